Source: an optimization exercise on an open RTL-to-GDS flow (aim: small area, a short achievable clock period and few clock cycles per item). Production flows keep margins and buffers that such runs may drop. At most, simulation tests tie the RTL to the original design; equivalence was not proved. Runs are listed by start time; runs that overlapped did not see each other's results, and the first one shown may already differ from the original design. The series may have gaps, and a smaller design here may also do less where the tests do not look. No functional check of the RTL was part of runs 12 to 18, 22, 25, 29, 30, 32, 34, 37 and 43.

[design/flow/config.mk]
export PLATFORM = sky130hd
export DESIGN_NAME = HitTest
export DESIGN_NICKNAME = HitTest
export VERILOG_FILES = /design/flow/design.v
export SDC_FILE = /design/flow/constraint.sdc
export NUM_CORES = 4
export LEC_CHECK = 0
export CAP_MARGIN = 20
export CORE_MARGIN = 2
export CORE_UTILIZATION = 40
export SLEW_MARGIN = 20
[design/flow/constraint.sdc]
create_clock -name core_clock -period 10.0 [get_ports {clk}]
set_input_delay 2.0000 -clock core_clock [delete_from_list [all_inputs] [get_ports {clk}]]
set_output_delay 2.0000 -clock core_clock [all_outputs]
set_load 0.01 [all_outputs]
[design/flow/design.v]
module Calvalid(
    input clk,
    input rst,
    input start,
    input [15:0] r2,
    input signed [15:0] x,dx,
    input signed [15:0] y,dy,
    output valid,
    output ready
);
reg [1:0] state;
reg res;
reg val;
reg signed [31:0] xx;
reg signed [31:0] yy;
assign ready=res;
assign valid=val;
always @(posedge clk)begin
    if(rst)begin
        state<=2'd0;
        res<=0;
    end else
    case(state)
        2'd1:begin
            xx<=xx*xx;
            yy<=yy*yy;
            state<=2'd2;
        end 
        2'd2:begin
            val<=(r2>=(xx+yy));
            res<=1;
            state<=2'd0;
        end
        2'd0:begin
            res<=0;
            if(start)begin
                xx<=x-dx;
                yy<=y-dy;
                state<=2'd1;
            end
        end
    endcase
end
endmodule
module HitTest(
    input clk,
    input rst,
    input start,
    input rsel,             
    input [15:0] x,
    input [15:0] y,
    input [15:0] notex,
    input [15:0] notey,
    input signed [15:0] indx,
    input signed [15:0] indy,
    output valJR,
    output valE,
    output valr,
    output valR,
    output ready
);
wire [15:0] r2 =( rsel)?8'd26:8'd37;
localparam [15:0] E = 16'd32;
localparam [15:0] JR = 16'd75;
wire valErd,valrrd,valRrd,valJRrd;
assign ready=valJRrd&valErd&valrrd&valRrd;
Calvalid calvJR(
    .start(start),
    .clk(clk),
    .rst(rst),
    .x(x),
    .dx(notex),
    .y(y),
    .dy(notey),
    .r2(JR*JR),
    .valid(valJR),
    .ready(valJRrd)
);
Calvalid calvE(
    .start(start),
    .clk(clk),
    .rst(rst),
    .x(x),
    .dx(notex),
    .y(y),
    .dy(notey),
    .r2(E*E),
    .valid(valE),
    .ready(valErd)
);
Calvalid calvr(
    .start(start),
    .clk(clk),
    .rst(rst),
    .x(x),
    .dx(notex),
    .y(y),
    .dy(notey),
    .r2(r2),
    .valid(valr),
    .ready(valrrd)
);
Calvalid calvR(
    .start(start),
    .clk(clk),
    .rst(rst),
    .x(x),
    .dx(indx),
    .y(y),
    .dy(indy),
    .r2(r2),
    .valid(valR),
    .ready(valRrd)
);
endmodule
[design/flow/run.sh]
#!/bin/bash
# synth_recipe.tcl (not shown) runs the flow's synth.tcl, then flattens the netlist and writes it again
# the make line also repeats each setting of config.mk as NAME=value (left out here)
make -C /OpenROAD-flow-scripts/flow DESIGN_CONFIG=/design/flow/config.mk WORK_HOME=/design/flow/orfs CLKGATE_MAP_FILE= SYNTH_SCRIPT=/design/flow/synth_recipe.tcl finish
==> metrics.md, run 1 <==
| Metric | Value |
|---|---|
| Critical path capture point type | `flip-flop` |
| Clock Sinks | `272` |
| Post-CTS Setup Inserts | `0` |
| Setup TNS | `0 ns` |
| Worst path buffer plus inverter count | `6` |
| Critical Path End | `calvr.yy[30]` |
| Clock latency (worst-skew pair) | `0.69 ns` |
| Initial antenna violation count | `18` |
| Largest family of logic cells by synthesized area | `adder cells` |
| Slowest stage delay, CP | `around 1.1 ns` |
| Die area | `between 300,000 and 400,000 sq um` |
| Commonest cells after routing, fill and taps aside | `inv_1, fa_1, ha_1` |
| Maxcap violations | `0` |
| Detailed Routing Iterations Pass 1 | `5` |
| CP Launch Type | `flip-flop` |
| Synth area leaders | `fa_1, ha_1, inv_1` |
| Routability cong. | `approximately 0.9` |
| Root Driver | `clkbuf_16` |
| Post-synth EDFFs | `260` |
| Initial DRC Count | `about 5,000` |
| Slew Limit Fails | `0` |
| Placed Instance Area | `~130,000 sq um` |
| Hold_buf cts | `0` |
| RSZ-0062 raised after global routing | `false` |
| Worst Path Required | `slightly above 10 ns` |
| Crit path max-delay family | `adder cells` |
| Area growth syn-to-layout | `5.912%` |
| Fraction of layout cells with a size suffix above 1 | `0.02534` |
| WP data arrival | `approximately 9.4 ns` |
| Dpl hpwl | `around 280,000 microns` |
| Slew at the pin with the worst max-slew slack | `1.127 ns` |
| Io pins | `roughly 110` |
| Critical R2R Launch | `calvr.yy[7]` |
| Top cell type by total area after synthesis | `fa_1` |
| Most common flop cell mapped by yosys | `edfxtp_1` |
| Synthesized cell area | `~130,000 sq um` |
| Fmax | `approximately 110 MHz` |
| Post-synth ARST share | `0` |
| Initial core utilization | `0.4022` |
| H-tree levels | `2` |
| Commonest non-fill, non-tap cell in the layout | `inv_1` |
| Die extent in x | `~570 microns` |
| Reg2Reg Capture Point | `calvr.yy[30]` |
| Post-layout nets | `about 18,000` |
| Compound-Gate Fraction of Synth Area | `0.06075` |
| Outcome | `complete, no violations` |
| Total grt overflow | `0` |
| TritonCTS clock tree | `built` |
| Mux contribution to synthesized area | `0.004363` |
| Top cell type's share of synthesized area | `0.4624` |
| Core footprint | `roughly 320,000 sq um` |
| Crit path depth | `27` |
| Port bufs | `around 100` |
| Drt via density | `~5.0` |
| Distinct cells, synth | `94` |
| Simple-gate portion of the synthesized area | `0.1198` |
| Synth Area in Adders | `0.5994` |
| Crit path kind | `reg2reg` |
| Setup WS post-layout | `approximately 1 ns` |
| Crit. Startpoint | `calvr.yy[7]` |
| Routed len/inst | `19.44 microns` |
| Synth Area in XOR/XNOR | `0.03634` |
| Synthesized area per cell | `around 9.6 sq um` |
| CTS clk-pin slew, worst paths | `0.06 ns` |
| Worst Hold Class | `reg2reg` |
| Clock Skew | `a little under 0.05 ns` |
| R2r setup slk | `~0.99 ns` |
| Vias in the first global route | `around 94,000` |
| HP Start | `calvR.state[0]` |
| Max-slew headroom | `0.2490` |
| DRC Markers | `0` |
| Post-route cell area | `134,300 sq um` |
| CTS max path bufs | `3` |
| Global-route usage over all layers | `0.2175` |
| Die H | `567.0 microns` |
| Period utilisation layout | `0.9010` |
| Fin util | `0.4259` |
| Final ANT Viol Nets | `0` |
| Final setup fails | `0` |
| Slowest cell on the critical path | `edfxtp_1` |
| Most frequent cell on the critical path | `fa_1` |
| Hold Vio Cnt, Final | `0` |
| Placement row count | `206` |
| Largest net degree at the start of global routing | `63` |
| Filler cell count | `30,910` |
| Min cycle time layout | `approximately 9 ns` |
| DRT Wirelength | `approximately 340,000 microns` |
| Warnings, synthesis | `1` |
| Total number of vias | `between 80,000 and 90,000` |
| Resized Gates After CTS | `0` |
| Sequential-to-total area share from yosys stat | `0.06348` |
| Synthesis-stage register bit count | `roughly 270` |
| Synth Instances | `13,220` |
| First-pass GRT wire length | `approximately 550,000 microns` |
| Crit path max fanout | `23` |
| TritonCTS Buffers | `between 40 and 50` |
| Reg2Reg Depth | `27` |
| Pre-CTS setup slack | `about 1.1 ns` |
final cells by class:
cell class / count / area, sq um / share of cell area
multi-input combinational: 9038 / 104100 / 0.7756
clock buffer: 51 / 1115 / 0.008303
clock inverter: 26 / 232.7 / 0.001733
timing repair buffer: 267 / 2292 / 0.01707
sequential: 272 / 8048 / 0.05994
tap: 4160 / 5205 / 0.03877
inverter: 3525 / 13230 / 0.09855
antenna: 3 / 7.507 / 0.00005591
layer usage:
layer,vias to the layer above,share of wire,track usage
met5,-,0.000039,0
met4,2,0.028,0.05249
met3,317,0.054,0.02503
met2,1984,0.47,0.3566
met1,44300,0.45,0.3073
li1,39600,-,-
worst min path at each step:
stage	slack, ns	endpoint	cells after the start
final	0.48	calvR.state[0]	2
after global routing	0.50	calvR.state[0]	2
after CTS	0.48	calvR.state[0]	2
after detailed placement	0.47	calvR.state[0]	2
after global placement	0.47	calvr.state[0]	2
after floorplan	0.42	calvJR.res	1
metrics by stage:
step,hold slack [ns],std cells
floorplan,0.4193,13220
global placement,0.4688,17260
detailed placement,0.4733,17260
CTS,0.4818,17340
global route,0.4961,17340
finish,0.4785,17340
synthesized netlist by cell type (all sizes together) (27+ instances only):
library cell / number
inv: 3525
fa: 2928
ha: 1388
and2: 1261
nand2: 894
clkbuf: 373
xnor2: 353
nor2: 342
o21ai: 319
a21oi: 307
edfxtp: 260
xor2: 173
a21o: 132
nor3: 90
nor2b: 66
nand3: 60
a31oi: 56
nand2b: 56
o21bai: 47
o21a: 44
a211oi: 33
o31ai: 33
and3: 32
a21boi: 27
cell families (layout without fill, tap and decap cells):
| family | Yosys count | count (layout) |
|---|---|---|
| multiplexers | 52 | 52 |
| adder cells (fa/ha/maj) | 4316 | 4316 |
| XOR/XNOR | 526 | 526 |
| other | 1 | 6 |
| AND/OR/NAND/NOR | 2933 | 2933 |
| flip-flops | 272 | 272 |
| buffers and inverters | 3911 | 3869 |
| AO/OA/AOI/OAI | 1208 | 1208 |
sequential cells by signal (all words and copies together), names as in the netlist, 2 cells and up:
signal,cells
calvE.yy,32
calvR.state,2
calvr.yy,32
calvR.yy,32
calvE.state,2
calvJR.state,2
calvJR.xx,32
calvE.xx,32
calvr.xx,32
calvr.state,2
calvR.xx,32
calvJR.yy,32
worst min-delay path, cell delays in order (launching register included):
cell and delay [ns]:
dfxtp_1 0.32, nand2_1 0.06, a21oi_1 0.05
Testbench counts, summed over its fixed seeds: cycles 48,000, items 16,000.
Power of run 1 is left out: the tool's default activity adds up to more than one toggle a clock period on the data nets, which glitch-free logic cannot reach.
==> run 2: too many edits to list; what changed since run 1 <==
design/flow/design.v: 115 -> 1723 lines; modules unchanged: 0
  Calvalid: edited, 44 -> 842 lines, not shown
  CalvalidR: new, 847 lines, shown in part
  FullAdd: new, 4 lines
  HitTest: edited, 71 -> 30 lines
==> module CalvalidR as of run 2, first 73 of 847 lines <==
module CalvalidR(
    input [15:0] x, dx,
    input [15:0] y, dy,
    input rsel,
    output inR
);
wire [16:0] a = {x[15], x} - {dx[15], dx};
wire [16:0] b = {y[15], y} - {dy[15], dy};
wire t1 = a[1] & ~a[0];
wire t2 = a[2] & ~a[1];
wire t3 = a[3] & ~a[2];
wire t4 = a[4] & ~a[3];
wire t5 = a[5] & ~a[4];
wire t6 = a[6] & ~a[5];
wire t7 = a[7] & ~a[6];
wire t8 = a[8] & ~a[7];
wire t9 = a[9] & ~a[8];
wire t10 = a[10] & ~a[9];
wire t11 = a[11] & ~a[10];
wire t12 = a[12] & ~a[11];
wire t13 = a[13] & ~a[12];
wire t14 = a[14] & ~a[13];
wire t15 = a[15] & ~a[14];
wire t16 = a[0] & a[1];
wire t17 = a[0] & a[2];
wire t18 = a[0] & a[3];
wire t19 = a[0] & a[4];
wire t20 = a[0] & a[5];
wire t21 = a[0] & a[6];
wire t22 = a[0] & a[7];
wire t23 = a[0] & a[8];
wire t24 = a[0] & a[9];
wire t25 = a[0] & a[10];
wire t26 = a[0] & a[11];
wire t27 = a[0] & a[12];
wire t28 = a[0] & a[13];
wire t29 = a[0] & a[14];
wire t30 = a[0] & a[15];
wire t31 = a[1] & a[2];
wire t32 = a[1] & a[3];
wire t33 = a[1] & a[4];
wire t34 = a[1] & a[5];
wire t35 = a[1] & a[6];
wire t36 = a[1] & a[7];
wire t37 = a[1] & a[8];
wire t38 = a[1] & a[9];
wire t39 = a[1] & a[10];
wire t40 = a[1] & a[11];
wire t41 = a[1] & a[12];
wire t42 = a[1] & a[13];
wire t43 = a[1] & a[14];
wire t44 = a[1] & a[15];
wire t45 = a[2] & a[3];
wire t46 = a[2] & a[4];
wire t47 = a[2] & a[5];
wire t48 = a[2] & a[6];
wire t49 = a[2] & a[7];
wire t50 = a[2] & a[8];
wire t51 = a[2] & a[9];
wire t52 = a[2] & a[10];
wire t53 = a[2] & a[11];
wire t54 = a[2] & a[12];
wire t55 = a[2] & a[13];
wire t56 = a[2] & a[14];
wire t57 = a[2] & a[15];
wire t58 = a[3] & a[4];
wire t59 = a[3] & a[5];
wire t60 = a[3] & a[6];
wire t61 = a[3] & a[7];
wire t62 = a[3] & a[8];
wire t63 = a[3] & a[9];
wire t64 = a[3] & a[10];
wire t65 = a[3] & a[11];
==> module FullAdd as of run 2 <==
module FullAdd(input a, b, c, output s, co);
assign s = a ^ b ^ c;
assign co = (a & b) | (c & (a ^ b));
endmodule
==> module HitTest as of run 2 <==
module HitTest(
    input clk,
    input rst,
    input start,
    input rsel,
    input [15:0] x,
    input [15:0] y,
    input [15:0] notex,
    input [15:0] notey,
    input signed [15:0] indx,
    input signed [15:0] indy,
    output reg valJR,
    output reg valE,
    output reg valr,
    output reg valR,
    output reg ready
);
wire nJR, nE, nR, iJR, iE, iR;
Calvalid calvN(.x(x), .dx(notex), .y(y), .dy(notey), .rsel(rsel),
               .inJR(nJR), .inE(nE), .inR(nR));
CalvalidR calvI(.x(x), .dx(indx), .y(y), .dy(indy), .rsel(rsel),
               .inR(iR));
always @(posedge clk) begin
    ready <= start & ~rst;
    valJR <= nJR;
    valE  <= nE;
    valr  <= nR;
    valR  <= iR;
end
endmodule
--- a/design/flow/config.mk
+++ b/design/flow/config.mk
@@ -10,2 +10,4 @@
 export CORE_UTILIZATION = 40
 export SLEW_MARGIN = 20
+export SYNTH_HIERARCHICAL = 1
+export SYNTH_MINIMUM_KEEP_SIZE = 0
==> run 2 against run 1 <==
Against the previous run:
- still clean
- count of clock-buffer cells in the layout decreased by 47
- synthesized area decreased by 86%
- first-iteration DRC count decreased by 78%
- worst setup slack got worse by 0.45 ns
- sequential share of layout area decreased by 5.5 points
- cell count decreased by 85%
==> metrics.md, run 2 <==
| Metric | Value |
|---|---|
| Setup WS post-layout | `approximately 0.54 ns` |
| Dpl hpwl | `~45,000 microns` |
| Distinct cells, synth | `between 70 and 80` |
| Placement row count | `slightly below 80` |
| DRC Markers | `0` |
| Hold_buf cts | `0` |
| Pre-CTS setup slack | `about 0.36 ns` |
| Initial core utilization | `0.4045` |
| Maxcap violations | `0` |
| Total grt overflow | `0` |
| Root Driver | `clkbuf_16` |
| Synthesized area per cell | `between 9 and 10 sq um` |
| Total number of vias | `about 15,000` |
| Clock Sinks | `5` |
| Resized Gates After CTS | `0` |
| CP Launch Type | `input port` |
| Synth area leaders | `fa_1, ha_1, nor2_1` |
| Crit path kind | `in2reg` |
| Worst Path Required | `just over 10 ns` |
| Die area | `~48,000 sq um` |
| Hold slack | `2.314 ns` |
| Crit path max fanout | `18` |
| Placed Instance Area | `just over 20,000 sq um` |
| Top cell type's share of synthesized area | `0.5180` |
| TritonCTS Buffers | `3` |
| Synth Instances | `just under 2,000` |
| DRT Wirelength | `~56,000 microns` |
| N_diodes | `0` |
| Commonest non-fill, non-tap cell in the layout | `nor2_1` |
| Count leader, synth | `nor2_1` |
| Core footprint | `45,380 sq um` |
| Global-route usage over all layers | `0.2425` |
| Warnings, synthesis | `7` |
| CTS clk-pin slew, worst paths | `0.05 ns` |
| Slew at the pin with the worst max-slew slack | `around 1.0 ns` |
| Routability cong. | `between 0.8 and 0.9` |
| Post-synth EDFFs | `0` |
| Synthesis-stage register bit count | `5` |
| RSZ-0062 raised after global routing | `false` |
| Top cell type by total area after synthesis | `fa_1` |
| Detailed Routing Iterations Pass 1 | `5` |
| Slew Limit Fails | `0` |
| Seq. cell area | `about 100 sq um` |
| Hold Vio Cnt, Final | `0` |
| Max-slew headroom | `0.3083` |
| Drt via density | `between 5 and 6` |
| Most frequent cells after synthesis | `nor2_1, fa_1, ha_1` |
| Final ANT Viol Nets | `0` |
| Post-synth ARST share | `0` |
| Sequential-to-total area share from yosys stat | `0.005453` |
| Post-CTS Setup Inserts | `0` |
| Routed len/inst | `about 21 microns` |
| Synthesized cell area | `between 15,000 and 20,000 sq um` |
| Port bufs | `104` |
| WP data arrival | `around 9.6 ns` |
| Filler cell count | `4,340` |
| Die H | `~220 microns` |
| Critical path capture point type | `flip-flop` |
| Most common flop cell mapped by yosys | `dfxtp_1` |
| Initial antenna violation count | `1` |
| Fmax | `between 100 and 150 MHz` |
| Commonest cells after routing, fill and taps aside | `nor2_1, fa_1, ha_1` |
| Post-route cell area | `approximately 21,000 sq um` |
| Critical Path End | `valJR` |
| Setup TNS | `0 ns` |
| CTS max path bufs | `2` |
| Crit. Startpoint | `y[0]` |
| Fraction of layout cells with a size suffix above 1 | `0.05528` |
| Die extent in x | `around 220 microns` |
| Period utilisation layout | `0.9465` |
| Area of the multi-input gates | `approximately 17,000 sq um` |
| Post-layout nets | `about 2,800` |
| TritonCTS clock tree | `built` |
| Initial DRC Count | `1,107` |
| H-tree levels | `1` |
| Min cycle time layout | `approximately 9.5 ns` |
| Worst Hold Class | `in2reg` |
| First-pass GRT wire length | `between 80,000 and 90,000 microns` |
| Io pins | `~110` |
| Area growth syn-to-layout | `11.97%` |
| Final setup fails | `0` |
| Vias in the first global route | `16,000` |
| Largest net degree at the start of global routing | `19` |
| Outcome | `complete, no violations` |
==> run 2: cell types whose count changed in the layout (fill, tap and decap cells not counted), moves of 103 or more <==
cell,previous run,this run
nand2_1,894,42
xor2_1,172,54
xnor2_1,350,64
nor2_1,339,527
and2_1,1261,7
a21o_1,132,29
ha_1,1385,172
fa_1,2928,475
o21ai_0,303,31
edfxtp_1,260,0
a21oi_1,303,57
inv_1,3524,149
==> run 2: worst min path at each step <==
| stage | endpoint | cells past startpoint | startpoint |
|---|---|---|---|
| after global routing | ready | 2 | start |
| after detailed placement | ready | 2 | start |
| final | ready | 2 | start |
| after CTS | ready | 2 | start |
| after global placement | ready | 2 | start |
| after floorplan | ready | 1 | rst |
==> run 2: per-module statistics from Yosys, one instance, submodules excluded <==
module     flip-flops and latches  cells  times used
FullAdd                         0      1         468
HitTest                         5      6           1
Calvalid                        0    747           1
CalvalidR                       0    714           1
==> run 2: area by class of cell <==
class / count / share of cell area
clock buffers: 4 / 0.003835
repair buffers: 180 / 0.07962
flip-flops and latches: 5 / 0.004870
inverters: 149 / 0.02721
multi-input cells: 1706 / 0.8479
well taps: 600 / 0.03653
==> run 2: through the flow <==
stage,utilization,instances
3_5_place_dp,0.4510,2640
2_1_floorplan,-,1935
6_report,0.4529,2644
3_3_place_gp,0.4508,2640
4_1_cts,0.4527,2644
5_1_grt,0.4529,2644
==> run 2: worst max-delay path: stages <==
cell and delay [ns]:
clkdlybuf4s50_1 0.44, inv_1 0.07, ha_1 0.21, inv_1 0.07, fa_1 0.47, a211oi_2 0.29
o21ai_1 0.16, a31oi_2 0.41, o21bai_1 0.10, a21oi_1 0.18, xor2_1 0.16, buf_4 0.31
nor2_1 0.11, fa_1 0.44, fa_1 0.58, fa_1 0.45, fa_1 0.54, fa_1 0.43
fa_1 0.48, ha_1 0.32, xnor2_1 0.13, nor4_1 0.28, nand3_1 0.16, nor4_1 0.23
buf_4 0.19, inv_1 0.06, a2111oi_2 0.32
==> run 2: kinds of logic after synthesis <==
logic type | Yosys count | synth area share
and+or+nand+nor | 741 | 0.1752
muxes | 3 | 0.001908
xor gates and xnor gates | 125 | 0.06244
buffers and inverters | 224 | 0.04621
adders and majority gates | 647 | 0.6353
AOI/OAI and AO/OA | 190 | 0.07355
DFF | 5 | 0.005453
==> run 2: per-layer routing <==
metal,GRT usage,vias up,part of all wire
met5,0,-,0.00023
met4,0.04014,2,0.014
met3,0.04078,63,0.085
met2,0.3908,614,0.46
met1,0.3487,7499,0.44
li1,-,6351,-
Testbench counts for the RTL of run 2, summed over its fixed seeds: cycles 16,000, items 16,000.
Power of run 2 is left out for the same reason.
==> run 3, diff against run 2 <==
--- a/design/flow/config.mk
+++ b/design/flow/config.mk
@@ -9,4 +9,5 @@
 export CORE_MARGIN = 2
 export CORE_UTILIZATION = 40
+export SETUP_SLACK_MARGIN = 2
 export SLEW_MARGIN = 20
 export SYNTH_HIERARCHICAL = 1
==> run 3 against run 2 <==
Against the previous run:
- die area is the same
- synthesized area stayed put
- final area rose by 13%
- utilization increased by 5.8 points
- flip-flop and latch count unchanged
- routed wire length is 8.7% higher
- global-route usage rose by 2.1 points
- critical endpoint is now valE
- worst setup slack improved by 0.94 ns
- first-iteration DRC count grew 12%
==> metrics.md, run 3 <==
| Metric | Value |
|---|---|
| Top cell type by total area after synthesis | `fa_1` |
| Commonest non-fill, non-tap cell in the layout | `nor2_1` |
| Io pins | `roughly 110` |
| Min cycle time layout | `8.527 ns` |
| DRC Markers | `0` |
| Maxcap violations | `0` |
| Fmax | `between 100 and 150 MHz` |
| DRT Wirelength | `60,400 microns` |
| Most frequent cells after synthesis | `nor2_1, fa_1, ha_1` |
| Final ANT Viol Nets | `0` |
| Dpl hpwl | `46,860 microns` |
| Crit. Startpoint | `x[0]` |
| Synth area leaders | `fa_1, ha_1, nor2_1` |
| Initial DRC Count | `approximately 1,200` |
| Hold Vio Cnt, Final | `0` |
| RSZ-0062 raised after global routing | `true` |
| Synthesized area per cell | `approximately 9.5 sq um` |
| Drt via density | `5.444` |
| Setup WS post-layout | `around 1.5 ns` |
| CP Launch Type | `input port` |
| Slew at the pin with the worst max-slew slack | `between 1 and 1.5 ns` |
| Synthesized cell area | `18,360 sq um` |
| Pre-CTS setup slack | `between 0.2 and 0.25 ns` |
| Post-route cell area | `around 23,000 sq um` |
| Global-route usage over all layers | `0.2636` |
| Synth Instances | `approximately 1,900` |
| Die area | `47,620 sq um` |
| Crit path kind | `in2reg` |
| TritonCTS clock tree | `built` |
| Clock Sinks | `5` |
| Critical path capture point type | `flip-flop` |
| Top cell type's share of synthesized area | `0.5180` |
| Period utilisation layout | `0.8527` |
| Die extent in x | `218.2 microns` |
| Die H | `approximately 220 microns` |
| Worst hold stages | `2` |
| Distinct cells, synth | `just under 80` |
| Most common flop cell mapped by yosys | `dfxtp_1` |
| Worst Hold Class | `in2reg` |
| Initial antenna violation count | `1` |
| Post-synth ARST share | `0` |
| Placed Instance Area | `20,670 sq um` |
| Setup TNS | `0 ns` |
| Core footprint | `between 40,000 and 50,000 sq um` |
| Crit path max fanout | `4` |
| Routed len/inst | `21.61 microns` |
| Outcome | `complete, no violations` |
| Seq. cell area | `100.1 sq um` |
| Max-slew headroom | `0.2892` |
| Placement row count | `78` |
| TritonCTS Buffers | `3` |
| Area of the multi-input gates | `between 15,000 and 20,000 sq um` |
| HP Start | `start` |
| Initial core utilization | `0.4045` |
| Fraction of layout cells with a size suffix above 1 | `0.2251` |
| Slew Limit Fails | `0` |
| Detailed Routing Iterations Pass 1 | `6` |
| Commonest cells after routing, fill and taps aside | `nor2_1, fa_1, buf_4` |
| Total grt overflow | `0` |
| Filler cell count | `about 4,100` |
| First-pass GRT wire length | `between 90,000 and 100,000 microns` |
| Count leader, synth | `nor2_1` |
| WP data arrival | `slightly below 9 ns` |
| Post-synth EDFFs | `0` |
| Vias in the first global route | `around 17,000` |
| Port bufs | `104` |
| Total number of vias | `15,220` |
| Critical Path End | `valE` |
| H-tree levels | `1` |
| Synthesis-stage register bit count | `5` |
| Root Driver | `clkbuf_16` |
| CTS clk-pin slew, worst paths | `~0.04 ns` |
| Worst Path Required | `slightly above 10 ns` |
| Area growth syn-to-layout | `26.38%` |
| N_diodes | `0` |
| Largest net degree at the start of global routing | `19` |
| CTS max path bufs | `2` |
| Sequential-to-total area share from yosys stat | `0.005453` |
| Final setup fails | `0` |
| Post-layout nets | `about 3,000` |
| Routability cong. | `roughly 0.9` |
| Warnings, synthesis | `7` |
==> run 3: per-layer routing <==
layer  global-route usage  part of all wire
met2               0.4309              0.47
met3              0.05303             0.083
met1               0.3476              0.41
met4              0.09456             0.039
met5                    0                 0
==> run 3: layout make-up <==
class                           count  area share
Inverter                          149     0.02508
Timing Repair Buffer              331      0.1271
Sequential cell                     5    0.004315
Multi-Input combinational cell   1706      0.8077
Tap cell                          600     0.03236
Clock buffer                        4    0.003398
==> run 3: logic make-up after synthesis <==
| group | synth area share |
|---|---|
| simple gates | 0.1752 |
| buf+inv | 0.04621 |
| fa+ha+maj | 0.6353 |
| compound gates | 0.07355 |
| flops | 0.005453 |
| mux | 0.001908 |
| xor+xnor | 0.06244 |
==> run 3: through the flow <==
step | std cells | utilization | hold slack (ns)
final | 2795 | 0.5112 | 2.338
after global routing | 2795 | 0.5112 | 2.357
after CTS | 2770 | 0.5016 | 2.340
after detailed placement | 2646 | 0.4555 | 2.584
after global placement | 2646 | 0.4552 | 2.569
after floorplan | 1935 | - | 2.064
==> run 3: worst min-delay path by stage <==
stage,endpoint
floorplan,ready
CTS,ready
global route,ready
finish,ready
detailed placement,ready
global placement,ready
==> run 3: timing repair <==
item | CTS | global route
cloned | 3 | 0
pin swaps | 123 | 62
resized for setup | 318 | 63
hold buffers | 0 | 0
endpoints found under the setup margin | 4 | 4
buffers inserted | 117 | 25
==> run 3: worst max-delay path: stages <==
cell      delay, ns
buf_8          0.11
inv_4          0.05
ha_4           0.13
inv_2          0.04
fa_2           0.38
nand3_4        0.11
a21oi_4        0.07
o31ai_2        0.22
nand2b_1       0.13
a21o_1         0.19
a21o_1         0.22
xnor2_4        0.25
buf_4          0.17
nor2_2         0.04
fa_2           0.52
fa_2           0.44
fa_1           0.51
fa_1           0.44
fa_2           0.57
fa_2           0.46
ha_4           0.26
xnor2_2        0.12
nor4_1         0.20
nand3_1        0.18
nor4_4         0.46
inv_2          0.11
nor4_2         0.29
==> run 3: per-module statistics from Yosys, one instance, submodules excluded <==
module     area [sq um]  copies in the design
HitTest           113.9                     1
Calvalid           4497                     1
FullAdd           20.02                   468
CalvalidR          4377                     1
Power of run 3 is left out for the same reason.
==> run 4, diff against run 3 <==
--- a/design/flow/config.mk
+++ b/design/flow/config.mk
@@ -9,5 +9,5 @@
 export CORE_MARGIN = 2
 export CORE_UTILIZATION = 40
-export SETUP_SLACK_MARGIN = 2
+export SETUP_SLACK_MARGIN = 1
 export SLEW_MARGIN = 20
 export SYNTH_HIERARCHICAL = 1
==> run 4 against run 3 <==
Against the previous run:
- worst hold slack got worse by 0.025 ns
- fmax down 2.3%
- die area did not move
- flip-flop and latch count is the same
==> metrics.md, run 4 <==
| Metric | Value |
|---|---|
| DRT Wirelength | `~57,000 microns` |
| Placement row count | `78` |
| Port bufs | `~100` |
| Critical path capture point type | `flip-flop` |
| Dpl hpwl | `approximately 45,000 microns` |
| Count leader, synth | `nor2_1` |
| Filler cell count | `~4,300` |
| Period utilisation layout | `0.8730` |
| Crit path kind | `in2reg` |
| Most frequent cells after synthesis | `nor2_1, fa_1, ha_1` |
| Min cycle time layout | `between 8 and 9 ns` |
| Routability cong. | `between 0.8 and 0.9` |
| Commonest cells after routing, fill and taps aside | `nor2_1, fa_1, ha_1` |
| DRC Markers | `0` |
| Sequential-to-total area share from yosys stat | `0.005453` |
| Top cell type by total area after synthesis | `fa_1` |
| Slowest cell on the critical path | `fa_1` |
| Worst Hold Class | `in2reg` |
| WP data arrival | `8.89 ns` |
| First-pass GRT wire length | `a little under 90,000 microns` |
| Initial DRC Count | `1,119` |
| Post-synth EDFFs | `0` |
| Detailed Routing Iterations Pass 1 | `5` |
| Hold Vio Cnt, Final | `0` |
| TritonCTS clock tree | `built` |
| Top cell type's share of synthesized area | `0.5180` |
| Final setup fails | `0` |
| Global-route usage over all layers | `0.2433` |
| Core footprint | `approximately 45,000 sq um` |
| Clock Sinks | `5` |
| Post-layout nets | `2,843` |
| Synthesized cell area | `about 18,000 sq um` |
| Worst Path Required | `10.15 ns` |
| Slew Limit Fails | `0` |
| Die H | `218.2 microns` |
| N_diodes | `0` |
| Synth area leaders | `fa_1, ha_1, nor2_1` |
| Commonest non-fill, non-tap cell in the layout | `nor2_1` |
| Most common flop cell mapped by yosys | `dfxtp_1` |
| Hold_buf cts | `0` |
| CP Launch Type | `input port` |
| Warnings, synthesis | `7` |
| Post-synth ARST share | `0` |
| Maxcap violations | `0` |
| Die area | `roughly 48,000 sq um` |
| Max-slew headroom | `0.3463` |
| TritonCTS Buffers | `3` |
| Vias in the first global route | `16,080` |
| CTS max path bufs | `2` |
| Synthesized area per cell | `9.486 sq um` |
| Fmax | `114.5 MHz` |
| Setup TNS | `0 ns` |
| Area growth syn-to-layout | `17.35%` |
| Drt via density | `5.480` |
| Slowest stage delay, CP | `between 0.5 and 0.6 ns` |
| Slew at the pin with the worst max-slew slack | `0.9773 ns` |
| Initial antenna violation count | `1` |
| Synth Instances | `a little under 2,000` |
| Crit path max fanout | `7` |
| Fraction of layout cells with a size suffix above 1 | `0.1169` |
| Io pins | `around 110` |
| Root Driver | `clkbuf_16` |
| Total grt overflow | `0` |
| Total number of vias | `14,770` |
| Most frequent cell on the critical path | `fa_1` |
| H-tree levels | `1` |
| Distinct cells, synth | `just under 80` |
| Initial core utilization | `0.4045` |
| CTS clk-pin slew, worst paths | `around 0.050 ns` |
| Final ANT Viol Nets | `0` |
| Routed len/inst | `about 21 microns` |
| Largest net degree at the start of global routing | `19` |
| Synthesis-stage register bit count | `5` |
| Die extent in x | `around 220 microns` |
| Outcome | `complete, no violations` |
| RSZ-0062 raised after global routing | `false` |
-- run 4: through the flow --
| stage | hold WS, ns | worst slack, ns | cells | util | instance area, sq um |
|---|---|---|---|---|---|
| 2_1_floorplan | 2.064 | 1.341 | 1935 | - | 18360 |
| 3_3_place_gp | 2.571 | 0.4146 | 2640 | 0.4508 | 20460 |
| 3_5_place_dp | 2.581 | 0.3571 | 2640 | 0.4510 | 20470 |
| 4_1_cts | 2.313 | 1.006 | 2659 | 0.4575 | 20760 |
| 5_1_grt | 2.338 | 0.9623 | 2695 | 0.4747 | 21540 |
| 6_report | 2.314 | 1.270 | 2695 | 0.4747 | 21540 |
-- run 4: per-module statistics from Yosys (local to each module, per instance) --
module	times used	cells	flip-flops and latches	area (sq um)
Calvalid	1	747	0	4497
CalvalidR	1	714	0	4377
FullAdd	468	1	0	20.02
HitTest	1	6	5	113.9
-- run 4: routing by layer --
metal  GRT usage  part of all wire
met1      0.3481              0.44
met2      0.3925              0.46
met3     0.04245             0.081
met4     0.04104             0.015
met5           0           0.00023
-- run 4: worst paths after layout --
| check | startpoint | end | cells past startpoint |
|---|---|---|---|
| max | notex[5] | valr | 26 |
| min | start | ready | 2 |
-- run 4: critical path, delay by kind of cell --
| family | cells | cell delay (ns) |
|---|---|---|
| compound gates | 2 | 0.32 |
| xor+xnor | 2 | 0.28 |
| fa+ha+maj | 8 | 3.37 |
| buf+inv | 6 | 1.17 |
| simple gates | 8 | 1.73 |
-- run 4: logic make-up after synthesis --
group | after synthesis | share of synthesized area
AND/OR/NAND/NOR | 741 | 0.1752
adder cells (fa/ha/maj) | 647 | 0.6353
buffers and inverters | 224 | 0.04621
AO/OA/AOI/OAI | 190 | 0.07355
XOR/XNOR | 125 | 0.06244
flip-flops | 5 | 0.005453
multiplexers | 3 | 0.001908
-- run 4: final cells by class --
cell class              count  area [sq um]  share of cell area
multi-input cells        1706         17890              0.8304
repair buffers            231          2165              0.1005
well taps                 600         750.7             0.03485
inverters                 149         559.3             0.02596
flip-flops and latches      5         100.1            0.004647
clock buffers               4         78.83            0.003659
-- run 4: timing repair --
action / in CTS / in global routing
setup buffers: 15 / 36
cloned: 0 / 0
hold endpoints to repair: 0 / 0
pin swaps: 3 / 56
gates resized for setup: 20 / 120
endpoints found under the setup margin: 3 / 4
Power of run 4 is left out for the same reason.
--- run 5: outline of the changes from run 4 ---
design/flow/design.v: 1723 -> 1760 lines; modules unchanged: 1
  Calvalid: edited, 842 -> 841 lines, not shown
  CalvalidR: edited, 847 -> 846 lines, shown in part
  HitTest: edited, 30 -> 35 lines
  RippleSub: new, 34 lines
==> module CalvalidR, changes in run 5, first 49 of 685 lines <==
@@ -1,10 +1,9 @@
 module CalvalidR(
-    input [15:0] x, dx,
-    input [15:0] y, dy,
+    input [16:0] na, nb,
     input rsel,
     output inR
 );
-wire [16:0] a = {x[15], x} - {dx[15], dx};
-wire [16:0] b = {y[15], y} - {dy[15], dy};
+wire [16:0] a = ~na;
+wire [16:0] b = ~nb;
 wire t1 = a[1] & ~a[0];
 wire t2 = a[2] & ~a[1];
@@ -307,236 +306,236 @@
 wire t299 = ~(b[16] & b[13]);
 wire t300 = ~(b[16] & b[14]);
-wire s301 = t81 ^ t231;
-wire c301 = t81 & t231;
+wire s301 = t27 ^ t40;
+wire c301 = t27 & t40;
 wire s302, c302;
-FullAdd fa302(.a(t7), .b(t157), .c(t83), .s(s302), .co(c302));
+FullAdd fa302(.a(t7), .b(t28), .c(t41), .s(s302), .co(c302));
 wire s303, c303;
-FullAdd fa303(.a(t91), .b(t241), .c(t92), .s(s303), .co(c303));
+FullAdd fa303(.a(t29), .b(t42), .c(t54), .s(s303), .co(c303));
 wire s304, c304;
-FullAdd fa304(.a(t242), .b(t84), .c(t234), .s(s304), .co(c304));
+FullAdd fa304(.a(t65), .b(t75), .c(t84), .s(s304), .co(c304));
 wire s305, c305;
-FullAdd fa305(.a(t8), .b(t158), .c(t93), .s(s305), .co(c305));
+FullAdd fa305(.a(t8), .b(t30), .c(t43), .s(s305), .co(c305));
 wire s306, c306;
-FullAdd fa306(.a(t243), .b(t85), .c(t235), .s(s306), .co(c306));
-wire s307 = t76 ^ t226;
-wire c307 = t76 & t226;
+FullAdd fa306(.a(t55), .b(t66), .c(t76), .s(s306), .co(c306));
+wire s307 = t85 ^ t93;
+wire c307 = t85 & t93;
 wire s308, c308;
-FullAdd fa308(.a(t100), .b(t250), .c(t101), .s(s308), .co(c308));
+FullAdd fa308(.a(t44), .b(t56), .c(t67), .s(s308), .co(c308));
 wire s309, c309;
-FullAdd fa309(.a(t251), .b(t94), .c(t244), .s(s309), .co(c309));
+FullAdd fa309(.a(t77), .b(t86), .c(t94), .s(s309), .co(c309));
 wire s310, c310;
-FullAdd fa310(.a(t86), .b(t236), .c(t77), .s(s310), .co(c310));
+FullAdd fa310(.a(t100), .b(t101), .c(t136), .s(s310), .co(c310));
==> module HitTest as of run 5 <==
module HitTest(
    input clk,
    input rst,
    input start,
    input rsel,
    input [15:0] x,
    input [15:0] y,
    input [15:0] notex,
    input [15:0] notey,
    input signed [15:0] indx,
    input signed [15:0] indy,
    output valJR,
    output valE,
    output valr,
    output valR,
    output reg ready
);
reg [16:0] nax, nay, nbx, nby;
reg rs;
wire [16:0] dax, day, dbx, dby;
RippleSub subax(.p(x), .c(notex), .nd(dax));
RippleSub subay(.p(y), .c(notey), .nd(day));
RippleSub subbx(.p(x), .c(indx), .nd(dbx));
RippleSub subby(.p(y), .c(indy), .nd(dby));
always @(posedge clk) begin
    ready <= start & ~rst;
    nax <= dax;
    nay <= day;
    nbx <= dbx;
    nby <= dby;
    rs <= rsel;
end
Calvalid calvN(.na(nax), .nb(nay), .rsel(rs), .inJR(valJR), .inE(valE), .inR(valr));
CalvalidR calvI(.na(nbx), .nb(nby), .rsel(rs), .inR(valR));
endmodule
==> module RippleSub as of run 5 <==
module RippleSub(
    input [15:0] p,
    input [15:0] c,
    output [16:0] nd
);
wire [16:0] u = ~{p[15], p};
wire [16:0] v = {c[15], c};
wire [17:0] k;
wire [7:0] g = u[7:0] & v[7:0];
wire [7:0] t = u[7:0] | v[7:0];
wire G1 = g[1] | (t[1] & g[0]);
wire G2 = g[3] | (t[3] & g[2]);
wire T2 = t[3] & t[2];
wire G3 = G2 | (T2 & G1);
wire G4 = g[5] | (t[5] & g[4]);
wire T4 = t[5] & t[4];
wire G5 = g[7] | (t[7] & g[6]);
wire T5 = t[7] & t[6];
wire G6 = G5 | (T5 & G4);
wire T6 = T5 & T4;
wire G7 = G6 | (T6 & G3);
assign k[0] = 1'b0;
assign k[8] = G7;
assign nd[0] = u[0] ^ v[0];
assign k[1] = g[0];
genvar i;
generate for (i = 1; i < 17; i = i + 1) begin : r
    if (i != 7) begin : f
        FullAdd fa(.a(u[i]), .b(v[i]), .c(k[i]), .s(nd[i]), .co(k[i + 1]));
    end else begin : e
        assign nd[i] = u[i] ^ v[i] ^ k[i];
    end
end endgenerate
endmodule
==> run 5 against run 4 <==
Against the previous run:
- global-route usage shrank 2.2 points
- via count shrank 14%
- worst hold slack lost 0.22 ns
- flip-flop and latch count grew 65
- routed wire length shrank 10%
- cell count shrank 10%
- synthesized area grew 2.4%
- die area grew 2.3%
- sequential share of layout area grew 6.4 points
- synthesized cell count shrank 6.4%
- worst setup slack gained 0.062 ns
- critical path type is now reg2out
- critical endpoint is now valr
==> metrics.md, run 5 <==
| Metric | Value |
|---|---|
| Routability cong. | `between 0.9 and 1` |
| Post-layout nets | `approximately 2,600` |
| Synthesized area per cell | `between 10 and 15 sq um` |
| Setup TNS | `0 ns` |
| Top cell type's share of synthesized area | `0.5658` |
| Commonest non-fill, non-tap cell in the layout | `fa_1` |
| Slew Limit Fails | `0` |
| Vias in the first global route | `around 14,000` |
| DRC Markers | `0` |
| Crit path kind | `reg2out` |
| Hold_buf cts | `0` |
| Synthesis-stage register bit count | `70` |
| Crit path max fanout | `18` |
| Initial antenna violation count | `2` |
| H-tree levels | `3` |
| Io pins | `105` |
| Maxcap violations | `0` |
| Total grt overflow | `0` |
| Area growth syn-to-layout | `8.544%` |
| Post-synth EDFFs | `0` |
| Outcome | `complete, no violations` |
| Post-CTS Setup Inserts | `0` |
| Port bufs | `~100` |
| Detailed Routing Iterations Pass 1 | `5` |
| Count leader, synth | `fa_1` |
| Fmax | `115.4 MHz` |
| RSZ-0062 raised after global routing | `false` |
| Final setup fails | `0` |
| Die H | `220.7 microns` |
| Synth area leaders | `fa_1, nor2_1, ha_1` |
| CTS max path bufs | `2` |
| TritonCTS clock tree | `built` |
| Post-synth ARST share | `0` |
| CTS clk-pin slew, worst paths | `~0.05 ns` |
| Top cell type by total area after synthesis | `fa_1` |
| TritonCTS Buffers | `9` |
| DRT Wirelength | `~50,000 microns` |
| WP data arrival | `6.67 ns` |
| Most common flop cell mapped by yosys | `dfxtp_1` |
| Global-route usage over all layers | `0.2211` |
| Die area | `roughly 49,000 sq um` |
| Initial core utilization | `0.4044` |
| Filler cell count | `about 4,400` |
| Worst Hold Class | `in2reg` |
| Placement row count | `a little under 80` |
| Worst Path Required | `about 8.0 ns` |
| Routed len/inst | `between 20 and 25 microns` |
| Core footprint | `about 46,000 sq um` |
| Total number of vias | `12,770` |
| First-pass GRT wire length | `about 81,000 microns` |
| Critical path capture point type | `primary output` |
| Final ANT Viol Nets | `0` |
| Hold Vio Cnt, Final | `0` |
| Distinct cells, synth | `50` |
| Synth Instances | `~1,800` |
| Initial DRC Count | `approximately 750` |
| Root Driver | `clkbuf_16` |
| Synthesized cell area | `18,790 sq um` |
| Most frequent cells after synthesis | `fa_1, nor2_1, inv_1` |
| Max-slew headroom | `0.2954` |
| Fraction of layout cells with a size suffix above 1 | `0.05429` |
| Min cycle time layout | `around 8.7 ns` |
| Commonest cells after routing, fill and taps aside | `fa_1, nor2_1, inv_1` |
| Drt via density | `between 5 and 6` |
| Slew at the pin with the worst max-slew slack | `approximately 1.1 ns` |
| Die extent in x | `around 220 microns` |
| Sequential-to-total area share from yosys stat | `0.07459` |
| Period utilisation layout | `0.8669` |
| Largest net degree at the start of global routing | `19` |
| Clock Sinks | `70` |
| Dpl hpwl | `40,620 microns` |
| Fin util | `0.4390` |
| Warnings, synthesis | `7` |
| Resized Gates After CTS | `0` |
| CP Launch Type | `flip-flop` |
[run 5: changes by cell type after synthesis, moves of 44 or more]
cell	before	now
dfxtp_1	5	70
clkbuf_1	69	131
fa_1	475	531
or2_2	1	56
ha_1	172	120
a21oi_1	57	13
[run 5: final timing paths]
| check | from | end | slack, ns | depth (start not counted) |
|---|---|---|---|---|
| hold / removal | rsel | rs | 2.10 | 1 |
| setup / recovery | nax[0] | valr | 1.33 | 16 |
[run 5: modules after synthesis, one instance, submodules excluded]
module,cells inside,times used,flops+latches
CalvalidR,509,1,0
FullAdd,1,528,0
Calvalid,556,1,0
HitTest,71,1,70
RippleSub,37,4,0
[run 5: metrics by stage]
stage / hold WS, ns / cell area [sq um] / setup slack [ns] / cells
2_1_floorplan: 2.028 / 18790 / 2.874 / 1812
3_3_place_gp: 2.460 / 20120 / 1.741 / 2397
3_5_place_dp: 2.460 / 20120 / 1.677 / 2397
4_1_cts: 2.088 / 20390 / 1.290 / 2412
5_1_grt: 2.108 / 20390 / 1.074 / 2414
6_report: 2.098 / 20390 / 1.331 / 2414
[run 5: per-layer routing]
metal	part of all wire	track usage	routed length, microns
met2	0.50	0.3677	25160
met5	0	0	0
met1	0.40	0.2890	20380
met4	0.027	0.06822	1391
met3	0.076	0.04921	3878
[run 5: logic make-up (layout without fill, tap and decap cells)]
group	count (synthesis)	after routing	share of synthesized area
XOR/XNOR	71	71	0.03390
adder cells (fa/ha/maj)	659	659	0.6502
AO/OA/AOI/OAI	64	64	0.02644
AND/OR/NAND/NOR	675	675	0.1591
buffers and inverters	273	266	0.05574
flip-flops	70	70	0.07459
other	0	2	0
[run 5: final cells by class]
cell class / instances / area, sq um / area share
diodes: 2 / 5.005 / 0.0002454
clock buffers: 9 / 225.2 / 0.01104
clock inverters: 6 / 40.04 / 0.001963
inverters: 139 / 521.8 / 0.02558
multi-input cells: 1469 / 16340 / 0.8012
flip-flops and latches: 70 / 1401 / 0.06872
well taps: 607 / 759.5 / 0.03724
repair buffers: 112 / 1101 / 0.05399
[run 5: critical path, cell delays in order, from the launching register on]
cell	delay (ns)
dfxtp_1	0.84
nor2_1	0.14
fa_1	0.59
fa_1	0.44
fa_1	0.50
fa_1	0.41
fa_1	0.45
fa_1	0.49
inv_1	0.04
ha_1	0.27
xnor2_1	0.17
nor4_1	0.30
nand3_1	0.17
nor3_4	0.34
o211ai_1	0.19
nor4b_2	0.36
clkdlybuf4s50_1	0.60
Testbench counts for the RTL of run 5, summed over its fixed seeds: cycles 16,000, items 16,000.
Power of run 5 is left out for the same reason.
==> run 6, diff against run 5 <==
--- a/design/flow/config.mk
+++ b/design/flow/config.mk
@@ -9,5 +9,5 @@
 export CORE_MARGIN = 2
 export CORE_UTILIZATION = 40
-export SETUP_SLACK_MARGIN = 1
+export SETUP_SLACK_MARGIN = 3
 export SLEW_MARGIN = 20
 export SYNTH_HIERARCHICAL = 1
==> run 6 against run 5 <==
Against the previous run:
- largest cell class unchanged
- routed wire length increased by 2.1%
- via count up 1.1%
- utilization up 1.8 points
- still clean on timing, DRC and antenna
- highest routed layer unchanged
- critical path type unchanged
- die area is the same
- critical path depth increased by 3
==> metrics.md, run 6 <==
| Metric | Value |
|---|---|
| Outcome | `complete, no violations` |
| Min cycle time layout | `roughly 7.7 ns` |
| Max-slew headroom | `0.4930` |
| Dpl hpwl | `approximately 41,000 microns` |
| Warnings, synthesis | `7` |
| Fin util | `0.4573` |
| CP Launch Type | `flip-flop` |
| Most frequent cells after synthesis | `fa_1, nor2_1, inv_1` |
| Seq. cell area | `between 1500 and 2000 sq um` |
| Post-synth EDFFs | `0` |
| Maxcap violations | `0` |
| Synth Instances | `about 1,800` |
| Detailed Routing Iterations Pass 1 | `6` |
| Slew Limit Fails | `0` |
| H-tree levels | `3` |
| TritonCTS Buffers | `9` |
| Die H | `between 200 and 250 microns` |
| Placement row count | `79` |
| CTS clk-pin slew, worst paths | `roughly 0.07 ns` |
| Worst hold stages | `3` |
| WP data arrival | `around 5.7 ns` |
| Hold Vio Cnt, Final | `0` |
| TritonCTS clock tree | `built` |
| Routability cong. | `around 0.9` |
| Initial DRC Count | `799` |
| Sequential-to-total area share from yosys stat | `0.07459` |
| Die extent in x | `between 200 and 250 microns` |
| Synthesized cell area | `18,790 sq um` |
| Critical path capture point type | `primary output` |
| Final ANT Viol Nets | `0` |
| Total number of vias | `between 10,000 and 15,000` |
| Fmax | `130.2 MHz` |
| Placed cell count | `between 2,000 and 2,500` |
| Period utilisation layout | `0.7683` |
| Core footprint | `46,460 sq um` |
| Area of the multi-input gates | `16,560 sq um` |
| Setup TNS | `0 ns` |
| Crit path kind | `reg2out` |
| Largest net degree at the start of global routing | `19` |
| Final non-filler cell total | `between 2,000 and 2,500` |
| Count leader, synth | `fa_1` |
| Final setup fails | `0` |
| Initial antenna violation count | `2` |
| HP Start | `y[0]` |
| CTS max path bufs | `2` |
| Distinct cells, synth | `50` |
| Initial core utilization | `0.4044` |
| Slew at the pin with the worst max-slew slack | `0.7594 ns` |
| Die area | `approximately 49,000 sq um` |
| First-pass GRT wire length | `roughly 80,000 microns` |
| Top cell type's share of synthesized area | `0.5658` |
| Worst Path Required | `roughly 8 ns` |
| Routed len/inst | `~21 microns` |
| Area growth syn-to-layout | `13.08%` |
| Commonest non-fill, non-tap cell in the layout | `fa_1` |
| DRT Wirelength | `a little over 50,000 microns` |
| Vias in the first global route | `~15,000` |
| Synth area leaders | `fa_1, nor2_1, ha_1` |
| Total grt overflow | `0` |
| Synthesis-stage register bit count | `70` |
| Post-synth ARST share | `0` |
| Io pins | `105` |
| Crit path max fanout | `6` |
| Commonest cells after routing, fill and taps aside | `fa_1, nor2_1, inv_1` |
| Hold path endpoint | `nby[0]` |
| Fraction of layout cells with a size suffix above 1 | `0.1470` |
| Top cell type by total area after synthesis | `fa_1` |
| Clock Sinks | `70` |
| Port bufs | `between 100 and 150` |
| Worst Hold Class | `in2reg` |
| Global-route usage over all layers | `0.2257` |
| RSZ-0062 raised after global routing | `true` |
| Hold slack | `roughly 2.0 ns` |
| Drt via density | `5.236` |
| Root Driver | `clkbuf_16` |
| Most common flop cell mapped by yosys | `dfxtp_1` |
| DRC Markers | `0` |
| Filler cell count | `roughly 4,300` |
| Post-layout nets | `around 2,600` |
| Synthesized area per cell | `roughly 10 sq um` |
-- run 6: cell count changes in the layout (fill, tap and decap cells not counted), sizes merged --
cell,delta
diode,-1
dlymetal6s2s,+5
clkinv,-2
inv,+1
clkbuf,+3
bufinv,+2
clkdlybuf4s15,+1
clkdlybuf4s50,-21
clkinvlp,-1
dlygate4sd2,+9
buf,+55
-- run 6: logic make-up after synthesis --
| logic type | after synthesis | synth area share |
|---|---|---|
| AO/OA/AOI/OAI | 64 | 0.02644 |
| XOR/XNOR | 71 | 0.03390 |
| adder cells (fa/ha/maj) | 659 | 0.6502 |
| buffers and inverters | 273 | 0.05574 |
| flip-flops | 70 | 0.07459 |
| AND/OR/NAND/NOR | 675 | 0.1591 |
-- run 6: worst max-delay path by stage --
stage	cells after the start	from	slack, ns	to
detailed placement	16	nax[1]	1.90	valr
floorplan	17	nax[12]	3.00	valr
CTS	17	nax[0]	2.33	valr
global placement	16	nax[0]	1.97	valr
global route	17	nax[6]	2.13	valr
finish	19	nax[13]	2.32	valr
-- run 6: timing repair --
action,in CTS,in global routing
cloned,0,0
buffers inserted,39,10
setup endpoints to repair,9,8
pin swaps,30,31
hold buffers,0,0
gates resized for setup,157,58
-- run 6: stage by stage --
step | setup WS [ns] | instance area [sq um]
global placement | 1.973 | 20140
floorplan | 3.001 | 18810
CTS | 2.332 | 21000
global route | 2.128 | 21250
detailed placement | 1.903 | 20140
finish | 2.317 | 21250
-- run 6: modules after synthesis (local to each module, per instance) --
module	flops+latches	times used	cells inside	area, sq um
Calvalid	0	1	556	3107
CalvalidR	0	1	509	2795
FullAdd	0	528	1	20.02
HitTest	70	1	71	1415
RippleSub	0	4	37	225.2
-- run 6: final cells by class --
class                      instances  share of cell area
antenna                            1           0.0001178
clock inverter                     6            0.004476
clock buffer                      10             0.01078
timing repair buffer             163             0.07126
inverter                         139             0.02456
tap                              607             0.03575
sequential                        70             0.07367
multi-input combinational       1469              0.7794
-- run 6: worst max-delay path: stages (launching register included) --
cell and delay, ns:
dfxtp_4 0.42, buf_6 0.15, buf_4 0.11, nor2_1 0.05, fa_2 0.38, fa_1 0.47, fa_1 0.55, fa_2 0.36
fa_1 0.51, fa_1 0.41, ha_1 0.29, xnor2_1 0.15, nand4_1 0.11, nor3_2 0.18, nand3_2 0.11, nor3_4 0.28
o211ai_1 0.22, buf_4 0.19, nor4b_2 0.18, buf_2 0.18
-- run 6: routing by layer --
metal / track usage / wire length (microns) / vias up
li1: - / - / 5565
met1: 0.2977 / 21240 / 6804
met2: 0.3732 / 25470 / 463
met3: 0.05113 / 3939 / 74
met4: 0.06600 / 1250 / 0
met5: 0 / 0 / -
Power of run 6 is left out for the same reason.
==> run 7, diff against run 6 <==
--- a/design/flow/config.mk
+++ b/design/flow/config.mk
@@ -9,5 +9,5 @@
 export CORE_MARGIN = 2
 export CORE_UTILIZATION = 40
-export SETUP_SLACK_MARGIN = 3
+export SETUP_SLACK_MARGIN = 2.5
 export SLEW_MARGIN = 20
 export SYNTH_HIERARCHICAL = 1
==> run 7 against run 6 <==
Against the previous run:
- still clean on timing, DRC and antenna
- utilization fell by 0.30 points
- die area did not move
- fmax fell by 0.59%
- worst setup slack got worse by 0.045 ns
- via count rose by 0.73%
- critical endpoint unchanged
- largest cell class unchanged
==> metrics.md, run 7 <==
| Metric | Value |
|---|---|
| Initial DRC Count | `just under 800` |
| Die H | `~220 microns` |
| Worst Path Required | `approximately 8 ns` |
| Clock Sinks | `70` |
| Synthesized cell area | `between 15,000 and 20,000 sq um` |
| CP Launch Type | `flip-flop` |
| Fraction of layout cells with a size suffix above 1 | `0.1316` |
| Die extent in x | `around 220 microns` |
| Final ANT Viol Nets | `0` |
| Final setup fails | `0` |
| Hold_buf cts | `0` |
| Max-slew headroom | `0.3740` |
| CTS max path bufs | `2` |
| TritonCTS Buffers | `9` |
| Routed len/inst | `21.09 microns` |
| DRC Markers | `0` |
| Area of the multi-input gates | `~17,000 sq um` |
| Filler cell count | `between 4,000 and 5,000` |
| Slew at the pin with the worst max-slew slack | `around 0.94 ns` |
| Detailed Routing Iterations Pass 1 | `5` |
| Distinct cells, synth | `50` |
| Min cycle time layout | `7.728 ns` |
| Crit path kind | `reg2out` |
| Synth Instances | `1,812` |
| Worst Hold Class | `in2reg` |
| Top cell type's share of synthesized area | `0.5658` |
| Setup WS post-layout | `2.272 ns` |
| Initial antenna violation count | `2` |
| Io pins | `105` |
| First-pass GRT wire length | `around 80,000 microns` |
| Core footprint | `between 40,000 and 50,000 sq um` |
| Fmax | `approximately 130 MHz` |
| Most common flop cell mapped by yosys | `dfxtp_1` |
| Most frequent cells after synthesis | `fa_1, nor2_1, inv_1` |
| Die area | `a little under 50,000 sq um` |
| Critical path capture point type | `primary output` |
| Commonest cells after routing, fill and taps aside | `fa_1, nor2_1, inv_1` |
| Dpl hpwl | `~41,000 microns` |
| Placement row count | `79` |
| Count leader, synth | `fa_1` |
| Setup TNS | `0 ns` |
| Global-route usage over all layers | `0.2236` |
| Routed wl met3 | `between 4000 and 5000 microns` |
| Crit path max fanout | `6` |
| M1 wire length | `just over 20,000 microns` |
| Port bufs | `104` |
| CTS clk-pin slew, worst paths | `~0.060 ns` |
| H-tree levels | `3` |
| Synthesized area per cell | `between 10 and 15 sq um` |
| Outcome | `complete, no violations` |
| Top cell type by total area after synthesis | `fa_1` |
| DRT Wirelength | `between 50,000 and 60,000 microns` |
| Post-synth ARST share | `0` |
| Synth area leaders | `fa_1, nor2_1, ha_1` |
| RSZ-0062 raised after global routing | `true` |
| Slew Limit Fails | `0` |
| Vias in the first global route | `about 14,000` |
| Area growth syn-to-layout | `12.35%` |
| Pre-CTS setup slack | `1.677 ns` |
| WP data arrival | `5.73 ns` |
| Maxcap violations | `0` |
| Seq. cell area | `1565 sq um` |
| Synthesis-stage register bit count | `70` |
| Routability cong. | `0.9270` |
| Post-layout nets | `2,601` |
| Post-synth EDFFs | `0` |
| Drt via density | `around 5.3` |
| Total number of vias | `~13,000` |
| TritonCTS clock tree | `built` |
| Initial core utilization | `0.4044` |
| Sequential-to-total area share from yosys stat | `0.07459` |
| Highest Signal Layer | `met4` |
| Largest net degree at the start of global routing | `19` |
| Warnings, synthesis | `7` |
| Commonest non-fill, non-tap cell in the layout | `fa_1` |
| Root Driver | `clkbuf_16` |
| Period utilisation layout | `0.7728` |
| Met2 routed WL | `roughly 26,000 microns` |
| Hold Vio Cnt, Final | `0` |
| Total grt overflow | `0` |
==> run 7: area by class of cell <==
type                    count  area share
clock buffers               9     0.01067
flip-flops and latches     70     0.07416
diodes                      2   0.0002371
multi-input cells        1469      0.7829
clock inverters             6    0.001897
well taps                 607     0.03598
inverters                 139     0.02472
repair buffers            161     0.06947
==> run 7: path summary, 6_finish.rpt <==
kind	cells after the start	startpoint	slack [ns]	end
hold / removal	1	rsel	2.10	rs
setup / recovery	16	nax[16]	2.27	valr
==> run 7: per-layer routing <==
layer,vias up,global-route usage
met1,6863,0.2916
li1,5552,-
met4,0,0.06578
met3,76,0.05086
met5,-,0
met2,509,0.3734
==> run 7: critical path, cell delays in order, from the launching register on <==
cell	delay [ns]
dfxtp_4	0.37
buf_4	0.16
or2_2	0.28
fa_1	0.57
fa_1	0.47
fa_1	0.58
fa_1	0.45
fa_1	0.52
ha_4	0.30
xor2_2	0.16
nand4_1	0.14
nor3_2	0.18
nand3_2	0.12
nor3_4	0.33
o211ai_1	0.19
nor4b_2	0.35
buf_2	0.19
==> run 7: modules after synthesis (local to each module, per instance) <==
module	cell area, sq um	flops+latches
FullAdd	20.02	0
Calvalid	3107	0
RippleSub	225.2	0
HitTest	1415	70
CalvalidR	2795	0
==> run 7: logic make-up (layout without fill, tap and decap cells) <==
group | count (synthesis) | count (layout) | share of synthesized area
simple gates | 675 | 675 | 0.1591
fa+ha+maj | 659 | 659 | 0.6502
compound gates | 64 | 64 | 0.02644
other cells | 0 | 2 | 0
xor+xnor | 71 | 71 | 0.03390
buf+inv | 273 | 315 | 0.05574
flops | 70 | 70 | 0.07459
==> run 7: metrics by stage <==
step / hold WS (ns) / area, sq um / instances / util
floorplan: 2.028 / 18790 / 1812 / -
global placement: 2.460 / 20120 / 2397 / 0.4332
detailed placement: 2.460 / 20120 / 2397 / 0.4332
CTS: 2.088 / 20630 / 2424 / 0.4441
global route: 2.108 / 21110 / 2463 / 0.4544
finish: 2.099 / 21110 / 2463 / 0.4544
==> run 7: what timing repair did <==
| item | 4_1_cts | 5_1_grt |
|---|---|---|
| gates resized for setup | 103 | 51 |
| endpoints found under the setup margin | 4 | 4 |
| pin swaps | 7 | 27 |
| setup buffers | 12 | 37 |
Power of run 7 is left out for the same reason.
==> run 8, diff against run 7 <==
--- a/design/flow/config.mk
+++ b/design/flow/config.mk
@@ -9,4 +9,6 @@
 export CORE_MARGIN = 2
 export CORE_UTILIZATION = 40
+export CTS_CLUSTER_DIAMETER = 500
+export CTS_CLUSTER_SIZE = 100
 export SETUP_SLACK_MARGIN = 2.5
 export SLEW_MARGIN = 20
==> run 8 against run 7 <==
Against the previous run:
- via count did not move
- utilization stayed put
- first-iteration DRC count unchanged
- worst hold slack did not move
- final area is the same
- fmax unchanged
- sequential share of layout area unchanged
- worst setup slack unchanged
- critical endpoint unchanged
==> metrics.md, run 8 <==
| Metric | Value |
|---|---|
| RSZ-0062 raised after global routing | `true` |
| Min cycle time layout | `7.728 ns` |
| Synthesized cell area | `~19,000 sq um` |
| Total number of vias | `around 13,000` |
| Filler cell count | `around 4,300` |
| Clock Sinks | `70` |
| DRC Markers | `0` |
| Final ANT Viol Nets | `0` |
| Most frequent cells after synthesis | `fa_1, nor2_1, inv_1` |
| Largest net degree at the start of global routing | `19` |
| Commonest cells after routing, fill and taps aside | `fa_1, nor2_1, inv_1` |
| Initial antenna violation count | `2` |
| Global-route usage over all layers | `0.2236` |
| Io pins | `between 100 and 150` |
| Fraction of layout cells with a size suffix above 1 | `0.1316` |
| Initial DRC Count | `between 700 and 800` |
| Placement row count | `79` |
| Initial core utilization | `0.4044` |
| TritonCTS clock tree | `built` |
| Hold Vio Cnt, Final | `0` |
| Synth area leaders | `fa_1, nor2_1, ha_1` |
| WP data arrival | `~5.7 ns` |
| Core footprint | `roughly 46,000 sq um` |
| Area growth syn-to-layout | `12.35%` |
| Critical path capture point type | `primary output` |
| Hold path endpoint | `rs` |
| Setup TNS | `0 ns` |
| Total grt overflow | `0` |
| CTS clk-pin slew, worst paths | `0.06 ns` |
| Worst Path Required | `8.00 ns` |
| Outcome | `complete, no violations` |
| Distinct cells, synth | `50` |
| Dpl hpwl | `40,620 microns` |
| Post-synth ARST share | `0` |
| Seq. cell area | `around 1600 sq um` |
| HP Start | `rsel` |
| Synthesized area per cell | `around 10 sq um` |
| Drt via density | `between 5 and 6` |
| Die extent in x | `approximately 220 microns` |
| Top cell type's share of synthesized area | `0.5658` |
| Crit path max fanout | `6` |
| Period utilisation layout | `0.7728` |
| First-pass GRT wire length | `slightly above 80,000 microns` |
| CTS max path bufs | `2` |
| Sequential-to-total area share from yosys stat | `0.07459` |
| Detailed Routing Iterations Pass 1 | `5` |
| Die H | `around 220 microns` |
| Vias in the first global route | `14,480` |
| Area of the multi-input gates | `16,520 sq um` |
| DRT Wirelength | `about 52,000 microns` |
| Worst hold stages | `1` |
| Post-layout nets | `2,601` |
| Die area | `approximately 50,000 sq um` |
| Port bufs | `between 100 and 150` |
| Max-slew headroom | `0.3740` |
| Post-synth EDFFs | `0` |
| Most common flop cell mapped by yosys | `dfxtp_1` |
| Hold_buf cts | `0` |
| Slew Limit Fails | `0` |
| CP Launch Type | `flip-flop` |
| Warnings, synthesis | `7` |
| Synth Instances | `roughly 1,800` |
| Worst Hold Class | `in2reg` |
| Commonest non-fill, non-tap cell in the layout | `fa_1` |
| TritonCTS Buffers | `9` |
| Slew at the pin with the worst max-slew slack | `around 0.94 ns` |
| Final setup fails | `0` |
| Fmax | `approximately 130 MHz` |
| H-tree levels | `3` |
| Crit path kind | `reg2out` |
| Routed len/inst | `21.09 microns` |
| Synthesis-stage register bit count | `70` |
| Routability cong. | `0.9270` |
| Count leader, synth | `fa_1` |
| Root Driver | `clkbuf_16` |
| Top cell type by total area after synthesis | `fa_1` |
| Maxcap violations | `0` |
-- run 8: Yosys stat by module, one instance, submodules excluded --
| module | cells inside | times used | cell area, sq um |
|---|---|---|---|
| Calvalid | 556 | 1 | 3107 |
| CalvalidR | 509 | 1 | 2795 |
| HitTest | 71 | 1 | 1415 |
| RippleSub | 37 | 4 | 225.2 |
| FullAdd | 1 | 528 | 20.02 |
-- run 8: through the flow --
step / setup WS (ns) / util / area [sq um] / std cells / hold WS [ns]
final: 2.272 / 0.4544 / 21110 / 2463 / 2.099
after global routing: 2.166 / 0.4544 / 21110 / 2463 / 2.108
after CTS: 2.316 / 0.4441 / 20630 / 2424 / 2.088
after detailed placement: 1.677 / 0.4332 / 20120 / 2397 / 2.460
after global placement: 1.741 / 0.4332 / 20120 / 2397 / 2.460
after floorplan: 2.874 / - / 18790 / 1812 / 2.028
-- run 8: final cells by class --
| type | instances | share of cell area |
|---|---|---|
| clock inverters | 6 | 0.001897 |
| repair buffers | 161 | 0.06947 |
| well taps | 607 | 0.03598 |
| flip-flops and latches | 70 | 0.07416 |
| clock buffers | 9 | 0.01067 |
| diodes | 2 | 0.0002371 |
| inverters | 139 | 0.02472 |
| multi-input cells | 1469 | 0.7829 |
-- run 8: logic make-up (layout without fill, tap and decap cells) --
group | after synthesis | count (layout) | synth area share
compound gates | 64 | 64 | 0.02644
simple gates | 675 | 675 | 0.1591
buf+inv | 273 | 315 | 0.05574
other cells | 0 | 2 | 0
flops | 70 | 70 | 0.07459
fa+ha+maj | 659 | 659 | 0.6502
xor+xnor | 71 | 71 | 0.03390
-- run 8: worst max-delay path, stage by stage, from the launching register on --
cell	delay, ns
dfxtp_4	0.37
buf_4	0.16
or2_2	0.28
fa_1	0.57
fa_1	0.47
fa_1	0.58
fa_1	0.45
fa_1	0.52
ha_4	0.30
xor2_2	0.16
nand4_1	0.14
nor3_2	0.18
nand3_2	0.12
nor3_4	0.33
o211ai_1	0.19
nor4b_2	0.35
buf_2	0.19
-- run 8: metal layers --
layer  vias up  GRT usage  part of all wire
met4         0    0.06578             0.028
met2       509     0.3734              0.50
met1      6863     0.2916              0.40
met3        76    0.05086             0.081
met5         -          0                 0
li1       5552          -                 -
-- run 8: worst max-delay path by stage --
stage / from / endpoint / slack (ns) / cells after the start
6_report: nax[16] / valr / 2.27 / 16
3_3_place_gp: nax[0] / valr / 1.74 / 16
5_1_grt: nax[7] / valr / 2.17 / 17
4_1_cts: nax[1] / valr / 2.32 / 16
2_1_floorplan: nax[12] / valr / 2.87 / 17
3_5_place_dp: nax[0] / valr / 1.68 / 16
-- run 8: repair_timing --
| action | in CTS | in global routing |
|---|---|---|
| gates cloned | 0 | 0 |
| setup buffers | 12 | 37 |
| pin swaps | 7 | 27 |
| endpoints found under the setup margin | 4 | 4 |
| gates resized for setup | 103 | 51 |
Power of run 8 is left out for the same reason.
==> run 9, diff against run 8 <==
--- a/design/flow/config.mk
+++ b/design/flow/config.mk
@@ -8,7 +8,5 @@
 export CAP_MARGIN = 20
 export CORE_MARGIN = 2
-export CORE_UTILIZATION = 40
-export CTS_CLUSTER_DIAMETER = 500
-export CTS_CLUSTER_SIZE = 100
+export CORE_UTILIZATION = 60
 export SETUP_SLACK_MARGIN = 2.5
 export SLEW_MARGIN = 20
==> run 9 against run 8 <==
Against the previous run:
- fmax up 1.6%
- flip-flop and latch count did not move
- synthesized cell count did not move
- synthesized area unchanged
- global-route usage rose by 10 points
- critical endpoint unchanged
- count of clock-buffer cells in the layout rose by 1
- highest routed layer unchanged
- final area decreased by 0.91%
- cell count down 8.6%
- worst hold slack better by 0.0072 ns
==> metrics.md, run 9 <==
| Metric | Value |
|---|---|
| Outcome | `complete, no violations` |
| CP Launch Type | `flip-flop` |
| Worst path buffer plus inverter count | `2` |
| First-pass GRT wire length | `80,760 microns` |
| TritonCTS clock tree | `built` |
| Io pins | `105` |
| Setup TNS | `0 ns` |
| Slowest cell on the critical path | `fa_1` |
| Maxcap violations | `0` |
| WP data arrival | `approximately 5.6 ns` |
| Cell Chain, Critical Path | `nor2_1 > fa_1 > fa_1 > fa_1 > fa_2 > fa_1 > fa_1 > ha_4 > xnor2_4 > nand4_1 > nor3_1 > nand3_1 > nor3_4 > o211ai_1 > buf_4 > nor4b_2 > buf_2` |
| Commonest non-fill, non-tap cell in the layout | `fa_1` |
| Root Driver | `clkbuf_16` |
| Slew at the pin with the worst max-slew slack | `around 0.63 ns` |
| Area growth syn-to-layout | `11.32%` |
| Critical Path End | `valr` |
| Hold Vio Cnt, Final | `0` |
| Count leader, synth | `fa_1` |
| Synthesized area per cell | `slightly above 10 sq um` |
| Die extent in x | `~180 microns` |
| Routed len/inst | `21.85 microns` |
| Initial antenna violation count | `0` |
| DRC Markers | `0` |
| Vias in the first global route | `14,860` |
| Post-layout nets | `roughly 2,600` |
| Placed Instance Area | `between 15,000 and 20,000 sq um` |
| Clock Sinks | `70` |
| Min cycle time layout | `around 7.6 ns` |
| Routability cong. | `~0.91` |
| Distinct cells, synth | `50` |
| Total number of vias | `between 10,000 and 15,000` |
| Core footprint | `~30,000 sq um` |
| Port bufs | `~100` |
| Global-route usage over all layers | `0.3266` |
| Filler cell count | `around 2,400` |
| Crit path depth | `17` |
| Hold_buf cts | `0` |
| Detailed Routing Iterations Pass 1 | `5` |
| H-tree levels | `3` |
| Top cell type by total area after synthesis | `fa_1` |
| RSZ-0062 raised after global routing | `true` |
| Fraction of layout cells with a size suffix above 1 | `0.1348` |
| Fmax | `approximately 130 MHz` |
| Post-route cell area | `20,920 sq um` |
| Most common flop cell mapped by yosys | `dfxtp_1` |
| Post-synth EDFFs | `0` |
| Critical path capture point type | `primary output` |
| Final setup fails | `0` |
| Placement row count | `64` |
| Most frequent cell on the critical path | `fa_1` |
| Commonest cells after routing, fill and taps aside | `fa_1, nor2_1, inv_1` |
| Synth area leaders | `fa_1, nor2_1, ha_1` |
| Largest net degree at the start of global routing | `19` |
| Post-synth ARST share | `0` |
| Crit path max-delay family | `adder cells` |
| Slew Limit Fails | `0` |
| Most frequent cells after synthesis | `fa_1, nor2_1, inv_1` |
| Top cell type's share of synthesized area | `0.5658` |
| Period utilisation layout | `0.7608` |
| Max-slew headroom | `0.5790` |
| Crit. Startpoint | `nax[4]` |
| DRT Wirelength | `49,180 microns` |
| CTS max path bufs | `2` |
| Initial core utilization | `0.6110` |
| Dpl hpwl | `approximately 38,000 microns` |
| TritonCTS Buffers | `9` |
| Crit path kind | `reg2out` |
| Slowest stage delay, CP | `0.54 ns` |
| Initial DRC Count | `between 700 and 800` |
| Warnings, synthesis | `7` |
| Die area | `32,740 sq um` |
| Worst Path Required | `roughly 8.0 ns` |
| Drt via density | `approximately 5.8` |
| Worst Hold Class | `in2reg` |
| Sequential-to-total area share from yosys stat | `0.07459` |
| Total grt overflow | `0` |
| Synthesized cell area | `about 19,000 sq um` |
| CTS clk-pin slew, worst paths | `0.06 ns` |
| Die H | `roughly 180 microns` |
| Crit path max fanout | `18` |
| Synth Instances | `between 1,500 and 2,000` |
| Synthesis-stage register bit count | `70` |
| Final ANT Viol Nets | `0` |
-- run 9: area by class of cell --
| class | count | area (sq um) | area share |
|---|---|---|---|
| antenna | 1 | 2.502 | 0.0001196 |
| clock buffer | 10 | 229.0 | 0.01095 |
| clock inverter | 6 | 86.33 | 0.004128 |
| inverter | 139 | 521.8 | 0.02495 |
| multi-input combinational | 1469 | 16490 | 0.7885 |
| sequential | 70 | 1604 | 0.07669 |
| tap | 396 | 495.5 | 0.02369 |
| timing repair buffer | 160 | 1485 | 0.07101 |
-- run 9: through the flow --
stage | instances | setup slack, ns | utilization | hold slack, ns
6_report | 2251 | 2.392 | 0.6802 | 2.106
5_1_grt | 2250 | 2.258 | 0.6801 | 2.101
4_1_cts | 2222 | 2.404 | 0.6684 | 2.098
3_5_place_dp | 2181 | 1.844 | 0.6446 | 2.463
3_3_place_gp | 2181 | 1.927 | 0.6446 | 2.456
2_1_floorplan | 1812 | 2.874 | - | 2.028
-- run 9: logic make-up (layout without fill, tap and decap cells) --
family                     Yosys count  count (layout)  synth area share
buffers and inverters              273             315           0.05574
and+or+nand+nor                    675             675            0.1591
adders and majority gates          659             659            0.6502
xor gates and xnor gates            71              71           0.03390
AOI/OAI and AO/OA                   64              64           0.02644
other                                0               1                 0
DFF                                 70              70           0.07459
-- run 9: worst min path at each step --
stage / start / to / depth (start not counted)
after floorplan: rsel / rs / 0
after global placement: rsel / rs / 1
after detailed placement: rsel / rs / 1
after CTS: rsel / rs / 1
after global routing: rsel / rs / 1
final: rsel / rs / 1
-- run 9: modules after synthesis (local to each module, per instance) --
module / flip-flops and latches / cells / cell area, sq um
FullAdd: 0 / 1 / 20.02
RippleSub: 0 / 37 / 225.2
HitTest: 70 / 71 / 1415
Calvalid: 0 / 556 / 3107
CalvalidR: 0 / 509 / 2795
-- run 9: routing by layer --
| metal | up-vias | wire length, microns | GRT usage |
|---|---|---|---|
| li1 | 5558 | - | - |
| met1 | 6782 | 18770 | 0.4183 |
| met2 | 512 | 25210 | 0.5634 |
| met3 | 124 | 3239 | 0.05059 |
| met4 | 0 | 1959 | 0.1291 |
| met5 | - | 0 | 0 |
-- run 9: repair_timing --
item / CTS / global route
buffers inserted: 25 / 28
pin swaps: 8 / 12
endpoints found under the setup margin: 4 / 4
gates resized for setup: 115 / 59
Power of run 9 is left out for the same reason.
==> run 10, diff against run 9 <==
--- a/design/flow/design.v
+++ b/design/flow/design.v
@@ -815,28 +815,71 @@
 wire [12:0] lx = {s536, s535, s534, s533, s532, s531, s530, s529, s528, s527, t1, 1'b0, a[0]};
 wire [12:0] ly = {c535, c534, c533, c532, c531, c530, c529, c528, c527, s498, t151, 1'b0, b[0]};
-wire [13:0] lsum = lx + ly;
-wire hi_ok = ((s537 ^ c536) == lsum[13]) &
-    ((s538 ^ c537) == (s537 | c536)) &
-    ((s539 ^ c538) == (s538 | c537)) &
-    ((s540 ^ c539) == (s539 | c538)) &
-    ((s541 ^ c540) == (s540 | c539)) &
-    ((s542 ^ c541 ^ 1'b1) == (s541 | c540)) &
-    ((s543 ^ c542 ^ 1'b1) == (s542 & c541)) &
-    ((s544 ^ c543 ^ 1'b1) == (s543 & c542)) &
-    ((s545 ^ c544 ^ 1'b1) == (s544 & c543)) &
-    ((s546 ^ c545 ^ 1'b1) == (s545 & c544)) &
-    ((s547 ^ c546 ^ 1'b1) == (s546 & c545)) &
-    ((s548 ^ c547 ^ 1'b1) == (s547 & c546)) &
-    ((s549 ^ c548 ^ 1'b1) == (s548 & c547)) &
-    ((s550 ^ c549 ^ 1'b1) == (s549 & c548)) &
-    ((s551 ^ c550 ^ 1'b1) == (s550 & c549)) &
-    ((s552 ^ c551 ^ 1'b1) == (s551 & c550)) &
-    ((s553 ^ c552 ^ 1'b1) == (s552 & c551)) &
-    ((s554 ^ c553 ^ 1'b1) == (s553 & c552)) &
-    ((s555 ^ c554 ^ 1'b1) == (s554 & c553));
-wire [12:0] l = lsum[12:0];
-assign inJR = hi_ok & (l <= 13'd5625);
-assign inE = hi_ok & (l <= 13'd1024);
-assign inR = hi_ok & (l <= (rsel ? 13'd26 : 13'd37));
+wire cl;
+wire h556;
+LowBit #(.ZI(0)) hb556(.x(s537), .y(c536), .c(cl), .ok(h556));
+wire h557;
+HiBit #(.ZI(0), .ZP(0)) hb557(.x(s538), .y(c537), .xp(s537), .yp(c536), .ok(h557));
+wire h558;
+HiBit #(.ZI(0), .ZP(0)) hb558(.x(s539), .y(c538), .xp(s538), .yp(c537), .ok(h558));
+wire h559;
+HiBit #(.ZI(0), .ZP(0)) hb559(.x(s540), .y(c539), .xp(s539), .yp(c538), .ok(h559));
+wire h560;
+HiBit #(.ZI(0), .ZP(0)) hb560(.x(s541), .y(c540), .xp(s540), .yp(c539), .ok(h560));
+wire h561;
+HiBit #(.ZI(1), .ZP(0)) hb561(.x(s542), .y(c541), .xp(s541), .yp(c540), .ok(h561));
+wire h562;
+HiBit #(.ZI(1), .ZP(1)) hb562(.x(s543), .y(c542), .xp(s542), .yp(c541), .ok(h562));
+wire h563;
+HiBit #(.ZI(1), .ZP(1)) hb563(.x(s544), .y(c543), .xp(s543), .yp(c542), .ok(h563));
+wire h564;
+HiBit #(.ZI(1), .ZP(1)) hb564(.x(s545), .y(c544), .xp(s544), .yp(c543), .ok(h564));
+wire h565;
+HiBit #(.ZI(1), .ZP(1)) hb565(.x(s546), .y(c545), .xp(s545), .yp(c544), .ok(h565));
+wire h566;
+HiBit #(.ZI(1), .ZP(1)) hb566(.x(s547), .y(c546), .xp(s546), .yp(c545), .ok(h566));
+wire h567;
+HiBit #(.ZI(1), .ZP(1)) hb567(.x(s548), .y(c547), .xp(s547), .yp(c546), .ok(h567));
+wire h568;
+HiBit #(.ZI(1), .ZP(1)) hb568(.x(s549), .y(c548), .xp(s548), .yp(c547), .ok(h568));
+wire h569;
+HiBit #(.ZI(1), .ZP(1)) hb569(.x(s550), .y(c549), .xp(s549), .yp(c548), .ok(h569));
+wire h570;
+HiBit #(.ZI(1), .ZP(1)) hb570(.x(s551), .y(c550), .xp(s550), .yp(c549), .ok(h570));
+wire h571;
+HiBit #(.ZI(1), .ZP(1)) hb571(.x(s552), .y(c551), .xp(s551), .yp(c550), .ok(h571));
+wire h572;
+HiBit #(.ZI(1), .ZP(1)) hb572(.x(s553), .y(c552), .xp(s552), .yp(c551), .ok(h572));
+wire h573;
+HiBit #(.ZI(1), .ZP(1)) hb573(.x(s554), .y(c553), .xp(s553), .yp(c552), .ok(h573));
+wire h574;
+HiBit #(.ZI(1), .ZP(1)) hb574(.x(s555), .y(c554), .xp(s554), .yp(c553), .ok(h574));
+wire q575;
+Nand3 g575(.a(h556), .b(h557), .c(h558), .y(q575));
+wire q576;
+Nand3 g576(.a(h559), .b(h560), .c(h561), .y(q576));
+wire q577;
+Nand3 g577(.a(h562), .b(h563), .c(h564), .y(q577));
+wire q578;
+Nand3 g578(.a(h565), .b(h566), .c(h567), .y(q578));
+wire q579;
+Nand3 g579(.a(h568), .b(h569), .c(h570), .y(q579));
+wire q580;
+Nand2 g580(.a(h571), .b(h572), .y(q580));
+wire q581;
+Nand2 g581(.a(h573), .b(h574), .y(q581));
+wire q582;
+Nor3 g582(.a(q575), .b(q576), .c(q577), .y(q582));
+wire q583;
+Nor2 g583(.a(q578), .b(q579), .y(q583));
+wire q584;
+Nor2 g584(.a(q580), .b(q581), .y(q584));
+wire q585;
+Nand3 g585(.a(q582), .b(q583), .c(q584), .y(q585));
+wire hi_ok = ~q585;
+wire lJR, lE, lR;
+LowN low(.lx(lx), .ly(ly), .rsel(rsel), .c(cl), .inJR(lJR), .inE(lE), .inR(lR));
+assign inJR = hi_ok & lJR;
+assign inE = hi_ok & lE;
+assign inR = hi_ok & lR;
 endmodule
 module CalvalidR(
@@ -1656,33 +1699,120 @@
 wire [5:0] lx = {s529, s528, s527, t1, 1'b0, a[0]};
 wire [5:0] ly = {c528, c527, s498, t151, 1'b0, b[0]};
-wire [6:0] lsum = lx + ly;
-wire hi_ok = ((s530 ^ c529) == lsum[6]) &
-    ((s531 ^ c530) == (s530 | c529)) &
-    ((s532 ^ c531) == (s531 | c530)) &
-    ((s533 ^ c532) == (s532 | c531)) &
-    ((s534 ^ c533) == (s533 | c532)) &
-    ((s535 ^ c534) == (s534 | c533)) &
-    ((s536 ^ c535) == (s535 | c534)) &
-    ((s537 ^ c536) == (s536 | c535)) &
-    ((s538 ^ c537) == (s537 | c536)) &
-    ((s539 ^ c538) == (s538 | c537)) &
-    ((s540 ^ c539) == (s539 | c538)) &
-    ((s541 ^ c540) == (s540 | c539)) &
-    ((s542 ^ c541 ^ 1'b1) == (s541 | c540)) &
-    ((s543 ^ c542 ^ 1'b1) == (s542 & c541)) &
-    ((s544 ^ c543 ^ 1'b1) == (s543 & c542)) &
-    ((s545 ^ c544 ^ 1'b1) == (s544 & c543)) &
-    ((s546 ^ c545 ^ 1'b1) == (s545 & c544)) &
-    ((s547 ^ c546 ^ 1'b1) == (s546 & c545)) &
-    ((s548 ^ c547 ^ 1'b1) == (s547 & c546)) &
-    ((s549 ^ c548 ^ 1'b1) == (s548 & c547)) &
-    ((s550 ^ c549 ^ 1'b1) == (s549 & c548)) &
-    ((s551 ^ c550 ^ 1'b1) == (s550 & c549)) &
-    ((s552 ^ c551 ^ 1'b1) == (s551 & c550)) &
-    ((s553 ^ c552 ^ 1'b1) == (s552 & c551)) &
-    ((s554 ^ c553 ^ 1'b1) == (s553 & c552)) &
-    ((s555 ^ c554 ^ 1'b1) == (s554 & c553));
-wire [5:0] l = lsum[5:0];
-assign inR = hi_ok & (l <= (rsel ? 6'd26 : 6'd37));
+wire cl;
+wire h556;
+LowBit #(.ZI(0)) hb556(.x(s530), .y(c529), .c(cl), .ok(h556));
+wire h557;
+HiBit #(.ZI(0), .ZP(0)) hb557(.x(s531), .y(c530), .xp(s530), .yp(c529), .ok(h557));
+wire h558;
+HiBit #(.ZI(0), .ZP(0)) hb558(.x(s532), .y(c531), .xp(s531), .yp(c530), .ok(h558));
+wire h559;
+HiBit #(.ZI(0), .ZP(0)) hb559(.x(s533), .y(c532), .xp(s532), .yp(c531), .ok(h559));
+wire h560;
+HiBit #(.ZI(0), .ZP(0)) hb560(.x(s534), .y(c533), .xp(s533), .yp(c532), .ok(h560));
+wire h561;
+HiBit #(.ZI(0), .ZP(0)) hb561(.x(s535), .y(c534), .xp(s534), .yp(c533), .ok(h561));
+wire h562;
+HiBit #(.ZI(0), .ZP(0)) hb562(.x(s536), .y(c535), .xp(s535), .yp(c534), .ok(h562));
+wire h563;
+HiBit #(.ZI(0), .ZP(0)) hb563(.x(s537), .y(c536), .xp(s536), .yp(c535), .ok(h563));
+wire h564;
+HiBit #(.ZI(0), .ZP(0)) hb564(.x(s538), .y(c537), .xp(s537), .yp(c536), .ok(h564));
+wire h565;
+HiBit #(.ZI(0), .ZP(0)) hb565(.x(s539), .y(c538), .xp(s538), .yp(c537), .ok(h565));
+wire h566;
+HiBit #(.ZI(0), .ZP(0)) hb566(.x(s540), .y(c539), .xp(s539), .yp(c538), .ok(h566));
+wire h567;
+HiBit #(.ZI(0), .ZP(0)) hb567(.x(s541), .y(c540), .xp(s540), .yp(c539), .ok(h567));
+wire h568;
+HiBit #(.ZI(1), .ZP(0)) hb568(.x(s542), .y(c541), .xp(s541), .yp(c540), .ok(h568));
+wire h569;
+HiBit #(.ZI(1), .ZP(1)) hb569(.x(s543), .y(c542), .xp(s542), .yp(c541), .ok(h569));
+wire h570;
+HiBit #(.ZI(1), .ZP(1)) hb570(.x(s544), .y(c543), .xp(s543), .yp(c542), .ok(h570));
+wire h571;
+HiBit #(.ZI(1), .ZP(1)) hb571(.x(s545), .y(c544), .xp(s544), .yp(c543), .ok(h571));
+wire h572;
+HiBit #(.ZI(1), .ZP(1)) hb572(.x(s546), .y(c545), .xp(s545), .yp(c544), .ok(h572));
+wire h573;
+HiBit #(.ZI(1), .ZP(1)) hb573(.x(s547), .y(c546), .xp(s546), .yp(c545), .ok(h573));
+wire h574;
+HiBit #(.ZI(1), .ZP(1)) hb574(.x(s548), .y(c547), .xp(s547), .yp(c546), .ok(h574));
+wire h575;
+HiBit #(.ZI(1), .ZP(1)) hb575(.x(s549), .y(c548), .xp(s548), .yp(c547), .ok(h575));
+wire h576;
+HiBit #(.ZI(1), .ZP(1)) hb576(.x(s550), .y(c549), .xp(s549), .yp(c548), .ok(h576));
+wire h577;
+HiBit #(.ZI(1), .ZP(1)) hb577(.x(s551), .y(c550), .xp(s550), .yp(c549), .ok(h577));
+wire h578;
+HiBit #(.ZI(1), .ZP(1)) hb578(.x(s552), .y(c551), .xp(s551), .yp(c550), .ok(h578));
+wire h579;
+HiBit #(.ZI(1), .ZP(1)) hb579(.x(s553), .y(c552), .xp(s552), .yp(c551), .ok(h579));
+wire h580;
+HiBit #(.ZI(1), .ZP(1)) hb580(.x(s554), .y(c553), .xp(s553), .yp(c552), .ok(h580));
+wire h581;
+HiBit #(.ZI(1), .ZP(1)) hb581(.x(s555), .y(c554), .xp(s554), .yp(c553), .ok(h581));
+wire q582;
+Nand3 g582(.a(h556), .b(h557), .c(h558), .y(q582));
+wire q583;
+Nand3 g583(.a(h559), .b(h560), .c(h561), .y(q583));
+wire q584;
+Nand3 g584(.a(h562), .b(h563), .c(h564), .y(q584));
+wire q585;
+Nand3 g585(.a(h565), .b(h566), .c(h567), .y(q585));
+wire q586;
+Nand3 g586(.a(h568), .b(h569), .c(h570), .y(q586));
+wire q587;
+Nand3 g587(.a(h571), .b(h572), .c(h573), .y(q587));
+wire q588;
+Nand3 g588(.a(h574), .b(h575), .c(h576), .y(q588));
+wire q589;
+Nand3 g589(.a(h577), .b(h578), .c(h579), .y(q589));
+wire q590;
+Nand2 g590(.a(h580), .b(h581), .y(q590));
+wire q591;
+Nor3 g591(.a(q582), .b(q583), .c(q584), .y(q591));
+wire q592;
+Nor3 g592(.a(q585), .b(q586), .c(q587), .y(q592));
+wire q593;
+Nor3 g593(.a(q588), .b(q589), .c(q590), .y(q593));
+wire q594;
+Nand3 g594(.a(q591), .b(q592), .c(q593), .y(q594));
+wire hi_ok = ~q594;
+wire lR;
+LowR low(.lx(lx), .ly(ly), .rsel(rsel), .c(cl), .inR(lR));
+assign inR = hi_ok & lR;
+endmodule
+module LowN(input [12:0] lx, ly, input rsel, output c, inJR, inE, inR);
+wire [12:0] l;
+assign {c, l} = lx + ly;
+assign inJR = l <= 13'd5625;
+assign inE = l <= 13'd1024;
+assign inR = l <= (rsel ? 13'd26 : 13'd37);
+endmodule
+module LowR(input [5:0] lx, ly, input rsel, output c, inR);
+wire [5:0] l;
+assign {c, l} = lx + ly;
+assign inR = l <= (rsel ? 6'd26 : 6'd37);
+endmodule
+module HiBit #(parameter ZI = 0, ZP = 0) (input x, y, xp, yp, output ok);
+wire p = ZI ? ~(x ^ y) : (x ^ y);
+wire g = ZP ? (xp & yp) : (xp | yp);
+assign ok = p == g;
+endmodule
+module LowBit #(parameter ZI = 0) (input x, y, c, output ok);
+wire p = ZI ? ~(x ^ y) : (x ^ y);
+assign ok = p == c;
+endmodule
+module Nand2(input a, b, output y);
+assign y = ~(a & b);
+endmodule
+module Nand3(input a, b, c, output y);
+assign y = ~(a & b & c);
+endmodule
+module Nor2(input a, b, output y);
+assign y = ~(a | b);
+endmodule
+module Nor3(input a, b, c, output y);
+assign y = ~(a | b | c);
 endmodule
 module FullAdd(input a, b, c, output s, co);
==> design/flow/flow/run.sh (new file) <==
#!/bin/bash
# The standard layout, with the ports buffered by the smallest buffer
# (sky130_fd_sc_hd__buf_1) rather than the cell buffer_ports picks by itself;
# timing repair still resizes any port buffer on a critical path.
set -euo pipefail
bash standard.sh BUFFER_PORTS_ARGS="-buffer_cell sky130_fd_sc_hd__buf_1" finish > standard.log 2>&1
==> design/flow/standard.sh (new file) <==
#!/bin/bash
# synth_recipe.tcl (not shown) runs the flow's synth.tcl, then flattens the netlist and writes it again
# the make line also repeats each setting of config.mk as NAME=value (left out here)
make -C /OpenROAD-flow-scripts/flow DESIGN_CONFIG=/design/flow/config.mk WORK_HOME=/design/flow/orfs CLKGATE_MAP_FILE= SYNTH_SCRIPT=/design/flow/synth_recipe.tcl "${@:-finish}"
removed: design/flow/run.sh
==> run 10 against run 9 <==
Against the previous run:
- fmax rose by 5.0%
- via count about the same
- die area increased by 0.54%
- flip-flop and latch count unchanged
- final area shrank 5.5%
- non-clock buffer count decreased by 39
- count of clock-buffer cells in the layout is 1 lower
- critical path type unchanged
- critical endpoint is now valJR
==> metrics.md, run 10 <==
| Metric | Value |
|---|---|
| TritonCTS clock tree | `built` |
| Slew Limit Fails | `0` |
| DRC Markers | `0` |
| First-pass GRT wire length | `76,300 microns` |
| Total grt overflow | `0` |
| Synth Instances | `~1,800` |
| Die extent in x | `181.4 microns` |
| TritonCTS Buffers | `9` |
| Die area | `~33,000 sq um` |
| Sequential-to-total area share from yosys stat | `0.07418` |
| Post-synth EDFFs | `0` |
| Drt via density | `approximately 5.8` |
| Mux contribution to synthesized area | `0` |
| Crit path max fanout | `18` |
| Largest family of logic cells by synthesized area | `adder cells` |
| DRT Wirelength | `between 40,000 and 50,000 microns` |
| Largest net degree at the start of global routing | `19` |
| Fmax | `~140 MHz` |
| Synthesis-stage register bit count | `70` |
| Min cycle time layout | `between 7 and 8 ns` |
| Dpl hpwl | `between 30,000 and 40,000 microns` |
| Worst hold stages | `1` |
| Outcome | `complete, no violations` |
| Vias in the first global route | `14,540` |
| Placement row count | `64` |
| Cell Chain, Critical Path | `buf_4 > nor2_1 > fa_1 > fa_1 > fa_1 > ha_1 > a21oi_4 > nand2_2 > a2111oi_4 > o31ai_1 > a21o_1 > a21o_1 > xnor3_1 > nand3_1 > nor3_2 > nand3_1 > nor2b_1 > buf_1` |
| Most frequent cell on the critical path | `fa_1` |
| Hold_buf cts | `0` |
| Final setup fails | `0` |
| Synth area leaders | `fa_1, nor2_1, dfxtp_1` |
| Core footprint | `about 31,000 sq um` |
| Post-layout nets | `about 2,600` |
| Global-route usage over all layers | `0.3026` |
| Post-synth ARST share | `0` |
| Synth Area in XOR/XNOR | `0.05570` |
| Area growth syn-to-layout | `4.597%` |
| Detailed Routing Iterations Pass 1 | `5` |
| Simple-gate portion of the synthesized area | `0.1715` |
| Hold slack | `1.764 ns` |
| Commonest cells after routing, fill and taps aside | `fa_1, nor2_1, buf_1` |
| Io pins | `between 100 and 150` |
| Period utilisation layout | `0.7245` |
| Die H | `181.4 microns` |
| M1 wire length | `~18,000 microns` |
| Synth Area in Adders | `0.6185` |
| Routed len/inst | `approximately 20 microns` |
| HP Start | `rsel` |
| Count leader, synth | `fa_1` |
| Warnings, synthesis | `7` |
| Final ANT Viol Nets | `0` |
| Initial antenna violation count | `3` |
| Hold Vio Cnt, Final | `0` |
| RSZ-0062 raised after global routing | `false` |
| Worst Path Required | `~8 ns` |
| CTS clk-pin slew, worst paths | `approximately 0.06 ns` |
| Routability cong. | `approximately 0.85` |
| CP Launch Type | `flip-flop` |
| Synthesized area per cell | `a little over 10 sq um` |
| H-tree levels | `3` |
| Most frequent cells after synthesis | `fa_1, nor2_1, clkbuf_1` |
| Maxcap violations | `0` |
| Routed wl met3 | `between 3000 and 4000 microns` |
| WP data arrival | `~5.3 ns` |
| Fraction of layout cells with a size suffix above 1 | `0.08616` |
| Slew at the pin with the worst max-slew slack | `0.8774 ns` |
| Top cell type's share of synthesized area | `0.5617` |
| Top cell type by total area after synthesis | `fa_1` |
| Most common flop cell mapped by yosys | `dfxtp_1` |
| Initial core utilization | `0.6127` |
| Critical path capture point type | `primary output` |
| Port bufs | `around 100` |
| Crit path kind | `reg2out` |
| Slowest cell on the critical path | `fa_1` |
| Slowest stage delay, CP | `about 0.50 ns` |
| Root Driver | `clkbuf_16` |
| Hold path endpoint | `rs` |
| Distinct cells, synth | `59` |
| Compound-Gate Fraction of Synth Area | `0.03173` |
| CTS max path bufs | `2` |
| Met2 routed WL | `approximately 23,000 microns` |
| Total number of vias | `between 10,000 and 15,000` |
| Commonest non-fill, non-tap cell in the layout | `fa_1` |
| Setup TNS | `0 ns` |
| Highest Signal Layer | `met5` |
| Synthesized cell area | `roughly 19,000 sq um` |
| Clock Sinks | `70` |
| Max-slew headroom | `0.4143` |
| Worst Hold Class | `in2reg` |
| Initial DRC Count | `roughly 730` |
[run 10: cell count changes in the layout (fill, tap and decap cells not counted), moves of 35 or more]
cell             delta
buf_1             +104
clkdlybuf4s50_1   -100
dfxtp_4            -40
inv_1              -38
ha_1               -36
buf_4              -35
[run 10: Yosys stat by module (local to each module, per instance), a selection]
| module | copies in the design | area, sq um | cells |
|---|---|---|---|
| Nand2 | 3 | 3.754 | 1 |
| FullAdd | 528 | 20.02 | 1 |
| Nor3 | 4 | 10.01 | 1 |
| LowR | 1 | 380.4 | 45 |
| RippleSub | 4 | 225.2 | 37 |
| Calvalid | 1 | 1837 | 393 |
| Nor2 | 2 | 3.754 | 1 |
| Nand3 | 15 | 5.005 | 1 |
[run 10: worst max-delay path by stage]
stage                 from    end  slack (ns)  cells after the start
floorplan           nax[4]   valE        3.32                     18
global placement    nax[4]   valr        2.74                     17
detailed placement  nax[2]  valJR        2.66                     17
CTS                 nax[8]  valJR        2.54                     14
global route        nby[7]   valR        2.51                     13
finish              nay[5]  valJR        2.75                     18
[run 10: critical path: cells and delay by family (launching register included)]
family | cells | cell delay (ns)
fa+ha+maj | 4 | 1.84
compound gates | 5 | 1.22
buf+inv | 2 | 0.46
simple gates | 6 | 0.88
xor+xnor | 1 | 0.19
flops | 1 | 0.30
[run 10: per-stage QoR]
step / worst slack [ns] / cell area [sq um] / instances / utilization
2_1_floorplan: 3.321 / 18910 / 1854 / -
3_3_place_gp: 2.743 / 19380 / 2235 / 0.6285
3_5_place_dp: 2.657 / 19380 / 2235 / 0.6285
4_1_cts: 2.539 / 19650 / 2250 / 0.6375
5_1_grt: 2.512 / 19760 / 2255 / 0.6409
6_report: 2.755 / 19760 / 2255 / 0.6409
[run 10: timing repair]
action / CTS / global route
buffers inserted: 0 / 3
gates resized for setup: 9 / 43
endpoints found under the hold margin: 0 / 0
setup endpoints to repair: 3 / 4
[run 10: cells by family (layout without fill, tap and decap cells)]
| family | after synthesis | count (layout) |
|---|---|---|
| DFF | 70 | 70 |
| buffers and inverters | 234 | 237 |
| xor gates and xnor gates | 113 | 113 |
| and+or+nand+nor | 738 | 738 |
| AOI/OAI and AO/OA | 74 | 74 |
| adders and majority gates | 617 | 617 |
| other | 2 | 10 |
[run 10: area by class of cell]
class	count	area, sq um
multi-input cells	1550	16620
fillers	2532	11070
flip-flops and latches	70	1475
repair buffers	121	521.8
well taps	396	495.5
inverters	101	379.1
clock buffers	9	225.2
clock inverters	6	40.04
diodes	2	5.005
[run 10: layer usage]
layer,GRT usage,vias up
li1,-,5599
met1,0.3974,6807
met2,0.5067,473
met3,0.06639,104
met4,0.09789,2
met5,0,-
Testbench counts for the RTL of run 10, summed over its fixed seeds: cycles 16,000, items 16,000.
Power of run 10 is left out for the same reason.
==> run 11, diff against run 10 <==
==> design/flow/run.sh (new file) <==
#!/bin/bash
# synth_recipe.tcl (not shown) runs the flow's synth.tcl, then flattens the netlist and writes it again
# the make line also repeats each setting of config.mk as NAME=value (left out here)
make -C /OpenROAD-flow-scripts/flow DESIGN_CONFIG=/design/flow/config.mk WORK_HOME=/design/flow/orfs CLKGATE_MAP_FILE= SYNTH_SCRIPT=/design/flow/synth_recipe.tcl finish
removed: design/flow/flow/run.sh
removed: design/flow/standard.sh
==> run 11 against run 10 <==
Against the previous run:
- global-route usage down 0.28 points
- synthesized area did not move
- flip-flop and latch count stayed put
- first-iteration DRC count up 5.4%
- synthesized cell count unchanged
- critical path depth is 4 lower
- worst hold slack improved by 0.35 ns
==> metrics.md, run 11 <==
| Metric | Value |
|---|---|
| Clock Sinks | `70` |
| Commonest non-fill, non-tap cell in the layout | `fa_1` |
| TritonCTS clock tree | `built` |
| Drt via density | `5.769` |
| Vias in the first global route | `approximately 15,000` |
| Port bufs | `104` |
| Fmax | `~130 MHz` |
| Highest Signal Layer | `met5` |
| Slew at the pin with the worst max-slew slack | `approximately 0.77 ns` |
| Initial core utilization | `0.6127` |
| Post-synth ARST share | `0` |
| Final setup fails | `0` |
| Most frequent cells after synthesis | `fa_1, nor2_1, clkbuf_1` |
| DRC Markers | `0` |
| Synth Instances | `1,848` |
| CTS clk-pin slew, worst paths | `roughly 0.060 ns` |
| Dpl hpwl | `36,180 microns` |
| Total grt overflow | `0` |
| M1 wire length | `approximately 17,000 microns` |
| Setup TNS | `0 ns` |
| Top cell type's share of synthesized area | `0.5617` |
| Routability cong. | `a little under 0.9` |
| Crit path kind | `reg2out` |
| CTS max path bufs | `2` |
| Synthesis-stage register bit count | `70` |
| CP Launch Type | `flip-flop` |
| Global-route usage over all layers | `0.2998` |
| Distinct cells, synth | `a little under 60` |
| Maxcap violations | `0` |
| Period utilisation layout | `0.7470` |
| Placement row count | `between 60 and 70` |
| Synthesized cell area | `roughly 19,000 sq um` |
| Final ANT Viol Nets | `0` |
| Crit path max fanout | `14` |
| HP Start | `rsel` |
| WP data arrival | `about 5.5 ns` |
| Warnings, synthesis | `7` |
| Total number of vias | `~13,000` |
| Synth area leaders | `fa_1, nor2_1, dfxtp_1` |
| Fraction of layout cells with a size suffix above 1 | `0.09547` |
| Commonest cells after routing, fill and taps aside | `fa_1, nor2_1, inv_1, clkdlybuf4s50_1, ha_1` |
| Filler cell count | `approximately 2,500` |
| Worst Hold Class | `in2reg` |
| Slowest cell on the critical path | `clkdlybuf4s50_1` |
| Slowest stage delay, CP | `0.55 ns` |
| Area growth syn-to-layout | `8.643%` |
| Most common flop cell mapped by yosys | `dfxtp_1` |
| Hold Vio Cnt, Final | `0` |
| Die area | `~33,000 sq um` |
| Die H | `around 180 microns` |
| Post-synth EDFFs | `0` |
| DRT Wirelength | `about 45,000 microns` |
| Sequential-to-total area share from yosys stat | `0.07418` |
| RSZ-0062 raised after global routing | `true` |
| Post-layout nets | `2,558` |
| Met2 routed WL | `between 20,000 and 25,000 microns` |
| Top cell type by total area after synthesis | `fa_1` |
| Outcome | `complete, no violations` |
| Core footprint | `around 30,000 sq um` |
| Die extent in x | `181.4 microns` |
| Worst hold stages | `1` |
| Initial antenna violation count | `10` |
| Detailed Routing Iterations Pass 1 | `5` |
| Hold path endpoint | `rs` |
| Io pins | `around 110` |
| Slew Limit Fails | `0` |
| Max-slew headroom | `0.4831` |
| Count leader, synth | `fa_1` |
| Worst Path Required | `~8 ns` |
| Initial DRC Count | `a little under 800` |
| Routed wl met3 | `~3900 microns` |
| Synthesized area per cell | `10.22 sq um` |
| Largest net degree at the start of global routing | `19` |
| H-tree levels | `3` |
| TritonCTS Buffers | `9` |
| Cell Chain, Critical Path | `or2_2 > fa_1 > fa_1 > fa_1 > fa_1 > fa_1 > fa_1 > xor2_1 > xnor2_1 > nand3_1 > nor3_2 > nand3_2 > nor2b_1 > clkdlybuf4s50_1` |
| Root Driver | `clkbuf_16` |
| First-pass GRT wire length | `roughly 76,000 microns` |
| Most frequent cell on the critical path | `fa_1` |
| Routed len/inst | `about 20 microns` |
| Critical path capture point type | `primary output` |
| Worst path buffer plus inverter count | `1` |
| Crit path max-delay family | `adder cells` |
| Min cycle time layout | `~7.5 ns` |
## run 11: cell count changes in the layout (fill, tap and decap cells not counted), sizes merged
cell           before  now
clkinvlp            1    2
clkinv              5    2
inv               101  102
clkdlybuf4s50       0  101
clkbuf              9   11
diode               2    5
dlymetal6s2s        0    3
buf               121   13
## run 11: logic make-up (layout without fill, tap and decap cells)
family / after synthesis / in the layout / share of synthesized area
compound gates: 74 / 74 / 0.03173
other cells: 2 / 13 / 0.0003976
xor+xnor: 113 / 113 / 0.05570
flops: 70 / 70 / 0.07418
buf+inv: 234 / 234 / 0.04802
simple gates: 738 / 738 / 0.1715
fa+ha+maj: 617 / 617 / 0.6185
## run 11: routing by layer
layer / GRT usage / vias to the layer above
met5: 0 / -
met1: 0.3870 / 6790
met2: 0.5016 / 518
li1: - / 5588
met4: 0.09268 / 10
met3: 0.07842 / 102
## run 11: what timing repair did
item,in CTS,in global routing
buffers inserted,1,3
setup endpoints to repair,4,4
hold buffers,0,0
resized for setup,72,34
pin swaps,1,4
## run 11: area by class of cell
cell class	instances	area, sq um	area share
multi-input cells	1550	16640	0.8108
flip-flops and latches	70	1562	0.07608
repair buffers	117	1157	0.05639
well taps	396	495.5	0.02414
inverters	101	379.1	0.01847
clock buffers	11	242.7	0.01183
clock inverters	5	33.78	0.001646
diodes	5	12.51	0.0006096
## run 11: through the flow
step | cell area [sq um] | cells | setup WS (ns) | hold slack, ns | utilization
after global routing | 20510 | 2251 | 2.296 | 2.109 | 0.6654
after floorplan | 18910 | 1854 | 3.321 | 2.028 | -
after global placement | 19990 | 2230 | 2.336 | 2.460 | 0.6484
after CTS | 20390 | 2247 | 2.506 | 2.110 | 0.6614
final | 20520 | 2255 | 2.530 | 2.114 | 0.6657
after detailed placement | 19990 | 2230 | 2.317 | 2.462 | 0.6484
## run 11: worst max path at each step
| stage | start | to | slack (ns) | cells past startpoint |
|---|---|---|---|---|
| 2_1_floorplan | nax[4] | valE | 3.32 | 18 |
| 3_3_place_gp | nax[3] | valr | 2.34 | 17 |
| 3_5_place_dp | nay[0] | valJR | 2.32 | 17 |
| 4_1_cts | nax[0] | valJR | 2.51 | 14 |
| 5_1_grt | nax[0] | valr | 2.30 | 14 |
| 6_report | nax[0] | valr | 2.53 | 14 |
## run 11: per-module statistics from Yosys (local to each module, per instance), a selection
module | cell area (sq um) | flip-flops and latches
Nor3 | 10.01 | 0
LowR | 380.4 | 0
FullAdd | 20.02 | 0
Nor2 | 3.754 | 0
HitTest | 1415 | 70
Calvalid | 1837 | 0
Nand2 | 3.754 | 0
LowN | 870.8 | 0
CalvalidR | 1823 | 0
Nand3 | 5.005 | 0
RippleSub | 225.2 | 0
Power of run 11 is left out for the same reason.
## Run 12: large edit since run 11, in outline
design/flow/design.v: 1890 -> 1908 lines; modules unchanged: 11
  Calvalid: edited, 884 -> 900 lines, not shown
  CalvalidR: edited, 900 -> 902 lines, shown in part
==> module CalvalidR, changes in run 12, first 44 of 875 lines <==
@@ -306,520 +306,520 @@
 wire t299 = ~(b[16] & b[13]);
 wire t300 = ~(b[16] & b[14]);
-wire s301 = t27 ^ t40;
-wire c301 = t27 & t40;
+wire s301, c301;
+FullAdd fa301(.a(t16), .b(t17), .c(t166), .s(s301), .co(c301));
 wire s302, c302;
-FullAdd fa302(.a(t7), .b(t28), .c(t41), .s(s302), .co(c302));
+FullAdd fa302(.a(t2), .b(t18), .c(t152), .s(s302), .co(c302));
 wire s303, c303;
-FullAdd fa303(.a(t29), .b(t42), .c(t54), .s(s303), .co(c303));
+FullAdd fa303(.a(t19), .b(t31), .c(t32), .s(s303), .co(c303));
 wire s304, c304;
-FullAdd fa304(.a(t65), .b(t75), .c(t84), .s(s304), .co(c304));
-wire s305, c305;
-FullAdd fa305(.a(t8), .b(t30), .c(t43), .s(s305), .co(c305));
+FullAdd fa304(.a(t169), .b(t181), .c(t182), .s(s304), .co(c304));
+wire s305 = t27 ^ t40;
+wire c305 = t27 & t40;
 wire s306, c306;
-FullAdd fa306(.a(t55), .b(t66), .c(t76), .s(s306), .co(c306));
-wire s307 = t85 ^ t93;
-wire c307 = t85 & t93;
+FullAdd fa306(.a(t7), .b(t28), .c(t41), .s(s306), .co(c306));
+wire s307, c307;
+FullAdd fa307(.a(t29), .b(t42), .c(t54), .s(s307), .co(c307));
 wire s308, c308;
-FullAdd fa308(.a(t44), .b(t56), .c(t67), .s(s308), .co(c308));
+FullAdd fa308(.a(t65), .b(t75), .c(t84), .s(s308), .co(c308));
 wire s309, c309;
-FullAdd fa309(.a(t77), .b(t86), .c(t94), .s(s309), .co(c309));
+FullAdd fa309(.a(t8), .b(t30), .c(t43), .s(s309), .co(c309));
 wire s310, c310;
-FullAdd fa310(.a(t100), .b(t101), .c(t136), .s(s310), .co(c310));
-wire s311, c311;
-FullAdd fa311(.a(t194), .b(t206), .c(t217), .s(s311), .co(c311));
+FullAdd fa310(.a(t55), .b(t66), .c(t76), .s(s310), .co(c310));
+wire s311 = t85 ^ t93;
+wire c311 = t85 & t93;
 wire s312, c312;
-FullAdd fa312(.a(t9), .b(t57), .c(t68), .s(s312), .co(c312));
+FullAdd fa312(.a(t44), .b(t56), .c(t67), .s(s312), .co(c312));
 wire s313, c313;
removed: design/flow/run.sh
==> design/flow/flow/run.sh (new file) <==
#!/bin/bash
# The standard layout, with the ports buffered by the smallest buffer
# (sky130_fd_sc_hd__buf_1) rather than the cell buffer_ports picks by itself;
# timing repair still resizes any port buffer on a critical path.
set -euo pipefail
bash standard.sh BUFFER_PORTS_ARGS="-buffer_cell sky130_fd_sc_hd__buf_1" finish > standard.log 2>&1
==> design/flow/standard.sh (new file) <==
#!/bin/bash
# synth_recipe.tcl (not shown) runs the flow's synth.tcl, then flattens the netlist and writes it again
# the make line also repeats each setting of config.mk as NAME=value (left out here)
make -C /OpenROAD-flow-scripts/flow DESIGN_CONFIG=/design/flow/config.mk WORK_HOME=/design/flow/orfs CLKGATE_MAP_FILE= SYNTH_SCRIPT=/design/flow/synth_recipe.tcl "${@:-finish}"
==> run 12 against run 11 <==
Against the previous run:
- global-route usage rose by 0.81 points
- synthesized area rose by 0.92%
- critical endpoint is now valR
- synthesized cell count rose by 1.2%
- worst setup slack improved by 0.26 ns
- utilization fell by 2.9 points
- routed wire length rose by 2.8%
- cell count rose by 1.3%
- via count rose by 1.0%
==> metrics.md, run 12 <==
| Metric | Value |
|---|---|
| Outcome | `complete, no violations` |
| Slew Limit Fails | `0` |
| First-pass GRT wire length | `around 79,000 microns` |
| Count leader, synth | `fa_1` |
| Final ANT Viol Nets | `0` |
| Clock Sinks | `70` |
| Max-slew headroom | `0.3131` |
| Area growth syn-to-layout | `4.811%` |
| Total number of vias | `roughly 13,000` |
| Commonest non-fill, non-tap cell in the layout | `fa_1` |
| Post-route cell area | `roughly 20,000 sq um` |
| Setup TNS | `0 ns` |
| Synthesized cell area | `~19,000 sq um` |
| Routed len/inst | `20.47 microns` |
| Commonest cells after routing, fill and taps aside | `fa_1, nor2_1, inv_1, buf_1, ha_1` |
| Placed Instance Area | `between 15,000 and 20,000 sq um` |
| Core footprint | `roughly 31,000 sq um` |
| Die H | `~180 microns` |
| Root Driver | `clkbuf_16` |
| Top cell type by total area after synthesis | `fa_1` |
| Synthesis-stage register bit count | `70` |
| DRT Wirelength | `between 40,000 and 50,000 microns` |
| TritonCTS clock tree | `built` |
| RSZ-0062 raised after global routing | `false` |
| Die extent in x | `~180 microns` |
| Worst Path Required | `around 8 ns` |
| Initial antenna violation count | `2` |
| TritonCTS Buffers | `9` |
| CTS max path bufs | `2` |
| Crit path max fanout | `18` |
| Post-synth EDFFs | `0` |
| CP Launch Type | `flip-flop` |
| Placement row count | `65` |
| Drt via density | `between 5 and 6` |
| WP data arrival | `between 5 and 6 ns` |
| Die area | `approximately 33,000 sq um` |
| Crit path kind | `reg2out` |
| DRC Markers | `0` |
| Area of the multi-input gates | `16,770 sq um` |
| Filler cell count | `~2,700` |
| Period utilisation layout | `0.7207` |
| Slew at the pin with the worst max-slew slack | `~1.0 ns` |
| Hold_buf cts | `0` |
| Fmax | `between 100 and 150 MHz` |
| Largest net degree at the start of global routing | `19` |
| Global-route usage over all layers | `0.3079` |
| Most frequent cells after synthesis | `fa_1, nor2_1, clkbuf_1` |
| CTS clk-pin slew, worst paths | `~0.060 ns` |
| Worst Hold Class | `in2reg` |
| Detailed Routing Iterations Pass 1 | `5` |
| Fraction of layout cells with a size suffix above 1 | `0.08302` |
| H-tree levels | `3` |
| Final setup fails | `0` |
| Maxcap violations | `0` |
| Distinct cells, synth | `64` |
| Port bufs | `between 100 and 150` |
| Min cycle time layout | `7.207 ns` |
| Critical path capture point type | `primary output` |
| Warnings, synthesis | `7` |
| Top cell type's share of synthesized area | `0.5565` |
| Seq. cell area | `1483 sq um` |
| Hold Vio Cnt, Final | `0` |
| Dpl hpwl | `about 37,000 microns` |
| Post-layout nets | `2,593` |
| Sequential-to-total area share from yosys stat | `0.07351` |
| Most common flop cell mapped by yosys | `dfxtp_1` |
| Post-synth ARST share | `0` |
| Initial core utilization | `0.6073` |
| Synthesized area per cell | `~10 sq um` |
| Routability cong. | `just under 0.9` |
| Vias in the first global route | `roughly 15,000` |
| Synth area leaders | `fa_1, nor2_1, dfxtp_1` |
| Total grt overflow | `0` |
| Synth Instances | `about 1,900` |
| Initial DRC Count | `659` |
| Io pins | `between 100 and 150` |
## run 12: cell types whose count changed after synthesis, moves of 3 or more
| cell | before | now |
|---|---|---|
| a211oi_1 | 1 | 4 |
| a21oi_1 | 13 | 16 |
| buf_2 | 11 | 8 |
| ha_1 | 79 | 88 |
| inv_1 | 101 | 104 |
| nand2_1 | 39 | 47 |
| nand2b_1 | 14 | 11 |
## run 12: path summary, 6_finish.rpt
| kind | from | slack (ns) | depth (start not counted) | to |
|---|---|---|---|---|
| setup / recovery | nby[7] | 2.79 | 13 | valR |
| hold / removal | rsel | 1.77 | 1 | rs |
## run 12: layout make-up
class | instances | share of cell area
Multi-Input combinational cell | 1570 | 0.8395
Sequential cell | 70 | 0.07420
Timing Repair Buffer | 120 | 0.02555
Tap cell | 402 | 0.02517
Inverter | 104 | 0.01954
Clock buffer | 10 | 0.01146
Clock inverter | 5 | 0.004195
Antenna cell | 3 | 0.0003757
## run 12: per-module statistics from Yosys, one instance, submodules excluded, a selection
module / cell area (sq um) / flip-flops and latches / cells inside
Calvalid: 1936 / 0 / 401
LowN: 935.9 / 0 / 130
LowR: 380.4 / 0 / 45
Nand3: 5.005 / 0 / 1
Nand2: 3.754 / 0 / 1
Nor3: 10.01 / 0 / 1
HitTest: 1415 / 70 / 71
## run 12: worst max-delay path, stage by stage, from the launching register on
cell and delay (ns):
dfxtp_1 0.97, nor2_1 0.17, fa_1 0.50, fa_1 0.47, fa_1 0.57, fa_1 0.43
fa_1 0.56, xor2_1 0.18, xnor2_1 0.13, nand3_1 0.10, nor3_2 0.29, nand3_1 0.18
nor2b_1 0.15, buf_1 0.16
## run 12: metal layers
metal	global-route usage	vias up	routed length, microns
li1	-	5685	-
met1	0.4137	6911	18720
met2	0.5235	466	23420
met3	0.05268	77	3286
met4	0.08452	0	1324
met5	0	-	0
## run 12: cell families (layout without fill, tap and decap cells)
group	count (synthesis)	count (layout)	synth area share
buffers and inverters	236	239	0.04778
other	2	11	0.0003939
adder cells (fa/ha/maj)	626	626	0.6188
AND/OR/NAND/NOR	743	743	0.1706
flip-flops	70	70	0.07351
AO/OA/AOI/OAI	84	84	0.03603
XOR/XNOR	109	109	0.05296
## run 12: metrics by stage
stage                     hold slack [ns]  worst slack, ns    util  cells
final                               1.771            2.793  0.6365   2284
after global routing                1.766            2.503  0.6363   2281
after CTS                           1.760            2.503  0.6341   2281
after detailed placement            2.105            2.808  0.6237   2266
after global placement              2.101            2.895  0.6237   2266
after floorplan                     2.028            3.359       -   1876
## run 12: what timing repair did
action                     in CTS  in global routing
setup endpoints to repair       3                  4
gates resized for setup        10                 44
cloned                          0                  0
setup buffers                   0                  0
Power of run 12 is left out for the same reason.
==> run 13, diff against run 12 <==
--- a/design/flow/design.v
+++ b/design/flow/design.v
@@ -1858,8 +1858,9 @@
 reg rs;
 wire [16:0] dax, day, dbx, dby;
-RippleSub subax(.p(x), .c(notex), .nd(dax));
-RippleSub subay(.p(y), .c(notey), .nd(day));
-RippleSub subbx(.p(x), .c(indx), .nd(dbx));
-RippleSub subby(.p(y), .c(indy), .nd(dby));
+wire [15:0] nx = ~x, ny = ~y;    
+RippleSub subax(.np(nx), .c(notex), .nd(dax));
+RippleSub subay(.np(ny), .c(notey), .nd(day));
+RippleSub subbx(.np(nx), .c(indx), .nd(dbx));
+RippleSub subby(.np(ny), .c(indy), .nd(dby));
 always @(posedge clk) begin
     ready <= start & ~rst;
@@ -1874,13 +1875,13 @@
 endmodule
 module RippleSub(
-    input [15:0] p,
+    input [15:0] np,
     input [15:0] c,
     output [16:0] nd
 );
-wire [16:0] u = ~{p[15], p};
+wire [16:0] u = {np[15], np};
 wire [16:0] v = {c[15], c};
 wire [17:0] k;
-wire [7:0] g = u[7:0] & v[7:0];
-wire [7:0] t = u[7:0] | v[7:0];
+wire [8:0] g = u[8:0] & v[8:0];
+wire [8:0] t = u[8:0] | v[8:0];
 wire G1 = g[1] | (t[1] & g[0]);
 wire G2 = g[3] | (t[3] & g[2]);
@@ -1894,11 +1895,12 @@
 wire T6 = T5 & T4;
 wire G7 = G6 | (T6 & G3);
+wire G8 = g[8] | (t[8] & G7);
 assign k[0] = 1'b0;
-assign k[8] = G7;
+assign k[9] = G8;
 assign nd[0] = u[0] ^ v[0];
 assign k[1] = g[0];
 genvar i;
 generate for (i = 1; i < 17; i = i + 1) begin : r
-    if (i != 7) begin : f
+    if (i != 8) begin : f
         FullAdd fa(.a(u[i]), .b(v[i]), .c(k[i]), .s(nd[i]), .co(k[i + 1]));
     end else begin : e
--- a/design/flow/config.mk
+++ b/design/flow/config.mk
@@ -9,5 +9,5 @@
 export CORE_MARGIN = 2
 export CORE_UTILIZATION = 60
-export SETUP_SLACK_MARGIN = 2.5
+export SETUP_SLACK_MARGIN = 3.5
 export SLEW_MARGIN = 20
 export SYNTH_HIERARCHICAL = 1
==> run 13 against run 12 <==
Against the previous run:
- critical path depth is 3 higher
- non-clock buffer count is 76 higher
- synthesized area is 0.89% lower
- global-route usage is 1.2 points higher
- highest routed layer unchanged
- routed wire length is 2.3% higher
- critical path type unchanged
- fmax is 3.6% higher
- die area is 0.87% lower
- utilization is 3.6 points higher
==> metrics.md, run 13 <==
| Metric | Value |
|---|---|
| Outcome | `complete, no violations` |
| Detailed Routing Iterations Pass 1 | `5` |
| Worst Path Required | `about 8.0 ns` |
| Dpl hpwl | `roughly 36,000 microns` |
| Vias in the first global route | `15,340` |
| DRT Wirelength | `~48,000 microns` |
| Worst path buffer plus inverter count | `3` |
| Initial antenna violation count | `1` |
| Setup TNS | `0 ns` |
| CTS max path bufs | `2` |
| Final setup fails | `0` |
| Drt via density | `between 5 and 6` |
| Crit path max-delay family | `adder cells` |
| H-tree levels | `3` |
| Critical path capture point type | `primary output` |
| Largest net degree at the start of global routing | `19` |
| Routed len/inst | `between 20 and 25 microns` |
| Count leader, synth | `fa_1` |
| TritonCTS Buffers | `9` |
| Slew Limit Fails | `0` |
| Total grt overflow | `0` |
| Synthesized cell area | `about 19,000 sq um` |
| Sequential-to-total area share from yosys stat | `0.07416` |
| DRC Markers | `0` |
| Total number of vias | `about 13,000` |
| Maxcap violations | `0` |
| Synthesis-stage register bit count | `70` |
| Worst Hold Class | `in2reg` |
| Io pins | `around 110` |
| TritonCTS clock tree | `built` |
| Crit path kind | `reg2out` |
| Final ANT Viol Nets | `0` |
| Initial DRC Count | `941` |
| Final non-filler cell total | `between 2,000 and 2,500` |
| Crit path max fanout | `4` |
| Filler cell count | `~2,500` |
| Top cell type by total area after synthesis | `fa_1` |
| Slowest cell on the critical path | `fa_2` |
| WP data arrival | `around 5.0 ns` |
| Warnings, synthesis | `7` |
| Max-slew headroom | `0.5860` |
| Fraction of layout cells with a size suffix above 1 | `0.1540` |
| Most frequent cells after synthesis | `fa_1, nor2_1, clkbuf_1` |
| CTS clk-pin slew, worst paths | `around 0.06 ns` |
| Clock Sinks | `70` |
| Port bufs | `roughly 100` |
| Root Driver | `clkbuf_16` |
| Commonest non-fill, non-tap cell in the layout | `fa_1` |
| Slew at the pin with the worst max-slew slack | `approximately 0.62 ns` |
| First-pass GRT wire length | `80,150 microns` |
| Post-synth ARST share | `0` |
| Slowest stage delay, CP | `around 0.60 ns` |
| Die area | `~33,000 sq um` |
| Synth Instances | `between 1,500 and 2,000` |
| Routability cong. | `0.8696` |
| Top cell type's share of synthesized area | `0.5615` |
| Global-route usage over all layers | `0.3197` |
| Post-synth EDFFs | `0` |
| Seq. cell area | `1605 sq um` |
| Min cycle time layout | `between 6 and 7 ns` |
| Post-layout nets | `about 2,600` |
| Die H | `181.5 microns` |
| Core footprint | `between 30,000 and 40,000 sq um` |
| Placement row count | `between 60 and 70` |
| Hold Vio Cnt, Final | `0` |
| Area of the multi-input gates | `16,930 sq um` |
| Period utilisation layout | `0.6955` |
| Die extent in x | `between 150 and 200 microns` |
| Commonest cells after routing, fill and taps aside | `fa_1, nor2_1, buf_1` |
| Initial core utilization | `0.6129` |
| Fmax | `~140 MHz` |
| Synthesized area per cell | `10.30 sq um` |
| Most frequent cell on the critical path | `fa_2` |
| Synth area leaders | `fa_1, nor2_1, dfxtp_1` |
| Area growth syn-to-layout | `9.714%` |
| Most common flop cell mapped by yosys | `dfxtp_1` |
| Placed cell count | `2,210` |
| RSZ-0062 raised after global routing | `true` |
| Hold slack | `about 1.8 ns` |
| Cell Chain, Critical Path | `buf_12 > buf_4 > nor2_2 > fa_1 > fa_2 > fa_2 > fa_2 > fa_2 > fa_1 > xor2_1 > xnor2_1 > nand3_1 > nor3_2 > nand3_4 > nor2b_2 > buf_2` |
| Distinct cells, synth | `between 50 and 60` |
| CP Launch Type | `flip-flop` |
[run 13: logic make-up (layout without fill, tap and decap cells)]
logic type                 Yosys count  after routing  synth area share
and+or+nand+nor                    734            734            0.1707
adders and majority gates          618            618            0.6198
buffers and inverters              192            267           0.04019
xor gates and xnor gates           114            114           0.05575
AOI/OAI and AO/OA                  103            103           0.03794
DFF                                 70             70           0.07416
other                                2              9         0.0003974
muxes                                2              2          0.001060
[run 13: worst paths after layout]
check	end	from	slack (ns)	cells after the start
worst max-delay path	valr	nax[1]	3.04	16
worst min-delay path	rs	rsel	1.77	1
[run 13: metrics by stage]
step                      cell area [sq um]  utilization  setup WS, ns
after floorplan                       18980            -         3.500
after global placement                19310       0.6263         2.764
after CTS                             20610       0.6687         3.025
final                                 20730       0.6724         3.045
after detailed placement              19310       0.6263         2.746
after global routing                  20730       0.6724         2.835
[run 13: per-module statistics from Yosys, one instance, submodules excluded, excerpt]
| module | cells | times used |
|---|---|---|
| Nor3 | 1 | 4 |
| CalvalidR | 392 | 1 |
| RippleSub | 22 | 4 |
| HitTest | 103 | 1 |
| LowN | 123 | 1 |
| Calvalid | 401 | 1 |
| Nand3 | 1 | 15 |
[run 13: area by class of cell]
cell class / count / share of cell area
multi-input cells: 1579 / 0.8166
repair buffers: 196 / 0.05806
clock inverters: 6 / 0.002414
diodes: 1 / 0.0001207
clock buffers: 10 / 0.01153
flip-flops and latches: 70 / 0.07743
inverters: 55 / 0.009958
well taps: 396 / 0.02390
[run 13: repair_timing]
item | CTS | global route
endpoints found under the setup margin | 4 | 4
pin swaps | 30 | 11
resized for setup | 161 | 25
buffers inserted | 83 | 3
hold buffers | 0 | 0
[run 13: routing by layer]
layer  vias to the layer above  GRT usage  wire, microns
li1                       5788          -              -
met1                      6878     0.4199          18390
met2                       566     0.5476          24050
met3                        95    0.05917           3814
met4                         0    0.09431           1566
met5                         -          0              0
Power of run 13 is left out for the same reason.
==> run 14, diff against run 13 <==
--- a/design/flow/config.mk
+++ b/design/flow/config.mk
@@ -9,5 +9,5 @@
 export CORE_MARGIN = 2
 export CORE_UTILIZATION = 60
-export SETUP_SLACK_MARGIN = 3.5
+export SETUP_SLACK_MARGIN = 3
 export SLEW_MARGIN = 20
 export SYNTH_HIERARCHICAL = 1
==> run 14 against run 13 <==
Against the previous run:
- count of clock-buffer cells in the layout unchanged
- cell count down 0.69%
- worst setup slack worse by 0.038 ns
- largest cell class unchanged
==> metrics.md, run 14 <==
| Metric | Value |
|---|---|
| Synthesized area per cell | `10.30 sq um` |
| TritonCTS Buffers | `9` |
| Initial antenna violation count | `1` |
| DRT Wirelength | `between 40,000 and 50,000 microns` |
| Placement row count | `64` |
| N_diodes | `0` |
| Routed len/inst | `roughly 21 microns` |
| Commonest cells after routing, fill and taps aside | `fa_1, nor2_1, buf_1` |
| Commonest non-fill, non-tap cell in the layout | `fa_1` |
| Post-synth ARST share | `0` |
| CP Launch Type | `flip-flop` |
| Warnings, synthesis | `7` |
| RSZ-0062 raised after global routing | `true` |
| Critical Path End | `valE` |
| Total number of vias | `between 10,000 and 15,000` |
| Max-slew headroom | `0.6486` |
| Hold Vio Cnt, Final | `0` |
| Top cell type by total area after synthesis | `fa_1` |
| Largest net degree at the start of global routing | `19` |
| Port bufs | `roughly 100` |
| Hold_buf cts | `0` |
| CTS max path bufs | `2` |
| Global-route usage over all layers | `0.3168` |
| DRC Markers | `0` |
| Initial DRC Count | `approximately 790` |
| Worst Path Required | `~8 ns` |
| H-tree levels | `3` |
| Clock Sinks | `70` |
| First-pass GRT wire length | `between 70,000 and 80,000 microns` |
| Root Driver | `clkbuf_16` |
| Detailed Routing Iterations Pass 1 | `5` |
| Drt via density | `roughly 5.9` |
| Critical path capture point type | `primary output` |
| Worst Hold Class | `in2reg` |
| CTS clk-pin slew, worst paths | `about 0.060 ns` |
| Io pins | `around 110` |
| Slew at the pin with the worst max-slew slack | `0.5271 ns` |
| Crit path kind | `reg2out` |
| Min cycle time layout | `approximately 7.0 ns` |
| Most common flop cell mapped by yosys | `dfxtp_1` |
| Crit. Startpoint | `nax[1]` |
| WP data arrival | `4.99 ns` |
| Core footprint | `around 30,000 sq um` |
| Synth Instances | `~1,800` |
| HP Start | `rsel` |
| Maxcap violations | `0` |
| Period utilisation layout | `0.6993` |
| Outcome | `complete, no violations` |
| Post-layout nets | `2,615` |
| Final ANT Viol Nets | `0` |
| Slew Limit Fails | `0` |
| Vias in the first global route | `~15,000` |
| Initial core utilization | `0.6129` |
| TritonCTS clock tree | `built` |
| Setup TNS | `0 ns` |
| Synthesis-stage register bit count | `70` |
| Post-synth EDFFs | `0` |
| Synth area leaders | `fa_1, nor2_1, dfxtp_1` |
| Total grt overflow | `0` |
| Sequential-to-total area share from yosys stat | `0.07416` |
| Area growth syn-to-layout | `9.753%` |
| Distinct cells, synth | `57` |
| Count leader, synth | `fa_1` |
| Final setup fails | `0` |
| Most frequent cells after synthesis | `fa_1, nor2_1, clkbuf_1` |
| Fmax | `143.0 MHz` |
| Die extent in x | `approximately 180 microns` |
| Die H | `around 180 microns` |
| Crit path max fanout | `13` |
| Synthesized cell area | `around 19,000 sq um` |
| Routability cong. | `just under 0.9` |
| Die area | `roughly 33,000 sq um` |
| Fraction of layout cells with a size suffix above 1 | `0.1420` |
| Dpl hpwl | `between 30,000 and 40,000 microns` |
| Top cell type's share of synthesized area | `0.5615` |
## run 14: cell counts after synthesis
Identical to the previous run, type by type.
## run 14: cell type report
cell class	count	area [sq um]
clock buffer	10	239.0
tap	396	495.5
inverter	55	206.4
multi-input combinational	1579	16920
fill	2488	10090
sequential	70	1607
clock inverter	5	106.4
timing repair buffer	182	1167
## run 14: Yosys stat by module (local to each module, per instance), a selection
module | copies in the design | cell area, sq um | flip-flops and latches | cells inside
FullAdd | 528 | 20.02 | 0 | 1
RippleSub | 4 | 147.6 | 0 | 22
Calvalid | 1 | 1936 | 0 | 401
Nand3 | 15 | 5.005 | 0 | 1
LowR | 1 | 380.4 | 0 | 45
CalvalidR | 1 | 1833 | 0 | 392
Nor2 | 2 | 3.754 | 0 | 1
HitTest | 1 | 1535 | 70 | 103
Nor3 | 4 | 10.01 | 0 | 1
Nand2 | 3 | 3.754 | 0 | 1
LowN | 1 | 957.2 | 0 | 123
## run 14: through the flow
stage,worst slack (ns),cells,util,hold slack (ns),cell area [sq um]
3_3_place_gp,2.813,2212,0.6264,2.110,19310
5_1_grt,2.797,2297,0.6727,1.760,20740
6_report,3.007,2297,0.6727,1.777,20740
3_5_place_dp,2.734,2212,0.6264,2.113,19310
4_1_cts,2.984,2247,0.6501,1.763,20040
2_1_floorplan,3.315,1841,-,2.028,18920
## run 14: routing by layer
| layer | up-vias | GRT usage | wire length (microns) |
|---|---|---|---|
| met5 | - | 0 | 14 |
| met4 | 2 | 0.1063 | 1820 |
| met3 | 117 | 0.05235 | 3064 |
| met2 | 562 | 0.5477 | 24780 |
| met1 | 7036 | 0.4102 | 18840 |
| li1 | 5762 | - | - |
## run 14: logic make-up after synthesis
group	Yosys count	share of synthesized area
flip-flops	70	0.07416
buffers and inverters	192	0.04019
multiplexers	2	0.001060
adder cells (fa/ha/maj)	618	0.6198
AND/OR/NAND/NOR	734	0.1707
AO/OA/AOI/OAI	103	0.03794
XOR/XNOR	114	0.05575
other	2	0.0003974
## run 14: worst min path at each step
stage,endpoint,slack (ns),depth (start not counted)
after floorplan,rs,2.03,0
after global placement,rs,2.11,1
after detailed placement,rs,2.11,1
after CTS,rs,1.76,1
after global routing,rs,1.76,1
final,rs,1.78,1
## run 14: repair_timing
action / 4_1_cts / 5_1_grt
pin swaps: 4 / 20
resized for setup: 112 / 65
endpoints found under the setup margin: 4 / 4
setup buffers: 20 / 49
gates cloned: 0 / 1
## run 14: critical path: stages (launching register included)
cell and delay [ns]:
dfxtp_4 0.40, or2_2 0.33, fa_1 0.42, fa_1 0.45, fa_1 0.49, fa_2 0.41, fa_1 0.48, fa_1 0.58
xor2_1 0.19, xnor2_1 0.14, nand3_1 0.13, nor3_2 0.20, nand3_4 0.15, nor2b_2 0.15, buf_2 0.14
Power of run 14 is left out for the same reason.
==> run 15, diff against run 14 <==
--- a/design/flow/config.mk
+++ b/design/flow/config.mk
@@ -9,5 +9,5 @@
 export CORE_MARGIN = 2
 export CORE_UTILIZATION = 60
-export SETUP_SLACK_MARGIN = 3
+export SETUP_SLACK_MARGIN = 2.5
 export SLEW_MARGIN = 20
 export SYNTH_HIERARCHICAL = 1
==> run 15 against run 14 <==
Against the previous run:
- still clean on timing, DRC and antenna
- synthesized cell count is the same
- sequential share of layout area shrank 0.16 points
- flip-flop and latch count is the same
- first-iteration DRC count down 12%
- die area stayed put
- worst hold slack lost 0.0062 ns
- routed wire length decreased by 3.4%
- utilization fell by 3.2 points
- final area down 4.7%
- fmax fell by 3.6%
- via count shrank 2.9%
- synthesized area unchanged
==> metrics.md, run 15 <==
| Metric | Value |
|---|---|
| Outcome | `complete, no violations` |
| Final non-filler cell total | `~2,200` |
| DRT Wirelength | `approximately 47,000 microns` |
| Synth Instances | `about 1,800` |
| Routability cong. | `about 0.88` |
| Detailed Routing Iterations Pass 1 | `5` |
| Final ANT Viol Nets | `0` |
| TritonCTS Buffers | `9` |
| Drt via density | `between 5 and 6` |
| Synth area leaders | `fa_1, nor2_1, dfxtp_1` |
| Die H | `around 180 microns` |
| Top cell type's share of synthesized area | `0.5615` |
| Crit path kind | `reg2out` |
| Final setup fails | `0` |
| Commonest cells after routing, fill and taps aside | `fa_1, nor2_1, buf_1` |
| Setup TNS | `0 ns` |
| Global-route usage over all layers | `0.3135` |
| Maxcap violations | `0` |
| Die area | `~33,000 sq um` |
| Warnings, synthesis | `7` |
| Fmax | `roughly 140 MHz` |
| Clock Sinks | `70` |
| Total grt overflow | `0` |
| Area growth syn-to-layout | `4.562%` |
| Largest net degree at the start of global routing | `19` |
| Crit path max fanout | `18` |
| Hold Vio Cnt, Final | `0` |
| Initial core utilization | `0.6129` |
| Worst Path Required | `8.00 ns` |
| Total number of vias | `around 13,000` |
| Slew Limit Fails | `0` |
| DRC Markers | `0` |
| Synthesized area per cell | `10.30 sq um` |
| Routed len/inst | `around 21 microns` |
| CTS clk-pin slew, worst paths | `approximately 0.06 ns` |
| Initial antenna violation count | `1` |
| Core footprint | `30,830 sq um` |
| CTS max path bufs | `2` |
| N_diodes | `0` |
| Top cell type by total area after synthesis | `fa_1` |
| Die extent in x | `roughly 180 microns` |
| Io pins | `roughly 110` |
| TritonCTS clock tree | `built` |
| Hold_buf cts | `0` |
| Placement row count | `64` |
| Min cycle time layout | `about 7.3 ns` |
| H-tree levels | `3` |
| Most frequent cells after synthesis | `fa_1, nor2_1, clkbuf_1` |
| Dpl hpwl | `37,050 microns` |
| Synthesized cell area | `about 19,000 sq um` |
| Mux contribution to synthesized area | `0.001059` |
| Post-layout nets | `2,545` |
| Critical path capture point type | `primary output` |
| Simple-gate portion of the synthesized area | `0.1707` |
| WP data arrival | `approximately 5.3 ns` |
| Compound-Gate Fraction of Synth Area | `0.03794` |
| Distinct cells, synth | `57` |
| Synth Area in Adders | `0.6198` |
| Period utilisation layout | `0.7256` |
| Placed cell count | `about 2,200` |
| Root Driver | `clkbuf_16` |
| Commonest non-fill, non-tap cell in the layout | `fa_1` |
| CP Launch Type | `flip-flop` |
| Most common flop cell mapped by yosys | `dfxtp_1` |
| Count leader, synth | `fa_1` |
| Port bufs | `about 100` |
| Vias in the first global route | `14,920` |
| Fraction of layout cells with a size suffix above 1 | `0.07974` |
| Sequential-to-total area share from yosys stat | `0.07416` |
| RSZ-0062 raised after global routing | `true` |
| Max-slew headroom | `0.3382` |
| Post-synth EDFFs | `0` |
| Post-synth ARST share | `0` |
| Synth Area in XOR/XNOR | `0.05575` |
| First-pass GRT wire length | `about 79,000 microns` |
| Worst Hold Class | `in2reg` |
| Largest family of logic cells by synthesized area | `adder cells` |
| Synthesis-stage register bit count | `70` |
| Initial DRC Count | `691` |
| Slew at the pin with the worst max-slew slack | `0.9913 ns` |
## run 15: through the flow
stage / hold WS (ns) / worst slack, ns / utilization / instance area (sq um)
3_5_place_dp: 2.113 / 2.734 / 0.6264 / 19310
4_1_cts: 1.763 / 2.508 / 0.6383 / 19680
2_1_floorplan: 2.028 / 3.315 / - / 18920
3_3_place_gp: 2.110 / 2.813 / 0.6264 / 19310
6_report: 1.771 / 2.744 / 0.6409 / 19760
5_1_grt: 1.758 / 2.490 / 0.6409 / 19760
## run 15: per-module statistics from Yosys (local to each module, per instance), a selection
module     copies in the design  cells inside  cell area, sq um  flip-flops and latches
LowN                          1           123             957.2                       0
HitTest                       1           103              1535                      70
Nor3                          4             1             10.01                       0
Nor2                          2             1             3.754                       0
CalvalidR                     1           392              1833                       0
FullAdd                     528             1             20.02                       0
Calvalid                      1           401              1936                       0
RippleSub                     4            22             147.6                       0
LowR                          1            45             380.4                       0
Nand3                        15             1             5.005                       0
Nand2                         3             1             3.754                       0
## run 15: worst max-delay path, cell delays in order, from the launching register on
cell and delay (ns):
dfxtp_1 0.97, nor2_1 0.12, ha_1 0.33, fa_1 0.53, fa_1 0.47, fa_1 0.42
fa_1 0.46, fa_1 0.55, xor2_1 0.18, xnor2_1 0.13, nand3_1 0.18, nor3_2 0.14
nand3_1 0.14, nor2b_1 0.13, buf_1 0.16
## run 15: cell type report
class	instances	area [sq um]
Inverter	55	206.4
Timing Repair Buffer	112	454.2
Sequential cell	70	1499
Multi-Input combinational cell	1579	16760
Tap cell	396	495.5
Fill cell	2559	11070
Clock inverter	5	106.4
Clock buffer	10	239.0
## run 15: cell families after synthesis
| family | count (synthesis) |
|---|---|
| adder cells (fa/ha/maj) | 618 |
| other | 2 |
| AND/OR/NAND/NOR | 734 |
| AO/OA/AOI/OAI | 103 |
| flip-flops | 70 |
| buffers and inverters | 192 |
| multiplexers | 2 |
| XOR/XNOR | 114 |
## run 15: worst paths after layout
check / start / end / slack (ns) / depth (start not counted)
hold / removal: rsel / rs / 1.77 / 1
setup / recovery: nby[5] / valR / 2.74 / 14
## run 15: timing repair
action / in CTS / in global routing
endpoints found under the setup margin: 3 / 4
resized for setup: 17 / 46
pin swaps: 0 / 0
buffers inserted: 0 / 0
## run 15: metal layers
layer  global-route usage  vias to the layer above  wire length (microns)
li1                     -                     5619                      -
met1               0.4070                     6852                  18240
met2               0.5418                      498                  23760
met3              0.04914                      114                   3039
met4               0.1076                        2                   1836
met5                    0                        -                      8
Power of run 15 is left out for the same reason.
==> run 16, diff against run 15 <==
--- a/design/flow/config.mk
+++ b/design/flow/config.mk
@@ -8,6 +8,6 @@
 export CAP_MARGIN = 20
 export CORE_MARGIN = 2
-export CORE_UTILIZATION = 60
-export SETUP_SLACK_MARGIN = 2.5
+export CORE_UTILIZATION = 75
+export SETUP_SLACK_MARGIN = 3.5
 export SLEW_MARGIN = 20
 export SYNTH_HIERARCHICAL = 1
==> run 16 against run 15 <==
Against the previous run:
- global-route usage grew 7.3 points
- via count grew 7.9%
- routed wire length grew 3.4%
- synthesized cell count is the same
- final area grew 4.9%
- cell count grew 0.90%
- sequential share of layout area grew 0.24 points
- worst hold slack lost 0.0080 ns
- worst setup slack gained 0.32 ns
==> metrics.md, run 16 <==
| Metric | Value |
|---|---|
| Outcome | `complete, no violations` |
| Synthesized cell area | `around 19,000 sq um` |
| WP data arrival | `between 4 and 5 ns` |
| Top cell type by total area after synthesis | `fa_1` |
| DRT Wirelength | `~48,000 microns` |
| Crit path kind | `reg2out` |
| Count leader, synth | `fa_1` |
| Commonest cells after routing, fill and taps aside | `fa_1, nor2_1, buf_1` |
| Layer with the highest usage | `met2` |
| Compound-Gate Fraction of Synth Area | `0.03794` |
| Die H | `approximately 160 microns` |
| Synthesis-stage register bit count | `70` |
| Synth Instances | `about 1,800` |
| TritonCTS Buffers | `9` |
| Mux contribution to synthesized area | `0.001059` |
| RSZ-0062 raised after global routing | `true` |
| Crit path max-delay family | `adder cells` |
| Synth Area in XOR/XNOR | `0.05575` |
| Distinct cells, synth | `57` |
| Hold Vio Cnt, Final | `0` |
| Slew Limit Fails | `0` |
| CP Launch Type | `flip-flop` |
| Setup TNS | `0 ns` |
| Detailed Routing Iterations Pass 1 | `7` |
| Synth Area in Adders | `0.6198` |
| Total number of vias | `14,120` |
| Die area | `around 26,000 sq um` |
| CTS clk-pin slew, worst paths | `0.06 ns` |
| Slowest stage delay, CP | `0.59 ns` |
| Routed len/inst | `approximately 22 microns` |
| Most frequent cells after synthesis | `fa_1, nor2_1, clkbuf_1` |
| Routability cong. | `0.9537` |
| Initial DRC Count | `1,271` |
| Post-synth EDFFs | `0` |
| Worst Path Required | `~8.0 ns` |
| Root Driver | `clkbuf_16` |
| Core footprint | `around 25,000 sq um` |
| Largest family of logic cells by synthesized area | `adder cells` |
| Worst Hold Class | `in2reg` |
| Die extent in x | `roughly 160 microns` |
| Largest net degree at the start of global routing | `19` |
| Io pins | `approximately 110` |
| Total grt overflow | `0` |
| Cell Chain, Critical Path | `buf_6 > buf_4 > nor2_4 > fa_2 > fa_1 > fa_2 > fa_2 > fa_1 > fa_1 > xnor2_2 > xnor2_1 > nand3_1 > nor3_2 > nand3_2 > nor2b_2 > buf_2` |
| Fmax | `~140 MHz` |
| Port bufs | `104` |
| GR Util met1 | `0.4857` |
| Top cell type's share of synthesized area | `0.5615` |
| Area growth syn-to-layout | `9.694%` |
| Slowest cell on the critical path | `fa_1` |
| Global-route usage over all layers | `0.3864` |
| Dpl hpwl | `35,260 microns` |
| Post-layout nets | `2,629` |
| Initial antenna violation count | `1` |
| Final ANT Viol Nets | `0` |
| M3 GR Usage | `0.07512` |
| Worst path buffer plus inverter count | `3` |
| Fraction of layout cells with a size suffix above 1 | `0.1566` |
| Min cycle time layout | `~7 ns` |
| Synth area leaders | `fa_1, nor2_1, dfxtp_1` |
| First-pass GRT wire length | `77,600 microns` |
| Drt via density | `6.284` |
| Slew at the pin with the worst max-slew slack | `0.6087 ns` |
| Clock Sinks | `70` |
| DRC Markers | `0` |
| TritonCTS clock tree | `built` |
| Max-slew headroom | `0.5937` |
| H-tree levels | `3` |
| Initial core utilization | `0.7569` |
| Crit path max fanout | `5` |
| Critical path capture point type | `primary output` |
| GRT met2 Usage | `0.6583` |
| Warnings, synthesis | `7` |
| Post-synth ARST share | `0` |
| Sequential-to-total area share from yosys stat | `0.07416` |
| Vias in the first global route | `approximately 15,000` |
| Most common flop cell mapped by yosys | `dfxtp_1` |
| Simple-gate portion of the synthesized area | `0.1707` |
| CTS max path bufs | `2` |
| Period utilisation layout | `0.6932` |
| Maxcap violations | `0` |
| Placement row count | `58` |
| Synthesized area per cell | `slightly above 10 sq um` |
| Commonest non-fill, non-tap cell in the layout | `fa_1` |
| Final setup fails | `0` |
run 16: timing repair:
item | 4_1_cts | 5_1_grt
pin swaps | 16 | 30
setup buffers | 43 | 46
cloned | 0 | 1
endpoints found under the setup margin | 4 | 4
gates resized for setup | 131 | 55
hold buffers | 0 | 0
run 16: final cells by class:
type	count	area (sq um)
multi-input cells	1579	16940
well taps	330	412.9
clock inverters	6	93.84
fillers	1480	4237
flip-flops and latches	70	1623
clock buffers	10	229.0
diodes	1	2.502
inverters	55	206.4
repair buffers	196	1219
run 16: path summary, 6_finish.rpt:
| kind | start | end | slack, ns | depth (start not counted) |
|---|---|---|---|---|
| setup / recovery | nax[0] | valJR | 3.07 | 16 |
| hold / removal | rsel | rs | 1.76 | 1 |
run 16: Yosys stat by module (local to each module, per instance), excerpt:
module     cell area, sq um  cells  flops+latches
Calvalid               1936    401              0
CalvalidR              1833    392              0
HitTest                1535    103             70
LowN                  957.2    123              0
LowR                  380.4     45              0
RippleSub             147.6     22              0
FullAdd               20.02      1              0
Nor3                  10.01      1              0
Nand3                 5.005      1              0
Nand2                 3.754      1              0
Nor2                  3.754      1              0
run 16: cell families after synthesis:
group,Yosys count
compound gates,103
xor+xnor,114
fa+ha+maj,618
buf+inv,192
flops,70
mux,2
other cells,2
simple gates,734
run 16: per-stage QoR:
step                worst slack, ns  utilization  hold slack, ns  cell area (sq um)  cells
detailed placement            2.874       0.7689           2.100              19190   2140
global route                  2.871       0.8303           1.774              20730   2247
global placement              2.937       0.7689           2.100              19190   2140
finish                        3.068       0.8303           1.763              20730   2247
CTS                           3.035       0.8074           1.765              20160   2199
floorplan                     3.500            -           2.028              18980   1841
run 16: metal layers:
| metal | part of all wire | vias to the layer above | wire [microns] |
|---|---|---|---|
| met5 | 0 | - | 0 |
| met4 | 0.055 | 0 | 2664 |
| met3 | 0.10 | 208 | 4833 |
| met2 | 0.51 | 939 | 24590 |
| met1 | 0.34 | 7179 | 16390 |
| li1 | - | 5794 | - |
Power of run 16 is left out for the same reason.
==> run 17, diff against run 16 <==
==> design/flow/flow/run.sh (replaced) <==
#!/bin/bash
set -euo pipefail
B="BUFFER_PORTS_ARGS=-buffer_cell sky130_fd_sc_hd__buf_1"
R=orfs/results/sky130hd/HitTest/base
bash standard.sh "$B" place > standard_place.log 2>&1
cat > upsize.tcl <<EOT
read_liberty $FLOW_HOME/platforms/sky130hd/lib/sky130_fd_sc_hd__tt_025C_1v80.lib
read_db $R/3_place.odb
set n 0
foreach inst [[ord::get_db_block] getInsts] {
  set name [\$inst getName]
  if {[[\$inst getMaster] getName] eq "sky130_fd_sc_hd__dfxtp_1" && [string match {n[ab][xy]*} \$name]} {
    replace_cell \$name sky130_fd_sc_hd__dfxtp_4
    incr n
  }
}
puts "upsized \$n registers"
detailed_placement
check_placement -verbose
write_db $R/3_place.odb
EOT
openroad -no_init -exit upsize.tcl > upsize.log 2>&1
bash standard.sh "$B" finish > standard_finish.log 2>&1
--- a/design/flow/config.mk
+++ b/design/flow/config.mk
@@ -8,6 +8,6 @@
 export CAP_MARGIN = 20
 export CORE_MARGIN = 2
-export CORE_UTILIZATION = 75
-export SETUP_SLACK_MARGIN = 3.5
+export CORE_UTILIZATION = 60
+export SETUP_SLACK_MARGIN = 2.5
 export SLEW_MARGIN = 20
 export SYNTH_HIERARCHICAL = 1
==> run 17 against run 16 <==
Against the previous run:
- still clean on timing, DRC and antenna
- critical path depth grew 2
- global-route usage shrank 7.3 points
- flip-flop and latch count is the same
- critical path type unchanged
==> metrics.md, run 17 <==
| Metric | Value |
|---|---|
| Routed len/inst | `~21 microns` |
| TritonCTS clock tree | `built` |
| Total number of vias | `between 10,000 and 15,000` |
| Routability cong. | `just under 0.9` |
| Post-synth EDFFs | `0` |
| Crit path max fanout | `18` |
| Slew Limit Fails | `0` |
| Largest net degree at the start of global routing | `19` |
| CTS max path bufs | `2` |
| Outcome | `complete, no violations` |
| RSZ-0062 raised after global routing | `false` |
| Synth Area in XOR/XNOR | `0.05575` |
| Largest family of logic cells by synthesized area | `adder cells` |
| Die area | `roughly 33,000 sq um` |
| Setup TNS | `0 ns` |
| Core footprint | `a little over 30,000 sq um` |
| Compound-Gate Fraction of Synth Area | `0.03794` |
| Vias in the first global route | `14,930` |
| Final setup fails | `0` |
| Cell Chain, Critical Path | `buf_4 > nor2_1 > fa_1 > fa_1 > ha_1 > fa_1 > ha_1 > ha_1 > a21oi_1 > o21ai_1 > a21o_1 > a21o_1 > xnor3_1 > nand3_1 > nor3_2 > nand3_2 > nor2b_1 > buf_1` |
| Drt via density | `slightly below 6` |
| CP Launch Type | `flip-flop` |
| Maxcap violations | `0` |
| Clock Sinks | `70` |
| Initial DRC Count | `roughly 740` |
| Worst hold stages | `1` |
| Port bufs | `approximately 100` |
| Die H | `about 180 microns` |
| H-tree levels | `3` |
| Filler cell count | `2,556` |
| Crit path kind | `reg2out` |
| Global-route usage over all layers | `0.3136` |
| Critical path capture point type | `primary output` |
| Fraction of layout cells with a size suffix above 1 | `0.09175` |
| N_diodes | `0` |
| Most frequent cells after synthesis | `fa_1, nor2_1, clkbuf_1` |
| Root Driver | `clkbuf_16` |
| Min cycle time layout | `roughly 7 ns` |
| Area growth syn-to-layout | `4.979%` |
| Detailed Routing Iterations Pass 1 | `5` |
| First-pass GRT wire length | `roughly 79,000 microns` |
| Most common flop cell mapped by yosys | `dfxtp_1` |
| Slowest stage delay, CP | `~0.48 ns` |
| Sequential-to-total area share from yosys stat | `0.07416` |
| Dpl hpwl | `about 37,000 microns` |
| Worst Path Required | `~8.0 ns` |
| Post-layout nets | `2,545` |
| Post-synth ARST share | `0` |
| Period utilisation layout | `0.7149` |
| Hold path endpoint | `rs` |
| Slowest cell on the critical path | `fa_1` |
| Hold Vio Cnt, Final | `0` |
| Mux contribution to synthesized area | `0.001059` |
| Synth Area in Adders | `0.6198` |
| Commonest non-fill, non-tap cell in the layout | `fa_1` |
| TritonCTS Buffers | `9` |
| Synthesized area per cell | `between 10 and 15 sq um` |
| Count leader, synth | `fa_1` |
| Worst Hold Class | `in2reg` |
| Hold_buf cts | `0` |
| DRT Wirelength | `approximately 47,000 microns` |
| Total grt overflow | `0` |
| Die extent in x | `around 180 microns` |
| Initial core utilization | `0.6129` |
| Warnings, synthesis | `7` |
| CTS clk-pin slew, worst paths | `~0.060 ns` |
| Simple-gate portion of the synthesized area | `0.1707` |
| Initial antenna violation count | `1` |
| Post-CTS Setup Inserts | `0` |
| Fmax | `between 100 and 150 MHz` |
| Distinct cells, synth | `57` |
| Top cell type by total area after synthesis | `fa_1` |
| Io pins | `between 100 and 150` |
| Placement row count | `64` |
| DRC Markers | `0` |
| Synth Instances | `~1,800` |
| Synthesis-stage register bit count | `70` |
| Commonest cells after routing, fill and taps aside | `fa_1, nor2_1, buf_1` |
| HP Start | `rsel` |
| Final ANT Viol Nets | `0` |
| Top cell type's share of synthesized area | `0.5615` |
| Synthesized cell area | `18,900 sq um` |
| Synth area leaders | `fa_1, nor2_1, dfxtp_1` |
| WP data arrival | `between 5 and 6 ns` |
| Resized Gates After CTS | `0` |
run 17: cell counts after synthesis:
Identical to the previous run, type by type.
run 17: worst max-delay path by stage:
| stage | start | to | slack [ns] |
|---|---|---|---|
| after floorplan | nax[2] | valE | 3.32 |
| after global placement | nay[3] | valE | 2.81 |
| after detailed placement | nay[1] | valE | 2.73 |
| after CTS | nay[7] | valE | 2.78 |
| after global routing | nay[7] | valE | 2.53 |
| final | nay[7] | valE | 2.85 |
run 17: worst max-delay path, delay by kind of cell (launching register included):
kind	cells	cell delay (ns)
AO/OA/AOI/OAI	4	0.73
adder cells (fa/ha/maj)	6	2.38
AND/OR/NAND/NOR	5	0.75
buffers and inverters	2	0.44
XOR/XNOR	1	0.19
flip-flops	1	0.33
run 17: modules after synthesis, one instance, submodules excluded, excerpt:
| module | flops+latches | copies in the design | cell area (sq um) | cells |
|---|---|---|---|---|
| Nor2 | 0 | 2 | 3.754 | 1 |
| Nand3 | 0 | 15 | 5.005 | 1 |
| FullAdd | 0 | 528 | 20.02 | 1 |
| RippleSub | 0 | 4 | 147.6 | 22 |
| Calvalid | 0 | 1 | 1936 | 401 |
| Nand2 | 0 | 3 | 3.754 | 1 |
| HitTest | 70 | 1 | 1535 | 103 |
| LowN | 0 | 1 | 957.2 | 123 |
| Nor3 | 0 | 4 | 10.01 | 1 |
| CalvalidR | 0 | 1 | 1833 | 392 |
run 17: metal layers:
layer,GRT usage,routed length (microns)
met5,0,8
met4,0.1037,1833
met3,0.04773,2870
met2,0.5445,23860
met1,0.4074,18380
run 17: cell families (layout without fill, tap and decap cells):
kind of cell             count (synthesis)  count (layout)
other                                    2               8
adder cells (fa/ha/maj)                618             618
XOR/XNOR                               114             114
multiplexers                             2               2
AND/OR/NAND/NOR                        734             734
AO/OA/AOI/OAI                          103             103
buffers and inverters                  192             182
flip-flops                              70              70
run 17: cell type report:
class | count | area (sq um) | area share
clock buffers | 9 | 225.2 | 0.01135
clock inverters | 6 | 40.04 | 0.002018
inverters | 55 | 206.4 | 0.01041
multi-input cells | 1579 | 16760 | 0.8450
flip-flops and latches | 70 | 1657 | 0.08351
well taps | 396 | 495.5 | 0.02498
repair buffers | 112 | 450.4 | 0.02271
run 17: stage by stage:
step | setup WS, ns | utilization | cell area (sq um) | instances | hold WS (ns)
finish | 2.851 | 0.6434 | 19840 | 2227 | 1.773
global route | 2.525 | 0.6434 | 19840 | 2227 | 1.764
CTS | 2.778 | 0.6433 | 19830 | 2227 | 1.766
detailed placement | 2.734 | 0.6264 | 19310 | 2212 | 2.113
global placement | 2.813 | 0.6264 | 19310 | 2212 | 2.110
floorplan | 3.315 | - | 18920 | 1841 | 2.028
Power of run 17 is left out for the same reason.
==> run 18, diff against run 17 <==
--- a/design/flow/flow/run.sh
+++ b/design/flow/flow/run.sh
@@ -3,8 +3,8 @@
 B="BUFFER_PORTS_ARGS=-buffer_cell sky130_fd_sc_hd__buf_1"
 R=orfs/results/sky130hd/HitTest/base
-bash standard.sh "$B" place > standard_place.log 2>&1
+bash standard.sh "$B" floorplan > standard_floorplan.log 2>&1
 cat > upsize.tcl <<EOT
 read_liberty $FLOW_HOME/platforms/sky130hd/lib/sky130_fd_sc_hd__tt_025C_1v80.lib
-read_db $R/3_place.odb
+read_db $R/2_floorplan.odb
 set n 0
 foreach inst [[ord::get_db_block] getInsts] {
@@ -16,7 +16,5 @@
 }
 puts "upsized \$n registers"
-detailed_placement
-check_placement -verbose
-write_db $R/3_place.odb
+write_db $R/2_floorplan.odb
 EOT
 openroad -no_init -exit upsize.tcl > upsize.log 2>&1
==> run 18 against run 17 <==
Against the previous run:
- still clean on timing, DRC and antenna
- first-iteration DRC count rose by 11%
- utilization is 0.073 points lower
- non-clock buffer count fell by 8
- routed wire length decreased by 3.0%
- worst setup slack improved by 0.037 ns
- final area down 0.11%
- fmax up 0.51%
- via count down 1.2%
- global-route usage decreased by 1.2 points
- count of clock-buffer cells in the layout increased by 1
- worst hold slack lost 0.015 ns
- flip-flop and latch count unchanged
- critical path type unchanged
==> metrics.md, run 18 <==
| Metric | Value |
|---|---|
| Outcome | `complete, no violations` |
| M3 GR Usage | `0.05415` |
| Worst Path Required | `roughly 8 ns` |
| Drt via density | `around 5.8` |
| Fraction of layout cells with a size suffix above 1 | `0.08827` |
| Initial DRC Count | `815` |
| Placement row count | `64` |
| Count leader, synth | `fa_1` |
| Top cell type by total area after synthesis | `fa_1` |
| TritonCTS clock tree | `built` |
| Synthesized area per cell | `~10 sq um` |
| DRC Markers | `0` |
| Root Driver | `clkbuf_16` |
| Final setup fails | `0` |
| Dpl hpwl | `between 30,000 and 40,000 microns` |
| Period utilisation layout | `0.7113` |
| Hold Vio Cnt, Final | `0` |
| Slew Limit Fails | `0` |
| Worst Hold Class | `in2reg` |
| Layer with the highest usage | `met2` |
| Total grt overflow | `0` |
| Largest net degree at the start of global routing | `19` |
| Routability cong. | `0.9110` |
| Synthesis-stage register bit count | `70` |
| GRT met2 Usage | `0.5001` |
| CTS clk-pin slew, worst paths | `~0.06 ns` |
| Crit path kind | `reg2out` |
| Setup TNS | `0 ns` |
| H-tree levels | `3` |
| Total number of vias | `12,980` |
| Post-synth EDFFs | `0` |
| Setup WS post-layout | `2.887 ns` |
| Resized Gates After CTS | `0` |
| Global-route usage over all layers | `0.3012` |
| Fmax | `between 100 and 150 MHz` |
| Synth Instances | `1,835` |
| Die area | `between 30,000 and 40,000 sq um` |
| Commonest non-fill, non-tap cell in the layout | `fa_1` |
| Min cycle time layout | `between 7 and 8 ns` |
| Maxcap violations | `0` |
| Vias in the first global route | `14,410` |
| Pre-CTS setup slack | `between 3 and 4 ns` |
| Die extent in x | `181.5 microns` |
| Die H | `181.5 microns` |
| Core footprint | `approximately 30,000 sq um` |
| Io pins | `roughly 110` |
| Synthesized cell area | `18,900 sq um` |
| Initial antenna violation count | `0` |
| Commonest cells after routing, fill and taps aside | `fa_1, nor2_1, buf_1` |
| Warnings, synthesis | `7` |
| Distinct cells, synth | `57` |
| Routed len/inst | `between 20 and 25 microns` |
| Most frequent cells after synthesis | `fa_1, nor2_1, clkbuf_1` |
| Post-CTS Setup Inserts | `0` |
| Crit path max fanout | `18` |
| Top cell type's share of synthesized area | `0.5615` |
| CP Launch Type | `flip-flop` |
| Initial core utilization | `0.6129` |
| Most common flop cell mapped by yosys | `dfxtp_1` |
| Post-synth ARST share | `0` |
| Clock Sinks | `70` |
| N_diodes | `0` |
| DRT Wirelength | `45,520 microns` |
| Post-layout nets | `about 2,500` |
| Sequential-to-total area share from yosys stat | `0.07416` |
| Fin util | `0.6427` |
| RSZ-0062 raised after global routing | `false` |
| WP data arrival | `5.11 ns` |
| CTS max path bufs | `2` |
| GR Util met1 | `0.4071` |
| TritonCTS Buffers | `9` |
| Synth area leaders | `fa_1, nor2_1, dfxtp_1` |
| Area growth syn-to-layout | `4.860%` |
| Critical path capture point type | `primary output` |
| Hold_buf cts | `0` |
| Port bufs | `104` |
| First-pass GRT wire length | `approximately 76,000 microns` |
| Final ANT Viol Nets | `0` |
| Detailed Routing Iterations Pass 1 | `5` |
[run 18: cell count changes in the layout (fill, tap and decap cells not counted)]
cell,change
buf_4,-8
nand3_2,-1
clkinvlp_4,-2
clkinv_1,-1
inv_6,+2
nand3_1,+1
clkbuf_8,+1
bufinv_16,+1
[run 18: modules after synthesis (local to each module, per instance), excerpt]
module,times used,cells
LowN,1,123
LowR,1,45
CalvalidR,1,392
HitTest,1,103
Nor3,4,1
FullAdd,528,1
Calvalid,1,401
[run 18: worst paths after layout]
check	start	endpoint	cells after the start	slack [ns]
hold / removal	rsel	rs	1	1.76
setup / recovery	nax[4]	valJR	17	2.89
[run 18: final cells by class]
cell class,count,area (sq um)
Tap cell,396,495.5
Timing Repair Buffer,104,390.4
Fill cell,2585,11020
Clock buffer,10,239.0
Sequential cell,70,1657
Clock inverter,6,68.82
Multi-Input combinational cell,1579,16760
Inverter,55,206.4
[run 18: per-layer routing]
layer | wire, microns | vias up
met5 | 0 | -
met4 | 1573 | 0
met3 | 3277 | 97
met2 | 22430 | 523
met1 | 18230 | 6746
li1 | - | 5610
[run 18: through the flow]
| step | cell area, sq um | std cells | hold WS (ns) |
|---|---|---|---|
| finish | 19810 | 2220 | 1.758 |
| detailed placement | 19510 | 2204 | 2.112 |
| floorplan | 18920 | 1841 | 2.028 |
| global route | 19810 | 2220 | 1.755 |
| global placement | 19510 | 2204 | 2.105 |
| CTS | 19810 | 2220 | 1.746 |
[run 18: cells by family after synthesis]
logic type / after synthesis / synth area share
muxes: 2 / 0.001060
buffers and inverters: 192 / 0.04019
adders and majority gates: 618 / 0.6198
other: 2 / 0.0003974
DFF: 70 / 0.07416
and+or+nand+nor: 734 / 0.1707
xor gates and xnor gates: 114 / 0.05575
AOI/OAI and AO/OA: 103 / 0.03794
[run 18: critical path, cell delays in order, from the launching register on]
cell and delay (ns):
dfxtp_4 0.49, nor2b_1 0.22, fa_1 0.44, fa_1 0.48, ha_1 0.30, fa_1 0.46
ha_1 0.29, ha_1 0.39, a21oi_1 0.28, o21ai_1 0.12, a21o_1 0.19, a21o_1 0.17
xnor3_1 0.19, nand3_1 0.09, nor3_2 0.16, nand3_1 0.20, nor2b_1 0.16, buf_1 0.16
Power of run 18 is left out for the same reason.
==> run 19, diff against run 18 <==
--- a/design/flow/design.v
+++ b/design/flow/design.v
@@ -834,4 +834,5 @@
 wire h564;
 LowBit #(.ZI(0)) hb564(.x(s545), .y(c525), .c(cl), .ok(h564));
+wire okl = h564;
 wire h565;
 HiBit #(.ZI(0), .ZP(0)) hb565(.x(s546), .y(c545), .xp(s545), .yp(c525), .ok(h565));
@@ -871,31 +872,27 @@
 HiBit #(.ZI(1), .ZP(1)) hb582(.x(s563), .y(c562), .xp(s562), .yp(c561), .ok(h582));
 wire q583;
-Nand3 g583(.a(h564), .b(h565), .c(h566), .y(q583));
+Nand3 g583(.a(h565), .b(h566), .c(h567), .y(q583));
 wire q584;
-Nand3 g584(.a(h567), .b(h568), .c(h569), .y(q584));
+Nand3 g584(.a(h568), .b(h569), .c(h570), .y(q584));
 wire q585;
-Nand3 g585(.a(h570), .b(h571), .c(h572), .y(q585));
+Nand3 g585(.a(h571), .b(h572), .c(h573), .y(q585));
 wire q586;
-Nand3 g586(.a(h573), .b(h574), .c(h575), .y(q586));
+Nand3 g586(.a(h574), .b(h575), .c(h576), .y(q586));
 wire q587;
-Nand3 g587(.a(h576), .b(h577), .c(h578), .y(q587));
+Nand3 g587(.a(h577), .b(h578), .c(h579), .y(q587));
 wire q588;
-Nand2 g588(.a(h579), .b(h580), .y(q588));
+Nand3 g588(.a(h580), .b(h581), .c(h582), .y(q588));
 wire q589;
-Nand2 g589(.a(h581), .b(h582), .y(q589));
+Nor3 g589(.a(q583), .b(q584), .c(q585), .y(q589));
 wire q590;
-Nor3 g590(.a(q583), .b(q584), .c(q585), .y(q590));
+Nor3 g590(.a(q586), .b(q587), .c(q588), .y(q590));
 wire q591;
-Nor2 g591(.a(q586), .b(q587), .y(q591));
-wire q592;
-Nor2 g592(.a(q588), .b(q589), .y(q592));
-wire q593;
-Nand3 g593(.a(q590), .b(q591), .c(q592), .y(q593));
-wire hi_ok = ~q593;
+Nand2 g591(.a(q589), .b(q590), .y(q591));
+wire hi_ok = ~q591;
 wire lJR, lE, lR;
 LowN low(.lx(lx), .ly(ly), .rsel(rsel), .c(cl), .inJR(lJR), .inE(lE), .inR(lR));
-assign inJR = hi_ok & lJR;
-assign inE = hi_ok & lE;
-assign inR = hi_ok & lR;
+assign inJR = hi_ok & okl & lJR;
+assign inE = hi_ok & okl & lE;
+assign inR = hi_ok & okl & lR;
 endmodule
 module CalvalidR(
@@ -1720,4 +1717,5 @@
 wire h557;
 LowBit #(.ZI(0)) hb557(.x(s531), .y(c331), .c(cl), .ok(h557));
+wire okl = h557;
 wire h558;
 HiBit #(.ZI(0), .ZP(0)) hb558(.x(s532), .y(c531), .xp(s531), .yp(c331), .ok(h558));
@@ -1771,19 +1769,19 @@
 HiBit #(.ZI(1), .ZP(1)) hb582(.x(s556), .y(c555), .xp(s555), .yp(c554), .ok(h582));
 wire q583;
-Nand3 g583(.a(h557), .b(h558), .c(h559), .y(q583));
+Nand3 g583(.a(h558), .b(h559), .c(h560), .y(q583));
 wire q584;
-Nand3 g584(.a(h560), .b(h561), .c(h562), .y(q584));
+Nand3 g584(.a(h561), .b(h562), .c(h563), .y(q584));
 wire q585;
-Nand3 g585(.a(h563), .b(h564), .c(h565), .y(q585));
+Nand3 g585(.a(h564), .b(h565), .c(h566), .y(q585));
 wire q586;
-Nand3 g586(.a(h566), .b(h567), .c(h568), .y(q586));
+Nand3 g586(.a(h567), .b(h568), .c(h569), .y(q586));
 wire q587;
-Nand3 g587(.a(h569), .b(h570), .c(h571), .y(q587));
+Nand3 g587(.a(h570), .b(h571), .c(h572), .y(q587));
 wire q588;
-Nand3 g588(.a(h572), .b(h573), .c(h574), .y(q588));
+Nand3 g588(.a(h573), .b(h574), .c(h575), .y(q588));
 wire q589;
-Nand3 g589(.a(h575), .b(h576), .c(h577), .y(q589));
+Nand3 g589(.a(h576), .b(h577), .c(h578), .y(q589));
 wire q590;
-Nand3 g590(.a(h578), .b(h579), .c(h580), .y(q590));
+Nand2 g590(.a(h579), .b(h580), .y(q590));
 wire q591;
 Nand2 g591(.a(h581), .b(h582), .y(q591));
@@ -1799,5 +1797,5 @@
 wire lR;
 LowR low(.lx(lx), .ly(ly), .rsel(rsel), .c(cl), .inR(lR));
-assign inR = hi_ok & lR;
+assign inR = hi_ok & okl & lR;
 endmodule
 module LowN(input [12:0] lx, ly, input rsel, output c, inJR, inE, inR);
==> run 19 against run 18 <==
Against the previous run:
- still clean on timing, DRC and antenna
- flip-flop and latch count unchanged
- fmax decreased by 0.15%
- first-iteration DRC count decreased by 23%
- routed wire length increased by 1.7%
- global-route usage increased by 0.70 points
==> metrics.md, run 19 <==
| Metric | Value |
|---|---|
| Most frequent cell on the critical path | `fa_1` |
| Core footprint | `approximately 31,000 sq um` |
| Maxcap violations | `0` |
| Die H | `roughly 180 microns` |
| Post-layout nets | `2,537` |
| Commonest non-fill, non-tap cell in the layout | `fa_1` |
| Crit path max fanout | `18` |
| Critical path capture point type | `primary output` |
| Fmax | `around 140 MHz` |
| Total grt overflow | `0` |
| Synthesis-stage register bit count | `70` |
| CTS clk-pin slew, worst paths | `0.06 ns` |
| Final ANT Viol Nets | `0` |
| Outcome | `complete, no violations` |
| Post-CTS Setup Inserts | `0` |
| Synth Instances | `1,835` |
| RSZ-0062 raised after global routing | `false` |
| Most common flop cell mapped by yosys | `dfxtp_1` |
| Placed Instance Area | `between 15,000 and 20,000 sq um` |
| H-tree levels | `3` |
| Die area | `around 33,000 sq um` |
| CP Launch Type | `flip-flop` |
| Drt via density | `~5.8` |
| Cell Chain, Critical Path | `nor2b_1 > fa_1 > fa_1 > fa_1 > fa_1 > fa_1 > fa_1 > xnor2_1 > xnor2_1 > nand3_1 > nor3_2 > nand2_1 > nor2b_1 > and2_1 > buf_1` |
| Slowest stage delay, CP | `between 0.5 and 0.6 ns` |
| Top cell type's share of synthesized area | `0.5612` |
| Post-route cell area | `~20,000 sq um` |
| Total number of vias | `12,900` |
| Clock Sinks | `70` |
| Initial DRC Count | `630` |
| Most frequent cells after synthesis | `fa_1, nor2_1, clkbuf_1` |
| Port bufs | `around 100` |
| Routed len/inst | `~21 microns` |
| Area growth syn-to-layout | `4.771%` |
| Largest net degree at the start of global routing | `19` |
| Vias in the first global route | `14,760` |
| Die extent in x | `roughly 180 microns` |
| Final setup fails | `0` |
| Commonest cells after routing, fill and taps aside | `fa_1, nor2_1, buf_1` |
| Period utilisation layout | `0.7123` |
| Hold Vio Cnt, Final | `0` |
| Crit path max-delay family | `adder cells` |
| Dpl hpwl | `36,190 microns` |
| Synthesized cell area | `approximately 19,000 sq um` |
| Post-synth EDFFs | `0` |
| Root Driver | `clkbuf_16` |
| Post-synth ARST share | `0` |
| Initial antenna violation count | `0` |
| N_diodes | `0` |
| DRC Markers | `0` |
| Min cycle time layout | `just over 7 ns` |
| TritonCTS Buffers | `9` |
| Worst path buffer plus inverter count | `1` |
| Io pins | `around 110` |
| Detailed Routing Iterations Pass 1 | `5` |
| Fraction of layout cells with a size suffix above 1 | `0.08832` |
| CTS max path bufs | `2` |
| Setup TNS | `0 ns` |
| WP data arrival | `approximately 5 ns` |
| Synth area leaders | `fa_1, nor2_1, dfxtp_1` |
| Worst Path Required | `about 8 ns` |
| Initial core utilization | `0.6132` |
| DRT Wirelength | `46,290 microns` |
| Worst Hold Class | `in2reg` |
| Placement row count | `64` |
| Sequential-to-total area share from yosys stat | `0.07412` |
| Routability cong. | `slightly below 0.9` |
| Resized Gates After CTS | `0` |
| Slowest cell on the critical path | `fa_1` |
| Hold_buf cts | `0` |
| First-pass GRT wire length | `approximately 78,000 microns` |
| TritonCTS clock tree | `built` |
| Crit path kind | `reg2out` |
| Synthesized area per cell | `~10 sq um` |
| Count leader, synth | `fa_1` |
| Distinct cells, synth | `between 50 and 60` |
| Warnings, synthesis | `7` |
| Slew Limit Fails | `0` |
| Global-route usage over all layers | `0.3081` |
| Top cell type by total area after synthesis | `fa_1` |
==> run 19: cell count changes after synthesis <==
cell	previous run	this run
nor3_2	5	6
and2_1	0	3
clkbuf_1	121	117
nand3_1	20	19
nand2_1	36	37
nor2b_1	65	62
nor2_1	514	513
buf_2	10	14
==> run 19: cell families after synthesis <==
group	synth area share
buf+inv	0.04044
compound gates	0.03792
flops	0.07412
simple gates	0.1709
mux	0.001059
other cells	0.0003972
xor+xnor	0.05573
fa+ha+maj	0.6195
==> run 19: per-module statistics from Yosys, one instance, submodules excluded, excerpt <==
module | cells | area, sq um
Calvalid | 402 | 1943
Nor3 | 1 | 10.01
RippleSub | 22 | 147.6
LowN | 123 | 957.2
HitTest | 103 | 1535
LowR | 45 | 380.4
Nand2 | 1 | 3.754
FullAdd | 1 | 20.02
CalvalidR | 393 | 1838
Nand3 | 1 | 5.005
==> run 19: through the flow <==
stage	cells	utilization	hold WS (ns)	setup WS, ns
floorplan	1841	-	2.028	3.415
global placement	2204	0.6329	2.097	3.322
detailed placement	2204	0.6329	2.093	3.205
CTS	2219	0.6425	1.753	2.840
global route	2219	0.6425	1.765	2.571
finish	2219	0.6425	1.762	2.877
==> run 19: cell type report <==
cell class	count	area, sq um
clock buffer	9	225.2
clock inverter	6	71.32
tap	396	495.5
inverter	55	206.4
timing repair buffer	104	390.4
multi-input combinational	1579	16760
sequential	70	1657
fill	2536	11020
==> run 19: per-layer routing <==
metal / GRT usage / part of all wire
met3: 0.04914 / 0.063
met1: 0.4175 / 0.41
met2: 0.5238 / 0.50
met5: 0 / 0
met4: 0.08163 / 0.028
==> run 19: worst paths after layout <==
kind,startpoint,end,depth (start not counted)
max,nax[7],valJR,15
min,rsel,rs,1
Testbench counts for the RTL of run 19, summed over its fixed seeds: cycles 16,000, items 16,000.
Power of run 19 is left out for the same reason.
==> run 20, diff against run 19 <==
--- a/design/flow/config.mk
+++ b/design/flow/config.mk
@@ -9,5 +9,5 @@
 export CORE_MARGIN = 2
 export CORE_UTILIZATION = 60
-export SETUP_SLACK_MARGIN = 2.5
+export SETUP_SLACK_MARGIN = 3
 export SLEW_MARGIN = 20
 export SYNTH_HIERARCHICAL = 1
==> run 20 against run 19 <==
Against the previous run:
- still clean
- critical endpoint unchanged
- fmax is 1.8% higher
- via count is 2.4% higher
- largest cell class unchanged
- cell count is 2.9% higher
- final area is 3.3% higher
- die area stayed put
==> metrics.md, run 20 <==
| Metric | Value |
|---|---|
| Global-route usage over all layers | `0.3103` |
| Synth Instances | `approximately 1,800` |
| Initial DRC Count | `between 700 and 800` |
| Synth Area in Adders | `0.6195` |
| Post-layout nets | `~2,600` |
| DRC Markers | `0` |
| Die H | `~180 microns` |
| Synth area leaders | `fa_1, nor2_1, dfxtp_1` |
| Commonest non-fill, non-tap cell in the layout | `fa_1` |
| Root Driver | `clkbuf_16` |
| Initial antenna violation count | `0` |
| Maxcap violations | `0` |
| Detailed Routing Iterations Pass 1 | `5` |
| Placement row count | `64` |
| Sequential-to-total area share from yosys stat | `0.07412` |
| Drt via density | `just under 6` |
| Core footprint | `between 30,000 and 40,000 sq um` |
| Routed len/inst | `between 20 and 25 microns` |
| Worst Hold Class | `in2reg` |
| Port bufs | `roughly 100` |
| Initial core utilization | `0.6132` |
| Area growth syn-to-layout | `8.253%` |
| Post-synth EDFFs | `0` |
| RSZ-0062 raised after global routing | `true` |
| Simple-gate portion of the synthesized area | `0.1709` |
| Vias in the first global route | `14,820` |
| First-pass GRT wire length | `between 70,000 and 80,000 microns` |
| Fin util | `0.6638` |
| WP data arrival | `around 5 ns` |
| CTS max path bufs | `2` |
| Most common flop cell mapped by yosys | `dfxtp_1` |
| Die area | `around 33,000 sq um` |
| Synthesized cell area | `18,910 sq um` |
| Crit path kind | `reg2out` |
| Critical path capture point type | `primary output` |
| Routability cong. | `between 0.8 and 0.9` |
| Warnings, synthesis | `7` |
| Synthesized area per cell | `between 10 and 15 sq um` |
| Most frequent cells after synthesis | `fa_1, nor2_1, clkbuf_1` |
| Dpl hpwl | `36,190 microns` |
| Total number of vias | `around 13,000` |
| Period utilisation layout | `0.6998` |
| Clock Sinks | `70` |
| Top cell type by total area after synthesis | `fa_1` |
| CP Launch Type | `flip-flop` |
| Outcome | `complete, no violations` |
| Compound-Gate Fraction of Synth Area | `0.03792` |
| Io pins | `roughly 110` |
| Final setup fails | `0` |
| Count leader, synth | `fa_1` |
| Fmax | `between 100 and 150 MHz` |
| Hold slack | `~1.8 ns` |
| N_diodes | `0` |
| Hold Vio Cnt, Final | `0` |
| Setup TNS | `0 ns` |
| TritonCTS clock tree | `built` |
| Largest family of logic cells by synthesized area | `adder cells` |
| Commonest cells after routing, fill and taps aside | `fa_1, nor2_1, buf_1` |
| Min cycle time layout | `6.998 ns` |
| DRT Wirelength | `47,420 microns` |
| Post-synth ARST share | `0` |
| Mux contribution to synthesized area | `0.001059` |
| CTS clk-pin slew, worst paths | `~0.060 ns` |
| Top cell type's share of synthesized area | `0.5612` |
| Synth Area in XOR/XNOR | `0.05572` |
| Crit path max fanout | `9` |
| Hold_buf cts | `0` |
| Slew Limit Fails | `0` |
| Synthesis-stage register bit count | `70` |
| Worst Path Required | `8.00 ns` |
| Die extent in x | `roughly 180 microns` |
| H-tree levels | `3` |
| Fraction of layout cells with a size suffix above 1 | `0.1394` |
| TritonCTS Buffers | `9` |
| Largest net degree at the start of global routing | `19` |
| Distinct cells, synth | `58` |
| Final ANT Viol Nets | `0` |
| Total grt overflow | `0` |
run 20: changes by cell type in the layout (fill, tap and decap cells not counted), moves of 3 or more:
| cell | before | now |
|---|---|---|
| buf_1 | 104 | 100 |
| buf_12 | 0 | 3 |
| buf_2 | 0 | 4 |
| buf_4 | 0 | 58 |
| fa_1 | 530 | 511 |
| fa_2 | 0 | 19 |
| nor2_1 | 513 | 510 |
| nor2_2 | 2 | 5 |
| nor2b_1 | 62 | 57 |
| nor2b_2 | 0 | 5 |
run 20: metrics by stage:
step | setup WS, ns | std cells | cell area (sq um)
floorplan | 3.415 | 1841 | 18930
global placement | 3.322 | 2204 | 19510
detailed placement | 3.205 | 2204 | 19510
CTS | 3.003 | 2232 | 19940
global route | 2.782 | 2283 | 20470
finish | 3.002 | 2283 | 20470
run 20: path summary, 6_finish.rpt:
| kind | from | end | slack, ns | cells past startpoint |
|---|---|---|---|---|
| min | rsel | rs | 1.76 | 1 |
| max | nax[3] | valJR | 3.00 | 16 |
run 20: critical path, stage by stage (launching register included):
cell,delay [ns]
dfxtp_4,0.38
buf_8,0.15
or2_4,0.26
ha_4,0.16
fa_2,0.54
fa_1,0.46
fa_2,0.60
fa_2,0.45
fa_1,0.58
xor2_1,0.18
xnor2_1,0.13
nand3_1,0.12
nor3_2,0.12
nand2_1,0.12
nor2b_2,0.17
and2_1,0.14
buf_2,0.12
run 20: timing repair:
item                       CTS  global route
setup endpoints to repair    3             4
gates resized for setup     12            34
buffers inserted            13            51
pin swaps                    6            25
run 20: layer usage:
metal | wire, microns | GRT usage | part of all wire | vias up
met1 | 19420 | 0.4216 | 0.41 | 6890
met3 | 3290 | 0.04914 | 0.069 | 75
li1 | - | - | - | 5738
met4 | 1259 | 0.08195 | 0.027 | 0
met5 | 0 | 0 | 0 | -
met2 | 23450 | 0.5264 | 0.49 | 503
run 20: Yosys stat by module, one instance, submodules excluded, a selection:
module     cells inside  flops+latches
Nor3                  1              0
HitTest             103             70
LowR                 45              0
Nand3                 1              0
CalvalidR           393              0
FullAdd               1              0
Calvalid            402              0
LowN                123              0
RippleSub            22              0
Nand2                 1              0
run 20: area by class of cell:
cell class	count	area (sq um)
sequential	70	1657
fill	2483	10360
clock buffer	9	225.2
multi-input combinational	1579	16880
timing repair buffer	168	925.9
inverter	55	206.4
clock inverter	6	71.32
tap	396	495.5
run 20: logic make-up (layout without fill, tap and decap cells):
logic type	count (synthesis)	after routing
adder cells (fa/ha/maj)	618	618
multiplexers	2	2
flip-flops	70	70
AND/OR/NAND/NOR	734	734
other	2	8
XOR/XNOR	114	114
AO/OA/AOI/OAI	103	103
buffers and inverters	192	238
Power of run 20 is left out for the same reason.
==> run 21, diff against run 20 <==
--- a/design/flow/config.mk
+++ b/design/flow/config.mk
@@ -9,5 +9,5 @@
 export CORE_MARGIN = 2
 export CORE_UTILIZATION = 60
-export SETUP_SLACK_MARGIN = 3
+export SETUP_SLACK_MARGIN = 2
 export SLEW_MARGIN = 20
 export SYNTH_HIERARCHICAL = 1
==> run 21 against run 20 <==
Against the previous run:
- non-clock buffer count down 64
- cell count down 2.8%
- die area unchanged
- synthesized area unchanged
- utilization down 2.1 points
==> metrics.md, run 21 <==
| Metric | Value |
|---|---|
| Min cycle time layout | `a little over 7 ns` |
| Total grt overflow | `0` |
| Die area | `~33,000 sq um` |
| Slowest cell on the critical path | `fa_1` |
| Vias in the first global route | `approximately 15,000` |
| Top cell type's share of synthesized area | `0.5612` |
| First-pass GRT wire length | `77,680 microns` |
| RSZ-0062 raised after global routing | `false` |
| Slowest stage delay, CP | `around 0.54 ns` |
| Setup TNS | `0 ns` |
| Die extent in x | `181.5 microns` |
| CP Launch Type | `flip-flop` |
| Warnings, synthesis | `7` |
| Post-synth EDFFs | `0` |
| Worst Hold Class | `in2reg` |
| TritonCTS Buffers | `9` |
| Worst path buffer plus inverter count | `1` |
| Hold Vio Cnt, Final | `0` |
| DRC Markers | `0` |
| Period utilisation layout | `0.7123` |
| Area of the multi-input gates | `between 15,000 and 20,000 sq um` |
| Synth area leaders | `fa_1, nor2_1, dfxtp_1` |
| CTS max path bufs | `2` |
| Placed Instance Area | `19,510 sq um` |
| Crit path max-delay family | `adder cells` |
| Sequential-to-total area share from yosys stat | `0.07412` |
| Root Driver | `clkbuf_16` |
| Initial core utilization | `0.6132` |
| Commonest cells after routing, fill and taps aside | `fa_1, nor2_1, buf_1` |
| Maxcap violations | `0` |
| Routability cong. | `approximately 0.87` |
| Post-route cell area | `a little under 20,000 sq um` |
| Post-synth ARST share | `0` |
| CTS clk-pin slew, worst paths | `about 0.060 ns` |
| Outcome | `complete, no violations` |
| Port bufs | `between 100 and 150` |
| H-tree levels | `3` |
| Placed cell count | `between 2,000 and 2,500` |
| Critical path capture point type | `primary output` |
| Commonest non-fill, non-tap cell in the layout | `fa_1` |
| Seq. cell area | `between 1500 and 2000 sq um` |
| Placement row count | `64` |
| Fmax | `about 140 MHz` |
| Initial DRC Count | `630` |
| Post-layout nets | `between 2,000 and 3,000` |
| Worst Path Required | `about 8.0 ns` |
| Distinct cells, synth | `58` |
| Crit path max fanout | `18` |
| Most frequent cells after synthesis | `fa_1, nor2_1, clkbuf_1` |
| Detailed Routing Iterations Pass 1 | `5` |
| N_diodes | `0` |
| Filler cell count | `between 2,000 and 3,000` |
| Area growth syn-to-layout | `4.771%` |
| Routed len/inst | `20.86 microns` |
| Global-route usage over all layers | `0.3081` |
| Synthesized cell area | `about 19,000 sq um` |
| Final ANT Viol Nets | `0` |
| Hold_buf cts | `0` |
| Fraction of layout cells with a size suffix above 1 | `0.08832` |
| Die H | `about 180 microns` |
| Core footprint | `between 30,000 and 40,000 sq um` |
| Count leader, synth | `fa_1` |
| Cell Chain, Critical Path | `nor2b_1 > fa_1 > fa_1 > fa_1 > fa_1 > fa_1 > fa_1 > xnor2_1 > xnor2_1 > nand3_1 > nor3_2 > nand2_1 > nor2b_1 > and2_1 > buf_1` |
| Dpl hpwl | `around 36,000 microns` |
| Synth Instances | `1,835` |
| Final setup fails | `0` |
| Hold slack | `roughly 1.8 ns` |
| Final non-filler cell total | `~2,200` |
| Resized Gates After CTS | `0` |
| Initial antenna violation count | `0` |
| Total number of vias | `approximately 13,000` |
| DRT Wirelength | `46,290 microns` |
| Largest net degree at the start of global routing | `19` |
| Post-CTS Setup Inserts | `0` |
| Most frequent cell on the critical path | `fa_1` |
| Crit path kind | `reg2out` |
| Synthesis-stage register bit count | `70` |
| Synthesized area per cell | `roughly 10 sq um` |
| TritonCTS clock tree | `built` |
| Top cell type by total area after synthesis | `fa_1` |
| Clock Sinks | `70` |
| Io pins | `105` |
| Most common flop cell mapped by yosys | `dfxtp_1` |
| WP data arrival | `just over 5 ns` |
| Slew Limit Fails | `0` |
| Drt via density | `a little under 6` |
==> run 21: cell counts after synthesis <==
No cell type changed its count.
==> run 21: per-stage QoR <==
step,util,setup slack (ns)
after global routing,0.6425,2.571
after CTS,0.6425,2.840
after detailed placement,0.6329,3.205
after global placement,0.6329,3.322
final,0.6425,2.877
after floorplan,-,3.415
==> run 21: path summary, 6_finish.rpt <==
check	from	to	slack (ns)	cells after the start
hold / removal	rsel	rs	1.76	1
setup / recovery	nax[7]	valJR	2.88	15
==> run 21: logic make-up (layout without fill, tap and decap cells) <==
logic type	after synthesis	count (layout)	share of synthesized area
muxes	2	2	0.001059
adders and majority gates	618	618	0.6195
buffers and inverters	192	174	0.04044
other	2	8	0.0003972
AOI/OAI and AO/OA	103	103	0.03792
DFF	70	70	0.07412
and+or+nand+nor	734	734	0.1709
xor gates and xnor gates	114	114	0.05573
==> run 21: metal layers <==
layer / GRT usage / share of wire / up-vias
met5: 0 / 0 / -
li1: - / - / 5609
met2: 0.5238 / 0.50 / 481
met1: 0.4175 / 0.41 / 6738
met4: 0.08163 / 0.028 / 0
met3: 0.04914 / 0.063 / 68
==> run 21: area by class of cell <==
type | instances | area share
Tap cell | 396 | 0.02501
Multi-Input combinational cell | 1579 | 0.8463
Timing Repair Buffer | 104 | 0.01971
Sequential cell | 70 | 0.08363
Clock buffer | 9 | 0.01137
Inverter | 55 | 0.01042
Clock inverter | 6 | 0.003601
==> run 21: Yosys stat by module (local to each module, per instance), a selection <==
module / cell area (sq um) / cells inside / copies in the design / flip-flops and latches
Calvalid: 1943 / 402 / 1 / 0
CalvalidR: 1838 / 393 / 1 / 0
FullAdd: 20.02 / 1 / 528 / 0
HitTest: 1535 / 103 / 1 / 70
LowN: 957.2 / 123 / 1 / 0
LowR: 380.4 / 45 / 1 / 0
Nand2: 3.754 / 1 / 3 / 0
Nand3: 5.005 / 1 / 14 / 0
Nor3: 10.01 / 1 / 5 / 0
RippleSub: 147.6 / 22 / 4 / 0
Power of run 21 is left out for the same reason.
==> run 22, diff against run 21 <==
--- a/design/flow/design.v
+++ b/design/flow/design.v
@@ -871,4 +871,6 @@
 wire h582;
 HiBit #(.ZI(1), .ZP(1)) hb582(.x(s563), .y(c562), .xp(s562), .yp(c561), .ok(h582));
+wire lJR, lE, lR;
+LowN low(.lx(lx), .ly(ly), .rsel(rsel), .c(cl), .inJR(lJR), .inE(lE), .inR(lR));
 wire q583;
 Nand3 g583(.a(h565), .b(h566), .c(h567), .y(q583));
@@ -887,12 +889,7 @@
 wire q590;
 Nor3 g590(.a(q586), .b(q587), .c(q588), .y(q590));
-wire q591;
-Nand2 g591(.a(q589), .b(q590), .y(q591));
-wire hi_ok = ~q591;
-wire lJR, lE, lR;
-LowN low(.lx(lx), .ly(ly), .rsel(rsel), .c(cl), .inJR(lJR), .inE(lE), .inR(lR));
-assign inJR = hi_ok & okl & lJR;
-assign inE = hi_ok & okl & lE;
-assign inR = hi_ok & okl & lR;
+And4 g591(.a(q589), .b(q590), .c(lJR), .d(okl), .y(inJR));
+And4 g592(.a(q589), .b(q590), .c(lE), .d(okl), .y(inE));
+And4 g593(.a(q589), .b(q590), .c(lR), .d(okl), .y(inR));
 endmodule
 module CalvalidR(
@@ -1768,4 +1765,6 @@
 wire h582;
 HiBit #(.ZI(1), .ZP(1)) hb582(.x(s556), .y(c555), .xp(s555), .yp(c554), .ok(h582));
+wire lR;
+LowR low(.lx(lx), .ly(ly), .rsel(rsel), .c(cl), .inR(lR));
 wire q583;
 Nand3 g583(.a(h558), .b(h559), .c(h560), .y(q583));
@@ -1792,10 +1791,7 @@
 wire q594;
 Nor3 g594(.a(q589), .b(q590), .c(q591), .y(q594));
-wire q595;
-Nand3 g595(.a(q592), .b(q593), .c(q594), .y(q595));
-wire hi_ok = ~q595;
-wire lR;
-LowR low(.lx(lx), .ly(ly), .rsel(rsel), .c(cl), .inR(lR));
-assign inR = hi_ok & okl & lR;
+wire ol595;
+And2 g596(.a(lR), .b(okl), .y(ol595));
+And4 g597(.a(q592), .b(q593), .c(q594), .d(ol595), .y(inR));
 endmodule
 module LowN(input [12:0] lx, ly, input rsel, output c, inJR, inE, inR);
@@ -1820,4 +1816,13 @@
 assign ok = p == c;
 endmodule
+module And2(input a, b, output y);
+assign y = a & b;
+endmodule
+module And3(input a, b, c, output y);
+assign y = a & b & c;
+endmodule
+module And4(input a, b, c, d, output y);
+assign y = a & b & c & d;
+endmodule
 module Nand2(input a, b, output y);
 assign y = ~(a & b);
--- a/design/flow/config.mk
+++ b/design/flow/config.mk
@@ -9,5 +9,5 @@
 export CORE_MARGIN = 2
 export CORE_UTILIZATION = 60
-export SETUP_SLACK_MARGIN = 2
+export SETUP_SLACK_MARGIN = 2.5
 export SLEW_MARGIN = 20
 export SYNTH_HIERARCHICAL = 1
==> run 22 against run 21 <==
Against the previous run:
- worst hold slack got worse by 0.016 ns
- synthesized cell count fell by 0.16%
- count of clock-buffer cells in the layout rose by 1
- cell count barely moved
- die area did not move
- highest routed layer is now met5
- routed wire length rose by 1.4%
- synthesized area did not move
==> metrics.md, run 22 <==
| Metric | Value |
|---|---|
| Outcome | `complete, no violations` |
| Total grt overflow | `0` |
| Worst Hold Class | `in2reg` |
| Crit path max fanout | `18` |
| Top cell type's share of synthesized area | `0.5612` |
| Hold Vio Cnt, Final | `0` |
| Total number of vias | `approximately 13,000` |
| Critical path capture point type | `primary output` |
| Sequential-to-total area share from yosys stat | `0.07412` |
| CTS max path bufs | `2` |
| Hold_buf cts | `0` |
| Warnings, synthesis | `7` |
| Core footprint | `a little over 30,000 sq um` |
| Filler cell count | `2,534` |
| Most frequent cells after synthesis | `fa_1, nor2_1, clkbuf_1` |
| Count leader, synth | `fa_1` |
| Post-synth EDFFs | `0` |
| Post-synth ARST share | `0` |
| TritonCTS Buffers | `9` |
| Initial core utilization | `0.6132` |
| Global-route usage over all layers | `0.3108` |
| CTS clk-pin slew, worst paths | `roughly 0.060 ns` |
| Synthesized cell area | `roughly 19,000 sq um` |
| Die extent in x | `around 180 microns` |
| Initial DRC Count | `646` |
| Crit path kind | `reg2out` |
| Fmax | `around 140 MHz` |
| Initial antenna violation count | `3` |
| Vias in the first global route | `around 15,000` |
| Final setup fails | `0` |
| Die H | `between 150 and 200 microns` |
| Min cycle time layout | `a little over 7 ns` |
| Period utilisation layout | `0.7193` |
| Root Driver | `clkbuf_16` |
| Slew Limit Fails | `0` |
| CP Launch Type | `flip-flop` |
| Die area | `about 33,000 sq um` |
| Port bufs | `about 100` |
| Setup TNS | `0 ns` |
| Fraction of layout cells with a size suffix above 1 | `0.09046` |
| Dpl hpwl | `between 30,000 and 40,000 microns` |
| Placement row count | `64` |
| Synthesized area per cell | `between 10 and 15 sq um` |
| Detailed Routing Iterations Pass 1 | `5` |
| Commonest non-fill, non-tap cell in the layout | `fa_1` |
| Synth area leaders | `fa_1, nor2_1, dfxtp_1` |
| Synthesis-stage register bit count | `70` |
| Maxcap violations | `0` |
| Most common flop cell mapped by yosys | `dfxtp_1` |
| Distinct cells, synth | `just under 60` |
| DRC Markers | `0` |
| Io pins | `105` |
| H-tree levels | `3` |
| Final ANT Viol Nets | `0` |
| Routed len/inst | `21.15 microns` |
| Top cell type by total area after synthesis | `fa_1` |
| First-pass GRT wire length | `around 78,000 microns` |
| DRT Wirelength | `46,960 microns` |
| WP data arrival | `around 5.2 ns` |
| Clock Sinks | `70` |
| Area growth syn-to-layout | `4.937%` |
| N_diodes | `0` |
| Post-layout nets | `approximately 2,500` |
| TritonCTS clock tree | `built` |
| Routability cong. | `0.8651` |
| Drt via density | `5.894` |
| Worst Path Required | `8.00 ns` |
| Commonest cells after routing, fill and taps aside | `fa_1, nor2_1, buf_1` |
| Worst hold stages | `1` |
| Largest net degree at the start of global routing | `19` |
| RSZ-0062 raised after global routing | `false` |
| Synth Instances | `between 1,500 and 2,000` |
-- run 22: cell count changes after synthesis, sizes merged --
| cell | delta |
|---|---|
| nand3 | -1 |
| and4 | +4 |
| and2 | -2 |
| nor2 | -1 |
| nand2 | -2 |
| nor2b | -1 |
-- run 22: final cells by class --
class                      instances  area, sq um  share of cell area
clock buffer                      10        229.0             0.01154
inverter                          55        206.4             0.01041
timing repair buffer             107        412.9             0.02081
clock inverter                     6        70.07            0.003532
multi-input combinational       1576        16770              0.8452
sequential                        70         1657             0.08350
tap                              396        495.5             0.02497
-- run 22: path summary, 6_finish.rpt --
| check | startpoint | slack (ns) | end |
|---|---|---|---|
| setup / recovery | nay[10] | 2.81 | valE |
| hold / removal | rsel | 1.75 | rs |
-- run 22: Yosys stat by module (local to each module, per instance), a selection --
| module | flops+latches | cell area (sq um) | cells inside |
|---|---|---|---|
| Nor3 | 0 | 10.01 | 1 |
| And2 | 0 | 6.256 | 1 |
| Nand3 | 0 | 5.005 | 1 |
| And4 | 0 | 8.758 | 1 |
| Calvalid | 0 | 1919 | 398 |
| FullAdd | 0 | 20.02 | 1 |
| RippleSub | 0 | 147.6 | 22 |
-- run 22: cell families after synthesis --
logic type      synth area share
mux                     0.001059
buf+inv                  0.04044
compound gates           0.03792
xor+xnor                 0.05573
other cells            0.0003972
flops                    0.07412
simple gates              0.1709
fa+ha+maj                 0.6195
-- run 22: through the flow --
| stage | cells | util | hold WS, ns | cell area, sq um | worst slack [ns] |
|---|---|---|---|---|---|
| after detailed placement | 2201 | 0.6329 | 2.099 | 19510 | 3.095 |
| after global routing | 2220 | 0.6435 | 1.744 | 19840 | 2.545 |
| after CTS | 2217 | 0.6426 | 1.730 | 19810 | 2.708 |
| after global placement | 2201 | 0.6329 | 2.096 | 19510 | 3.173 |
| after floorplan | 1838 | - | 2.028 | 18930 | 3.333 |
| final | 2220 | 0.6435 | 1.746 | 19840 | 2.807 |
-- run 22: metal layers --
layer | global-route usage | vias up | part of all wire
met4 | 0.1200 | 2 | 0.038
met1 | 0.3932 | 6840 | 0.38
met5 | 0 | - | 0.00023
met3 | 0.05195 | 128 | 0.066
met2 | 0.5393 | 502 | 0.52
li1 | - | 5612 | -
-- run 22: critical path, stage by stage, from the launching register on --
cell       delay (ns)
dfxtp_4          0.51
nor2_1           0.10
fa_1             0.59
fa_1             0.45
ha_1             0.33
fa_1             0.54
fa_1             0.41
ha_1             0.40
nor2b_1          0.18
a2bb2oi_1        0.18
nand3_1          0.09
mux2i_1          0.24
nand3b_1         0.14
nor4_2           0.20
o21a_1           0.15
and4_1           0.18
buf_1            0.15
-- run 22: what timing repair did --
item                                    4_1_cts  5_1_grt
gates resized for setup                       0        1
endpoints found under the setup margin        0        1
buffers inserted                              0        3
Power of run 22 is left out for the same reason.
==> run 23, diff against run 22 <==
--- a/design/flow/design.v
+++ b/design/flow/design.v
@@ -871,6 +871,4 @@
 wire h582;
 HiBit #(.ZI(1), .ZP(1)) hb582(.x(s563), .y(c562), .xp(s562), .yp(c561), .ok(h582));
-wire lJR, lE, lR;
-LowN low(.lx(lx), .ly(ly), .rsel(rsel), .c(cl), .inJR(lJR), .inE(lE), .inR(lR));
 wire q583;
 Nand3 g583(.a(h565), .b(h566), .c(h567), .y(q583));
@@ -889,7 +887,12 @@
 wire q590;
 Nor3 g590(.a(q586), .b(q587), .c(q588), .y(q590));
-And4 g591(.a(q589), .b(q590), .c(lJR), .d(okl), .y(inJR));
-And4 g592(.a(q589), .b(q590), .c(lE), .d(okl), .y(inE));
-And4 g593(.a(q589), .b(q590), .c(lR), .d(okl), .y(inR));
+wire q591;
+Nand2 g591(.a(q589), .b(q590), .y(q591));
+wire hi_ok = ~q591;
+wire lJR, lE, lR;
+LowN low(.lx(lx), .ly(ly), .rsel(rsel), .c(cl), .inJR(lJR), .inE(lE), .inR(lR));
+assign inJR = hi_ok & okl & lJR;
+assign inE = hi_ok & okl & lE;
+assign inR = hi_ok & okl & lR;
 endmodule
 module CalvalidR(
@@ -1765,6 +1768,4 @@
 wire h582;
 HiBit #(.ZI(1), .ZP(1)) hb582(.x(s556), .y(c555), .xp(s555), .yp(c554), .ok(h582));
-wire lR;
-LowR low(.lx(lx), .ly(ly), .rsel(rsel), .c(cl), .inR(lR));
 wire q583;
 Nand3 g583(.a(h558), .b(h559), .c(h560), .y(q583));
@@ -1791,7 +1792,10 @@
 wire q594;
 Nor3 g594(.a(q589), .b(q590), .c(q591), .y(q594));
-wire ol595;
-And2 g596(.a(lR), .b(okl), .y(ol595));
-And4 g597(.a(q592), .b(q593), .c(q594), .d(ol595), .y(inR));
+wire q595;
+Nand3 g595(.a(q592), .b(q593), .c(q594), .y(q595));
+wire hi_ok = ~q595;
+wire lR;
+LowR low(.lx(lx), .ly(ly), .rsel(rsel), .c(cl), .inR(lR));
+assign inR = hi_ok & okl & lR;
 endmodule
 module LowN(input [12:0] lx, ly, input rsel, output c, inJR, inE, inR);
@@ -1816,13 +1820,4 @@
 assign ok = p == c;
 endmodule
-module And2(input a, b, output y);
-assign y = a & b;
-endmodule
-module And3(input a, b, c, output y);
-assign y = a & b & c;
-endmodule
-module And4(input a, b, c, d, output y);
-assign y = a & b & c & d;
-endmodule
 module Nand2(input a, b, output y);
 assign y = ~(a & b);
--- a/design/flow/config.mk
+++ b/design/flow/config.mk
@@ -9,4 +9,5 @@
 export CORE_MARGIN = 2
 export CORE_UTILIZATION = 60
+export CTS_BUF_LIST = sky130_fd_sc_hd__clkbuf_8
 export SETUP_SLACK_MARGIN = 2.5
 export SLEW_MARGIN = 20
==> run 23 against run 22 <==
Against the previous run:
- still clean
- utilization fell by 0.43 points
- via count down 1.3%
- synthesized cell count up 0.16%
- worst setup slack improved by 0.043 ns
- cell count hardly changed
- count of clock-buffer cells in the layout shrank 1
- flip-flop and latch count unchanged
- critical endpoint is now valJR
==> metrics.md, run 23 <==
| Metric | Value |
|---|---|
| Synthesized cell area | `roughly 19,000 sq um` |
| Port bufs | `about 100` |
| Outcome | `complete, no violations` |
| Post-layout nets | `around 2,500` |
| Routed wl met3 | `roughly 3000 microns` |
| Initial core utilization | `0.6132` |
| Min cycle time layout | `a little over 7 ns` |
| Fin util | `0.6392` |
| Sequential-to-total area share from yosys stat | `0.07412` |
| Crit path max fanout | `18` |
| Count leader, synth | `fa_1` |
| Top cell type by total area after synthesis | `fa_1` |
| Most common flop cell mapped by yosys | `dfxtp_1` |
| Post-CTS Setup Inserts | `0` |
| Die extent in x | `181.5 microns` |
| Root Driver | `clkbuf_8` |
| Commonest non-fill, non-tap cell in the layout | `fa_1` |
| Initial antenna violation count | `0` |
| Vias in the first global route | `between 10,000 and 15,000` |
| Critical path capture point type | `primary output` |
| Slowest cell on the critical path | `fa_1` |
| Detailed Routing Iterations Pass 1 | `4` |
| Drt via density | `between 5 and 6` |
| Worst Path Required | `~8.0 ns` |
| RSZ-0062 raised after global routing | `false` |
| Worst Hold Class | `in2reg` |
| Fmax | `between 100 and 150 MHz` |
| Total grt overflow | `0` |
| Highest Signal Layer | `met4` |
| Die H | `181.5 microns` |
| Synthesized area per cell | `10.30 sq um` |
| Post-synth ARST share | `0` |
| DRC Markers | `0` |
| CTS clk-pin slew, worst paths | `~0.080 ns` |
| Met2 routed WL | `around 23,000 microns` |
| Io pins | `roughly 110` |
| Distinct cells, synth | `58` |
| N_diodes | `0` |
| Post-synth EDFFs | `0` |
| Largest net degree at the start of global routing | `19` |
| Total number of vias | `12,910` |
| Routability cong. | `0.8713` |
| Filler cell count | `2,552` |
| TritonCTS clock tree | `built` |
| Commonest cells after routing, fill and taps aside | `fa_1, nor2_1, buf_1` |
| CP Launch Type | `flip-flop` |
| Slew Limit Fails | `0` |
| Synth Instances | `1,835` |
| Final setup fails | `0` |
| WP data arrival | `between 5 and 6 ns` |
| Maxcap violations | `0` |
| Warnings, synthesis | `7` |
| Die area | `about 33,000 sq um` |
| Initial DRC Count | `672` |
| Critical Path End | `valJR` |
| H-tree levels | `3` |
| Hold slack | `1.734 ns` |
| Area growth syn-to-layout | `4.236%` |
| Synth area leaders | `fa_1, nor2_1, dfxtp_1` |
| Synthesis-stage register bit count | `70` |
| Slowest stage delay, CP | `~0.54 ns` |
| CTS max path bufs | `2` |
| Setup TNS | `0 ns` |
| Final ANT Viol Nets | `0` |
| M1 wire length | `approximately 19,000 microns` |
| Crit path kind | `reg2out` |
| Core footprint | `around 30,000 sq um` |
| Top cell type's share of synthesized area | `0.5612` |
| Placement row count | `64` |
| Resized Gates After CTS | `0` |
| Global-route usage over all layers | `0.3074` |
| Dpl hpwl | `36,190 microns` |
| Hold Vio Cnt, Final | `0` |
| Most frequent cells after synthesis | `fa_1, nor2_1, clkbuf_1` |
| Period utilisation layout | `0.7150` |
| First-pass GRT wire length | `about 77,000 microns` |
| DRT Wirelength | `around 46,000 microns` |
| TritonCTS Buffers | `9` |
| Crit. Startpoint | `nax[5]` |
| Hold_buf cts | `0` |
| Fraction of layout cells with a size suffix above 1 | `0.08832` |
| Routed len/inst | `just over 20 microns` |
| Clock Sinks | `70` |
| Cell Chain, Critical Path | `nor2_1 > fa_1 > fa_1 > fa_1 > fa_1 > fa_1 > fa_1 > xor2_1 > xnor2_1 > nand3_1 > nor3_2 > nand2_1 > nor2b_1 > and2_1 > buf_1` |
| Most frequent cell on the critical path | `fa_1` |
## run 23: final cells by class
type / instances / area (sq um) / share of cell area
clock buffers: 9 / 123.9 / 0.006286
clock inverters: 6 / 71.32 / 0.003619
inverters: 55 / 206.4 / 0.01048
multi-input cells: 1579 / 16760 / 0.8506
flip-flops and latches: 70 / 1657 / 0.08406
well taps: 396 / 495.5 / 0.02514
repair buffers: 104 / 390.4 / 0.01981
## run 23: modules after synthesis, one instance, submodules excluded, a selection
module | area (sq um) | times used | flops+latches | cells inside
FullAdd | 20.02 | 528 | 0 | 1
HitTest | 1535 | 1 | 70 | 103
LowN | 957.2 | 1 | 0 | 123
LowR | 380.4 | 1 | 0 | 45
Nand2 | 3.754 | 3 | 0 | 1
Nand3 | 5.005 | 14 | 0 | 1
Nor3 | 10.01 | 5 | 0 | 1
RippleSub | 147.6 | 4 | 0 | 22
## run 23: critical path, delay by kind of cell (launching register included)
kind,cells,cell delay [ns]
flip-flops,1,0.50
AND/OR/NAND/NOR,6,0.96
XOR/XNOR,2,0.32
adder cells (fa/ha/maj),6,2.88
buffers and inverters,1,0.15
## run 23: routing by layer
layer	GRT usage	vias up
met1	0.4172	6756
li1	-	5611
met5	0	-
met3	0.04914	78
met4	0.08163	0
met2	0.5218	469
## run 23: cells by family (layout without fill, tap and decap cells)
group | after synthesis | after routing | share of synthesized area
simple gates | 734 | 734 | 0.1709
fa+ha+maj | 618 | 618 | 0.6195
buf+inv | 192 | 174 | 0.04044
xor+xnor | 114 | 114 | 0.05573
compound gates | 103 | 103 | 0.03792
flops | 70 | 70 | 0.07412
other cells | 2 | 8 | 0.0003972
mux | 2 | 2 | 0.001059
## run 23: metrics by stage
| stage | setup WS [ns] | instances | cell area (sq um) |
|---|---|---|---|
| floorplan | 3.415 | 1841 | 18930 |
| global placement | 3.322 | 2204 | 19510 |
| detailed placement | 3.205 | 2204 | 19510 |
| CTS | 2.804 | 2219 | 19710 |
| global route | 2.533 | 2219 | 19710 |
| finish | 2.850 | 2219 | 19710 |
## run 23: worst min-delay path by stage
| stage | start | to | slack (ns) | cells past startpoint |
|---|---|---|---|---|
| global placement | rsel | rs | 2.10 | 1 |
| global route | rsel | rs | 1.73 | 1 |
| CTS | rsel | rs | 1.72 | 1 |
| floorplan | rsel | rs | 2.03 | 0 |
| finish | rsel | rs | 1.73 | 1 |
| detailed placement | rsel | rs | 2.09 | 1 |
Testbench counts for the RTL of run 23, summed over its fixed seeds: cycles 16,000, items 16,000.
Power of run 23 is left out for the same reason.
==> run 24, diff against run 23 <==
--- a/design/flow/design.v
+++ b/design/flow/design.v
@@ -829,70 +829,79 @@
 FullAdd fa562(.a(c519), .b(s543), .c(c542), .s(s562), .co(c562));
 wire s563 = c521 ^ s544 ^ c543;
-wire [12:0] lx = {c524, c523, c482, c481, s424, c422, s358, c356, s302, t167, t1, 1'b0, a[0]};
-wire [12:0] ly = {s525, s524, s523, s482, s481, s423, s422, s357, s356, s301, t151, 1'b0, b[0]};
+wire s564 = a[0] ^ b[0];
+wire c564 = a[0] & b[0];
+wire s565 = t1 ^ t151;
+wire c565 = t1 & t151;
+wire s566, c566;
+FullAdd fa566(.a(t167), .b(c565), .c(s301), .s(s566), .co(c566));
+wire s567, c567;
+FullAdd fa567(.a(s302), .b(s356), .c(c566), .s(s567), .co(c567));
+wire s568, c568;
+FullAdd fa568(.a(c356), .b(s357), .c(c567), .s(s568), .co(c568));
+wire [5:0] ll = {s568, s567, s566, s565, c564, s564};
+wire cr = c568;
+wire [6:0] lx = {c524, c523, c482, c481, s424, c422, s358};
+wire [6:0] ly = {s525, s524, s523, s482, s481, s423, s422};
 wire cl;
-wire h564;
-LowBit #(.ZI(0)) hb564(.x(s545), .y(c525), .c(cl), .ok(h564));
-wire okl = h564;
-wire h565;
-HiBit #(.ZI(0), .ZP(0)) hb565(.x(s546), .y(c545), .xp(s545), .yp(c525), .ok(h565));
-wire h566;
-HiBit #(.ZI(0), .ZP(0)) hb566(.x(s547), .y(c546), .xp(s546), .yp(c545), .ok(h566));
-wire h567;
-HiBit #(.ZI(0), .ZP(0)) hb567(.x(s548), .y(c547), .xp(s547), .yp(c546), .ok(h567));
-wire h568;
-HiBit #(.ZI(0), .ZP(0)) hb568(.x(s549), .y(c548), .xp(s548), .yp(c547), .ok(h568));
 wire h569;
-HiBit #(.ZI(1), .ZP(0)) hb569(.x(s550), .y(c549), .xp(s549), .yp(c548), .ok(h569));
+LowBit #(.ZI(0)) hb569(.x(s545), .y(c525), .c(cl), .ok(h569));
+wire okl = h569;
 wire h570;
-HiBit #(.ZI(1), .ZP(1)) hb570(.x(s551), .y(c550), .xp(s550), .yp(c549), .ok(h570));
+HiBit #(.ZI(0), .ZP(0)) hb570(.x(s546), .y(c545), .xp(s545), .yp(c525), .ok(h570));
 wire h571;
-HiBit #(.ZI(1), .ZP(1)) hb571(.x(s552), .y(c551), .xp(s551), .yp(c550), .ok(h571));
+HiBit #(.ZI(0), .ZP(0)) hb571(.x(s547), .y(c546), .xp(s546), .yp(c545), .ok(h571));
 wire h572;
-HiBit #(.ZI(1), .ZP(1)) hb572(.x(s553), .y(c552), .xp(s552), .yp(c551), .ok(h572));
+HiBit #(.ZI(0), .ZP(0)) hb572(.x(s548), .y(c547), .xp(s547), .yp(c546), .ok(h572));
 wire h573;
-HiBit #(.ZI(1), .ZP(1)) hb573(.x(s554), .y(c553), .xp(s553), .yp(c552), .ok(h573));
+HiBit #(.ZI(0), .ZP(0)) hb573(.x(s549), .y(c548), .xp(s548), .yp(c547), .ok(h573));
 wire h574;
-HiBit #(.ZI(1), .ZP(1)) hb574(.x(s555), .y(c554), .xp(s554), .yp(c553), .ok(h574));
+HiBit #(.ZI(1), .ZP(0)) hb574(.x(s550), .y(c549), .xp(s549), .yp(c548), .ok(h574));
 wire h575;
-HiBit #(.ZI(1), .ZP(1)) hb575(.x(s556), .y(c555), .xp(s555), .yp(c554), .ok(h575));
+HiBit #(.ZI(1), .ZP(1)) hb575(.x(s551), .y(c550), .xp(s550), .yp(c549), .ok(h575));
 wire h576;
-HiBit #(.ZI(1), .ZP(1)) hb576(.x(s557), .y(c556), .xp(s556), .yp(c555), .ok(h576));
+HiBit #(.ZI(1), .ZP(1)) hb576(.x(s552), .y(c551), .xp(s551), .yp(c550), .ok(h576));
 wire h577;
-HiBit #(.ZI(1), .ZP(1)) hb577(.x(s558), .y(c557), .xp(s557), .yp(c556), .ok(h577));
+HiBit #(.ZI(1), .ZP(1)) hb577(.x(s553), .y(c552), .xp(s552), .yp(c551), .ok(h577));
 wire h578;
-HiBit #(.ZI(1), .ZP(1)) hb578(.x(s559), .y(c558), .xp(s558), .yp(c557), .ok(h578));
+HiBit #(.ZI(1), .ZP(1)) hb578(.x(s554), .y(c553), .xp(s553), .yp(c552), .ok(h578));
 wire h579;
-HiBit #(.ZI(1), .ZP(1)) hb579(.x(s560), .y(c559), .xp(s559), .yp(c558), .ok(h579));
+HiBit #(.ZI(1), .ZP(1)) hb579(.x(s555), .y(c554), .xp(s554), .yp(c553), .ok(h579));
 wire h580;
-HiBit #(.ZI(1), .ZP(1)) hb580(.x(s561), .y(c560), .xp(s560), .yp(c559), .ok(h580));
+HiBit #(.ZI(1), .ZP(1)) hb580(.x(s556), .y(c555), .xp(s555), .yp(c554), .ok(h580));
 wire h581;
-HiBit #(.ZI(1), .ZP(1)) hb581(.x(s562), .y(c561), .xp(s561), .yp(c560), .ok(h581));
+HiBit #(.ZI(1), .ZP(1)) hb581(.x(s557), .y(c556), .xp(s556), .yp(c555), .ok(h581));
 wire h582;
-HiBit #(.ZI(1), .ZP(1)) hb582(.x(s563), .y(c562), .xp(s562), .yp(c561), .ok(h582));
-wire q583;
-Nand3 g583(.a(h565), .b(h566), .c(h567), .y(q583));
-wire q584;
-Nand3 g584(.a(h568), .b(h569), .c(h570), .y(q584));
-wire q585;
-Nand3 g585(.a(h571), .b(h572), .c(h573), .y(q585));
-wire q586;
-Nand3 g586(.a(h574), .b(h575), .c(h576), .y(q586));
-wire q587;
-Nand3 g587(.a(h577), .b(h578), .c(h579), .y(q587));
+HiBit #(.ZI(1), .ZP(1)) hb582(.x(s558), .y(c557), .xp(s557), .yp(c556), .ok(h582));
+wire h583;
+HiBit #(.ZI(1), .ZP(1)) hb583(.x(s559), .y(c558), .xp(s558), .yp(c557), .ok(h583));
+wire h584;
+HiBit #(.ZI(1), .ZP(1)) hb584(.x(s560), .y(c559), .xp(s559), .yp(c558), .ok(h584));
+wire h585;
+HiBit #(.ZI(1), .ZP(1)) hb585(.x(s561), .y(c560), .xp(s560), .yp(c559), .ok(h585));
+wire h586;
+HiBit #(.ZI(1), .ZP(1)) hb586(.x(s562), .y(c561), .xp(s561), .yp(c560), .ok(h586));
+wire h587;
+HiBit #(.ZI(1), .ZP(1)) hb587(.x(s563), .y(c562), .xp(s562), .yp(c561), .ok(h587));
+wire lJR, lE, lR;
+LowN low(.ll(ll), .cr(cr), .lx(lx), .ly(ly), .rsel(rsel), .c(cl), .inJR(lJR), .inE(lE), .inR(lR));
 wire q588;
-Nand3 g588(.a(h580), .b(h581), .c(h582), .y(q588));
+Nand3 g588(.a(h570), .b(h571), .c(h572), .y(q588));
 wire q589;
-Nor3 g589(.a(q583), .b(q584), .c(q585), .y(q589));
+Nand3 g589(.a(h573), .b(h574), .c(h575), .y(q589));
 wire q590;
-Nor3 g590(.a(q586), .b(q587), .c(q588), .y(q590));
+Nand3 g590(.a(h576), .b(h577), .c(h578), .y(q590));
 wire q591;
-Nand2 g591(.a(q589), .b(q590), .y(q591));
-wire hi_ok = ~q591;
-wire lJR, lE, lR;
-LowN low(.lx(lx), .ly(ly), .rsel(rsel), .c(cl), .inJR(lJR), .inE(lE), .inR(lR));
-assign inJR = hi_ok & okl & lJR;
-assign inE = hi_ok & okl & lE;
-assign inR = hi_ok & okl & lR;
+Nand3 g591(.a(h579), .b(h580), .c(h581), .y(q591));
+wire q592;
+Nand3 g592(.a(h582), .b(h583), .c(h584), .y(q592));
+wire q593;
+Nand3 g593(.a(h585), .b(h586), .c(h587), .y(q593));
+wire q594;
+Nor3 g594(.a(q588), .b(q589), .c(q590), .y(q594));
+wire q595;
+Nor3 g595(.a(q591), .b(q592), .c(q593), .y(q595));
+And4 g596(.a(q594), .b(q595), .c(lJR), .d(okl), .y(inJR));
+And4 g597(.a(q594), .b(q595), .c(lE), .d(okl), .y(inE));
+And4 g598(.a(q594), .b(q595), .c(lR), .d(okl), .y(inR));
 endmodule
 module CalvalidR(
@@ -1712,101 +1721,109 @@
 FullAdd fa555(.a(c501), .b(s529), .c(c528), .s(s555), .co(c555));
 wire s556 = c503 ^ s530 ^ c529;
-wire [5:0] lx = {c330, s302, t167, t1, 1'b0, a[0]};
-wire [5:0] ly = {s331, s330, s301, t151, 1'b0, b[0]};
-wire cl;
-wire h557;
-LowBit #(.ZI(0)) hb557(.x(s531), .y(c331), .c(cl), .ok(h557));
-wire okl = h557;
-wire h558;
-HiBit #(.ZI(0), .ZP(0)) hb558(.x(s532), .y(c531), .xp(s531), .yp(c331), .ok(h558));
-wire h559;
-HiBit #(.ZI(0), .ZP(0)) hb559(.x(s533), .y(c532), .xp(s532), .yp(c531), .ok(h559));
-wire h560;
-HiBit #(.ZI(0), .ZP(0)) hb560(.x(s534), .y(c533), .xp(s533), .yp(c532), .ok(h560));
-wire h561;
-HiBit #(.ZI(0), .ZP(0)) hb561(.x(s535), .y(c534), .xp(s534), .yp(c533), .ok(h561));
+wire s557 = a[0] ^ b[0];
+wire c557 = a[0] & b[0];
+wire s558 = t1 ^ t151;
+wire c558 = t1 & t151;
+wire s559, c559;
+FullAdd fa559(.a(t167), .b(c558), .c(s301), .s(s559), .co(c559));
+wire s560, c560;
+FullAdd fa560(.a(s302), .b(s330), .c(c559), .s(s560), .co(c560));
+wire s561, c561;
+FullAdd fa561(.a(c330), .b(s331), .c(c560), .s(s561), .co(c561));
+wire [5:0] l = {s561, s560, s559, s558, c557, s557};
+wire cl = c561;
 wire h562;
-HiBit #(.ZI(0), .ZP(0)) hb562(.x(s536), .y(c535), .xp(s535), .yp(c534), .ok(h562));
+LowBit #(.ZI(0)) hb562(.x(s531), .y(c331), .c(cl), .ok(h562));
+wire okl = h562;
 wire h563;
-HiBit #(.ZI(0), .ZP(0)) hb563(.x(s537), .y(c536), .xp(s536), .yp(c535), .ok(h563));
+HiBit #(.ZI(0), .ZP(0)) hb563(.x(s532), .y(c531), .xp(s531), .yp(c331), .ok(h563));
 wire h564;
-HiBit #(.ZI(0), .ZP(0)) hb564(.x(s538), .y(c537), .xp(s537), .yp(c536), .ok(h564));
+HiBit #(.ZI(0), .ZP(0)) hb564(.x(s533), .y(c532), .xp(s532), .yp(c531), .ok(h564));
 wire h565;
-HiBit #(.ZI(0), .ZP(0)) hb565(.x(s539), .y(c538), .xp(s538), .yp(c537), .ok(h565));
+HiBit #(.ZI(0), .ZP(0)) hb565(.x(s534), .y(c533), .xp(s533), .yp(c532), .ok(h565));
 wire h566;
-HiBit #(.ZI(0), .ZP(0)) hb566(.x(s540), .y(c539), .xp(s539), .yp(c538), .ok(h566));
+HiBit #(.ZI(0), .ZP(0)) hb566(.x(s535), .y(c534), .xp(s534), .yp(c533), .ok(h566));
 wire h567;
-HiBit #(.ZI(0), .ZP(0)) hb567(.x(s541), .y(c540), .xp(s540), .yp(c539), .ok(h567));
+HiBit #(.ZI(0), .ZP(0)) hb567(.x(s536), .y(c535), .xp(s535), .yp(c534), .ok(h567));
 wire h568;
-HiBit #(.ZI(0), .ZP(0)) hb568(.x(s542), .y(c541), .xp(s541), .yp(c540), .ok(h568));
+HiBit #(.ZI(0), .ZP(0)) hb568(.x(s537), .y(c536), .xp(s536), .yp(c535), .ok(h568));
 wire h569;
-HiBit #(.ZI(1), .ZP(0)) hb569(.x(s543), .y(c542), .xp(s542), .yp(c541), .ok(h569));
+HiBit #(.ZI(0), .ZP(0)) hb569(.x(s538), .y(c537), .xp(s537), .yp(c536), .ok(h569));
 wire h570;
-HiBit #(.ZI(1), .ZP(1)) hb570(.x(s544), .y(c543), .xp(s543), .yp(c542), .ok(h570));
+HiBit #(.ZI(0), .ZP(0)) hb570(.x(s539), .y(c538), .xp(s538), .yp(c537), .ok(h570));
 wire h571;
-HiBit #(.ZI(1), .ZP(1)) hb571(.x(s545), .y(c544), .xp(s544), .yp(c543), .ok(h571));
+HiBit #(.ZI(0), .ZP(0)) hb571(.x(s540), .y(c539), .xp(s539), .yp(c538), .ok(h571));
 wire h572;
-HiBit #(.ZI(1), .ZP(1)) hb572(.x(s546), .y(c545), .xp(s545), .yp(c544), .ok(h572));
+HiBit #(.ZI(0), .ZP(0)) hb572(.x(s541), .y(c540), .xp(s540), .yp(c539), .ok(h572));
 wire h573;
-HiBit #(.ZI(1), .ZP(1)) hb573(.x(s547), .y(c546), .xp(s546), .yp(c545), .ok(h573));
+HiBit #(.ZI(0), .ZP(0)) hb573(.x(s542), .y(c541), .xp(s541), .yp(c540), .ok(h573));
 wire h574;
-HiBit #(.ZI(1), .ZP(1)) hb574(.x(s548), .y(c547), .xp(s547), .yp(c546), .ok(h574));
+HiBit #(.ZI(1), .ZP(0)) hb574(.x(s543), .y(c542), .xp(s542), .yp(c541), .ok(h574));
 wire h575;
-HiBit #(.ZI(1), .ZP(1)) hb575(.x(s549), .y(c548), .xp(s548), .yp(c547), .ok(h575));
+HiBit #(.ZI(1), .ZP(1)) hb575(.x(s544), .y(c543), .xp(s543), .yp(c542), .ok(h575));
 wire h576;
-HiBit #(.ZI(1), .ZP(1)) hb576(.x(s550), .y(c549), .xp(s549), .yp(c548), .ok(h576));
+HiBit #(.ZI(1), .ZP(1)) hb576(.x(s545), .y(c544), .xp(s544), .yp(c543), .ok(h576));
 wire h577;
-HiBit #(.ZI(1), .ZP(1)) hb577(.x(s551), .y(c550), .xp(s550), .yp(c549), .ok(h577));
+HiBit #(.ZI(1), .ZP(1)) hb577(.x(s546), .y(c545), .xp(s545), .yp(c544), .ok(h577));
 wire h578;
-HiBit #(.ZI(1), .ZP(1)) hb578(.x(s552), .y(c551), .xp(s551), .yp(c550), .ok(h578));
+HiBit #(.ZI(1), .ZP(1)) hb578(.x(s547), .y(c546), .xp(s546), .yp(c545), .ok(h578));
 wire h579;
-HiBit #(.ZI(1), .ZP(1)) hb579(.x(s553), .y(c552), .xp(s552), .yp(c551), .ok(h579));
+HiBit #(.ZI(1), .ZP(1)) hb579(.x(s548), .y(c547), .xp(s547), .yp(c546), .ok(h579));
 wire h580;
-HiBit #(.ZI(1), .ZP(1)) hb580(.x(s554), .y(c553), .xp(s553), .yp(c552), .ok(h580));
+HiBit #(.ZI(1), .ZP(1)) hb580(.x(s549), .y(c548), .xp(s548), .yp(c547), .ok(h580));
 wire h581;
-HiBit #(.ZI(1), .ZP(1)) hb581(.x(s555), .y(c554), .xp(s554), .yp(c553), .ok(h581));
+HiBit #(.ZI(1), .ZP(1)) hb581(.x(s550), .y(c549), .xp(s549), .yp(c548), .ok(h581));
 wire h582;
-HiBit #(.ZI(1), .ZP(1)) hb582(.x(s556), .y(c555), .xp(s555), .yp(c554), .ok(h582));
-wire q583;
-Nand3 g583(.a(h558), .b(h559), .c(h560), .y(q583));
-wire q584;
-Nand3 g584(.a(h561), .b(h562), .c(h563), .y(q584));
-wire q585;
-Nand3 g585(.a(h564), .b(h565), .c(h566), .y(q585));
-wire q586;
-Nand3 g586(.a(h567), .b(h568), .c(h569), .y(q586));
-wire q587;
-Nand3 g587(.a(h570), .b(h571), .c(h572), .y(q587));
+HiBit #(.ZI(1), .ZP(1)) hb582(.x(s551), .y(c550), .xp(s550), .yp(c549), .ok(h582));
+wire h583;
+HiBit #(.ZI(1), .ZP(1)) hb583(.x(s552), .y(c551), .xp(s551), .yp(c550), .ok(h583));
+wire h584;
+HiBit #(.ZI(1), .ZP(1)) hb584(.x(s553), .y(c552), .xp(s552), .yp(c551), .ok(h584));
+wire h585;
+HiBit #(.ZI(1), .ZP(1)) hb585(.x(s554), .y(c553), .xp(s553), .yp(c552), .ok(h585));
+wire h586;
+HiBit #(.ZI(1), .ZP(1)) hb586(.x(s555), .y(c554), .xp(s554), .yp(c553), .ok(h586));
+wire h587;
+HiBit #(.ZI(1), .ZP(1)) hb587(.x(s556), .y(c555), .xp(s555), .yp(c554), .ok(h587));
+wire lR;
+LowR low(.l(l), .rsel(rsel), .inR(lR));
 wire q588;
-Nand3 g588(.a(h573), .b(h574), .c(h575), .y(q588));
+Nand3 g588(.a(h563), .b(h564), .c(h565), .y(q588));
 wire q589;
-Nand3 g589(.a(h576), .b(h577), .c(h578), .y(q589));
+Nand3 g589(.a(h566), .b(h567), .c(h568), .y(q589));
 wire q590;
-Nand2 g590(.a(h579), .b(h580), .y(q590));
+Nand3 g590(.a(h569), .b(h570), .c(h571), .y(q590));
 wire q591;
-Nand2 g591(.a(h581), .b(h582), .y(q591));
+Nand3 g591(.a(h572), .b(h573), .c(h574), .y(q591));
 wire q592;
-Nor3 g592(.a(q583), .b(q584), .c(q585), .y(q592));
+Nand3 g592(.a(h575), .b(h576), .c(h577), .y(q592));
 wire q593;
-Nor3 g593(.a(q586), .b(q587), .c(q588), .y(q593));
+Nand3 g593(.a(h578), .b(h579), .c(h580), .y(q593));
 wire q594;
-Nor3 g594(.a(q589), .b(q590), .c(q591), .y(q594));
+Nand3 g594(.a(h581), .b(h582), .c(h583), .y(q594));
 wire q595;
-Nand3 g595(.a(q592), .b(q593), .c(q594), .y(q595));
-wire hi_ok = ~q595;
-wire lR;
-LowR low(.lx(lx), .ly(ly), .rsel(rsel), .c(cl), .inR(lR));
-assign inR = hi_ok & okl & lR;
+Nand2 g595(.a(h584), .b(h585), .y(q595));
+wire q596;
+Nand2 g596(.a(h586), .b(h587), .y(q596));
+wire q597;
+Nor3 g597(.a(q588), .b(q589), .c(q590), .y(q597));
+wire q598;
+Nor3 g598(.a(q591), .b(q592), .c(q593), .y(q598));
+wire q599;
+Nor3 g599(.a(q594), .b(q595), .c(q596), .y(q599));
+wire ol600;
+And2 g601(.a(lR), .b(okl), .y(ol600));
+And4 g602(.a(q597), .b(q598), .c(q599), .d(ol600), .y(inR));
 endmodule
-module LowN(input [12:0] lx, ly, input rsel, output c, inJR, inE, inR);
-wire [12:0] l;
-assign {c, l} = lx + ly;
+module LowN(input [5:0] ll, input cr, input [6:0] lx, ly, input rsel,
+            output c, inJR, inE, inR);
+wire [6:0] lh;
+assign {c, lh} = lx + ly + cr;
+wire [12:0] l = {lh, ll};
 assign inJR = l <= 13'd5625;
 assign inE = l <= 13'd1024;
 assign inR = l <= (rsel ? 13'd26 : 13'd37);
 endmodule
-module LowR(input [5:0] lx, ly, input rsel, output c, inR);
-wire [5:0] l;
-assign {c, l} = lx + ly;
+module LowR(input [5:0] l, input rsel, output inR);
 assign inR = l <= (rsel ? 6'd26 : 6'd37);
 endmodule
@@ -1820,4 +1837,13 @@
 assign ok = p == c;
 endmodule
+module And2(input a, b, output y);
+assign y = a & b;
+endmodule
+module And3(input a, b, c, output y);
+assign y = a & b & c;
+endmodule
+module And4(input a, b, c, d, output y);
+assign y = a & b & c & d;
+endmodule
 module Nand2(input a, b, output y);
 assign y = ~(a & b);
==> run 24 against run 23 <==
Against the previous run:
- highest routed layer is now met5
- synthesized area shrank 2.8%
- routed wire length grew 0.22%
- final area shrank 2.9%
- flip-flop and latch count is the same
- first-iteration DRC count shrank 1.0%
==> metrics.md, run 24 <==
| Metric | Value |
|---|---|
| First-pass GRT wire length | `between 70,000 and 80,000 microns` |
| Die H | `approximately 180 microns` |
| Sequential-to-total area share from yosys stat | `0.07628` |
| Core footprint | `around 30,000 sq um` |
| Critical path capture point type | `primary output` |
| Outcome | `complete, no violations` |
| DRC Markers | `0` |
| Clock Sinks | `70` |
| Post-synth EDFFs | `0` |
| DRT Wirelength | `around 46,000 microns` |
| Synthesis-stage register bit count | `70` |
| Placement row count | `between 60 and 70` |
| Slowest cell on the critical path | `fa_1` |
| Initial core utilization | `0.6053` |
| Top cell type's share of synthesized area | `0.5841` |
| Period utilisation layout | `0.7068` |
| Detailed Routing Iterations Pass 1 | `5` |
| Total grt overflow | `0` |
| Largest net degree at the start of global routing | `19` |
| CTS clk-pin slew, worst paths | `roughly 0.08 ns` |
| CP Launch Type | `flip-flop` |
| Commonest non-fill, non-tap cell in the layout | `fa_1` |
| Compound-Gate Fraction of Synth Area | `0.02438` |
| Most frequent cells after synthesis | `fa_1, nor2_1, clkbuf_1` |
| Filler cell count | `between 2,000 and 3,000` |
| Mux contribution to synthesized area | `0` |
| Crit path max fanout | `18` |
| Simple-gate portion of the synthesized area | `0.1695` |
| Synthesized cell area | `~18,000 sq um` |
| Warnings, synthesis | `7` |
| Cell Chain, Critical Path | `or2_2 > fa_1 > fa_1 > fa_1 > fa_1 > fa_1 > fa_1 > xor2_1 > xnor2_1 > nand3_1 > nor3_2 > and4_1 > buf_1` |
| WP data arrival | `~5.1 ns` |
| Io pins | `around 110` |
| Worst Path Required | `8.00 ns` |
| Slew at the pin with the worst max-slew slack | `between 0.4 and 0.5 ns` |
| CTS max path bufs | `2` |
| Post-CTS Setup Inserts | `0` |
| Drt via density | `a little under 6` |
| Count leader, synth | `fa_1` |
| Final setup fails | `0` |
| Worst Hold Class | `in2reg` |
| Vias in the first global route | `~14,000` |
| Fraction of layout cells with a size suffix above 1 | `0.08486` |
| Die area | `~32,000 sq um` |
| Total number of vias | `~12,000` |
| Synth Area in Adders | `0.6379` |
| Synth Instances | `1,756` |
| Largest family of logic cells by synthesized area | `adder cells` |
| Post-layout nets | `~2,500` |
| RSZ-0062 raised after global routing | `false` |
| Setup TNS | `0 ns` |
| Hold_buf cts | `0` |
| Post-synth ARST share | `0` |
| Routability cong. | `0.8825` |
| Synthesized area per cell | `~10 sq um` |
| Hold Vio Cnt, Final | `0` |
| TritonCTS clock tree | `built` |
| N_diodes | `0` |
| Most common flop cell mapped by yosys | `dfxtp_1` |
| Slew Limit Fails | `0` |
| Maxcap violations | `0` |
| Most frequent cell on the critical path | `fa_1` |
| Final ANT Viol Nets | `0` |
| Max-slew headroom | `0.6885` |
| Routed len/inst | `roughly 22 microns` |
| Resized Gates After CTS | `0` |
| Initial antenna violation count | `2` |
| Commonest cells after routing, fill and taps aside | `fa_1, nor2_1, buf_1` |
| Synth Area in XOR/XNOR | `0.05210` |
| Top cell type by total area after synthesis | `fa_1` |
| Area growth syn-to-layout | `4.209%` |
| Crit path kind | `reg2out` |
| Worst path buffer plus inverter count | `1` |
| TritonCTS Buffers | `9` |
| Dpl hpwl | `36,930 microns` |
| H-tree levels | `3` |
| Root Driver | `clkbuf_8` |
| Die extent in x | `about 180 microns` |
| Fmax | `approximately 140 MHz` |
| Min cycle time layout | `7.068 ns` |
| Initial DRC Count | `665` |
| Synth area leaders | `fa_1, nor2_1, dfxtp_1` |
| Crit path max-delay family | `adder cells` |
| Global-route usage over all layers | `0.3180` |
| Port bufs | `104` |
| Distinct cells, synth | `49` |
| Slowest stage delay, CP | `between 0.5 and 0.6 ns` |
==> run 24: Yosys stat by module (local to each module, per instance), excerpt <==
module | cell area (sq um) | copies in the design
FullAdd | 20.02 | 534
RippleSub | 147.6 | 4
CalvalidR | 1853 | 1
And2 | 6.256 | 1
LowR | 141.4 | 1
And4 | 8.758 | 4
Calvalid | 1938 | 1
HitTest | 1535 | 1
LowN | 499.2 | 1
==> run 24: per-stage QoR <==
| step | hold WS [ns] | area [sq um] | instances | setup slack, ns | utilization |
|---|---|---|---|---|---|
| 3_5_place_dp | 2.102 | 18990 | 2124 | 3.332 | 0.6256 |
| 2_1_floorplan | 2.028 | 18370 | 1756 | 3.496 | - |
| 6_report | 1.706 | 19140 | 2140 | 2.932 | 0.6308 |
| 3_3_place_gp | 2.096 | 18990 | 2124 | 3.360 | 0.6256 |
| 4_1_cts | 1.681 | 19140 | 2140 | 2.898 | 0.6308 |
| 5_1_grt | 1.700 | 19140 | 2140 | 2.702 | 0.6308 |
==> run 24: final timing paths <==
kind,depth (start not counted),end,startpoint
setup / recovery,13,valJR,nax[1]
hold / removal,1,rs,rsel
==> run 24: routing by layer <==
layer | GRT usage | vias up | share of wire
met5 | 0 | - | 0.00048
met4 | 0.08774 | 4 | 0.024
met3 | 0.07125 | 66 | 0.075
met2 | 0.5325 | 448 | 0.50
met1 | 0.4211 | 6611 | 0.40
li1 | - | 5318 | -
==> run 24: logic make-up (layout without fill, tap and decap cells) <==
group	count (synthesis)	after routing
flops	70	70
buf+inv	187	175
simple gates	712	712
compound gates	69	69
fa+ha+maj	615	615
xor+xnor	103	103
==> run 24: final cells by class <==
| cell class | instances | area (sq um) | share of cell area |
|---|---|---|---|
| inverters | 55 | 206.4 | 0.01078 |
| clock inverters | 7 | 33.78 | 0.001765 |
| flip-flops and latches | 70 | 1657 | 0.08653 |
| multi-input cells | 1499 | 16240 | 0.8482 |
| clock buffers | 9 | 123.9 | 0.006470 |
| well taps | 396 | 495.5 | 0.02588 |
| repair buffers | 104 | 390.4 | 0.02039 |
Testbench counts for the RTL of run 24, summed over its fixed seeds: cycles 16,000, items 16,000.
Power of run 24 is left out for the same reason.
==> run 25, diff against run 24 <==
--- a/design/flow/design.v
+++ b/design/flow/design.v
@@ -901,7 +901,11 @@
 wire q595;
 Nor3 g595(.a(q591), .b(q592), .c(q593), .y(q595));
-And4 g596(.a(q594), .b(q595), .c(lJR), .d(okl), .y(inJR));
-And4 g597(.a(q594), .b(q595), .c(lE), .d(okl), .y(inE));
-And4 g598(.a(q594), .b(q595), .c(lR), .d(okl), .y(inR));
+wire q596;
+Nand2 g596(.a(q594), .b(q595), .y(q596));
+wire q597;
+assign q597 = ~q596;
+assign inJR = q597 & okl & lJR;
+assign inE = q597 & okl & lE;
+assign inR = q597 & okl & lR;
 endmodule
 module CalvalidR(
@@ -1812,7 +1816,9 @@
 wire q599;
 Nor3 g599(.a(q594), .b(q595), .c(q596), .y(q599));
-wire ol600;
-And2 g601(.a(lR), .b(okl), .y(ol600));
-And4 g602(.a(q597), .b(q598), .c(q599), .d(ol600), .y(inR));
+wire q600;
+Nand3 g600(.a(q597), .b(q598), .c(q599), .y(q600));
+wire q601;
+assign q601 = ~q600;
+assign inR = q601 & okl & lR;
 endmodule
 module LowN(input [5:0] ll, input cr, input [6:0] lx, ly, input rsel,
--- a/design/flow/config.mk
+++ b/design/flow/config.mk
@@ -9,5 +9,4 @@
 export CORE_MARGIN = 2
 export CORE_UTILIZATION = 60
-export CTS_BUF_LIST = sky130_fd_sc_hd__clkbuf_8
 export SETUP_SLACK_MARGIN = 2.5
 export SLEW_MARGIN = 20
==> run 25 against run 24 <==
Against the previous run:
- sequential share of layout area fell by 0.086 points
- synthesized area is essentially flat
- worst setup slack worse by 0.054 ns
- first-iteration DRC count increased by 9.0%
- final area grew 1.0%
- critical path depth rose by 2
- fmax shrank 0.76%
- critical endpoint is now valr
==> metrics.md, run 25 <==
| Metric | Value |
|---|---|
| Distinct cells, synth | `48` |
| WP data arrival | `roughly 5 ns` |
| Vias in the first global route | `between 10,000 and 15,000` |
| TritonCTS clock tree | `built` |
| Synthesized area per cell | `10.44 sq um` |
| Critical path capture point type | `primary output` |
| Warnings, synthesis | `7` |
| Port bufs | `approximately 100` |
| Setup TNS | `0 ns` |
| Die H | `179.0 microns` |
| Drt via density | `slightly below 6` |
| RSZ-0062 raised after global routing | `false` |
| Outcome | `complete, no violations` |
| Final setup fails | `0` |
| CTS clk-pin slew, worst paths | `around 0.06 ns` |
| Hold_buf cts | `0` |
| Synth Instances | `about 1,800` |
| Initial core utilization | `0.6054` |
| Synthesis-stage register bit count | `70` |
| Commonest cells after routing, fill and taps aside | `fa_1, nor2_1, buf_1` |
| Synth area leaders | `fa_1, nor2_1, dfxtp_1` |
| Dpl hpwl | `about 35,000 microns` |
| Total number of vias | `about 12,000` |
| Max-slew headroom | `0.7118` |
| Routed len/inst | `just over 20 microns` |
| First-pass GRT wire length | `roughly 74,000 microns` |
| Post-CTS Setup Inserts | `0` |
| Final ANT Viol Nets | `0` |
| Global-route usage over all layers | `0.3085` |
| Area growth syn-to-layout | `5.244%` |
| Synthesized cell area | `approximately 18,000 sq um` |
| Crit path max fanout | `18` |
| CTS max path bufs | `2` |
| Resized Gates After CTS | `0` |
| Clock Sinks | `70` |
| Hold Vio Cnt, Final | `0` |
| Die area | `between 30,000 and 40,000 sq um` |
| Maxcap violations | `0` |
| Die extent in x | `179.0 microns` |
| Top cell type's share of synthesized area | `0.5840` |
| Io pins | `roughly 110` |
| Placement row count | `64` |
| Slew at the pin with the worst max-slew slack | `0.4291 ns` |
| Initial antenna violation count | `1` |
| Period utilisation layout | `0.7122` |
| Min cycle time layout | `around 7 ns` |
| Crit path kind | `reg2out` |
| Placed Instance Area | `18,990 sq um` |
| Root Driver | `clkbuf_16` |
| Most common flop cell mapped by yosys | `dfxtp_1` |
| Post-synth ARST share | `0` |
| Count leader, synth | `fa_1` |
| N_diodes | `0` |
| Initial DRC Count | `~730` |
| Detailed Routing Iterations Pass 1 | `5` |
| Fmax | `140.4 MHz` |
| H-tree levels | `3` |
| Slew Limit Fails | `0` |
| Post-route cell area | `19,340 sq um` |
| CP Launch Type | `flip-flop` |
| TritonCTS Buffers | `9` |
| Post-layout nets | `about 2,500` |
| Seq. cell area | `1657 sq um` |
| Core footprint | `between 30,000 and 40,000 sq um` |
| DRC Markers | `0` |
| Worst Path Required | `~8.0 ns` |
| Most frequent cells after synthesis | `fa_1, nor2_1, clkbuf_1` |
| Fraction of layout cells with a size suffix above 1 | `0.08586` |
| Area of the multi-input gates | `roughly 16,000 sq um` |
| Commonest non-fill, non-tap cell in the layout | `fa_1` |
| Total grt overflow | `0` |
| Routability cong. | `slightly below 0.9` |
| Post-synth EDFFs | `0` |
| Largest net degree at the start of global routing | `19` |
| Filler cell count | `between 2,000 and 2,500` |
| Worst Hold Class | `in2reg` |
| Hold slack | `1.760 ns` |
| Top cell type by total area after synthesis | `fa_1` |
| Sequential-to-total area share from yosys stat | `0.07627` |
| DRT Wirelength | `around 44,000 microns` |
[run 25: logic make-up (layout without fill, tap and decap cells)]
logic type | Yosys count | after routing | share of synthesized area
AOI/OAI and AO/OA | 69 | 69 | 0.02438
and+or+nand+nor | 715 | 715 | 0.1695
DFF | 70 | 70 | 0.07627
buffers and inverters | 187 | 175 | 0.03991
adders and majority gates | 615 | 615 | 0.6378
xor gates and xnor gates | 103 | 103 | 0.05210
[run 25: final cells by class]
cell class	instances	share of cell area
clock inverters	5	0.005500
flip-flops and latches	70	0.08567
multi-input cells	1502	0.8398
repair buffers	104	0.02019
clock buffers	11	0.01255
well taps	396	0.02562
inverters	55	0.01068
[run 25: per-module statistics from Yosys, one instance, submodules excluded, a selection]
module / times used / cell area [sq um] / flip-flops and latches / cells inside
Calvalid: 1 / 1963 / 0 / 403
CalvalidR: 1 / 1862 / 0 / 394
HitTest: 1 / 1535 / 70 / 103
LowN: 1 / 499.2 / 0 / 65
LowR: 1 / 141.4 / 0 / 19
Nand2: 3 / 3.754 / 0 / 1
Nand3: 14 / 5.005 / 0 / 1
[run 25: stage by stage]
step                setup slack, ns    util  instances
floorplan                     3.415       -       1759
global placement              3.352  0.6256       2127
detailed placement            3.245  0.6256       2127
CTS                           2.867  0.6371       2143
global route                  2.622  0.6371       2143
finish                        2.878  0.6371       2143
[run 25: per-layer routing]
metal,vias up,GRT usage,routed length (microns)
met3,110,0.06722,3325
met4,0,0.1196,1943
met5,-,0,0
met2,482,0.5019,21590
met1,6537,0.4082,17450
li1,5312,-,-
[run 25: path summary, 6_finish.rpt]
check	to	startpoint	cells past startpoint
worst max-delay path	valr	nax[5]	15
worst min-delay path	rs	rsel	1
[run 25: critical path, cell delays in order, from the launching register on]
cell and delay, ns:
dfxtp_4 0.49, nor2_1 0.10, fa_1 0.44, fa_1 0.46, fa_1 0.44, fa_1 0.53
fa_1 0.43, fa_1 0.53, xor2_1 0.18, xnor2_1 0.14, nand3_1 0.11, nor3_2 0.24
nand2_1 0.14, nor2b_1 0.22, and2_1 0.16, buf_1 0.15
Power of run 25 is left out for the same reason.
==> run 26, diff against run 25 <==
--- a/design/flow/design.v
+++ b/design/flow/design.v
@@ -901,11 +901,7 @@
 wire q595;
 Nor3 g595(.a(q591), .b(q592), .c(q593), .y(q595));
-wire q596;
-Nand2 g596(.a(q594), .b(q595), .y(q596));
-wire q597;
-assign q597 = ~q596;
-assign inJR = q597 & okl & lJR;
-assign inE = q597 & okl & lE;
-assign inR = q597 & okl & lR;
+And4 g596(.a(q594), .b(q595), .c(lJR), .d(okl), .y(inJR));
+And4 g597(.a(q594), .b(q595), .c(lE), .d(okl), .y(inE));
+And4 g598(.a(q594), .b(q595), .c(lR), .d(okl), .y(inR));
 endmodule
 module CalvalidR(
@@ -1816,9 +1812,7 @@
 wire q599;
 Nor3 g599(.a(q594), .b(q595), .c(q596), .y(q599));
-wire q600;
-Nand3 g600(.a(q597), .b(q598), .c(q599), .y(q600));
-wire q601;
-assign q601 = ~q600;
-assign inR = q601 & okl & lR;
+wire ol600;
+And2 g601(.a(lR), .b(okl), .y(ol600));
+And4 g602(.a(q597), .b(q598), .c(q599), .d(ol600), .y(inR));
 endmodule
 module LowN(input [5:0] ll, input cr, input [6:0] lx, ly, input rsel,
--- a/design/flow/flow/run.sh
+++ b/design/flow/flow/run.sh
@@ -11,5 +11,5 @@
   set name [\$inst getName]
   if {[[\$inst getMaster] getName] eq "sky130_fd_sc_hd__dfxtp_1" && [string match {n[ab][xy]*} \$name]} {
-    replace_cell \$name sky130_fd_sc_hd__dfxtp_4
+    replace_cell \$name sky130_fd_sc_hd__dfxtp_2
     incr n
   }
==> run 26 against run 25 <==
Against the previous run:
- global-route usage rose by 0.47 points
- fmax fell by 2.0%
- cell count fell by 0.14%
- flip-flop and latch count did not move
- via count rose by 0.42%
- worst hold slack got worse by 0.0046 ns
- count of clock-buffer cells in the layout fell by 1
- final area fell by 1.3%
- critical endpoint is now valE
- largest cell class unchanged
==> metrics.md, run 26 <==
| Metric | Value |
|---|---|
| M1 wire length | `~18,000 microns` |
| Synth Instances | `around 1,800` |
| Most frequent cell on the critical path | `fa_1` |
| Maxcap violations | `0` |
| Compound-Gate Fraction of Synth Area | `0.02438` |
| Global-route usage over all layers | `0.3132` |
| Port bufs | `about 100` |
| Placement row count | `64` |
| WP data arrival | `~5.3 ns` |
| Simple-gate portion of the synthesized area | `0.1695` |
| Crit path max fanout | `18` |
| Slew at the pin with the worst max-slew slack | `around 0.58 ns` |
| CP Launch Type | `flip-flop` |
| Die area | `around 32,000 sq um` |
| Synthesis-stage register bit count | `70` |
| Hold path endpoint | `rs` |
| Total grt overflow | `0` |
| Most common flop cell mapped by yosys | `dfxtp_1` |
| Dpl hpwl | `36,940 microns` |
| Initial core utilization | `0.6053` |
| Top cell type's share of synthesized area | `0.5841` |
| Outcome | `complete, no violations` |
| Highest Signal Layer | `met4` |
| Critical path capture point type | `primary output` |
| Final setup fails | `0` |
| Slew Limit Fails | `0` |
| Max-slew headroom | `0.6162` |
| Post-synth ARST share | `0` |
| Top cell type by total area after synthesis | `fa_1` |
| Post-layout nets | `around 2,500` |
| Cell Chain, Critical Path | `nor2b_1 > fa_1 > fa_1 > fa_1 > fa_1 > fa_1 > fa_1 > xor2_1 > xnor2_1 > nand3_1 > nor3_2 > and4_1 > buf_1` |
| Initial DRC Count | `705` |
| Post-CTS Setup Inserts | `0` |
| DRT Wirelength | `45,730 microns` |
| Count leader, synth | `fa_1` |
| Detailed Routing Iterations Pass 1 | `5` |
| Slowest cell on the critical path | `dfxtp_2` |
| H-tree levels | `3` |
| Routability cong. | `0.8862` |
| Vias in the first global route | `around 14,000` |
| Io pins | `105` |
| Root Driver | `clkbuf_16` |
| DRC Markers | `0` |
| Largest net degree at the start of global routing | `19` |
| Area growth syn-to-layout | `3.930%` |
| Period utilisation layout | `0.7269` |
| Synth Area in Adders | `0.6379` |
| Distinct cells, synth | `49` |
| TritonCTS clock tree | `built` |
| Setup TNS | `0 ns` |
| Synth area leaders | `fa_1, nor2_1, dfxtp_1` |
| Worst hold stages | `1` |
| Commonest cells after routing, fill and taps aside | `fa_1, nor2_1, buf_1` |
| Routed len/inst | `about 21 microns` |
| CTS clk-pin slew, worst paths | `~0.060 ns` |
| Worst Hold Class | `in2reg` |
| Synth Area in XOR/XNOR | `0.05210` |
| Die extent in x | `roughly 180 microns` |
| Clock Sinks | `70` |
| HP Start | `rsel` |
| Synthesized area per cell | `10.46 sq um` |
| Synthesized cell area | `roughly 18,000 sq um` |
| CTS max path bufs | `2` |
| Slowest stage delay, CP | `about 0.58 ns` |
| Post-synth EDFFs | `0` |
| Min cycle time layout | `7.269 ns` |
| Worst Path Required | `8.00 ns` |
| TritonCTS Buffers | `9` |
| Hold_buf cts | `0` |
| RSZ-0062 raised after global routing | `false` |
| Die H | `179.0 microns` |
| Largest family of logic cells by synthesized area | `adder cells` |
| Final ANT Viol Nets | `0` |
| First-pass GRT wire length | `between 70,000 and 80,000 microns` |
| Mux contribution to synthesized area | `0` |
| Core footprint | `30,350 sq um` |
| Fmax | `about 140 MHz` |
| Commonest non-fill, non-tap cell in the layout | `fa_1` |
| N_diodes | `0` |
| Sequential-to-total area share from yosys stat | `0.07628` |
| Total number of vias | `~12,000` |
| Met2 routed WL | `between 20,000 and 25,000 microns` |
| Hold Vio Cnt, Final | `0` |
| Fraction of layout cells with a size suffix above 1 | `0.08658` |
| Drt via density | `roughly 5.8` |
| Crit path kind | `reg2out` |
| Initial antenna violation count | `0` |
| Routed wl met3 | `about 2100 microns` |
| Most frequent cells after synthesis | `fa_1, nor2_1, clkbuf_1` |
| Warnings, synthesis | `7` |
| Resized Gates After CTS | `0` |
-- run 26: layout make-up --
type / count / area [sq um]
Multi-Input combinational cell: 1499 / 16240
Fill cell: 2537 / 11260
Sequential cell: 70 / 1486
Tap cell: 396 / 495.5
Timing Repair Buffer: 104 / 390.4
Clock buffer: 10 / 239.0
Inverter: 55 / 206.4
Clock inverter: 6 / 37.54
-- run 26: cell families (layout without fill, tap and decap cells) --
group           count (synthesis)  count (layout)
compound gates                 69              69
xor+xnor                      103             103
fa+ha+maj                     615             615
buf+inv                       187             175
flops                          70              70
simple gates                  712             712
-- run 26: stage by stage --
step | util | std cells | hold slack [ns] | worst slack [ns] | cell area, sq um
after floorplan | - | 1756 | 2.028 | 3.496 | 18370
after global placement | 0.6200 | 2124 | 2.107 | 3.213 | 18820
after detailed placement | 0.6200 | 2124 | 2.103 | 3.107 | 18820
after CTS | 0.6291 | 2140 | 1.743 | 2.737 | 19090
after global routing | 0.6291 | 2140 | 1.747 | 2.603 | 19090
final | 0.6291 | 2140 | 1.756 | 2.731 | 19090
-- run 26: layer usage --
metal | track usage | vias to the layer above
met5 | 0 | -
met1 | 0.4030 | 6715
met3 | 0.03478 | 88
met2 | 0.5572 | 380
met4 | 0.1006 | 0
li1 | - | 5310
-- run 26: worst max path at each step --
stage	to	start	slack [ns]
6_report	valE	nax[8]	2.73
5_1_grt	valE	nax[8]	2.60
4_1_cts	valE	nax[8]	2.74
3_5_place_dp	valE	nax[8]	3.11
3_3_place_gp	valr	nax[8]	3.21
2_1_floorplan	valE	nax[1]	3.50
-- run 26: Yosys stat by module, one instance, submodules excluded, a selection --
| module | flip-flops and latches | area (sq um) | cells |
|---|---|---|---|
| LowN | 0 | 499.2 | 65 |
| Nor3 | 0 | 10.01 | 1 |
| Nand2 | 0 | 3.754 | 1 |
| And4 | 0 | 8.758 | 1 |
| LowR | 0 | 141.4 | 19 |
| Nand3 | 0 | 5.005 | 1 |
| CalvalidR | 0 | 1853 | 392 |
| Calvalid | 0 | 1938 | 399 |
| RippleSub | 0 | 147.6 | 22 |
| HitTest | 70 | 1535 | 103 |
| And2 | 0 | 6.256 | 1 |
| FullAdd | 0 | 20.02 | 1 |
-- run 26: critical path, delay by kind of cell, from the launching register on --
kind,cells,cell delay [ns]
DFF,1,0.58
and+or+nand+nor,4,0.96
buffers and inverters,1,0.16
adders and majority gates,6,2.86
xor gates and xnor gates,2,0.37
Testbench counts for the RTL of run 26, summed over its fixed seeds: cycles 16,000, items 16,000.
Power of run 26 is left out for the same reason.
==> run 27, diff against run 26 <==
--- a/design/flow/flow/run.sh
+++ b/design/flow/flow/run.sh
@@ -11,5 +11,5 @@
   set name [\$inst getName]
   if {[[\$inst getMaster] getName] eq "sky130_fd_sc_hd__dfxtp_1" && [string match {n[ab][xy]*} \$name]} {
-    replace_cell \$name sky130_fd_sc_hd__dfxtp_2
+    replace_cell \$name sky130_fd_sc_hd__dfxtp_4
     incr n
   }
==> run 27 against run 26 <==
Against the previous run:
- critical path type unchanged
- synthesized area stayed put
- die area stayed put
- via count is 0.23% lower
- cell count stayed put
- non-clock buffer count stayed put
- highest routed layer is now met5
- utilization is 0.50 points higher
- global-route usage is 0.45 points higher
- routed wire length is 1.0% higher
- worst hold slack worse by 0.0074 ns
==> metrics.md, run 27 <==
| Metric | Value |
|---|---|
| Initial antenna violation count | `2` |
| Worst Path Required | `8.00 ns` |
| Initial core utilization | `0.6053` |
| N_diodes | `0` |
| Slew Limit Fails | `0` |
| Placement row count | `64` |
| Slew at the pin with the worst max-slew slack | `about 0.46 ns` |
| Top cell type's share of synthesized area | `0.5841` |
| Resized Gates After CTS | `0` |
| Period utilisation layout | `0.7025` |
| WP data arrival | `between 5 and 6 ns` |
| Port bufs | `104` |
| TritonCTS clock tree | `built` |
| Maxcap violations | `0` |
| Post-layout nets | `between 2,000 and 2,500` |
| Crit path max-delay family | `adder cells` |
| Die extent in x | `179.0 microns` |
| Synthesized cell area | `between 15,000 and 20,000 sq um` |
| TritonCTS Buffers | `9` |
| GR Util met1 | `0.4216` |
| Area of the multi-input gates | `~16,000 sq um` |
| Dpl hpwl | `between 30,000 and 40,000 microns` |
| Critical path capture point type | `primary output` |
| Fmax | `~140 MHz` |
| Synthesis-stage register bit count | `70` |
| Top cell type by total area after synthesis | `fa_1` |
| Area growth syn-to-layout | `4.761%` |
| Warnings, synthesis | `7` |
| GRT met2 Usage | `0.5335` |
| Routed len/inst | `roughly 22 microns` |
| DRC Markers | `0` |
| Setup TNS | `0 ns` |
| Synth area leaders | `fa_1, nor2_1, dfxtp_1` |
| Synthesized area per cell | `~10 sq um` |
| Slowest cell on the critical path | `fa_1` |
| Post-synth EDFFs | `0` |
| Seq. cell area | `1657 sq um` |
| Count leader, synth | `fa_1` |
| Synth Instances | `between 1,500 and 2,000` |
| H-tree levels | `3` |
| Core footprint | `a little over 30,000 sq um` |
| Worst Hold Class | `in2reg` |
| CTS clk-pin slew, worst paths | `0.06 ns` |
| RSZ-0062 raised after global routing | `false` |
| Final ANT Viol Nets | `0` |
| Min cycle time layout | `between 7 and 8 ns` |
| Largest net degree at the start of global routing | `19` |
| Crit path kind | `reg2out` |
| Hold_buf cts | `0` |
| Die H | `about 180 microns` |
| Clock Sinks | `70` |
| Max-slew headroom | `0.6919` |
| Slowest stage delay, CP | `0.55 ns` |
| Hold Vio Cnt, Final | `0` |
| Most frequent cell on the critical path | `fa_1` |
| Outcome | `complete, no violations` |
| Filler cell count | `2,504` |
| Sequential-to-total area share from yosys stat | `0.07628` |
| First-pass GRT wire length | `roughly 76,000 microns` |
| Fraction of layout cells with a size suffix above 1 | `0.08486` |
| DRT Wirelength | `46,200 microns` |
| Total grt overflow | `0` |
| Initial DRC Count | `between 700 and 800` |
| Detailed Routing Iterations Pass 1 | `5` |
| Final setup fails | `0` |
| Global-route usage over all layers | `0.3176` |
| Post-CTS Setup Inserts | `0` |
| Layer with the highest usage | `met2` |
| Post-synth ARST share | `0` |
| Total number of vias | `around 12,000` |
| Vias in the first global route | `13,800` |
| Routability cong. | `0.8825` |
| Die area | `approximately 32,000 sq um` |
| Distinct cells, synth | `49` |
| Root Driver | `clkbuf_16` |
| Crit path max fanout | `18` |
| CTS max path bufs | `2` |
| Most frequent cells after synthesis | `fa_1, nor2_1, clkbuf_1` |
| Commonest non-fill, non-tap cell in the layout | `fa_1` |
| CP Launch Type | `flip-flop` |
| Most common flop cell mapped by yosys | `dfxtp_1` |
| Commonest cells after routing, fill and taps aside | `fa_1, nor2_1, buf_1` |
| M3 GR Usage | `0.07188` |
| Drt via density | `a little under 6` |
| Cell Chain, Critical Path | `or2_2 > fa_1 > fa_1 > fa_1 > fa_1 > fa_1 > fa_1 > xor2_1 > xnor2_1 > nand3_1 > nor3_2 > and4_1 > buf_1` |
| Io pins | `105` |
| Worst path buffer plus inverter count | `1` |
[run 27: cell type report]
cell class | instances | area share
clock buffers | 11 | 0.01209
clock inverters | 5 | 0.001365
inverters | 55 | 0.01073
multi-input cells | 1499 | 0.8437
flip-flops and latches | 70 | 0.08607
well taps | 396 | 0.02574
repair buffers | 104 | 0.02028
[run 27: worst paths after layout]
check                  start  depth (start not counted)    end
worst max-delay path  nax[1]                         13  valJR
worst min-delay path    rsel                          1     rs
[run 27: cells by family after synthesis]
group           share of synthesized area
fa+ha+maj                          0.6379
compound gates                    0.02438
xor+xnor                          0.05210
flops                             0.07628
simple gates                       0.1695
buf+inv                           0.03984
[run 27: Yosys stat by module, one instance, submodules excluded, a selection]
module | flip-flops and latches | cell area (sq um) | copies in the design
Calvalid | 0 | 1938 | 1
CalvalidR | 0 | 1853 | 1
HitTest | 70 | 1535 | 1
LowN | 0 | 499.2 | 1
RippleSub | 0 | 147.6 | 4
LowR | 0 | 141.4 | 1
FullAdd | 0 | 20.02 | 534
Nor3 | 0 | 10.01 | 5
And4 | 0 | 8.758 | 4
And2 | 0 | 6.256 | 1
Nand3 | 0 | 5.005 | 13
Nand2 | 0 | 3.754 | 2
[run 27: per-stage QoR]
stage	instances	instance area, sq um	setup WS [ns]	utilization	hold slack, ns
2_1_floorplan	1756	18370	3.496	-	2.028
3_3_place_gp	2124	18990	3.360	0.6256	2.096
3_5_place_dp	2124	18990	3.332	0.6256	2.102
4_1_cts	2140	19250	2.956	0.6342	1.734
5_1_grt	2140	19250	2.751	0.6342	1.744
6_report	2140	19250	2.975	0.6342	1.748
[run 27: layer usage]
metal	share of wire	wire length, microns
met1	0.40	18370
met2	0.50	23110
met3	0.078	3607
met4	0.023	1082
met5	0.00054	25
Power of run 27 is left out for the same reason.
==> run 28, diff against run 27 <==
--- a/design/flow/config.mk
+++ b/design/flow/config.mk
@@ -8,5 +8,5 @@
 export CAP_MARGIN = 20
 export CORE_MARGIN = 2
-export CORE_UTILIZATION = 60
+export CORE_UTILIZATION = 70
 export SETUP_SLACK_MARGIN = 2.5
 export SLEW_MARGIN = 20
==> run 28 against run 27 <==
Against the previous run:
- critical endpoint unchanged
- critical path type unchanged
- final area decreased by 0.21%
- critical path depth stayed put
- utilization rose by 11 points
- still clean
- cell count fell by 2.7%
==> metrics.md, run 28 <==
| Metric | Value |
|---|---|
| Outcome | `complete, no violations` |
| Most common flop cell mapped by yosys | `dfxtp_1` |
| DRT Wirelength | `44,910 microns` |
| Pre-CTS setup slack | `3.310 ns` |
| Warnings, synthesis | `7` |
| Routability cong. | `about 0.93` |
| Hold_buf cts | `0` |
| Initial antenna violation count | `4` |
| Area growth syn-to-layout | `4.536%` |
| Synthesized area per cell | `10.46 sq um` |
| Post-synth ARST share | `0` |
| Initial DRC Count | `906` |
| CTS clk-pin slew, worst paths | `0.06 ns` |
| Die extent in x | `166 microns` |
| Root Driver | `clkbuf_16` |
| Distinct cells, synth | `49` |
| Global-route usage over all layers | `0.3515` |
| Crit path kind | `reg2out` |
| Most frequent cells after synthesis | `fa_1, nor2_1, clkbuf_1` |
| Slew Limit Fails | `0` |
| Fmax | `around 140 MHz` |
| Setup TNS | `0 ns` |
| Worst Hold Class | `in2reg` |
| Top cell type by total area after synthesis | `fa_1` |
| Sequential-to-total area share from yosys stat | `0.07628` |
| Area of the multi-input gates | `about 16,000 sq um` |
| Most frequent cell on the critical path | `fa_1` |
| CP Launch Type | `flip-flop` |
| Commonest cells after routing, fill and taps aside | `fa_1, nor2_1, buf_1` |
| WP data arrival | `approximately 5.0 ns` |
| Critical path capture point type | `primary output` |
| Core footprint | `~26,000 sq um` |
| Clock Sinks | `70` |
| Slowest stage delay, CP | `between 0.5 and 0.6 ns` |
| Maxcap violations | `0` |
| Initial core utilization | `0.7090` |
| Fraction of layout cells with a size suffix above 1 | `0.08658` |
| Port bufs | `104` |
| Period utilisation layout | `0.7020` |
| Synthesis-stage register bit count | `70` |
| Slowest cell on the critical path | `fa_1` |
| Slew at the pin with the worst max-slew slack | `~0.41 ns` |
| Count leader, synth | `fa_1` |
| Final ANT Viol Nets | `0` |
| Post-synth EDFFs | `0` |
| Die area | `27,560 sq um` |
| Placement row count | `between 50 and 60` |
| Die H | `approximately 170 microns` |
| Resized Gates After CTS | `0` |
| Cell Chain, Critical Path | `or2_2 > fa_1 > fa_1 > fa_1 > fa_1 > fa_1 > fa_1 > xor2_1 > xnor2_1 > nand3_1 > nor3_2 > and4_1 > buf_1` |
| Drt via density | `roughly 6.1` |
| CTS max path bufs | `2` |
| Post-CTS Setup Inserts | `0` |
| Routed len/inst | `roughly 22 microns` |
| Total number of vias | `between 10,000 and 15,000` |
| Synthesized cell area | `roughly 18,000 sq um` |
| Top cell type's share of synthesized area | `0.5841` |
| Largest net degree at the start of global routing | `19` |
| Synth Instances | `1,756` |
| Io pins | `about 110` |
| Crit path max fanout | `18` |
| Total grt overflow | `0` |
| H-tree levels | `3` |
| Detailed Routing Iterations Pass 1 | `5` |
| Hold slack | `1.765 ns` |
| Vias in the first global route | `14,230` |
| TritonCTS clock tree | `built` |
| Max-slew headroom | `0.7241` |
| Final setup fails | `0` |
| First-pass GRT wire length | `between 70,000 and 80,000 microns` |
| DRC Markers | `0` |
| Filler cell count | `roughly 1,800` |
| Worst Path Required | `approximately 8 ns` |
| Seq. cell area | `between 1500 and 2000 sq um` |
| Setup WS post-layout | `2.980 ns` |
| Min cycle time layout | `around 7.0 ns` |
| Hold Vio Cnt, Final | `0` |
| TritonCTS Buffers | `9` |
| Commonest non-fill, non-tap cell in the layout | `fa_1` |
| Synth area leaders | `fa_1, nor2_1, dfxtp_1` |
| RSZ-0062 raised after global routing | `false` |
| Post-layout nets | `approximately 2,500` |
| Dpl hpwl | `around 36,000 microns` |
run 28: routing by layer:
layer  vias to the layer above  global-route usage  part of all wire
li1                       5323                   -                 -
met1                      6676              0.4811              0.38
met2                       605              0.5903              0.51
met3                        98             0.04981             0.081
met4                         0              0.1195             0.030
met5                         -                   0                 0
run 28: worst paths after layout:
kind | slack [ns] | cells past startpoint | endpoint | start
setup / recovery | 2.98 | 13 | valJR | nax[2]
hold / removal | 1.76 | 1 | rs | rsel
run 28: critical path, delay by kind of cell (launching register included):
| family | cells | cell delay (ns) |
|---|---|---|
| flops | 1 | 0.41 |
| buf+inv | 1 | 0.15 |
| fa+ha+maj | 6 | 2.69 |
| simple gates | 4 | 1.07 |
| xor+xnor | 2 | 0.34 |
run 28: final cells by class:
type / count / share of cell area
multi-input cells: 1499 / 0.8455
repair buffers: 104 / 0.02033
clock buffers: 10 / 0.01244
diodes: 4 / 0.0005212
flip-flops and latches: 70 / 0.08626
clock inverters: 6 / 0.002345
inverters: 55 / 0.01075
well taps: 335 / 0.02183
run 28: per-stage QoR:
stage | instance area [sq um] | util | instances
floorplan | 18370 | - | 1756
global placement | 18910 | 0.7298 | 2063
detailed placement | 18910 | 0.7298 | 2063
CTS | 19190 | 0.7408 | 2079
global route | 19200 | 0.7412 | 2083
finish | 19200 | 0.7412 | 2083
run 28: cell families after synthesis:
logic type | synth area share
compound gates | 0.02438
fa+ha+maj | 0.6379
xor+xnor | 0.05210
buf+inv | 0.03984
simple gates | 0.1695
flops | 0.07628
run 28: per-module statistics from Yosys (local to each module, per instance), excerpt:
module	flops+latches	times used	cells inside	area, sq um
FullAdd	0	534	1	20.02
LowR	0	1	19	141.4
And2	0	1	1	6.256
RippleSub	0	4	22	147.6
Nor3	0	5	1	10.01
CalvalidR	0	1	392	1853
Power of run 28 is left out for the same reason.
## Run 29: large edit since run 28, in outline
design/flow/design.v: 1934 -> 1934 lines; modules unchanged: 14
  Calvalid: edited, 906 -> 906 lines, shown in part
  CalvalidR: edited, 911 -> 911 lines, not shown
==> module Calvalid, changes in run 29, first 41 of 532 lines <==
@@ -309,5 +309,5 @@
 FullAdd fa301(.a(t16), .b(t17), .c(t166), .s(s301), .co(c301));
 wire s302, c302;
-FullAdd fa302(.a(t2), .b(t18), .c(t152), .s(s302), .co(c302));
+FullAdd fa302(.a(t18), .b(t168), .c(t2), .s(s302), .co(c302));
 wire s303, c303;
 FullAdd fa303(.a(t19), .b(t31), .c(t32), .s(s303), .co(c303));
@@ -315,7 +315,7 @@
 FullAdd fa304(.a(t169), .b(t181), .c(t182), .s(s304), .co(c304));
 wire s305, c305;
-FullAdd fa305(.a(t3), .b(t20), .c(t33), .s(s305), .co(c305));
+FullAdd fa305(.a(t20), .b(t33), .c(t170), .s(s305), .co(c305));
 wire s306, c306;
-FullAdd fa306(.a(t153), .b(t170), .c(t183), .s(s306), .co(c306));
+FullAdd fa306(.a(t183), .b(t3), .c(t153), .s(s306), .co(c306));
 wire s307, c307;
 FullAdd fa307(.a(t21), .b(t34), .c(t45), .s(s307), .co(c307));
@@ -325,9 +325,9 @@
 wire c309 = t195 & t196;
 wire s310, c310;
-FullAdd fa310(.a(t4), .b(t22), .c(t35), .s(s310), .co(c310));
+FullAdd fa310(.a(t22), .b(t35), .c(t47), .s(s310), .co(c310));
 wire s311, c311;
-FullAdd fa311(.a(t47), .b(t154), .c(t172), .s(s311), .co(c311));
-wire s312 = t185 ^ t197;
-wire c312 = t185 & t197;
+FullAdd fa311(.a(t172), .b(t185), .c(t197), .s(s311), .co(c311));
+wire s312 = t4 ^ t154;
+wire c312 = t4 & t154;
 wire s313, c313;
 FullAdd fa313(.a(t23), .b(t36), .c(t48), .s(s313), .co(c313));
@@ -337,9 +337,9 @@
 FullAdd fa315(.a(t186), .b(t198), .c(t208), .s(s315), .co(c315));
 wire s316, c316;
-FullAdd fa316(.a(t5), .b(t24), .c(t37), .s(s316), .co(c316));
+FullAdd fa316(.a(t24), .b(t37), .c(t49), .s(s316), .co(c316));
 wire s317, c317;
-FullAdd fa317(.a(t49), .b(t60), .c(t155), .s(s317), .co(c317));
+FullAdd fa317(.a(t60), .b(t174), .c(t187), .s(s317), .co(c317));
 wire s318, c318;
-FullAdd fa318(.a(t174), .b(t187), .c(t199), .s(s318), .co(c318));
--- a/design/flow/config.mk
+++ b/design/flow/config.mk
@@ -8,5 +8,5 @@
 export CAP_MARGIN = 20
 export CORE_MARGIN = 2
-export CORE_UTILIZATION = 70
+export CORE_UTILIZATION = 60
 export SETUP_SLACK_MARGIN = 2.5
 export SLEW_MARGIN = 20
==> run 29 against run 28 <==
Against the previous run:
- die area up 16%
- fmax down 1.1%
- count of clock-buffer cells in the layout down 1
- largest cell class unchanged
- synthesized area unchanged
- critical path type unchanged
- global-route usage down 2.9 points
- utilization down 11 points
- still clean
- cell count up 2.9%
- flip-flop and latch count unchanged
- sequential share of layout area about the same
- routed wire length up 4.1%
==> metrics.md, run 29 <==
| Metric | Value |
|---|---|
| M3 GR Usage | `0.04156` |
| Slowest cell on the critical path | `fa_1` |
| Largest net degree at the start of global routing | `19` |
| Most frequent cells after synthesis | `fa_1, nor2_1, clkbuf_1` |
| Post-synth EDFFs | `0` |
| Area growth syn-to-layout | `4.897%` |
| H-tree levels | `3` |
| WP data arrival | `approximately 5 ns` |
| Sequential-to-total area share from yosys stat | `0.07628` |
| DRT Wirelength | `about 47,000 microns` |
| Distinct cells, synth | `49` |
| GRT met2 Usage | `0.5455` |
| Initial core utilization | `0.6053` |
| Count leader, synth | `fa_1` |
| Global-route usage over all layers | `0.3226` |
| Drt via density | `5.857` |
| Filler cell count | `2,493` |
| TritonCTS Buffers | `9` |
| Total grt overflow | `0` |
| Period utilisation layout | `0.7101` |
| Initial DRC Count | `a little under 700` |
| Placement row count | `64` |
| Worst path buffer plus inverter count | `1` |
| Port bufs | `roughly 100` |
| CP Launch Type | `flip-flop` |
| Synth Instances | `around 1,800` |
| Most frequent cell on the critical path | `fa_1` |
| Placed Instance Area | `between 15,000 and 20,000 sq um` |
| Layer with the highest usage | `met2` |
| Top cell type by total area after synthesis | `fa_1` |
| Crit path max fanout | `18` |
| Resized Gates After CTS | `0` |
| Crit path max-delay family | `adder cells` |
| Routed len/inst | `21.80 microns` |
| Detailed Routing Iterations Pass 1 | `5` |
| Dpl hpwl | `between 30,000 and 40,000 microns` |
| Commonest non-fill, non-tap cell in the layout | `fa_1` |
| Max-slew headroom | `0.6650` |
| Slew at the pin with the worst max-slew slack | `~0.5 ns` |
| Hold_buf cts | `0` |
| Routability cong. | `just over 0.9` |
| Top cell type's share of synthesized area | `0.5841` |
| Die extent in x | `around 180 microns` |
| Fraction of layout cells with a size suffix above 1 | `0.08601` |
| CTS clk-pin slew, worst paths | `approximately 0.06 ns` |
| Fmax | `around 140 MHz` |
| Commonest cells after routing, fill and taps aside | `fa_1, nor2_1, buf_1` |
| Slew Limit Fails | `0` |
| Outcome | `complete, no violations` |
| Core footprint | `between 30,000 and 40,000 sq um` |
| Critical path capture point type | `primary output` |
| Crit path kind | `reg2out` |
| First-pass GRT wire length | `about 77,000 microns` |
| Final setup fails | `0` |
| Warnings, synthesis | `7` |
| Synthesis-stage register bit count | `70` |
| CTS max path bufs | `2` |
| Slowest stage delay, CP | `0.54 ns` |
| Synth area leaders | `fa_1, nor2_1, dfxtp_1` |
| RSZ-0062 raised after global routing | `false` |
| TritonCTS clock tree | `built` |
| Worst Hold Class | `in2reg` |
| Maxcap violations | `0` |
| Initial antenna violation count | `5` |
| Root Driver | `clkbuf_16` |
| Cell Chain, Critical Path | `nor2_1 > fa_1 > fa_1 > fa_1 > fa_1 > fa_1 > fa_1 > xor2_1 > xnor2_1 > nand3_1 > nor3_2 > and4_1 > buf_1` |
| Worst Path Required | `roughly 8 ns` |
| Fin util | `0.6350` |
| Post-CTS Setup Inserts | `0` |
| Post-synth ARST share | `0` |
| Min cycle time layout | `roughly 7.1 ns` |
| DRC Markers | `0` |
| Die area | `between 30,000 and 40,000 sq um` |
| Most common flop cell mapped by yosys | `dfxtp_1` |
| Post-layout nets | `around 2,500` |
| Hold Vio Cnt, Final | `0` |
| Clock Sinks | `70` |
| Setup TNS | `0 ns` |
| Synthesized area per cell | `approximately 10 sq um` |
| Die H | `roughly 180 microns` |
| Vias in the first global route | `14,190` |
| Synthesized cell area | `about 18,000 sq um` |
| Total number of vias | `around 13,000` |
| Post-route cell area | `around 19,000 sq um` |
| GR Util met1 | `0.4348` |
| Io pins | `105` |
| Final ANT Viol Nets | `0` |
-- run 29: logic make-up (layout without fill, tap and decap cells) --
kind of cell	Yosys count	in the layout	synth area share
adders and majority gates	615	615	0.6379
xor gates and xnor gates	103	103	0.05210
and+or+nand+nor	712	712	0.1695
DFF	70	70	0.07628
AOI/OAI and AO/OA	69	69	0.02438
buffers and inverters	187	175	0.03984
other	0	4	0
-- run 29: per-layer routing --
metal,wire length [microns],vias to the layer above
li1,-,5321
met1,19070,6723
met2,23550,425
met3,2640,87
met4,1475,2
met5,15,-
-- run 29: metrics by stage --
stage	hold WS, ns	instances	setup slack, ns
CTS	1.740	2140	2.893
global route	1.738	2142	2.736
global placement	2.094	2124	3.312
floorplan	2.028	1756	3.496
detailed placement	2.097	2124	3.279
finish	1.751	2144	2.899
-- run 29: final cells by class --
type / instances / area [sq um] / area share
Multi-Input combinational cell: 1499 / 16240 / 0.8426
Antenna cell: 4 / 10.01 / 0.0005194
Clock inverter: 7 / 48.80 / 0.002532
Sequential cell: 70 / 1657 / 0.08596
Timing Repair Buffer: 104 / 390.4 / 0.02026
Clock buffer: 9 / 225.2 / 0.01169
Inverter: 55 / 206.4 / 0.01071
Tap cell: 396 / 495.5 / 0.02571
-- run 29: per-module statistics from Yosys (local to each module, per instance), excerpt --
module     area (sq um)  flip-flops and latches
Nor3              10.01                       0
And2              6.256                       0
LowN              499.2                       0
FullAdd           20.02                       0
Nand2             3.754                       0
RippleSub         147.6                       0
CalvalidR          1851                       0
HitTest            1535                      70
And4              8.758                       0
Calvalid           1941                       0
LowR              141.4                       0
Nand3             5.005                       0
-- run 29: final timing paths --
path / cells after the start / slack (ns) / from / end
setup / recovery: 13 / 2.90 / nax[5] / valr
hold / removal: 1 / 1.75 / rsel / rs
Power of run 29 is left out for the same reason.
==> run 30, diff against run 29 <==
--- a/design/flow/design.v
+++ b/design/flow/design.v
@@ -898,10 +898,18 @@
 Nand3 g593(.a(h585), .b(h586), .c(h587), .y(q593));
 wire q594;
-Nor3 g594(.a(q588), .b(q589), .c(q590), .y(q594));
+Nor2 g594(.a(q588), .b(q589), .y(q594));
 wire q595;
-Nor3 g595(.a(q591), .b(q592), .c(q593), .y(q595));
-And4 g596(.a(q594), .b(q595), .c(lJR), .d(okl), .y(inJR));
-And4 g597(.a(q594), .b(q595), .c(lE), .d(okl), .y(inE));
-And4 g598(.a(q594), .b(q595), .c(lR), .d(okl), .y(inR));
+Nor2 g595(.a(q590), .b(q591), .y(q595));
+wire q596;
+Nor2 g596(.a(q592), .b(q593), .y(q596));
+wire ol597;
+And2 g598(.a(lJR), .b(okl), .y(ol597));
+And4 g599(.a(q594), .b(q595), .c(q596), .d(ol597), .y(inJR));
+wire ol600;
+And2 g601(.a(lE), .b(okl), .y(ol600));
+And4 g602(.a(q594), .b(q595), .c(q596), .d(ol600), .y(inE));
+wire ol603;
+And2 g604(.a(lR), .b(okl), .y(ol603));
+And4 g605(.a(q594), .b(q595), .c(q596), .d(ol603), .y(inR));
 endmodule
 module CalvalidR(
==> run 30 against run 29 <==
Against the previous run:
- count of clock-buffer cells in the layout up 1
- utilization increased by 0.11 points
- global-route usage decreased by 1.3 points
- routed wire length down 3.1%
- synthesized cell count increased by 0.23%
- final area rose by 0.18%
- critical path type unchanged
- still clean
==> metrics.md, run 30 <==
| Metric | Value |
|---|---|
| First-pass GRT wire length | `around 74,000 microns` |
| Top cell type's share of synthesized area | `0.5836` |
| Crit path max fanout | `18` |
| Crit path kind | `reg2out` |
| Routed wl met3 | `about 3300 microns` |
| Post-synth EDFFs | `0` |
| HP Start | `rsel` |
| Synth Instances | `~1,800` |
| Placement row count | `64` |
| Drt via density | `5.847` |
| Distinct cells, synth | `slightly below 50` |
| Met2 routed WL | `approximately 22,000 microns` |
| Count leader, synth | `fa_1` |
| Most frequent cells after synthesis | `fa_1, nor2_1, clkbuf_1` |
| Die area | `32,060 sq um` |
| Die H | `between 150 and 200 microns` |
| TritonCTS clock tree | `built` |
| Worst Path Required | `approximately 8.0 ns` |
| Hold Vio Cnt, Final | `0` |
| Global-route usage over all layers | `0.3093` |
| Dpl hpwl | `35,520 microns` |
| DRT Wirelength | `45,300 microns` |
| Min cycle time layout | `approximately 7.1 ns` |
| M1 wire length | `about 19,000 microns` |
| Slowest stage delay, CP | `~0.55 ns` |
| Fraction of layout cells with a size suffix above 1 | `0.08524` |
| Crit path max-delay family | `adder cells` |
| Worst path buffer plus inverter count | `2` |
| Hold_buf cts | `0` |
| Initial antenna violation count | `0` |
| Final setup fails | `0` |
| Most frequent cell on the critical path | `fa_1` |
| Worst Hold Class | `in2reg` |
| Synthesized area per cell | `roughly 10 sq um` |
| Synthesized cell area | `roughly 18,000 sq um` |
| DRC Markers | `0` |
| Io pins | `between 100 and 150` |
| Filler cell count | `approximately 2,500` |
| Max-slew headroom | `0.6594` |
| Port bufs | `104` |
| Die extent in x | `approximately 180 microns` |
| CTS clk-pin slew, worst paths | `0.06 ns` |
| Initial core utilization | `0.6058` |
| Period utilisation layout | `0.7093` |
| Commonest non-fill, non-tap cell in the layout | `fa_1` |
| Final ANT Viol Nets | `0` |
| Maxcap violations | `0` |
| WP data arrival | `5.09 ns` |
| Top cell type by total area after synthesis | `fa_1` |
| Clock Sinks | `70` |
| Cell Chain, Critical Path | `nor2_1 > fa_1 > fa_1 > fa_1 > fa_1 > fa_1 > inv_1 > fa_1 > xor2_1 > o2111ai_1 > or4_1 > a211oi_2 > and2_1 > and4_1 > buf_1` |
| Warnings, synthesis | `7` |
| Slew Limit Fails | `0` |
| Commonest cells after routing, fill and taps aside | `fa_1, nor2_1, buf_1` |
| CTS max path bufs | `2` |
| Fmax | `between 100 and 150 MHz` |
| Routed len/inst | `around 21 microns` |
| Total number of vias | `about 13,000` |
| RSZ-0062 raised after global routing | `false` |
| Highest Signal Layer | `met4` |
| Synthesis-stage register bit count | `70` |
| Resized Gates After CTS | `0` |
| Worst hold stages | `1` |
| N_diodes | `0` |
| Post-CTS Setup Inserts | `0` |
| Most common flop cell mapped by yosys | `dfxtp_1` |
| Largest net degree at the start of global routing | `19` |
| Initial DRC Count | `about 800` |
| Setup TNS | `0 ns` |
| Root Driver | `clkbuf_16` |
| TritonCTS Buffers | `9` |
| Sequential-to-total area share from yosys stat | `0.07622` |
| Slowest cell on the critical path | `or4_1` |
| Synth area leaders | `fa_1, nor2_1, dfxtp_1` |
| Detailed Routing Iterations Pass 1 | `5` |
| Outcome | `complete, no violations` |
| Critical path capture point type | `primary output` |
| Area growth syn-to-layout | `4.995%` |
| Routability cong. | `about 0.85` |
| Post-synth ARST share | `0` |
| Slew at the pin with the worst max-slew slack | `just over 0.5 ns` |
| H-tree levels | `3` |
| Total grt overflow | `0` |
| Post-layout nets | `between 2,000 and 2,500` |
| Hold path endpoint | `rs` |
| Vias in the first global route | `13,940` |
| CP Launch Type | `flip-flop` |
| Core footprint | `30,350 sq um` |
-- run 30: changes by cell type after synthesis, sizes merged --
| cell | previous run | this run |
|---|---|---|
| and2 | 1 | 4 |
| buf | 10 | 14 |
| clkbuf | 122 | 118 |
| nor2 | 509 | 512 |
| nor3 | 13 | 11 |
-- run 30: routing by layer --
metal	up-vias	global-route usage
met5	-	0
met4	0	0.08435
met3	92	0.05110
met2	521	0.5130
met1	6592	0.4275
li1	5330	-
-- run 30: layout make-up --
cell class	instances	area, sq um	area share
multi-input cells	1503	16250	0.8417
flip-flops and latches	70	1657	0.08581
well taps	396	495.5	0.02567
repair buffers	104	390.4	0.02022
clock buffers	10	239.0	0.01238
inverters	55	206.4	0.01069
clock inverters	6	68.82	0.003565
-- run 30: logic make-up after synthesis --
family / Yosys count / share of synthesized area
xor gates and xnor gates: 103 / 0.05206
and+or+nand+nor: 716 / 0.1699
DFF: 70 / 0.07622
adders and majority gates: 615 / 0.6374
buffers and inverters: 187 / 0.04008
AOI/OAI and AO/OA: 69 / 0.02436
-- run 30: Yosys stat by module, one instance, submodules excluded, excerpt --
module,cell area [sq um],flip-flops and latches,cells,copies in the design
CalvalidR,1856,0,392,1
RippleSub,147.6,0,22,4
And4,8.758,0,1,4
LowN,499.2,0,65,1
FullAdd,20.02,0,1,534
LowR,141.4,0,19,1
Nand2,3.754,0,1,2
HitTest,1535,70,103,1
Nand3,5.005,0,1,13
And2,6.256,0,1,4
-- run 30: how the worst max path moves through the flow --
stage,from,to,slack [ns],cells after the start
floorplan,nax[1],valE,3.39,16
global placement,nay[1],valE,3.35,15
detailed placement,nay[1],valE,3.32,15
CTS,nay[1],valE,2.93,15
global route,nay[1],valE,2.74,15
finish,nay[1],valE,2.91,15
-- run 30: stage by stage --
step	setup slack (ns)	hold WS (ns)	instance area [sq um]	std cells	util
after floorplan	3.395	2.028	18390	1760	-
after global placement	3.352	2.119	19000	2128	0.6259
after detailed placement	3.317	2.129	19000	2128	0.6259
after CTS	2.928	1.785	19300	2144	0.6361
after global routing	2.739	1.785	19300	2144	0.6361
final	2.907	1.792	19300	2144	0.6361
Power of run 30 is left out for the same reason.
==> run 31, diff against run 30 <==
==> design/flow/design.v: back to that of run 24 <==
--- a/design/flow/config.mk
+++ b/design/flow/config.mk
@@ -9,5 +9,5 @@
 export CORE_MARGIN = 2
 export CORE_UTILIZATION = 60
-export SETUP_SLACK_MARGIN = 2.5
+export SETUP_SLACK_MARGIN = 3.3
 export SLEW_MARGIN = 20
 export SYNTH_HIERARCHICAL = 1
==> run 31 against run 30 <==
Against the previous run:
- fmax increased by 3.1%
- die area about the same
- sequential share of layout area decreased by 0.30 points
- utilization rose by 2.3 points
- synthesized area is essentially flat
- final area increased by 3.6%
- critical endpoint is now valJR
- largest cell class unchanged
==> metrics.md, run 31 <==
| Metric | Value |
|---|---|
| Outcome | `complete, no violations` |
| CP Launch Type | `flip-flop` |
| Die extent in x | `around 180 microns` |
| H-tree levels | `3` |
| Synthesized area per cell | `~10 sq um` |
| DRC Markers | `0` |
| N_diodes | `0` |
| Fraction of layout cells with a size suffix above 1 | `0.1384` |
| DRT Wirelength | `around 47,000 microns` |
| Placement row count | `64` |
| Commonest cells after routing, fill and taps aside | `fa_1, nor2_1, buf_1` |
| Sequential-to-total area share from yosys stat | `0.07628` |
| Final setup fails | `0` |
| Commonest non-fill, non-tap cell in the layout | `fa_1` |
| Post-synth EDFFs | `0` |
| Synth Instances | `around 1,800` |
| Slew at the pin with the worst max-slew slack | `around 0.47 ns` |
| Initial antenna violation count | `2` |
| Synth area leaders | `fa_1, nor2_1, dfxtp_1` |
| Top cell type by total area after synthesis | `fa_1` |
| Crit path kind | `reg2out` |
| Post-layout nets | `approximately 2,500` |
| Routability cong. | `0.8825` |
| Post-synth ARST share | `0` |
| Dpl hpwl | `between 30,000 and 40,000 microns` |
| Total number of vias | `about 13,000` |
| Min cycle time layout | `approximately 6.9 ns` |
| Root Driver | `clkbuf_16` |
| Initial DRC Count | `between 800 and 900` |
| Worst hold stages | `1` |
| Die area | `32,030 sq um` |
| Core footprint | `30,350 sq um` |
| Most common flop cell mapped by yosys | `dfxtp_1` |
| Maxcap violations | `0` |
| Fmax | `~150 MHz` |
| Period utilisation layout | `0.6877` |
| Global-route usage over all layers | `0.3255` |
| Count leader, synth | `fa_1` |
| First-pass GRT wire length | `about 77,000 microns` |
| Io pins | `105` |
| TritonCTS clock tree | `built` |
| Synthesis-stage register bit count | `70` |
| Area growth syn-to-layout | `8.861%` |
| Warnings, synthesis | `7` |
| Vias in the first global route | `approximately 14,000` |
| Max-slew headroom | `0.6836` |
| Top cell type's share of synthesized area | `0.5841` |
| RSZ-0062 raised after global routing | `true` |
| Port bufs | `104` |
| Total grt overflow | `0` |
| Drt via density | `just under 6` |
| Filler cell count | `roughly 2,400` |
| Clock Sinks | `70` |
| Synthesized cell area | `between 15,000 and 20,000 sq um` |
| Most frequent cells after synthesis | `fa_1, nor2_1, clkbuf_1` |
| Worst Hold Class | `in2reg` |
| Worst Path Required | `~8 ns` |
| Distinct cells, synth | `a little under 50` |
| Final ANT Viol Nets | `0` |
| Initial core utilization | `0.6053` |
| Detailed Routing Iterations Pass 1 | `5` |
| Setup TNS | `0 ns` |
| TritonCTS Buffers | `9` |
| Die H | `179.0 microns` |
| CTS max path bufs | `2` |
| Critical path capture point type | `primary output` |
| Hold Vio Cnt, Final | `0` |
| CTS clk-pin slew, worst paths | `~0.060 ns` |
| WP data arrival | `approximately 5 ns` |
| Slew Limit Fails | `0` |
| Routed len/inst | `~21 microns` |
| Largest net degree at the start of global routing | `19` |
| Crit path max fanout | `18` |
-- run 31: cell count changes in the layout (fill, tap and decap cells not counted), sizes merged, moves of 2 or more --
cell / before / now
buf: 104 / 181
and2: 4 / 1
inv: 56 / 54
clkinv: 3 / 5
nor2: 512 / 509
nor3: 11 / 13
-- run 31: worst paths after layout --
check / slack, ns / startpoint / endpoint
max: 3.12 / nay[1] / valJR
min: 1.74 / rsel / rs
-- run 31: kinds of logic after synthesis --
family,after synthesis,synth area share
compound gates,69,0.02438
xor+xnor,103,0.05210
fa+ha+maj,615,0.6379
buf+inv,187,0.03984
flops,70,0.07628
simple gates,712,0.1695
-- run 31: timing repair --
item / CTS / global route
buffers inserted: 69 / 8
pin swaps: 16 / 8
setup endpoints to repair: 4 / 4
hold endpoints to repair: 0 / 0
resized for setup: 24 / 9
cloned: 0 / 0
hold buffers: 0 / 0
-- run 31: layout make-up --
cell class | instances | area (sq um) | area share
Multi-Input combinational cell | 1499 | 16330 | 0.8166
Timing Repair Buffer | 181 | 1050 | 0.05249
Clock inverter | 5 | 26.28 | 0.001314
Inverter | 55 | 206.4 | 0.01032
Clock buffer | 11 | 232.7 | 0.01164
Tap cell | 396 | 495.5 | 0.02477
Sequential cell | 70 | 1657 | 0.08283
-- run 31: modules after synthesis, one instance, submodules excluded, excerpt --
module     flip-flops and latches  area, sq um
And2                            0        6.256
Calvalid                        0         1938
CalvalidR                       0         1853
FullAdd                         0        20.02
HitTest                        70         1535
LowN                            0        499.2
LowR                            0        141.4
Nand2                           0        3.754
Nand3                           0        5.005
Nor3                            0        10.01
-- run 31: critical path: stages (launching register included) --
cell	delay, ns
dfxtp_4	0.48
nor2_1	0.11
fa_1	0.45
fa_1	0.57
fa_2	0.45
fa_1	0.39
fa_1	0.46
fa_1	0.53
xor2_1	0.20
xnor2_1	0.14
nand3_1	0.14
nor3_4	0.26
and4_1	0.22
buf_2	0.13
-- run 31: routing by layer --
| layer | vias to the layer above | global-route usage | part of all wire |
|---|---|---|---|
| met5 | - | 0 | 0.00017 |
| met4 | 2 | 0.08977 | 0.025 |
| met3 | 77 | 0.06531 | 0.070 |
| met2 | 459 | 0.5494 | 0.50 |
| met1 | 6852 | 0.4322 | 0.40 |
| li1 | 5465 | - | - |
-- run 31: metrics by stage --
step | std cells | utilization | cell area (sq um) | hold WS (ns) | setup slack, ns
finish | 2217 | 0.6590 | 20000 | 1.744 | 3.123
global route | 2217 | 0.6590 | 20000 | 1.744 | 2.949
CTS | 2209 | 0.6558 | 19900 | 1.734 | 3.123
detailed placement | 2124 | 0.6256 | 18990 | 2.102 | 3.332
global placement | 2124 | 0.6256 | 18990 | 2.096 | 3.360
floorplan | 1756 | - | 18370 | 2.028 | 3.496
Testbench counts for the RTL of run 31, summed over its fixed seeds: cycles 16,000, items 16,000.
Power of run 31 is left out for the same reason.
==> run 32, diff against run 31 <==
--- a/design/flow/design.v
+++ b/design/flow/design.v
@@ -1906,6 +1906,6 @@
 wire [16:0] v = {c[15], c};
 wire [17:0] k;
-wire [8:0] g = u[8:0] & v[8:0];
-wire [8:0] t = u[8:0] | v[8:0];
+wire [6:0] g = u[6:0] & v[6:0];
+wire [6:0] t = u[6:0] | v[6:0];
 wire G1 = g[1] | (t[1] & g[0]);
 wire G2 = g[3] | (t[3] & g[2]);
@@ -1914,17 +1914,14 @@
 wire G4 = g[5] | (t[5] & g[4]);
 wire T4 = t[5] & t[4];
-wire G5 = g[7] | (t[7] & g[6]);
-wire T5 = t[7] & t[6];
-wire G6 = G5 | (T5 & G4);
-wire T6 = T5 & T4;
-wire G7 = G6 | (T6 & G3);
-wire G8 = g[8] | (t[8] & G7);
+wire G5 = g[6] | (t[6] & G4);
+wire T5 = t[6] & T4;
+wire G6 = G5 | (T5 & G3);
 assign k[0] = 1'b0;
-assign k[9] = G8;
+assign k[7] = G6;
 assign nd[0] = u[0] ^ v[0];
 assign k[1] = g[0];
 genvar i;
 generate for (i = 1; i < 17; i = i + 1) begin : r
-    if (i != 8) begin : f
+    if (i != 6) begin : f
         FullAdd fa(.a(u[i]), .b(v[i]), .c(k[i]), .s(nd[i]), .co(k[i + 1]));
     end else begin : e
--- a/design/flow/config.mk
+++ b/design/flow/config.mk
@@ -9,5 +9,5 @@
 export CORE_MARGIN = 2
 export CORE_UTILIZATION = 60
-export SETUP_SLACK_MARGIN = 3.3
+export SETUP_SLACK_MARGIN = 2.5
 export SLEW_MARGIN = 20
 export SYNTH_HIERARCHICAL = 1
==> run 32 against run 31 <==
Against the previous run:
- die area decreased by 0.40%
- fmax shrank 3.1%
- highest routed layer is now met4
- flip-flop and latch count unchanged
- final area down 4.1%
- via count fell by 3.5%
==> metrics.md, run 32 <==
| Metric | Value |
|---|---|
| CTS clk-pin slew, worst paths | `around 0.050 ns` |
| Top cell type's share of synthesized area | `0.5865` |
| Fmax | `140.9 MHz` |
| Most frequent cells after synthesis | `fa_1, nor2_1, clkbuf_1` |
| Worst Hold Class | `in2reg` |
| Critical path capture point type | `primary output` |
| Distinct cells, synth | `49` |
| Global-route usage over all layers | `0.3169` |
| Total number of vias | `12,410` |
| Final ANT Viol Nets | `0` |
| Detailed Routing Iterations Pass 1 | `5` |
| Highest Signal Layer | `met4` |
| Commonest non-fill, non-tap cell in the layout | `fa_1` |
| Post-synth EDFFs | `0` |
| M1 wire length | `~18,000 microns` |
| Initial DRC Count | `635` |
| Commonest cells after routing, fill and taps aside | `fa_1, nor2_1, buf_1` |
| Crit path kind | `reg2out` |
| Die area | `between 30,000 and 40,000 sq um` |
| Met2 routed WL | `around 24,000 microns` |
| Post-layout nets | `about 2,400` |
| Post-synth ARST share | `0` |
| Initial antenna violation count | `3` |
| WP data arrival | `5.10 ns` |
| Final setup fails | `0` |
| DRT Wirelength | `about 45,000 microns` |
| Total grt overflow | `0` |
| Synthesis-stage register bit count | `70` |
| Synthesized cell area | `18,300 sq um` |
| Root Driver | `clkbuf_16` |
| Port bufs | `~100` |
| Synth Area in XOR/XNOR | `0.05231` |
| Fraction of layout cells with a size suffix above 1 | `0.08681` |
| Max-slew headroom | `0.6939` |
| Mux contribution to synthesized area | `0` |
| Count leader, synth | `fa_1` |
| Clock Sinks | `70` |
| First-pass GRT wire length | `approximately 76,000 microns` |
| H-tree levels | `3` |
| Routed wl met3 | `2497 microns` |
| Slew Limit Fails | `0` |
| Most common flop cell mapped by yosys | `dfxtp_1` |
| CTS max path bufs | `2` |
| Period utilisation layout | `0.7095` |
| Setup TNS | `0 ns` |
| Synth Instances | `~1,700` |
| Die H | `roughly 180 microns` |
| Min cycle time layout | `about 7.1 ns` |
| Hold_buf cts | `0` |
| Simple-gate portion of the synthesized area | `0.1664` |
| Io pins | `about 110` |
| Resized Gates After CTS | `0` |
| Routed len/inst | `21.38 microns` |
| TritonCTS Buffers | `9` |
| Area growth syn-to-layout | `4.787%` |
| Post-CTS Setup Inserts | `0` |
| RSZ-0062 raised after global routing | `false` |
| Final non-filler cell total | `roughly 2,100` |
| Synth Area in Adders | `0.6405` |
| Die extent in x | `approximately 180 microns` |
| Drt via density | `about 5.9` |
| Synthesized area per cell | `~11 sq um` |
| TritonCTS clock tree | `built` |
| Core footprint | `29,800 sq um` |
| Hold Vio Cnt, Final | `0` |
| Worst Path Required | `around 8 ns` |
| Crit path max fanout | `18` |
| DRC Markers | `0` |
| Maxcap violations | `0` |
| Top cell type by total area after synthesis | `fa_1` |
| Vias in the first global route | `14,180` |
| Routability cong. | `about 0.9` |
| Largest family of logic cells by synthesized area | `adder cells` |
| Compound-Gate Fraction of Synth Area | `0.02421` |
| Warnings, synthesis | `7` |
| Slew at the pin with the worst max-slew slack | `between 0.4 and 0.5 ns` |
| CP Launch Type | `flip-flop` |
| Placement row count | `63` |
| Initial core utilization | `0.6141` |
| Placed cell count | `~2,100` |
| Dpl hpwl | `35,580 microns` |
| Synth area leaders | `fa_1, nor2_1, dfxtp_1` |
| Sequential-to-total area share from yosys stat | `0.07659` |
| Largest net degree at the start of global routing | `19` |
| Outcome | `complete, no violations` |
[run 32: cell types whose count changed after synthesis]
cell      previous run  this run
nor4_1               5         1
a221oi_1             4         0
o21ai_1              9         1
a211o_1              0         4
nor3_1               8         4
o21ai_2              0         4
or3_1                4         0
[run 32: metrics by stage]
stage / setup slack, ns / cell area, sq um / hold slack (ns) / util
3_3_place_gp: 2.985 / 18900 / 2.094 / 0.6345
5_1_grt: 2.573 / 19170 / 1.778 / 0.6434
2_1_floorplan: 3.206 / 18300 / 2.028 / -
6_report: 2.905 / 19170 / 1.778 / 0.6434
4_1_cts: 2.818 / 19170 / 1.766 / 0.6433
3_5_place_dp: 2.845 / 18900 / 2.119 / 0.6345
[run 32: kinds of logic (layout without fill, tap and decap cells)]
| logic type | after synthesis | after routing |
|---|---|---|
| XOR/XNOR | 103 | 103 |
| flip-flops | 70 | 70 |
| buffers and inverters | 187 | 175 |
| adder cells (fa/ha/maj) | 615 | 615 |
| AO/OA/AOI/OAI | 65 | 65 |
| other | 0 | 2 |
| AND/OR/NAND/NOR | 700 | 700 |
[run 32: worst max-delay path: stages, from the launching register on]
cell and delay, ns:
dfxtp_4 0.41, or2_2 0.33, fa_1 0.44, fa_1 0.49
fa_1 0.40, fa_1 0.41, fa_1 0.40, fa_1 0.56
xor2_1 0.20, xnor2_1 0.14, nand3_1 0.15, nor3_2 0.42
and4_1 0.25, buf_1 0.15
[run 32: area by class of cell]
class / instances / area (sq um)
timing repair buffer: 104 / 390.4
clock buffer: 14 / 254.0
multi-input combinational: 1483 / 16160
fill: 2465 / 10620
inverter: 55 / 206.4
antenna: 2 / 5.005
tap: 390 / 488.0
sequential: 70 / 1657
clock inverter: 2 / 8.758
[run 32: final timing paths]
check,start,to,slack [ns],cells after the start
max,nax[2],valr,2.90,13
min,rsel,rs,1.78,1
[run 32: per-layer routing]
metal | global-route usage | vias up
met2 | 0.5504 | 433
met3 | 0.03367 | 98
met4 | 0.1101 | 0
met5 | 0 | -
met1 | 0.4176 | 6631
li1 | - | 5245
[run 32: Yosys stat by module, one instance, submodules excluded, a selection]
| module | cells | flops+latches | times used | area (sq um) |
|---|---|---|---|---|
| RippleSub | 18 | 0 | 4 | 128.9 |
| LowN | 65 | 0 | 1 | 499.2 |
| HitTest | 103 | 70 | 1 | 1535 |
| Calvalid | 399 | 0 | 1 | 1938 |
| Nand3 | 1 | 0 | 13 | 5.005 |
| FullAdd | 1 | 0 | 534 | 20.02 |
| And2 | 1 | 0 | 1 | 6.256 |
| CalvalidR | 392 | 0 | 1 | 1853 |
| LowR | 19 | 0 | 1 | 141.4 |
| Nor3 | 1 | 0 | 5 | 10.01 |
| And4 | 1 | 0 | 4 | 8.758 |
| Nand2 | 1 | 0 | 2 | 3.754 |
Power of run 32 is left out for the same reason.
==> run 33, diff against run 32 <==
--- a/design/flow/design.v
+++ b/design/flow/design.v
@@ -1906,6 +1906,6 @@
 wire [16:0] v = {c[15], c};
 wire [17:0] k;
-wire [6:0] g = u[6:0] & v[6:0];
-wire [6:0] t = u[6:0] | v[6:0];
+wire [8:0] g = u[8:0] & v[8:0];
+wire [8:0] t = u[8:0] | v[8:0];
 wire G1 = g[1] | (t[1] & g[0]);
 wire G2 = g[3] | (t[3] & g[2]);
@@ -1914,14 +1914,17 @@
 wire G4 = g[5] | (t[5] & g[4]);
 wire T4 = t[5] & t[4];
-wire G5 = g[6] | (t[6] & G4);
-wire T5 = t[6] & T4;
-wire G6 = G5 | (T5 & G3);
+wire G5 = g[7] | (t[7] & g[6]);
+wire T5 = t[7] & t[6];
+wire G6 = G5 | (T5 & G4);
+wire T6 = T5 & T4;
+wire G7 = G6 | (T6 & G3);
+wire G8 = g[8] | (t[8] & G7);
 assign k[0] = 1'b0;
-assign k[7] = G6;
+assign k[9] = G8;
 assign nd[0] = u[0] ^ v[0];
 assign k[1] = g[0];
 genvar i;
 generate for (i = 1; i < 17; i = i + 1) begin : r
-    if (i != 6) begin : f
+    if (i != 8) begin : f
         FullAdd fa(.a(u[i]), .b(v[i]), .c(k[i]), .s(nd[i]), .co(k[i + 1]));
     end else begin : e
--- a/design/flow/flow/run.sh
+++ b/design/flow/flow/run.sh
@@ -19,3 +19,3 @@
 EOT
 openroad -no_init -exit upsize.tcl > upsize.log 2>&1
-bash standard.sh "$B" finish > standard_finish.log 2>&1
+bash standard.sh "$B" SETUP_MOVE_SEQUENCE=sizeup,swap finish > standard_finish.log 2>&1
--- a/design/flow/config.mk
+++ b/design/flow/config.mk
@@ -9,5 +9,5 @@
 export CORE_MARGIN = 2
 export CORE_UTILIZATION = 60
-export SETUP_SLACK_MARGIN = 2.5
+export SETUP_SLACK_MARGIN = 3.3
 export SLEW_MARGIN = 20
 export SYNTH_HIERARCHICAL = 1
==> run 33 against run 32 <==
Against the previous run:
- synthesized area is 0.41% higher
- worst setup slack gained 0.20 ns
- worst hold slack got worse by 0.030 ns
- count of clock-buffer cells in the layout shrank 3
- first-iteration DRC count rose by 9.9%
- cell count grew 0.94%
- flip-flop and latch count did not move
- synthesized cell count is 0.92% higher
- fmax grew 2.9%
- utilization shrank 0.58 points
- routed wire length up 2.2%
- final area increased by 0.94%
- critical path type unchanged
- highest routed layer is now met5
==> metrics.md, run 33 <==
| Metric | Value |
|---|---|
| Synthesized area per cell | `roughly 10 sq um` |
| Most common flop cell mapped by yosys | `dfxtp_1` |
| Distinct cells, synth | `a little under 50` |
| Post-synth EDFFs | `0` |
| Top cell type by total area after synthesis | `fa_1` |
| DRC Markers | `0` |
| Fmax | `145.1 MHz` |
| Warnings, synthesis | `7` |
| Total grt overflow | `0` |
| Critical path capture point type | `primary output` |
| Sequential-to-total area share from yosys stat | `0.07628` |
| Area of the multi-input gates | `16,340 sq um` |
| Routed wl met3 | `approximately 3300 microns` |
| Crit path max fanout | `18` |
| Drt via density | `~6` |
| TritonCTS Buffers | `9` |
| Synthesized cell area | `~18,000 sq um` |
| Period utilisation layout | `0.6894` |
| Seq. cell area | `~1700 sq um` |
| DRT Wirelength | `46,340 microns` |
| Routability cong. | `roughly 0.9` |
| TritonCTS clock tree | `built` |
| Initial antenna violation count | `2` |
| CP Launch Type | `flip-flop` |
| Commonest cells after routing, fill and taps aside | `fa_1, nor2_1, buf_1` |
| Hold_buf cts | `0` |
| Crit path kind | `reg2out` |
| Io pins | `105` |
| Filler cell count | `~2,500` |
| Final ANT Viol Nets | `0` |
| Die extent in x | `between 150 and 200 microns` |
| Die area | `around 32,000 sq um` |
| Worst Path Required | `8.00 ns` |
| N_diodes | `0` |
| Final setup fails | `0` |
| Dpl hpwl | `~37,000 microns` |
| Clock Sinks | `70` |
| RSZ-0062 raised after global routing | `true` |
| Most frequent cells after synthesis | `fa_1, nor2_1, clkbuf_1` |
| H-tree levels | `3` |
| Min cycle time layout | `between 6 and 7 ns` |
| Commonest non-fill, non-tap cell in the layout | `fa_1` |
| First-pass GRT wire length | `about 76,000 microns` |
| Die H | `approximately 180 microns` |
| Highest Signal Layer | `met5` |
| Synth Instances | `1,756` |
| Synth area leaders | `fa_1, nor2_1, dfxtp_1` |
| Met2 routed WL | `23,330 microns` |
| Synthesis-stage register bit count | `70` |
| Post-layout nets | `approximately 2,500` |
| Slew Limit Fails | `0` |
| Placement row count | `between 60 and 70` |
| Root Driver | `clkbuf_16` |
| Largest net degree at the start of global routing | `19` |
| Top cell type's share of synthesized area | `0.5841` |
| Vias in the first global route | `13,810` |
| Post-synth ARST share | `0` |
| Total number of vias | `~12,000` |
| Global-route usage over all layers | `0.3179` |
| Routed len/inst | `roughly 22 microns` |
| Port bufs | `roughly 100` |
| CTS clk-pin slew, worst paths | `about 0.060 ns` |
| Max-slew headroom | `0.6578` |
| Area growth syn-to-layout | `5.339%` |
| Worst Hold Class | `in2reg` |
| Initial DRC Count | `about 700` |
| Setup TNS | `0 ns` |
| Count leader, synth | `fa_1` |
| Hold Vio Cnt, Final | `0` |
| Post-CTS Setup Inserts | `0` |
| WP data arrival | `between 4 and 5 ns` |
| Detailed Routing Iterations Pass 1 | `5` |
| Outcome | `complete, no violations` |
| Initial core utilization | `0.6053` |
| Maxcap violations | `0` |
| Fraction of layout cells with a size suffix above 1 | `0.1003` |
| M1 wire length | `between 15,000 and 20,000 microns` |
| Slew at the pin with the worst max-slew slack | `roughly 0.5 ns` |
| Core footprint | `slightly above 30,000 sq um` |
| CTS max path bufs | `2` |
## run 33: cell types whose count changed after synthesis
cell,delta
nor3_1,+4
a221oi_1,+4
a211o_1,-4
o21ai_2,-4
or3_1,+4
nor4_1,+4
o21ai_1,+8
## run 33: final timing paths
| kind | start | slack (ns) | depth (start not counted) | endpoint |
|---|---|---|---|---|
| min | rsel | 1.75 | 1 | rs |
| max | nax[8] | 3.11 | 13 | valJR |
## run 33: worst max-delay path, stage by stage (launching register included)
cell     delay (ns)
dfxtp_4        0.50
nor2b_4        0.20
fa_2           0.46
fa_2           0.56
fa_2           0.44
fa_2           0.35
fa_2           0.54
fa_1           0.44
xor2_1         0.17
xnor2_1        0.16
nand3_1        0.13
nor3_4         0.25
and4_1         0.21
buf_2          0.13
## run 33: repair_timing
| item | CTS | global route |
|---|---|---|
| cloned | 0 | 0 |
| endpoints found under the setup margin | 4 | 4 |
| resized for setup | 26 | 7 |
| pin swaps | 14 | 5 |
## run 33: logic make-up after synthesis
kind of cell | share of synthesized area
xor+xnor | 0.05210
fa+ha+maj | 0.6379
simple gates | 0.1695
compound gates | 0.02438
buf+inv | 0.03984
flops | 0.07628
## run 33: per-module statistics from Yosys, one instance, submodules excluded, a selection
module / cell area (sq um) / flops+latches
Calvalid: 1938 / 0
CalvalidR: 1853 / 0
HitTest: 1535 / 70
LowN: 499.2 / 0
RippleSub: 147.6 / 0
LowR: 141.4 / 0
FullAdd: 20.02 / 0
Nor3: 10.01 / 0
And4: 8.758 / 0
And2: 6.256 / 0
Nand3: 5.005 / 0
## run 33: layer usage
layer / vias to the layer above / GRT usage
li1: 5318 / -
met3: 62 / 0.07082
met4: 4 / 0.08062
met5: - / 0
met1: 6659 / 0.4228
met2: 424 / 0.5340
## run 33: cell type report
cell class,count,area share
Clock buffer,11,0.01203
Clock inverter,5,0.001358
Timing Repair Buffer,104,0.02043
Tap cell,396,0.02560
Inverter,55,0.01067
Sequential cell,70,0.08560
Multi-Input combinational cell,1499,0.8443
## run 33: metrics by stage
| step | cells | setup WS (ns) | util | hold WS, ns | cell area [sq um] |
|---|---|---|---|---|---|
| 6_report | 2140 | 3.106 | 0.6377 | 1.748 | 19350 |
| 5_1_grt | 2140 | 2.932 | 0.6377 | 1.744 | 19350 |
| 4_1_cts | 2140 | 3.081 | 0.6367 | 1.734 | 19320 |
| 3_5_place_dp | 2124 | 3.332 | 0.6256 | 2.102 | 18990 |
| 3_3_place_gp | 2124 | 3.360 | 0.6256 | 2.096 | 18990 |
| 2_1_floorplan | 1756 | 3.496 | - | 2.028 | 18370 |
Testbench counts for the RTL of run 33, summed over its fixed seeds: cycles 16,000, items 16,000.
Power of run 33 is left out for the same reason.
==> run 34, diff against run 33 <==
--- a/design/flow/design.v
+++ b/design/flow/design.v
@@ -902,6 +902,14 @@
 Nor3 g595(.a(q591), .b(q592), .c(q593), .y(q595));
 And4 g596(.a(q594), .b(q595), .c(lJR), .d(okl), .y(inJR));
-And4 g597(.a(q594), .b(q595), .c(lE), .d(okl), .y(inE));
-And4 g598(.a(q594), .b(q595), .c(lR), .d(okl), .y(inR));
+wire q597;
+Nor3 g597(.a(q588), .b(q589), .c(q590), .y(q597));
+wire q598;
+Nor3 g598(.a(q591), .b(q592), .c(q593), .y(q598));
+And4 g599(.a(q597), .b(q598), .c(lE), .d(okl), .y(inE));
+wire q600;
+Nor3 g600(.a(q588), .b(q589), .c(q590), .y(q600));
+wire q601;
+Nor3 g601(.a(q591), .b(q592), .c(q593), .y(q601));
+And4 g602(.a(q600), .b(q601), .c(lR), .d(okl), .y(inR));
 endmodule
 module CalvalidR(
==> run 34 against run 33 <==
Against the previous run:
- critical path type unchanged
- fmax hardly changed
- worst setup slack worse by 0.0038 ns
- die area is 0.22% higher
- critical endpoint unchanged
- flip-flop and latch count stayed put
- count of clock-buffer cells in the layout is 1 higher
- critical path depth stayed put
- sequential share of layout area is 0.081 points lower
- worst hold slack better by 0.0073 ns
- synthesized cell count is 0.23% higher
- cell count is 0.23% higher
- first-iteration DRC count is 0.14% lower
==> metrics.md, run 34 <==
| Metric | Value |
|---|---|
| Outcome | `complete, no violations` |
| Total grt overflow | `0` |
| Port bufs | `between 100 and 150` |
| Critical path capture point type | `primary output` |
| Worst Path Required | `8.00 ns` |
| Post-layout nets | `about 2,500` |
| Largest net degree at the start of global routing | `19` |
| Initial core utilization | `0.6051` |
| Maxcap violations | `0` |
| Die area | `roughly 32,000 sq um` |
| DRT Wirelength | `46,620 microns` |
| Slew at the pin with the worst max-slew slack | `roughly 0.46 ns` |
| Most frequent cells after synthesis | `fa_1, nor2_1, clkbuf_1` |
| Crit. Startpoint | `nax[9]` |
| Fraction of layout cells with a size suffix above 1 | `0.1116` |
| Core footprint | `approximately 30,000 sq um` |
| Commonest non-fill, non-tap cell in the layout | `fa_1` |
| Count leader, synth | `fa_1` |
| Post-synth ARST share | `0` |
| Most common flop cell mapped by yosys | `dfxtp_1` |
| Hold Vio Cnt, Final | `0` |
| Filler cell count | `between 2,000 and 3,000` |
| Hold_buf cts | `0` |
| M1 wire length | `between 15,000 and 20,000 microns` |
| H-tree levels | `3` |
| DRC Markers | `0` |
| Area growth syn-to-layout | `6.109%` |
| Area of the multi-input gates | `between 15,000 and 20,000 sq um` |
| Final setup fails | `0` |
| Max-slew headroom | `0.6940` |
| Sequential-to-total area share from yosys stat | `0.07611` |
| Vias in the first global route | `around 14,000` |
| Post-synth EDFFs | `0` |
| Drt via density | `~5.8` |
| Setup TNS | `0 ns` |
| Global-route usage over all layers | `0.3163` |
| Crit path kind | `reg2out` |
| Placement row count | `64` |
| Synthesized area per cell | `approximately 10 sq um` |
| Commonest cells after routing, fill and taps aside | `fa_1, nor2_1, buf_1` |
| WP data arrival | `between 4 and 5 ns` |
| Root Driver | `clkbuf_16` |
| Post-CTS Setup Inserts | `0` |
| Critical Path End | `valJR` |
| Initial antenna violation count | `2` |
| Final ANT Viol Nets | `0` |
| Period utilisation layout | `0.6898` |
| Initial DRC Count | `around 700` |
| Crit path max fanout | `18` |
| TritonCTS Buffers | `9` |
| Synth Instances | `1,760` |
| Synthesized cell area | `around 18,000 sq um` |
| Top cell type by total area after synthesis | `fa_1` |
| Met2 routed WL | `about 24,000 microns` |
| Routed wl met3 | `2767 microns` |
| Highest Signal Layer | `met5` |
| Min cycle time layout | `6.898 ns` |
| Distinct cells, synth | `49` |
| Fmax | `between 100 and 150 MHz` |
| Detailed Routing Iterations Pass 1 | `5` |
| Worst Hold Class | `in2reg` |
| Routability cong. | `just over 0.9` |
| CP Launch Type | `flip-flop` |
| Synth area leaders | `fa_1, nor2_1, dfxtp_1` |
| First-pass GRT wire length | `~75,000 microns` |
| Die H | `between 150 and 200 microns` |
| Seq. cell area | `between 1500 and 2000 sq um` |
| Clock Sinks | `70` |
| Warnings, synthesis | `7` |
| Die extent in x | `about 180 microns` |
| TritonCTS clock tree | `built` |
| Routed len/inst | `21.73 microns` |
| Dpl hpwl | `37,280 microns` |
| Total number of vias | `approximately 12,000` |
| RSZ-0062 raised after global routing | `true` |
| Top cell type's share of synthesized area | `0.5828` |
| CTS clk-pin slew, worst paths | `around 0.060 ns` |
| Io pins | `around 110` |
| CTS max path bufs | `2` |
| Synthesis-stage register bit count | `70` |
| Slew Limit Fails | `0` |
-- run 34: changes by cell type in the layout (fill, tap and decap cells not counted), moves of 3 or more --
| cell | change |
|---|---|
| nor3_2 | +6 |
| nand3_2 | +3 |
| nand3_1 | -3 |
| nor2b_1 | -3 |
| bufinv_16 | +3 |
| nor2_2 | +3 |
| nor2_1 | -4 |
-- run 34: layout make-up --
class | count | area share
diodes | 1 | 0.0001281
clock inverters | 4 | 0.004867
inverters | 55 | 0.01057
flip-flops and latches | 70 | 0.08480
clock buffers | 12 | 0.01262
multi-input cells | 1503 | 0.8414
well taps | 396 | 0.02536
repair buffers | 104 | 0.02024
-- run 34: worst min-delay path by stage --
stage / start / end / cells after the start
2_1_floorplan: rsel / rs / 0
3_3_place_gp: rsel / rs / 1
3_5_place_dp: rsel / rs / 1
4_1_cts: rsel / rs / 1
5_1_grt: rsel / rs / 1
6_report: rsel / rs / 1
-- run 34: what timing repair did --
action,CTS,global route
resized for setup,24,27
endpoints found under the setup margin,4,4
pin swaps,12,24
-- run 34: cell families (layout without fill, tap and decap cells) --
| family | Yosys count | after routing | share of synthesized area |
|---|---|---|---|
| AOI/OAI and AO/OA | 69 | 69 | 0.02433 |
| xor gates and xnor gates | 103 | 103 | 0.05199 |
| adders and majority gates | 615 | 615 | 0.6365 |
| buffers and inverters | 187 | 175 | 0.03975 |
| DFF | 70 | 70 | 0.07611 |
| other | 0 | 1 | 0 |
| and+or+nand+nor | 716 | 716 | 0.1713 |
-- run 34: worst max-delay path, stage by stage, from the launching register on --
cell,delay [ns]
dfxtp_4,0.48
nor2b_4,0.20
fa_2,0.45
fa_1,0.52
fa_1,0.44
fa_2,0.36
fa_1,0.57
fa_1,0.45
xor2_1,0.19
xnor2_1,0.17
nand3_2,0.17
nor3_2,0.21
and4_1,0.19
buf_2,0.12
-- run 34: metrics by stage --
stage	util	std cells	area [sq um]	hold slack [ns]	setup slack (ns)
finish	0.6420	2145	19540	1.755	3.102
floorplan	-	1760	18410	2.028	3.469
global placement	0.6253	2128	19030	2.098	3.321
detailed placement	0.6253	2128	19030	2.113	3.281
global route	0.6420	2145	19540	1.740	2.920
CTS	0.6388	2144	19440	1.744	2.998
-- run 34: per-layer routing --
layer / GRT usage / up-vias
li1: - / 5339
met1: 0.4003 / 6621
met2: 0.5542 / 420
met3: 0.05004 / 110
met4: 0.1132 / 2
met5: 0 / -
-- run 34: per-module statistics from Yosys (local to each module, per instance), excerpt --
| module | cells inside | area (sq um) | times used |
|---|---|---|---|
| And2 | 1 | 6.256 | 1 |
| Calvalid | 399 | 1938 | 1 |
| CalvalidR | 392 | 1853 | 1 |
| FullAdd | 1 | 20.02 | 534 |
| HitTest | 103 | 1535 | 1 |
| LowN | 65 | 499.2 | 1 |
| LowR | 19 | 141.4 | 1 |
| Nand2 | 1 | 3.754 | 2 |
| Nand3 | 1 | 5.005 | 13 |
| Nor3 | 1 | 10.01 | 9 |
| RippleSub | 22 | 147.6 | 4 |
Power of run 34 is left out for the same reason.
==> run 35, diff against run 34 <==
--- a/design/flow/design.v
+++ b/design/flow/design.v
@@ -902,14 +902,6 @@
 Nor3 g595(.a(q591), .b(q592), .c(q593), .y(q595));
 And4 g596(.a(q594), .b(q595), .c(lJR), .d(okl), .y(inJR));
-wire q597;
-Nor3 g597(.a(q588), .b(q589), .c(q590), .y(q597));
-wire q598;
-Nor3 g598(.a(q591), .b(q592), .c(q593), .y(q598));
-And4 g599(.a(q597), .b(q598), .c(lE), .d(okl), .y(inE));
-wire q600;
-Nor3 g600(.a(q588), .b(q589), .c(q590), .y(q600));
-wire q601;
-Nor3 g601(.a(q591), .b(q592), .c(q593), .y(q601));
-And4 g602(.a(q600), .b(q601), .c(lR), .d(okl), .y(inR));
+And4 g597(.a(q594), .b(q595), .c(lE), .d(okl), .y(inE));
+And4 g598(.a(q594), .b(q595), .c(lR), .d(okl), .y(inR));
 endmodule
 module CalvalidR(
--- a/design/flow/config.mk
+++ b/design/flow/config.mk
@@ -6,4 +6,5 @@
 export NUM_CORES = 4
 export LEC_CHECK = 0
+export ABC_AREA = 1
 export CAP_MARGIN = 20
 export CORE_MARGIN = 2
==> run 35 against run 34 <==
Against the previous run:
- routed wire length grew 8.5%
- synthesized area grew 9.4%
- worst hold slack gained 0.028 ns
- count of clock-buffer cells in the layout shrank 2
- final area grew 8.3%
- critical endpoint is now valE
- non-clock buffer count is the same
- worst setup slack gained 0.14 ns
==> metrics.md, run 35 <==
| Metric | Value |
|---|---|
| Synth area leaders | `fa_1, nor2_1, nand2_1` |
| Commonest cells after routing, fill and taps aside | `nor2_1, fa_1, nand2_1` |
| Synthesized area per cell | `8.379 sq um` |
| Commonest non-fill, non-tap cell in the layout | `nor2_1` |
| Filler cell count | `2,989` |
| Distinct cells, synth | `32` |
| Top cell type by total area after synthesis | `fa_1` |
| First-pass GRT wire length | `approximately 85,000 microns` |
| Routed len/inst | `roughly 18 microns` |
| Final ANT Viol Nets | `0` |
| TritonCTS clock tree | `built` |
| Setup TNS | `0 ns` |
| DRC Markers | `0` |
| Total grt overflow | `0` |
| Most frequent cell on the critical path | `fa_1` |
| Clock Sinks | `70` |
| Fmax | `147.9 MHz` |
| WP data arrival | `around 4.8 ns` |
| Die H | `about 190 microns` |
| Hold Vio Cnt, Final | `0` |
| Most frequent cells after synthesis | `nor2_1, fa_1, nand2_1` |
| Fraction of layout cells with a size suffix above 1 | `0.08197` |
| Final setup fails | `0` |
| Worst Hold Class | `in2reg` |
| N_diodes | `0` |
| RSZ-0062 raised after global routing | `true` |
| Placed cell count | `2,823` |
| Dpl hpwl | `~41,000 microns` |
| Period utilisation layout | `0.6760` |
| Worst path buffer plus inverter count | `3` |
| Root Driver | `clkbuf_16` |
| Worst Path Required | `approximately 8.0 ns` |
| Sequential-to-total area share from yosys stat | `0.06960` |
| Placement row count | `67` |
| CTS clk-pin slew, worst paths | `~0.06 ns` |
| Cell Chain, Critical Path | `nor2_4 > fa_1 > fa_1 > fa_1 > fa_2 > fa_1 > fa_2 > inv_2 > nand2_2 > nand3_2 > nand2_1 > nand3_2 > inv_2 > nand2_2 > nor2_4 > nand2_1 > nor2_1 > buf_2` |
| Vias in the first global route | `around 17,000` |
| Detailed Routing Iterations Pass 1 | `6` |
| Initial antenna violation count | `1` |
| Post-layout nets | `between 3,000 and 4,000` |
| Initial DRC Count | `a little under 1,000` |
| DRT Wirelength | `between 50,000 and 60,000 microns` |
| Pre-CTS setup slack | `3.379 ns` |
| Critical path capture point type | `primary output` |
| Slowest stage delay, CP | `~0.60 ns` |
| Crit path kind | `reg2out` |
| GR Util met1 | `0.4163` |
| Placed Instance Area | `between 20,000 and 25,000 sq um` |
| Area growth syn-to-layout | `5.083%` |
| Most common flop cell mapped by yosys | `dfxtp_1` |
| Routability cong. | `0.9275` |
| Outcome | `complete, no violations` |
| M3 GR Usage | `0.07298` |
| Slew at the pin with the worst max-slew slack | `between 0.4 and 0.5 ns` |
| Synthesis-stage register bit count | `70` |
| Initial core utilization | `0.6050` |
| Setup WS post-layout | `3.240 ns` |
| Max-slew headroom | `0.6807` |
| Die extent in x | `between 150 and 200 microns` |
| Synthesized cell area | `just over 20,000 sq um` |
| GRT met2 Usage | `0.5156` |
| Warnings, synthesis | `7` |
| Total number of vias | `about 15,000` |
| Core footprint | `33,280 sq um` |
| Layer with the highest usage | `met2` |
| Post-synth ARST share | `0` |
| Slew Limit Fails | `0` |
| Slowest cell on the critical path | `fa_2` |
| Top cell type's share of synthesized area | `0.5329` |
| Io pins | `105` |
| Post-route cell area | `about 21,000 sq um` |
| Count leader, synth | `nor2_1` |
| Post-synth EDFFs | `0` |
| CP Launch Type | `flip-flop` |
| Die area | `35,040 sq um` |
| Largest net degree at the start of global routing | `19` |
| Maxcap violations | `0` |
| Min cycle time layout | `6.760 ns` |
| CTS max path bufs | `2` |
| Synth Instances | `2,403` |
| Crit path max fanout | `17` |
| Port bufs | `104` |
| Post-CTS Setup Inserts | `0` |
| TritonCTS Buffers | `9` |
| Drt via density | `5.391` |
| H-tree levels | `3` |
| Global-route usage over all layers | `0.3119` |
| Final non-filler cell total | `~2,800` |
| Crit path max-delay family | `adder cells` |
==> run 35: area by class of cell <==
cell class | instances | area [sq um] | area share
repair buffers | 104 | 395.4 | 0.01869
clock buffers | 10 | 229.0 | 0.01082
flip-flops and latches | 70 | 1657 | 0.07830
multi-input cells | 1873 | 17000 | 0.8037
well taps | 448 | 560.5 | 0.02649
clock inverters | 6 | 71.32 | 0.003371
inverters | 328 | 1241 | 0.05866
==> run 35: final timing paths <==
kind	startpoint	endpoint	slack, ns	cells after the start
worst min-delay path	rsel	rs	1.78	1
worst max-delay path	nax[7]	valE	3.24	18
==> run 35: kinds of logic (layout without fill, tap and decap cells) <==
group | after synthesis | count (layout) | share of synthesized area
and+or+nand+nor | 1229 | 1229 | 0.2430
adders and majority gates | 615 | 615 | 0.5820
buffers and inverters | 460 | 448 | 0.09582
DFF | 70 | 70 | 0.06960
AOI/OAI and AO/OA | 24 | 24 | 0.007333
xor gates and xnor gates | 5 | 5 | 0.002175
==> run 35: what timing repair did <==
item | CTS | global route
gates resized for setup | 35 | 48
pin swaps | 10 | 17
hold buffers | 0 | 0
cloned | 0 | 0
endpoints found under the hold margin | 0 | 0
endpoints found under the setup margin | 4 | 4
==> run 35: per-layer routing <==
| metal | up-vias | routed length (microns) |
|---|---|---|
| met5 | - | 13 |
| met4 | 2 | 1554 |
| met3 | 102 | 4139 |
| met2 | 561 | 24330 |
| met1 | 7652 | 20570 |
| li1 | 6987 | - |
==> run 35: stage by stage <==
stage | hold slack [ns] | utilization
final | 1.783 | 0.6357
after CTS | 1.771 | 0.6319
after detailed placement | 2.125 | 0.6203
after global placement | 2.116 | 0.6203
after global routing | 1.767 | 0.6357
after floorplan | 2.028 | -
==> run 35: Yosys stat by module (local to each module, per instance), a selection <==
module / times used / flops+latches / cells inside / cell area [sq um]
Calvalid: 1 / 0 / 450 / 2061
CalvalidR: 1 / 0 / 442 / 1959
HitTest: 1 / 70 / 104 / 1531
LowN: 1 / 0 / 114 / 660.6
RippleSub: 4 / 0 / 40 / 196.4
LowR: 1 / 0 / 25 / 152.6
FullAdd: 534 / 0 / 1 / 20.02
Nor3: 5 / 0 / 4 / 17.52
And4: 4 / 0 / 3 / 11.26
And2: 1 / 0 / 2 / 7.507
Nand3: 13 / 0 / 1 / 5.005
Nand2: 2 / 0 / 1 / 3.754
Testbench counts for the RTL of run 35, summed over its fixed seeds: cycles 16,000, items 16,000.
Power of run 35 is left out for the same reason.
==> run 36, diff against run 35 <==
--- a/design/flow/flow/run.sh
+++ b/design/flow/flow/run.sh
@@ -19,3 +19,5 @@
 EOT
 openroad -no_init -exit upsize.tcl > upsize.log 2>&1
-bash standard.sh "$B" SETUP_MOVE_SEQUENCE=sizeup,swap finish > standard_finish.log 2>&1
+bash standard.sh "$B" SETUP_MOVE_SEQUENCE=sizeup,swap \
+  "CTS_ARGS=-sink_clustering_enable -repair_clock_nets -sink_clustering_size 40 -sink_clustering_max_diameter 400 -distance_between_buffers 400 -branching_point_buffers_distance 400" \
+  finish > standard_finish.log 2>&1
--- a/design/flow/config.mk
+++ b/design/flow/config.mk
@@ -6,5 +6,4 @@
 export NUM_CORES = 4
 export LEC_CHECK = 0
-export ABC_AREA = 1
 export CAP_MARGIN = 20
 export CORE_MARGIN = 2
==> run 36 against run 35 <==
Against the previous run:
- still clean
- global-route usage grew 0.60 points
- fmax shrank 1.9%
- utilization grew 0.19 points
- flip-flop and latch count is the same
- synthesized cell count shrank 27%
- routed wire length shrank 8.4%
- count of clock-buffer cells in the layout grew 1
- via count shrank 19%
- critical path type unchanged
- largest cell class unchanged
- highest routed layer unchanged
==> metrics.md, run 36 <==
| Metric | Value |
|---|---|
| Outcome | `complete, no violations` |
| Most frequent cells after synthesis | `fa_1, nor2_1, clkbuf_1` |
| Detailed Routing Iterations Pass 1 | `5` |
| Fraction of layout cells with a size suffix above 1 | `0.1003` |
| Most common flop cell mapped by yosys | `dfxtp_1` |
| Worst path buffer plus inverter count | `1` |
| Global-route usage over all layers | `0.3179` |
| Routed len/inst | `roughly 22 microns` |
| Most frequent cell on the critical path | `fa_2` |
| Dpl hpwl | `~37,000 microns` |
| First-pass GRT wire length | `~76,000 microns` |
| Clock Sinks | `70` |
| Post-layout nets | `approximately 2,500` |
| Distinct cells, synth | `about 50` |
| Max-slew headroom | `0.6578` |
| Commonest non-fill, non-tap cell in the layout | `fa_1` |
| Hold_buf cts | `0` |
| RSZ-0062 raised after global routing | `true` |
| Fmax | `145.1 MHz` |
| Warnings, synthesis | `7` |
| Slew at the pin with the worst max-slew slack | `just over 0.5 ns` |
| Period utilisation layout | `0.6894` |
| Final ANT Viol Nets | `0` |
| Area growth syn-to-layout | `5.339%` |
| H-tree levels | `3` |
| Sequential-to-total area share from yosys stat | `0.07628` |
| Die extent in x | `179.0 microns` |
| Placed cell count | `between 2,000 and 2,500` |
| Io pins | `about 110` |
| Post-synth EDFFs | `0` |
| Commonest cells after routing, fill and taps aside | `fa_1, nor2_1, buf_1` |
| DRT Wirelength | `about 46,000 microns` |
| Top cell type by total area after synthesis | `fa_1` |
| Slew Limit Fails | `0` |
| Placement row count | `64` |
| Initial core utilization | `0.6053` |
| Critical Path End | `valJR` |
| Setup TNS | `0 ns` |
| Die H | `between 150 and 200 microns` |
| Crit path max fanout | `18` |
| WP data arrival | `between 4 and 5 ns` |
| DRC Markers | `0` |
| Drt via density | `approximately 5.8` |
| N_diodes | `0` |
| Initial DRC Count | `roughly 700` |
| Synthesis-stage register bit count | `70` |
| Critical path capture point type | `primary output` |
| TritonCTS clock tree | `built` |
| Core footprint | `30,350 sq um` |
| Largest net degree at the start of global routing | `19` |
| Crit. Startpoint | `nax[8]` |
| Post-synth ARST share | `0` |
| Die area | `approximately 32,000 sq um` |
| Hold Vio Cnt, Final | `0` |
| Final non-filler cell total | `2,140` |
| Crit path depth | `13` |
| TritonCTS Buffers | `9` |
| Slowest stage delay, CP | `around 0.56 ns` |
| Slowest cell on the critical path | `fa_2` |
| Port bufs | `104` |
| Initial antenna violation count | `2` |
| Synth area leaders | `fa_1, nor2_1, dfxtp_1` |
| CP Launch Type | `flip-flop` |
| Crit path max-delay family | `adder cells` |
| Min cycle time layout | `slightly below 7 ns` |
| Top cell type's share of synthesized area | `0.5841` |
| Cell Chain, Critical Path | `nor2b_4 > fa_2 > fa_2 > fa_2 > fa_2 > fa_2 > fa_1 > xor2_1 > xnor2_1 > nand3_1 > nor3_4 > and4_1 > buf_2` |
| Worst Path Required | `roughly 8 ns` |
| CTS clk-pin slew, worst paths | `roughly 0.060 ns` |
| Synth Instances | `about 1,800` |
| Synthesized cell area | `between 15,000 and 20,000 sq um` |
| Worst Hold Class | `in2reg` |
| Root Driver | `clkbuf_16` |
| Crit path kind | `reg2out` |
| Maxcap violations | `0` |
| Routability cong. | `between 0.8 and 0.9` |
| Total grt overflow | `0` |
| Count leader, synth | `fa_1` |
| CTS max path bufs | `2` |
| Final setup fails | `0` |
| Total number of vias | `between 10,000 and 15,000` |
| Vias in the first global route | `between 10,000 and 15,000` |
| Synthesized area per cell | `roughly 10 sq um` |
==> run 36: cell types whose count changed after synthesis, moves of 10 or more <==
| cell | previous run | this run |
|---|---|---|
| xnor2_1 | 1 | 64 |
| or2_2 | 1 | 56 |
| nand2_2 | 12 | 0 |
| nor2_1 | 602 | 507 |
| buf_2 | 124 | 6 |
| clkbuf_1 | 2 | 122 |
| nor2b_1 | 0 | 58 |
| inv_2 | 10 | 0 |
| xor2_1 | 4 | 35 |
| a21oi_1 | 6 | 18 |
| nand3_1 | 125 | 17 |
| inv_1 | 316 | 54 |
| nand2_1 | 462 | 34 |
==> run 36: worst min path at each step <==
stage,start,to,cells past startpoint
final,rsel,rs,1
after global routing,rsel,rs,1
after CTS,rsel,rs,1
after detailed placement,rsel,rs,1
after global placement,rsel,rs,1
after floorplan,rsel,rs,0
==> run 36: what timing repair did <==
action                                  4_1_cts  5_1_grt
gates resized for setup                      26        7
hold endpoints to repair                      0        0
pin swaps                                    14        5
setup buffers                                 0        0
endpoints found under the setup margin        4        4
==> run 36: cells by family (layout without fill, tap and decap cells) <==
kind of cell	Yosys count	after routing	synth area share
and+or+nand+nor	712	712	0.1695
DFF	70	70	0.07628
xor gates and xnor gates	103	103	0.05210
adders and majority gates	615	615	0.6379
buffers and inverters	187	175	0.03984
AOI/OAI and AO/OA	69	69	0.02438
==> run 36: through the flow <==
stage	area (sq um)	hold WS (ns)	utilization	setup WS [ns]
after floorplan	18370	2.028	-	3.496
after global placement	18990	2.096	0.6256	3.360
after detailed placement	18990	2.102	0.6256	3.332
after CTS	19320	1.734	0.6367	3.081
after global routing	19350	1.744	0.6377	2.932
final	19350	1.748	0.6377	3.106
==> run 36: cell type report <==
| type | count | area, sq um |
|---|---|---|
| Fill cell | 2490 | 11000 |
| Timing Repair Buffer | 104 | 395.4 |
| Inverter | 55 | 206.4 |
| Multi-Input combinational cell | 1499 | 16340 |
| Clock inverter | 5 | 26.28 |
| Sequential cell | 70 | 1657 |
| Clock buffer | 11 | 232.7 |
| Tap cell | 396 | 495.5 |
==> run 36: metal layers <==
| metal | vias to the layer above | track usage | wire, microns |
|---|---|---|---|
| met5 | - | 0 | 25 |
| li1 | 5318 | - | - |
| met4 | 4 | 0.08062 | 1025 |
| met2 | 424 | 0.5340 | 23330 |
| met3 | 62 | 0.07082 | 3297 |
| met1 | 6659 | 0.4228 | 18660 |
==> run 36: per-module statistics from Yosys, one instance, submodules excluded, excerpt <==
module     times used  area, sq um
Calvalid            1         1938
HitTest             1         1535
LowR                1        141.4
CalvalidR           1         1853
FullAdd           534        20.02
And2                1        6.256
LowN                1        499.2
And4                4        8.758
Nor3                5        10.01
Nand2               2        3.754
RippleSub           4        147.6
Nand3              13        5.005
Power of run 36 is left out for the same reason.
==> run 37, diff against run 36 <==
--- a/design/flow/design.v
+++ b/design/flow/design.v
@@ -1,9 +1,10 @@
 module Calvalid(
-    input [16:0] na, nb,
+    input [15:0] na, nb,
+    input sa, sb,
     input rsel,
     output inJR, inE, inR
 );
-wire [16:0] a = ~na;
-wire [16:0] b = ~nb;
+wire [16:0] a = {sa, ~na};
+wire [16:0] b = {sb, ~nb};
 wire t1 = a[1] & ~a[0];
 wire t2 = a[2] & ~a[1];
@@ -906,10 +907,11 @@
 endmodule
 module CalvalidR(
-    input [16:0] na, nb,
+    input [15:0] na, nb,
+    input sa, sb,
     input rsel,
     output inR
 );
-wire [16:0] a = ~na;
-wire [16:0] b = ~nb;
+wire [16:0] a = {sa, ~na};
+wire [16:0] b = {sb, ~nb};
 wire t1 = a[1] & ~a[0];
 wire t2 = a[2] & ~a[1];
@@ -1879,5 +1881,6 @@
     output reg ready
 );
-reg [16:0] nax, nay, nbx, nby;
+reg [15:0] nax, nay, nbx, nby;
+reg sax, say, sbx, sby;
 reg rs;
 wire [16:0] dax, day, dbx, dby;
@@ -1889,12 +1892,16 @@
 always @(posedge clk) begin
     ready <= start & ~rst;
-    nax <= dax;
-    nay <= day;
-    nbx <= dbx;
-    nby <= dby;
+    nax <= dax[15:0];
+    nay <= day[15:0];
+    nbx <= dbx[15:0];
+    nby <= dby[15:0];
+    sax <= ~dax[16];
+    say <= ~day[16];
+    sbx <= ~dbx[16];
+    sby <= ~dby[16];
     rs <= rsel;
 end
-Calvalid calvN(.na(nax), .nb(nay), .rsel(rs), .inJR(valJR), .inE(valE), .inR(valr));
-CalvalidR calvI(.na(nbx), .nb(nby), .rsel(rs), .inR(valR));
+Calvalid calvN(.na(nax), .nb(nay), .sa(sax), .sb(say), .rsel(rs), .inJR(valJR), .inE(valE), .inR(valr));
+CalvalidR calvI(.na(nbx), .nb(nby), .sa(sbx), .sb(sby), .rsel(rs), .inR(valR));
 endmodule
 module RippleSub(
==> design/flow/flow/run.sh (replaced) <==
#!/bin/bash
set -euo pipefail
B="BUFFER_PORTS_ARGS=-buffer_cell sky130_fd_sc_hd__buf_1"
R=orfs/results/sky130hd/HitTest/base
bash standard.sh "$B" floorplan > standard_floorplan.log 2>&1
cat > upsize.tcl <<EOT
read_liberty $FLOW_HOME/platforms/sky130hd/lib/sky130_fd_sc_hd__tt_025C_1v80.lib
read_db $R/2_floorplan.odb
set n 0
foreach inst [[ord::get_db_block] getInsts] {
  set name [\$inst getName]
  if {[[\$inst getMaster] getName] eq "sky130_fd_sc_hd__dfxtp_1" && [string match {[ns][ab][xy]*} \$name]} {
    replace_cell \$name sky130_fd_sc_hd__dfxtp_4
    incr n
  }
}
puts "upsized \$n registers"
write_db $R/2_floorplan.odb
EOT
openroad -no_init -exit upsize.tcl > upsize.log 2>&1
bash standard.sh "$B" SETUP_MOVE_SEQUENCE=sizeup,swap finish > standard_finish.log 2>&1
==> run 37 against run 36 <==
Against the previous run:
- synthesized area about the same
- count of clock-buffer cells in the layout down 2
- synthesized cell count up 0.23%
- die area about the same
- final area up 0.39%
- first-iteration DRC count up 3.4%
- worst setup slack worse by 0.17 ns
- critical path depth unchanged
- flip-flop and latch count unchanged
- utilization up 0.25 points
- largest cell class unchanged
- via count down 0.37%
- fmax down 2.4%
==> metrics.md, run 37 <==
| Metric | Value |
|---|---|
| Clock Sinks | `70` |
| Worst Path Required | `about 8 ns` |
| Crit path max-delay family | `adder cells` |
| Crit path kind | `reg2out` |
| Post-CTS Setup Inserts | `0` |
| Routed len/inst | `approximately 21 microns` |
| Area growth syn-to-layout | `5.691%` |
| Port bufs | `between 100 and 150` |
| Initial core utilization | `0.6057` |
| CTS clk-pin slew, worst paths | `roughly 0.070 ns` |
| Setup TNS | `0 ns` |
| Final ANT Viol Nets | `0` |
| Io pins | `around 110` |
| Slew Limit Fails | `0` |
| Total grt overflow | `0` |
| Maxcap violations | `0` |
| Detailed Routing Iterations Pass 1 | `5` |
| Warnings, synthesis | `7` |
| TritonCTS clock tree | `built` |
| Die extent in x | `179.0 microns` |
| Crit path max fanout | `18` |
| H-tree levels | `3` |
| Synthesis-stage register bit count | `70` |
| Slowest stage delay, CP | `roughly 0.55 ns` |
| Top cell type's share of synthesized area | `0.5838` |
| Fmax | `141.5 MHz` |
| Most frequent cell on the critical path | `fa_1` |
| Min cycle time layout | `just over 7 ns` |
| Top cell type by total area after synthesis | `fa_1` |
| TritonCTS Buffers | `9` |
| Max-slew headroom | `0.6994` |
| Die H | `179.0 microns` |
| CP Launch Type | `flip-flop` |
| Most common flop cell mapped by yosys | `dfxtp_1` |
| Filler cell count | `around 2,500` |
| Area of the multi-input gates | `about 16,000 sq um` |
| RSZ-0062 raised after global routing | `true` |
| Largest net degree at the start of global routing | `19` |
| Most frequent cells after synthesis | `fa_1, nor2_1, clkbuf_1` |
| First-pass GRT wire length | `between 70,000 and 80,000 microns` |
| Critical path capture point type | `primary output` |
| Worst Hold Class | `in2reg` |
| Post-synth ARST share | `0` |
| Distinct cells, synth | `48` |
| Initial DRC Count | `a little over 700` |
| Root Driver | `clkbuf_16` |
| Period utilisation layout | `0.7066` |
| Outcome | `complete, no violations` |
| N_diodes | `0` |
| Die area | `32,050 sq um` |
| Worst path buffer plus inverter count | `1` |
| Post-synth EDFFs | `0` |
| Vias in the first global route | `roughly 14,000` |
| Fraction of layout cells with a size suffix above 1 | `0.07437` |
| Commonest cells after routing, fill and taps aside | `fa_1, nor2_1, buf_1` |
| Seq. cell area | `between 1500 and 2000 sq um` |
| Placement row count | `between 60 and 70` |
| Hold slack | `between 1.5 and 2 ns` |
| Final setup fails | `0` |
| CTS max path bufs | `2` |
| Hold_buf cts | `0` |
| Global-route usage over all layers | `0.3140` |
| Drt via density | `between 5 and 6` |
| Synth area leaders | `fa_1, nor2_1, dfxtp_1` |
| Core footprint | `30,350 sq um` |
| Synthesized area per cell | `between 10 and 15 sq um` |
| Slowest cell on the critical path | `fa_1` |
| Routability cong. | `0.9035` |
| Sequential-to-total area share from yosys stat | `0.07624` |
| Dpl hpwl | `~36,000 microns` |
| Post-layout nets | `approximately 2,500` |
| DRT Wirelength | `45,910 microns` |
| Crit. Startpoint | `nax[8]` |
| Total number of vias | `~12,000` |
| Slew at the pin with the worst max-slew slack | `0.4502 ns` |
| WP data arrival | `5.07 ns` |
| Commonest non-fill, non-tap cell in the layout | `fa_1` |
| Hold Vio Cnt, Final | `0` |
| Initial antenna violation count | `1` |
| Synthesized cell area | `18,380 sq um` |
| Count leader, synth | `fa_1` |
| DRC Markers | `0` |
| Synth Instances | `1,760` |
| HP Start | `rsel` |
| Cell Chain, Critical Path | `nor2b_2 > fa_1 > fa_1 > fa_1 > fa_1 > fa_2 > fa_2 > xor2_2 > xnor2_1 > nand3_1 > nor3_4 > and4_1 > buf_2` |
-- run 37: changes by cell type in the layout (fill, tap and decap cells not counted), moves of 4 or more --
cell / before / now
nand2b_1: 2 / 54
xor2_1: 33 / 37
or2_2: 54 / 0
xnor2_1: 64 / 60
-- run 37: modules after synthesis, one instance, submodules excluded, excerpt --
module	cell area, sq um	cells inside
HitTest	1550	107
Nor3	10.01	1
And4	8.758	1
RippleSub	147.6	22
Nand2	3.754	1
And2	6.256	1
FullAdd	20.02	1
Nand3	5.005	1
Calvalid	1937	399
LowN	499.2	65
CalvalidR	1849	392
-- run 37: worst paths after layout --
check | cells after the start | end
worst max-delay path | 13 | valr
worst min-delay path | 1 | rs
-- run 37: metal layers --
metal,routed length (microns),vias up,track usage
met5,0,-,0
met1,18430,6536,0.4329
li1,-,5331,-
met3,3618,77,0.05810
met2,22420,477,0.5135
met4,1447,0,0.09214
-- run 37: timing repair --
item,CTS,global route
cloned,0,0
resized for setup,32,7
endpoints found under the setup margin,4,4
pin swaps,13,8
-- run 37: through the flow --
step	worst slack, ns	instance area [sq um]	utilization	instances
6_report	2.934	19430	0.6401	2144
5_1_grt	2.801	19430	0.6401	2144
4_1_cts	2.976	19400	0.6393	2144
3_5_place_dp	3.135	18990	0.6258	2128
3_3_place_gp	3.150	18990	0.6258	2128
2_1_floorplan	3.454	18380	-	1760
-- run 37: cell families after synthesis --
kind of cell,share of synthesized area
and+or+nand+nor,0.1689
adders and majority gates,0.6375
buffers and inverters,0.04084
xor gates and xnor gates,0.05207
DFF,0.07624
AOI/OAI and AO/OA,0.02437
-- run 37: layout make-up --
cell class,instances,share of cell area
multi-input cells,1499,0.8413
flip-flops and latches,70,0.08527
well taps,396,0.02550
repair buffers,104,0.02035
clock buffers,9,0.01159
inverters,59,0.01140
clock inverters,7,0.004573
Power of run 37 is left out for the same reason.
## Run 38: large edit since run 37, in outline
design/flow/design.v: 1941 -> 1264 lines; modules unchanged: 13
  Calvalid: edited, 907 -> 906 lines
  CalvalidR: edited, 912 -> 225 lines, shown in part
  HitTest: edited, 41 -> 40 lines
  Magnitude: new, 12 lines
==> module Calvalid, changes in run 38 <==
@@ -1,10 +1,9 @@
 module Calvalid(
-    input [15:0] na, nb,
-    input sa, sb,
+    input [16:0] na, nb,
     input rsel,
     output inJR, inE, inR
 );
-wire [16:0] a = {sa, ~na};
-wire [16:0] b = {sb, ~nb};
+wire [16:0] a = ~na;
+wire [16:0] b = ~nb;
 wire t1 = a[1] & ~a[0];
 wire t2 = a[2] & ~a[1];
==> module CalvalidR as of run 38, first 70 of 225 lines <==
module CalvalidR(
    input [15:0] ma, mb,
    input rsel,
    output inR
);
wire [5:0] s3 = {ma[2:0], mb[2:0]};
wire near = (ma[15:3] == 13'd0) & (mb[15:3] == 13'd0) & (
    (s3 == 6'd0) |
    (s3 == 6'd1) |
    (s3 == 6'd2) |
    (s3 == 6'd3) |
    (s3 == 6'd4) |
    (s3 == 6'd5) |
    (~rsel & (s3 == 6'd6)) |
    (s3 == 6'd8) |
    (s3 == 6'd9) |
    (s3 == 6'd10) |
    (s3 == 6'd11) |
    (s3 == 6'd12) |
    (s3 == 6'd13) |
    (~rsel & (s3 == 6'd14)) |
    (s3 == 6'd16) |
    (s3 == 6'd17) |
    (s3 == 6'd18) |
    (s3 == 6'd19) |
    (s3 == 6'd20) |
    (~rsel & (s3 == 6'd21)) |
    (s3 == 6'd24) |
    (s3 == 6'd25) |
    (s3 == 6'd26) |
    (s3 == 6'd27) |
    (s3 == 6'd28) |
    (~rsel & (s3 == 6'd29)) |
    (s3 == 6'd32) |
    (s3 == 6'd33) |
    (s3 == 6'd34) |
    (s3 == 6'd35) |
    (~rsel & (s3 == 6'd36)) |
    (s3 == 6'd40) |
    (s3 == 6'd41) |
    (~rsel & (s3 == 6'd42)) |
    (~rsel & (s3 == 6'd43)) |
    (~rsel & (s3 == 6'd48)) |
    (~rsel & (s3 == 6'd49)));
wire ma0_0 = ma[3:0] == 4'd0;
wire ma0_1 = ma[3:0] == 4'd1;
wire ma0_2 = ma[3:0] == 4'd2;
wire ma0_4 = ma[3:0] == 4'd4;
wire ma0_5 = ma[3:0] == 4'd5;
wire ma0_7 = ma[3:0] == 4'd7;
wire ma0_8 = ma[3:0] == 4'd8;
wire ma0_10 = ma[3:0] == 4'd10;
wire ma0_11 = ma[3:0] == 4'd11;
wire ma0_12 = ma[3:0] == 4'd12;
wire ma0_13 = ma[3:0] == 4'd13;
wire ma0_14 = ma[3:0] == 4'd14;
wire ma1_0 = ma[7:4] == 4'd0;
wire ma1_1 = ma[7:4] == 4'd1;
wire ma1_2 = ma[7:4] == 4'd2;
wire ma1_3 = ma[7:4] == 4'd3;
wire ma1_4 = ma[7:4] == 4'd4;
wire ma1_5 = ma[7:4] == 4'd5;
wire ma1_7 = ma[7:4] == 4'd7;
wire ma1_8 = ma[7:4] == 4'd8;
wire ma1_9 = ma[7:4] == 4'd9;
wire ma1_10 = ma[7:4] == 4'd10;
wire ma1_11 = ma[7:4] == 4'd11;
wire ma1_12 = ma[7:4] == 4'd12;
wire ma1_14 = ma[7:4] == 4'd14;
wire ma1_15 = ma[7:4] == 4'd15;
==> module HitTest as of run 38 <==
module HitTest(
    input clk,
    input rst,
    input start,
    input rsel,
    input [15:0] x,
    input [15:0] y,
    input [15:0] notex,
    input [15:0] notey,
    input signed [15:0] indx,
    input signed [15:0] indy,
    output valJR,
    output valE,
    output valr,
    output valR,
    output reg ready
);
reg [16:0] nax, nay;
reg [15:0] mbx, mby;
reg rs;
wire [16:0] dax, day, dbx, dby;
wire [15:0] nx = ~x, ny = ~y;    
RippleSub subax(.np(nx), .c(notex), .nd(dax));
RippleSub subay(.np(ny), .c(notey), .nd(day));
RippleSub subbx(.np(nx), .c(indx), .nd(dbx));
RippleSub subby(.np(ny), .c(indy), .nd(dby));
wire [15:0] abx, aby;
Magnitude magbx(.nd(dbx), .m(abx));
Magnitude magby(.nd(dby), .m(aby));
always @(posedge clk) begin
    ready <= start & ~rst;
    nax <= dax;
    nay <= day;
    mbx <= abx;
    mby <= aby;
    rs <= rsel;
end
Calvalid calvN(.na(nax), .nb(nay), .rsel(rs), .inJR(valJR), .inE(valE), .inR(valr));
CalvalidR calvI(.ma(mbx), .mb(mby), .rsel(rs), .inR(valR));
endmodule
==> module Magnitude as of run 38 <==
module Magnitude(
    input [16:0] nd,
    output [15:0] m
);
wire [15:0] c;
assign c[0] = 1'b1;
genvar i;
generate for (i = 1; i < 16; i = i + 1) begin : a
    assign c[i] = c[i - 1] & nd[i - 1];
end endgenerate
assign m = nd[15:0] ^ ({16{nd[16]}} | c);
endmodule
--- a/design/flow/flow/run.sh
+++ b/design/flow/flow/run.sh
@@ -10,5 +10,5 @@
 foreach inst [[ord::get_db_block] getInsts] {
   set name [\$inst getName]
-  if {[[\$inst getMaster] getName] eq "sky130_fd_sc_hd__dfxtp_1" && [string match {[ns][ab][xy]*} \$name]} {
+  if {[[\$inst getMaster] getName] eq "sky130_fd_sc_hd__dfxtp_1" && [string match {[nm][ab][xy]*} \$name]} {
     replace_cell \$name sky130_fd_sc_hd__dfxtp_4
     incr n
==> run 38 against run 37 <==
Against the previous run:
- critical path type unchanged
- critical endpoint unchanged
- utilization increased by 0.74 points
- worst hold slack got worse by 0.087 ns
- die area decreased by 23%
- still clean on timing, DRC and antenna
- cell count decreased by 16%
- worst setup slack improved by 0.068 ns
- count of clock-buffer cells in the layout increased by 4
- non-clock buffer count increased by 3
==> metrics.md, run 38 <==
| Metric | Value |
|---|---|
| Outcome | `complete, no violations` |
| Final ANT Viol Nets | `0` |
| DRC Markers | `0` |
| Initial DRC Count | `about 1,200` |
| Commonest cells after routing, fill and taps aside | `nor2_1, fa_1, buf_1` |
| Detailed Routing Iterations Pass 1 | `5` |
| Post-synth EDFFs | `0` |
| Io pins | `around 110` |
| Die H | `157.3 microns` |
| Top Registers | `nax (17), nay (17)` |
| Placement row count | `56` |
| Min cycle time layout | `about 7 ns` |
| First-pass GRT wire length | `68,320 microns` |
| WP data arrival | `around 5.0 ns` |
| Worst Path Required | `around 8.0 ns` |
| Global-route usage over all layers | `0.3680` |
| Routability cong. | `1.038` |
| H-tree levels | `3` |
| Period utilisation layout | `0.6998` |
| Placed cell count | `1,777` |
| Crit path kind | `reg2out` |
| Warnings, synthesis | `7` |
| Port bufs | `104` |
| Max-slew headroom | `0.2119` |
| Slowest cell on the critical path | `dfxtp_4` |
| Total number of vias | `around 12,000` |
| Dpl hpwl | `33,590 microns` |
| Distinct cells, synth | `73` |
| Top cell type by total area after synthesis | `fa_1` |
| Maxcap violations | `0` |
| Final non-filler cell total | `1,793` |
| Die area | `24,740 sq um` |
| Die extent in x | `157.3 microns` |
| Slew Limit Fails | `0` |
| Post-synth ARST share | `0` |
| Worst Hold Class | `in2reg` |
| Most frequent cells after synthesis | `fa_1, nor2_1, dfxtp_1` |
| Post-layout nets | `~1,900` |
| Hold Vio Cnt, Final | `0` |
| TritonCTS clock tree | `built` |
| Crit path max fanout | `18` |
| Worst path buffer plus inverter count | `1` |
| Synthesized cell area | `approximately 14,000 sq um` |
| Hold_buf cts | `0` |
| N_diodes | `0` |
| Most common flop cell mapped by yosys | `dfxtp_1` |
| Clock Sinks | `68` |
| Drt via density | `6.520` |
| TritonCTS Buffers | `9` |
| Largest net degree at the start of global routing | `19` |
| RSZ-0062 raised after global routing | `true` |
| Slew at the pin with the worst max-slew slack | `approximately 1.2 ns` |
| Synthesis-stage register bit count | `68` |
| Synthesized area per cell | `around 9.7 sq um` |
| CTS max path bufs | `2` |
| Synth area leaders | `fa_1, dfxtp_1, nor2_1` |
| DRT Wirelength | `between 40,000 and 50,000 microns` |
| Post-CTS Setup Inserts | `0` |
| Setup TNS | `0 ns` |
| Slowest stage delay, CP | `approximately 0.54 ns` |
| Cell Chain, Critical Path | `nor2b_4 > fa_2 > fa_2 > fa_2 > fa_2 > fa_2 > fa_2 > xor2_2 > xnor2_1 > nand3_1 > nor3_4 > and4_1 > buf_2` |
| Top cell type's share of synthesized area | `0.4246` |
| Area growth syn-to-layout | `6.852%` |
| Routed len/inst | `between 20 and 25 microns` |
| Total grt overflow | `0` |
| CP Launch Type | `flip-flop` |
| Final setup fails | `0` |
| Critical path capture point type | `primary output` |
| Initial antenna violation count | `0` |
| Crit path max-delay family | `adder cells` |
| Core footprint | `about 23,000 sq um` |
| Fmax | `around 140 MHz` |
| CTS clk-pin slew, worst paths | `0.06 ns` |
| Count leader, synth | `fa_1` |
| Root Driver | `clkbuf_16` |
| Vias in the first global route | `between 10,000 and 15,000` |
| Fraction of layout cells with a size suffix above 1 | `0.1262` |
| Synth Instances | `approximately 1,500` |
| Initial core utilization | `0.6060` |
| Most frequent cell on the critical path | `fa_2` |
| Sequential-to-total area share from yosys stat | `0.09657` |
[run 38: cell types whose count changed after synthesis, sizes merged, moves of 26 or more]
cell / previous run / this run
fa: 536 / 299
ha: 79 / 52
nand3: 17 / 43
nor4: 5 / 32
buf: 7 / 39
nor2: 509 / 282
or2: 1 / 28
nand4: 1 / 44
clkbuf: 125 / 65
nand2b: 54 / 5
[run 38: per-module statistics from Yosys (local to each module, per instance), a selection]
module / area, sq um / cells inside / copies in the design
FullAdd: 20.02 / 1 / 297
Calvalid: 1938 / 399 / 1
LowN: 499.2 / 65 / 1
HitTest: 1495 / 101 / 1
Nor3: 10.01 / 1 / 2
And4: 8.758 / 1 / 3
RippleSub: 147.6 / 22 / 4
Nand3: 5.005 / 1 / 6
CalvalidR: 2581 / 363 / 1
Magnitude: 282.8 / 38 / 2
[run 38: final cells by class]
type	count	area [sq um]
multi-input combinational	1228	12120
fill	1908	8199
sequential	68	1609
timing repair buffer	107	416.7
tap	319	399.1
clock buffer	13	270.3
inverter	55	206.4
clock inverter	3	43.79
[run 38: per-layer routing]
| metal | routed length [microns] | vias to the layer above | track usage | share of wire |
|---|---|---|---|---|
| met1 | 16740 | 5868 | 0.5044 | 0.39 |
| met5 | 0 | - | 0 | 0 |
| met3 | 4541 | 133 | 0.08287 | 0.11 |
| li1 | - | 4958 | - | - |
| met4 | 1785 | 0 | 0.1429 | 0.042 |
| met2 | 19810 | 731 | 0.5739 | 0.46 |
[run 38: timing repair]
action | CTS | global route
setup endpoints to repair | 3 | 33
gates cloned | 0 | 0
pin swaps | 13 | 7
gates resized for setup | 23 | 12
[run 38: final timing paths]
path,start,end,slack [ns],cells after the start
setup / recovery,nax[9],valr,3.00,13
hold / removal,rsel,rs,1.75,1
[run 38: through the flow]
step / util / setup WS [ns] / hold slack (ns) / instance area [sq um]
floorplan: - / 3.446 / 2.028 / 14100
global placement: 0.6294 / 3.203 / 2.092 / 14640
detailed placement: 0.6294 / 3.102 / 2.102 / 14640
CTS: 0.6458 / 3.079 / 1.736 / 15020
global route: 0.6475 / 2.889 / 1.738 / 15060
finish: 0.6475 / 3.002 / 1.745 / 15060
[run 38: kinds of logic after synthesis]
logic type | Yosys count | share of synthesized area
and+or+nand+nor | 665 | 0.2666
adders and majority gates | 352 | 0.4715
buffers and inverters | 159 | 0.05130
xor gates and xnor gates | 77 | 0.04979
AOI/OAI and AO/OA | 134 | 0.06426
DFF | 68 | 0.09657
Testbench counts for the RTL of run 38, summed over its fixed seeds: cycles 16,000, items 16,000.
Power of run 38 is left out for the same reason.
==> run 39: too many edits to list; what changed since run 38 <==
design/flow/design.v: 1264 -> 1180 lines; modules unchanged: 15
  Calvalid: edited, 906 -> 820 lines, shown in part
  HitTest: edited, 40 -> 42 lines
==> module Calvalid as of run 39, first 74 of 820 lines <==
module Calvalid(
    input [15:0] na, nb,
    input rsel,
    output inJR, inE, inR
);
wire [15:0] a = ~na;
wire [15:0] b = ~nb;
wire t1 = a[1] & ~a[0];
wire t2 = a[2] & ~a[1];
wire t3 = a[3] & ~a[2];
wire t4 = a[4] & ~a[3];
wire t5 = a[5] & ~a[4];
wire t6 = a[6] & ~a[5];
wire t7 = a[7] & ~a[6];
wire t8 = a[8] & ~a[7];
wire t9 = a[9] & ~a[8];
wire t10 = a[10] & ~a[9];
wire t11 = a[11] & ~a[10];
wire t12 = a[12] & ~a[11];
wire t13 = a[13] & ~a[12];
wire t14 = a[14] & ~a[13];
wire t15 = a[15] & ~a[14];
wire t16 = a[0] & a[1];
wire t17 = a[0] & a[2];
wire t18 = a[0] & a[3];
wire t19 = a[0] & a[4];
wire t20 = a[0] & a[5];
wire t21 = a[0] & a[6];
wire t22 = a[0] & a[7];
wire t23 = a[0] & a[8];
wire t24 = a[0] & a[9];
wire t25 = a[0] & a[10];
wire t26 = a[0] & a[11];
wire t27 = a[0] & a[12];
wire t28 = a[0] & a[13];
wire t29 = a[0] & a[14];
wire t30 = a[0] & a[15];
wire t31 = a[1] & a[2];
wire t32 = a[1] & a[3];
wire t33 = a[1] & a[4];
wire t34 = a[1] & a[5];
wire t35 = a[1] & a[6];
wire t36 = a[1] & a[7];
wire t37 = a[1] & a[8];
wire t38 = a[1] & a[9];
wire t39 = a[1] & a[10];
wire t40 = a[1] & a[11];
wire t41 = a[1] & a[12];
wire t42 = a[1] & a[13];
wire t43 = a[1] & a[14];
wire t44 = a[1] & a[15];
wire t45 = a[2] & a[3];
wire t46 = a[2] & a[4];
wire t47 = a[2] & a[5];
wire t48 = a[2] & a[6];
wire t49 = a[2] & a[7];
wire t50 = a[2] & a[8];
wire t51 = a[2] & a[9];
wire t52 = a[2] & a[10];
wire t53 = a[2] & a[11];
wire t54 = a[2] & a[12];
wire t55 = a[2] & a[13];
wire t56 = a[2] & a[14];
wire t57 = a[2] & a[15];
wire t58 = a[3] & a[4];
wire t59 = a[3] & a[5];
wire t60 = a[3] & a[6];
wire t61 = a[3] & a[7];
wire t62 = a[3] & a[8];
wire t63 = a[3] & a[9];
wire t64 = a[3] & a[10];
wire t65 = a[3] & a[11];
wire t66 = a[3] & a[12];
wire t67 = a[3] & a[13];
==> module HitTest, changes in run 39 <==
@@ -16,5 +16,5 @@
     output reg ready
 );
-reg [16:0] nax, nay;
+reg [15:0] nax, nay;
 reg [15:0] mbx, mby;
 reg rs;
@@ -25,11 +25,13 @@
 RippleSub subbx(.np(nx), .c(indx), .nd(dbx));
 RippleSub subby(.np(ny), .c(indy), .nd(dby));
-wire [15:0] abx, aby;
+wire [15:0] aax, aay, abx, aby;
+Magnitude magax(.nd(dax), .m(aax));
+Magnitude magay(.nd(day), .m(aay));
 Magnitude magbx(.nd(dbx), .m(abx));
 Magnitude magby(.nd(dby), .m(aby));
 always @(posedge clk) begin
     ready <= start & ~rst;
-    nax <= dax;
-    nay <= day;
+    nax <= ~aax;
+    nay <= ~aay;
     mbx <= abx;
     mby <= aby;
==> run 39 against run 38 <==
Against the previous run:
- flip-flop and latch count decreased by 2
- non-clock buffer count decreased by 1
- first-iteration DRC count rose by 0.59%
- count of clock-buffer cells in the layout is 4 lower
- synthesized cell count grew 3.0%
- highest routed layer unchanged
- utilization is 0.33 points lower
- global-route usage fell by 1.1 points
- sequential share of layout area fell by 0.26 points
- critical endpoint is now valE
- fmax up 3.1%
- worst hold slack better by 0.011 ns
- cell count up 2.3%
==> metrics.md, run 39 <==
| Metric | Value |
|---|---|
| Outcome | `complete, no violations` |
| Final ANT Viol Nets | `0` |
| Synthesized area per cell | `about 9.4 sq um` |
| Synth area leaders | `fa_1, dfxtp_1, nor2_1` |
| Initial DRC Count | `about 1,200` |
| DRC Markers | `0` |
| Area growth syn-to-layout | `6.642%` |
| Initial core utilization | `0.6041` |
| Port bufs | `104` |
| Pre-CTS setup slack | `~3.0 ns` |
| Routability cong. | `between 1 and 1.5` |
| Routed len/inst | `23.39 microns` |
| Count leader, synth | `nor2_1` |
| Final setup fails | `0` |
| Slew at the pin with the worst max-slew slack | `around 1 ns` |
| Slew Limit Fails | `0` |
| Io pins | `between 100 and 150` |
| N_diodes | `0` |
| Drt via density | `between 6 and 7` |
| Distinct cells, synth | `73` |
| TritonCTS Buffers | `9` |
| Core footprint | `approximately 23,000 sq um` |
| H-tree levels | `3` |
| Fraction of layout cells with a size suffix above 1 | `0.1115` |
| First-pass GRT wire length | `roughly 67,000 microns` |
| DRT Wirelength | `about 43,000 microns` |
| Crit path max fanout | `17` |
| Global-route usage over all layers | `0.3568` |
| Setup WS post-layout | `between 3 and 4 ns` |
| Root Driver | `clkbuf_16` |
| TritonCTS clock tree | `built` |
| Min cycle time layout | `approximately 6.8 ns` |
| Placed cell count | `approximately 1,800` |
| Slowest stage delay, CP | `around 0.54 ns` |
| Critical path capture point type | `primary output` |
| Die area | `around 25,000 sq um` |
| Slowest cell on the critical path | `fa_1` |
| Commonest cells after routing, fill and taps aside | `nor2_1, fa_1, buf_1` |
| Post-layout nets | `1,935` |
| Detailed Routing Iterations Pass 1 | `6` |
| Top cell type by total area after synthesis | `fa_1` |
| Placement row count | `56` |
| Vias in the first global route | `around 12,000` |
| Post-CTS Setup Inserts | `0` |
| Sequential-to-total area share from yosys stat | `0.09402` |
| Crit path kind | `reg2out` |
| Clock Sinks | `between 60 and 70` |
| Post-synth EDFFs | `0` |
| Most frequent cells after synthesis | `nor2_1, fa_1, xnor2_1` |
| Setup TNS | `0 ns` |
| Worst Path Required | `approximately 8.0 ns` |
| Top cell type's share of synthesized area | `0.3889` |
| Commonest non-fill, non-tap cell in the layout | `nor2_1` |
| RSZ-0062 raised after global routing | `true` |
| Maxcap violations | `0` |
| Synth Instances | `1,498` |
| Total number of vias | `11,980` |
| Initial antenna violation count | `0` |
| Fmax | `147.3 MHz` |
| Synthesis-stage register bit count | `66` |
| Largest net degree at the start of global routing | `18` |
| Post-synth ARST share | `0` |
| CTS clk-pin slew, worst paths | `approximately 0.060 ns` |
| WP data arrival | `4.79 ns` |
| Worst Hold Class | `in2reg` |
| Die extent in x | `about 160 microns` |
| Max-slew headroom | `0.3289` |
| Hold_buf cts | `0` |
| Hold Vio Cnt, Final | `0` |
| Final non-filler cell total | `around 1,800` |
| Total grt overflow | `0` |
| Filler cell count | `1,869` |
| Period utilisation layout | `0.6789` |
| CP Launch Type | `flip-flop` |
| Die H | `roughly 160 microns` |
| Cell Chain, Critical Path | `nor2b_4 > fa_2 > fa_2 > fa_2 > fa_1 > fa_1 > fa_1 > xnor2_1 > xnor2_1 > nand3_1 > nor3_4 > and4_1 > buf_2` |
| Dpl hpwl | `roughly 33,000 microns` |
| Synthesized cell area | `between 10,000 and 15,000 sq um` |
| Warnings, synthesis | `7` |
| Most common flop cell mapped by yosys | `dfxtp_1` |
| CTS max path bufs | `2` |
==> run 39: changes by cell type after synthesis, sizes merged, moves of 13 or more <==
cell,before,now
buf,39,97
clkbuf,65,7
fa,299,273
inv,54,88
nand2,52,39
nor2,282,301
or2,28,0
xnor2,55,96
xor2,20,5
==> run 39: through the flow <==
step	hold slack, ns	util	instance area, sq um
after global placement	2.094	0.6236	14510
final	1.756	0.6443	14990
after detailed placement	2.096	0.6236	14510
after CTS	1.747	0.6410	14910
after floorplan	2.028	-	14050
after global routing	1.740	0.6443	14990
==> run 39: what timing repair did <==
action                     in CTS  in global routing
pin swaps                       9                  9
cloned                          0                  0
setup endpoints to repair       5                 63
gates resized for setup        25                 17
==> run 39: Yosys stat by module (local to each module, per instance), a selection <==
module / area [sq um] / flops+latches / cells inside / times used
FullAdd: 20.02 / 0 / 1 / 271
LowN: 499.2 / 0 / 65 / 1
RippleSub: 147.6 / 0 / 22 / 4
Nand3: 5.005 / 0 / 1 / 6
Nor3: 10.01 / 0 / 1 / 2
Magnitude: 282.8 / 0 / 38 / 4
HitTest: 1575 / 66 / 131 / 1
Calvalid: 1769 / 0 / 362 / 1
CalvalidR: 2581 / 0 / 363 / 1
And4: 8.758 / 0 / 1 / 3
==> run 39: layout make-up <==
type                       count  area, sq um  area share
inverter                      89        334.1     0.02229
clock inverter                 7        98.84    0.006595
multi-input combinational   1239        11960      0.7980
clock buffer                   9        225.2     0.01503
tap                          319        399.1     0.02663
timing repair buffer         106        409.1     0.02730
sequential                    66         1562      0.1042
==> run 39: worst paths after layout <==
check	startpoint	end	slack (ns)	cells past startpoint
hold / removal	rsel	rs	1.76	1
setup / recovery	nax[8]	valE	3.21	13
==> run 39: cell families (layout without fill, tap and decap cells) <==
family,count (synthesis),in the layout,synth area share
compound gates,158,158,0.07603
flops,66,66,0.09402
xor+xnor,103,103,0.06624
fa+ha+maj,325,325,0.4350
buf+inv,193,211,0.06588
simple gates,653,653,0.2628
==> run 39: worst max-delay path: cells and delay by family (launching register included) <==
kind,cells,cell delay (ns)
simple gates,4,0.81
buf+inv,1,0.12
xor+xnor,2,0.33
flops,1,0.51
fa+ha+maj,6,2.68
==> run 39: per-layer routing <==
metal	track usage	wire length [microns]	up-vias
met3	0.09526	4770	167
met1	0.4541	16610	5890
met4	0.1610	1960	0
met5	0	0	-
li1	-	-	5129
met2	0.5737	19580	793
Testbench counts for the RTL of run 39, summed over its fixed seeds: cycles 16,000, items 16,000.
Power of run 39 is left out for the same reason.
==> run 40, diff against run 39 <==
--- a/design/flow/flow/run.sh
+++ b/design/flow/flow/run.sh
@@ -10,5 +10,5 @@
 foreach inst [[ord::get_db_block] getInsts] {
   set name [\$inst getName]
-  if {[[\$inst getMaster] getName] eq "sky130_fd_sc_hd__dfxtp_1" && [string match {[nm][ab][xy]*} \$name]} {
+  if {[[\$inst getMaster] getName] eq "sky130_fd_sc_hd__dfxtp_1" && [string match {na[xy]*} \$name]} {
     replace_cell \$name sky130_fd_sc_hd__dfxtp_4
     incr n
==> run 40 against run 39 <==
Against the previous run:
- die area is the same
- via count increased by 1.0%
- highest routed layer is now met5
- cell count up 0.33%
- largest cell class unchanged
==> metrics.md, run 40 <==
| Metric | Value |
|---|---|
| Period utilisation layout | `0.7121` |
| First-pass GRT wire length | `70,460 microns` |
| Synthesized area per cell | `between 9 and 10 sq um` |
| CTS max path bufs | `2` |
| Total number of vias | `about 12,000` |
| Initial core utilization | `0.6041` |
| CP Launch Type | `flip-flop` |
| Post-layout nets | `between 1,500 and 2,000` |
| Root Driver | `clkbuf_16` |
| Detailed Routing Iterations Pass 1 | `6` |
| Critical path capture point type | `primary output` |
| Die area | `between 20,000 and 25,000 sq um` |
| Fraction of layout cells with a size suffix above 1 | `0.09703` |
| Setup TNS | `0 ns` |
| Seq. cell area | `between 1000 and 1500 sq um` |
| H-tree levels | `3` |
| Final setup fails | `0` |
| Filler cell count | `around 1,900` |
| Count leader, synth | `nor2_1` |
| Synthesis-stage register bit count | `66` |
| Max-slew headroom | `0.2244` |
| Global-route usage over all layers | `0.3838` |
| Post-synth ARST share | `0` |
| Die H | `157.0 microns` |
| Worst Path Required | `approximately 8 ns` |
| Fmax | `roughly 140 MHz` |
| Post-CTS Setup Inserts | `0` |
| Clock Sinks | `66` |
| Most common flop cell mapped by yosys | `dfxtp_1` |
| Top cell type's share of synthesized area | `0.3889` |
| Io pins | `approximately 110` |
| CTS clk-pin slew, worst paths | `about 0.060 ns` |
| DRC Markers | `0` |
| Top cell type by total area after synthesis | `fa_1` |
| RSZ-0062 raised after global routing | `true` |
| Initial DRC Count | `~1,300` |
| Vias in the first global route | `approximately 12,000` |
| Placement row count | `56` |
| WP data arrival | `a little over 5 ns` |
| Core footprint | `23,260 sq um` |
| Initial antenna violation count | `8` |
| Crit path kind | `reg2out` |
| Die extent in x | `between 150 and 200 microns` |
| Slew Limit Fails | `0` |
| Routed len/inst | `24.84 microns` |
| Warnings, synthesis | `7` |
| Min cycle time layout | `around 7.1 ns` |
| Largest net degree at the start of global routing | `18` |
| TritonCTS Buffers | `9` |
| Commonest non-fill, non-tap cell in the layout | `nor2_1` |
| Sequential-to-total area share from yosys stat | `0.09402` |
| Distinct cells, synth | `73` |
| Maxcap violations | `0` |
| Worst hold stages | `1` |
| Crit path max fanout | `17` |
| Hold path endpoint | `rs` |
| Synth Instances | `between 1,000 and 1,500` |
| Commonest cells after routing, fill and taps aside | `nor2_1, fa_1, buf_1` |
| Dpl hpwl | `roughly 36,000 microns` |
| Routability cong. | `between 1 and 1.5` |
| Total grt overflow | `0` |
| Post-synth EDFFs | `0` |
| Area growth syn-to-layout | `5.849%` |
| Hold Vio Cnt, Final | `0` |
| Worst Hold Class | `in2reg` |
| Synthesized cell area | `14,050 sq um` |
| Drt via density | `around 6.6` |
| Final ANT Viol Nets | `0` |
| HP Start | `rsel` |
| Slew at the pin with the worst max-slew slack | `between 1 and 1.5 ns` |
| Synth area leaders | `fa_1, dfxtp_1, nor2_1` |
| Port bufs | `~100` |
| Area of the multi-input gates | `roughly 12,000 sq um` |
| TritonCTS clock tree | `built` |
| Outcome | `complete, no violations` |
| DRT Wirelength | `approximately 46,000 microns` |
| Most frequent cells after synthesis | `nor2_1, fa_1, xnor2_1` |
## run 40: cell families after synthesis
family / Yosys count / share of synthesized area
simple gates: 653 / 0.2628
fa+ha+maj: 325 / 0.4350
buf+inv: 193 / 0.06588
compound gates: 158 / 0.07603
xor+xnor: 103 / 0.06624
flops: 66 / 0.09402
## run 40: how the worst max path moves through the flow
stage	startpoint	cells after the start	to
CTS	nax[6]	13	valr
global route	nax[8]	13	valE
finish	nax[8]	13	valJR
floorplan	x[0]	18	nax[7]
global placement	x[0]	18	nax[4]
detailed placement	x[0]	18	nax[9]
## run 40: cell type report
cell class	instances	area share
tap	319	0.02683
clock buffer	9	0.01514
sequential	66	0.09690
clock inverter	7	0.003953
multi-input combinational	1239	0.8065
antenna	7	0.001178
timing repair buffer	105	0.02700
inverter	89	0.02246
## run 40: Yosys stat by module, one instance, submodules excluded, a selection
module / cell area, sq um / flops+latches / cells / times used
HitTest: 1575 / 66 / 131 / 1
Nor3: 10.01 / 0 / 1 / 2
And4: 8.758 / 0 / 1 / 3
RippleSub: 147.6 / 0 / 22 / 4
CalvalidR: 2581 / 0 / 363 / 1
FullAdd: 20.02 / 0 / 1 / 271
## run 40: worst max-delay path, stage by stage, from the launching register on
cell     delay [ns]
dfxtp_4        0.53
nor2b_4        0.23
fa_2           0.43
fa_1           0.39
fa_2           0.36
fa_1           0.53
fa_1           0.43
fa_2           0.56
xnor2_1        0.14
xnor2_1        0.18
nand3_1        0.22
nor3_4         0.36
and4_4         0.30
buf_2          0.13
## run 40: timing repair
action | in CTS | in global routing
hold buffers | 0 | 0
pin swaps | 11 | 11
endpoints found under the setup margin | 33 | 63
gates resized for setup | 29 | 28
## run 40: routing by layer
| metal | global-route usage | wire [microns] |
|---|---|---|
| met2 | 0.5892 | 20320 |
| met4 | 0.1459 | 2118 |
| met1 | 0.5257 | 17260 |
| met5 | 0 | 13 |
| met3 | 0.1021 | 6021 |
## run 40: through the flow
step	cells	area (sq um)	setup slack, ns	util	hold WS [ns]
after floorplan	1498	14050	3.403	-	2.028
after global placement	1818	14380	2.871	0.6181	2.095
after detailed placement	1818	14380	2.722	0.6181	2.101
after CTS	1834	14750	2.969	0.6339	1.743
after global routing	1839	14870	2.702	0.6393	1.743
final	1841	14880	2.879	0.6395	1.749
Power of run 40 is left out for the same reason.
==> run 41, diff against run 40 <==
--- a/design/flow/flow/run.sh
+++ b/design/flow/flow/run.sh
@@ -10,5 +10,5 @@
 foreach inst [[ord::get_db_block] getInsts] {
   set name [\$inst getName]
-  if {[[\$inst getMaster] getName] eq "sky130_fd_sc_hd__dfxtp_1" && [string match {na[xy]*} \$name]} {
+  if {[[\$inst getMaster] getName] eq "sky130_fd_sc_hd__dfxtp_1" && [string match {[nm][ab][xy]*} \$name]} {
     replace_cell \$name sky130_fd_sc_hd__dfxtp_4
     incr n
--- a/design/flow/config.mk
+++ b/design/flow/config.mk
@@ -8,5 +8,5 @@
 export CAP_MARGIN = 20
 export CORE_MARGIN = 2
-export CORE_UTILIZATION = 60
+export CORE_UTILIZATION = 50
 export SETUP_SLACK_MARGIN = 3.3
 export SLEW_MARGIN = 20
==> run 41 against run 40 <==
Against the previous run:
- flip-flop and latch count did not move
- routed wire length decreased by 5.4%
- non-clock buffer count is 1 lower
- critical endpoint unchanged
- highest routed layer is now met4
- synthesized cell count unchanged
- final area rose by 0.95%
- global-route usage decreased by 7.8 points
==> metrics.md, run 41 <==
| Metric | Value |
|---|---|
| HP Start | `rsel` |
| Top cell type by total area after synthesis | `fa_1` |
| M3 GR Usage | `0.04487` |
| Final ANT Viol Nets | `0` |
| Distinct cells, synth | `73` |
| Setup TNS | `0 ns` |
| Vias in the first global route | `11,920` |
| Crit path kind | `reg2out` |
| Initial DRC Count | `about 1,100` |
| Post-synth ARST share | `0` |
| Most common flop cell mapped by yosys | `dfxtp_1` |
| Detailed Routing Iterations Pass 1 | `5` |
| Slew at the pin with the worst max-slew slack | `0.9504 ns` |
| Placement row count | `just over 60` |
| First-pass GRT wire length | `about 70,000 microns` |
| Placed cell count | `~1,900` |
| Root Driver | `clkbuf_16` |
| Initial antenna violation count | `0` |
| Final setup fails | `0` |
| Synthesized cell area | `approximately 14,000 sq um` |
| CTS max path bufs | `2` |
| Most frequent cells after synthesis | `nor2_1, fa_1, xnor2_1` |
| Slew Limit Fails | `0` |
| Synth area leaders | `fa_1, dfxtp_1, nor2_1` |
| Total number of vias | `roughly 12,000` |
| Total grt overflow | `0` |
| Period utilisation layout | `0.6810` |
| WP data arrival | `slightly below 5 ns` |
| DRT Wirelength | `43,240 microns` |
| Largest net degree at the start of global routing | `18` |
| CTS clk-pin slew, worst paths | `around 0.05 ns` |
| Crit. Startpoint | `nax[13]` |
| Maxcap violations | `0` |
| H-tree levels | `3` |
| Max-slew headroom | `0.3575` |
| Sequential-to-total area share from yosys stat | `0.09402` |
| Core footprint | `around 28,000 sq um` |
| DRC Markers | `0` |
| Hold_buf cts | `0` |
| Top cell type's share of synthesized area | `0.3889` |
| Warnings, synthesis | `7` |
| Crit path max fanout | `17` |
| Layer with the highest usage | `met2` |
| Post-layout nets | `1,933` |
| Area growth syn-to-layout | `6.855%` |
| Io pins | `approximately 110` |
| TritonCTS clock tree | `built` |
| RSZ-0062 raised after global routing | `true` |
| Initial core utilization | `0.5072` |
| N_diodes | `0` |
| Die area | `29,460 sq um` |
| TritonCTS Buffers | `9` |
| CP Launch Type | `flip-flop` |
| Routed len/inst | `roughly 23 microns` |
| Drt via density | `slightly above 6` |
| Fraction of layout cells with a size suffix above 1 | `0.1050` |
| Worst Hold Class | `in2reg` |
| Synth Instances | `between 1,000 and 1,500` |
| Die H | `around 170 microns` |
| Count leader, synth | `nor2_1` |
| Worst Path Required | `8.00 ns` |
| Commonest cells after routing, fill and taps aside | `nor2_1, fa_1, buf_1` |
| Filler cell count | `~2,600` |
| Final non-filler cell total | `1,892` |
| Outcome | `complete, no violations` |
| Fmax | `between 100 and 150 MHz` |
| Hold Vio Cnt, Final | `0` |
| Post-synth EDFFs | `0` |
| Synthesis-stage register bit count | `between 60 and 70` |
| Die extent in x | `between 150 and 200 microns` |
| GR Util met1 | `0.4180` |
| Commonest non-fill, non-tap cell in the layout | `nor2_1` |
| GRT met2 Usage | `0.4907` |
| Global-route usage over all layers | `0.3055` |
| Routability cong. | `just under 1` |
| Clock Sinks | `66` |
| Dpl hpwl | `34,380 microns` |
| Port bufs | `104` |
| Critical path capture point type | `primary output` |
| Post-CTS Setup Inserts | `0` |
| Synthesized area per cell | `9.381 sq um` |
| Min cycle time layout | `between 6 and 7 ns` |
-- run 41: cell counts after synthesis --
Identical to the previous run, type by type.
-- run 41: area by class of cell --
class,instances,area [sq um],area share
tap,378,473.0,0.03149
multi-input combinational,1239,11940,0.7948
clock inverter,6,90.09,0.005999
clock buffer,10,229.0,0.01525
timing repair buffer,104,394.1,0.02625
sequential,66,1562,0.1040
inverter,89,334.1,0.02225
-- run 41: stage by stage --
step | instance area (sq um) | worst slack, ns | utilization | hold slack, ns
final | 15020 | 3.190 | 0.5420 | 1.755
after global routing | 15020 | 2.961 | 0.5420 | 1.756
after CTS | 14950 | 3.150 | 0.5395 | 1.743
after detailed placement | 14570 | 2.961 | 0.5257 | 2.096
after global placement | 14570 | 3.097 | 0.5257 | 2.094
after floorplan | 14050 | 3.403 | - | 2.028
-- run 41: timing repair --
item	CTS	global route
gates resized for setup	21	16
setup endpoints to repair	4	63
pin swaps	7	10
gates cloned	0	0
-- run 41: logic make-up after synthesis --
logic type | synth area share
simple gates | 0.2628
fa+ha+maj | 0.4350
buf+inv | 0.06588
compound gates | 0.07603
xor+xnor | 0.06624
flops | 0.09402
-- run 41: path summary, 6_finish.rpt --
path,end,slack [ns],depth (start not counted)
min,rs,1.75,1
max,valJR,3.19,13
-- run 41: modules after synthesis (local to each module, per instance), excerpt --
| module | flops+latches | copies in the design |
|---|---|---|
| CalvalidR | 0 | 1 |
| Calvalid | 0 | 1 |
| HitTest | 66 | 1 |
| LowN | 0 | 1 |
| Magnitude | 0 | 4 |
| RippleSub | 0 | 4 |
| FullAdd | 0 | 271 |
| Nor3 | 0 | 2 |
| And4 | 0 | 3 |
| Nand3 | 0 | 6 |
-- run 41: metal layers --
layer  vias up  share of wire  wire length (microns)
met5         -              0                      0
met4         0          0.042                   1813
met3       131          0.086                   3707
met2       629           0.45                  19520
met1      5858           0.42                  18200
li1       5117              -                      -
-- run 41: worst max-delay path: stages, from the launching register on --
cell	delay (ns)
dfxtp_4	0.52
nor2_4	0.07
fa_1	0.50
fa_1	0.57
fa_2	0.45
fa_2	0.35
fa_1	0.53
fa_1	0.47
xnor2_2	0.16
xnor2_1	0.15
nand3_1	0.13
nor3_4	0.22
and4_1	0.20
buf_2	0.13
Power of run 41 is left out for the same reason.
==> run 42, diff against run 41 <==
--- a/design/flow/config.mk
+++ b/design/flow/config.mk
@@ -8,5 +8,5 @@
 export CAP_MARGIN = 20
 export CORE_MARGIN = 2
-export CORE_UTILIZATION = 50
+export CORE_UTILIZATION = 70
 export SETUP_SLACK_MARGIN = 3.3
 export SLEW_MARGIN = 20
==> run 42 against run 41 <==
Against the previous run:
- routed wire length increased by 9.5%
- final area is 0.90% lower
- synthesized area unchanged
- utilization rose by 22 points
- cell count is 5.9% lower
- largest cell class unchanged
==> metrics.md, run 42 <==
| Metric | Value |
|---|---|
| Total grt overflow | `0` |
| Slew at the pin with the worst max-slew slack | `around 1.2 ns` |
| Die extent in x | `around 150 microns` |
| Largest family of logic cells by synthesized area | `adder cells` |
| Drt via density | `7.232` |
| Post-synth ARST share | `0` |
| Detailed Routing Iterations Pass 1 | `10` |
| Warnings, synthesis | `7` |
| Largest net degree at the start of global routing | `18` |
| Setup TNS | `0 ns` |
| Worst Hold Class | `in2reg` |
| TritonCTS clock tree | `built` |
| RSZ-0062 raised after global routing | `true` |
| Synth Instances | `approximately 1,500` |
| Initial core utilization | `0.7174` |
| Slew Limit Fails | `0` |
| Core footprint | `about 20,000 sq um` |
| Period utilisation layout | `0.7409` |
| Post-CTS Setup Inserts | `0` |
| Synth Area in XOR/XNOR | `0.06624` |
| Final setup fails | `0` |
| CTS clk-pin slew, worst paths | `about 0.050 ns` |
| Maxcap violations | `0` |
| Top cell type by total area after synthesis | `fa_1` |
| Most common flop cell mapped by yosys | `dfxtp_1` |
| Compound-Gate Fraction of Synth Area | `0.07603` |
| Fraction of layout cells with a size suffix above 1 | `0.1116` |
| Synthesized cell area | `between 10,000 and 15,000 sq um` |
| CP Launch Type | `flip-flop` |
| Min cycle time layout | `7.409 ns` |
| First-pass GRT wire length | `just over 70,000 microns` |
| Hold Vio Cnt, Final | `0` |
| Total number of vias | `between 10,000 and 15,000` |
| Port bufs | `104` |
| Count leader, synth | `nor2_1` |
| Root Driver | `clkbuf_16` |
| Synthesis-stage register bit count | `66` |
| Die H | `about 150 microns` |
| Sequential-to-total area share from yosys stat | `0.09402` |
| Max-slew headroom | `0.1872` |
| Area growth syn-to-layout | `5.894%` |
| TritonCTS Buffers | `9` |
| Top cell type's share of synthesized area | `0.3889` |
| H-tree levels | `3` |
| Initial antenna violation count | `2` |
| Final ANT Viol Nets | `0` |
| Synthesized area per cell | `between 9 and 10 sq um` |
| Routed len/inst | `~27 microns` |
| Outcome | `complete, no violations` |
| Simple-gate portion of the synthesized area | `0.2628` |
| Crit path max fanout | `17` |
| Synth Area in Adders | `0.4350` |
| DRT Wirelength | `47,360 microns` |
| DRC Markers | `0` |
| Vias in the first global route | `about 14,000` |
| Placement row count | `51` |
| Routability cong. | `~1.1` |
| CTS max path bufs | `2` |
| Mux contribution to synthesized area | `0` |
| Critical path capture point type | `primary output` |
| Distinct cells, synth | `73` |
| WP data arrival | `around 5.4 ns` |
| Post-layout nets | `slightly below 2,000` |
| Synth area leaders | `fa_1, dfxtp_1, nor2_1` |
| Post-route cell area | `around 15,000 sq um` |
| Initial DRC Count | `1,664` |
| Clock Sinks | `66` |
| Dpl hpwl | `around 35,000 microns` |
| Crit path kind | `reg2out` |
| Commonest non-fill, non-tap cell in the layout | `nor2_1` |
| Most frequent cells after synthesis | `nor2_1, fa_1, xnor2_1` |
| Fmax | `135.0 MHz` |
| Commonest cells after routing, fill and taps aside | `nor2_1, fa_1, buf_1` |
| Placed Instance Area | `approximately 14,000 sq um` |
| Hold_buf cts | `0` |
| Io pins | `between 100 and 150` |
| Global-route usage over all layers | `0.4350` |
| Hold slack | `1.759 ns` |
| Post-synth EDFFs | `0` |
| Die area | `21,230 sq um` |
| Worst Path Required | `about 8 ns` |
run 42: critical path, cell delays in order, from the launching register on:
cell	delay [ns]
dfxtp_4	0.44
nor2_1	0.54
fa_1	0.57
ha_1	0.26
fa_1	0.56
fa_1	0.44
fa_1	0.41
fa_1	0.51
xnor2_1	0.23
xnor2_1	0.18
nand3_1	0.20
nor3_4	0.30
and4_1	0.27
clkbuf_2	0.15
run 42: layout make-up:
class | instances | area, sq um
clock buffers | 11 | 232.7
inverters | 89 | 334.1
clock inverters | 4 | 45.04
multi-input cells | 1239 | 11970
flip-flops and latches | 66 | 1562
well taps | 265 | 331.6
diodes | 2 | 5.005
repair buffers | 105 | 401.6
fillers | 1200 | 4708
run 42: kinds of logic after synthesis:
group           after synthesis
buf+inv                     193
fa+ha+maj                   325
xor+xnor                    103
simple gates                653
compound gates              158
flops                        66
run 42: final timing paths:
path,end,slack [ns],startpoint,cells after the start
setup / recovery,valJR,2.59,nay[11],13
hold / removal,rs,1.76,rsel,1
run 42: repair_timing:
item	CTS	global route
endpoints found under the setup margin	3	63
gates resized for setup	18	29
gates cloned	0	0
pin swaps	6	11
run 42: routing by layer:
metal / vias to the layer above / share of wire / wire length, microns / global-route usage
met5: - / 0 / 0 / 0
met4: 0 / 0.090 / 4276 / 0.2917
met3: 449 / 0.13 / 6032 / 0.1100
met2: 1186 / 0.45 / 21180 / 0.6925
met1: 6130 / 0.33 / 15860 / 0.5258
li1: 5116 / - / - / -
run 42: stage by stage:
| stage | setup slack (ns) | cells | util |
|---|---|---|---|
| after floorplan | 3.403 | 1498 | - |
| after global placement | 3.204 | 1764 | 0.7367 |
| after detailed placement | 2.954 | 1764 | 0.7367 |
| after CTS | 3.044 | 1779 | 0.7544 |
| after global routing | 2.408 | 1779 | 0.7594 |
| final | 2.591 | 1781 | 0.7597 |
run 42: Yosys stat by module, one instance, submodules excluded, a selection:
module / copies in the design / flops+latches / area [sq um] / cells
Magnitude: 4 / 0 / 282.8 / 38
Nand3: 6 / 0 / 5.005 / 1
HitTest: 1 / 66 / 1575 / 131
CalvalidR: 1 / 0 / 2581 / 363
And4: 3 / 0 / 8.758 / 1
Nor3: 2 / 0 / 10.01 / 1
RippleSub: 4 / 0 / 147.6 / 22
FullAdd: 271 / 0 / 20.02 / 1
LowN: 1 / 0 / 499.2 / 65
Calvalid: 1 / 0 / 1769 / 362
Power of run 42 is left out for the same reason.
==> run 43, diff against run 42 <==
--- a/design/flow/design.v
+++ b/design/flow/design.v
@@ -1116,13 +1116,13 @@
 RippleSub subbx(.np(nx), .c(indx), .nd(dbx));
 RippleSub subby(.np(ny), .c(indy), .nd(dby));
-wire [15:0] aax, aay, abx, aby;
-Magnitude magax(.nd(dax), .m(aax));
-Magnitude magay(.nd(day), .m(aay));
-Magnitude magbx(.nd(dbx), .m(abx));
-Magnitude magby(.nd(dby), .m(aby));
+wire [15:0] aax, aay, abx, aby;    
+Magnitude #(.INV(1)) magax(.nd(dax), .m(aax));
+Magnitude #(.INV(1)) magay(.nd(day), .m(aay));
+Magnitude #(.INV(0)) magbx(.nd(dbx), .m(abx));
+Magnitude #(.INV(0)) magby(.nd(dby), .m(aby));
 always @(posedge clk) begin
     ready <= start & ~rst;
-    nax <= ~aax;
-    nay <= ~aay;
+    nax <= aax;
+    nay <= aay;
     mbx <= abx;
     mby <= aby;
@@ -1132,5 +1132,5 @@
 CalvalidR calvI(.ma(mbx), .mb(mby), .rsel(rs), .inR(valR));
 endmodule
-module Magnitude(
+module Magnitude #(parameter INV = 0) (
     input [16:0] nd,
     output [15:0] m
@@ -1142,5 +1142,9 @@
     assign c[i] = c[i - 1] & nd[i - 1];
 end endgenerate
-assign m = nd[15:0] ^ ({16{nd[16]}} | c);
+generate if (INV != 0) begin : inv
+    assign m = nd[15:0] ^ ~({16{nd[16]}} | c);
+end else begin : pos
+    assign m = nd[15:0] ^ ({16{nd[16]}} | c);
+end endgenerate
 endmodule
 module RippleSub(
--- a/design/flow/config.mk
+++ b/design/flow/config.mk
@@ -8,5 +8,5 @@
 export CAP_MARGIN = 20
 export CORE_MARGIN = 2
-export CORE_UTILIZATION = 70
+export CORE_UTILIZATION = 60
 export SETUP_SLACK_MARGIN = 3.3
 export SLEW_MARGIN = 20
==> run 43 against run 42 <==
Against the previous run:
- routed wire length down 11%
- sequential share of layout area is essentially flat
- via count is 8.7% lower
- worst setup slack better by 0.52 ns
- final area grew 0.10%
- critical path type unchanged
- worst hold slack worse by 0.013 ns
- synthesized area fell by 0.46%
- non-clock buffer count increased by 1
- utilization shrank 11 points
- global-route usage fell by 8.3 points
==> metrics.md, run 43 <==
| Metric | Value |
|---|---|
| CTS max path bufs | `2` |
| Post-synth ARST share | `0` |
| Slowest stage delay, CP | `around 0.59 ns` |
| Area growth syn-to-layout | `6.494%` |
| Total number of vias | `between 10,000 and 15,000` |
| Most common flop cell mapped by yosys | `dfxtp_1` |
| Die extent in x | `approximately 160 microns` |
| Detailed Routing Iterations Pass 1 | `6` |
| Crit path depth | `13` |
| Routed len/inst | `roughly 23 microns` |
| Vias in the first global route | `between 10,000 and 15,000` |
| DRC Markers | `0` |
| Period utilisation layout | `0.6888` |
| Warnings, synthesis | `7` |
| Synthesized cell area | `around 14,000 sq um` |
| Crit path kind | `reg2out` |
| Distinct cells, synth | `74` |
| Die area | `24,550 sq um` |
| Io pins | `between 100 and 150` |
| Filler cell count | `roughly 1,800` |
| Critical path capture point type | `primary output` |
| DRT Wirelength | `about 42,000 microns` |
| Worst Path Required | `roughly 8.0 ns` |
| Commonest cells after routing, fill and taps aside | `nor2_1, fa_1, buf_1` |
| Dpl hpwl | `roughly 33,000 microns` |
| Synthesis-stage register bit count | `66` |
| Placement row count | `55` |
| Synth area leaders | `fa_1, dfxtp_1, nor2_1` |
| Root Driver | `clkbuf_16` |
| Hold Vio Cnt, Final | `0` |
| H-tree levels | `3` |
| Post-layout nets | `1,913` |
| Drt via density | `approximately 6.5` |
| Final non-filler cell total | `1,807` |
| Maxcap violations | `0` |
| Fraction of layout cells with a size suffix above 1 | `0.1098` |
| WP data arrival | `4.89 ns` |
| Fmax | `about 150 MHz` |
| Max-slew headroom | `0.3309` |
| Top cell type's share of synthesized area | `0.3907` |
| Most frequent cell on the critical path | `fa_1` |
| Slew Limit Fails | `0` |
| Hold_buf cts | `0` |
| Sequential-to-total area share from yosys stat | `0.09445` |
| Cell Chain, Critical Path | `nor2_1 > fa_2 > fa_1 > fa_2 > fa_1 > fa_1 > fa_1 > nor2_1 > xnor2_1 > nand3_2 > nor3_4 > and4_1 > buf_2` |
| Count leader, synth | `nor2_1` |
| Die H | `around 160 microns` |
| Synthesized area per cell | `9.477 sq um` |
| TritonCTS clock tree | `built` |
| Critical Path End | `valr` |
| Worst path buffer plus inverter count | `1` |
| Global-route usage over all layers | `0.3520` |
| Commonest non-fill, non-tap cell in the layout | `nor2_1` |
| Initial antenna violation count | `0` |
| Routability cong. | `between 1 and 1.5` |
| Placed cell count | `1,791` |
| Crit path max fanout | `17` |
| Post-synth EDFFs | `0` |
| CTS clk-pin slew, worst paths | `approximately 0.060 ns` |
| Clock Sinks | `66` |
| Core footprint | `22,780 sq um` |
| Crit path max-delay family | `adder cells` |
| Slew at the pin with the worst max-slew slack | `roughly 0.99 ns` |
| Setup TNS | `0 ns` |
| RSZ-0062 raised after global routing | `true` |
| Crit. Startpoint | `nax[11]` |
| First-pass GRT wire length | `between 60,000 and 70,000 microns` |
| Outcome | `complete, no violations` |
| Initial core utilization | `0.6141` |
| Initial DRC Count | `~1,100` |
| Synth Instances | `~1,500` |
| Worst Hold Class | `in2reg` |
| Final ANT Viol Nets | `0` |
| Largest net degree at the start of global routing | `18` |
| Port bufs | `~100` |
| TritonCTS Buffers | `9` |
| Final setup fails | `0` |
| Total grt overflow | `0` |
| CP Launch Type | `flip-flop` |
| Min cycle time layout | `between 6 and 7 ns` |
| Most frequent cells after synthesis | `nor2_1, fa_1, buf_2` |
| Top cell type by total area after synthesis | `fa_1` |
| N_diodes | `0` |
| Slowest cell on the critical path | `fa_1` |
## run 43: cell count changes after synthesis, sizes merged, moves of 4 or more
cell / change
inv: -32
xnor2: -28
xor2: +28
and4: -8
nor2: +8
nand3: +6
a41oi: -4
## run 43: per-layer routing
metal / GRT usage / up-vias / share of wire
met5: 0 / - / 0
met4: 0.1739 / 0 / 0.055
met3: 0.05622 / 168 / 0.082
met2: 0.5985 / 637 / 0.49
met1: 0.4380 / 5869 / 0.38
li1: - / 5080 / -
## run 43: area by class of cell
type	count	area (sq um)	share of cell area
Multi-Input combinational cell	1249	11980	0.8040
Clock inverter	6	115.1	0.007727
Timing Repair Buffer	106	409.1	0.02747
Sequential cell	66	1562	0.1048
Clock buffer	10	229.0	0.01537
Inverter	57	214.0	0.01436
Tap cell	313	391.6	0.02629
## run 43: cell families (layout without fill, tap and decap cells)
group / Yosys count / count (layout) / share of synthesized area
AOI/OAI and AO/OA: 154 / 154 / 0.07263
and+or+nand+nor: 667 / 667 / 0.2717
DFF: 66 / 66 / 0.09445
buffers and inverters: 161 / 179 / 0.05760
xor gates and xnor gates: 103 / 103 / 0.06655
adders and majority gates: 325 / 325 / 0.4370
## run 43: per-stage QoR
stage | setup WS [ns] | util | hold WS, ns | cell area [sq um]
global route | 2.874 | 0.6540 | 1.736 | 14900
detailed placement | 3.086 | 0.6337 | 2.094 | 14430
CTS | 3.107 | 0.6516 | 1.735 | 14840
floorplan | 3.443 | - | 2.028 | 13990
finish | 3.112 | 0.6540 | 1.745 | 14900
global placement | 3.219 | 0.6337 | 2.092 | 14430
## run 43: modules after synthesis, one instance, submodules excluded, excerpt
module / flops+latches / area (sq um) / cells / times used
HitTest: 66 / 1455 / 99 / 1
LowN: 0 / 499.2 / 65 / 1
CalvalidR: 0 / 2581 / 363 / 1
Calvalid: 0 / 1769 / 362 / 1
FullAdd: 0 / 20.02 / 1 / 271
And4: 0 / 8.758 / 1 / 3
RippleSub: 0 / 147.6 / 22 / 4
Nand3: 0 / 5.005 / 1 / 6
Nor3: 0 / 10.01 / 1 / 2
## run 43: worst min-delay path by stage
stage,startpoint,end,cells after the start
floorplan,rsel,rs,0
finish,rsel,rs,1
detailed placement,rsel,rs,1
global route,rsel,rs,1
CTS,rsel,rs,1
global placement,rsel,rs,1
## run 43: repair_timing
action                     4_1_cts  5_1_grt
gates resized for setup         18       17
buffers inserted                 0        0
cloned                           0        0
pin swaps                        8       12
setup endpoints to repair        3       62
Power of run 43 is left out for the same reason.
==> run 44, diff against run 43 <==
--- a/design/flow/design.v
+++ b/design/flow/design.v
@@ -1116,13 +1116,13 @@
 RippleSub subbx(.np(nx), .c(indx), .nd(dbx));
 RippleSub subby(.np(ny), .c(indy), .nd(dby));
-wire [15:0] aax, aay, abx, aby;    
-Magnitude #(.INV(1)) magax(.nd(dax), .m(aax));
-Magnitude #(.INV(1)) magay(.nd(day), .m(aay));
-Magnitude #(.INV(0)) magbx(.nd(dbx), .m(abx));
-Magnitude #(.INV(0)) magby(.nd(dby), .m(aby));
+wire [15:0] aax, aay, abx, aby;
+Magnitude magax(.nd(dax), .m(aax));
+Magnitude magay(.nd(day), .m(aay));
+Magnitude magbx(.nd(dbx), .m(abx));
+Magnitude magby(.nd(dby), .m(aby));
 always @(posedge clk) begin
     ready <= start & ~rst;
-    nax <= aax;
-    nay <= aay;
+    nax <= ~aax;
+    nay <= ~aay;
     mbx <= abx;
     mby <= aby;
@@ -1132,5 +1132,5 @@
 CalvalidR calvI(.ma(mbx), .mb(mby), .rsel(rs), .inR(valR));
 endmodule
-module Magnitude #(parameter INV = 0) (
+module Magnitude(
     input [16:0] nd,
     output [15:0] m
@@ -1142,9 +1142,5 @@
     assign c[i] = c[i - 1] & nd[i - 1];
 end endgenerate
-generate if (INV != 0) begin : inv
-    assign m = nd[15:0] ^ ~({16{nd[16]}} | c);
-end else begin : pos
-    assign m = nd[15:0] ^ ({16{nd[16]}} | c);
-end endgenerate
+assign m = nd[15:0] ^ ({16{nd[16]}} | c);
 endmodule
 module RippleSub(
--- a/design/flow/config.mk
+++ b/design/flow/config.mk
@@ -9,5 +9,5 @@
 export CORE_MARGIN = 2
 export CORE_UTILIZATION = 60
-export SETUP_SLACK_MARGIN = 3.3
+export SETUP_SLACK_MARGIN = 3.6
 export SLEW_MARGIN = 20
 export SYNTH_HIERARCHICAL = 1
==> run 44 against run 43 <==
Against the previous run:
- non-clock buffer count rose by 1
- final area grew 1.3%
- via count fell by 0.76%
- utilization is 0.52 points lower
- synthesized cell count rose by 1.5%
- synthesized area is 0.47% higher
- die area increased by 0.45%
- global-route usage shrank 1.3 points
- largest cell class unchanged
==> metrics.md, run 44 <==
| Metric | Value |
|---|---|
| Post-synth ARST share | `0` |
| Area growth syn-to-layout | `7.398%` |
| Most frequent cell on the critical path | `fa_1` |
| Slowest stage delay, CP | `0.53 ns` |
| Synthesized area per cell | `9.381 sq um` |
| Hold_buf cts | `0` |
| Fmax | `about 150 MHz` |
| Die area | `about 25,000 sq um` |
| TritonCTS Buffers | `9` |
| Final non-filler cell total | `roughly 1,800` |
| Largest net degree at the start of global routing | `18` |
| Vias in the first global route | `between 10,000 and 15,000` |
| Placed cell count | `1,820` |
| Worst Hold Class | `in2reg` |
| Most frequent cells after synthesis | `nor2_1, fa_1, xnor2_1` |
| Crit path kind | `reg2out` |
| Crit path max fanout | `17` |
| Final ANT Viol Nets | `0` |
| Most common flop cell mapped by yosys | `dfxtp_1` |
| Global-route usage over all layers | `0.3386` |
| Top cell type's share of synthesized area | `0.3889` |
| Critical path capture point type | `primary output` |
| Synthesis-stage register bit count | `66` |
| Warnings, synthesis | `7` |
| Io pins | `105` |
| Root Driver | `clkbuf_16` |
| Routability cong. | `1.064` |
| DRT Wirelength | `approximately 41,000 microns` |
| DRC Markers | `0` |
| CTS clk-pin slew, worst paths | `~0.05 ns` |
| Worst Path Required | `roughly 8 ns` |
| Commonest cells after routing, fill and taps aside | `nor2_1, fa_1, buf_1` |
| Min cycle time layout | `around 6.9 ns` |
| Die extent in x | `about 160 microns` |
| Slew at the pin with the worst max-slew slack | `around 1.1 ns` |
| Post-CTS Setup Inserts | `0` |
| Pre-CTS setup slack | `3.206 ns` |
| First-pass GRT wire length | `between 60,000 and 70,000 microns` |
| Sequential-to-total area share from yosys stat | `0.09402` |
| Slowest cell on the critical path | `fa_1` |
| Top cell type by total area after synthesis | `fa_1` |
| Total grt overflow | `0` |
| Dpl hpwl | `between 30,000 and 40,000 microns` |
| Outcome | `complete, no violations` |
| Setup WS post-layout | `approximately 3.1 ns` |
| Slew Limit Fails | `0` |
| Filler cell count | `roughly 1,900` |
| Initial DRC Count | `between 1,000 and 1,500` |
| Clock Sinks | `between 60 and 70` |
| RSZ-0062 raised after global routing | `true` |
| Synthesized cell area | `roughly 14,000 sq um` |
| TritonCTS clock tree | `built` |
| Initial core utilization | `0.6041` |
| Initial antenna violation count | `0` |
| Core footprint | `between 20,000 and 25,000 sq um` |
| Detailed Routing Iterations Pass 1 | `10` |
| Die H | `approximately 160 microns` |
| Cell Chain, Critical Path | `nor2b_4 > fa_1 > fa_1 > fa_1 > fa_2 > fa_1 > fa_1 > xnor2_2 > xnor2_1 > nand3_1 > nor3_4 > and4_1 > buf_2` |
| Total number of vias | `roughly 12,000` |
| Seq. cell area | `1562 sq um` |
| N_diodes | `0` |
| Maxcap violations | `0` |
| H-tree levels | `3` |
| Hold Vio Cnt, Final | `0` |
| Placement row count | `56` |
| Drt via density | `around 6.4` |
| Distinct cells, synth | `73` |
| Count leader, synth | `nor2_1` |
| Post-synth EDFFs | `0` |
| WP data arrival | `4.85 ns` |
| Post-layout nets | `slightly below 2,000` |
| Synth Instances | `around 1,500` |
| Fraction of layout cells with a size suffix above 1 | `0.1279` |
| CP Launch Type | `flip-flop` |
| CTS max path bufs | `2` |
| Area of the multi-input gates | `between 10,000 and 15,000 sq um` |
| Hold slack | `~1.8 ns` |
| Max-slew headroom | `0.2886` |
| Port bufs | `around 100` |
| Routed len/inst | `22.25 microns` |
| Synth area leaders | `fa_1, dfxtp_1, nor2_1` |
| Final setup fails | `0` |
| Setup TNS | `0 ns` |
| Commonest non-fill, non-tap cell in the layout | `nor2_1` |
| Period utilisation layout | `0.6850` |
[run 44: stage by stage]
step	util	area (sq um)
finish	0.6488	15090
global route	0.6488	15090
CTS	0.6418	14930
detailed placement	0.6276	14600
global placement	0.6276	14600
floorplan	-	14180
[run 44: logic make-up (layout without fill, tap and decap cells)]
logic type / count (synthesis) / count (layout) / synth area share
fa+ha+maj: 325 / 325 / 0.4350
flops: 66 / 66 / 0.09402
compound gates: 158 / 158 / 0.07603
xor+xnor: 103 / 103 / 0.06624
buf+inv: 193 / 212 / 0.06588
simple gates: 653 / 653 / 0.2628
[run 44: per-layer routing]
metal	track usage	up-vias	part of all wire
met5	0	-	0
met4	0.1571	0	0.048
met3	0.06278	143	0.096
met2	0.5418	676	0.47
met1	0.4495	5725	0.39
li1	-	5121	-
[run 44: critical path: cells and delay by family (launching register included)]
| family | cells | cell delay [ns] |
|---|---|---|
| DFF | 1 | 0.49 |
| buffers and inverters | 1 | 0.13 |
| xor gates and xnor gates | 2 | 0.32 |
| and+or+nand+nor | 4 | 0.81 |
| adders and majority gates | 6 | 2.77 |
[run 44: worst paths after layout]
check                  start  endpoint  depth (start not counted)
worst max-delay path  nax[6]      valE                         13
worst min-delay path    rsel        rs                          1
[run 44: Yosys stat by module, one instance, submodules excluded, excerpt]
module	times used	cells	cell area, sq um	flip-flops and latches
Nor3	2	1	10.01	0
LowN	1	65	499.2	0
HitTest	1	131	1575	66
RippleSub	4	22	147.6	0
FullAdd	271	1	20.02	0
Magnitude	4	38	282.8	0
Calvalid	1	362	1769	0
And4	3	1	8.758	0
CalvalidR	1	363	2581	0
Nand3	6	1	5.005	0
[run 44: final cells by class]
class	instances	area share
inverters	89	0.02213
clock inverters	4	0.002819
flip-flops and latches	66	0.1035
repair buffers	107	0.02761
clock buffers	12	0.01567
well taps	319	0.02644
multi-input cells	1239	0.8019
[run 44: repair_timing]
action | CTS | global route
setup endpoints to repair | 20 | 63
pin swaps | 11 | 16
resized for setup | 16 | 43
gates cloned | 0 | 0
Testbench counts for the RTL of run 44, summed over its fixed seeds: cycles 16,000, items 16,000.
Power of run 44 is left out for the same reason.
==> run 45, diff against run 44 <==
--- a/design/flow/config.mk
+++ b/design/flow/config.mk
@@ -9,5 +9,5 @@
 export CORE_MARGIN = 2
 export CORE_UTILIZATION = 60
-export SETUP_SLACK_MARGIN = 3.6
+export SETUP_SLACK_MARGIN = 3.0
 export SLEW_MARGIN = 20
 export SYNTH_HIERARCHICAL = 1
==> run 45 against run 44 <==
Against the previous run:
- count of clock-buffer cells in the layout down 3
- die area unchanged
- worst setup slack worse by 0.018 ns
- non-clock buffer count down 1
- cell count about the same
- final area down 1.1%
- first-iteration DRC count down 5.1%
- utilization down 0.73 points
- critical path depth unchanged
- global-route usage up 1.6 points
- worst hold slack worse by 0.0023 ns
==> metrics.md, run 45 <==
| Metric | Value |
|---|---|
| Outcome | `complete, no violations` |
| Top cell type by total area after synthesis | `fa_1` |
| Distinct cells, synth | `73` |
| Initial DRC Count | `between 1,000 and 1,500` |
| Period utilisation layout | `0.6868` |
| Fraction of layout cells with a size suffix above 1 | `0.09894` |
| Die H | `157.0 microns` |
| DRC Markers | `0` |
| CTS clk-pin slew, worst paths | `0.06 ns` |
| Root Driver | `clkbuf_16` |
| Global-route usage over all layers | `0.3550` |
| Final ANT Viol Nets | `0` |
| Largest net degree at the start of global routing | `18` |
| Hold_buf cts | `0` |
| Worst Path Required | `approximately 8 ns` |
| First-pass GRT wire length | `66,630 microns` |
| Placement row count | `56` |
| Final setup fails | `0` |
| H-tree levels | `3` |
| Total grt overflow | `0` |
| Die extent in x | `157.0 microns` |
| Routed len/inst | `~23 microns` |
| Seq. cell area | `1562 sq um` |
| Drt via density | `~6.6` |
| Placed cell count | `1,819` |
| Detailed Routing Iterations Pass 1 | `8` |
| Synthesized cell area | `14,050 sq um` |
| Initial core utilization | `0.6041` |
| Clock Sinks | `66` |
| CP Launch Type | `flip-flop` |
| Core footprint | `23,260 sq um` |
| WP data arrival | `4.87 ns` |
| DRT Wirelength | `42,460 microns` |
| TritonCTS clock tree | `built` |
| CTS max path bufs | `2` |
| Sequential-to-total area share from yosys stat | `0.09402` |
| Worst hold stages | `1` |
| Crit path max fanout | `16` |
| Area growth syn-to-layout | `6.188%` |
| HP Start | `rsel` |
| Post-synth ARST share | `0` |
| Slew at the pin with the worst max-slew slack | `approximately 1.0 ns` |
| Crit path kind | `reg2out` |
| Setup TNS | `0 ns` |
| Area of the multi-input gates | `11,900 sq um` |
| Total number of vias | `about 12,000` |
| N_diodes | `0` |
| Count leader, synth | `nor2_1` |
| Synth Instances | `~1,500` |
| Die area | `24,660 sq um` |
| Commonest non-fill, non-tap cell in the layout | `nor2_1` |
| Synthesis-stage register bit count | `66` |
| Slew Limit Fails | `0` |
| Initial antenna violation count | `0` |
| Most common flop cell mapped by yosys | `dfxtp_1` |
| Maxcap violations | `0` |
| Routability cong. | `approximately 1.0` |
| Worst Hold Class | `in2reg` |
| Min cycle time layout | `roughly 7 ns` |
| Commonest cells after routing, fill and taps aside | `nor2_1, fa_1, buf_1` |
| Post-synth EDFFs | `0` |
| TritonCTS Buffers | `9` |
| RSZ-0062 raised after global routing | `true` |
| Vias in the first global route | `between 10,000 and 15,000` |
| Final non-filler cell total | `1,835` |
| Critical path capture point type | `primary output` |
| Warnings, synthesis | `7` |
| Synth area leaders | `fa_1, dfxtp_1, nor2_1` |
| Post-layout nets | `approximately 1,900` |
| Hold Vio Cnt, Final | `0` |
| Fmax | `between 100 and 150 MHz` |
| Top cell type's share of synthesized area | `0.3889` |
| Most frequent cells after synthesis | `nor2_1, fa_1, xnor2_1` |
| Port bufs | `104` |
| Synthesized area per cell | `9.381 sq um` |
| Io pins | `around 110` |
| Filler cell count | `1,882` |
| Max-slew headroom | `0.2917` |
| Dpl hpwl | `~33,000 microns` |
| Crit. Startpoint | `nax[15]` |
==> run 45: path summary, 6_finish.rpt <==
check	to	slack [ns]
setup / recovery	valE	3.13
hold / removal	rs	1.76
==> run 45: area by class of cell <==
type / instances / share of cell area
sequential: 66 / 0.1046
tap: 319 / 0.02675
clock buffer: 9 / 0.01509
inverter: 89 / 0.02239
multi-input combinational: 1239 / 0.7971
timing repair buffer: 106 / 0.02742
clock inverter: 7 / 0.006624
==> run 45: per-module statistics from Yosys (local to each module, per instance), a selection <==
| module | cells inside | flops+latches |
|---|---|---|
| CalvalidR | 363 | 0 |
| Calvalid | 362 | 0 |
| HitTest | 131 | 66 |
| LowN | 65 | 0 |
| Magnitude | 38 | 0 |
| RippleSub | 22 | 0 |
| FullAdd | 1 | 0 |
| Nor3 | 1 | 0 |
| And4 | 1 | 0 |
| Nand3 | 1 | 0 |
==> run 45: repair_timing <==
action	4_1_cts	5_1_grt
buffers inserted	0	0
endpoints found under the hold margin	0	0
resized for setup	0	22
setup endpoints to repair	0	4
==> run 45: cell families (layout without fill, tap and decap cells) <==
kind of cell    count (synthesis)  in the layout  share of synthesized area
simple gates                  653            653                     0.2628
compound gates                158            158                    0.07603
xor+xnor                      103            103                    0.06624
fa+ha+maj                     325            325                     0.4350
flops                          66             66                    0.09402
buf+inv                       193            211                    0.06588
==> run 45: worst max-delay path: stages (launching register included) <==
cell and delay, ns:
dfxtp_4 0.50, nor2_1 0.11, fa_1 0.50, fa_1 0.55, fa_1 0.43, fa_1 0.39
fa_1 0.55, fa_1 0.49, xnor2_1 0.19, xnor2_1 0.13, nand3_1 0.09, nor3_2 0.24
and4_1 0.22, clkbuf_2 0.13
==> run 45: metrics by stage <==
step | hold WS [ns] | utilization | worst slack, ns | instance area, sq um
floorplan | 2.028 | - | 3.403 | 14050
global placement | 2.094 | 0.6236 | 3.176 | 14510
detailed placement | 2.096 | 0.6236 | 2.986 | 14510
CTS | 1.747 | 0.6375 | 3.045 | 14830
global route | 1.740 | 0.6415 | 2.925 | 14920
finish | 1.756 | 0.6415 | 3.132 | 14920
==> run 45: layer usage <==
layer | wire (microns) | vias to the layer above | GRT usage | part of all wire
met5 | 0 | - | 0 | 0
met4 | 2118 | 0 | 0.1563 | 0.050
met3 | 5184 | 184 | 0.08921 | 0.12
met2 | 19070 | 839 | 0.5691 | 0.45
met1 | 16090 | 5912 | 0.4588 | 0.38
li1 | - | 5119 | - | -
Power of run 45 is left out for the same reason.
==> run 46, diff against run 45 <==
==> design/flow/run.sh (new file) <==
#!/bin/bash
# synth_recipe.tcl (not shown) runs the flow's synth.tcl, then flattens the netlist and writes it again
# the make line also repeats each setting of config.mk as NAME=value (left out here)
make -C /OpenROAD-flow-scripts/flow DESIGN_CONFIG=/design/flow/config.mk WORK_HOME=/design/flow/orfs CLKGATE_MAP_FILE= SYNTH_SCRIPT=/design/flow/synth_recipe.tcl finish
--- a/design/flow/config.mk
+++ b/design/flow/config.mk
@@ -9,5 +9,5 @@
 export CORE_MARGIN = 2
 export CORE_UTILIZATION = 60
-export SETUP_SLACK_MARGIN = 3.0
+export SETUP_SLACK_MARGIN = 2.5
 export SLEW_MARGIN = 20
 export SYNTH_HIERARCHICAL = 1
removed: design/flow/flow/run.sh
removed: design/flow/standard.sh
==> run 46 against run 45 <==
Against the previous run:
- die area unchanged
- utilization up 2.4 points
- synthesized cell count unchanged
- non-clock buffer count up 22
- sequential share of layout area down 1.3 points
- worst hold slack better by 0.37 ns
==> metrics.md, run 46 <==
| Metric | Value |
|---|---|
| Outcome | `complete, no violations` |
| WP data arrival | `between 5 and 6 ns` |
| Die H | `around 160 microns` |
| Worst Path Required | `around 8.0 ns` |
| Crit path kind | `reg2out` |
| Sequential-to-total area share from yosys stat | `0.09402` |
| Initial antenna violation count | `0` |
| Synthesis-stage register bit count | `66` |
| Die extent in x | `157.0 microns` |
| Fraction of layout cells with a size suffix above 1 | `0.07747` |
| Count leader, synth | `nor2_1` |
| Post-synth ARST share | `0` |
| Slew Limit Fails | `0` |
| Area growth syn-to-layout | `10.24%` |
| TritonCTS Buffers | `9` |
| Most frequent cells after synthesis | `nor2_1, fa_1, xnor2_1` |
| Most common flop cell mapped by yosys | `dfxtp_1` |
| First-pass GRT wire length | `~66,000 microns` |
| Global-route usage over all layers | `0.3443` |
| Maxcap violations | `0` |
| Total number of vias | `about 12,000` |
| N_diodes | `0` |
| Warnings, synthesis | `7` |
| Root Driver | `clkbuf_16` |
| Synth Instances | `~1,500` |
| Total grt overflow | `0` |
| Max-slew headroom | `0.3197` |
| Routed len/inst | `about 22 microns` |
| TritonCTS clock tree | `built` |
| Period utilisation layout | `0.7278` |
| Initial DRC Count | `approximately 1,200` |
| DRT Wirelength | `between 40,000 and 50,000 microns` |
| H-tree levels | `3` |
| Core footprint | `approximately 23,000 sq um` |
| Port bufs | `approximately 100` |
| CTS clk-pin slew, worst paths | `~0.050 ns` |
| Min cycle time layout | `between 7 and 8 ns` |
| Synthesized cell area | `roughly 14,000 sq um` |
| Crit. Startpoint | `nax[6]` |
| Detailed Routing Iterations Pass 1 | `7` |
| Fmax | `~140 MHz` |
| Largest net degree at the start of global routing | `18` |
| Initial core utilization | `0.6041` |
| Filler cell count | `about 1,900` |
| Final setup fails | `0` |
| Synth area leaders | `fa_1, dfxtp_1, nor2_1` |
| Commonest cells after routing, fill and taps aside | `nor2_1, fa_1, clkdlybuf4s50_1` |
| CP Launch Type | `flip-flop` |
| Distinct cells, synth | `73` |
| Dpl hpwl | `about 33,000 microns` |
| Routability cong. | `1.043` |
| RSZ-0062 raised after global routing | `false` |
| DRC Markers | `0` |
| Placement row count | `56` |
| Commonest non-fill, non-tap cell in the layout | `nor2_1` |
| Post-synth EDFFs | `0` |
| Drt via density | `6.434` |
| Slew at the pin with the worst max-slew slack | `1.012 ns` |
| Critical Path End | `valE` |
| Hold Vio Cnt, Final | `0` |
| Crit path max fanout | `17` |
| CTS max path bufs | `2` |
| Clock Sinks | `66` |
| Hold_buf cts | `0` |
| Top cell type by total area after synthesis | `fa_1` |
| Vias in the first global route | `12,270` |
| Die area | `between 20,000 and 25,000 sq um` |
| Worst Hold Class | `in2reg` |
| Synthesized area per cell | `9.381 sq um` |
| Io pins | `105` |
| Post-layout nets | `1,957` |
| Final ANT Viol Nets | `0` |
| Critical path capture point type | `primary output` |
| Setup TNS | `0 ns` |
| Top cell type's share of synthesized area | `0.3889` |
## run 46: modules after synthesis (local to each module, per instance), a selection
module	cells	times used	cell area, sq um	flops+latches
And4	1	3	8.758	0
Nor3	1	2	10.01	0
HitTest	131	1	1575	66
FullAdd	1	271	20.02	0
Magnitude	38	4	282.8	0
RippleSub	22	4	147.6	0
Nand3	1	6	5.005	0
CalvalidR	363	1	2581	0
Calvalid	362	1	1769	0
LowN	65	1	499.2	0
## run 46: kinds of logic after synthesis
logic type,count (synthesis),share of synthesized area
adder cells (fa/ha/maj),325,0.4350
AND/OR/NAND/NOR,653,0.2628
flip-flops,66,0.09402
XOR/XNOR,103,0.06624
AO/OA/AOI/OAI,158,0.07603
buffers and inverters,193,0.06588
## run 46: metrics by stage
stage / cell area (sq um) / util / hold slack [ns] / std cells / setup WS, ns
2_1_floorplan: 14050 / - / 2.028 / 1498 / 3.403
3_3_place_gp: 14900 / 0.6406 / 2.452 / 1817 / 2.613
3_5_place_dp: 14900 / 0.6406 / 2.466 / 1817 / 2.574
4_1_cts: 15230 / 0.6545 / 2.116 / 1831 / 2.506
5_1_grt: 15490 / 0.6660 / 2.127 / 1855 / 2.501
6_report: 15490 / 0.6660 / 2.124 / 1855 / 2.722
## run 46: area by class of cell
class	count	area, sq um	share of cell area
repair buffers	128	1234	0.07963
flip-flops and latches	66	1416	0.09142
clock inverters	2	37.54	0.002423
multi-input cells	1239	11820	0.7626
well taps	319	399.1	0.02576
inverters	89	334.1	0.02156
clock buffers	12	256.5	0.01656
## run 46: what timing repair did
action | 4_1_cts | 5_1_grt
endpoints found under the setup margin | 3 | 3
resized for setup | 24 | 32
pin swaps | 0 | 1
endpoints found under the hold margin | 0 | 0
setup buffers | 0 | 24
## run 46: layer usage
metal  share of wire  vias up  GRT usage
met5               0        -          0
met4           0.050        0     0.1481
met3            0.11      196    0.08563
met2            0.44      798     0.5447
met1            0.39     5765     0.4533
li1                -     5176          -
## run 46: critical path, cell delays in order (launching register included)
cell and delay (ns):
dfxtp_4 0.49, nor2b_1 0.22, fa_1 0.43, fa_1 0.44, fa_1 0.50, fa_1 0.41
fa_1 0.41, fa_1 0.50, xnor2_1 0.20, xnor2_1 0.14, nand3_1 0.14, nor3_4 0.30
and4_1 0.23, clkdlybuf4s50_1 0.53
## run 46: worst min-delay path by stage
| stage | start | endpoint | slack (ns) | depth (start not counted) |
|---|---|---|---|---|
| final | rsel | rs | 2.12 | 1 |
| after global routing | rsel | rs | 2.13 | 1 |
| after CTS | rsel | rs | 2.12 | 1 |
| after detailed placement | rsel | rs | 2.47 | 1 |
| after global placement | rsel | rs | 2.45 | 1 |
| after floorplan | rsel | rs | 2.03 | 0 |
Power of run 46 is left out for the same reason.

## what the ideal ports hide
The results above use ideal ports. As a check the final layouts listed here were re-extracted and re-timed, cells and wires unchanged. Step 1 (the two cells are an assumption about what drives the block):
set clk [get_ports {clk}]
set_driving_cell -lib_cell sky130_fd_sc_hd__clkbuf_16 $clk
set_driving_cell -lib_cell sky130_fd_sc_hd__buf_2 [delete_from_list [all_inputs] $clk]
Step 2 adds t to the input delays and takes it off the output delays; t is the mean of the earliest and latest rising clock arrival at the registers after step 1. Input paths then give back, and output paths get back, about the clock's delay inside the block. Slacks: ideal ports / drivers / drivers and shift; pairs: ideal ports / drivers.
run	shift t [ns]	slack for setup (ns)	slew at the worst register clock pin (ns)
run 1	0.749	0.990 / 0.990 / 0.990	0.07 / 0.07
run 2	0.274	0.535 / 0.546 / 0.271	0.05 / 0.05
run 3	0.258	1.473 / 1.466 / 1.208	0.04 / 0.04
run 4	0.275	1.270 / 1.272 / 0.997	0.05 / 0.05
run 5	0.396	1.331 / 1.283 / 1.678	0.06 / 0.06
run 6	0.415	2.317 / 2.266 / 2.681	0.07 / 0.07
run 7	0.398	2.272 / 2.220 / 2.438	0.06 / 0.06
run 8	0.398	2.272 / 2.220 / 2.438	0.06 / 0.06
run 9	0.381	2.392 / 2.349 / 2.408	0.06 / 0.06
run 10	0.384	2.755 / 2.709 / 2.769	0.06 / 0.06
run 11	0.386	2.530 / 2.489 / 2.476	0.06 / 0.06
run 12	0.384	2.793 / 2.746 / 2.845	0.06 / 0.06
run 13	0.383	3.045 / 2.998 / 3.380	0.07 / 0.07
run 14	0.384	3.007 / 2.961 / 3.345	0.06 / 0.06
run 15	0.386	2.744 / 2.698 / 3.083	0.06 / 0.06
run 16	0.377	3.068 / 3.025 / 3.402	0.06 / 0.06
run 17	0.385	2.851 / 2.806 / 3.191	0.06 / 0.06
run 18	0.387	2.887 / 2.843 / 3.229	0.06 / 0.06
run 19	0.382	2.877 / 2.831 / 3.213	0.06 / 0.06
run 20	0.383	3.002 / 2.955 / 3.337	0.06 / 0.06
run 21	0.382	2.877 / 2.831 / 3.213	0.06 / 0.06
run 22	0.390	2.807 / 2.763 / 3.153	0.06 / 0.06
run 23	0.401	2.850 / 2.809 / 3.210	0.09 / 0.09
run 24	0.425	2.932 / 2.889 / 3.314	0.09 / 0.09
run 25	0.385	2.878 / 2.832 / 3.217	0.06 / 0.06
run 26	0.382	2.731 / 2.688 / 3.069	0.06 / 0.06
run 27	0.389	2.975 / 2.927 / 3.316	0.06 / 0.06
run 28	0.369	2.980 / 2.944 / 3.313	0.06 / 0.06
run 29	0.385	2.899 / 2.851 / 3.236	0.06 / 0.06
run 30	0.383	2.907 / 2.860 / 3.243	0.07 / 0.07
run 31	0.391	3.123 / 3.076 / 3.467	0.06 / 0.06
run 32	0.379	2.905 / 2.860 / 2.819	0.05 / 0.05
run 33	0.390	3.106 / 3.057 / 3.447	0.06 / 0.06
run 34	0.395	3.102 / 3.055 / 3.450	0.06 / 0.06
run 35	0.390	3.240 / 3.191 / 3.581	0.06 / 0.06
run 36	0.390	3.106 / 3.057 / 3.447	0.06 / 0.06
run 37	0.379	2.934 / 2.891 / 3.270	0.07 / 0.07
run 38	0.379	3.002 / 2.960 / 3.183	0.06 / 0.06
run 39	0.371	3.211 / 3.169 / 3.085	0.06 / 0.06
run 40	0.385	2.879 / 2.833 / 3.063	0.07 / 0.07
run 41	0.372	3.190 / 3.152 / 3.168	0.06 / 0.06
run 42	0.380	2.591 / 2.545 / 2.924	0.06 / 0.06
run 43	0.394	3.112 / 3.062 / 3.203	0.06 / 0.06
run 44	0.371	3.150 / 3.107 / 3.316	0.05 / 0.05
run 45	0.372	3.132 / 3.090 / 2.986	0.06 / 0.06
run 46	0.359	2.722 / 2.685 / 2.483	0.06 / 0.06
After both steps setup and hold are still met in every run listed. The setup slack of run 4, which loses most, moves by +0.002 ns with the drivers and by -0.273 ns with both steps.
